Source: an optimization exercise on an open RTL-to-GDS flow (aim: small area and a short achievable clock period). Production flows keep margins and buffers that such runs may drop. Where RTL was checked, it was by simulation tests only, not by an equivalence proof against the original. Runs are listed by start time; runs that overlapped did not see each other's results, and the first one shown may already differ from the original design. Not every run is shown, and edits may drop behaviour that the tests do not exercise. The RTL of runs 4 to 21, 23 to 25, 27 to 29, 35, 38, 39, 41, 43 to 46, 54, 55, 61 and 62 was laid out without a check of its function. Power figures rest on the tool's default switching activity, not on a simulated workload.

<file path="design/flow/config.mk">
export PLATFORM = sky130hd
export DESIGN_NAME = Nbit_ALU_Register
export DESIGN_NICKNAME = Nbit_ALU_Register
export VERILOG_FILES = /design/flow/design.v
export SDC_FILE = /design/flow/constraint.sdc
export NUM_CORES = 4
export LEC_CHECK = 0
export CAP_MARGIN = 20
export CORE_MARGIN = 2
export CORE_UTILIZATION = 40
export SLEW_MARGIN = 20
</file>
<file path="design/flow/constraint.sdc">
create_clock -name core_clock -period 15.5 [get_ports {clk}]
set_input_delay 3.1000 -clock core_clock [delete_from_list [all_inputs] [get_ports {clk}]]
set_output_delay 3.1000 -clock core_clock [all_outputs]
set_load 0.01 [all_outputs]
</file>
<file path="design/flow/design.v">
`timescale 1ns / 1ps
module FA(
    input a,b, c_in,
    output c_out, sum
    );
wire		not_a, not_b, not_c;
wire		and1_out, and2_out, and3_out, and4_out, and5_out, and6_out, and7_out;
not	   not1		(not_a, a); 
not	   not2		(not_b, b);
not	   not3		(not_c, c_in);
and		and1		(and1_out, a, not_b, not_c);
and		and2		(and2_out, not_a, b, not_c);   
and		and3		(and3_out, not_a, not_b, c_in);  
and		and4		(and4_out, a, b, c_in);
or		or1		    (sum, and1_out, and2_out, and3_out, and4_out);
and		and5		(and5_out, a, c_in);
and		and6		(and6_out, b, c_in);
and		and7		(and7_out, a, b);
or		or2		    (c_out, and5_out, and6_out, and7_out);
endmodule
`timescale 1ns / 1ps
module Nbit_ALU(r1, r2, r3, ALUop);
parameter n = 32;
input  [n-1:0] r2, r3;
input  [2:0]   ALUop;
output reg [n-1:0] r1;
wire         sub  = ALUop[0] ^ ALUop[2];
wire [n-1:0] diff = r2 + (r3 ^ {n{sub}}) + sub;
always @* begin
    case (ALUop)
        3'b000: r1 = r2;
        3'b001: r1 = ~r2;
        3'b010: r1 = diff;
        3'b011: r1 = diff;
        3'b100: r1 = r2 | r3;
        3'b101: r1 = r2 & r3;
        3'b110: r1 = {{(n-1){1'b0}}, diff[n-1]};
        default: r1 = {n{1'b0}};
    endcase
end
endmodule
`timescale 1ns / 1ps
module dff(q, d, clk);
input		d, clk;       
output reg	q;            
always @(posedge clk)
q<=d;
endmodule
`timescale 1ns / 1ps
module Nbit_Register(outo, ino, clk);
parameter n = 32;
input [n-1:0] ino;
output [n-1:0] outo;
input clk;
genvar i;
generate
for (i = 0; i < n; i = i + 1) begin: registerblk
dff Dflipflop(.q(outo[i]) , .d(ino[i]), .clk(clk) );
end
endgenerate
endmodule
`timescale 1ns / 1ps
module Nbit_ALU_Register (r2, r3, ALUop, r0, clk);
parameter n = 32;
input[n-1:0] r2, r3;
input[2:0] ALUop;
input clk;
output [n-1:0] r0;
wire[n-1:0] r1;
Nbit_ALU #(n) alu1 (.r1(r1), .r2(r2), .r3(r3), .ALUop(ALUop) );
Nbit_Register #(n) reg1 (.outo(r0), .ino(r1), .clk(clk) );
endmodule
</file>
<file path="design/flow/run.sh">
#!/bin/bash
# synth_recipe.tcl (not shown) runs the flow's synth.tcl, then flattens the netlist and writes it again
# the make line also repeats each setting of config.mk as NAME=value (left out here)
make -C /OpenROAD-flow-scripts/flow DESIGN_CONFIG=/design/flow/config.mk WORK_HOME=/design/flow/orfs CLKGATE_MAP_FILE= SYNTH_SCRIPT=/design/flow/synth_recipe.tcl finish
</file>
==> flow_summary.json, run 1 <==
{
  "num_antenna_cells": 0,
  "final_util_pct": 50.8,
  "grt_max_degree": 63,
  "p_sw_uw": 177,
  "syn_inst": 532,
  "hold_path_class": "in2reg",
  "whs_path_depth": 4,
  "slew_viol_final": 0,
  "syn_avg_cell_area_um2": 7.47,
  "cp.arrival_ns": 7.25,
  "p_int_uw": 257,
  "setup_tns_ns": 0,
  "fin_area_um2": 4920,
  "synthDistinctLibCells": 56,
  "drtIter0Drc": 200,
  "outcome": "timing/DRC/antenna clean",
  "hold_violations": 0,
  "clock-sinks": 32,
  "vias": 3934,
  "ant_nets": 0,
  "leakagePower_nw": 1.90,
  "final-seq-area_um2": 641,
  "synth_seq_cells": 32,
  "numPortBuffers": 99,
  "overflow": 0,
  "p_total_uw": 434,
  "sw_frac_of_total_pct": 40.9,
  "top_regs": "reg1.registerblk.Dflipflop.q: 32 flops",
  "synthesis.nets": 639,
  "critPathCaptureType": "flop",
  "peakVddDrop_mv": 0.0409,
  "largest_reg_flops": 32,
  "first_global_vias": 3806,
  "grt.total_usage_pct": 20.5,
  "synth_edf_count": 0,
  "antenna_found_initial": 0,
  "cts_buffers": 5,
  "synth.cell_area_um2": 3970,
  "grt_setup_unrepaired": "no",
  "finalHoldWorstSlack_ns": 3.49,
  "dp.cells": 708,
  "path_max_fanout": 41,
  "hpwl_um": 8320,
  "cp.required_ns": 15.69,
  "synth_seq_area_share_pct": 16.1,
  "post-route-drc-count": 0,
  "drive_gt1_share_pct": 4.46,
  "slew_headroom_pct": 56.2,
  "stdcell_count": 716,
  "regMostFlops": "reg1.registerblk.Dflipflop.q",
  "synth_flop_cell": "dfxtp_1",
  "wirelength_um": 11200,
  "cts_resized": 0,
  "period_minus_slack_ns": 7.06,
  "cts_tree": "done",
  "period_share_pct": 45.6,
  "synthArstFlopShare_pct": 0,
  "hold_end": "reg1.registerblk[0].Dflipflop.q$_DFF_P_",
  "critPathLaunchType": "input pin",
  "finalWorstSetupSlack_ns": 8.44,
  "rows": 36,
  "via_per_inst": 5.49,
  "clock-root-buffer": "clkbuf_8",
  "p_comb_share_pct": 60.4,
  "hold_buffers": 0,
  "die_y_um": 104,
  "globalplace.congestion": 0.912,
  "hold_start": "ALUop[0]",
  "yosys_warnings": 2,
  "first_pass_iters": 4,
  "post_cts_buffers": 0,
  "worst_pin_slew_ns": 0.656,
  "ctsHtreeMaxLevel": 2,
  "io_pins": 100,
  "core_area_um2": 9680,
  "grt_pass1_wl_um": 18400,
  "fillers": 957,
  "start_util_pct": 41.0,
  "seq_power_share_pct": 23.1,
  "die_w_um": 104,
  "fp.dieArea_um2": 10700,
  "crit_type": "in2reg",
  "layout_commonest_cell": "clkdlybuf4s50_1",
  "clkPwrFrac_pct": 16.5,
  "setup_viol": 0,
  "area_growth_pct": 23.7,
  "p_per_area_nw_per_um2": 88.4,
  "nets": 689,
  "multiInputGateArea_um2": 2950,
  "pre_cts_slack_ns": 8.15,
  "placed_area_um2": 4830,
  "clk_path_buf_depth": 2,
  "drv_cap": 0,
  "wire_per_inst_um": 15.6,
  "layout_common_cells": "clkdlybuf4s50_1, a21oi_1, xnor2_1, nor2_1, ha_1",
  "path_clk_slew_ns": 0.08,
  "fmax_ghz": 0.142
}
-- routing by layer --
layer	vias to the layer above	track usage (%)	part of all wire (%)	wire length, um
met5	-	0	0	0
met3	10	2.77	5.0	554
met4	0	6.27	1.2	137
met2	105	33.2	45	5020
met1	1811	28.3	49	5450
li1	2008	-	-	-
-- cells in the mapped netlist, types with 15 or more instances --
library cell	number	area share, %
nand2b_1	32	5.0
xor2_1	15	3.3
ha_1	38	12
o21ai_0	15	1.9
nand2_1	21	2.0
a21oi_1	64	8.1
o22ai_1	27	4.3
buf_4	33	6.2
a31oi_1	36	5.7
a21o_1	15	2.8
nor2_1	42	4.0
clkbuf_1	20	1.9
dfxtp_1	32	16
xnor2_1	45	9.9
-- critical path: stages --
cell and delay [ns]:
clkdlybuf4s50_1 0.40, buf_4 0.29, xnor2_4 0.60, buf_4 0.41, xnor2_1 0.11, ha_1 0.45
nand4_1 0.16, or4_1 0.53, a311o_1 0.31, o211ai_1 0.13, nand2_2 0.12, o21ai_4 0.21
o21bai_1 0.13, nand3_1 0.09, a21o_1 0.16
-- power by group through the flow --
stage	logic, mW	registers (mW)	clock network (mW)
3_3_place_gp	0.257	0.102	0
5_1_grt	0.289	0.102	0.0787
3_5_place_dp	0.259	0.102	0
4_1_cts	0.261	0.101	0.0748
2_1_floorplan	0.191	0.101	0
6_report	0.262	0.101	0.0716
-- cells by family (layout without fill, tap and decap cells) --
group | count (synthesis) | after routing | synth area share [%]
AO/OA/AOI/OAI | 194 | 194 | 30.4
multiplexers | 1 | 1 | 0.252
XOR/XNOR | 61 | 61 | 13.6
adder cells (fa/ha/maj) | 39 | 39 | 12.5
AND/OR/NAND/NOR | 133 | 133 | 17.1
buffers and inverters | 72 | 123 | 9.95
flip-flops | 32 | 32 | 16.1
-- cell type report --
| class | count | share of cell area [%] |
|---|---|---|
| Multi-Input combinational cell | 428 | 60.0 |
| Tap cell | 133 | 3.39 |
| Clock buffer | 8 | 1.83 |
| Sequential cell | 32 | 13.0 |
| Inverter | 10 | 0.764 |
| Timing Repair Buffer | 105 | 21.0 |
-- worst max-delay path by stage --
stage / from / end / cells after the start
final: ALUop[2] / reg1.registerblk[31].Dflipflop.q$_DFF_P_ / 15
after floorplan: ALUop[0] / reg1.registerblk[24].Dflipflop.q$_DFF_P_ / 14
after detailed placement: ALUop[2] / reg1.registerblk[31].Dflipflop.q$_DFF_P_ / 15
after global routing: ALUop[2] / reg1.registerblk[31].Dflipflop.q$_DFF_P_ / 15
after CTS: ALUop[2] / reg1.registerblk[31].Dflipflop.q$_DFF_P_ / 15
after global placement: ALUop[2] / reg1.registerblk[31].Dflipflop.q$_DFF_P_ / 15
==> run 2: changes to the inputs <==
==> design/flow/flow/run.sh (new file) <==
#!/bin/bash
# Standard ORFS layout; the only change is the cell used to buffer the ports
# (a plain buf_1 instead of the delay buffer buffer_ports picks by default).
set -euo pipefail
export BUFFER_PORTS_ARGS="-buffer_cell sky130_fd_sc_hd__buf_1"
bash standard.sh > standard.log 2>&1
==> design/flow/standard.sh (new file) <==
#!/bin/bash
# synth_recipe.tcl (not shown) runs the flow's synth.tcl, then flattens the netlist and writes it again
# the make line also repeats each setting of config.mk as NAME=value (left out here)
make -C /OpenROAD-flow-scripts/flow DESIGN_CONFIG=/design/flow/config.mk WORK_HOME=/design/flow/orfs CLKGATE_MAP_FILE= SYNTH_SCRIPT=/design/flow/synth_recipe.tcl "${@:-finish}"
removed: design/flow/run.sh
==> flow_summary.json, run 2 <==
{
  "drive_gt1_share_pct": 4.81,
  "drtIter0Drc": 250,
  "setup_viol": 0,
  "ctsHtreeMaxLevel": 2,
  "fmax_ghz": 0.150,
  "area_growth_pct": 8.50,
  "rows": 36,
  "worst_pin_slew_ns": 0.678,
  "synth.cell_area_um2": 3970,
  "post-route-drc-count": 0,
  "p_sw_uw": 176,
  "cts_buffers": 5,
  "slew_headroom_pct": 54.8,
  "critPathCaptureType": "flop",
  "final-seq-area_um2": 641,
  "period_minus_slack_ns": 6.66,
  "fp.dieArea_um2": 10700,
  "slew_viol_final": 0,
  "globalplace.congestion": 0.886,
  "seq_power_share_pct": 24.6,
  "syn_avg_cell_area_um2": 7.47,
  "fillers": 1010,
  "start_util_pct": 41.0,
  "clkPwrFrac_pct": 18.5,
  "period_share_pct": 43.0,
  "layout_common_cells": "buf_1, a21oi_1, xnor2_1, nor2_1, ha_1",
  "hold_buffers": 0,
  "sw_frac_of_total_pct": 43.1,
  "drv_cap": 0,
  "synth_seq_cells": 32,
  "nets": 689,
  "first_pass_iters": 6,
  "io_pins": 100,
  "path_max_fanout": 64,
  "num_antenna_cells": 0,
  "regMostFlops": "reg1.registerblk.Dflipflop.q",
  "layout_commonest_cell": "buf_1",
  "grt_pass1_wl_um": 17800,
  "setup_tns_ns": 0,
  "cp.required_ns": 15.70,
  "multiInputGateArea_um2": 2950,
  "p_comb_share_pct": 56.9,
  "p_comb_uw": 232,
  "yosys_warnings": 2,
  "hold_violations": 0,
  "cp.arrival_ns": 6.86,
  "grt.total_usage_pct": 19.9,
  "hold_path_class": "in2reg",
  "synth_edf_count": 0,
  "vias": 3950,
  "pre_cts_slack_ns": 8.53,
  "first_global_vias": 3702,
  "pg_clk_uw": 75.3,
  "synth_seq_area_share_pct": 16.1,
  "wirelength_um": 11000,
  "leakagePower_nw": 1.64,
  "peakVddDrop_mv": 0.0369,
  "synth_area_leaders": "dfxtp_1, ha_1, xnor2_1",
  "outcome": "timing/DRC/antenna clean",
  "via_per_inst": 5.52,
  "grt_max_degree": 65,
  "path_clk_slew_ns": 0.08,
  "clk_path_buf_depth": 2,
  "largest_reg_flops": 32,
  "cts_tree": "done",
  "synthesis.nets": 639,
  "power_leader": "combinational logic",
  "ant_nets": 0,
  "finalWorstSetupSlack_ns": 8.84,
  "synthDistinctLibCells": 56,
  "synth_flop_cell": "dfxtp_1",
  "core_area_um2": 9680,
  "clock-root-buffer": "clkbuf_8",
  "yosysMostFrequentCell": "a21oi_1",
  "yosys.area.top_type": "dfxtp_1",
  "grt_setup_unrepaired": "no",
  "p_per_area_nw_per_um2": 94.6,
  "numPortBuffers": 99,
  "syn_inst": 532,
  "hpwl_um": 8150,
  "die_y_um": 104,
  "synth_top_area_share_pct": 16.1,
  "die_w_um": 104,
  "post_cts_buffers": 0,
  "pg_seq_uw": 100,
  "wire_per_inst_um": 15.4,
  "clock-sinks": 32,
  "cts_resized": 0,
  "crit_type": "in2reg",
  "overflow": 0,
  "antenna_found_initial": 0,
  "p_int_uw": 232,
  "synthArstFlopShare_pct": 0,
  "top_regs": "reg1.registerblk.Dflipflop.q: 32 flops",
  "critPathLaunchType": "input pin",
  "synth.cells.most_frequent": "a21oi_1, xnor2_1, nor2_1, ha_1, a31oi_1"
}
run 2: routing by layer:
metal / GRT usage (%) / vias up / wire [um] / part of all wire, %
met5: 0 / - / 0 / 0
met1: 26.8 / 1808 / 5240 / 48
met2: 32.6 / 127 / 5000 / 46
li1: - / 2004 / - / -
met3: 3.46 / 11 / 602 / 5.5
met4: 5.98 / 0 / 148 / 1.3
run 2: path summary, 6_finish.rpt:
check | slack, ns | to | start | cells past startpoint
worst max-delay path | 8.84 | reg1.registerblk[31].Dflipflop.q$_DFF_P_ | ALUop[0] | 15
worst min-delay path | 3.15 | reg1.registerblk[23].Dflipflop.q$_DFF_P_ | r3[23] | 3
run 2: stage by stage:
stage	hold slack (ns)	cell area, um^2	power, mW	std cells	utilization [%]
floorplan	3.21	3970	0.292	532	-
global placement	3.47	4210	0.329	708	43.5
detailed placement	3.47	4210	0.331	708	43.5
CTS	3.15	4310	0.410	715	44.5
global route	3.15	4310	0.438	715	44.5
finish	3.15	4310	0.408	715	44.5
run 2: logic make-up (layout without fill, tap and decap cells):
kind of cell | Yosys count | count (layout) | synth area share, %
xor gates and xnor gates | 61 | 61 | 13.6
AOI/OAI and AO/OA | 194 | 194 | 30.4
DFF | 32 | 32 | 16.1
muxes | 1 | 1 | 0.252
buffers and inverters | 72 | 122 | 9.95
and+or+nand+nor | 133 | 133 | 17.1
adders and majority gates | 39 | 39 | 12.5
run 2: cell type report:
cell class | count | share of cell area (%)
multi-input combinational | 428 | 68.4
sequential | 32 | 14.9
timing repair buffer | 105 | 9.72
tap | 133 | 3.86
clock buffer | 7 | 2.24
inverter | 10 | 0.871
run 2: critical path: stages:
cell      delay, ns
clkbuf_2       0.07
buf_4          0.53
xnor2_4        0.20
buf_4          0.46
xnor2_1        0.14
ha_1           0.47
nand4_1        0.17
or4_1          0.52
a311o_1        0.31
o211ai_1       0.12
nand2_2        0.12
o21ai_4        0.22
o21bai_1       0.14
nand3_1        0.09
a21o_1         0.16
==> run 3: changes to the inputs <==
--- a/design/flow/design.v
+++ b/design/flow/design.v
@@ -23,21 +23,193 @@
 parameter n = 32;
 input  [n-1:0] r2, r3;
 input  [2:0]   ALUop;
-output reg [n-1:0] r1;
-wire         sub  = ALUop[0] ^ ALUop[2];
-wire [n-1:0] diff = r2 + (r3 ^ {n{sub}}) + sub;
+output [n-1:0] r1;
+wire arith = (ALUop == 3'b010) | (ALUop == 3'b011) | (ALUop == 3'b110);
+wire sub   = ALUop[0] ^ ALUop[2];
+wire cin   = arith & sub;
+wire slt   = (ALUop == 3'b110);
+wire [n-1:0] bb = r3 ^ {n{sub}};
+wire [n-1:0] p  = r2 ^ bb;
+wire [n-1:0] g  = r2 & bb & {n{arith}};
+reg  [n-1:0] y;
 always @* begin
     case (ALUop)
-        3'b000: r1 = r2;
-        3'b001: r1 = ~r2;
-        3'b010: r1 = diff;
-        3'b011: r1 = diff;
-        3'b100: r1 = r2 | r3;
-        3'b101: r1 = r2 & r3;
-        3'b110: r1 = {{(n-1){1'b0}}, diff[n-1]};
-        default: r1 = {n{1'b0}};
+        3'b000: y = r2;
+        3'b001: y = ~r2;
+        3'b010: y = p;
+        3'b011: y = p;
+        3'b100: y = r2 | r3;
+        3'b101: y = r2 & r3;
+        default: y = {n{1'b0}};
     endcase
 end
+wire gs0_0 = g[0] | (p[0] & cin);
+wire g1_1 = g[1] | (p[1] & gs0_0);
+wire g1_3 = g[3] | (p[3] & g[2]);
+wire p1_3 = p[3] & p[2];
+wire g1_5 = g[5] | (p[5] & g[4]);
+wire p1_5 = p[5] & p[4];
+wire g1_7 = g[7] | (p[7] & g[6]);
+wire p1_7 = p[7] & p[6];
+wire g1_9 = g[9] | (p[9] & g[8]);
+wire p1_9 = p[9] & p[8];
+wire g1_11 = g[11] | (p[11] & g[10]);
+wire p1_11 = p[11] & p[10];
+wire g1_13 = g[13] | (p[13] & g[12]);
+wire p1_13 = p[13] & p[12];
+wire g1_15 = g[15] | (p[15] & g[14]);
+wire p1_15 = p[15] & p[14];
+wire g1_17 = g[17] | (p[17] & g[16]);
+wire p1_17 = p[17] & p[16];
+wire g1_19 = g[19] | (p[19] & g[18]);
+wire p1_19 = p[19] & p[18];
+wire g1_21 = g[21] | (p[21] & g[20]);
+wire p1_21 = p[21] & p[20];
+wire g1_23 = g[23] | (p[23] & g[22]);
+wire p1_23 = p[23] & p[22];
+wire g1_25 = g[25] | (p[25] & g[24]);
+wire p1_25 = p[25] & p[24];
+wire g1_27 = g[27] | (p[27] & g[26]);
+wire p1_27 = p[27] & p[26];
+wire g1_29 = g[29] | (p[29] & g[28]);
+wire p1_29 = p[29] & p[28];
+wire g1_31 = g[31] | (p[31] & g[30]);
+wire p1_31 = p[31] & p[30];
+wire g2_3 = g1_3 | (p1_3 & g1_1);
+wire g2_5 = g1_5 | (p1_5 & g1_3);
+wire p2_5 = p1_5 & p1_3;
+wire g2_7 = g1_7 | (p1_7 & g1_5);
+wire p2_7 = p1_7 & p1_5;
+wire g2_9 = g1_9 | (p1_9 & g1_7);
+wire p2_9 = p1_9 & p1_7;
+wire g2_11 = g1_11 | (p1_11 & g1_9);
+wire p2_11 = p1_11 & p1_9;
+wire g2_13 = g1_13 | (p1_13 & g1_11);
+wire p2_13 = p1_13 & p1_11;
+wire g2_15 = g1_15 | (p1_15 & g1_13);
+wire p2_15 = p1_15 & p1_13;
+wire g2_17 = g1_17 | (p1_17 & g1_15);
+wire p2_17 = p1_17 & p1_15;
+wire g2_19 = g1_19 | (p1_19 & g1_17);
+wire p2_19 = p1_19 & p1_17;
+wire g2_21 = g1_21 | (p1_21 & g1_19);
+wire p2_21 = p1_21 & p1_19;
+wire g2_23 = g1_23 | (p1_23 & g1_21);
+wire p2_23 = p1_23 & p1_21;
+wire g2_25 = g1_25 | (p1_25 & g1_23);
+wire p2_25 = p1_25 & p1_23;
+wire g2_27 = g1_27 | (p1_27 & g1_25);
+wire p2_27 = p1_27 & p1_25;
+wire g2_29 = g1_29 | (p1_29 & g1_27);
+wire p2_29 = p1_29 & p1_27;
+wire g2_31 = g1_31 | (p1_31 & g1_29);
+wire p2_31 = p1_31 & p1_29;
+wire g3_5 = g2_5 | (p2_5 & g1_1);
+wire g3_7 = g2_7 | (p2_7 & g2_3);
+wire g3_9 = g2_9 | (p2_9 & g2_5);
+wire p3_9 = p2_9 & p2_5;
+wire g3_11 = g2_11 | (p2_11 & g2_7);
+wire p3_11 = p2_11 & p2_7;
+wire g3_13 = g2_13 | (p2_13 & g2_9);
+wire p3_13 = p2_13 & p2_9;
+wire g3_15 = g2_15 | (p2_15 & g2_11);
+wire p3_15 = p2_15 & p2_11;
+wire g3_17 = g2_17 | (p2_17 & g2_13);
+wire p3_17 = p2_17 & p2_13;
+wire g3_19 = g2_19 | (p2_19 & g2_15);
+wire p3_19 = p2_19 & p2_15;
+wire g3_21 = g2_21 | (p2_21 & g2_17);
+wire p3_21 = p2_21 & p2_17;
+wire g3_23 = g2_23 | (p2_23 & g2_19);
+wire p3_23 = p2_23 & p2_19;
+wire g3_25 = g2_25 | (p2_25 & g2_21);
+wire p3_25 = p2_25 & p2_21;
+wire g3_27 = g2_27 | (p2_27 & g2_23);
+wire p3_27 = p2_27 & p2_23;
+wire g3_29 = g2_29 | (p2_29 & g2_25);
+wire p3_29 = p2_29 & p2_25;
+wire g3_31 = g2_31 | (p2_31 & g2_27);
+wire p3_31 = p2_31 & p2_27;
+wire g4_9 = g3_9 | (p3_9 & g1_1);
+wire g4_11 = g3_11 | (p3_11 & g2_3);
+wire g4_13 = g3_13 | (p3_13 & g3_5);
+wire g4_15 = g3_15 | (p3_15 & g3_7);
+wire g4_17 = g3_17 | (p3_17 & g3_9);
+wire p4_17 = p3_17 & p3_9;
+wire g4_19 = g3_19 | (p3_19 & g3_11);
+wire p4_19 = p3_19 & p3_11;
+wire g4_21 = g3_21 | (p3_21 & g3_13);
+wire p4_21 = p3_21 & p3_13;
+wire g4_23 = g3_23 | (p3_23 & g3_15);
+wire p4_23 = p3_23 & p3_15;
+wire g4_25 = g3_25 | (p3_25 & g3_17);
+wire p4_25 = p3_25 & p3_17;
+wire g4_27 = g3_27 | (p3_27 & g3_19);
+wire p4_27 = p3_27 & p3_19;
+wire g4_29 = g3_29 | (p3_29 & g3_21);
+wire p4_29 = p3_29 & p3_21;
+wire g4_31 = g3_31 | (p3_31 & g3_23);
+wire p4_31 = p3_31 & p3_23;
+wire g5_17 = g4_17 | (p4_17 & g1_1);
+wire g5_19 = g4_19 | (p4_19 & g2_3);
+wire g5_21 = g4_21 | (p4_21 & g3_5);
+wire g5_23 = g4_23 | (p4_23 & g3_7);
+wire g5_25 = g4_25 | (p4_25 & g4_9);
+wire g5_27 = g4_27 | (p4_27 & g4_11);
+wire g5_29 = g4_29 | (p4_29 & g4_13);
+wire g5_31 = g4_31 | (p4_31 & g4_15);
+wire g6_2 = g[2] | (p[2] & g1_1);
+wire g6_4 = g[4] | (p[4] & g2_3);
+wire g6_6 = g[6] | (p[6] & g3_5);
+wire g6_8 = g[8] | (p[8] & g3_7);
+wire g6_10 = g[10] | (p[10] & g4_9);
+wire g6_12 = g[12] | (p[12] & g4_11);
+wire g6_14 = g[14] | (p[14] & g4_13);
+wire g6_16 = g[16] | (p[16] & g4_15);
+wire g6_18 = g[18] | (p[18] & g5_17);
+wire g6_20 = g[20] | (p[20] & g5_19);
+wire g6_22 = g[22] | (p[22] & g5_21);
+wire g6_24 = g[24] | (p[24] & g5_23);
+wire g6_26 = g[26] | (p[26] & g5_25);
+wire g6_28 = g[28] | (p[28] & g5_27);
+wire g6_30 = g[30] | (p[30] & g5_29);
+wire [n:0] c;
+assign c[0] = cin;
+assign c[1] = gs0_0;
+assign c[2] = g1_1;
+assign c[3] = g6_2;
+assign c[4] = g2_3;
+assign c[5] = g6_4;
+assign c[6] = g3_5;
+assign c[7] = g6_6;
+assign c[8] = g3_7;
+assign c[9] = g6_8;
+assign c[10] = g4_9;
+assign c[11] = g6_10;
+assign c[12] = g4_11;
+assign c[13] = g6_12;
+assign c[14] = g4_13;
+assign c[15] = g6_14;
+assign c[16] = g4_15;
+assign c[17] = g6_16;
+assign c[18] = g5_17;
+assign c[19] = g6_18;
+assign c[20] = g5_19;
+assign c[21] = g6_20;
+assign c[22] = g5_21;
+assign c[23] = g6_22;
+assign c[24] = g5_23;
+assign c[25] = g6_24;
+assign c[26] = g5_25;
+assign c[27] = g6_26;
+assign c[28] = g5_27;
+assign c[29] = g6_28;
+assign c[30] = g5_29;
+assign c[31] = g6_30;
+assign c[32] = g5_31;
+wire [n-1:0] y1 = ~y & {n{~slt}};
+assign r1[n-1:1] = c[n-1:1] & y1[n-1:1] | ~c[n-1:1] & y[n-1:1];
+assign r1[0] = slt ? (p[n-1] ^ c[n-1]) : (y[0] ^ c[0]);
 endmodule
 `timescale 1ns / 1ps
 module dff(q, d, clk);
--- a/design/flow/config.mk
+++ b/design/flow/config.mk
@@ -5,6 +5,7 @@
 export SDC_FILE = /design/flow/constraint.sdc
 export NUM_CORES = 4
 export LEC_CHECK = 0
+export ABC_AREA = 1
 export CAP_MARGIN = 20
 export CORE_MARGIN = 2
 export CORE_UTILIZATION = 40
==> flow_summary.json, run 3 <==
{
  "overflow": 0,
  "synthesis.nets": 698,
  "cts_buffers": 5,
  "clock-root-buffer": "clkbuf_8",
  "yosys.area.top_type": "dfxtp_1",
  "pre_cts_slack_ns": 9.46,
  "hold_violations": 0,
  "placed_area_um2": 4210,
  "p_total_uw": 340,
  "ant_nets": 0,
  "cp.required_ns": 15.70,
  "peakVddDrop_mv": 0.0386,
  "synth_area_leaders": "dfxtp_1, nand2_1, o2111ai_1",
  "post_cts_buffers": 0,
  "regMostFlops": "reg1.registerblk.Dflipflop.q",
  "drtIter0Drc": 185,
  "synth_xor_area_share_pct": 7.10,
  "synth_flop_cell": "dfxtp_1",
  "synth_edf_count": 0,
  "wirelength_um": 12400,
  "layout_commonest_cell": "nand2_1",
  "cp.arrival_ns": 5.96,
  "drive_gt1_share_pct": 7.14,
  "worst_pin_slew_ns": 1.03,
  "largest_reg_flops": 32,
  "rows": 36,
  "area_growth_pct": 8.88,
  "synth_adder_area_share_pct": 9.83,
  "post-route-drc-count": 0,
  "final_util_pct": 44.4,
  "ctsHtreeMaxLevel": 2,
  "first_global_vias": 4049,
  "fin_area_um2": 4300,
  "numPortBuffers": 99,
  "yosysMostFrequentCell": "nand2_1",
  "synth-simple-area-share_pct": 26.2,
  "period_share_pct": 37.2,
  "synthArstFlopShare_pct": 0,
  "wire_per_inst_um": 15.6,
  "leakagePower_nw": 1.81,
  "first_pass_iters": 5,
  "synth.cells.most_frequent": "nand2_1, o2111ai_1, inv_1, nor2_1, nand3_1",
  "synth_top_area_share_pct": 16.2,
  "synth.cell_area_um2": 3950,
  "layout_common_cells": "nand2_1, buf_1, o2111ai_1, inv_1, nor2_1",
  "finalWorstSetupSlack_ns": 9.73,
  "clk_path_buf_depth": 2,
  "synthDistinctLibCells": 38,
  "crit_type": "in2reg",
  "grt_max_degree": 34,
  "grt_setup_unrepaired": "no",
  "slew_viol_final": 0,
  "synth_compound_area_share_pct": 27.3,
  "synth_mux_area_share_pct": 0.285,
  "vias": 4358,
  "grt_pass1_wl_um": 19700,
  "synth_top_family_by_area": "compound AO/OA/AOI/OAI gates",
  "die_y_um": 103,
  "p_per_area_nw_per_um2": 79.1,
  "syn_inst": 599,
  "fmax_ghz": 0.173,
  "hold_buffers": 0,
  "critPathCaptureType": "flop",
  "stdcell_count": 791,
  "fp.dieArea_um2": 10700,
  "cts_resized": 0,
  "synth_seq_area_share_pct": 16.2,
  "globalplace.congestion": 0.959,
  "hold_path_class": "in2reg",
  "period_minus_slack_ns": 5.77,
  "critPathLaunchType": "input pin",
  "grt.total_usage_pct": 23.7,
  "syn_avg_cell_area_um2": 6.59,
  "die_w_um": 103,
  "top_regs": "reg1.registerblk.Dflipflop.q: 32 flops",
  "start_util_pct": 40.7,
  "synth_seq_cells": 32,
  "via_per_inst": 5.51,
  "hpwl_um": 8930,
  "dp.cells": 783,
  "yosys_warnings": 2,
  "setup_viol": 0,
  "nets": 756,
  "finalHoldWorstSlack_ns": 3.23,
  "cts_tree": "done",
  "slew_headroom_pct": 30.8,
  "drv_cap": 0,
  "path_max_fanout": 33,
  "path_clk_slew_ns": 0.08,
  "core_area_um2": 9680,
  "num_antenna_cells": 0,
  "setup_tns_ns": 0,
  "clock-sinks": 32,
  "io_pins": 100,
  "antenna_found_initial": 0,
  "fillers": 1048,
  "outcome": "timing/DRC/antenna clean"
}
[run 3: cell count changes in the layout (fill, tap and decap cells not counted), moves of 33 or more]
cell | before | now
nand2_1 | 21 | 147
o2111ai_1 | 1 | 46
xnor2_1 | 45 | 0
a21oi_1 | 64 | 22
a31oi_1 | 36 | 0
nand3_1 | 3 | 36
[run 3: area by class of cell]
class                      count  area (um^2)  area share, %
clock buffer                   8         90.1           2.10
inverter                      44          165           3.84
multi-input combinational    467         2800           65.2
sequential                    32          641           14.9
tap                          133          166           3.87
timing repair buffer         107          432           10.0
[run 3: cell families (layout without fill, tap and decap cells)]
group                    count (synthesis)  in the layout
AND/OR/NAND/NOR                        246            246
AO/OA/AOI/OAI                          157            157
buffers and inverters                  100            159
XOR/XNOR                                32             32
flip-flops                              32             32
adder cells (fa/ha/maj)                 31             31
multiplexers                             1              1
[run 3: per-layer routing]
metal	vias to the layer above	wire length, um	GRT usage (%)
met5	-	0	0
met4	0	238	7.19
met3	16	811	4.37
met2	157	5700	40.8
met1	2005	5610	30.2
li1	2180	-	-
[run 3: worst max-delay path: stages]
cell	delay, ns
buf_1	0.07
buf_4	0.30
nor2_1	0.12
nor2_4	0.11
buf_4	0.47
xor2_1	0.15
ha_1	0.32
o21ai_1	0.06
nand2_1	0.09
nand2_1	0.05
nand2_1	0.09
nand2_1	0.08
o21ai_2	0.28
nand3_2	0.10
nand2_2	0.13
nand2_1	0.06
nand2_1	0.15
nand2_1	0.09
nand3_1	0.08
nand2_1	0.06
[run 3: power breakdown]
group	switching, mW	leakage, nW	total, mW	internal (mW)
logic	0.106	1.49	0.163	0.0575
registers	0.00429	0.269	0.104	0.0996
clock network	0.0367	0.0455	0.0730	0.0363
total	0.147	1.81	0.340	0.193
[run 3: path summary, 6_finish.rpt]
kind / depth (start not counted) / start / slack, ns / end
min: 3 / r2[22] / 3.23 / reg1.registerblk[22].Dflipflop.q$_DFF_P_
max: 20 / ALUop[2] / 9.73 / reg1.registerblk[21].Dflipflop.q$_DFF_P_
## Run 4: large edit since run 3, in outline
design/flow/design.v: 244 -> 771 lines; modules unchanged: 3
  g_inv: new, 1 line
  g_nand2: new, 1 line, not shown
  g_nor2: new, 1 line, not shown
  g_nand2b: new, 1 line, not shown
  g_nor2b: new, 1 line, not shown
  g_a21oi: new, 1 line, not shown
  g_o21ai: new, 1 line, not shown
  g_a2bb2oi: new, 1 line, not shown
  g_xor2: new, 1 line, not shown
  g_xnor2: new, 1 line, not shown
  g_mux2: new, 1 line, not shown
  g_mux2i: new, 1 line, not shown
  g_buf: new, 1 line, not shown
  g_o22ai: new, 1 line, not shown
  g_a32oi: new, 1 line, not shown
  and 1 more new or edited module, 0 of them shown
  removed: FA
==> module g_inv as of run 4 <==
module g_inv    (input a, output y);               assign y = ~a;                        endmodule
--- a/design/flow/config.mk
+++ b/design/flow/config.mk
@@ -5,8 +5,9 @@
 export SDC_FILE = /design/flow/constraint.sdc
 export NUM_CORES = 4
 export LEC_CHECK = 0
-export ABC_AREA = 1
 export CAP_MARGIN = 20
 export CORE_MARGIN = 2
 export CORE_UTILIZATION = 40
 export SLEW_MARGIN = 20
+export SYNTH_HIERARCHICAL = 1
+export SYNTH_MINIMUM_KEEP_SIZE = 0
==> flow_summary.json, run 4 <==
{
  "outcome": "timing/DRC/antenna clean",
  "clk_path_buf_depth": 2,
  "hpwl_um": 5880,
  "path_clk_slew_ns": 0.06,
  "synth_seq_cells": 32,
  "cp.arrival_ns": 6.11,
  "multiInputGateArea_um2": 2090,
  "critPathCaptureType": "flop",
  "slowest_stage": "o21ai_1",
  "synth_seq_area_share_pct": 22.3,
  "critPathLaunchType": "input pin",
  "drtIter0Drc": 163,
  "syn_avg_cell_area_um2": 6.94,
  "inverters": 15,
  "core_area_um2": 6870,
  "syn_inst": 414,
  "synthDistinctLibCells": 17,
  "clock_buffers": 8,
  "num_antenna_cells": 0,
  "clock-root-buffer": "clkbuf_8",
  "finalHoldWorstSlack_ns": 3.15,
  "clock-sinks": 32,
  "p_per_area_nw_per_um2": 96.1,
  "wl_met3_um": 414,
  "grt_max_degree": 34,
  "post_cts_buffers": 0,
  "antenna_found_initial": 0,
  "critPathMaxStageDelay_ns": 0.33,
  "setup_viol": 0,
  "yosys_warnings": 7,
  "die_y_um": 88.7,
  "wl_met2_um": 3590,
  "ctsHtreeMaxLevel": 2,
  "synth_edf_count": 0,
  "grt.total_usage_pct": 20.2,
  "seq_share_pct": 18.9,
  "leakagePower_nw": 1.39,
  "wire_per_inst_um": 12.8,
  "clock_area_share_pct": 2.65,
  "synth_area_leaders": "dfxtp_1, mux2i_1, nand2_1",
  "top_regs": "reg1.registerblk.Dflipflop.q: 32 flops",
  "buffers": 102,
  "nets": 580,
  "grt_setup_unrepaired": "no",
  "hold_violations": 0,
  "fin_area_um2": 3390,
  "setup_tns_ns": 0,
  "slew_viol_final": 0,
  "fillers": 729,
  "fmax_ghz": 0.168,
  "cpLargestDelayFamily": "compound AO/OA/AOI/OAI gates",
  "crit_buf_inv": 6,
  "placed_area_um2": 3300,
  "multi_input_area_share_pct": 61.7,
  "largest_class": "multi-input gates",
  "taps": 96,
  "cpMostUsedCell": "o21ai_1",
  "ant_nets": 0,
  "io_pins": 100,
  "yosysMostFrequentCell": "nand2_1",
  "cts_tree": "done",
  "period_share_pct": 38.3,
  "worst_pin_slew_ns": 0.838,
  "hold_path_class": "in2reg",
  "final-seq-area_um2": 641,
  "area_growth_pct": 18.2,
  "die_w_um": 88.7,
  "synthesis.nets": 483,
  "layout_common_cells": "buf_1, nand2_1, nor2_1, o21ai_1, mux2i_1",
  "start_util_pct": 41.8,
  "globalplace.congestion": 0.813,
  "layout_commonest_cell": "buf_1",
  "n_sequential_cell": 32,
  "synth_top_area_share_pct": 22.3,
  "hold_buffers": 0,
  "post-route-drc-count": 0,
  "overflow": 0,
  "crit_chain": "buf_1 -> inv_2 -> ha_1 -> mux2i_2 -> buf_4 -> mux2i_1 -> nor2_1 -> o21ai_1 -> inv_1 -> o21ai_1 -> inv_1 -> o21ai_1 -> a21oi_2 -> o21ai_1 -> inv_1 -> o21ai_1 -> xor2_1 -> mux2i_1",
  "cp.required_ns": 15.67,
  "nMultiInputCombCells": 355,
  "synth.cells.most_frequent": "nand2_1, nor2_1, o21ai_1, mux2i_1",
  "grt_pass1_wl_um": 12600,
  "drv_cap": 0,
  "period_minus_slack_ns": 5.94,
  "fp.dieArea_um2": 7870,
  "rows": 30,
  "cts_buffers": 5,
  "synthArstFlopShare_pct": 0,
  "largest_reg_flops": 32,
  "yosys.area.top_type": "dfxtp_1",
  "buffer_area_share_pct": 11.6,
  "numPortBuffers": 99,
  "vias": 2996,
  "wirelength_um": 7790,
  "grtUsageMet2_pct": 34.3,
  "regMostFlops": "reg1.registerblk.Dflipflop.q",
  "grt_util_met1_pct": 26.5,
  "top_usage_layer": "met2",
  "first_pass_iters": 4,
  "drt-met1-wl_um": 3700,
  "grtUsageMet3_pct": 3.73,
  "slew_headroom_pct": 44.1
}
[run 4: power by group]
group | internal (mW) | switching [mW]
Sequential | 0.100 | 0.00441
Clock | 0.0362 | 0.0328
Combinational | 0.0572 | 0.0950
Total | 0.194 | 0.132
[run 4: modules after synthesis, one instance, submodules excluded, a selection]
module / copies in the design / flip-flops and latches / cells / cell area (um^2)
g_xor2: 6 / 0 / 1 / 8.76
g_a21oi: 25 / 0 / 1 / 8.76
g_buf: 12 / 0 / 1 / 7.51
g_mux2i: 33 / 0 / 1 / 10.0
g_xnor2: 27 / 0 / 1 / 8.76
g_nor2: 62 / 0 / 1 / 3.75
g_o22ai: 32 / 0 / 1 / 6.26
g_o21ai: 51 / 0 / 1 / 5.00
g_nand2b: 32 / 0 / 1 / 6.26
g_nand2: 78 / 0 / 1 / 3.75
g_inv: 12 / 0 / 1 / 3.75
dff: 32 / 1 / 1 / 20.0
[run 4: final timing paths]
check	startpoint	endpoint	cells after the start
worst min-delay path	ALUop[0]	reg1.registerblk[0].Dflipflop.q$_DFF_P_	3
worst max-delay path	ALUop[1]	reg1.registerblk[0].Dflipflop.q$_DFF_P_	18
[run 4: metrics by stage]
| stage | cells | worst slack [ns] | power [mW] | util [%] |
|---|---|---|---|---|
| global placement | 600 | 9.41 | 0.257 | 48.1 |
| finish | 608 | 9.56 | 0.326 | 49.4 |
| global route | 608 | 9.16 | 0.352 | 49.4 |
| CTS | 608 | 9.55 | 0.329 | 49.4 |
| floorplan | 414 | 10.02 | 0.218 | - |
| detailed placement | 600 | 9.27 | 0.258 | 48.1 |
[run 4: logic make-up (layout without fill, tap and decap cells)]
logic type	after synthesis	count (layout)	share of synthesized area [%]
fa+ha+maj	1	1	0.436
mux	34	34	11.9
xor+xnor	33	33	10.1
flops	32	32	22.3
simple gates	178	178	26.5
compound gates	109	109	23.7
buf+inv	27	125	5.10
[run 4: worst min-delay path: cells and delay by family]
family | cells | cell delay (ns)
multiplexers | 1 | 0.12
buffers and inverters | 1 | 0.09
AND/OR/NAND/NOR | 1 | 0.07
## Run 5: large edit since run 4, in outline
design/flow/design.v: 771 -> 673 lines; modules unchanged: 18
  Nbit_ALU: edited, 723 -> 625 lines, not shown
==> flow_summary.json, run 5 <==
{
  "hold_end": "reg1.registerblk[0].Dflipflop.q$_DFF_P_",
  "pg_seq_uw": 104,
  "top_regs": "reg1.registerblk.Dflipflop.q: 32 flops",
  "grt.total_usage_pct": 18.6,
  "num_antenna_cells": 0,
  "setup_viol": 0,
  "synth_area_leaders": "dfxtp_1, mux2i_1, nand2_1",
  "synth_seq_cells": 32,
  "crit_chain": "buf_1 -> inv_2 -> ha_1 -> mux2i_4 -> mux2i_1 -> nor2_1 -> o21ai_1 -> inv_1 -> o21ai_1 -> a21oi_2 -> o21ai_1 -> a21oi_2 -> inv_1 -> a21oi_2 -> o21ai_1 -> a21oi_2 -> o21ai_1 -> xor2_1 -> mux2i_1",
  "cts_resized": 0,
  "crit_type": "in2reg",
  "grt_setup_unrepaired": "no",
  "cts_buffers": 5,
  "cpLargestDelayFamily": "compound AO/OA/AOI/OAI gates",
  "synth_adder_area_share_pct": 0.477,
  "regMostFlops": "reg1.registerblk.Dflipflop.q",
  "grtUsageMet2_pct": 33.0,
  "seq_power_share_pct": 34.2,
  "hpwl_um": 4790,
  "leakagePower_nw": 1.33,
  "post_cts_buffers": 0,
  "largest_reg_flops": 32,
  "cts_tree": "done",
  "via_per_inst": 4.92,
  "final_util_pct": 49.4,
  "worst_pin_slew_ns": 0.985,
  "clk_path_buf_depth": 2,
  "cp.required_ns": 15.72,
  "yosys.area.top_type": "dfxtp_1",
  "top_usage_layer": "met2",
  "critPathLaunchType": "input pin",
  "clock-sinks": 32,
  "post-route-drc-count": 0,
  "grt_util_met1_pct": 23.1,
  "ant_nets": 0,
  "cpMostUsedCell": "o21ai_1",
  "hold_start": "ALUop[0]",
  "yosys_warnings": 7,
  "finalHoldWorstSlack_ns": 3.13,
  "ctsHtreeMaxLevel": 2,
  "pre_cts_slack_ns": 8.59,
  "wire_per_inst_um": 12.5,
  "core_area_um2": 6350,
  "overflow": 0,
  "vias": 2652,
  "slew_viol_final": 0,
  "globalplace.congestion": 0.811,
  "die_y_um": 85.0,
  "cp.depth": 19,
  "critPathCapture": "reg1.registerblk[0].Dflipflop.q$_DFF_P_",
  "layout_commonest_cell": "buf_1",
  "synth-simple-area-share_pct": 25.7,
  "drtIter0Drc": 63,
  "numPortBuffers": 99,
  "hold_buffers": 0,
  "first_global_vias": 2456,
  "stdcell_count": 539,
  "area_growth_pct": 19.4,
  "p_sw_uw": 118,
  "crit_buf_inv": 4,
  "cp.arrival_ns": 6.85,
  "p_int_uw": 187,
  "nets": 530,
  "finalWorstSetupSlack_ns": 8.87,
  "antenna_found_initial": 0,
  "setup_tns_ns": 0,
  "slowest_stage": "mux2i_4",
  "syn_inst": 365,
  "peakVddDrop_mv": 0.0455,
  "synth_seq_area_share_pct": 24.4,
  "synth_top_area_share_pct": 24.4,
  "synth_top_family_by_area": "simple AND/OR/NAND/NOR gates",
  "grtUsageMet3_pct": 3.31,
  "outcome": "timing/DRC/antenna clean",
  "p_comb_uw": 130,
  "fmax_ghz": 0.151,
  "yosysMostFrequentCell": "nand2_1",
  "hold_violations": 0,
  "layout_common_cells": "buf_1, nor2_1, nand2_1, o21ai_1, mux2i_1",
  "crit_start": "ALUop[1]",
  "drv_cap": 0,
  "sw_frac_of_total_pct": 38.7,
  "whs_path_depth": 3,
  "period_minus_slack_ns": 6.63,
  "path_max_fanout": 32,
  "synthDistinctLibCells": 17,
  "power_leader": "combinational logic",
  "start_util_pct": 41.3,
  "synth_mux_area_share_pct": 13.0,
  "critPathMaxStageDelay_ns": 0.78,
  "rows": 29,
  "period_share_pct": 42.8,
  "syn_avg_cell_area_um2": 7.19,
  "path_clk_slew_ns": 0.07,
  "wirelength_um": 6730,
  "synthArstFlopShare_pct": 0,
  "synth_edf_count": 0,
  "dp.cells": 531,
  "clkPwrFrac_pct": 23.1,
  "grt_pass1_wl_um": 11000,
  "pg_clk_uw": 70.5,
  "die_w_um": 85.0
}
-- run 5: cell types whose count changed in the layout (fill, tap and decap cells not counted), moves of 3 or more --
cell	change
xnor2_1	-5
nand2_1	-19
inv_1	-3
a21oi_2	-9
nor2_1	-4
xor2_1	+5
o21ai_1	-14
-- run 5: layout make-up --
class                      count  area, um^2
fill                         668        3210
multi-input combinational    309        1870
sequential                    32         641
timing repair buffer         101         394
tap                           77        96.3
clock buffer                   6        82.6
inverter                      12        45.0
clock inverter                 2        10.0
-- run 5: Yosys stat by module, one instance, submodules excluded, a selection --
| module | flip-flops and latches | copies in the design | cell area, um^2 | cells |
|---|---|---|---|---|
| dff | 1 | 32 | 20.0 | 1 |
| g_mux2i | 0 | 33 | 10.0 | 1 |
| g_a21oi | 0 | 16 | 8.76 | 1 |
| g_xnor2 | 0 | 22 | 8.76 | 1 |
| g_xor2 | 0 | 11 | 8.76 | 1 |
| g_buf | 0 | 12 | 7.51 | 1 |
| g_nand2b | 0 | 32 | 6.26 | 1 |
| g_o22ai | 0 | 32 | 6.26 | 1 |
| g_o21ai | 0 | 37 | 5.00 | 1 |
| g_inv | 0 | 9 | 3.75 | 1 |
| g_nand2 | 0 | 59 | 3.75 | 1 |
| g_nor2 | 0 | 58 | 3.75 | 1 |
-- run 5: metal layers --
| layer | up-vias | share of wire [%] |
|---|---|---|
| li1 | 1427 | - |
| met1 | 1161 | 46 |
| met2 | 62 | 48 |
| met3 | 2 | 4.7 |
| met4 | 0 | 0.51 |
| met5 | - | 0 |
-- run 5: kinds of logic after synthesis --
| kind of cell | after synthesis |
|---|---|
| simple gates | 155 |
| flops | 32 |
| xor+xnor | 33 |
| fa+ha+maj | 1 |
| buf+inv | 24 |
| mux | 34 |
| compound gates | 86 |
-- run 5: through the flow --
step	area (um^2)	power, mW
6_report	3140	0.305
5_1_grt	3140	0.329
4_1_cts	3140	0.309
3_5_place_dp	3040	0.236
3_3_place_gp	3030	0.234
2_1_floorplan	2630	0.202
--- run 6: outline of the changes from run 5 ---
design/flow/design.v: 673 -> 710 lines; modules unchanged: 3
  g_inv: edited, 1 -> 1 line
  g_buf: edited, 1 -> 1 line
  g_nand2: edited, 1 -> 1 line, not shown
  g_nor2: edited, 1 -> 1 line, not shown
  g_and2: new, 1 line, not shown
  g_or2: new, 1 line, not shown
  g_nand2b: edited, 1 -> 1 line, not shown
  g_a21oi: edited, 1 -> 1 line, not shown
  g_o21ai: edited, 1 -> 1 line, not shown
  g_a21o: new, 1 line, not shown
  g_o21a: new, 1 line, not shown
  g_o22ai: edited, 1 -> 1 line, not shown
  g_xor2: edited, 1 -> 1 line, not shown
  g_xnor2: edited, 1 -> 1 line, not shown
  g_mux2i: edited, 1 -> 1 line, not shown
  g_nand3: new, 1 line, not shown
  g_a31oi: new, 1 line, not shown
  Nbit_ALU: edited, 625 -> 660 lines, not shown
  removed: g_nor2b, g_a2bb2oi, g_mux2, g_a32oi
==> module g_inv as of run 6 <==
module g_inv    (input a, output y);                  assign y = ~a;                             endmodule
==> module g_buf as of run 6 <==
module g_buf    (input a, output y);                  assign y = a;                              endmodule
==> flow_summary.json, run 6 <==
{
  "synth_top_family_by_area": "simple AND/OR/NAND/NOR gates",
  "critPathLaunchType": "input pin",
  "nets": 539,
  "hold_buffers": 0,
  "layout_common_cells": "buf_1, nand2_1, nor2_1, nand2b_1, mux2i_1",
  "leakagePower_nw": 1.41,
  "start_util_pct": 41.7,
  "grt_pass1_wl_um": 11200,
  "synth_compound_area_share_pct": 20.0,
  "wire_per_inst_um": 12.7,
  "vias": 2761,
  "cts_tree": "done",
  "critPathCapture": "reg1.registerblk[0].Dflipflop.q$_DFF_P_",
  "area_growth_pct": 18.9,
  "clk_path_buf_depth": 2,
  "top_regs": "reg1.registerblk.Dflipflop.q: 32 flops",
  "yosysMostFrequentCell": "nand2_1",
  "critPathMaxStageDelay_ns": 0.36,
  "cp.arrival_ns": 6.74,
  "grtUsageMet3_pct": 3.18,
  "hold_start": "r2[31]",
  "wl_met3_um": 357,
  "cpMostUsedCell": "o21ai_1",
  "clock-root-buffer": "clkbuf_8",
  "synth_area_leaders": "dfxtp_1, mux2i_1, xnor2_1",
  "synthArstFlopShare_pct": 0,
  "io_pins": 100,
  "overflow": 0,
  "first_global_vias": 2552,
  "synth_seq_area_share_pct": 24.1,
  "synth-simple-area-share_pct": 25.5,
  "yosys_warnings": 7,
  "worst_pin_slew_ns": 1.02,
  "stdcell_count": 548,
  "via_per_inst": 5.04,
  "cts_buffers": 5,
  "synthDistinctLibCells": 16,
  "outcome": "timing/DRC/antenna clean",
  "p_per_area_nw_per_um2": 95.1,
  "peakVddDrop_mv": 0.0478,
  "hold_violations": 0,
  "period_share_pct": 42.4,
  "antenna_found_initial": 0,
  "cp.required_ns": 15.67,
  "synth.cell_area_um2": 2660,
  "path_max_fanout": 32,
  "path_clk_slew_ns": 0.07,
  "setup_tns_ns": 0,
  "ant_nets": 0,
  "synth_adder_area_share_pct": 0,
  "slew_headroom_pct": 30.5,
  "yosys.area.top_type": "dfxtp_1",
  "grt_setup_unrepaired": "no",
  "p_total_uw": 301,
  "synth_seq_cells": 32,
  "fp.dieArea_um2": 7320,
  "slowest_stage": "o21ai_1",
  "syn_inst": 374,
  "numPortBuffers": 99,
  "grt_max_degree": 34,
  "layout_commonest_cell": "buf_1",
  "die_w_um": 85.6,
  "synth_edf_count": 0,
  "dp.cells": 541,
  "period_minus_slack_ns": 6.57,
  "largest_reg_flops": 32,
  "drt-met1-wl_um": 3180,
  "hold_end": "reg1.registerblk[31].Dflipflop.q$_DFF_P_",
  "drive_gt1_share_pct": 3.18,
  "synth_top_area_share_pct": 24.1,
  "synth_flop_cell": "dfxtp_1",
  "critPathCaptureType": "flop",
  "synthesis.nets": 442,
  "cts_resized": 0,
  "syn_avg_cell_area_um2": 7.12,
  "setup_viol": 0,
  "whs_path_depth": 4,
  "globalplace.congestion": 0.827,
  "post-route-drc-count": 0,
  "synth_xor_area_share_pct": 11.2,
  "top_layer_used": "met4",
  "drtIter0Drc": 137,
  "wl_met2_um": 3400,
  "first_pass_iters": 5,
  "rows": 29,
  "clock-sinks": 32,
  "synth.cells.most_frequent": "nand2_1, nor2_1, mux2i_1, nand2b_1",
  "crit_start": "ALUop[1]",
  "crit_type": "in2reg",
  "synth_mux_area_share_pct": 13.2,
  "die_y_um": 85.6,
  "grt.total_usage_pct": 18.9,
  "ctsHtreeMaxLevel": 2,
  "crit_chain": "buf_1 -> xor2_1 -> mux2i_4 -> mux2i_1 -> nor2_1 -> o21a_1 -> o21ai_1 -> a21oi_2 -> o21ai_1 -> a21o_1 -> inv_1 -> o21ai_1 -> a21o_1 -> inv_1 -> o21ai_1 -> inv_1 -> o21ai_1 -> xor2_1 -> mux2i_1",
  "hold_path_class": "in2reg",
  "num_antenna_cells": 0,
  "core_area_um2": 6390,
  "slew_viol_final": 0,
  "grt_util_met1_pct": 23.2,
  "regMostFlops": "reg1.registerblk.Dflipflop.q",
  "grtUsageMet2_pct": 33.7,
  "top_usage_layer": "met2"
}
run 6: per-module statistics from Yosys (local to each module, per instance), excerpt:
module / flip-flops and latches / cells / times used / area (um^2)
g_o21a: 0 / 1 / 3 / 7.51
g_inv: 0 / 1 / 21 / 3.75
g_nand2b: 0 / 1 / 34 / 6.26
g_a21o: 0 / 1 / 14 / 7.51
g_o22ai: 0 / 1 / 32 / 6.26
g_and2: 0 / 1 / 4 / 6.26
g_buf: 0 / 1 / 11 / 7.51
g_or2: 0 / 1 / 1 / 6.26
g_mux2i: 0 / 1 / 35 / 10.0
g_nor2: 0 / 1 / 49 / 3.75
run 6: through the flow:
step / cell area, um^2 / worst slack [ns] / hold WS [ns] / util [%]
5_1_grt: 3160 / 8.47 / 3.26 / 49.5
3_3_place_gp: 3090 / 8.84 / 3.49 / 48.3
4_1_cts: 3160 / 8.94 / 3.22 / 49.5
3_5_place_dp: 3090 / 8.66 / 3.49 / 48.3
6_report: 3160 / 8.93 / 3.23 / 49.5
2_1_floorplan: 2660 / 9.66 / 3.28 / -
run 6: kinds of logic (layout without fill, tap and decap cells):
kind of cell | Yosys count | after routing
XOR/XNOR | 34 | 34
AO/OA/AOI/OAI | 86 | 86
flip-flops | 32 | 32
multiplexers | 35 | 35
buffers and inverters | 32 | 129
AND/OR/NAND/NOR | 155 | 155
run 6: worst max-delay path: cells and delay by family:
kind | cells | cell delay [ns]
AO/OA/AOI/OAI | 9 | 1.94
XOR/XNOR | 2 | 0.46
buffers and inverters | 4 | 0.46
multiplexers | 3 | 0.66
AND/OR/NAND/NOR | 1 | 0.08
run 6: report_power, final:
group          total [mW]  internal (mW)  switching, mW
clock network      0.0629         0.0306         0.0324
registers           0.105          0.100        0.00478
logic               0.133         0.0544         0.0785
total               0.301          0.185          0.116
run 6: final cells by class:
class	instances	area, um^2
sequential	32	641
multi-input combinational	310	1880
clock inverter	1	5.00
timing repair buffer	101	387
clock buffer	6	72.6
tap	77	96.3
fill	666	3220
inverter	21	78.8
--- run 7: outline of the changes from run 6 ---
design/flow/design.v: 710 -> 710 lines; modules unchanged: 20
  Nbit_ALU: edited, 660 -> 660 lines, not shown
==> flow_summary.json, run 7 <==
{
  "period_share_pct": 41.2,
  "top_regs": "reg1.registerblk.Dflipflop.q: 32 flops",
  "ctsHtreeMaxLevel": 2,
  "wirelength_um": 6800,
  "fillers": 727,
  "num_antenna_cells": 0,
  "fmax_ghz": 0.157,
  "nets": 539,
  "drv_cap": 0,
  "dp.cells": 544,
  "synth_flop_cell": "dfxtp_1",
  "hold_buffers": 0,
  "hold_violations": 0,
  "die_w_um": 86.4,
  "antenna_found_initial": 0,
  "yosys.area.top_type": "dfxtp_1",
  "synthDistinctLibCells": 16,
  "synth_area_leaders": "dfxtp_1, mux2i_1, nand2b_1",
  "cts_tree": "done",
  "final_util_pct": 48.1,
  "cpLargestDelayFamily": "compound AO/OA/AOI/OAI gates",
  "drtIter0Drc": 117,
  "slew_headroom_pct": 35.3,
  "path_clk_slew_ns": 0.06,
  "area_growth_pct": 18.4,
  "synth-simple-area-share_pct": 25.8,
  "core_area_um2": 6680,
  "finalWorstSetupSlack_ns": 9.11,
  "path_max_fanout": 33,
  "setup_tns_ns": 0,
  "pre_cts_slack_ns": 8.83,
  "overflow": 0,
  "top_usage_layer": "met2",
  "grt.total_usage_pct": 18.1,
  "vias": 2728,
  "synth_edf_count": 0,
  "peakVddDrop_mv": 0.0365,
  "globalplace.congestion": 0.793,
  "slew_viol_final": 0,
  "first_pass_iters": 4,
  "synthArstFlopShare_pct": 0,
  "start_util_pct": 40.6,
  "grt_max_degree": 34,
  "cts_resized": 0,
  "setup_viol": 0,
  "ant_nets": 0,
  "hold_path_class": "in2reg",
  "first_global_vias": 2486,
  "clock-sinks": 32,
  "slowest_stage": "mux2i_4",
  "fp.dieArea_um2": 7460,
  "grtUsageMet3_pct": 3.62,
  "cts_buffers": 5,
  "grt_setup_unrepaired": "no",
  "multiInputGateArea_um2": 1930,
  "die_y_um": 86.4,
  "period_minus_slack_ns": 6.39,
  "clk_path_buf_depth": 2,
  "cpMostUsedCell": "o21ai_1",
  "clock-root-buffer": "clkbuf_8",
  "grt_pass1_wl_um": 11000,
  "synth_adder_area_share_pct": 0,
  "rows": 30,
  "yosys_warnings": 7,
  "crit_chain": "buf_1 -> mux2i_4 -> mux2i_1 -> nor2_1 -> o21a_1 -> o21a_1 -> o21ai_1 -> a21oi_2 -> o21ai_1 -> a21oi_2 -> o21ai_1 -> a21oi_2 -> o21ai_1 -> xor2_1 -> mux2i_1",
  "worst_pin_slew_ns": 0.951,
  "syn_avg_cell_area_um2": 7.24,
  "via_per_inst": 4.95,
  "syn_inst": 375,
  "synth.cells.most_frequent": "nand2_1, nor2_1, mux2i_1, nand2b_1",
  "synth_mux_area_share_pct": 12.9,
  "numPortBuffers": 99,
  "grt_util_met1_pct": 22.7,
  "layout_commonest_cell": "buf_1",
  "synth_top_area_share_pct": 23.6,
  "cp.arrival_ns": 6.60,
  "hpwl_um": 4970,
  "layout_common_cells": "buf_1, nand2_1, nor2_1, nand2b_1, mux2i_1",
  "p_per_area_nw_per_um2": 92.8,
  "yosysMostFrequentCell": "nand2_1",
  "outcome": "timing/DRC/antenna clean",
  "synth_top_family_by_area": "simple AND/OR/NAND/NOR gates",
  "largest_reg_flops": 32,
  "io_pins": 100,
  "synth_compound_area_share_pct": 20.5,
  "synth.cell_area_um2": 2710,
  "post-route-drc-count": 0,
  "synthesis.nets": 443,
  "critPathMaxStageDelay_ns": 0.88,
  "critPathLaunchType": "input pin",
  "drive_gt1_share_pct": 4.46,
  "crit_type": "in2reg",
  "post_cts_buffers": 0,
  "final-seq-area_um2": 641,
  "wire_per_inst_um": 12.3,
  "critPathCaptureType": "flop",
  "leakagePower_nw": 1.43,
  "synth_seq_cells": 32,
  "crit_buf_inv": 1,
  "stdcell_count": 551,
  "cp.required_ns": 15.71,
  "synth_xor_area_share_pct": 11.0,
  "synth_seq_area_share_pct": 23.6,
  "regMostFlops": "reg1.registerblk.Dflipflop.q",
  "grtUsageMet2_pct": 31.4
}
[run 7: changes by cell type after synthesis, sizes merged]
cell | previous run | this run
o21ai | 32 | 25
buf | 11 | 12
a21oi | 5 | 11
or2 | 1 | 7
xnor2 | 30 | 21
xor2 | 4 | 13
nor2 | 49 | 52
o21a | 3 | 10
and2 | 4 | 6
a21o | 14 | 8
nand2 | 67 | 56
[run 7: through the flow]
stage | total power [mW] | cell area (um^2) | hold slack [ns]
detailed placement | 0.240 | 3140 | 3.48
finish | 0.298 | 3210 | 3.23
global route | 0.321 | 3210 | 3.27
CTS | 0.302 | 3210 | 3.23
floorplan | 0.205 | 2710 | 3.28
global placement | 0.239 | 3140 | 3.49
[run 7: final cells by class]
| type | instances | share of cell area, % |
|---|---|---|
| Clock buffer | 6 | 2.26 |
| Tap cell | 80 | 3.12 |
| Inverter | 21 | 2.45 |
| Sequential cell | 32 | 19.9 |
| Clock inverter | 1 | 0.156 |
| Multi-Input combinational cell | 310 | 60.0 |
| Timing Repair Buffer | 101 | 12.0 |
[run 7: final timing paths]
check,cells past startpoint,slack (ns),start,endpoint
max,15,9.11,ALUop[2],reg1.registerblk[0].Dflipflop.q$_DFF_P_
min,4,3.23,r2[31],reg1.registerblk[31].Dflipflop.q$_DFF_P_
[run 7: logic make-up after synthesis]
group	count (synthesis)
muxes	35
AOI/OAI and AO/OA	86
and+or+nand+nor	155
xor gates and xnor gates	34
buffers and inverters	33
DFF	32
[run 7: where the power goes]
group / switching, mW / internal (mW) / total, mW / leakage, nW
combinational: 0.0785 / 0.0543 / 0.133 / 1.11
sequential: 0.00430 / 0.100 / 0.105 / 0.270
clock: 0.0301 / 0.0305 / 0.0606 / 0.0410
[run 7: per-layer routing]
| layer | routed length (um) | up-vias |
|---|---|---|
| met4 | 90 | 0 |
| met2 | 3150 | 81 |
| met1 | 3210 | 1188 |
| met3 | 345 | 7 |
| met5 | 0 | - |
| li1 | - | 1452 |
--- run 8: outline of the changes from run 7 ---
design/flow/design.v: 710 -> 778 lines; modules unchanged: 20
  Nbit_ALU: edited, 660 -> 728 lines, not shown
==> flow_summary.json, run 8 <==
{
  "synth_flop_cell": "dfxtp_1",
  "synth_edf_count": 0,
  "vias": 3062,
  "path_max_fanout": 32,
  "fp.dieArea_um2": 7960,
  "cpMostUsedCell": "o21ai_1",
  "slew_viol_final": 0,
  "cp.required_ns": 15.68,
  "overflow": 0,
  "fmax_ghz": 0.174,
  "grt_max_degree": 34,
  "grtUsageMet2_pct": 34.8,
  "slowest_stage": "o21ai_1",
  "wire_per_inst_um": 12.9,
  "cts_tree": "done",
  "start_util_pct": 40.7,
  "first_pass_iters": 5,
  "io_pins": 100,
  "hold_path_class": "in2reg",
  "hold_violations": 0,
  "via_per_inst": 5.05,
  "synth.cell_area_um2": 2910,
  "grt_pass1_wl_um": 12700,
  "slew_headroom_pct": 52.7,
  "p_per_area_nw_per_um2": 95.7,
  "cpLargestDelayFamily": "compound AO/OA/AOI/OAI gates",
  "synth_seq_area_share_pct": 22.0,
  "ant_nets": 0,
  "globalplace.congestion": 0.832,
  "synth_top_family_by_area": "simple AND/OR/NAND/NOR gates",
  "drtIter0Drc": 128,
  "synth_mux_area_share_pct": 12.1,
  "area_growth_pct": 18.1,
  "yosysMostFrequentCell": "nor2_1",
  "clk_path_buf_depth": 2,
  "nets": 574,
  "layout_common_cells": "buf_1, nor2_1, nand2_1, o21ai_1, nand2b_1",
  "hpwl_um": 5870,
  "yosys.area.top_type": "dfxtp_1",
  "synthArstFlopShare_pct": 0,
  "period_share_pct": 37.2,
  "wl_met3_um": 371,
  "crit_type": "in2reg",
  "grt.total_usage_pct": 20.2,
  "top_usage_layer": "met2",
  "critPathLaunchType": "input pin",
  "critPathMaxStageDelay_ns": 0.38,
  "peakVddDrop_mv": 0.0478,
  "clock-root-buffer": "clkbuf_8",
  "ctsHtreeMaxLevel": 2,
  "drt-met1-wl_um": 3620,
  "synth_top_area_share_pct": 22.0,
  "synth-simple-area-share_pct": 27.1,
  "placed_area_um2": 3340,
  "top_layer_used": "met4",
  "synth_xor_area_share_pct": 10.2,
  "crit_start": "ALUop[1]",
  "critPathCapture": "reg1.registerblk[29].Dflipflop.q$_DFF_P_",
  "hold_buffers": 0,
  "num_antenna_cells": 0,
  "die_w_um": 89.2,
  "synth.cells.most_frequent": "nor2_1, nand2_1, o21ai_1, mux2i_1, nand2b_1",
  "outcome": "timing/DRC/antenna clean",
  "critPathCaptureType": "flop",
  "cp.arrival_ns": 5.94,
  "syn_inst": 409,
  "yosys_warnings": 7,
  "drv_cap": 0,
  "grt_setup_unrepaired": "no",
  "setup_viol": 0,
  "clock-sinks": 32,
  "finalHoldWorstSlack_ns": 3.22,
  "grt_util_met1_pct": 26.6,
  "post-route-drc-count": 0,
  "wirelength_um": 7840,
  "period_minus_slack_ns": 5.76,
  "crit_chain": "buf_1 -> xor2_1 -> mux2i_2 -> buf_4 -> mux2i_1 -> nor2_1 -> o21a_1 -> o21a_1 -> o21ai_1 -> inv_1 -> o21ai_1 -> a21oi_2 -> o21ai_1 -> nand2_1 -> xnor2_1",
  "antenna_found_initial": 0,
  "synth_adder_area_share_pct": 0,
  "worst_pin_slew_ns": 0.709,
  "cts_buffers": 5,
  "regMostFlops": "reg1.registerblk.Dflipflop.q",
  "path_clk_slew_ns": 0.07,
  "layout_commonest_cell": "buf_1",
  "synth_seq_cells": 32,
  "post_cts_buffers": 0,
  "fin_area_um2": 3430,
  "drive_gt1_share_pct": 6.31,
  "setup_tns_ns": 0,
  "largest_reg_flops": 32,
  "numPortBuffers": 99,
  "wl_met2_um": 3790,
  "syn_avg_cell_area_um2": 7.11,
  "leakagePower_nw": 1.40,
  "die_y_um": 89.2,
  "crit_buf_inv": 3,
  "synth_compound_area_share_pct": 24.3,
  "cts_resized": 0,
  "synth_area_leaders": "dfxtp_1, mux2i_1, nor2_1",
  "fillers": 794,
  "cp.depth": 15,
  "top_regs": "reg1.registerblk.Dflipflop.q: 32 flops",
  "first_global_vias": 2855,
  "grtUsageMet3_pct": 3.14,
  "synthDistinctLibCells": 14,
  "synthesis.nets": 477,
  "core_area_um2": 7140,
  "rows": 31
}
==> run 8: metrics by stage <==
step / utilization (%) / power, mW / setup slack [ns] / cells
floorplan: - / 0.219 / 10.30 / 409
global placement: 46.8 / 0.258 / 9.61 / 598
detailed placement: 46.8 / 0.260 / 9.49 / 598
CTS: 48.1 / 0.332 / 9.78 / 606
global route: 48.1 / 0.356 / 9.49 / 606
finish: 48.1 / 0.329 / 9.74 / 606
==> run 8: how the worst min path moves through the flow <==
stage / startpoint / slack (ns) / endpoint / cells past startpoint
3_5_place_dp: reg1.registerblk[30].Dflipflop.q$_DFF_P_ / 3.49 / r0[30] / 1
3_3_place_gp: reg1.registerblk[18].Dflipflop.q$_DFF_P_ / 3.49 / r0[18] / 1
6_report: r2[31] / 3.22 / reg1.registerblk[31].Dflipflop.q$_DFF_P_ / 4
2_1_floorplan: ALUop[0] / 3.28 / reg1.registerblk[0].Dflipflop.q$_DFF_P_ / 2
4_1_cts: r2[31] / 3.22 / reg1.registerblk[31].Dflipflop.q$_DFF_P_ / 4
5_1_grt: r2[31] / 3.24 / reg1.registerblk[31].Dflipflop.q$_DFF_P_ / 4
==> run 8: where the power goes <==
part	internal (mW)	switching, mW	total, mW
Sequential	0.101	0.00508	0.106
Combinational	0.0591	0.0940	0.153
Clock	0.0363	0.0336	0.0699
Total	0.196	0.133	0.329
==> run 8: area by class of cell <==
class | count | area [um^2] | share of cell area [%]
multi-input combinational | 356 | 2150 | 62.6
inverter | 9 | 33.8 | 0.984
sequential | 32 | 641 | 18.7
timing repair buffer | 102 | 394 | 11.5
clock buffer | 8 | 90.1 | 2.62
tap | 99 | 124 | 3.61
==> run 8: modules after synthesis (local to each module, per instance), a selection <==
module   cell area, um^2  cells inside
dff                 20.0             1
g_xnor2             8.76             1
g_a21oi             8.76             1
g_nand2             3.75             1
g_xor2              8.76             1
g_inv               3.75             1
g_or2               6.26             1
g_nor2              3.75             1
g_o22ai             6.26             1
## Run 9: large edit since run 8, in outline
design/flow/design.v: 778 -> 794 lines; modules unchanged: 20
  Nbit_ALU: edited, 728 -> 744 lines, not shown
==> flow_summary.json, run 9 <==
{
  "die_w_um": 88.7,
  "ctsHtreeMaxLevel": 2,
  "clkPwrFrac_pct": 21.1,
  "slew_viol_final": 0,
  "cpLargestDelayFamily": "compound AO/OA/AOI/OAI gates",
  "synth_edf_count": 0,
  "grt_max_degree": 34,
  "top_regs": "reg1.registerblk.Dflipflop.q: 32 flops",
  "numPortBuffers": 99,
  "clock-sinks": 32,
  "first_pass_iters": 5,
  "num_antenna_cells": 0,
  "via_per_inst": 5.02,
  "first_global_vias": 2875,
  "cp.arrival_ns": 6.03,
  "hold_path_class": "in2reg",
  "critPathCaptureType": "flop",
  "dp.cells": 604,
  "p_per_area_nw_per_um2": 96.2,
  "crit_type": "in2reg",
  "period_share_pct": 37.7,
  "grt_setup_unrepaired": "no",
  "slowest_stage": "o21ai_1",
  "critPathLaunchType": "input pin",
  "cpMostUsedCell": "o21ai_1",
  "cp.required_ns": 15.68,
  "outcome": "timing/DRC/antenna clean",
  "hold_violations": 0,
  "grt_pass1_wl_um": 12800,
  "synth_seq_cells": 32,
  "yosysMostFrequentCell": "nand2_1",
  "path_clk_slew_ns": 0.07,
  "leakagePower_nw": 1.42,
  "post-route-drc-count": 0,
  "wirelength_um": 7860,
  "synthArstFlopShare_pct": 0,
  "nets": 583,
  "rows": 30,
  "die_y_um": 88.7,
  "antenna_found_initial": 0,
  "vias": 3071,
  "drive_gt1_share_pct": 6.59,
  "critPathMaxStageDelay_ns": 0.30,
  "path_max_fanout": 32,
  "hpwl_um": 6010,
  "synthesis.nets": 484,
  "p_comb_share_pct": 46.9,
  "clock-root-buffer": "clkbuf_8",
  "hold_buffers": 0,
  "io_pins": 100,
  "p_int_uw": 195,
  "start_util_pct": 41.7,
  "synth_seq_area_share_pct": 22.3,
  "syn_inst": 416,
  "setup_tns_ns": 0,
  "drv_cap": 0,
  "yosys_warnings": 7,
  "globalplace.congestion": 0.851,
  "post_cts_buffers": 0,
  "synth_area_leaders": "dfxtp_1, mux2i_1, nand2_1",
  "period_minus_slack_ns": 5.85,
  "largest_reg_flops": 32,
  "cts_buffers": 5,
  "p_sw_uw": 133,
  "peakVddDrop_mv": 0.0357,
  "core_area_um2": 6870,
  "layout_commonest_cell": "buf_1",
  "sw_frac_of_total_pct": 40.6,
  "synth.cell_area_um2": 2870,
  "synth_top_area_share_pct": 22.3,
  "synth.cells.most_frequent": "nand2_1, nor2_1, o21ai_1, mux2i_1, nand2b_1",
  "stdcell_count": 612,
  "setup_viol": 0,
  "wire_per_inst_um": 12.8,
  "seq_power_share_pct": 31.9,
  "layout_common_cells": "buf_1, nand2_1, nor2_1, o21ai_1, nand2b_1",
  "overflow": 0,
  "worst_pin_slew_ns": 0.939,
  "cts_tree": "done",
  "placed_area_um2": 3320,
  "final_util_pct": 49.7,
  "area_growth_pct": 19.1,
  "fp.dieArea_um2": 7860,
  "ant_nets": 0,
  "fin_area_um2": 3410,
  "grt.total_usage_pct": 20.3,
  "drtIter0Drc": 104,
  "cts_resized": 0,
  "regMostFlops": "reg1.registerblk.Dflipflop.q",
  "crit_chain": "buf_1 -> xor2_1 -> mux2i_2 -> buf_4 -> mux2i_1 -> nor2_1 -> o21a_1 -> o21ai_1 -> inv_1 -> o21ai_1 -> a21o_1 -> inv_1 -> o21ai_1 -> inv_1 -> o21ai_1 -> nand2_1 -> xnor2_1",
  "slew_headroom_pct": 37.3,
  "syn_avg_cell_area_um2": 6.89,
  "yosys.area.top_type": "dfxtp_1",
  "clk_path_buf_depth": 2,
  "crit_buf_inv": 5,
  "p_total_uw": 328,
  "fmax_ghz": 0.171,
  "synth_flop_cell": "dfxtp_1",
  "synthDistinctLibCells": 14
}
[run 9: cell count changes after synthesis]
cell / change
inv_1: +8
xnor2_1: +11
o21ai_1: +11
nor2_1: -6
xor2_1: -11
buf_4: -1
nand2_1: +20
or2_1: -14
o21a_1: -16
a21o_1: +5
[run 9: power groups by stage]
stage	Clock, mW	Combinational, mW	Sequential (mW)
after global routing	0.0755	0.174	0.107
after CTS	0.0721	0.155	0.105
after global placement	0	0.151	0.107
after detailed placement	0	0.154	0.107
final	0.0695	0.154	0.105
after floorplan	0	0.102	0.117
[run 9: final timing paths]
kind	from	endpoint	slack, ns	cells after the start
worst min-delay path	ALUop[0]	reg1.registerblk[0].Dflipflop.q$_DFF_P_	3.22	3
worst max-delay path	ALUop[1]	reg1.registerblk[31].Dflipflop.q$_DFF_P_	9.65	17
[run 9: metal layers]
layer  part of all wire [%]  routed length, um  up-vias  track usage [%]
met3                    5.0                389        8             3.73
li1                       -                  -     1611                -
met2                     48               3760       77             35.0
met4                    1.2                 94        0             5.65
met1                     46               3610     1375             25.9
met5                      0                  0        -                0
[run 9: modules after synthesis, one instance, submodules excluded, excerpt]
module,copies in the design,cell area [um^2]
dff,32,20.0
g_a21o,5,7.51
g_inv,17,3.75
g_nor2,60,3.75
g_o21a,2,7.51
g_o21ai,50,5.00
g_xnor2,31,8.76
[run 9: cell type report]
class                   instances  area, um^2
clock inverters                 2        10.0
flip-flops and latches         32         641
well taps                      96         120
clock buffers                   6        82.6
fillers                       781        3460
inverters                      17        63.8
repair buffers                103         409
multi-input cells             356        2090
[run 9: cells by family after synthesis]
kind of cell              synth area share (%)
AOI/OAI and AO/OA                         23.7
muxes                                     12.2
xor gates and xnor gates                  10.4
DFF                                       22.3
and+or+nand+nor                           26.3
buffers and inverters                     5.11
[run 9: stage by stage]
step	worst slack, ns	hold slack (ns)
finish	9.65	3.22
CTS	9.62	3.22
global route	9.33	3.25
global placement	9.55	3.49
detailed placement	9.33	3.49
floorplan	10.21	3.28
--- run 10: outline of the changes from run 9 ---
design/flow/design.v: 794 -> 798 lines; modules unchanged: 20
  Nbit_ALU: edited, 744 -> 748 lines, not shown
==> flow_summary.json, run 10 <==
{
  "outcome": "timing/DRC/antenna clean",
  "drive_gt1_share_pct": 6.58,
  "post-route-drc-count": 0,
  "synth_adder_area_share_pct": 0,
  "nMultiInputCombCells": 356,
  "worst_pin_slew_ns": 0.960,
  "overflow": 0,
  "pg_clk_uw": 68.5,
  "setup_tns_ns": 0,
  "crit_type": "in2reg",
  "critPathLaunchType": "input pin",
  "synth_mux_area_share_pct": 11.7,
  "grt_pass1_wl_um": 12600,
  "path_max_fanout": 33,
  "first_global_vias": 2756,
  "pre_cts_slack_ns": 8.94,
  "syn_avg_cell_area_um2": 7.12,
  "slowest_stage": "mux2i_4",
  "area_growth_pct": 18.2,
  "synthDistinctLibCells": 16,
  "synth_seq_cells": 32,
  "p_comb_uw": 154,
  "multiInputGateArea_um2": 2210,
  "grt.total_usage_pct": 18.7,
  "synth.cells.most_frequent": "nor2_1, nand2_1, mux2i_1, nand2b_1",
  "cts_tree": "done",
  "cp.required_ns": 15.67,
  "synth-simple-area-share_pct": 26.9,
  "p_comb_share_pct": 46.9,
  "drtIter0Drc": 95,
  "leakagePower_nw": 1.52,
  "rows": 31,
  "hpwl_um": 5650,
  "period_share_pct": 40.6,
  "seq_power_share_pct": 32.2,
  "wirelength_um": 7770,
  "hold_path_class": "in2reg",
  "via_per_inst": 5.02,
  "synth_top_family_by_area": "simple AND/OR/NAND/NOR gates",
  "synthArstFlopShare_pct": 0,
  "synth_compound_area_share_pct": 24.5,
  "largest_class": "multi-input gates",
  "syn_inst": 419,
  "die_y_um": 90.4,
  "taps": 99,
  "synth_flop_cell": "dfxtp_1",
  "antenna_found_initial": 0,
  "start_util_pct": 41.1,
  "grt_setup_unrepaired": "no",
  "power_leader": "combinational logic",
  "synth_xor_area_share_pct": 9.98,
  "yosysMostFrequentCell": "nor2_1",
  "yosys.area.top_type": "dfxtp_1",
  "fillers": 805,
  "clock-root-buffer": "clkbuf_8",
  "hold_buffers": 0,
  "crit_buf_inv": 2,
  "io_pins": 100,
  "critPathCaptureType": "flop",
  "synth.cell_area_um2": 2980,
  "core_area_um2": 7250,
  "p_sw_uw": 131,
  "buffers": 102,
  "peakVddDrop_mv": 0.0341,
  "period_minus_slack_ns": 6.29,
  "hold_violations": 0,
  "num_antenna_cells": 0,
  "synth_seq_area_share_pct": 21.5,
  "seq_share_pct": 18.2,
  "slew_viol_final": 0,
  "ant_nets": 0,
  "buffer_area_share_pct": 11.2,
  "layout_common_cells": "buf_1, nor2_1, nand2_1, nand2b_1, mux2i_1",
  "synth_top_area_share_pct": 21.5,
  "top_regs": "reg1.registerblk.Dflipflop.q: 32 flops",
  "p_int_uw": 198,
  "post_cts_buffers": 0,
  "wire_per_inst_um": 12.6,
  "layout_commonest_cell": "buf_1",
  "fp.dieArea_um2": 8160,
  "crit_chain": "buf_1 -> mux2i_4 -> mux2i_1 -> nor2_1 -> o21a_1 -> o21a_1 -> o21ai_1 -> a21oi_2 -> o21ai_1 -> buf_4 -> a21oi_2 -> nor2_1 -> xor2_1",
  "synthesis.nets": 487,
  "nets": 584,
  "slew_headroom_pct": 34.6,
  "grt_max_degree": 34,
  "yosys_warnings": 7,
  "cp.arrival_ns": 6.46,
  "n_sequential_cell": 32,
  "synth_edf_count": 0,
  "cts_resized": 0,
  "clock-sinks": 32,
  "numPortBuffers": 99,
  "cts_buffers": 5,
  "globalplace.congestion": 0.827,
  "sw_frac_of_total_pct": 39.8,
  "cpLargestDelayFamily": "compound AO/OA/AOI/OAI gates",
  "setup_viol": 0,
  "clock_buffers": 8,
  "finalWorstSetupSlack_ns": 9.21,
  "clock_area_share_pct": 2.56,
  "critPathMaxStageDelay_ns": 0.89,
  "inverters": 19
}
run 10: cell types whose count changed after synthesis, sizes merged, moves of 2 or more:
cell	previous run	this run
o21ai	50	31
a21oi	20	23
xor2	3	18
xnor2	31	16
or2	0	15
o21a	2	18
nor2	60	68
and2	0	5
nand2	84	56
inv	17	19
run 10: through the flow:
step	cell area, um^2	util [%]	power [mW]	instances	hold WS, ns
3_5_place_dp	3440	47.4	0.262	608	3.49
4_1_cts	3530	48.6	0.333	616	3.23
3_3_place_gp	3440	47.4	0.260	608	3.49
5_1_grt	3530	48.6	0.355	616	3.27
6_report	3530	48.6	0.329	616	3.24
2_1_floorplan	2980	-	0.221	419	3.28
run 10: layer usage:
| layer | share of wire [%] | global-route usage [%] | vias up |
|---|---|---|---|
| met3 | 3.4 | 3.42 | 10 |
| met4 | 1.4 | 6.41 | 0 |
| li1 | - | - | 1613 |
| met1 | 48 | 24.5 | 1410 |
| met2 | 47 | 30.8 | 62 |
| met5 | 0 | 0 | - |
run 10: per-module statistics from Yosys, one instance, submodules excluded, a selection:
| module | flip-flops and latches | cell area (um^2) | times used |
|---|---|---|---|
| g_nor2 | 0 | 3.75 | 68 |
| g_and2 | 0 | 6.26 | 5 |
| g_a21o | 0 | 7.51 | 5 |
| g_mux2i | 0 | 10.0 | 35 |
| g_buf | 0 | 7.51 | 12 |
| g_xnor2 | 0 | 8.76 | 16 |
| g_inv | 0 | 3.75 | 19 |
| g_o21a | 0 | 7.51 | 18 |
| g_nand2 | 0 | 3.75 | 56 |
| g_xor2 | 0 | 8.76 | 18 |
| g_nand2b | 0 | 6.26 | 34 |
| g_or2 | 0 | 6.26 | 15 |
| g_a21oi | 0 | 8.76 | 23 |
| g_o22ai | 0 | 6.26 | 32 |
run 10: worst paths after layout:
check	endpoint	startpoint	slack, ns	cells after the start
setup / recovery	reg1.registerblk[31].Dflipflop.q$_DFF_P_	ALUop[2]	9.21	13
hold / removal	reg1.registerblk[15].Dflipflop.q$_DFF_P_	r2[15]	3.24	4
--- run 11: outline of the changes from run 10 ---
design/flow/design.v: 798 -> 722 lines; modules unchanged: 20
  Nbit_ALU: edited, 748 -> 672 lines, not shown
==> flow_summary.json, run 11 <==
{
  "regMostFlops": "reg1.registerblk.Dflipflop.q",
  "leakagePower_nw": 1.42,
  "yosysMostFrequentCell": "nor2_1",
  "die_w_um": 87.1,
  "p_comb_share_pct": 45.4,
  "io_pins": 100,
  "vias": 2789,
  "path_clk_slew_ns": 0.07,
  "critPathLaunchType": "input pin",
  "setup_tns_ns": 0,
  "antenna_found_initial": 0,
  "synth_edf_count": 0,
  "drtIter0Drc": 106,
  "cp.required_ns": 15.68,
  "hold_path_class": "in2reg",
  "die_y_um": 87.1,
  "p_int_uw": 185,
  "synth_top_area_share_pct": 23.2,
  "core_area_um2": 6760,
  "grt_pass1_wl_um": 11200,
  "top_regs": "reg1.registerblk.Dflipflop.q: 32 flops",
  "period_minus_slack_ns": 6.44,
  "nets": 545,
  "fp.dieArea_um2": 7590,
  "clock-root-buffer": "clkbuf_8",
  "layout_commonest_cell": "buf_1",
  "synth.cell_area_um2": 2760,
  "hold_violations": 0,
  "critPathMaxStageDelay_ns": 0.66,
  "placed_area_um2": 3190,
  "crit_type": "in2reg",
  "grt_setup_unrepaired": "no",
  "wire_per_inst_um": 12.7,
  "peakVddDrop_mv": 0.0355,
  "slew_headroom_pct": 33.5,
  "seq_power_share_pct": 34.9,
  "num_antenna_cells": 0,
  "overflow": 0,
  "hold_buffers": 0,
  "synth.cells.most_frequent": "nor2_1, nand2_1, mux2i_1, nand2b_1",
  "synth_seq_area_share_pct": 23.2,
  "final_util_pct": 48.2,
  "cts_resized": 0,
  "dp.cells": 550,
  "clkPwrFrac_pct": 19.7,
  "post-route-drc-count": 0,
  "pre_cts_slack_ns": 8.78,
  "yosys.area.top_type": "dfxtp_1",
  "synthDistinctLibCells": 16,
  "outcome": "timing/DRC/antenna clean",
  "first_global_vias": 2566,
  "fin_area_um2": 3250,
  "synth_flop_cell": "dfxtp_1",
  "path_max_fanout": 32,
  "critPathCaptureType": "flop",
  "sw_frac_of_total_pct": 38.8,
  "finalWorstSetupSlack_ns": 9.06,
  "p_per_area_nw_per_um2": 92.9,
  "synthArstFlopShare_pct": 0,
  "via_per_inst": 5.03,
  "ctsHtreeMaxLevel": 2,
  "synthesis.nets": 449,
  "ant_nets": 0,
  "globalplace.congestion": 0.818,
  "start_util_pct": 40.9,
  "hpwl_um": 5080,
  "fmax_ghz": 0.155,
  "first_pass_iters": 4,
  "synth_area_leaders": "dfxtp_1, mux2i_1, nor2_1",
  "crit_chain": "buf_1 -> xor2_1 -> mux2i_4 -> mux2i_1 -> nor2_1 -> o21a_1 -> o21a_1 -> o21ai_1 -> a21oi_2 -> o21ai_1 -> inv_1 -> o21a_1 -> o21ai_1 -> nand2_1 -> xnor2_1",
  "worst_pin_slew_ns": 0.977,
  "p_total_uw": 302,
  "rows": 30,
  "p_sw_uw": 117,
  "drive_gt1_share_pct": 4.63,
  "period_share_pct": 41.5,
  "grt_max_degree": 34,
  "syn_inst": 381,
  "cp.arrival_ns": 6.61,
  "finalHoldWorstSlack_ns": 3.24,
  "clk_path_buf_depth": 2,
  "numPortBuffers": 99,
  "cts_buffers": 5,
  "setup_viol": 0,
  "post_cts_buffers": 0,
  "grt.total_usage_pct": 18.4,
  "largest_reg_flops": 32,
  "syn_avg_cell_area_um2": 7.25,
  "slowest_stage": "o21ai_1",
  "clock-sinks": 32,
  "layout_common_cells": "buf_1, nor2_1, nand2_1, nand2b_1, mux2i_1",
  "yosys_warnings": 7,
  "drv_cap": 0,
  "synth_seq_cells": 32,
  "wirelength_um": 7030,
  "stdcell_count": 555,
  "cts_tree": "done",
  "slew_viol_final": 0,
  "area_growth_pct": 17.7
}
## run 11: cell count changes in the layout (fill, tap and decap cells not counted), sizes merged, moves of 2 or more
cell	change
a21oi	-10
clkbuf	-3
inv	-4
nor2	-11
o21a	-3
o21ai	-5
or2	-6
xnor2	+2
xor2	-2
## run 11: final timing paths
path | slack, ns | start | cells past startpoint | to
worst min-delay path | 3.24 | r2[29] | 4 | reg1.registerblk[29].Dflipflop.q$_DFF_P_
worst max-delay path | 9.06 | ALUop[1] | 15 | reg1.registerblk[25].Dflipflop.q$_DFF_P_
## run 11: routing by layer
metal	routed length, um	global-route usage, %	vias up
li1	-	-	1472
met1	3210	22.2	1231
met2	3360	33.2	78
met3	366	3.32	8
met4	97	5.03	0
met5	0	0	-
## run 11: cells by family after synthesis
group / Yosys count / share of synthesized area [%]
buffers and inverters: 27 / 5.30
muxes: 35 / 12.7
and+or+nand+nor: 161 / 26.3
AOI/OAI and AO/OA: 92 / 21.8
DFF: 32 / 23.2
xor gates and xnor gates: 34 / 10.8
## run 11: final cells by class
cell class / instances / area (um^2)
Sequential cell: 32 / 641
Timing Repair Buffer: 101 / 387
Multi-Input combinational cell: 322 / 2000
Clock buffer: 5 / 68.8
Fill cell: 735 / 3500
Inverter: 15 / 56.3
Tap cell: 80 / 100
## run 11: power groups by stage
stage	Combinational [mW]	Clock (mW)	Sequential, mW
floorplan	0.0917	0	0.117
global placement	0.137	0	0.107
detailed placement	0.138	0	0.107
CTS	0.139	0.0617	0.106
global route	0.154	0.0657	0.107
finish	0.137	0.0596	0.105
## run 11: critical path: cells and delay by family
family,cells,cell delay (ns)
AO/OA/AOI/OAI,7,1.90
XOR/XNOR,2,0.42
buffers and inverters,2,0.43
multiplexers,2,0.59
AND/OR/NAND/NOR,2,0.17
## Run 12: large edit since run 11, in outline
design/flow/design.v: 722 -> 738 lines; modules unchanged: 20
  Nbit_ALU: edited, 672 -> 688 lines, not shown
==> flow_summary.json, run 12 <==
{
  "outcome": "timing/DRC/antenna clean",
  "die_y_um": 86.7,
  "layout_commonest_cell": "buf_1",
  "yosysMostFrequentCell": "nand2_1",
  "via_per_inst": 4.96,
  "fp.dieArea_um2": 7510,
  "cts_tree": "done",
  "clk_path_buf_depth": 2,
  "ctsHtreeMaxLevel": 2,
  "sw_frac_of_total_pct": 38.9,
  "crit_type": "in2reg",
  "synth_seq_area_share_pct": 23.4,
  "pg_clk_uw": 69.9,
  "first_pass_iters": 5,
  "leakagePower_nw": 1.42,
  "p_sw_uw": 121,
  "cp.required_ns": 15.72,
  "core_area_um2": 6720,
  "critPathCaptureType": "flop",
  "antenna_found_initial": 0,
  "grt_setup_unrepaired": "no",
  "fmax_ghz": 0.160,
  "cp.arrival_ns": 6.47,
  "finalHoldWorstSlack_ns": 3.23,
  "peakVddDrop_mv": 0.0450,
  "yosys.area.top_type": "dfxtp_1",
  "synth_flop_cell": "dfxtp_1",
  "rows": 30,
  "first_global_vias": 2588,
  "hold_buffers": 0,
  "layout_common_cells": "buf_1, nand2_1, nor2_1, o21ai_1, nand2b_1",
  "cts_buffers": 5,
  "syn_avg_cell_area_um2": 7.03,
  "wire_per_inst_um": 12.2,
  "setup_tns_ns": 0,
  "slew_viol_final": 0,
  "slew_headroom_pct": 31.6,
  "worst_pin_slew_ns": 1.01,
  "pg_seq_uw": 105,
  "wirelength_um": 6900,
  "io_pins": 100,
  "p_comb_uw": 137,
  "regMostFlops": "reg1.registerblk.Dflipflop.q",
  "synth_seq_cells": 32,
  "path_max_fanout": 33,
  "ant_nets": 0,
  "p_total_uw": 312,
  "post-route-drc-count": 0,
  "period_share_pct": 40.3,
  "cts_resized": 0,
  "yosys_warnings": 7,
  "critPathLaunchType": "input pin",
  "synthDistinctLibCells": 16,
  "clock-sinks": 32,
  "nets": 553,
  "top_regs": "reg1.registerblk.Dflipflop.q: 32 flops",
  "grt_pass1_wl_um": 11200,
  "num_antenna_cells": 0,
  "drtIter0Drc": 109,
  "overflow": 0,
  "p_comb_share_pct": 44.0,
  "synthArstFlopShare_pct": 0,
  "drive_gt1_share_pct": 4.73,
  "area_growth_pct": 18.8,
  "hpwl_um": 4990,
  "hold_violations": 0,
  "synthesis.nets": 457,
  "largest_reg_flops": 32,
  "grt.total_usage_pct": 18.6,
  "period_minus_slack_ns": 6.25,
  "grt_max_degree": 34,
  "p_per_area_nw_per_um2": 96.2,
  "synth_top_area_share_pct": 23.4,
  "globalplace.congestion": 0.787,
  "synth_edf_count": 0,
  "post_cts_buffers": 0,
  "synth_area_leaders": "dfxtp_1, mux2i_1, nand2_1",
  "clkPwrFrac_pct": 22.4,
  "vias": 2809,
  "numPortBuffers": 99,
  "synth.cell_area_um2": 2730,
  "path_clk_slew_ns": 0.07,
  "drv_cap": 0,
  "die_w_um": 86.7,
  "start_util_pct": 40.7,
  "seq_power_share_pct": 33.6,
  "hold_path_class": "in2reg",
  "setup_viol": 0,
  "clock-root-buffer": "clkbuf_8",
  "syn_inst": 389,
  "power_leader": "combinational logic",
  "synth.cells.most_frequent": "nand2_1, nor2_1, o21ai_1, mux2i_1, nand2b_1",
  "p_int_uw": 191
}
## run 12: cells by family (layout without fill, tap and decap cells)
| kind of cell | count (synthesis) | in the layout | share of synthesized area [%] |
|---|---|---|---|
| muxes | 35 | 35 | 12.8 |
| DFF | 32 | 32 | 23.4 |
| buffers and inverters | 35 | 132 | 6.45 |
| and+or+nand+nor | 161 | 161 | 25.6 |
| AOI/OAI and AO/OA | 92 | 92 | 20.8 |
| xor gates and xnor gates | 34 | 34 | 10.9 |
## run 12: area by class of cell
type	count	area [um^2]
multi-input cells	322	1940
well taps	80	100
inverters	23	86.3
clock inverters	2	10.0
flip-flops and latches	32	641
fillers	715	3470
repair buffers	101	387
clock buffers	6	82.6
## run 12: path summary, 6_finish.rpt
path,startpoint,cells after the start,endpoint,slack (ns)
max,ALUop[2],14,reg1.registerblk[0].Dflipflop.q$_DFF_P_,9.25
min,r2[31],4,reg1.registerblk[31].Dflipflop.q$_DFF_P_,3.23
## run 12: per-stage QoR
stage / setup WS, ns / cell area (um^2) / utilization (%) / instances
after floorplan: 10.11 / 2730 / - / 389
after global placement: 9.10 / 3160 / 47.0 / 558
after detailed placement: 8.92 / 3160 / 47.0 / 558
after CTS: 9.21 / 3250 / 48.3 / 566
after global routing: 8.76 / 3250 / 48.3 / 566
final: 9.25 / 3250 / 48.3 / 566
## run 12: layer usage
metal	global-route usage (%)	vias to the layer above	wire length [um]
met4	5.40	0	80
met3	3.14	6	293
met2	31.7	61	3190
li1	-	1503	-
met5	0	-	0
met1	24.0	1239	3340
## run 12: worst max-delay path, cell delays in order
cell and delay [ns]:
buf_1 0.36, mux2i_4 0.92, mux2i_1 0.20, nor2_1 0.18
o21a_1 0.14, o21ai_1 0.11, a21oi_2 0.23, o21ai_1 0.20
a21oi_2 0.39, o21ai_1 0.16, inv_1 0.07, o21ai_1 0.09
xor2_1 0.17, mux2i_1 0.13
## Run 13: large edit since run 12, in outline
design/flow/design.v: 738 -> 976 lines; modules unchanged: 20
  Nbit_ALU: edited, 688 -> 926 lines, not shown
==> flow_summary.json, run 13 <==
{
  "hpwl_um": 8550,
  "hold_path_class": "in2reg",
  "first_global_vias": 3533,
  "sw_frac_of_total_pct": 45.3,
  "syn_inst": 508,
  "io_pins": 100,
  "slew_headroom_pct": 54.4,
  "crit_start": "ALUop[1]",
  "stdcell_count": 711,
  "pre_cts_slack_ns": 9.60,
  "largest_reg_flops": 32,
  "cts_resized": 0,
  "regMostFlops": "reg1.registerblk.Dflipflop.q",
  "p_per_area_nw_per_um2": 93.5,
  "layout_common_cells": "buf_1, nor2_1, nand2_1, o21ai_1, a21oi_2",
  "grt_pass1_wl_um": 16900,
  "synth.cells.most_frequent": "nor2_1, nand2_1, o21ai_1, a21oi_2, mux2i_1",
  "start_util_pct": 41.2,
  "finalWorstSetupSlack_ns": 9.92,
  "synthesis.nets": 576,
  "p_int_uw": 200,
  "post_cts_buffers": 0,
  "vias": 3784,
  "slowest_stage": "o21ai_1",
  "hold_buffers": 0,
  "fp.dieArea_um2": 9210,
  "grt_setup_unrepaired": "no",
  "cpMostUsedCell": "o21ai_1",
  "yosys_warnings": 7,
  "synthDistinctLibCells": 13,
  "path_max_fanout": 32,
  "synth_seq_cells": 32,
  "setup_tns_ns": 0,
  "yosys.area.top_type": "dfxtp_1",
  "fmax_ghz": 0.179,
  "finalHoldWorstSlack_ns": 3.21,
  "nets": 674,
  "hold_start": "r2[31]",
  "die_y_um": 96.0,
  "first_pass_iters": 6,
  "grt_util_met1_pct": 30.7,
  "placed_area_um2": 3830,
  "rows": 33,
  "top_regs": "reg1.registerblk.Dflipflop.q: 32 flops",
  "overflow": 0,
  "area_growth_pct": 15.6,
  "via_per_inst": 5.32,
  "worst_pin_slew_ns": 0.683,
  "drtIter0Drc": 241,
  "drv_cap": 0,
  "synth_top_area_share_pct": 18.9,
  "clk_path_buf_depth": 2,
  "clkPwrFrac_pct": 17.3,
  "numPortBuffers": 99,
  "seq_power_share_pct": 28.8,
  "leakagePower_nw": 1.54,
  "crit_type": "in2reg",
  "dp.cells": 704,
  "crit_buf_inv": 3,
  "slew_viol_final": 0,
  "outcome": "timing/DRC/antenna clean",
  "cts_tree": "done",
  "p_comb_share_pct": 53.8,
  "synth_area_leaders": "dfxtp_1, a21oi_2, nor2_1",
  "top_usage_layer": "met2",
  "cp.required_ns": 15.68,
  "crit_chain": "buf_1 -> xor2_1 -> mux2i_2 -> buf_4 -> mux2i_1 -> nor2_1 -> o21a_1 -> o21ai_1 -> inv_1 -> o21ai_1 -> a21oi_2 -> o21ai_1 -> nand2_1 -> xnor2_1",
  "whs_path_depth": 4,
  "synth_flop_cell": "dfxtp_1",
  "critPathLaunchType": "input pin",
  "post-route-drc-count": 0,
  "synth_edf_count": 0,
  "synth_seq_area_share_pct": 18.9,
  "wirelength_um": 10700,
  "yosysMostFrequentCell": "nor2_1",
  "antenna_found_initial": 0,
  "die_w_um": 96.0,
  "clock-root-buffer": "clkbuf_8",
  "cts_buffers": 5,
  "hold_end": "reg1.registerblk[31].Dflipflop.q$_DFF_P_",
  "setup_viol": 0,
  "globalplace.congestion": 0.963,
  "period_share_pct": 36.0,
  "fin_area_um2": 3910,
  "period_minus_slack_ns": 5.58,
  "core_area_um2": 8220,
  "peakVddDrop_mv": 0.0305,
  "ctsHtreeMaxLevel": 2,
  "grtUsageMet3_pct": 3.13,
  "synthArstFlopShare_pct": 0,
  "p_sw_uw": 166,
  "drive_gt1_share_pct": 10.6,
  "syn_avg_cell_area_um2": 6.66,
  "grt_max_degree": 34,
  "critPathCaptureType": "flop",
  "cp.arrival_ns": 5.76,
  "critPathMaxStageDelay_ns": 0.43,
  "path_clk_slew_ns": 0.07,
  "hold_violations": 0,
  "wire_per_inst_um": 15.1,
  "p_total_uw": 366,
  "grtUsageMet2_pct": 38.8,
  "cpLargestDelayFamily": "compound AO/OA/AOI/OAI gates",
  "layout_commonest_cell": "buf_1",
  "ant_nets": 0,
  "grt.total_usage_pct": 23.5,
  "synth.cell_area_um2": 3380,
  "final_util_pct": 47.6,
  "clock-sinks": 32,
  "num_antenna_cells": 0
}
## run 13: cells by family after synthesis
logic type / Yosys count / share of synthesized area (%)
buf+inv: 22 / 3.77
xor+xnor: 34 / 8.80
simple gates: 227 / 27.7
mux: 35 / 10.4
compound gates: 158 / 30.5
flops: 32 / 18.9
## run 13: power groups by stage
stage	Clock, mW	Sequential [mW]	Combinational, mW
after floorplan	0	0.117	0.133
after global placement	0	0.107	0.196
after detailed placement	0	0.108	0.196
after CTS	0.0645	0.106	0.197
after global routing	0.0675	0.107	0.219
final	0.0633	0.105	0.197
## run 13: per-layer routing
layer	vias to the layer above	wire, um
li1	1944	-
met1	1679	5050
met2	137	4730
met3	24	638
met4	0	321
met5	-	0
## run 13: final cells by class
cell class | count | area (um^2)
repair buffers | 103 | 402
multi-input cells | 454 | 2620
clock inverters | 1 | 5.00
flip-flops and latches | 32 | 641
clock buffers | 6 | 72.6
well taps | 105 | 131
fillers | 932 | 4300
inverters | 10 | 37.5
## run 13: modules after synthesis, one instance, submodules excluded, a selection
module   copies in the design  flops+latches  cells inside
g_nor2                     97              0             1
g_nand2                    96              0             1
g_xnor2                    21              0             1
g_xor2                     13              0             1
g_o21ai                    72              0             1
g_a21oi                    52              0             1
g_inv                      10              0             1
## run 13: worst max-delay path by stage
| stage | to | slack (ns) | depth (start not counted) |
|---|---|---|---|
| finish | reg1.registerblk[30].Dflipflop.q$_DFF_P_ | 9.92 | 14 |
| floorplan | reg1.registerblk[24].Dflipflop.q$_DFF_P_ | 10.48 | 13 |
| global placement | reg1.registerblk[30].Dflipflop.q$_DFF_P_ | 9.74 | 14 |
| global route | reg1.registerblk[30].Dflipflop.q$_DFF_P_ | 9.70 | 14 |
| CTS | reg1.registerblk[30].Dflipflop.q$_DFF_P_ | 9.90 | 14 |
| detailed placement | reg1.registerblk[30].Dflipflop.q$_DFF_P_ | 9.60 | 14 |
==> run 14: changes to the inputs <==
==> design/flow/design.v: back to that of run 8 <==
==> design/flow/flow/run.sh (replaced) <==
#!/bin/bash
# Standard ORFS layout with two changes: the ports are buffered with buf_1 (instead of the
# delay buffer buffer_ports picks by default), and timing repair aims for a setup slack of
# 10.0 ns, so that it sizes the critical paths for a shorter period than the clock's.
set -euo pipefail
export BUFFER_PORTS_ARGS="-buffer_cell sky130_fd_sc_hd__buf_1"
export SETUP_SLACK_MARGIN=10.0
bash standard.sh > standard.log 2>&1
==> flow_summary.json, run 14 <==
{
  "p_per_area_nw_per_um2": 95.5,
  "path_max_fanout": 32,
  "yosys_warnings": 7,
  "clk_path_buf_depth": 2,
  "hold_path_class": "in2reg",
  "wirelength_um": 7900,
  "leakagePower_nw": 1.42,
  "top_regs": "reg1.registerblk.Dflipflop.q: 32 flops",
  "wire_per_inst_um": 13.0,
  "period_share_pct": 34.6,
  "grt_max_degree": 34,
  "vias": 3063,
  "grt.total_usage_pct": 20.3,
  "grt_util_met1_pct": 26.6,
  "largest_reg_flops": 32,
  "top_layer_used": "met4",
  "die_y_um": 89.2,
  "syn_inst": 409,
  "yosysMostFrequentCell": "nor2_1",
  "synth_seq_cells": 32,
  "num_antenna_cells": 0,
  "grtUsageMet3_pct": 3.14,
  "post-route-drc-count": 0,
  "whs_path_depth": 3,
  "crit_start": "ALUop[1]",
  "critPathCaptureType": "flop",
  "io_pins": 100,
  "setup_viol": 0,
  "first_pass_iters": 5,
  "synth.cells.most_frequent": "nor2_1, nand2_1, o21ai_1, mux2i_1, nand2b_1",
  "p_int_uw": 198,
  "cts_tree": "done",
  "worst_pin_slew_ns": 0.695,
  "cp.depth": 15,
  "grt_pass1_wl_um": 12700,
  "clock-root-buffer": "clkbuf_8",
  "slew_headroom_pct": 53.6,
  "final_util_pct": 48.9,
  "setup_tns_ns": 0,
  "ctsHtreeMaxLevel": 2,
  "synthesis.nets": 477,
  "cp.required_ns": 15.68,
  "first_global_vias": 2865,
  "layout_commonest_cell": "buf_1",
  "outcome": "timing/DRC/antenna clean",
  "drv_cap": 0,
  "layout_common_cells": "buf_1, nor2_1, nand2_1, nand2b_1",
  "critPathCapture": "reg1.registerblk[29].Dflipflop.q$_DFF_P_",
  "cp.arrival_ns": 5.53,
  "crit_buf_inv": 3,
  "fmax_ghz": 0.187,
  "drt-met1-wl_um": 3710,
  "via_per_inst": 5.05,
  "synthArstFlopShare_pct": 0,
  "synth_flop_cell": "dfxtp_1",
  "crit_chain": "buf_2 -> xor2_1 -> mux2i_2 -> buf_12 -> mux2i_1 -> nor2_1 -> o21a_1 -> o21a_1 -> o21ai_2 -> inv_1 -> o21ai_2 -> a21oi_2 -> o21ai_1 -> nand2_1 -> xnor2_1",
  "slowest_stage": "o21ai_2",
  "start_util_pct": 40.7,
  "crit_type": "in2reg",
  "slew_viol_final": 0,
  "synth_area_leaders": "dfxtp_1, mux2i_1, nor2_1",
  "critPathMaxStageDelay_ns": 0.28,
  "sw_frac_of_total_pct": 40.5,
  "numPortBuffers": 99,
  "synthDistinctLibCells": 14,
  "cpLargestDelayFamily": "compound AO/OA/AOI/OAI gates",
  "synth_edf_count": 0,
  "nets": 574,
  "overflow": 0,
  "clock-sinks": 32,
  "grt_setup_unrepaired": "yes",
  "area_growth_pct": 20.2,
  "hold_violations": 0,
  "clkPwrFrac_pct": 21.0,
  "die_w_um": 89.2,
  "synth_top_area_share_pct": 22.0,
  "hpwl_um": 5870,
  "synth_seq_area_share_pct": 22.0,
  "hold_end": "reg1.registerblk[0].Dflipflop.q$_DFF_P_",
  "hold_buffers": 0,
  "syn_avg_cell_area_um2": 7.11,
  "top_usage_layer": "met2",
  "antenna_found_initial": 0,
  "p_sw_uw": 135,
  "critPathLaunchType": "input pin",
  "ant_nets": 0,
  "cts_buffers": 5,
  "period_minus_slack_ns": 5.36,
  "wl_met2_um": 3810,
  "fp.dieArea_um2": 7960,
  "peakVddDrop_mv": 0.0478,
  "path_clk_slew_ns": 0.07,
  "hold_start": "ALUop[0]",
  "globalplace.congestion": 0.832,
  "regMostFlops": "reg1.registerblk.Dflipflop.q",
  "yosys.area.top_type": "dfxtp_1",
  "synth.cell_area_um2": 2910,
  "drive_gt1_share_pct": 8.28,
  "wl_met3_um": 324,
  "seq_power_share_pct": 31.7,
  "rows": 31,
  "drtIter0Drc": 144,
  "p_comb_share_pct": 47.4,
  "grtUsageMet2_pct": 35.2,
  "core_area_um2": 7140
}
==> run 14: final cells by class <==
class / count / area [um^2]
Clock buffer: 8 / 90.1
Fill cell: 785 / 3640
Inverter: 9 / 33.8
Multi-Input combinational cell: 356 / 2190
Sequential cell: 32 / 641
Tap cell: 99 / 124
Timing Repair Buffer: 102 / 414
==> run 14: logic make-up (layout without fill, tap and decap cells) <==
logic type | after synthesis | in the layout | synth area share (%)
buffers and inverters | 21 | 119 | 4.26
and+or+nand+nor | 178 | 178 | 27.1
xor gates and xnor gates | 34 | 34 | 10.2
muxes | 35 | 35 | 12.1
AOI/OAI and AO/OA | 109 | 109 | 24.3
DFF | 32 | 32 | 22.0
==> run 14: power by group through the flow <==
| stage | Clock (mW) | Combinational [mW] | Sequential (mW) |
|---|---|---|---|
| finish | 0.0700 | 0.158 | 0.106 |
| detailed placement | 0 | 0.153 | 0.107 |
| global placement | 0 | 0.151 | 0.107 |
| CTS | 0.0723 | 0.155 | 0.106 |
| global route | 0.0755 | 0.178 | 0.108 |
| floorplan | 0 | 0.102 | 0.117 |
==> run 14: metrics by stage <==
stage               instances  instance area, um^2  setup WS, ns  hold slack [ns]  total power [mW]
floorplan                 409                 2910         10.30             3.28             0.219
global placement          598                 3340          9.61             3.49             0.258
detailed placement        598                 3340          9.49             3.49             0.260
CTS                       606                 3450         10.01             3.22             0.333
global route              606                 3490          9.92             3.19             0.361
finish                    606                 3490         10.14             3.18             0.334
==> run 14: repair_timing <==
action / 4_1_cts / 5_1_grt
buffers inserted: 0 / 0
endpoints found under the hold margin: 0 / 0
endpoints found under the setup margin: 6 / 15
gates resized for setup: 5 / 11
==> run 14: modules after synthesis, one instance, submodules excluded, a selection <==
module	flip-flops and latches	cells inside	copies in the design
g_o21ai	0	1	39
g_or2	0	1	14
g_xor2	0	1	14
g_o21a	0	1	18
g_inv	0	1	9
g_nand2	0	1	64
g_nor2	0	1	66
==> run 15: changes to the inputs <==
==> design/flow/flow/run.sh (replaced) <==
#!/bin/bash
# Standard ORFS layout with two changes: the ports are buffered with buf_1 (instead of the
# delay buffer buffer_ports picks by default), and timing repair aims for a setup slack of
# 10.5 ns, so that it sizes the critical paths for a shorter period than the clock's.
set -euo pipefail
export BUFFER_PORTS_ARGS="-buffer_cell sky130_fd_sc_hd__buf_1"
export SETUP_SLACK_MARGIN=10.5
bash standard.sh > standard.log 2>&1
==> flow_summary.json, run 15 <==
{
  "clock-sinks": 32,
  "cp.required_ns": 15.72,
  "hold_buffers": 0,
  "p_int_uw": 224,
  "antenna_found_initial": 0,
  "drtIter0Drc": 128,
  "via_per_inst": 5.09,
  "finalWorstSetupSlack_ns": 10.39,
  "synthesis.nets": 477,
  "n_sequential_cell": 32,
  "start_util_pct": 40.7,
  "wl_met3_um": 457,
  "worst_pin_slew_ns": 0.696,
  "sw_frac_of_total_pct": 40.6,
  "synthDistinctLibCells": 14,
  "slew_viol_final": 0,
  "yosys.area.top_type": "dfxtp_1",
  "pg_seq_uw": 105,
  "multi_input_area_share_pct": 61.7,
  "p_comb_uw": 202,
  "synth_mux_area_share_pct": 12.1,
  "synth_edf_count": 0,
  "drive_gt1_share_pct": 24.4,
  "outcome": "timing/DRC/antenna clean",
  "finalHoldWorstSlack_ns": 3.12,
  "buffer_area_share_pct": 16.5,
  "cp.arrival_ns": 5.34,
  "ant_nets": 0,
  "layout_common_cells": "buf_1, nand2_1, nor2_1, nand2b_1",
  "path_clk_slew_ns": 0.07,
  "dp.cells": 598,
  "overflow": 0,
  "path_max_fanout": 8,
  "grt_max_degree": 34,
  "power_leader": "combinational logic",
  "final-seq-area_um2": 641,
  "critPathLaunchType": "input pin",
  "setup_tns_ns": 0,
  "p_sw_uw": 153,
  "clock-root-buffer": "clkbuf_8",
  "drv_cap": 0,
  "syn_avg_cell_area_um2": 7.11,
  "layout_commonest_cell": "buf_1",
  "period_minus_slack_ns": 5.11,
  "fp.dieArea_um2": 7960,
  "largest_reg_flops": 32,
  "synth_xor_area_share_pct": 10.2,
  "buffers": 123,
  "core_area_um2": 7140,
  "synth_top_family_by_area": "simple AND/OR/NAND/NOR gates",
  "grt_setup_unrepaired": "yes",
  "largest_class": "multi-input gates",
  "stdcell_count": 627,
  "drt-met1-wl_um": 4040,
  "placed_area_um2": 3380,
  "post-route-drc-count": 0,
  "pg_clk_uw": 68.8,
  "p_per_area_nw_per_um2": 92.2,
  "synth_area_leaders": "dfxtp_1, mux2i_1, nor2_1",
  "synth.cells.most_frequent": "nor2_1, nand2_1, o21ai_1, mux2i_1, nand2b_1",
  "hold_start": "ALUop[0]",
  "final_util_pct": 57.2,
  "period_share_pct": 33.0,
  "synth_flop_cell": "dfxtp_1",
  "seq_share_pct": 15.7,
  "top_regs": "reg1.registerblk.Dflipflop.q: 32 flops",
  "clkPwrFrac_pct": 18.3,
  "synth_top_area_share_pct": 22.0,
  "synth.cell_area_um2": 2910,
  "slew_headroom_pct": 53.6,
  "synth_compound_area_share_pct": 24.3,
  "ctsHtreeMaxLevel": 2,
  "first_global_vias": 2957,
  "synth_adder_area_share_pct": 0,
  "setup_viol": 0,
  "synth-simple-area-share_pct": 27.1,
  "first_pass_iters": 5,
  "grt_pass1_wl_um": 13300,
  "hold_path_class": "in2reg",
  "num_antenna_cells": 0,
  "clk_path_buf_depth": 2,
  "cts_tree": "done",
  "vias": 3193,
  "post_cts_buffers": 10,
  "clock_buffers": 8,
  "fillers": 707,
  "pre_cts_slack_ns": 9.78,
  "crit_type": "in2reg",
  "wl_met2_um": 4280,
  "hold_violations": 0,
  "synth_seq_area_share_pct": 22.0,
  "synthArstFlopShare_pct": 0,
  "p_total_uw": 376,
  "nets": 595,
  "inverters": 9,
  "io_pins": 100,
  "synth_seq_cells": 32,
  "multiInputGateArea_um2": 2520,
  "fin_area_um2": 4080,
  "critPathCaptureType": "flop",
  "syn_inst": 409,
  "top_layer_used": "met4"
}
[run 15: changes by cell type in the layout (fill, tap and decap cells not counted), sizes merged]
cell / previous run / this run
buf: 100 / 122
clkbuf: 10 / 9
[run 15: how the worst max path moves through the flow]
| stage | start | end | slack, ns |
|---|---|---|---|
| after CTS | ALUop[1] | reg1.registerblk[0].Dflipflop.q$_DFF_P_ | 10.41 |
| after floorplan | ALUop[0] | reg1.registerblk[29].Dflipflop.q$_DFF_P_ | 10.47 |
| after global placement | ALUop[1] | reg1.registerblk[0].Dflipflop.q$_DFF_P_ | 9.84 |
| after global routing | ALUop[1] | reg1.registerblk[0].Dflipflop.q$_DFF_P_ | 10.24 |
| after detailed placement | ALUop[1] | reg1.registerblk[0].Dflipflop.q$_DFF_P_ | 9.78 |
| final | ALUop[1] | reg1.registerblk[21].Dflipflop.q$_DFF_P_ | 10.39 |
[run 15: modules after synthesis, one instance, submodules excluded, excerpt]
module,cells,cell area [um^2],flip-flops and latches
g_nand2b,1,6.26,0
g_or2,1,6.26,0
g_o21ai,1,5.00,0
g_o22ai,1,6.26,0
g_inv,1,3.75,0
g_xnor2,1,8.76,0
g_xor2,1,8.76,0
g_buf,1,7.51,0
g_mux2i,1,10.0,0
g_o21a,1,7.51,0
g_nor2,1,3.75,0
dff,1,20.0,1
g_a21oi,1,8.76,0
g_nand2,1,3.75,0
[run 15: metal layers]
layer  track usage (%)  up-vias
met2              36.6       93
li1                  -     1632
met5                 0        -
met3              3.88       13
met4              4.61        0
met1              27.4     1455
[run 15: critical path: stages]
cell and delay, ns:
buf_12 0.11, xor2_4 0.18, mux2i_4 0.24, buf_12 0.15, buf_16 0.13, mux2i_4 0.07
nor2_2 0.14, o21a_1 0.19, buf_4 0.14, o21ai_2 0.09, a21oi_2 0.18, o21ai_1 0.10
a21oi_2 0.19, o21ai_1 0.10, nand2_1 0.09, xnor2_1 0.13
==> run 16: changes to the inputs <==
==> design/flow/flow/run.sh (replaced) <==
#!/bin/bash
# Standard ORFS layout with two changes: the ports are buffered with buf_1 (instead of the
# delay buffer buffer_ports picks by default), and timing repair aims for a setup slack of
# 11.0 ns, so that it sizes the critical paths for a shorter period than the clock's.
set -euo pipefail
export BUFFER_PORTS_ARGS="-buffer_cell sky130_fd_sc_hd__buf_1"
export SETUP_SLACK_MARGIN=11.0
bash standard.sh > standard.log 2>&1
==> flow_summary.json, run 16 <==
{
  "synthArstFlopShare_pct": 0,
  "finalWorstSetupSlack_ns": 10.31,
  "critPathMaxStageDelay_ns": 0.27,
  "die_w_um": 89.2,
  "regMostFlops": "reg1.registerblk.Dflipflop.q",
  "synthesis.nets": 477,
  "peakVddDrop_mv": 0.0483,
  "cts_buffers": 5,
  "overflow": 0,
  "synth.cell_area_um2": 2910,
  "seq_power_share_pct": 24.8,
  "first_pass_iters": 4,
  "io_pins": 100,
  "inverters": 9,
  "critPathCaptureType": "flop",
  "nMultiInputCombCells": 356,
  "post-route-drc-count": 0,
  "num_antenna_cells": 0,
  "largest_reg_flops": 32,
  "setup_viol": 0,
  "fin_area_um2": 4730,
  "ant_nets": 0,
  "final-seq-area_um2": 641,
  "post_cts_buffers": 31,
  "clk_path_buf_depth": 2,
  "synth_flop_cell": "dfxtp_1",
  "p_sw_uw": 175,
  "start_util_pct": 40.7,
  "p_total_uw": 424,
  "multi_input_area_share_pct": 60.5,
  "worst_pin_slew_ns": 0.771,
  "grt_pass1_wl_um": 14700,
  "setup_tns_ns": 0,
  "p_int_uw": 249,
  "crit_buf_inv": 4,
  "grt_setup_unrepaired": "yes",
  "final_util_pct": 66.2,
  "clkPwrFrac_pct": 16.5,
  "hold_buffers": 0,
  "syn_avg_cell_area_um2": 7.11,
  "via_per_inst": 5.39,
  "multiInputGateArea_um2": 2860,
  "period_share_pct": 33.5,
  "ctsHtreeMaxLevel": 2,
  "grt_max_degree": 33,
  "pre_cts_slack_ns": 9.73,
  "placed_area_um2": 3410,
  "area_growth_pct": 62.6,
  "vias": 3544,
  "crit_chain": "buf_8 -> xor2_4 -> mux2i_4 -> buf_6 -> buf_16 -> mux2i_2 -> nand2_1 -> o21a_1 -> o21ai_2 -> buf_4 -> a21oi_4 -> o21ai_4 -> a21oi_4 -> o21ai_2 -> xor2_1 -> mux2i_1",
  "path_clk_slew_ns": 0.07,
  "rows": 31,
  "cts_tree": "done",
  "buffers": 153,
  "layout_commonest_cell": "buf_1",
  "yosys.area.top_type": "dfxtp_1",
  "top_regs": "reg1.registerblk.Dflipflop.q: 32 flops",
  "wirelength_um": 10500,
  "fmax_ghz": 0.193,
  "globalplace.congestion": 0.885,
  "grt.total_usage_pct": 23.7,
  "synth_edf_count": 0,
  "drv_cap": 0,
  "cpLargestDelayFamily": "compound AO/OA/AOI/OAI gates",
  "wire_per_inst_um": 16.0,
  "layout_common_cells": "buf_1, nand2_1, nor2_1, nand2b_1, buf_4",
  "clock-sinks": 32,
  "slew_headroom_pct": 48.6,
  "clock-root-buffer": "clkbuf_8",
  "die_y_um": 89.2,
  "critPathLaunchType": "input pin",
  "cts_resized": 77,
  "syn_inst": 409,
  "buffer_area_share_pct": 20.7,
  "largest_class": "multi-input gates",
  "synth_seq_area_share_pct": 22.0,
  "yosysMostFrequentCell": "nor2_1",
  "hold_violations": 0,
  "synth_top_area_share_pct": 22.0,
  "hpwl_um": 5850,
  "synth.cells.most_frequent": "nor2_1, nand2_1, o21ai_1, mux2i_1, nand2b_1",
  "first_global_vias": 3144,
  "synth_seq_cells": 32,
  "hold_path_class": "in2reg",
  "p_comb_share_pct": 58.7,
  "drive_gt1_share_pct": 36.7,
  "drtIter0Drc": 197,
  "p_per_area_nw_per_um2": 89.8,
  "core_area_um2": 7140,
  "n_sequential_cell": 32,
  "fillers": 587,
  "sw_frac_of_total_pct": 41.3,
  "crit_type": "in2reg",
  "nets": 625,
  "synthDistinctLibCells": 14,
  "synth_area_leaders": "dfxtp_1, mux2i_1, nor2_1",
  "slowest_stage": "mux2i_4",
  "yosys_warnings": 7,
  "path_max_fanout": 8,
  "outcome": "timing/DRC/antenna clean",
  "antenna_found_initial": 0,
  "clock_buffers": 8,
  "taps": 99,
  "leakagePower_nw": 1.78,
  "cp.required_ns": 15.68,
  "seq_share_pct": 13.6,
  "fp.dieArea_um2": 7960,
  "numPortBuffers": 99,
  "period_minus_slack_ns": 5.19,
  "slew_viol_final": 0,
  "cp.arrival_ns": 5.37,
  "clock_area_share_pct": 1.91
}
==> run 16: changes by cell type in the layout (fill, tap and decap cells not counted), moves of 7 or more <==
| cell | previous run | this run |
|---|---|---|
| mux2i_1 | 21 | 9 |
| o21ai_1 | 22 | 13 |
| buf_4 | 17 | 33 |
| nand2_1 | 62 | 55 |
| buf_6 | 2 | 16 |
| nand2_2 | 2 | 9 |
| nor2_1 | 43 | 34 |
| mux2i_4 | 5 | 18 |
==> run 16: routing by layer <==
metal	up-vias	wire (um)	track usage, %
li1	1707	-	-
met2	155	5290	40.5
met4	0	278	8.28
met1	1657	4190	30.2
met5	-	0	0
met3	25	728	3.69
==> run 16: logic make-up after synthesis <==
group           Yosys count  share of synthesized area, %
buf+inv                  21                          4.26
flops                    32                          22.0
mux                      35                          12.1
simple gates            178                          27.1
compound gates          109                          24.3
xor+xnor                 34                          10.2
==> run 16: power by group through the flow <==
stage / combinational (mW) / sequential, mW / clock (mW)
floorplan: 0.107 / 0.117 / 0
global placement: 0.156 / 0.107 / 0
detailed placement: 0.158 / 0.107 / 0
CTS: 0.201 / 0.105 / 0.0718
global route: 0.268 / 0.107 / 0.0737
finish: 0.249 / 0.105 / 0.0700
==> run 16: final timing paths <==
| path | start | end | depth (start not counted) |
|---|---|---|---|
| max | ALUop[0] | reg1.registerblk[0].Dflipflop.q$_DFF_P_ | 16 |
| min | ALUop[1] | reg1.registerblk[0].Dflipflop.q$_DFF_P_ | 4 |
==> run 16: metrics by stage <==
stage               hold slack, ns  instances
finish                        3.20        657
global placement              3.49        598
floorplan                     3.28        409
global route                  3.22        657
CTS                           3.18        640
detailed placement            3.48        598
==> run 16: Yosys stat by module, one instance, submodules excluded, a selection <==
module,copies in the design,cell area (um^2),cells inside,flops+latches
g_o21ai,39,5.00,1,0
g_buf,12,7.51,1,0
g_nand2,64,3.75,1,0
g_o21a,18,7.51,1,0
g_o22ai,32,6.26,1,0
g_inv,9,3.75,1,0
--- run 17: outline of the changes from run 16 ---
design/flow/design.v: 778 -> 719 lines; modules unchanged: 20
  g_a32oi: new, 1 line
  Nbit_ALU: edited, 728 -> 668 lines, not shown
==> module g_a32oi as of run 17 <==
module g_a32oi  (input a1, a2, a3, b1, b2, output y); assign y = ~((a1 & a2 & a3) | (b1 & b2));   endmodule
==> design/flow/flow/run.sh (replaced) <==
#!/bin/bash
# Standard ORFS layout; the only change is the cell used to buffer the ports
# (a plain buf_1 instead of the delay buffer buffer_ports picks by default).
set -euo pipefail
export BUFFER_PORTS_ARGS="-buffer_cell sky130_fd_sc_hd__buf_1"
bash standard.sh > standard.log 2>&1
==> flow_summary.json, run 17 <==
{
  "clkPwrFrac_pct": 22.5,
  "seq_power_share_pct": 34.7,
  "yosys.area.top_type": "dfxtp_1",
  "drtIter0Drc": 116,
  "core_area_um2": 6420,
  "outcome": "timing/DRC/antenna clean",
  "synthDistinctLibCells": 14,
  "multiInputGateArea_um2": 1870,
  "synth_top_area_share_pct": 23.8,
  "cts_tree": "done",
  "largest_reg_flops": 32,
  "path_max_fanout": 32,
  "stdcell_count": 553,
  "syn_avg_cell_area_um2": 7.11,
  "fmax_ghz": 0.153,
  "post_cts_buffers": 0,
  "clk_path_buf_depth": 2,
  "grt_max_degree": 34,
  "p_sw_uw": 117,
  "synth_seq_cells": 32,
  "pre_cts_slack_ns": 8.65,
  "antenna_found_initial": 0,
  "hold_buffers": 0,
  "critPathLaunchType": "input pin",
  "top_regs": "reg1.registerblk.Dflipflop.q: 32 flops",
  "cp.required_ns": 15.67,
  "grt.total_usage_pct": 18.4,
  "via_per_inst": 4.96,
  "p_comb_uw": 131,
  "peakVddDrop_mv": 0.0359,
  "syn_inst": 379,
  "die_y_um": 86.1,
  "yosysMostFrequentCell": "nor2_1",
  "cts_resized": 0,
  "nets": 543,
  "drive_gt1_share_pct": 5.46,
  "fin_area_um2": 3200,
  "hold_path_class": "in2reg",
  "regMostFlops": "reg1.registerblk.Dflipflop.q",
  "setup_viol": 0,
  "slew_viol_final": 0,
  "whs_path_depth": 4,
  "synthArstFlopShare_pct": 0,
  "clock-root-buffer": "clkbuf_8",
  "slew_headroom_pct": 35.3,
  "pg_clk_uw": 68.5,
  "placed_area_um2": 3110,
  "pg_seq_uw": 106,
  "dp.cells": 545,
  "synth_flop_cell": "dfxtp_1",
  "drv_cap": 0,
  "sw_frac_of_total_pct": 38.4,
  "synth_seq_area_share_pct": 23.8,
  "post-route-drc-count": 0,
  "hpwl_um": 4990,
  "first_global_vias": 2372,
  "critPathCaptureType": "flop",
  "ant_nets": 0,
  "first_pass_iters": 4,
  "synthesis.nets": 447,
  "path_clk_slew_ns": 0.07,
  "start_util_pct": 41.9,
  "grt_setup_unrepaired": "no",
  "numPortBuffers": 99,
  "cp.arrival_ns": 6.71,
  "layout_commonest_cell": "buf_1",
  "die_w_um": 86.1,
  "ctsHtreeMaxLevel": 2,
  "io_pins": 100,
  "cts_buffers": 5,
  "fp.dieArea_um2": 7410,
  "area_growth_pct": 19.0,
  "num_antenna_cells": 0,
  "overflow": 0,
  "leakagePower_nw": 1.40,
  "setup_tns_ns": 0,
  "grt_pass1_wl_um": 10900,
  "synth.cell_area_um2": 2690,
  "p_int_uw": 188,
  "layout_common_cells": "buf_1, nor2_1, nand2_1, nand2b_1, mux2i_1",
  "rows": 29,
  "clock-sinks": 32,
  "hold_violations": 0,
  "power_leader": "combinational logic",
  "worst_pin_slew_ns": 0.950,
  "period_share_pct": 42.2,
  "fillers": 686,
  "finalWorstSetupSlack_ns": 8.96,
  "yosys_warnings": 7,
  "globalplace.congestion": 0.837,
  "synth_edf_count": 0,
  "vias": 2742,
  "synth.cells.most_frequent": "nor2_1, nand2_1, mux2i_1, nand2b_1",
  "period_minus_slack_ns": 6.54,
  "crit_type": "in2reg",
  "synth_area_leaders": "dfxtp_1, mux2i_1, nor2_1",
  "wire_per_inst_um": 12.5,
  "p_per_area_nw_per_um2": 95.1,
  "wirelength_um": 6900,
  "p_comb_share_pct": 42.8,
  "final-seq-area_um2": 641
}
## run 17: per-layer routing
metal / wire length, um / GRT usage, %
met2: 3170 / 29.2
met4: 104 / 6.78
met1: 3280 / 24.5
met3: 347 / 3.75
met5: 0 / 0
## run 17: worst max-delay path, stage by stage
cell and delay (ns):
buf_1 0.30, xor2_1 0.16, mux2i_4 0.75, mux2i_1 0.22
nor2_1 0.18, o21a_1 0.15, o21ai_1 0.13, a21oi_2 0.24
o21ai_1 0.22, a21oi_2 0.29, o21ai_1 0.20, a21oi_2 0.21
o21ai_1 0.12, a21oi_2 0.18, nor2_1 0.07, xor2_1 0.17
## run 17: layout make-up
cell class | count | share of cell area (%)
clock buffers | 6 | 2.58
clock inverters | 2 | 0.312
inverters | 32 | 3.75
multi-input cells | 303 | 58.3
flip-flops and latches | 32 | 20.0
well taps | 77 | 3.01
repair buffers | 101 | 12.1
## run 17: cells by family (layout without fill, tap and decap cells)
family / Yosys count / in the layout / synth area share [%]
AO/OA/AOI/OAI: 86 / 86 / 20.6
XOR/XNOR: 34 / 34 / 11.1
buffers and inverters: 44 / 141 / 7.80
flip-flops: 32 / 32 / 23.8
multiplexers: 35 / 35 / 13.0
AND/OR/NAND/NOR: 148 / 148 / 23.8
## run 17: final timing paths
check / startpoint / slack, ns / end
worst min-delay path: r2[7] / 3.23 / reg1.registerblk[7].Dflipflop.q$_DFF_P_
worst max-delay path: ALUop[1] / 8.96 / reg1.registerblk[31].Dflipflop.q$_DFF_P_
## run 17: per-stage QoR
step	total power, mW	util, %	hold WS [ns]
5_1_grt	0.329	49.9	3.27
3_3_place_gp	0.237	48.5	3.49
6_report	0.305	49.9	3.23
4_1_cts	0.308	49.9	3.23
3_5_place_dp	0.238	48.5	3.49
2_1_floorplan	0.203	-	3.28
==> run 18: changes to the inputs <==
--- a/design/flow/design.v
+++ b/design/flow/design.v
@@ -543,22 +543,22 @@
 g_inv u_n_gn2 (.a(gn2), .y(n_gn2));
 wire n_tn2;
 g_inv u_n_tn2 (.a(tn2), .y(n_tn2));
-wire kn3;
-g_a32oi u_kn3 (.a1(n_tn2), .a2(G1_1), .a3(en_0), .b1(n_gn2), .b2(en_0), .y(kn3));
+wire G8_2;
+g_a21oi u_G8_2 (.a1(n_tn2), .a2(G1_1), .b1(n_gn2), .y(G8_2));
 wire G8_4;
 g_o21ai u_G8_4 (.a1(tn4), .a2(G2_3), .b1(gn4), .y(G8_4));
 wire n_gn6;
 g_inv u_n_gn6 (.a(gn6), .y(n_gn6));
 wire n_tn6;
 g_inv u_n_tn6 (.a(tn6), .y(n_tn6));
-wire kn7;
-g_a32oi u_kn7 (.a1(n_tn6), .a2(G7_5), .a3(en_0), .b1(n_gn6), .b2(en_0), .y(kn7));
+wire G8_6;
+g_a21oi u_G8_6 (.a1(n_tn6), .a2(G7_5), .b1(n_gn6), .y(G8_6));
 wire n_gn8;
 g_inv u_n_gn8 (.a(gn8), .y(n_gn8));
 wire n_tn8;
 g_inv u_n_tn8 (.a(tn8), .y(n_tn8));
-wire kn9;
-g_a32oi u_kn9 (.a1(n_tn8), .a2(G3_7), .a3(en_0), .b1(n_gn8), .b2(en_0), .y(kn9));
+wire G8_8;
+g_a21oi u_G8_8 (.a1(n_tn8), .a2(G3_7), .b1(n_gn8), .y(G8_8));
 wire G8_10;
 g_o21ai u_G8_10 (.a1(tn10), .a2(G7_9), .b1(gn10), .y(G8_10));
 wire G8_12;
@@ -567,30 +567,30 @@
 g_inv u_n_gn14 (.a(gn14), .y(n_gn14));
 wire n_tn14;
 g_inv u_n_tn14 (.a(tn14), .y(n_tn14));
-wire kn15;
-g_a32oi u_kn15 (.a1(n_tn14), .a2(G7_13), .a3(en_0), .b1(n_gn14), .b2(en_0), .y(kn15));
+wire G8_14;
+g_a21oi u_G8_14 (.a1(n_tn14), .a2(G7_13), .b1(n_gn14), .y(G8_14));
 wire G8_16;
 g_o21ai u_G8_16 (.a1(tn16), .a2(G4_15), .b1(gn16), .y(G8_16));
 wire n_gn18;
 g_inv u_n_gn18 (.a(gn18), .y(n_gn18));
 wire n_tn18;
 g_inv u_n_tn18 (.a(tn18), .y(n_tn18));
-wire kn19;
-g_a32oi u_kn19 (.a1(n_tn18), .a2(G7_17), .a3(en_1), .b1(n_gn18), .b2(en_1), .y(kn19));
+wire G8_18;
+g_a21oi u_G8_18 (.a1(n_tn18), .a2(G7_17), .b1(n_gn18), .y(G8_18));
 wire n_gn20;
 g_inv u_n_gn20 (.a(gn20), .y(n_gn20));
 wire n_tn20;
 g_inv u_n_tn20 (.a(tn20), .y(n_tn20));
-wire kn21;
-g_a32oi u_kn21 (.a1(n_tn20), .a2(G6_19), .a3(en_1), .b1(n_gn20), .b2(en_1), .y(kn21));
+wire G8_20;
+g_a21oi u_G8_20 (.a1(n_tn20), .a2(G6_19), .b1(n_gn20), .y(G8_20));
 wire G8_22;
 g_o21ai u_G8_22 (.a1(tn22), .a2(G7_21), .b1(gn22), .y(G8_22));
 wire n_gn24;
 g_inv u_n_gn24 (.a(gn24), .y(n_gn24));
 wire n_tn24;
 g_inv u_n_tn24 (.a(tn24), .y(n_tn24));
-wire kn25;
-g_a32oi u_kn25 (.a1(n_tn24), .a2(G5_23), .a3(en_1), .b1(n_gn24), .b2(en_1), .y(kn25));
+wire G8_24;
+g_a21oi u_G8_24 (.a1(n_tn24), .a2(G5_23), .b1(n_gn24), .y(G8_24));
 wire G8_26;
 g_o21ai u_G8_26 (.a1(tn26), .a2(G7_25), .b1(gn26), .y(G8_26));
 wire G8_28;
@@ -607,7 +607,9 @@
 wire kn2;
 g_nand2 u_kn2 (.a(G1_1), .b(en_0), .y(kn2));
 g_xnor2 u_r2 (.a(y2), .b(kn2), .y(r1[2]));
-g_xnor2 u_r3 (.a(y3), .b(kn3), .y(r1[3]));
+wire k3;
+g_nor2 u_k3 (.a(G8_2), .b(enn_0), .y(k3));
+g_xor2 u_r3 (.a(y3), .b(k3), .y(r1[3]));
 wire k4;
 g_nor2 u_k4 (.a(G2_3), .b(enn_0), .y(k4));
 g_xor2 u_r4 (.a(y4), .b(k4), .y(r1[4]));
@@ -617,11 +619,15 @@
 wire kn6;
 g_nand2 u_kn6 (.a(G7_5), .b(en_0), .y(kn6));
 g_xnor2 u_r6 (.a(y6), .b(kn6), .y(r1[6]));
-g_xnor2 u_r7 (.a(y7), .b(kn7), .y(r1[7]));
+wire k7;
+g_nor2 u_k7 (.a(G8_6), .b(enn_0), .y(k7));
+g_xor2 u_r7 (.a(y7), .b(k7), .y(r1[7]));
 wire kn8;
 g_nand2 u_kn8 (.a(G3_7), .b(en_0), .y(kn8));
 g_xnor2 u_r8 (.a(y8), .b(kn8), .y(r1[8]));
-g_xnor2 u_r9 (.a(y9), .b(kn9), .y(r1[9]));
+wire k9;
+g_nor2 u_k9 (.a(G8_8), .b(enn_0), .y(k9));
+g_xor2 u_r9 (.a(y9), .b(k9), .y(r1[9]));
 wire k10;
 g_nor2 u_k10 (.a(G7_9), .b(enn_0), .y(k10));
 g_xor2 u_r10 (.a(y10), .b(k10), .y(r1[10]));
@@ -637,7 +643,9 @@
 wire kn14;
 g_nand2 u_kn14 (.a(G7_13), .b(en_0), .y(kn14));
 g_xnor2 u_r14 (.a(y14), .b(kn14), .y(r1[14]));
-g_xnor2 u_r15 (.a(y15), .b(kn15), .y(r1[15]));
+wire k15;
+g_nor2 u_k15 (.a(G8_14), .b(enn_0), .y(k15));
+g_xor2 u_r15 (.a(y15), .b(k15), .y(r1[15]));
 wire k16;
 g_nor2 u_k16 (.a(G4_15), .b(enn_1), .y(k16));
 g_xor2 u_r16 (.a(y16), .b(k16), .y(r1[16]));
@@ -647,11 +655,15 @@
 wire kn18;
 g_nand2 u_kn18 (.a(G7_17), .b(en_1), .y(kn18));
 g_xnor2 u_r18 (.a(y18), .b(kn18), .y(r1[18]));
-g_xnor2 u_r19 (.a(y19), .b(kn19), .y(r1[19]));
+wire k19;
+g_nor2 u_k19 (.a(G8_18), .b(enn_1), .y(k19));
+g_xor2 u_r19 (.a(y19), .b(k19), .y(r1[19]));
 wire kn20;
 g_nand2 u_kn20 (.a(G6_19), .b(en_1), .y(kn20));
 g_xnor2 u_r20 (.a(y20), .b(kn20), .y(r1[20]));
-g_xnor2 u_r21 (.a(y21), .b(kn21), .y(r1[21]));
+wire k21;
+g_nor2 u_k21 (.a(G8_20), .b(enn_1), .y(k21));
+g_xor2 u_r21 (.a(y21), .b(k21), .y(r1[21]));
 wire k22;
 g_nor2 u_k22 (.a(G7_21), .b(enn_1), .y(k22));
 g_xor2 u_r22 (.a(y22), .b(k22), .y(r1[22]));
@@ -661,7 +673,9 @@
 wire kn24;
 g_nand2 u_kn24 (.a(G5_23), .b(en_1), .y(kn24));
 g_xnor2 u_r24 (.a(y24), .b(kn24), .y(r1[24]));
-g_xnor2 u_r25 (.a(y25), .b(kn25), .y(r1[25]));
+wire k25;
+g_nor2 u_k25 (.a(G8_24), .b(enn_1), .y(k25));
+g_xor2 u_r25 (.a(y25), .b(k25), .y(r1[25]));
 wire k26;
 g_nor2 u_k26 (.a(G7_25), .b(enn_1), .y(k26));
 g_xor2 u_r26 (.a(y26), .b(k26), .y(r1[26]));
==> flow_summary.json, run 18 <==
{
  "hpwl_um": 5080,
  "synth_edf_count": 0,
  "drt-met1-wl_um": 3280,
  "rows": 30,
  "clk_path_buf_depth": 2,
  "yosys_warnings": 7,
  "critPathLaunchType": "input pin",
  "setup_tns_ns": 0,
  "fillers": 706,
  "vias": 2785,
  "grt_max_degree": 34,
  "synth_flop_cell": "dfxtp_1",
  "overflow": 0,
  "wirelength_um": 7080,
  "fin_area_um2": 3240,
  "nets": 550,
  "synth_seq_cells": 32,
  "clock-root-buffer": "clkbuf_8",
  "grt_setup_unrepaired": "no",
  "slew_headroom_pct": 35.9,
  "start_util_pct": 40.7,
  "wl_met2_um": 3380,
  "synthDistinctLibCells": 13,
  "post_cts_buffers": 0,
  "largest_reg_flops": 32,
  "slew_viol_final": 0,
  "wire_per_inst_um": 12.6,
  "ctsHtreeMaxLevel": 2,
  "area_growth_pct": 19.0,
  "layout_commonest_cell": "buf_1",
  "cp.arrival_ns": 6.81,
  "drive_gt1_share_pct": 6.64,
  "synth.cell_area_um2": 2720,
  "finalHoldWorstSlack_ns": 3.24,
  "io_pins": 100,
  "pre_cts_slack_ns": 8.61,
  "fp.dieArea_um2": 7480,
  "p_total_uw": 311,
  "first_global_vias": 2497,
  "finalWorstSetupSlack_ns": 8.86,
  "numPortBuffers": 99,
  "worst_pin_slew_ns": 0.941,
  "dp.cells": 555,
  "yosys.area.top_type": "dfxtp_1",
  "drtIter0Drc": 124,
  "syn_inst": 386,
  "clock-sinks": 32,
  "leakagePower_nw": 1.45,
  "via_per_inst": 4.96,
  "final_util_pct": 48.5,
  "path_max_fanout": 33,
  "hold_buffers": 0,
  "path_clk_slew_ns": 0.07,
  "stdcell_count": 562,
  "placed_area_um2": 3140,
  "cts_resized": 0,
  "crit_buf_inv": 1,
  "cpLargestDelayFamily": "compound AO/OA/AOI/OAI gates",
  "ant_nets": 0,
  "regMostFlops": "reg1.registerblk.Dflipflop.q",
  "wl_met3_um": 335,
  "hold_path_class": "in2reg",
  "top_layer_used": "met4",
  "synth_seq_area_share_pct": 23.6,
  "grt.total_usage_pct": 18.4,
  "critPathMaxStageDelay_ns": 0.88,
  "synth.cells.most_frequent": "nor2_1, nand2_1, mux2i_1, nand2b_1",
  "core_area_um2": 6680,
  "die_y_um": 86.5,
  "top_regs": "reg1.registerblk.Dflipflop.q: 32 flops",
  "p_per_area_nw_per_um2": 96.1,
  "globalplace.congestion": 0.835,
  "yosysMostFrequentCell": "nor2_1",
  "synth_top_area_share_pct": 23.6,
  "layout_common_cells": "buf_1, nor2_1, nand2_1, nand2b_1, mux2i_1",
  "num_antenna_cells": 0,
  "post-route-drc-count": 0,
  "critPathCaptureType": "flop",
  "crit_chain": "buf_1 -> mux2i_4 -> mux2i_1 -> nor2_1 -> o21a_1 -> o21ai_1 -> a21oi_2 -> o21ai_1 -> a21oi_2 -> o21ai_1 -> a21oi_2 -> o21ai_1 -> a21oi_2 -> nor2_1 -> xor2_1",
  "setup_viol": 0,
  "synthesis.nets": 454,
  "first_pass_iters": 4,
  "slowest_stage": "mux2i_4",
  "cts_tree": "done",
  "syn_avg_cell_area_um2": 7.05,
  "period_minus_slack_ns": 6.64,
  "hold_violations": 0,
  "outcome": "timing/DRC/antenna clean",
  "peakVddDrop_mv": 0.0380,
  "die_w_um": 86.5,
  "period_share_pct": 42.8,
  "synth_area_leaders": "dfxtp_1, mux2i_1, nor2_1",
  "synthArstFlopShare_pct": 0,
  "drv_cap": 0,
  "grt_pass1_wl_um": 11100,
  "crit_type": "in2reg",
  "fmax_ghz": 0.151,
  "cp.required_ns": 15.67,
  "antenna_found_initial": 0,
  "cts_buffers": 5
}
-- run 18: cell families (layout without fill, tap and decap cells) --
family	Yosys count	after routing	share of synthesized area (%)
AOI/OAI and AO/OA	86	86	20.4
xor gates and xnor gates	34	34	10.9
buffers and inverters	44	140	7.73
muxes	35	35	12.9
and+or+nand+nor	155	155	24.5
DFF	32	32	23.6
-- run 18: per-layer routing --
layer / track usage, % / vias to the layer above
met5: 0 / -
met1: 23.7 / 1234
met4: 5.97 / 0
li1: - / 1476
met3: 3.71 / 8
met2: 30.9 / 67
-- run 18: final cells by class --
cell class | count | area, um^2 | share of cell area (%)
inverters | 32 | 120 | 3.71
clock buffers | 7 | 96.3 | 2.98
flip-flops and latches | 32 | 641 | 19.8
multi-input cells | 310 | 1890 | 58.5
repair buffers | 101 | 387 | 11.9
well taps | 80 | 100 | 3.09
-- run 18: Yosys stat by module, one instance, submodules excluded, excerpt --
module	area, um^2	cells inside
g_nand2b	6.26	1
g_inv	3.75	1
g_o21ai	5.00	1
g_xor2	8.76	1
g_o21a	7.51	1
g_buf	7.51	1
g_nor2	3.75	1
g_a21oi	8.76	1
g_nand2	3.75	1
dff	20.0	1
g_o22ai	6.26	1
g_mux2i	10.0	1
-- run 18: report_power, final --
| group | internal [mW] | leakage (nW) | switching, mW |
|---|---|---|---|
| clock network | 0.0396 | 0.0503 | 0.0329 |
| logic | 0.0517 | 1.13 | 0.0816 |
| registers | 0.100 | 0.270 | 0.00493 |
-- run 18: path summary, 6_finish.rpt --
path,cells past startpoint,slack (ns),endpoint,start
worst min-delay path,4,3.24,reg1.registerblk[17].Dflipflop.q$_DFF_P_,r2[17]
worst max-delay path,15,8.86,reg1.registerblk[31].Dflipflop.q$_DFF_P_,ALUop[2]
## Run 19: large edit since run 18, in outline
design/flow/design.v: 733 -> 813 lines; modules unchanged: 21
  Nbit_ALU: edited, 682 -> 762 lines, not shown
==> flow_summary.json, run 19 <==
{
  "outcome": "timing/DRC/antenna clean",
  "worst_pin_slew_ns": 0.711,
  "cpMostUsedCell": "o21ai_1",
  "critPathMaxStageDelay_ns": 0.39,
  "synth_top_area_share_pct": 21.7,
  "hold_violations": 0,
  "synth.cells.most_frequent": "nor2_1, nand2_1, o21ai_1, a21oi_2, mux2i_1",
  "top_regs": "reg1.registerblk.Dflipflop.q: 32 flops",
  "fmax_ghz": 0.172,
  "drive_gt1_share_pct": 9.52,
  "p_comb_share_pct": 46.9,
  "cts_tree": "done",
  "drv_cap": 0,
  "period_minus_slack_ns": 5.82,
  "drtIter0Drc": 156,
  "slew_viol_final": 0,
  "synth_area_leaders": "dfxtp_1, mux2i_1, a21oi_2",
  "clkPwrFrac_pct": 21.0,
  "critPathLaunchType": "input pin",
  "area_growth_pct": 18.2,
  "hold_path_class": "in2reg",
  "synth_edf_count": 0,
  "num_antenna_cells": 0,
  "sw_frac_of_total_pct": 41.3,
  "syn_inst": 426,
  "p_sw_uw": 136,
  "antenna_found_initial": 0,
  "rows": 31,
  "overflow": 0,
  "crit_buf_inv": 3,
  "largest_reg_flops": 32,
  "layout_common_cells": "buf_1, nor2_1, nand2_1, o21ai_1, a21oi_2",
  "cts_resized": 0,
  "synthesis.nets": 494,
  "path_max_fanout": 32,
  "hpwl_um": 5940,
  "yosys.area.top_type": "dfxtp_1",
  "ctsHtreeMaxLevel": 2,
  "synth.cell_area_um2": 2950,
  "synthDistinctLibCells": 13,
  "finalHoldWorstSlack_ns": 3.22,
  "yosys_warnings": 7,
  "die_w_um": 89.9,
  "globalplace.congestion": 0.917,
  "pre_cts_slack_ns": 9.39,
  "crit_chain": "buf_1 -> xor2_1 -> mux2i_2 -> buf_4 -> mux2i_1 -> nor2_1 -> o21a_1 -> o21ai_1 -> inv_1 -> o21ai_1 -> a21oi_2 -> o21ai_1 -> a21oi_2 -> xnor2_1 -> mux2i_1",
  "post_cts_buffers": 0,
  "cp.arrival_ns": 6.00,
  "setup_tns_ns": 0,
  "synth_seq_area_share_pct": 21.7,
  "synthArstFlopShare_pct": 0,
  "slew_headroom_pct": 52.6,
  "wirelength_um": 7970,
  "grt_setup_unrepaired": "no",
  "grt.total_usage_pct": 19.8,
  "post-route-drc-count": 0,
  "syn_avg_cell_area_um2": 6.93,
  "cpLargestDelayFamily": "compound AO/OA/AOI/OAI gates",
  "p_per_area_nw_per_um2": 94.6,
  "seq_power_share_pct": 32.1,
  "grt_pass1_wl_um": 13400,
  "clk_path_buf_depth": 2,
  "grt_max_degree": 34,
  "synth_flop_cell": "dfxtp_1",
  "leakagePower_nw": 1.50,
  "first_pass_iters": 6,
  "via_per_inst": 4.94,
  "layout_commonest_cell": "buf_1",
  "core_area_um2": 7210,
  "p_int_uw": 194,
  "cp.required_ns": 15.68,
  "cts_buffers": 5,
  "dp.cells": 616,
  "numPortBuffers": 99,
  "die_y_um": 89.9,
  "stdcell_count": 624,
  "io_pins": 100,
  "vias": 3080,
  "crit_type": "in2reg",
  "nets": 592,
  "start_util_pct": 40.9,
  "ant_nets": 0,
  "first_global_vias": 2952,
  "yosysMostFrequentCell": "nor2_1",
  "peakVddDrop_mv": 0.0342,
  "synth_seq_cells": 32,
  "slowest_stage": "o21ai_1",
  "path_clk_slew_ns": 0.07,
  "period_share_pct": 37.6,
  "regMostFlops": "reg1.registerblk.Dflipflop.q",
  "setup_viol": 0,
  "wire_per_inst_um": 12.8,
  "clock-root-buffer": "clkbuf_8",
  "hold_buffers": 0,
  "clock-sinks": 32,
  "finalWorstSetupSlack_ns": 9.68,
  "critPathCaptureType": "flop",
  "fp.dieArea_um2": 8080
}
-- run 19: per-layer routing --
metal  global-route usage (%)  part of all wire [%]  vias to the layer above
met3                     3.77                   6.2                       10
met2                     33.2                    45                      105
met4                     4.23                   1.1                        0
li1                         -                     -                     1621
met5                        0                     0                        -
met1                     26.5                    48                     1344
-- run 19: logic make-up after synthesis --
| logic type | after synthesis | synth area share [%] |
|---|---|---|
| multiplexers | 35 | 11.9 |
| AND/OR/NAND/NOR | 178 | 25.5 |
| AO/OA/AOI/OAI | 109 | 24.5 |
| buffers and inverters | 38 | 6.36 |
| XOR/XNOR | 34 | 10.1 |
| flip-flops | 32 | 21.7 |
-- run 19: worst paths after layout --
kind / startpoint / end / slack, ns / depth (start not counted)
worst max-delay path: ALUop[1] / reg1.registerblk[0].Dflipflop.q$_DFF_P_ / 9.68 / 15
worst min-delay path: ALUop[0] / reg1.registerblk[0].Dflipflop.q$_DFF_P_ / 3.22 / 3
-- run 19: tightest hold or removal path, stage by stage --
cell	delay, ns
buf_1	0.13
nor2_1	0.14
mux2i_1	0.08
-- run 19: area by class of cell --
type                            count  area [um^2]
Inverter                           26         97.6
Multi-Input combinational cell    356         2130
Tap cell                           99          124
Timing Repair Buffer              103          402
Clock inverter                      2         10.0
Sequential cell                    32          641
Clock buffer                        6         82.6
Fill cell                         787         3730
-- run 19: stage by stage --
stage	cell area (um^2)	utilization, %	power [mW]
2_1_floorplan	2950	-	0.221
3_3_place_gp	3390	47.1	0.260
3_5_place_dp	3400	47.1	0.262
4_1_cts	3490	48.4	0.334
5_1_grt	3490	48.4	0.357
6_report	3490	48.4	0.330
-- run 19: power groups by stage --
stage	clock [mW]	sequential, mW	combinational, mW
after global placement	0	0.108	0.153
after CTS	0.0727	0.106	0.155
after detailed placement	0	0.108	0.154
final	0.0694	0.106	0.155
after floorplan	0	0.117	0.104
after global routing	0.0766	0.108	0.173
==> run 20: changes to the inputs <==
--- a/design/flow/design.v
+++ b/design/flow/design.v
@@ -615,22 +615,22 @@
 g_inv u_n_gn2 (.a(gn2), .y(n_gn2));
 wire n_tn2;
 g_inv u_n_tn2 (.a(tn2), .y(n_tn2));
-wire G6_2;
-g_a21oi u_G6_2 (.a1(n_tn2), .a2(G1_1), .b1(n_gn2), .y(G6_2));
+wire kn3;
+g_a32oi u_kn3 (.a1(n_tn2), .a2(G1_1), .a3(en_0), .b1(n_gn2), .b2(en_0), .y(kn3));
 wire G6_4;
 g_o21ai u_G6_4 (.a1(tn4), .a2(G2_3), .b1(gn4), .y(G6_4));
 wire n_gn6;
 g_inv u_n_gn6 (.a(gn6), .y(n_gn6));
 wire n_tn6;
 g_inv u_n_tn6 (.a(tn6), .y(n_tn6));
-wire G6_6;
-g_a21oi u_G6_6 (.a1(n_tn6), .a2(G3_5), .b1(n_gn6), .y(G6_6));
+wire kn7;
+g_a32oi u_kn7 (.a1(n_tn6), .a2(G3_5), .a3(en_0), .b1(n_gn6), .b2(en_0), .y(kn7));
 wire n_gn8;
 g_inv u_n_gn8 (.a(gn8), .y(n_gn8));
 wire n_tn8;
 g_inv u_n_tn8 (.a(tn8), .y(n_tn8));
-wire G6_8;
-g_a21oi u_G6_8 (.a1(n_tn8), .a2(G3_7), .b1(n_gn8), .y(G6_8));
+wire kn9;
+g_a32oi u_kn9 (.a1(n_tn8), .a2(G3_7), .a3(en_0), .b1(n_gn8), .b2(en_0), .y(kn9));
 wire G6_10;
 g_o21ai u_G6_10 (.a1(tn10), .a2(G4_9), .b1(gn10), .y(G6_10));
 wire G6_12;
@@ -643,38 +643,38 @@
 g_inv u_n_gn18 (.a(gn18), .y(n_gn18));
 wire n_tn18;
 g_inv u_n_tn18 (.a(tn18), .y(n_tn18));
-wire G6_18;
-g_a21oi u_G6_18 (.a1(n_tn18), .a2(G5_17), .b1(n_gn18), .y(G6_18));
+wire kn19;
+g_a32oi u_kn19 (.a1(n_tn18), .a2(G5_17), .a3(en_1), .b1(n_gn18), .b2(en_1), .y(kn19));
 wire n_gn20;
 g_inv u_n_gn20 (.a(gn20), .y(n_gn20));
 wire n_tn20;
 g_inv u_n_tn20 (.a(tn20), .y(n_tn20));
-wire G6_20;
-g_a21oi u_G6_20 (.a1(n_tn20), .a2(G5_19), .b1(n_gn20), .y(G6_20));
+wire kn21;
+g_a32oi u_kn21 (.a1(n_tn20), .a2(G5_19), .a3(en_1), .b1(n_gn20), .b2(en_1), .y(kn21));
 wire n_gn22;
 g_inv u_n_gn22 (.a(gn22), .y(n_gn22));
 wire n_tn22;
 g_inv u_n_tn22 (.a(tn22), .y(n_tn22));
-wire G6_22;
-g_a21oi u_G6_22 (.a1(n_tn22), .a2(G5_21), .b1(n_gn22), .y(G6_22));
+wire kn23;
+g_a32oi u_kn23 (.a1(n_tn22), .a2(G5_21), .a3(en_1), .b1(n_gn22), .b2(en_1), .y(kn23));
 wire n_gn24;
 g_inv u_n_gn24 (.a(gn24), .y(n_gn24));
 wire n_tn24;
 g_inv u_n_tn24 (.a(tn24), .y(n_tn24));
-wire G6_24;
-g_a21oi u_G6_24 (.a1(n_tn24), .a2(G5_23), .b1(n_gn24), .y(G6_24));
+wire kn25;
+g_a32oi u_kn25 (.a1(n_tn24), .a2(G5_23), .a3(en_1), .b1(n_gn24), .b2(en_1), .y(kn25));
 wire n_gn26;
 g_inv u_n_gn26 (.a(gn26), .y(n_gn26));
 wire n_tn26;
 g_inv u_n_tn26 (.a(tn26), .y(n_tn26));
-wire G6_26;
-g_a21oi u_G6_26 (.a1(n_tn26), .a2(G5_25), .b1(n_gn26), .y(G6_26));
+wire kn27;
+g_a32oi u_kn27 (.a1(n_tn26), .a2(G5_25), .a3(en_1), .b1(n_gn26), .b2(en_1), .y(kn27));
 wire n_gn28;
 g_inv u_n_gn28 (.a(gn28), .y(n_gn28));
 wire n_tn28;
 g_inv u_n_tn28 (.a(tn28), .y(n_tn28));
-wire G6_28;
-g_a21oi u_G6_28 (.a1(n_tn28), .a2(G5_27), .b1(n_gn28), .y(G6_28));
+wire kn29;
+g_a32oi u_kn29 (.a1(n_tn28), .a2(G5_27), .a3(en_1), .b1(n_gn28), .b2(en_1), .y(kn29));
 wire n_gn30;
 g_inv u_n_gn30 (.a(gn30), .y(n_gn30));
 wire n_tn30;
@@ -687,9 +687,7 @@
 wire kn2;
 g_nand2 u_kn2 (.a(G1_1), .b(en_0), .y(kn2));
 g_xnor2 u_r2 (.a(y2), .b(kn2), .y(r1[2]));
-wire k3;
-g_nor2 u_k3 (.a(G6_2), .b(enn_0), .y(k3));
-g_xor2 u_r3 (.a(y3), .b(k3), .y(r1[3]));
+g_xnor2 u_r3 (.a(y3), .b(kn3), .y(r1[3]));
 wire k4;
 g_nor2 u_k4 (.a(G2_3), .b(enn_0), .y(k4));
 g_xor2 u_r4 (.a(y4), .b(k4), .y(r1[4]));
@@ -699,15 +697,11 @@
 wire kn6;
 g_nand2 u_kn6 (.a(G3_5), .b(en_0), .y(kn6));
 g_xnor2 u_r6 (.a(y6), .b(kn6), .y(r1[6]));
-wire k7;
-g_nor2 u_k7 (.a(G6_6), .b(enn_0), .y(k7));
-g_xor2 u_r7 (.a(y7), .b(k7), .y(r1[7]));
+g_xnor2 u_r7 (.a(y7), .b(kn7), .y(r1[7]));
 wire kn8;
 g_nand2 u_kn8 (.a(G3_7), .b(en_0), .y(kn8));
 g_xnor2 u_r8 (.a(y8), .b(kn8), .y(r1[8]));
-wire k9;
-g_nor2 u_k9 (.a(G6_8), .b(enn_0), .y(k9));
-g_xor2 u_r9 (.a(y9), .b(k9), .y(r1[9]));
+g_xnor2 u_r9 (.a(y9), .b(kn9), .y(r1[9]));
 wire k10;
 g_nor2 u_k10 (.a(G4_9), .b(enn_0), .y(k10));
 g_xor2 u_r10 (.a(y10), .b(k10), .y(r1[10]));
@@ -735,39 +729,27 @@
 wire kn18;
 g_nand2 u_kn18 (.a(G5_17), .b(en_1), .y(kn18));
 g_xnor2 u_r18 (.a(y18), .b(kn18), .y(r1[18]));
-wire k19;
-g_nor2 u_k19 (.a(G6_18), .b(enn_1), .y(k19));
-g_xor2 u_r19 (.a(y19), .b(k19), .y(r1[19]));
+g_xnor2 u_r19 (.a(y19), .b(kn19), .y(r1[19]));
 wire kn20;
 g_nand2 u_kn20 (.a(G5_19), .b(en_1), .y(kn20));
 g_xnor2 u_r20 (.a(y20), .b(kn20), .y(r1[20]));
-wire k21;
-g_nor2 u_k21 (.a(G6_20), .b(enn_1), .y(k21));
-g_xor2 u_r21 (.a(y21), .b(k21), .y(r1[21]));
+g_xnor2 u_r21 (.a(y21), .b(kn21), .y(r1[21]));
 wire kn22;
 g_nand2 u_kn22 (.a(G5_21), .b(en_1), .y(kn22));
 g_xnor2 u_r22 (.a(y22), .b(kn22), .y(r1[22]));
-wire k23;
-g_nor2 u_k23 (.a(G6_22), .b(enn_1), .y(k23));
-g_xor2 u_r23 (.a(y23), .b(k23), .y(r1[23]));
+g_xnor2 u_r23 (.a(y23), .b(kn23), .y(r1[23]));
 wire kn24;
 g_nand2 u_kn24 (.a(G5_23), .b(en_1), .y(kn24));
 g_xnor2 u_r24 (.a(y24), .b(kn24), .y(r1[24]));
-wire k25;
-g_nor2 u_k25 (.a(G6_24), .b(enn_1), .y(k25));
-g_xor2 u_r25 (.a(y25), .b(k25), .y(r1[25]));
+g_xnor2 u_r25 (.a(y25), .b(kn25), .y(r1[25]));
 wire kn26;
 g_nand2 u_kn26 (.a(G5_25), .b(en_1), .y(kn26));
 g_xnor2 u_r26 (.a(y26), .b(kn26), .y(r1[26]));
-wire k27;
-g_nor2 u_k27 (.a(G6_26), .b(enn_1), .y(k27));
-g_xor2 u_r27 (.a(y27), .b(k27), .y(r1[27]));
+g_xnor2 u_r27 (.a(y27), .b(kn27), .y(r1[27]));
 wire kn28;
 g_nand2 u_kn28 (.a(G5_27), .b(en_1), .y(kn28));
 g_xnor2 u_r28 (.a(y28), .b(kn28), .y(r1[28]));
-wire k29;
-g_nor2 u_k29 (.a(G6_28), .b(enn_1), .y(k29));
-g_xor2 u_r29 (.a(y29), .b(k29), .y(r1[29]));
+g_xnor2 u_r29 (.a(y29), .b(kn29), .y(r1[29]));
 wire kn30;
 g_nand2 u_kn30 (.a(G5_29), .b(en_1), .y(kn30));
 g_xnor2 u_r30 (.a(y30), .b(kn30), .y(r1[30]));
==> flow_summary.json, run 20 <==
{
  "outcome": "timing/DRC/antenna clean",
  "critPathMaxStageDelay_ns": 0.87,
  "crit_chain": "buf_1 -> mux2i_4 -> mux2i_1 -> nor2_1 -> o21a_1 -> o21ai_1 -> inv_1 -> o21ai_1 -> a21oi_2 -> o21ai_1 -> a21oi_2 -> nor2_1 -> xor2_1",
  "vias": 3026,
  "clock-sinks": 32,
  "fp.dieArea_um2": 7990,
  "synth.cell_area_um2": 2920,
  "regMostFlops": "reg1.registerblk.Dflipflop.q",
  "hold_violations": 0,
  "worst_pin_slew_ns": 0.944,
  "finalHoldWorstSlack_ns": 3.22,
  "ctsHtreeMaxLevel": 2,
  "critPathLaunchType": "input pin",
  "nets": 580,
  "synth_edf_count": 0,
  "p_total_uw": 326,
  "numPortBuffers": 99,
  "fillers": 758,
  "post-route-drc-count": 0,
  "synth_flop_cell": "dfxtp_1",
  "path_clk_slew_ns": 0.07,
  "crit_buf_inv": 2,
  "cts_tree": "done",
  "period_minus_slack_ns": 5.87,
  "cpMostUsedCell": "o21ai_1",
  "overflow": 0,
  "drv_cap": 0,
  "peakVddDrop_mv": 0.0336,
  "num_antenna_cells": 0,
  "yosysMostFrequentCell": "nand2_1",
  "setup_viol": 0,
  "globalplace.congestion": 0.894,
  "area_growth_pct": 17.9,
  "fmax_ghz": 0.170,
  "cts_buffers": 5,
  "grt.total_usage_pct": 19.3,
  "drive_gt1_share_pct": 7.21,
  "layout_commonest_cell": "buf_1",
  "wirelength_um": 7640,
  "yosys_warnings": 7,
  "grt_max_degree": 34,
  "layout_common_cells": "buf_1, nand2_1, nor2_1, o21ai_1",
  "clock-root-buffer": "clkbuf_8",
  "setup_tns_ns": 0,
  "start_util_pct": 40.7,
  "first_global_vias": 2695,
  "final-seq-area_um2": 641,
  "slowest_stage": "mux2i_4",
  "syn_avg_cell_area_um2": 7.00,
  "period_share_pct": 37.9,
  "yosys.area.top_type": "dfxtp_1",
  "synth_seq_cells": 32,
  "critPathCaptureType": "flop",
  "hold_buffers": 0,
  "path_max_fanout": 33,
  "finalWorstSetupSlack_ns": 9.63,
  "via_per_inst": 4.94,
  "cp.required_ns": 15.67,
  "die_y_um": 89.4,
  "post_cts_buffers": 0,
  "synth_seq_area_share_pct": 22.0,
  "grt_setup_unrepaired": "no",
  "synthArstFlopShare_pct": 0,
  "io_pins": 100,
  "cpLargestDelayFamily": "multiplexers",
  "core_area_um2": 7180,
  "synth_area_leaders": "dfxtp_1, mux2i_1, nand2_1",
  "multiInputGateArea_um2": 2110,
  "grt_pass1_wl_um": 12200,
  "antenna_found_initial": 0,
  "wire_per_inst_um": 12.5,
  "pre_cts_slack_ns": 9.28,
  "rows": 31,
  "drtIter0Drc": 153,
  "hpwl_um": 5820,
  "synthesis.nets": 485,
  "leakagePower_nw": 1.42,
  "p_per_area_nw_per_um2": 94.7,
  "cp.arrival_ns": 6.04,
  "slew_headroom_pct": 35.7,
  "largest_reg_flops": 32,
  "die_w_um": 89.4,
  "top_regs": "reg1.registerblk.Dflipflop.q: 32 flops",
  "hold_path_class": "in2reg",
  "cts_resized": 0,
  "slew_viol_final": 0,
  "clk_path_buf_depth": 2,
  "synth.cells.most_frequent": "nand2_1, nor2_1, o21ai_1, mux2i_1, nand2b_1",
  "ant_nets": 0,
  "crit_type": "in2reg",
  "syn_inst": 417,
  "synthDistinctLibCells": 14,
  "first_pass_iters": 5,
  "synth_top_area_share_pct": 22.0
}
[run 20: cells by family (layout without fill, tap and decap cells)]
kind of cell / after synthesis / in the layout / synth area share [%]
mux: 35 / 35 / 12.0
xor+xnor: 34 / 34 / 10.2
flops: 32 / 32 / 22.0
simple gates: 169 / 169 / 24.7
buf+inv: 38 / 134 / 6.43
compound gates: 109 / 109 / 24.7
[run 20: power by group]
part | switching [mW] | internal [mW]
Sequential | 0.00498 | 0.101
Combinational | 0.0946 | 0.0571
Clock | 0.0319 | 0.0362
Total | 0.131 | 0.194
[run 20: routing by layer]
metal  global-route usage (%)  vias up  wire length (um)
met5                        0        -                 0
met1                     26.1     1315              3710
met2                     32.3       87              3490
li1                         -     1618                 -
met4                     4.07        0                77
met3                     3.32        6               363
[run 20: final timing paths]
| check | startpoint | endpoint | slack (ns) | cells after the start |
|---|---|---|---|---|
| worst max-delay path | ALUop[2] | reg1.registerblk[31].Dflipflop.q$_DFF_P_ | 9.63 | 13 |
| worst min-delay path | r2[31] | reg1.registerblk[31].Dflipflop.q$_DFF_P_ | 3.22 | 4 |
[run 20: final cells by class]
cell class | instances | area share, %
inverters | 26 | 2.84
well taps | 99 | 3.60
clock buffers | 8 | 2.62
repair buffers | 100 | 11.0
flip-flops and latches | 32 | 18.6
multi-input cells | 347 | 61.3
[run 20: per-stage QoR]
step	cell area (um^2)	instances	util (%)
5_1_grt	3440	612	48.0
6_report	3440	612	48.0
3_3_place_gp	3350	604	46.6
3_5_place_dp	3350	604	46.7
4_1_cts	3440	612	48.0
2_1_floorplan	2920	417	-
--- run 21: outline of the changes from run 20 ---
design/flow/design.v: 795 -> 773 lines; modules unchanged: 21
  Nbit_ALU: edited, 744 -> 722 lines, not shown
==> flow_summary.json, run 21 <==
{
  "period_share_pct": 41.9,
  "post-route-drc-count": 0,
  "placed_area_um2": 3260,
  "period_minus_slack_ns": 6.50,
  "critPathMaxStageDelay_ns": 0.89,
  "syn_inst": 406,
  "synth_top_area_share_pct": 22.8,
  "crit_buf_inv": 1,
  "wirelength_um": 7280,
  "p_int_uw": 190,
  "fp.dieArea_um2": 7720,
  "slowest_stage": "mux2i_4",
  "synth_seq_area_share_pct": 22.8,
  "p_sw_uw": 123,
  "via_per_inst": 4.82,
  "num_antenna_cells": 0,
  "numPortBuffers": 99,
  "grt_max_degree": 34,
  "fin_area_um2": 3350,
  "hold_end": "reg1.registerblk[21].Dflipflop.q$_DFF_P_",
  "ant_nets": 0,
  "synthArstFlopShare_pct": 0,
  "hold_path_class": "in2reg",
  "nets": 570,
  "synth_seq_cells": 32,
  "die_w_um": 87.9,
  "leakagePower_nw": 1.50,
  "outcome": "timing/DRC/antenna clean",
  "cts_buffers": 5,
  "yosys_warnings": 7,
  "wire_per_inst_um": 12.1,
  "clock-sinks": 32,
  "synthDistinctLibCells": 13,
  "path_max_fanout": 32,
  "synth_area_leaders": "dfxtp_1, mux2i_1, nor2_1",
  "critPathLaunchType": "input pin",
  "top_regs": "reg1.registerblk.Dflipflop.q: 32 flops",
  "worst_pin_slew_ns": 0.965,
  "setup_tns_ns": 0,
  "layout_commonest_cell": "buf_1",
  "overflow": 0,
  "post_cts_buffers": 0,
  "hold_violations": 0,
  "whs_path_depth": 4,
  "antenna_found_initial": 0,
  "path_clk_slew_ns": 0.07,
  "rows": 30,
  "start_util_pct": 41.4,
  "p_comb_share_pct": 44.5,
  "hold_start": "r2[21]",
  "dp.cells": 591,
  "clk_path_buf_depth": 2,
  "drv_cap": 0,
  "grt_setup_unrepaired": "no",
  "synthesis.nets": 474,
  "synth_flop_cell": "dfxtp_1",
  "sw_frac_of_total_pct": 39.2,
  "area_growth_pct": 18.9,
  "fmax_ghz": 0.154,
  "yosys.area.top_type": "dfxtp_1",
  "slew_viol_final": 0,
  "critPathCaptureType": "flop",
  "p_total_uw": 313,
  "hold_buffers": 0,
  "first_pass_iters": 4,
  "finalHoldWorstSlack_ns": 3.24,
  "globalplace.congestion": 0.840,
  "clkPwrFrac_pct": 21.7,
  "seq_power_share_pct": 33.8,
  "vias": 2885,
  "drive_gt1_share_pct": 6.76,
  "die_y_um": 87.9,
  "ctsHtreeMaxLevel": 2,
  "core_area_um2": 6790,
  "p_per_area_nw_per_um2": 93.6,
  "io_pins": 100,
  "pre_cts_slack_ns": 8.67,
  "cts_resized": 0,
  "synth.cells.most_frequent": "nor2_1, nand2_1, inv_1, mux2i_1",
  "peakVddDrop_mv": 0.0331,
  "first_global_vias": 2667,
  "cp.arrival_ns": 6.67,
  "synth_edf_count": 0,
  "crit_type": "in2reg",
  "slew_headroom_pct": 34.3,
  "grt.total_usage_pct": 18.9,
  "crit_chain": "buf_1 -> mux2i_4 -> mux2i_1 -> nor2_1 -> o21a_1 -> o21ai_1 -> a21oi_2 -> o21ai_1 -> a21oi_2 -> o21ai_1 -> a21oi_2 -> nor2_1 -> xor2_1",
  "syn_avg_cell_area_um2": 6.93,
  "cts_tree": "done",
  "final_util_pct": 49.2,
  "cpLargestDelayFamily": "compound AO/OA/AOI/OAI gates",
  "finalWorstSetupSlack_ns": 9.00,
  "drtIter0Drc": 116,
  "regMostFlops": "reg1.registerblk.Dflipflop.q",
  "hpwl_um": 5360,
  "synth.cell_area_um2": 2810,
  "grt_pass1_wl_um": 11600,
  "setup_viol": 0,
  "yosysMostFrequentCell": "nor2_1",
  "clock-root-buffer": "clkbuf_8",
  "layout_common_cells": "buf_1, nor2_1, nand2_1, inv_1",
  "cp.required_ns": 15.67,
  "stdcell_count": 599,
  "largest_reg_flops": 32
}
==> run 21: cell types whose count changed in the layout (fill, tap and decap cells not counted), moves of 2 or more <==
cell,before,now
a21oi_2,26,24
xor2_1,8,17
nor2_1,66,69
a32oi_1,9,0
inv_1,26,40
xnor2_1,26,17
nand2_1,69,58
o21ai_1,40,34
==> run 21: worst max path at each step <==
stage                     startpoint                                        to  slack (ns)  cells past startpoint
after CTS                   ALUop[1]  reg1.registerblk[31].Dflipflop.q$_DFF_P_        8.96                     14
final                       ALUop[2]  reg1.registerblk[31].Dflipflop.q$_DFF_P_        9.00                     13
after global placement      ALUop[2]  reg1.registerblk[31].Dflipflop.q$_DFF_P_        8.83                     13
after global routing        ALUop[2]  reg1.registerblk[31].Dflipflop.q$_DFF_P_        8.56                     13
after detailed placement    ALUop[1]  reg1.registerblk[31].Dflipflop.q$_DFF_P_        8.67                     14
after floorplan             ALUop[0]   reg1.registerblk[0].Dflipflop.q$_DFF_P_        9.99                     14
==> run 21: cells by family after synthesis <==
family,synth area share (%)
compound gates,21.2
buf+inv,8.54
mux,12.5
flops,22.8
simple gates,24.5
xor+xnor,10.6
==> run 21: power by group through the flow <==
stage                     Clock [mW]  Sequential, mW  Combinational (mW)
final                         0.0679           0.106               0.140
after global routing          0.0734           0.107               0.157
after CTS                     0.0696           0.106               0.141
after detailed placement           0           0.108               0.140
after global placement             0           0.108               0.138
after floorplan                    0           0.117              0.0930
==> run 21: routing by layer <==
metal  part of all wire (%)  vias up  GRT usage (%)  wire [um]
met1                     44     1285           22.8       3230
met5                      0        -              0          0
met4                    1.1        0           5.45         80
li1                       -     1530              -          -
met2                     50       64           33.7       3620
met3                    4.8        6           3.96        348
==> run 21: layout make-up <==
type | instances | area (um^2)
multi-input combinational | 322 | 1960
clock buffer | 8 | 90.1
timing repair buffer | 101 | 387
fill | 734 | 3450
sequential | 32 | 641
inverter | 40 | 150
tap | 96 | 120
==> run 22: changes to the inputs <==
--- a/design/flow/design.v
+++ b/design/flow/design.v
@@ -575,22 +575,22 @@
 g_inv u_n_gn2 (.a(gn2), .y(n_gn2));
 wire n_tn2;
 g_inv u_n_tn2 (.a(tn2), .y(n_tn2));
-wire G6_2;
-g_a21oi u_G6_2 (.a1(n_tn2), .a2(G1_1), .b1(n_gn2), .y(G6_2));
+wire kn3;
+g_a32oi u_kn3 (.a1(n_tn2), .a2(G1_1), .a3(en_0), .b1(n_gn2), .b2(en_0), .y(kn3));
 wire G6_4;
 g_o21ai u_G6_4 (.a1(tn4), .a2(G2_3), .b1(gn4), .y(G6_4));
 wire n_gn6;
 g_inv u_n_gn6 (.a(gn6), .y(n_gn6));
 wire n_tn6;
 g_inv u_n_tn6 (.a(tn6), .y(n_tn6));
-wire G6_6;
-g_a21oi u_G6_6 (.a1(n_tn6), .a2(G3_5), .b1(n_gn6), .y(G6_6));
+wire kn7;
+g_a32oi u_kn7 (.a1(n_tn6), .a2(G3_5), .a3(en_0), .b1(n_gn6), .b2(en_0), .y(kn7));
 wire n_gn8;
 g_inv u_n_gn8 (.a(gn8), .y(n_gn8));
 wire n_tn8;
 g_inv u_n_tn8 (.a(tn8), .y(n_tn8));
-wire G6_8;
-g_a21oi u_G6_8 (.a1(n_tn8), .a2(G3_7), .b1(n_gn8), .y(G6_8));
+wire kn9;
+g_a32oi u_kn9 (.a1(n_tn8), .a2(G3_7), .a3(en_0), .b1(n_gn8), .b2(en_0), .y(kn9));
 wire G6_10;
 g_o21ai u_G6_10 (.a1(tn10), .a2(G4_9), .b1(gn10), .y(G6_10));
 wire G6_12;
@@ -603,38 +603,38 @@
 g_inv u_n_gn18 (.a(gn18), .y(n_gn18));
 wire n_tn18;
 g_inv u_n_tn18 (.a(tn18), .y(n_tn18));
-wire G6_18;
-g_a21oi u_G6_18 (.a1(n_tn18), .a2(G5_17), .b1(n_gn18), .y(G6_18));
+wire kn19;
+g_a32oi u_kn19 (.a1(n_tn18), .a2(G5_17), .a3(en_1), .b1(n_gn18), .b2(en_1), .y(kn19));
 wire n_gn20;
 g_inv u_n_gn20 (.a(gn20), .y(n_gn20));
 wire n_tn20;
 g_inv u_n_tn20 (.a(tn20), .y(n_tn20));
-wire G6_20;
-g_a21oi u_G6_20 (.a1(n_tn20), .a2(G5_19), .b1(n_gn20), .y(G6_20));
+wire kn21;
+g_a32oi u_kn21 (.a1(n_tn20), .a2(G5_19), .a3(en_1), .b1(n_gn20), .b2(en_1), .y(kn21));
 wire n_gn22;
 g_inv u_n_gn22 (.a(gn22), .y(n_gn22));
 wire n_tn22;
 g_inv u_n_tn22 (.a(tn22), .y(n_tn22));
-wire G6_22;
-g_a21oi u_G6_22 (.a1(n_tn22), .a2(G5_21), .b1(n_gn22), .y(G6_22));
+wire kn23;
+g_a32oi u_kn23 (.a1(n_tn22), .a2(G5_21), .a3(en_1), .b1(n_gn22), .b2(en_1), .y(kn23));
 wire n_gn24;
 g_inv u_n_gn24 (.a(gn24), .y(n_gn24));
 wire n_tn24;
 g_inv u_n_tn24 (.a(tn24), .y(n_tn24));
-wire G6_24;
-g_a21oi u_G6_24 (.a1(n_tn24), .a2(G5_23), .b1(n_gn24), .y(G6_24));
+wire kn25;
+g_a32oi u_kn25 (.a1(n_tn24), .a2(G5_23), .a3(en_1), .b1(n_gn24), .b2(en_1), .y(kn25));
 wire n_gn26;
 g_inv u_n_gn26 (.a(gn26), .y(n_gn26));
 wire n_tn26;
 g_inv u_n_tn26 (.a(tn26), .y(n_tn26));
-wire G6_26;
-g_a21oi u_G6_26 (.a1(n_tn26), .a2(G5_25), .b1(n_gn26), .y(G6_26));
+wire kn27;
+g_a32oi u_kn27 (.a1(n_tn26), .a2(G5_25), .a3(en_1), .b1(n_gn26), .b2(en_1), .y(kn27));
 wire n_gn28;
 g_inv u_n_gn28 (.a(gn28), .y(n_gn28));
 wire n_tn28;
 g_inv u_n_tn28 (.a(tn28), .y(n_tn28));
-wire G6_28;
-g_a21oi u_G6_28 (.a1(n_tn28), .a2(G5_27), .b1(n_gn28), .y(G6_28));
+wire kn29;
+g_a32oi u_kn29 (.a1(n_tn28), .a2(G5_27), .a3(en_1), .b1(n_gn28), .b2(en_1), .y(kn29));
 wire n_gn30;
 g_inv u_n_gn30 (.a(gn30), .y(n_gn30));
 wire n_tn30;
@@ -647,9 +647,7 @@
 wire kn2;
 g_nand2 u_kn2 (.a(G1_1), .b(en_0), .y(kn2));
 g_xnor2 u_r2 (.a(y2), .b(kn2), .y(r1[2]));
-wire k3;
-g_nor2 u_k3 (.a(G6_2), .b(enn_0), .y(k3));
-g_xor2 u_r3 (.a(y3), .b(k3), .y(r1[3]));
+g_xnor2 u_r3 (.a(y3), .b(kn3), .y(r1[3]));
 wire k4;
 g_nor2 u_k4 (.a(G2_3), .b(enn_0), .y(k4));
 g_xor2 u_r4 (.a(y4), .b(k4), .y(r1[4]));
@@ -659,15 +657,11 @@
 wire kn6;
 g_nand2 u_kn6 (.a(G3_5), .b(en_0), .y(kn6));
 g_xnor2 u_r6 (.a(y6), .b(kn6), .y(r1[6]));
-wire k7;
-g_nor2 u_k7 (.a(G6_6), .b(enn_0), .y(k7));
-g_xor2 u_r7 (.a(y7), .b(k7), .y(r1[7]));
+g_xnor2 u_r7 (.a(y7), .b(kn7), .y(r1[7]));
 wire kn8;
 g_nand2 u_kn8 (.a(G3_7), .b(en_0), .y(kn8));
 g_xnor2 u_r8 (.a(y8), .b(kn8), .y(r1[8]));
-wire k9;
-g_nor2 u_k9 (.a(G6_8), .b(enn_0), .y(k9));
-g_xor2 u_r9 (.a(y9), .b(k9), .y(r1[9]));
+g_xnor2 u_r9 (.a(y9), .b(kn9), .y(r1[9]));
 wire k10;
 g_nor2 u_k10 (.a(G4_9), .b(enn_0), .y(k10));
 g_xor2 u_r10 (.a(y10), .b(k10), .y(r1[10]));
@@ -695,39 +689,27 @@
 wire kn18;
 g_nand2 u_kn18 (.a(G5_17), .b(en_1), .y(kn18));
 g_xnor2 u_r18 (.a(y18), .b(kn18), .y(r1[18]));
-wire k19;
-g_nor2 u_k19 (.a(G6_18), .b(enn_1), .y(k19));
-g_xor2 u_r19 (.a(y19), .b(k19), .y(r1[19]));
+g_xnor2 u_r19 (.a(y19), .b(kn19), .y(r1[19]));
 wire kn20;
 g_nand2 u_kn20 (.a(G5_19), .b(en_1), .y(kn20));
 g_xnor2 u_r20 (.a(y20), .b(kn20), .y(r1[20]));
-wire k21;
-g_nor2 u_k21 (.a(G6_20), .b(enn_1), .y(k21));
-g_xor2 u_r21 (.a(y21), .b(k21), .y(r1[21]));
+g_xnor2 u_r21 (.a(y21), .b(kn21), .y(r1[21]));
 wire kn22;
 g_nand2 u_kn22 (.a(G5_21), .b(en_1), .y(kn22));
 g_xnor2 u_r22 (.a(y22), .b(kn22), .y(r1[22]));
-wire k23;
-g_nor2 u_k23 (.a(G6_22), .b(enn_1), .y(k23));
-g_xor2 u_r23 (.a(y23), .b(k23), .y(r1[23]));
+g_xnor2 u_r23 (.a(y23), .b(kn23), .y(r1[23]));
 wire kn24;
 g_nand2 u_kn24 (.a(G5_23), .b(en_1), .y(kn24));
 g_xnor2 u_r24 (.a(y24), .b(kn24), .y(r1[24]));
-wire k25;
-g_nor2 u_k25 (.a(G6_24), .b(enn_1), .y(k25));
-g_xor2 u_r25 (.a(y25), .b(k25), .y(r1[25]));
+g_xnor2 u_r25 (.a(y25), .b(kn25), .y(r1[25]));
 wire kn26;
 g_nand2 u_kn26 (.a(G5_25), .b(en_1), .y(kn26));
 g_xnor2 u_r26 (.a(y26), .b(kn26), .y(r1[26]));
-wire k27;
-g_nor2 u_k27 (.a(G6_26), .b(enn_1), .y(k27));
-g_xor2 u_r27 (.a(y27), .b(k27), .y(r1[27]));
+g_xnor2 u_r27 (.a(y27), .b(kn27), .y(r1[27]));
 wire kn28;
 g_nand2 u_kn28 (.a(G5_27), .b(en_1), .y(kn28));
 g_xnor2 u_r28 (.a(y28), .b(kn28), .y(r1[28]));
-wire k29;
-g_nor2 u_k29 (.a(G6_28), .b(enn_1), .y(k29));
-g_xor2 u_r29 (.a(y29), .b(k29), .y(r1[29]));
+g_xnor2 u_r29 (.a(y29), .b(kn29), .y(r1[29]));
 wire kn30;
 g_nand2 u_kn30 (.a(G5_29), .b(en_1), .y(kn30));
 g_xnor2 u_r30 (.a(y30), .b(kn30), .y(r1[30]));
==> flow_summary.json, run 22 <==
{
  "area_growth_pct": 19.2,
  "hold_buffers": 0,
  "yosys.area.top_type": "dfxtp_1",
  "top_regs": "reg1.registerblk.Dflipflop.q: 32 flops",
  "yosys_warnings": 7,
  "synthDistinctLibCells": 14,
  "stdcell_count": 574,
  "wirelength_um": 7300,
  "drv_cap": 0,
  "pg_clk_uw": 83.6,
  "p_comb_share_pct": 42.1,
  "post_cts_buffers": 0,
  "fin_area_um2": 3310,
  "vias": 2884,
  "hpwl_um": 5320,
  "synth_area_leaders": "dfxtp_1, mux2i_1, xnor2_1",
  "die_y_um": 87.4,
  "numPortBuffers": 99,
  "syn_inst": 397,
  "p_comb_uw": 138,
  "hold_violations": 0,
  "core_area_um2": 6760,
  "first_global_vias": 2635,
  "synth_flop_cell": "dfxtp_1",
  "slew_headroom_pct": 31.3,
  "critPathLaunchType": "input pin",
  "layout_common_cells": "buf_1, nor2_1, nand2_1, inv_1",
  "critPathCaptureType": "flop",
  "synth_seq_cells": 32,
  "path_clk_slew_ns": 0.08,
  "synth_top_area_share_pct": 23.0,
  "seq_power_share_pct": 32.3,
  "synth.cells.most_frequent": "nor2_1, nand2_1, inv_1, mux2i_1",
  "io_pins": 100,
  "synthArstFlopShare_pct": 0,
  "setup_viol": 0,
  "setup_tns_ns": 0,
  "dp.cells": 566,
  "worst_pin_slew_ns": 1.01,
  "synth_edf_count": 0,
  "cts_resized": 0,
  "ctsHtreeMaxLevel": 2,
  "synth.cell_area_um2": 2780,
  "yosysMostFrequentCell": "nor2_1",
  "syn_avg_cell_area_um2": 7.00,
  "synth_seq_area_share_pct": 23.0,
  "clkPwrFrac_pct": 25.5,
  "globalplace.congestion": 0.831,
  "grt_setup_unrepaired": "no",
  "cts_tree": "done",
  "ant_nets": 0,
  "grt_max_degree": 34,
  "drive_gt1_share_pct": 5.47,
  "fmax_ghz": 0.156,
  "rows": 30,
  "clk_path_buf_depth": 2,
  "peakVddDrop_mv": 0.0462,
  "p_per_area_nw_per_um2": 98.8,
  "leakagePower_nw": 1.45,
  "period_share_pct": 41.4,
  "p_int_uw": 202,
  "largest_reg_flops": 32,
  "nets": 561,
  "hold_path_class": "in2reg",
  "wire_per_inst_um": 12.7,
  "via_per_inst": 5.02,
  "grt.total_usage_pct": 19.3,
  "cp.required_ns": 15.68,
  "layout_commonest_cell": "buf_1",
  "clock-root-buffer": "clkbuf_8",
  "grt_pass1_wl_um": 11700,
  "clock-sinks": 32,
  "outcome": "timing/DRC/antenna clean",
  "cp.arrival_ns": 6.60,
  "sw_frac_of_total_pct": 38.3,
  "overflow": 0,
  "p_sw_uw": 125,
  "die_w_um": 87.4,
  "post-route-drc-count": 0,
  "power_leader": "combinational logic",
  "placed_area_um2": 3200,
  "start_util_pct": 41.1,
  "antenna_found_initial": 0,
  "fp.dieArea_um2": 7630,
  "first_pass_iters": 5,
  "cts_buffers": 5,
  "num_antenna_cells": 0,
  "slew_viol_final": 0,
  "crit_type": "in2reg",
  "drtIter0Drc": 140,
  "period_minus_slack_ns": 6.42,
  "synthesis.nets": 465,
  "path_max_fanout": 32,
  "regMostFlops": "reg1.registerblk.Dflipflop.q",
  "pg_seq_uw": 106
}
==> run 22: critical path, stage by stage <==
cell and delay [ns]:
buf_1 0.35, mux2i_4 0.92, mux2i_1 0.22, nor2_1 0.18, o21a_1 0.14, o21ai_1 0.12
a21oi_2 0.22, o21ai_1 0.25, a21oi_2 0.48, o21ai_1 0.18, a21oi_2 0.18, nor2_1 0.06
xor2_1 0.17
==> run 22: cells by family after synthesis <==
logic type / after synthesis / synth area share [%]
simple gates: 152 / 23.6
compound gates: 92 / 21.4
buf+inv: 52 / 8.64
mux: 35 / 12.6
xor+xnor: 34 / 10.7
flops: 32 / 23.0
==> run 22: worst paths after layout <==
check,end,cells past startpoint,from
worst max-delay path,reg1.registerblk[31].Dflipflop.q$_DFF_P_,13,ALUop[2]
worst min-delay path,reg1.registerblk[21].Dflipflop.q$_DFF_P_,4,r2[21]
==> run 22: cell type report <==
type / count / area (um^2)
clock inverter: 3 / 42.5
clock buffer: 5 / 68.8
timing repair buffer: 101 / 387
fill: 705 / 3440
multi-input combinational: 313 / 1920
inverter: 40 / 150
tap: 80 / 100
sequential: 32 / 641
==> run 22: per-module statistics from Yosys (local to each module, per instance), a selection <==
module,cell area [um^2],copies in the design
dff,20.0,32
g_mux2i,10.0,35
g_a21oi,8.76,15
g_xnor2,8.76,26
g_o21a,7.51,2
g_nand2b,6.26,34
==> run 22: metal layers <==
layer	vias to the layer above	track usage, %	routed length, um
li1	1525	-	-
met1	1273	24.4	3310
met2	77	33.2	3520
met3	9	3.41	363
met4	0	5.87	106
met5	-	0	0
==> run 22: through the flow <==
stage | hold slack (ns) | setup WS (ns) | util (%) | power, mW
4_1_cts | 3.23 | 9.10 | 49.0 | 0.330
6_report | 3.23 | 9.08 | 49.0 | 0.327
5_1_grt | 3.26 | 8.80 | 49.0 | 0.352
3_5_place_dp | 3.49 | 8.79 | 47.4 | 0.246
3_3_place_gp | 3.49 | 8.93 | 47.4 | 0.244
2_1_floorplan | 3.28 | 10.07 | - | 0.208
==> run 23: too many edits to list; what changed since run 22 <==
design/flow/design.v: 755 -> 841 lines; modules unchanged: 21
  Nbit_ALU: edited, 704 -> 790 lines, not shown
==> flow_summary.json, run 23 <==
{
  "outcome": "timing/DRC/antenna clean",
  "overflow": 0,
  "top_regs": "reg1.registerblk.Dflipflop.q: 32 flops",
  "peakVddDrop_mv": 0.0348,
  "crit_chain": "buf_1 -> mux2i_4 -> mux2i_1 -> nor2_1 -> o21a_1 -> o21ai_1 -> a21oi_2 -> o21ai_1 -> a21oi_2 -> o21ai_1 -> xor2_1 -> mux2i_1",
  "regMostFlops": "reg1.registerblk.Dflipflop.q",
  "synth_compound_area_share_pct": 23.6,
  "cpMostUsedCell": "o21ai_1",
  "fmax_ghz": 0.151,
  "numPortBuffers": 99,
  "hold_path_class": "in2reg",
  "final_util_pct": 48.9,
  "synth_seq_cells": 32,
  "vias": 3112,
  "area_growth_pct": 18.9,
  "grt_pass1_wl_um": 12500,
  "grt_util_met1_pct": 24.3,
  "ant_nets": 0,
  "leakagePower_nw": 1.54,
  "clock-sinks": 32,
  "via_per_inst": 4.89,
  "yosysMostFrequentCell": "nand2_1",
  "crit_start": "ALUop[2]",
  "fin_area_um2": 3550,
  "synth_top_area_share_pct": 21.5,
  "first_global_vias": 2764,
  "setup_tns_ns": 0,
  "setup_viol": 0,
  "cts_buffers": 5,
  "drive_gt1_share_pct": 6.51,
  "period_minus_slack_ns": 6.60,
  "io_pins": 100,
  "synth_top_family_by_area": "simple AND/OR/NAND/NOR gates",
  "post-route-drc-count": 0,
  "grt.total_usage_pct": 18.1,
  "slew_viol_final": 0,
  "rows": 31,
  "top_usage_layer": "met2",
  "clock-root-buffer": "clkbuf_8",
  "hpwl_um": 5670,
  "pre_cts_slack_ns": 8.59,
  "cts_tree": "done",
  "slew_headroom_pct": 32.8,
  "syn_inst": 440,
  "hold_buffers": 0,
  "cts_resized": 0,
  "nets": 606,
  "finalWorstSetupSlack_ns": 8.90,
  "num_antenna_cells": 0,
  "synthesis.nets": 508,
  "placed_area_um2": 3440,
  "synth_mux_area_share_pct": 11.7,
  "path_max_fanout": 33,
  "synth_flop_cell": "dfxtp_1",
  "largest_reg_flops": 32,
  "wirelength_um": 7690,
  "grtUsageMet2_pct": 30.5,
  "p_per_area_nw_per_um2": 93.4,
  "critPathCapture": "reg1.registerblk[0].Dflipflop.q$_DFF_P_",
  "hold_violations": 0,
  "clk_path_buf_depth": 2,
  "fp.dieArea_um2": 8170,
  "critPathMaxStageDelay_ns": 0.90,
  "layout_commonest_cell": "buf_1",
  "die_y_um": 90.4,
  "stdcell_count": 637,
  "finalHoldWorstSlack_ns": 3.21,
  "start_util_pct": 41.2,
  "path_clk_slew_ns": 0.07,
  "synth-simple-area-share_pct": 24.2,
  "cp.arrival_ns": 6.82,
  "first_pass_iters": 4,
  "grt_max_degree": 37,
  "fillers": 781,
  "ctsHtreeMaxLevel": 2,
  "grtUsageMet3_pct": 3.09,
  "critPathCaptureType": "flop",
  "post_cts_buffers": 0,
  "synth_seq_area_share_pct": 21.5,
  "yosys.area.top_type": "dfxtp_1",
  "drtIter0Drc": 128,
  "layout_common_cells": "buf_1, nand2_1, nor2_1, inv_1, o21ai_1",
  "p_total_uw": 331,
  "cp.required_ns": 15.71,
  "synth.cell_area_um2": 2990,
  "synth_area_leaders": "dfxtp_1, mux2i_1, nand2_1",
  "wire_per_inst_um": 12.1,
  "globalplace.congestion": 0.804,
  "synth_xor_area_share_pct": 9.97,
  "period_share_pct": 42.6,
  "yosys_warnings": 7,
  "core_area_um2": 7250,
  "synthDistinctLibCells": 14,
  "synth_adder_area_share_pct": 0,
  "drv_cap": 0,
  "synthArstFlopShare_pct": 0,
  "syn_avg_cell_area_um2": 6.78,
  "crit_type": "in2reg",
  "synth_edf_count": 0,
  "worst_pin_slew_ns": 0.986,
  "critPathLaunchType": "input pin",
  "die_w_um": 90.4,
  "synth.cells.most_frequent": "nand2_1, nor2_1, inv_1, o21ai_1, mux2i_1",
  "slowest_stage": "mux2i_4",
  "dp.cells": 629,
  "antenna_found_initial": 0,
  "grt_setup_unrepaired": "no"
}
-- run 23: report_power, final --
part / internal (mW) / switching (mW) / leakage (nW)
clock: 0.0396 / 0.0325 / 0.0503
sequential: 0.101 / 0.00520 / 0.270
combinational: 0.0588 / 0.0943 / 1.22
-- run 23: how the worst min path moves through the flow --
stage,end,cells after the start,slack [ns],startpoint
global route,reg1.registerblk[31].Dflipflop.q$_DFF_P_,4,3.25,r2[31]
CTS,reg1.registerblk[31].Dflipflop.q$_DFF_P_,4,3.21,r2[31]
global placement,r0[8],1,3.49,reg1.registerblk[8].Dflipflop.q$_DFF_P_
finish,reg1.registerblk[31].Dflipflop.q$_DFF_P_,4,3.21,r2[31]
detailed placement,r0[7],1,3.49,reg1.registerblk[7].Dflipflop.q$_DFF_P_
floorplan,reg1.registerblk[0].Dflipflop.q$_DFF_P_,2,3.28,ALUop[0]
-- run 23: critical path, delay by kind of cell --
kind,cells,cell delay (ns)
muxes,3,1.25
and+or+nand+nor,1,0.18
AOI/OAI and AO/OA,6,1.72
buffers and inverters,1,0.35
xor gates and xnor gates,1,0.20
-- run 23: per-layer routing --
layer	routed length, um	share of wire, %	up-vias
met3	346	4.5	6
met5	0	0	-
li1	-	-	1669
met4	74	0.96	0
met2	3570	46	82
met1	3700	48	1355
-- run 23: final cells by class --
class / instances / area (um^2) / area share [%]
inverter: 48 / 180 / 5.08
tap: 99 / 124 / 3.49
clock buffer: 7 / 96.3 / 2.71
timing repair buffer: 103 / 409 / 11.5
sequential: 32 / 641 / 18.0
multi-input combinational: 348 / 2100 / 59.1
-- run 23: per-module statistics from Yosys, one instance, submodules excluded, a selection --
module	cells	flip-flops and latches	copies in the design	cell area [um^2]
g_mux2i	1	0	35	10.0
g_o21ai	1	0	45	5.00
g_inv	1	0	48	3.75
g_xnor2	1	0	29	8.76
g_buf	1	0	12	7.51
g_nand2b	1	0	34	6.26
g_o21a	1	0	2	7.51
dff	1	1	32	20.0
==> run 24: changes to the inputs <==
==> design/flow/design.v: back to that of run 20 <==
--- a/design/flow/config.mk
+++ b/design/flow/config.mk
@@ -8,6 +8,7 @@
 export CAP_MARGIN = 20
 export CORE_MARGIN = 2
 export CORE_UTILIZATION = 40
+export GPL_TIMING_DRIVEN = 0
 export SLEW_MARGIN = 20
 export SYNTH_HIERARCHICAL = 1
 export SYNTH_MINIMUM_KEEP_SIZE = 0
==> flow_summary.json, run 24 <==
{
  "synth.cells.most_frequent": "nand2_1, nor2_1, o21ai_1, mux2i_1, nand2b_1",
  "rows": 31,
  "grt_pass1_wl_um": 12500,
  "drtIter0Drc": 139,
  "cts_resized": 0,
  "hold_violations": 0,
  "wl_met3_um": 407,
  "path_max_fanout": 16,
  "fmax_ghz": 0.171,
  "synth_flop_cell": "dfxtp_1",
  "cts_buffers": 5,
  "setup_viol": 0,
  "yosysMostFrequentCell": "nand2_1",
  "leakagePower_nw": 1.48,
  "period_share_pct": 37.8,
  "nets": 591,
  "ant_nets": 0,
  "synth_seq_cells": 32,
  "io_pins": 100,
  "hold_start": "ALUop[0]",
  "p_int_uw": 196,
  "cp.required_ns": 15.67,
  "hold_path_class": "in2reg",
  "first_pass_iters": 4,
  "fillers": 776,
  "slew_viol_final": 0,
  "core_area_um2": 7180,
  "post-route-drc-count": 0,
  "finalHoldWorstSlack_ns": 3.22,
  "outcome": "timing/DRC/antenna clean",
  "grtUsageMet2_pct": 34.9,
  "yosys_warnings": 7,
  "wire_per_inst_um": 12.4,
  "drv_cap": 0,
  "yosys.area.top_type": "dfxtp_1",
  "area_growth_pct": 20.2,
  "clkPwrFrac_pct": 20.7,
  "via_per_inst": 4.96,
  "synth_top_area_share_pct": 22.0,
  "grt_setup_unrepaired": "no",
  "globalplace.congestion": 0.835,
  "num_antenna_cells": 0,
  "synth_area_leaders": "dfxtp_1, mux2i_1, nand2_1",
  "overflow": 0,
  "drive_gt1_share_pct": 8.78,
  "post_cts_buffers": 0,
  "multiInputGateArea_um2": 2090,
  "final-seq-area_um2": 641,
  "grt_max_degree": 21,
  "crit_type": "in2reg",
  "regMostFlops": "reg1.registerblk.Dflipflop.q",
  "fp.dieArea_um2": 7990,
  "hold_end": "reg1.registerblk[0].Dflipflop.q$_DFF_P_",
  "layout_commonest_cell": "buf_1",
  "top_usage_layer": "met2",
  "top_layer_used": "met4",
  "synth_edf_count": 0,
  "ctsHtreeMaxLevel": 2,
  "die_w_um": 89.4,
  "top_regs": "reg1.registerblk.Dflipflop.q: 32 flops",
  "pg_clk_uw": 68.1,
  "power_leader": "combinational logic",
  "p_comb_share_pct": 47.1,
  "sw_frac_of_total_pct": 40.4,
  "setup_tns_ns": 0,
  "drt-met1-wl_um": 3630,
  "clk_path_buf_depth": 2,
  "path_clk_slew_ns": 0.07,
  "clock-root-buffer": "clkbuf_8",
  "largest_reg_flops": 32,
  "synthArstFlopShare_pct": 0,
  "peakVddDrop_mv": 0.0345,
  "whs_path_depth": 3,
  "wl_met2_um": 3650,
  "synthesis.nets": 485,
  "first_global_vias": 2774,
  "layout_common_cells": "buf_1, nand2_1, nor2_1, o21ai_1, mux2i_1",
  "synthDistinctLibCells": 14,
  "dp.cells": 615,
  "p_per_area_nw_per_um2": 93.7,
  "wirelength_um": 7750,
  "numPortBuffers": 99,
  "hpwl_um": 6030,
  "vias": 3091,
  "worst_pin_slew_ns": 0.464,
  "syn_avg_cell_area_um2": 7.00,
  "syn_inst": 417,
  "p_sw_uw": 133,
  "cp.arrival_ns": 6.03,
  "synth_seq_area_share_pct": 22.0,
  "seq_power_share_pct": 32.2,
  "slew_headroom_pct": 68.9,
  "grt.total_usage_pct": 19.8,
  "p_comb_uw": 155,
  "grtUsageMet3_pct": 3.14,
  "critPathLaunchType": "input pin",
  "die_y_um": 89.4,
  "start_util_pct": 40.7,
  "stdcell_count": 623,
  "clock-sinks": 32,
  "pg_seq_uw": 106,
  "grt_util_met1_pct": 25.5,
  "antenna_found_initial": 0,
  "hold_buffers": 0,
  "critPathCaptureType": "flop",
  "cts_tree": "done",
  "period_minus_slack_ns": 5.86,
  "synth.cell_area_um2": 2920
}
==> run 24: worst max-delay path: stages <==
cell,delay (ns)
buf_1,0.26
xor2_1,0.17
mux2i_1,0.10
buf_4,0.22
mux2i_1,0.18
nor2_1,0.08
o21a_1,0.18
o21ai_1,0.40
inv_1,0.11
o21ai_1,0.38
a21oi_2,0.15
o21ai_1,0.28
a21oi_2,0.10
xnor2_1,0.22
mux2i_1,0.10
==> run 24: cells by family after synthesis <==
logic type / after synthesis / share of synthesized area (%)
buffers and inverters: 38 / 6.43
xor gates and xnor gates: 34 / 10.2
muxes: 35 / 12.0
AOI/OAI and AO/OA: 109 / 24.7
and+or+nand+nor: 169 / 24.7
DFF: 32 / 22.0
==> run 24: how the worst max path moves through the flow <==
stage             start                                       to  slack, ns  cells past startpoint
6_report       ALUop[1]  reg1.registerblk[0].Dflipflop.q$_DFF_P_       9.64                     15
3_3_place_gp   ALUop[1]  reg1.registerblk[0].Dflipflop.q$_DFF_P_       9.37                     15
2_1_floorplan  ALUop[0]  reg1.registerblk[0].Dflipflop.q$_DFF_P_      10.25                     14
5_1_grt        ALUop[1]  reg1.registerblk[0].Dflipflop.q$_DFF_P_       9.32                     15
4_1_cts        ALUop[1]  reg1.registerblk[0].Dflipflop.q$_DFF_P_       9.63                     15
3_5_place_dp   ALUop[1]  reg1.registerblk[0].Dflipflop.q$_DFF_P_       9.34                     15
==> run 24: area by class of cell <==
cell class / instances / area share [%]
plain buffers: 12 / 2.57
clock buffers: 6 / 2.36
clock inverters: 2 / 0.286
inverters: 26 / 2.78
multi-input cells: 347 / 59.6
flip-flops and latches: 32 / 18.3
well taps: 99 / 3.53
repair buffers: 99 / 10.6
==> run 24: metrics by stage <==
stage	util [%]	cell area, um^2	power, mW	worst slack (ns)
CTS	48.9	3510	0.334	9.63
global route	48.9	3510	0.357	9.32
floorplan	-	2920	0.219	10.25
global placement	47.6	3410	0.260	9.37
detailed placement	47.6	3410	0.262	9.34
finish	48.9	3510	0.328	9.64
==> run 25: changes to the inputs <==
==> design/flow/design.v: back to that of run 17 <==
==> flow_summary.json, run 25 <==
{
  "post-route-drc-count": 0,
  "nets": 553,
  "setup_viol": 0,
  "fmax_ghz": 0.159,
  "crit_start": "ALUop[1]",
  "cp.required_ns": 15.67,
  "finalWorstSetupSlack_ns": 9.21,
  "hpwl_um": 5080,
  "ctsHtreeMaxLevel": 2,
  "syn_avg_cell_area_um2": 7.11,
  "via_per_inst": 4.85,
  "stdcell_count": 563,
  "top_regs": "reg1.registerblk.Dflipflop.q: 32 flops",
  "hold_end": "reg1.registerblk[19].Dflipflop.q$_DFF_P_",
  "placed_area_um2": 3160,
  "numPortBuffers": 99,
  "critPathCaptureType": "flop",
  "peakVddDrop_mv": 0.0370,
  "overflow": 0,
  "first_pass_iters": 4,
  "critPathMaxStageDelay_ns": 0.45,
  "grt_setup_unrepaired": "no",
  "clock-root-buffer": "clkbuf_8",
  "hold_path_class": "in2reg",
  "final_util_pct": 50.7,
  "whs_path_depth": 4,
  "wire_per_inst_um": 12.1,
  "synth_edf_count": 0,
  "hold_start": "r2[19]",
  "yosysMostFrequentCell": "nor2_1",
  "cp.depth": 17,
  "grt_max_degree": 18,
  "dp.cells": 555,
  "io_pins": 100,
  "core_area_um2": 6420,
  "worst_pin_slew_ns": 0.508,
  "layout_commonest_cell": "buf_1",
  "crit_type": "in2reg",
  "slew_viol_final": 0,
  "finalHoldWorstSlack_ns": 3.24,
  "antenna_found_initial": 0,
  "synthesis.nets": 447,
  "synth_seq_area_share_pct": 23.8,
  "drv_cap": 0,
  "slowest_stage": "o21ai_1",
  "cpLargestDelayFamily": "compound AO/OA/AOI/OAI gates",
  "clock-sinks": 32,
  "slew_headroom_pct": 65.9,
  "critPathCapture": "reg1.registerblk[0].Dflipflop.q$_DFF_P_",
  "rows": 29,
  "hold_violations": 0,
  "area_growth_pct": 20.8,
  "synth_seq_cells": 32,
  "globalplace.congestion": 0.794,
  "synth.cells.most_frequent": "nor2_1, nand2_1, mux2i_1, nand2b_1",
  "crit_buf_inv": 2,
  "die_y_um": 86.1,
  "synthDistinctLibCells": 14,
  "first_global_vias": 2384,
  "setup_tns_ns": 0,
  "yosys_warnings": 7,
  "clk_path_buf_depth": 2,
  "yosys.area.top_type": "dfxtp_1",
  "regMostFlops": "reg1.registerblk.Dflipflop.q",
  "ant_nets": 0,
  "synth.cell_area_um2": 2690,
  "drtIter0Drc": 123,
  "start_util_pct": 41.9,
  "synth_area_leaders": "dfxtp_1, mux2i_1, nor2_1",
  "path_clk_slew_ns": 0.07,
  "post_cts_buffers": 0,
  "critPathLaunchType": "input pin",
  "p_total_uw": 306,
  "grt_pass1_wl_um": 10800,
  "hold_buffers": 0,
  "pre_cts_slack_ns": 8.94,
  "drive_gt1_share_pct": 7.00,
  "p_per_area_nw_per_um2": 94.1,
  "leakagePower_nw": 1.45,
  "wirelength_um": 6810,
  "cp.arrival_ns": 6.45,
  "period_share_pct": 40.6,
  "cts_resized": 0,
  "synth_top_area_share_pct": 23.8,
  "outcome": "timing/DRC/antenna clean",
  "path_max_fanout": 16,
  "fp.dieArea_um2": 7410,
  "syn_inst": 379,
  "cts_buffers": 5,
  "fin_area_um2": 3250,
  "synthArstFlopShare_pct": 0,
  "crit_chain": "buf_1 -> xor2_1 -> mux2i_1 -> buf_4 -> mux2i_1 -> nor2_1 -> o21a_1 -> o21ai_1 -> a21oi_2 -> o21ai_1 -> a21oi_2 -> o21ai_1 -> a21oi_2 -> o21ai_1 -> a21oi_2 -> xnor2_1 -> mux2i_1",
  "num_antenna_cells": 0,
  "period_minus_slack_ns": 6.29,
  "grt.total_usage_pct": 18.4,
  "synth_flop_cell": "dfxtp_1",
  "die_w_um": 86.1,
  "vias": 2728,
  "layout_common_cells": "buf_1, nor2_1, nand2_1, mux2i_1, nand2b_1",
  "cts_tree": "done",
  "largest_reg_flops": 32
}
==> run 25: logic make-up (layout without fill, tap and decap cells) <==
family | after synthesis | after routing | share of synthesized area (%)
muxes | 35 | 35 | 13.0
xor gates and xnor gates | 34 | 34 | 11.1
and+or+nand+nor | 148 | 148 | 23.8
buffers and inverters | 44 | 151 | 7.80
AOI/OAI and AO/OA | 86 | 86 | 20.6
DFF | 32 | 32 | 23.8
==> run 25: worst min-delay path, stage by stage <==
cell and delay (ns):
buf_1 0.09, nand2_1 0.10, o22ai_1 0.09, xnor2_1 0.12
==> run 25: modules after synthesis, one instance, submodules excluded, a selection <==
module    cell area [um^2]  flip-flops and latches  times used  cells inside
dff                   20.0                       1          32             1
g_mux2i               10.0                       0          35             1
g_xnor2               8.76                       0          24             1
g_a32oi               8.76                       0           7             1
g_xor2                8.76                       0          10             1
g_a21oi               8.76                       0          14             1
g_buf                 7.51                       0          12             1
g_o21a                7.51                       0           2             1
g_o22ai               6.26                       0          32             1
g_nand2b              6.26                       0          34             1
g_o21ai               5.00                       0          31             1
g_nand2               3.75                       0          55             1
==> run 25: report_power, final <==
part           switching [mW]  internal, mW  total (mW)  leakage [nW]
sequential            0.00472         0.101       0.105         0.270
combinational          0.0796        0.0533       0.133          1.13
clock                  0.0324        0.0354      0.0678        0.0510
==> run 25: area by class of cell <==
class	instances	area, um^2
clock inverters	2	10.0
clock buffers	6	82.6
fillers	690	3170
multi-input cells	303	1840
plain buffers	12	90.1
repair buffers	99	372
flip-flops and latches	32	641
inverters	32	120
well taps	77	96.3
==> run 25: layer usage <==
metal / wire, um / global-route usage (%)
met5: 0 / 0
met4: 41 / 5.63
met2: 3210 / 29.5
met3: 320 / 4.04
met1: 3230 / 24.6
==> run 26: changes to the inputs <==
==> design/flow/design.v: back to that of run 22 <==
==> flow_summary.json, run 26 <==
{
  "synth_area_leaders": "dfxtp_1, mux2i_1, xnor2_1",
  "vias": 2905,
  "syn_inst": 397,
  "slew_viol_final": 0,
  "clk_path_buf_depth": 2,
  "synth_flop_cell": "dfxtp_1",
  "cp.arrival_ns": 6.11,
  "grt_setup_unrepaired": "no",
  "peakVddDrop_mv": 0.0361,
  "critPathLaunchType": "input pin",
  "overflow": 0,
  "synth_edf_count": 0,
  "yosys.area.top_type": "dfxtp_1",
  "hold_violations": 0,
  "die_y_um": 87.4,
  "first_global_vias": 2640,
  "cp.required_ns": 15.68,
  "yosys_warnings": 7,
  "syn_avg_cell_area_um2": 7.00,
  "regMostFlops": "reg1.registerblk.Dflipflop.q",
  "slowest_stage": "o21ai_1",
  "crit_type": "in2reg",
  "fp.dieArea_um2": 7630,
  "clock-root-buffer": "clkbuf_8",
  "drive_gt1_share_pct": 6.94,
  "setup_viol": 0,
  "path_clk_slew_ns": 0.07,
  "cts_buffers": 5,
  "cts_resized": 0,
  "ctsHtreeMaxLevel": 2,
  "worst_pin_slew_ns": 0.602,
  "numPortBuffers": 99,
  "largest_reg_flops": 32,
  "synthArstFlopShare_pct": 0,
  "die_w_um": 87.4,
  "synth_top_area_share_pct": 23.0,
  "grt_pass1_wl_um": 11400,
  "globalplace.congestion": 0.785,
  "leakagePower_nw": 1.51,
  "synthDistinctLibCells": 14,
  "grt.total_usage_pct": 18.7,
  "critPathMaxStageDelay_ns": 0.52,
  "area_growth_pct": 21.5,
  "clock-sinks": 32,
  "period_minus_slack_ns": 5.93,
  "slew_headroom_pct": 59.6,
  "synth_seq_area_share_pct": 23.0,
  "layout_commonest_cell": "buf_1",
  "layout_common_cells": "buf_1, nor2_1, nand2_1, inv_1, mux2i_1",
  "crit_buf_inv": 2,
  "antenna_found_initial": 0,
  "cts_tree": "done",
  "p_per_area_nw_per_um2": 99.0,
  "hold_buffers": 0,
  "yosysMostFrequentCell": "nor2_1",
  "nets": 571,
  "hpwl_um": 5270,
  "synthesis.nets": 465,
  "period_share_pct": 38.3,
  "rows": 30,
  "hold_path_class": "in2reg",
  "setup_tns_ns": 0,
  "post-route-drc-count": 0,
  "final_util_pct": 50.0,
  "num_antenna_cells": 0,
  "io_pins": 100,
  "fmax_ghz": 0.169,
  "wirelength_um": 7110,
  "path_max_fanout": 16,
  "drtIter0Drc": 103,
  "wire_per_inst_um": 12.2,
  "start_util_pct": 41.1,
  "critPathCaptureType": "flop",
  "core_area_um2": 6760,
  "cpLargestDelayFamily": "compound AO/OA/AOI/OAI gates",
  "ant_nets": 0,
  "synth.cells.most_frequent": "nor2_1, nand2_1, inv_1, mux2i_1",
  "synth_seq_cells": 32,
  "crit_chain": "buf_1 -> xor2_1 -> mux2i_1 -> buf_4 -> mux2i_1 -> nor2_1 -> o21a_1 -> o21ai_1 -> a21oi_2 -> o21ai_1 -> a21oi_2 -> o21ai_1 -> a21oi_2 -> xnor2_1 -> mux2i_1",
  "top_regs": "reg1.registerblk.Dflipflop.q: 32 flops",
  "via_per_inst": 4.97,
  "drv_cap": 0,
  "grt_max_degree": 21,
  "synth.cell_area_um2": 2780,
  "post_cts_buffers": 0,
  "outcome": "timing/DRC/antenna clean",
  "first_pass_iters": 4
}
## run 26: cell types whose count changed in the layout (fill, tap and decap cells not counted), sizes merged
| cell | change |
|---|---|
| nor2 | +1 |
| a21oi | +1 |
| o21ai | +3 |
| clkbuf | +1 |
| xnor2 | +2 |
| bufinv | +1 |
| a32oi | +2 |
| inv | +8 |
| clkinv | -2 |
| xor2 | -2 |
| nand2 | +3 |
## run 26: cells by family after synthesis
| family | synth area share, % |
|---|---|
| compound gates | 21.4 |
| xor+xnor | 10.7 |
| buf+inv | 8.64 |
| flops | 23.0 |
| mux | 12.6 |
| simple gates | 23.6 |
## run 26: worst paths after layout
path                     start                                       to  cells past startpoint
worst max-delay path  ALUop[1]  reg1.registerblk[0].Dflipflop.q$_DFF_P_                     15
worst min-delay path  ALUop[0]  reg1.registerblk[0].Dflipflop.q$_DFF_P_                      3
## run 26: cell type report
class	instances	area, um^2
Fill cell	718	3380
Multi-Input combinational cell	313	1900
Sequential cell	32	641
Timing Repair Buffer	99	372
Inverter	40	150
Tap cell	80	100
Clock buffer	7	96.3
Buffer	12	90.1
Clock inverter	1	30.0
## run 26: through the flow
stage               cells  power (mW)  cell area, um^2  hold slack, ns  setup WS [ns]
global placement      576       0.245             3250            3.49           9.25
CTS                   584       0.338             3380            3.21           9.52
finish                584       0.334             3380            3.21           9.57
detailed placement    576       0.246             3250            3.49           9.22
global route          584       0.359             3380            3.26           9.22
floorplan             397       0.208             2780            3.28          10.07
## run 26: report_power, final
group / leakage, nW / internal [mW] / switching, mW
registers: 0.270 / 0.101 / 0.00462
clock network: 0.0645 / 0.0567 / 0.0333
logic: 1.17 / 0.0551 / 0.0837
## run 26: layer usage
layer  wire length (um)  GRT usage (%)  vias up
met5                  0              0        -
met4                 98           5.73        0
met3                394           3.98       10
met2               3260           31.0       75
met1               3360           24.3     1273
li1                   -              -     1547
==> run 27: changes to the inputs <==
==> design/flow/design.v: back to that of run 20 <==
==> design/flow/flow/run.sh (replaced) <==
#!/bin/bash
# Standard ORFS layout with two changes: the ports are buffered with buf_1 (instead of the
# delay buffer buffer_ports picks by default), and timing repair aims for a setup slack of
# 9.9 ns, so that it sizes the critical paths for a shorter period than the clock's.
set -euo pipefail
export BUFFER_PORTS_ARGS="-buffer_cell sky130_fd_sc_hd__buf_1"
export SETUP_SLACK_MARGIN=9.9
bash standard.sh > standard.log 2>&1
==> flow_summary.json, run 27 <==
{
  "outcome": "timing/DRC/antenna clean",
  "area_growth_pct": 21.2,
  "cts_tree": "done",
  "period_share_pct": 34.6,
  "syn_avg_cell_area_um2": 7.00,
  "grt_setup_unrepaired": "yes",
  "start_util_pct": 40.7,
  "die_y_um": 89.4,
  "setup_tns_ns": 0,
  "antenna_found_initial": 0,
  "synth_seq_area_share_pct": 22.0,
  "setup_viol": 0,
  "grt_pass1_wl_um": 12600,
  "ant_nets": 0,
  "num_antenna_cells": 0,
  "slew_viol_final": 0,
  "globalplace.congestion": 0.835,
  "clkPwrFrac_pct": 20.8,
  "cts_resized": 3,
  "yosys_warnings": 7,
  "stdcell_count": 623,
  "synth.cell_area_um2": 2920,
  "largest_reg_flops": 32,
  "leakagePower_nw": 1.49,
  "wirelength_um": 7680,
  "cp.required_ns": 15.68,
  "slew_headroom_pct": 79.2,
  "worst_pin_slew_ns": 0.310,
  "layout_common_cells": "buf_1, nand2_1, nor2_1, o21ai_1, mux2i_1",
  "core_area_um2": 7180,
  "layout_commonest_cell": "buf_1",
  "regMostFlops": "reg1.registerblk.Dflipflop.q",
  "via_per_inst": 4.93,
  "synth_area_leaders": "dfxtp_1, mux2i_1, nand2_1",
  "final_util_pct": 49.3,
  "p_comb_uw": 157,
  "wire_per_inst_um": 12.3,
  "p_total_uw": 331,
  "synth_flop_cell": "dfxtp_1",
  "yosys.area.top_type": "dfxtp_1",
  "drv_cap": 0,
  "fin_area_um2": 3540,
  "pg_seq_uw": 106,
  "fmax_ghz": 0.186,
  "grt_max_degree": 21,
  "clock-sinks": 32,
  "hold_start": "ALUop[0]",
  "power_leader": "combinational logic",
  "synthDistinctLibCells": 14,
  "yosysMostFrequentCell": "nand2_1",
  "critPathLaunchType": "input pin",
  "grt.total_usage_pct": 19.9,
  "p_int_uw": 197,
  "dp.cells": 615,
  "crit_type": "in2reg",
  "post-route-drc-count": 0,
  "cts_buffers": 5,
  "synthArstFlopShare_pct": 0,
  "synthesis.nets": 485,
  "p_per_area_nw_per_um2": 93.6,
  "path_max_fanout": 16,
  "hold_path_class": "in2reg",
  "hold_buffers": 0,
  "post_cts_buffers": 0,
  "top_regs": "reg1.registerblk.Dflipflop.q: 32 flops",
  "ctsHtreeMaxLevel": 2,
  "cp.arrival_ns": 5.54,
  "die_w_um": 89.4,
  "rows": 31,
  "overflow": 0,
  "fp.dieArea_um2": 7990,
  "p_comb_share_pct": 47.3,
  "finalHoldWorstSlack_ns": 3.22,
  "hpwl_um": 6030,
  "clock-root-buffer": "clkbuf_8",
  "placed_area_um2": 3410,
  "synth_edf_count": 0,
  "drive_gt1_share_pct": 9.73,
  "seq_power_share_pct": 31.9,
  "synth_top_area_share_pct": 22.0,
  "drtIter0Drc": 123,
  "period_minus_slack_ns": 5.37,
  "path_clk_slew_ns": 0.08,
  "crit_start": "ALUop[0]",
  "nets": 591,
  "pre_cts_slack_ns": 9.34,
  "p_sw_uw": 135,
  "vias": 3073,
  "first_global_vias": 2787,
  "pg_clk_uw": 68.9,
  "io_pins": 100,
  "hold_violations": 0,
  "synth_seq_cells": 32,
  "clk_path_buf_depth": 2,
  "sw_frac_of_total_pct": 40.6,
  "critPathCaptureType": "flop",
  "first_pass_iters": 4,
  "finalWorstSetupSlack_ns": 10.13,
  "numPortBuffers": 99,
  "synth.cells.most_frequent": "nand2_1, nor2_1, o21ai_1, mux2i_1, nand2b_1",
  "peakVddDrop_mv": 0.0346,
  "syn_inst": 417
}
-- run 27: cell types whose count changed after synthesis, sizes merged --
| cell | previous run | this run |
|---|---|---|
| nand2 | 58 | 69 |
| nor2 | 60 | 66 |
| a21oi | 15 | 26 |
| inv | 40 | 26 |
| o21ai | 34 | 40 |
-- run 27: final timing paths --
check             cells past startpoint                                       to
setup / recovery                     15  reg1.registerblk[0].Dflipflop.q$_DFF_P_
hold / removal                        3  reg1.registerblk[0].Dflipflop.q$_DFF_P_
-- run 27: layout make-up --
| type | count | area [um^2] |
|---|---|---|
| multi-input cells | 347 | 2120 |
| inverters | 26 | 97.6 |
| well taps | 99 | 124 |
| clock inverters | 2 | 10.0 |
| clock buffers | 6 | 82.6 |
| fillers | 766 | 3640 |
| plain buffers | 12 | 90.1 |
| repair buffers | 99 | 373 |
| flip-flops and latches | 32 | 641 |
-- run 27: layer usage --
| layer | vias to the layer above | track usage [%] | wire, um |
|---|---|---|---|
| li1 | 1638 | - | - |
| met1 | 1344 | 25.5 | 3630 |
| met2 | 86 | 35.2 | 3600 |
| met3 | 5 | 3.14 | 388 |
| met4 | 0 | 4.07 | 64 |
| met5 | - | 0 | 0 |
-- run 27: kinds of logic (layout without fill, tap and decap cells) --
logic type | after synthesis | in the layout | synth area share (%)
muxes | 35 | 35 | 12.0
xor gates and xnor gates | 34 | 34 | 10.2
DFF | 32 | 32 | 22.0
and+or+nand+nor | 169 | 169 | 24.7
buffers and inverters | 38 | 145 | 6.43
AOI/OAI and AO/OA | 109 | 109 | 24.7
-- run 27: critical path: stages --
cell     delay (ns)
buf_1          0.19
xor2_1         0.16
mux2i_1        0.10
buf_4          0.21
mux2i_1        0.18
nor2_1         0.08
o21a_1         0.21
o21ai_4        0.24
inv_1          0.12
o21ai_4        0.23
a21oi_2        0.12
o21ai_2        0.20
a21oi_2        0.09
xnor2_1        0.21
mux2i_1        0.10
==> run 28: changes to the inputs <==
==> design/flow/flow/run.sh (replaced) <==
#!/bin/bash
# Standard ORFS layout with two changes: the ports are buffered with buf_1 (instead of the
# delay buffer buffer_ports picks by default), and timing repair aims for a setup slack of
# 10.2 ns, so that it sizes the critical paths for a shorter period than the clock's.
set -euo pipefail
export BUFFER_PORTS_ARGS="-buffer_cell sky130_fd_sc_hd__buf_1"
export SETUP_SLACK_MARGIN=10.2
bash standard.sh > standard.log 2>&1
==> flow_summary.json, run 28 <==
{
  "synth.cells.most_frequent": "nand2_1, nor2_1, o21ai_1, mux2i_1, nand2b_1",
  "first_global_vias": 2797,
  "grt_setup_unrepaired": "yes",
  "path_max_fanout": 8,
  "core_area_um2": 7180,
  "yosys.area.top_type": "dfxtp_1",
  "critPathMaxStageDelay_ns": 0.23,
  "slew_headroom_pct": 78.9,
  "syn_inst": 417,
  "period_minus_slack_ns": 5.15,
  "synth_flop_cell": "dfxtp_1",
  "path_clk_slew_ns": 0.08,
  "fp.dieArea_um2": 7990,
  "yosysMostFrequentCell": "nand2_1",
  "yosys_warnings": 7,
  "synthArstFlopShare_pct": 0,
  "start_util_pct": 40.7,
  "cp.arrival_ns": 5.32,
  "regMostFlops": "reg1.registerblk.Dflipflop.q",
  "critPathCaptureType": "flop",
  "setup_tns_ns": 0,
  "grt_pass1_wl_um": 12600,
  "p_total_uw": 343,
  "synth.cell_area_um2": 2920,
  "worst_pin_slew_ns": 0.315,
  "critPathCapture": "reg1.registerblk[31].Dflipflop.q$_DFF_P_",
  "crit_chain": "buf_2 -> xor2_2 -> mux2i_4 -> buf_4 -> mux2i_1 -> nor2_2 -> o21ai_1 -> a21oi_2 -> o21ai_2 -> a21oi_4 -> o21ai_2 -> a21oi_2 -> nor2_1 -> xor2_1",
  "fillers": 761,
  "seq_power_share_pct": 30.8,
  "clk_path_buf_depth": 2,
  "synth_seq_area_share_pct": 22.0,
  "crit_start": "ALUop[0]",
  "synth_seq_cells": 32,
  "area_growth_pct": 25.9,
  "period_share_pct": 33.3,
  "globalplace.congestion": 0.835,
  "hold_path_class": "in2reg",
  "wire_per_inst_um": 12.7,
  "rows": 31,
  "layout_commonest_cell": "buf_1",
  "layout_common_cells": "buf_1, nand2_1, nor2_1, nand2b_1",
  "clkPwrFrac_pct": 20.1,
  "drive_gt1_share_pct": 13.9,
  "nets": 593,
  "ctsHtreeMaxLevel": 2,
  "synth_area_leaders": "dfxtp_1, mux2i_1, nand2_1",
  "clock-root-buffer": "clkbuf_8",
  "io_pins": 100,
  "fmax_ghz": 0.194,
  "num_antenna_cells": 0,
  "outcome": "timing/DRC/antenna clean",
  "p_sw_uw": 141,
  "largest_reg_flops": 32,
  "via_per_inst": 4.96,
  "crit_type": "in2reg",
  "cts_buffers": 5,
  "first_pass_iters": 4,
  "sw_frac_of_total_pct": 41.1,
  "crit_buf_inv": 2,
  "synthDistinctLibCells": 14,
  "finalHoldWorstSlack_ns": 3.19,
  "cp.depth": 14,
  "cp.required_ns": 15.67,
  "p_per_area_nw_per_um2": 93.2,
  "overflow": 0,
  "leakagePower_nw": 1.52,
  "synth_top_area_share_pct": 22.0,
  "critPathLaunchType": "input pin",
  "wirelength_um": 7960,
  "slew_viol_final": 0,
  "p_comb_share_pct": 49.1,
  "fin_area_um2": 3670,
  "whs_path_depth": 3,
  "antenna_found_initial": 0,
  "hold_end": "reg1.registerblk[0].Dflipflop.q$_DFF_P_",
  "drtIter0Drc": 127,
  "syn_avg_cell_area_um2": 7.00,
  "drv_cap": 0,
  "die_w_um": 89.4,
  "cts_tree": "done",
  "vias": 3098,
  "placed_area_um2": 3410,
  "grt.total_usage_pct": 20.0,
  "hold_violations": 0,
  "hold_buffers": 0,
  "hold_start": "ALUop[0]",
  "post-route-drc-count": 0,
  "hpwl_um": 6030,
  "ant_nets": 0,
  "cpLargestDelayFamily": "compound AO/OA/AOI/OAI gates",
  "top_regs": "reg1.registerblk.Dflipflop.q: 32 flops",
  "numPortBuffers": 99,
  "slowest_stage": "buf_4",
  "clock-sinks": 32,
  "die_y_um": 89.4,
  "grt_max_degree": 21,
  "setup_viol": 0,
  "synthesis.nets": 485,
  "p_int_uw": 202,
  "synth_edf_count": 0,
  "peakVddDrop_mv": 0.0347
}
## run 28: power groups by stage
stage	logic, mW	registers (mW)	clock network [mW]
CTS	0.158	0.106	0.0725
finish	0.168	0.106	0.0688
global route	0.188	0.107	0.0754
global placement	0.152	0.107	0
detailed placement	0.155	0.107	0
floorplan	0.102	0.118	0
## run 28: cell families (layout without fill, tap and decap cells)
group / Yosys count / in the layout / synth area share (%)
XOR/XNOR: 34 / 34 / 10.2
AO/OA/AOI/OAI: 109 / 109 / 24.7
multiplexers: 35 / 35 / 12.0
buffers and inverters: 38 / 147 / 6.43
flip-flops: 32 / 32 / 22.0
AND/OR/NAND/NOR: 169 / 169 / 24.7
## run 28: layout make-up
type,instances,area [um^2],area share [%]
multi-input combinational,347,2230,60.6
sequential,32,641,17.4
timing repair buffer,101,393,10.7
tap,99,124,3.37
buffer,12,101,2.76
inverter,26,97.6,2.66
clock buffer,6,82.6,2.25
clock inverter,2,10.0,0.272
## run 28: what timing repair did
item / in CTS / in global routing
pin swaps: 2 / 11
buffers inserted: 0 / 1
endpoints found under the setup margin: 14 / 18
cloned: 0 / 1
resized for setup: 7 / 32
## run 28: layer usage
| metal | GRT usage, % | wire length, um |
|---|---|---|
| met2 | 35.6 | 3830 |
| met5 | 0 | 0 |
| met3 | 3.14 | 430 |
| met1 | 25.4 | 3640 |
| met4 | 4.07 | 61 |
## run 28: metrics by stage
stage / utilization (%) / worst slack (ns) / std cells
finish: 51.2 / 10.35 / 625
global route: 51.2 / 10.15 / 625
CTS: 49.3 / 10.21 / 623
detailed placement: 47.6 / 9.34 / 615
global placement: 47.6 / 9.37 / 615
floorplan: - / 10.25 / 417
## run 28: Yosys stat by module, one instance, submodules excluded, a selection
module    times used  cells inside  cell area [um^2]  flip-flops and latches
dff               32             1              20.0                       1
g_a32oi            9             1              8.76                       0
g_buf             12             1              7.51                       0
g_nand2b          34             1              6.26                       0
g_o21ai           40             1              5.00                       0
g_nor2            66             1              3.75                       0
==> run 29: changes to the inputs <==
==> design/flow/flow/run.sh (replaced) <==
#!/bin/bash
# Standard ORFS layout with two changes: the ports are buffered with buf_1 (instead of the
# delay buffer buffer_ports picks by default), and timing repair aims for a setup slack of
# 10.5 ns, so that it sizes the critical paths for a shorter period than the clock's.
set -euo pipefail
export BUFFER_PORTS_ARGS="-buffer_cell sky130_fd_sc_hd__buf_1"
export SETUP_SLACK_MARGIN=10.5
bash standard.sh > standard.log 2>&1
==> flow_summary.json, run 29 <==
{
  "buffer_area_share_pct": 17.7,
  "synth.cell_area_um2": 2920,
  "synth_seq_cells": 32,
  "wire_per_inst_um": 14.7,
  "outcome": "timing/DRC/antenna clean",
  "nets": 616,
  "critPathLaunchType": "input pin",
  "critPathMaxStageDelay_ns": 0.23,
  "path_clk_slew_ns": 0.08,
  "synth_seq_area_share_pct": 22.0,
  "fp.dieArea_um2": 7990,
  "num_antenna_cells": 0,
  "fmax_ghz": 0.194,
  "critPathCaptureType": "flop",
  "die_y_um": 89.4,
  "hold_start": "ALUop[1]",
  "layout_commonest_cell": "buf_1",
  "slew_headroom_pct": 80.1,
  "yosys_warnings": 7,
  "vias": 3372,
  "n_sequential_cell": 32,
  "hold_buffers": 0,
  "slowest_stage": "o21ai_4",
  "hold_path_class": "in2reg",
  "period_share_pct": 33.3,
  "synth_area_leaders": "dfxtp_1, mux2i_1, nand2_1",
  "slew_viol_final": 0,
  "buffers": 136,
  "synthArstFlopShare_pct": 0,
  "first_pass_iters": 4,
  "via_per_inst": 5.20,
  "grt_setup_unrepaired": "yes",
  "overflow": 0,
  "multi_input_area_share_pct": 60.4,
  "largest_reg_flops": 32,
  "seq_share_pct": 14.7,
  "multiInputGateArea_um2": 2630,
  "crit_buf_inv": 4,
  "peakVddDrop_mv": 0.0487,
  "cp.arrival_ns": 5.33,
  "globalplace.congestion": 0.927,
  "io_pins": 100,
  "post_cts_buffers": 8,
  "wirelength_um": 9540,
  "crit_start": "ALUop[1]",
  "cts_buffers": 5,
  "period_minus_slack_ns": 5.15,
  "path_max_fanout": 8,
  "clock_area_share_pct": 2.13,
  "antenna_found_initial": 0,
  "area_growth_pct": 49.3,
  "hpwl_um": 5960,
  "clk_path_buf_depth": 2,
  "synth_flop_cell": "dfxtp_1",
  "post-route-drc-count": 0,
  "drv_cap": 0,
  "numPortBuffers": 99,
  "cts_resized": 29,
  "rows": 31,
  "die_w_um": 89.4,
  "largest_class": "multi-input gates",
  "synth_edf_count": 0,
  "finalHoldWorstSlack_ns": 3.21,
  "grt_pass1_wl_um": 13100,
  "grt.total_usage_pct": 20.9,
  "grt_max_degree": 21,
  "leakagePower_nw": 1.71,
  "worst_pin_slew_ns": 0.290,
  "p_per_area_nw_per_um2": 90.1,
  "top_regs": "reg1.registerblk.Dflipflop.q: 32 flops",
  "fillers": 662,
  "crit_chain": "buf_12 -> xor2_4 -> mux2i_4 -> buf_6 -> buf_8 -> mux2i_4 -> nor2_2 -> o21a_1 -> o21ai_4 -> inv_2 -> o21ai_4 -> a21oi_4 -> o21ai_4 -> a21oi_2 -> xnor2_1 -> mux2i_1",
  "nMultiInputCombCells": 347,
  "syn_inst": 417,
  "synth_top_area_share_pct": 22.0,
  "cts_tree": "done",
  "first_global_vias": 2875,
  "start_util_pct": 40.7,
  "synth.cells.most_frequent": "nand2_1, nor2_1, o21ai_1, mux2i_1, nand2b_1",
  "core_area_um2": 7180,
  "hold_violations": 0,
  "taps": 99,
  "yosysMostFrequentCell": "nand2_1",
  "yosys.area.top_type": "dfxtp_1",
  "clock-sinks": 32,
  "cp.required_ns": 15.68,
  "synthDistinctLibCells": 14,
  "setup_viol": 0,
  "clock_buffers": 6,
  "inverters": 26,
  "layout_common_cells": "buf_1, nand2_1, nor2_2, nand2b_1",
  "synthesis.nets": 485,
  "cpLargestDelayFamily": "compound AO/OA/AOI/OAI gates",
  "final-seq-area_um2": 641,
  "syn_avg_cell_area_um2": 7.00,
  "crit_type": "in2reg",
  "regMostFlops": "reg1.registerblk.Dflipflop.q",
  "drtIter0Drc": 144,
  "clock-root-buffer": "clkbuf_8",
  "ctsHtreeMaxLevel": 2,
  "setup_tns_ns": 0,
  "drive_gt1_share_pct": 32.8,
  "cpMostUsedCell": "o21ai_4",
  "ant_nets": 0
}
## run 29: cell counts after synthesis
No cell type changed its count.
## run 29: report_power, final
part           internal [mW]  total [mW]  switching [mW]
Clock                 0.0355      0.0703          0.0348
Sequential             0.101       0.106         0.00472
Combinational         0.0900       0.216           0.126
Total                  0.227       0.392           0.166
## run 29: layer usage
metal | vias up | global-route usage (%) | wire length [um]
met1 | 1566 | 25.3 | 4040
met3 | 13 | 3.69 | 525
li1 | 1688 | - | -
met2 | 105 | 38.5 | 4820
met5 | - | 0 | 0
met4 | 0 | 4.34 | 157
## run 29: worst paths after layout
check,end,slack (ns),cells after the start
setup / recovery,reg1.registerblk[0].Dflipflop.q$_DFF_P_,10.35,16
hold / removal,reg1.registerblk[0].Dflipflop.q$_DFF_P_,3.21,4
## run 29: through the flow
step	area [um^2]	util, %	power (mW)	setup slack (ns)	instances
after floorplan	2930	-	0.221	10.48	417
after global placement	3430	47.8	0.261	9.75	615
after detailed placement	3430	47.8	0.263	9.74	615
after CTS	3700	51.6	0.349	10.38	632
after global routing	4360	60.7	0.417	10.26	648
final	4360	60.7	0.392	10.35	648
## run 29: kinds of logic (layout without fill, tap and decap cells)
| family | count (synthesis) | in the layout | share of synthesized area, % |
|---|---|---|---|
| buf+inv | 38 | 170 | 6.43 |
| mux | 35 | 35 | 12.0 |
| flops | 32 | 32 | 22.0 |
| xor+xnor | 34 | 34 | 10.2 |
| compound gates | 109 | 109 | 24.7 |
| simple gates | 169 | 169 | 24.7 |
## run 29: per-module statistics from Yosys (local to each module, per instance), a selection
module	flip-flops and latches	copies in the design	cells
dff	1	32	1
g_mux2i	0	35	1
g_a21oi	0	26	1
g_a32oi	0	9	1
g_xnor2	0	26	1
g_xor2	0	8	1
g_buf	0	12	1
g_o21a	0	2	1
g_nand2b	0	34	1
g_o22ai	0	32	1
g_o21ai	0	40	1
g_inv	0	26	1
g_nand2	0	69	1
g_nor2	0	66	1
==> run 30: changes to the inputs <==
==> design/flow/design.v: back to that of run 22 <==
==> design/flow/flow/run.sh (replaced) <==
#!/bin/bash
# Standard ORFS layout with two changes: the ports are buffered with buf_1 (instead of the
# delay buffer buffer_ports picks by default), and timing repair aims for a setup slack of
# 10.2 ns, so that it sizes the critical paths for a shorter period than the clock's.
set -euo pipefail
export BUFFER_PORTS_ARGS="-buffer_cell sky130_fd_sc_hd__buf_1"
export SETUP_SLACK_MARGIN=10.2
bash standard.sh > standard.log 2>&1
==> flow_summary.json, run 30 <==
{
  "critPathCaptureType": "flop",
  "top_regs": "reg1.registerblk.Dflipflop.q: 32 flops",
  "drv_cap": 0,
  "ant_nets": 0,
  "io_pins": 100,
  "overflow": 0,
  "setup_tns_ns": 0,
  "syn_avg_cell_area_um2": 7.00,
  "setup_viol": 0,
  "synth_compound_area_share_pct": 21.4,
  "dp.cells": 576,
  "fin_area_um2": 3760,
  "synth_mux_area_share_pct": 12.6,
  "synth_edf_count": 0,
  "synth_seq_area_share_pct": 23.0,
  "final-seq-area_um2": 641,
  "sw_frac_of_total_pct": 38.8,
  "synth-simple-area-share_pct": 23.6,
  "synth_flop_cell": "dfxtp_1",
  "grt_util_met1_pct": 26.4,
  "clock-root-buffer": "clkbuf_8",
  "p_comb_share_pct": 48.4,
  "grt_max_degree": 21,
  "outcome": "timing/DRC/antenna clean",
  "drive_gt1_share_pct": 19.9,
  "pg_seq_uw": 106,
  "p_total_uw": 347,
  "largest_reg_flops": 32,
  "crit_start": "ALUop[0]",
  "grt_setup_unrepaired": "no",
  "slew_viol_final": 0,
  "hold_end": "reg1.registerblk[0].Dflipflop.q$_DFF_P_",
  "period_minus_slack_ns": 5.23,
  "die_y_um": 87.4,
  "grt.total_usage_pct": 19.5,
  "worst_pin_slew_ns": 0.311,
  "crit_type": "in2reg",
  "finalWorstSetupSlack_ns": 10.27,
  "stdcell_count": 607,
  "synth_seq_cells": 32,
  "antenna_found_initial": 0,
  "path_max_fanout": 8,
  "yosys.area.top_type": "dfxtp_1",
  "multiInputGateArea_um2": 2090,
  "leakagePower_nw": 1.64,
  "area_growth_pct": 35.3,
  "placed_area_um2": 3260,
  "rows": 30,
  "peakVddDrop_mv": 0.0396,
  "first_pass_iters": 4,
  "num_antenna_cells": 0,
  "hold_start": "ALUop[0]",
  "period_share_pct": 33.7,
  "layout_common_cells": "buf_1, nand2_1, nor2_1, inv_1, nand2b_1",
  "synthDistinctLibCells": 14,
  "top_usage_layer": "met2",
  "p_sw_uw": 135,
  "clock-sinks": 32,
  "p_comb_uw": 168,
  "cts_buffers": 5,
  "syn_inst": 397,
  "layout_commonest_cell": "buf_1",
  "fmax_ghz": 0.191,
  "grt_pass1_wl_um": 11900,
  "synth_top_area_share_pct": 23.0,
  "slew_headroom_pct": 79.2,
  "wire_per_inst_um": 12.9,
  "yosys_warnings": 7,
  "hold_violations": 0,
  "fillers": 671,
  "synth_top_family_by_area": "simple AND/OR/NAND/NOR gates",
  "cp.arrival_ns": 5.39,
  "finalHoldWorstSlack_ns": 3.11,
  "whs_path_depth": 3,
  "seq_power_share_pct": 30.5,
  "p_int_uw": 212,
  "synth.cells.most_frequent": "nor2_1, nand2_1, inv_1, mux2i_1",
  "synth_adder_area_share_pct": 0,
  "numPortBuffers": 99,
  "wirelength_um": 7840,
  "core_area_um2": 6760,
  "globalplace.congestion": 0.827,
  "grtUsageMet3_pct": 4.08,
  "synth_area_leaders": "dfxtp_1, mux2i_1, xnor2_1",
  "drtIter0Drc": 77,
  "fp.dieArea_um2": 7630,
  "vias": 3075,
  "cp.required_ns": 15.67,
  "pg_clk_uw": 73.3,
  "hpwl_um": 5310,
  "grtUsageMet2_pct": 31.6,
  "post-route-drc-count": 0,
  "hold_path_class": "in2reg",
  "die_w_um": 87.4,
  "ctsHtreeMaxLevel": 2,
  "first_global_vias": 2680,
  "final_util_pct": 55.7,
  "synthesis.nets": 465,
  "synth.cell_area_um2": 2780,
  "cts_tree": "done",
  "yosysMostFrequentCell": "nor2_1",
  "clkPwrFrac_pct": 21.1,
  "pre_cts_slack_ns": 9.42,
  "power_leader": "combinational logic",
  "clk_path_buf_depth": 2,
  "p_per_area_nw_per_um2": 92.2,
  "nets": 595,
  "regMostFlops": "reg1.registerblk.Dflipflop.q",
  "synth_xor_area_share_pct": 10.7,
  "start_util_pct": 41.1,
  "critPathLaunchType": "input pin",
  "path_clk_slew_ns": 0.07,
  "synthArstFlopShare_pct": 0,
  "via_per_inst": 5.07
}
-- run 30: cell types whose count changed after synthesis --
cell,before,now
inv_1,26,40
o21ai_1,40,34
a21oi_2,26,15
nor2_1,66,60
nand2_1,69,58
-- run 30: layout make-up --
type	count	area share (%)
timing repair buffer	123	15.5
inverter	40	3.99
sequential	32	17.0
tap	80	2.66
buffer	12	2.69
clock buffer	7	2.56
multi-input combinational	313	55.6
-- run 30: worst max path at each step --
stage | to | slack [ns] | cells past startpoint
after global placement | reg1.registerblk[0].Dflipflop.q$_DFF_P_ | 9.46 | 15
after floorplan | reg1.registerblk[0].Dflipflop.q$_DFF_P_ | 10.22 | 14
final | reg1.registerblk[0].Dflipflop.q$_DFF_P_ | 10.27 | 16
after detailed placement | reg1.registerblk[0].Dflipflop.q$_DFF_P_ | 9.42 | 15
after global routing | reg1.registerblk[27].Dflipflop.q$_DFF_P_ | 10.16 | 16
after CTS | reg1.registerblk[25].Dflipflop.q$_DFF_P_ | 10.20 | 14
-- run 30: what timing repair did --
item                       in CTS  in global routing
setup endpoints to repair      21                 21
pin swaps                       3                 22
gates resized for setup         5                 60
setup buffers                  10                 13
hold endpoints to repair        0                  0
hold buffers                    0                  0
gates cloned                    0                  1
-- run 30: critical path: stages --
cell	delay, ns
buf_6	0.11
xor2_1	0.16
mux2i_2	0.14
buf_4	0.16
buf_6	0.13
buf_6	0.11
mux2i_2	0.06
nor2_1	0.17
o21ai_2	0.11
a21oi_2	0.21
o21ai_4	0.11
a21oi_4	0.29
o21ai_2	0.12
a21oi_2	0.18
xnor2_1	0.14
mux2i_1	0.09
-- run 30: Yosys stat by module (local to each module, per instance), excerpt --
module,cells,flops+latches,copies in the design
g_a32oi,1,0,9
g_buf,1,0,12
g_mux2i,1,0,35
g_nand2,1,0,58
g_nor2,1,0,60
g_o22ai,1,0,32
g_xor2,1,0,8
-- run 30: per-layer routing --
metal	part of all wire, %	vias up
li1	-	1598
met1	47	1385
met2	46	86
met3	5.4	6
met4	0.98	0
met5	0	-
==> run 31: changes to the inputs <==
==> design/flow/flow/run.sh (replaced) <==
#!/bin/bash
# Standard ORFS layout with two changes: the ports are buffered with buf_1 (instead of the
# delay buffer buffer_ports picks by default), and timing repair aims for a setup slack of
# 10.5 ns, so that it sizes the critical paths for a shorter period than the clock's.
set -euo pipefail
export BUFFER_PORTS_ARGS="-buffer_cell sky130_fd_sc_hd__buf_1"
export SETUP_SLACK_MARGIN=10.5
bash standard.sh > standard.log 2>&1
==> flow_summary.json, run 31 <==
{
  "period_minus_slack_ns": 5.18,
  "synthArstFlopShare_pct": 0,
  "synth.cell_area_um2": 2780,
  "rows": 30,
  "hold_violations": 0,
  "num_antenna_cells": 0,
  "cts_buffers": 5,
  "grt.total_usage_pct": 19.8,
  "worst_pin_slew_ns": 0.294,
  "hold_path_class": "in2reg",
  "synth_flop_cell": "dfxtp_1",
  "fin_area_um2": 3890,
  "cts_tree": "done",
  "leakagePower_nw": 1.68,
  "clock-root-buffer": "clkbuf_8",
  "critPathCaptureType": "flop",
  "die_y_um": 87.4,
  "drive_gt1_share_pct": 20.3,
  "grtUsageMet2_pct": 35.6,
  "synth_top_area_share_pct": 23.0,
  "nets": 598,
  "area_growth_pct": 40.0,
  "top_usage_layer": "met2",
  "setup_viol": 0,
  "synthDistinctLibCells": 14,
  "yosysMostFrequentCell": "nor2_1",
  "core_area_um2": 6760,
  "grt_max_degree": 21,
  "fp.dieArea_um2": 7630,
  "first_pass_iters": 4,
  "cp.required_ns": 15.67,
  "hpwl_um": 5210,
  "antenna_found_initial": 0,
  "yosys.area.top_type": "dfxtp_1",
  "p_per_area_nw_per_um2": 90.3,
  "critPathLaunchType": "input pin",
  "fmax_ghz": 0.193,
  "grtUsageMet3_pct": 2.75,
  "cp.arrival_ns": 5.35,
  "drt-met1-wl_um": 3480,
  "slew_headroom_pct": 80.3,
  "crit_type": "in2reg",
  "path_clk_slew_ns": 0.06,
  "cts_resized": 21,
  "regMostFlops": "reg1.registerblk.Dflipflop.q",
  "wl_met2_um": 3960,
  "top_regs": "reg1.registerblk.Dflipflop.q: 32 flops",
  "start_util_pct": 41.1,
  "grt_pass1_wl_um": 12100,
  "peakVddDrop_mv": 0.0413,
  "wirelength_um": 7870,
  "setup_tns_ns": 0,
  "clock-sinks": 32,
  "synth_seq_area_share_pct": 23.0,
  "post-route-drc-count": 0,
  "placed_area_um2": 3280,
  "first_global_vias": 2733,
  "multiInputGateArea_um2": 2140,
  "grt_util_met1_pct": 24.6,
  "io_pins": 100,
  "layout_commonest_cell": "buf_1",
  "grt_setup_unrepaired": "yes",
  "die_w_um": 87.4,
  "finalHoldWorstSlack_ns": 3.20,
  "path_max_fanout": 8,
  "globalplace.congestion": 0.796,
  "syn_avg_cell_area_um2": 7.00,
  "wire_per_inst_um": 12.9,
  "period_share_pct": 33.4,
  "ctsHtreeMaxLevel": 2,
  "post_cts_buffers": 19,
  "overflow": 0,
  "top_layer_used": "met4",
  "clk_path_buf_depth": 2,
  "synth_area_leaders": "dfxtp_1, mux2i_1, xnor2_1",
  "synth_edf_count": 0,
  "via_per_inst": 5.06,
  "ant_nets": 0,
  "yosys_warnings": 7,
  "vias": 3089,
  "hold_buffers": 0,
  "synth.cells.most_frequent": "nor2_1, nand2_1, inv_1, mux2i_1",
  "outcome": "timing/DRC/antenna clean",
  "numPortBuffers": 99,
  "fillers": 641,
  "wl_met3_um": 344,
  "synthesis.nets": 465,
  "final-seq-area_um2": 641,
  "largest_reg_flops": 32,
  "syn_inst": 397,
  "slew_viol_final": 0,
  "synth_seq_cells": 32,
  "layout_common_cells": "buf_1, nand2_1, nor2_1, inv_1, nand2b_1",
  "drv_cap": 0,
  "drtIter0Drc": 119
}
==> run 31: cell counts after synthesis <==
No cell type changed its count.
==> run 31: metrics by stage <==
| step | power [mW] | utilization [%] | setup slack (ns) | instances |
|---|---|---|---|---|
| 4_1_cts | 0.334 | 53.9 | 10.37 | 604 |
| 2_1_floorplan | 0.211 | - | 10.33 | 397 |
| 5_1_grt | 0.374 | 57.6 | 10.18 | 611 |
| 3_3_place_gp | 0.248 | 48.5 | 9.72 | 576 |
| 6_report | 0.351 | 57.6 | 10.32 | 611 |
| 3_5_place_dp | 0.249 | 48.5 | 9.70 | 576 |
==> run 31: final cells by class <==
cell class	count	share of cell area, %
Multi-Input combinational cell	313	54.9
Clock buffer	8	2.32
Buffer	12	2.70
Timing Repair Buffer	126	17.2
Tap cell	80	2.57
Inverter	40	3.86
Sequential cell	32	16.5
==> run 31: where the power goes <==
part           switching [mW]  internal [mW]  total, mW
Clock                  0.0325         0.0362     0.0687
Combinational          0.0991         0.0775      0.177
Sequential            0.00500          0.101      0.106
==> run 31: worst paths after layout <==
path | start | to | slack (ns) | depth (start not counted)
setup / recovery | ALUop[0] | reg1.registerblk[0].Dflipflop.q$_DFF_P_ | 10.32 | 15
hold / removal | ALUop[1] | reg1.registerblk[0].Dflipflop.q$_DFF_P_ | 3.20 | 4
==> run 31: worst max-delay path, stage by stage <==
cell     delay [ns]
buf_8          0.10
xor2_2         0.16
mux2i_2        0.19
buf_6          0.20
mux2i_4        0.08
nor2_1         0.12
o21a_1         0.19
o21ai_2        0.10
a21oi_4        0.20
o21ai_4        0.09
a21oi_4        0.30
o21ai_2        0.11
a21oi_2        0.18
xnor2_1        0.13
mux2i_1        0.09
==> run 31: cell families (layout without fill, tap and decap cells) <==
group           count (synthesis)  in the layout  share of synthesized area (%)
simple gates                  152            152                           23.6
compound gates                 92             92                           21.4
buf+inv                        52            186                           8.64
mux                            35             35                           12.6
xor+xnor                       34             34                           10.7
flops                          32             32                           23.0
==> run 32: changes to the inputs <==
==> design/flow/flow/run.sh (replaced) <==
#!/bin/bash
# Standard ORFS layout with two changes: the ports are buffered with buf_1 (instead of the
# delay buffer buffer_ports picks by default), and timing repair aims for a setup slack of
# 9.9 ns, so that it sizes the critical paths for a shorter period than the clock's.
set -euo pipefail
export BUFFER_PORTS_ARGS="-buffer_cell sky130_fd_sc_hd__buf_1"
export SETUP_SLACK_MARGIN=9.9
bash standard.sh > standard.log 2>&1
==> flow_summary.json, run 32 <==
{
  "p_comb_share_pct": 42.7,
  "critPathMaxStageDelay_ns": 0.27,
  "outcome": "timing/DRC/antenna clean",
  "wirelength_um": 7110,
  "power_leader": "combinational logic",
  "via_per_inst": 4.96,
  "wire_per_inst_um": 12.1,
  "num_antenna_cells": 0,
  "hold_violations": 0,
  "hold_buffers": 0,
  "ctsHtreeMaxLevel": 2,
  "first_global_vias": 2660,
  "p_total_uw": 342,
  "finalWorstSetupSlack_ns": 10.13,
  "slowest_stage": "a21oi_2",
  "hpwl_um": 5270,
  "cp.arrival_ns": 5.54,
  "seq_power_share_pct": 30.9,
  "grt_max_degree": 21,
  "first_pass_iters": 4,
  "cp.required_ns": 15.67,
  "placed_area_um2": 3250,
  "clock-root-buffer": "clkbuf_8",
  "period_share_pct": 34.6,
  "setup_viol": 0,
  "hold_end": "reg1.registerblk[0].Dflipflop.q$_DFF_P_",
  "synth_flop_cell": "dfxtp_1",
  "synthesis.nets": 465,
  "overflow": 0,
  "clkPwrFrac_pct": 26.4,
  "dp.cells": 576,
  "p_per_area_nw_per_um2": 99.2,
  "start_util_pct": 41.1,
  "antenna_found_initial": 0,
  "grt.total_usage_pct": 18.9,
  "regMostFlops": "reg1.registerblk.Dflipflop.q",
  "hold_start": "ALUop[0]",
  "cts_tree": "done",
  "synth_area_leaders": "dfxtp_1, mux2i_1, xnor2_1",
  "synthDistinctLibCells": 14,
  "slew_headroom_pct": 70.6,
  "io_pins": 100,
  "syn_inst": 397,
  "drtIter0Drc": 96,
  "synth_top_area_share_pct": 23.0,
  "yosysMostFrequentCell": "nor2_1",
  "synth_edf_count": 0,
  "worst_pin_slew_ns": 0.438,
  "layout_commonest_cell": "buf_1",
  "core_area_um2": 6760,
  "drive_gt1_share_pct": 8.46,
  "grt_setup_unrepaired": "no",
  "largest_reg_flops": 32,
  "pg_seq_uw": 106,
  "synth_seq_cells": 32,
  "fp.dieArea_um2": 7630,
  "clk_path_buf_depth": 2,
  "hold_path_class": "in2reg",
  "numPortBuffers": 99,
  "stdcell_count": 588,
  "globalplace.congestion": 0.785,
  "finalHoldWorstSlack_ns": 3.21,
  "syn_avg_cell_area_um2": 7.00,
  "p_comb_uw": 146,
  "synth.cells.most_frequent": "nor2_1, nand2_1, inv_1, mux2i_1",
  "path_max_fanout": 16,
  "fmax_ghz": 0.186,
  "p_int_uw": 218,
  "layout_common_cells": "buf_1, nor2_1, nand2_1, inv_1, mux2i_1",
  "fin_area_um2": 3450,
  "yosys_warnings": 7,
  "yosys.area.top_type": "dfxtp_1",
  "p_sw_uw": 124,
  "sw_frac_of_total_pct": 36.3,
  "period_minus_slack_ns": 5.37,
  "die_w_um": 87.4,
  "post-route-drc-count": 0,
  "crit_type": "in2reg",
  "area_growth_pct": 23.9,
  "crit_chain": "clkbuf_2 -> xor2_1 -> mux2i_1 -> buf_4 -> mux2i_1 -> nor2_1 -> o21a_1 -> o21ai_2 -> a21oi_2 -> o21ai_4 -> a21oi_4 -> buf_12 -> o21ai_1 -> a32oi_1 -> xnor2_1",
  "grt_pass1_wl_um": 11600,
  "setup_tns_ns": 0,
  "synthArstFlopShare_pct": 0,
  "path_clk_slew_ns": 0.07,
  "whs_path_depth": 3,
  "pre_cts_slack_ns": 9.22,
  "critPathLaunchType": "input pin",
  "cts_buffers": 5,
  "final_util_pct": 51.0,
  "ant_nets": 0,
  "top_regs": "reg1.registerblk.Dflipflop.q: 32 flops",
  "post_cts_buffers": 1,
  "leakagePower_nw": 1.54,
  "slew_viol_final": 0,
  "cts_resized": 3,
  "pg_clk_uw": 90.4,
  "vias": 2915,
  "die_y_um": 87.4,
  "synth.cell_area_um2": 2780,
  "synth_seq_area_share_pct": 23.0,
  "drv_cap": 0,
  "cpMostUsedCell": "mux2i_1",
  "critPathCaptureType": "flop",
  "peakVddDrop_mv": 0.0373,
  "clock-sinks": 32,
  "nets": 575,
  "rows": 30
}
==> run 32: changes by cell type in the layout (fill, tap and decap cells not counted), moves of 4 or more <==
cell	previous run	this run
nand2_2	4	0
o21ai_1	23	32
nor2_1	45	60
nand2_1	54	58
buf_6	5	0
o21ai_2	7	1
nor2_2	14	0
mux2i_1	24	35
mux2i_2	8	0
buf_4	29	15
==> run 32: worst max-delay path by stage <==
stage,startpoint,end,slack [ns],cells after the start
6_report,ALUop[1],reg1.registerblk[21].Dflipflop.q$_DFF_P_,10.13,15
3_3_place_gp,ALUop[1],reg1.registerblk[0].Dflipflop.q$_DFF_P_,9.25,15
5_1_grt,ALUop[1],reg1.registerblk[27].Dflipflop.q$_DFF_P_,9.91,15
3_5_place_dp,ALUop[1],reg1.registerblk[0].Dflipflop.q$_DFF_P_,9.22,15
2_1_floorplan,ALUop[0],reg1.registerblk[0].Dflipflop.q$_DFF_P_,10.07,14
4_1_cts,ALUop[1],reg1.registerblk[0].Dflipflop.q$_DFF_P_,9.97,15
==> run 32: critical path: cells and delay by family <==
| family | cells | cell delay, ns |
|---|---|---|
| compound gates | 7 | 1.18 |
| xor+xnor | 2 | 0.28 |
| buf+inv | 3 | 0.53 |
| mux | 2 | 0.30 |
| simple gates | 1 | 0.14 |
==> run 32: kinds of logic after synthesis <==
| group | share of synthesized area, % |
|---|---|
| buffers and inverters | 8.64 |
| muxes | 12.6 |
| xor gates and xnor gates | 10.7 |
| DFF | 23.0 |
| and+or+nand+nor | 23.6 |
| AOI/OAI and AO/OA | 21.4 |
==> run 32: final cells by class <==
cell class	count	area [um^2]
buffer	12	90.1
clock buffer	7	96.3
clock inverter	1	30.0
fill	709	3310
inverter	40	150
multi-input combinational	313	1920
sequential	32	641
tap	80	100
timing repair buffer	103	417
==> run 32: metal layers <==
metal  track usage, %  up-vias  part of all wire, %  wire length (um)
li1                 -     1550                    -                 -
met5                0        -                    0                 0
met1             24.4     1287                   48              3380
met2             31.4       72                   46              3270
met3             3.98        6                  5.2               370
met4             5.73        0                  1.2                84
==> run 33: changes to the inputs <==
--- a/design/flow/config.mk
+++ b/design/flow/config.mk
@@ -7,7 +7,7 @@
 export LEC_CHECK = 0
 export CAP_MARGIN = 20
 export CORE_MARGIN = 2
-export CORE_UTILIZATION = 40
+export CORE_UTILIZATION = 60
 export GPL_TIMING_DRIVEN = 0
 export SLEW_MARGIN = 20
 export SYNTH_HIERARCHICAL = 1
==> flow_summary.json, run 33 <==
{
  "hold_violations": 0,
  "largest_reg_flops": 32,
  "grt_setup_unrepaired": "no",
  "stdcell_count": 561,
  "fin_area_um2": 3370,
  "whs_path_depth": 3,
  "grt_max_degree": 21,
  "pg_clk_uw": 69.0,
  "synth_area_leaders": "dfxtp_1, mux2i_1, xnor2_1",
  "p_per_area_nw_per_um2": 95.2,
  "critPathCaptureType": "flop",
  "pre_cts_slack_ns": 9.29,
  "setup_viol": 0,
  "regMostFlops": "reg1.registerblk.Dflipflop.q",
  "synthDistinctLibCells": 14,
  "via_per_inst": 5.27,
  "cts_tree": "done",
  "hold_buffers": 0,
  "ant_nets": 0,
  "clkPwrFrac_pct": 21.5,
  "top_regs": "reg1.registerblk.Dflipflop.q: 32 flops",
  "start_util_pct": 63.0,
  "synth_compound_area_share_pct": 21.4,
  "top_layer_used": "met4",
  "grt_util_met1_pct": 35.9,
  "finalWorstSetupSlack_ns": 10.04,
  "die_w_um": 72.1,
  "first_pass_iters": 5,
  "vias": 2958,
  "p_comb_share_pct": 45.5,
  "cts_buffers": 5,
  "p_sw_uw": 125,
  "wl_met3_um": 380,
  "hpwl_um": 4930,
  "synth.cells.most_frequent": "nor2_1, nand2_1, inv_1, mux2i_1",
  "pg_seq_uw": 106,
  "synth_top_area_share_pct": 23.0,
  "synthArstFlopShare_pct": 0,
  "slew_viol_final": 0,
  "placed_area_um2": 3220,
  "seq_power_share_pct": 33.0,
  "p_comb_uw": 146,
  "clock-sinks": 32,
  "synth_mux_area_share_pct": 12.6,
  "drive_gt1_share_pct": 8.06,
  "num_antenna_cells": 0,
  "grt_pass1_wl_um": 11300,
  "cp.arrival_ns": 5.64,
  "synth_edf_count": 0,
  "wl_met2_um": 3280,
  "p_total_uw": 321,
  "synth_adder_area_share_pct": 0,
  "synth_seq_cells": 32,
  "syn_inst": 397,
  "top_usage_layer": "met2",
  "worst_pin_slew_ns": 0.479,
  "yosysMostFrequentCell": "nor2_1",
  "globalplace.congestion": 0.815,
  "power_leader": "combinational logic",
  "core_area_um2": 4410,
  "fmax_ghz": 0.183,
  "hold_path_class": "in2reg",
  "layout_commonest_cell": "buf_1",
  "path_clk_slew_ns": 0.07,
  "wirelength_um": 6940,
  "ctsHtreeMaxLevel": 2,
  "drt-met1-wl_um": 3220,
  "synth_top_family_by_area": "simple AND/OR/NAND/NOR gates",
  "final_util_pct": 76.3,
  "clock-root-buffer": "clkbuf_8",
  "area_growth_pct": 21.1,
  "nets": 576,
  "cp.required_ns": 15.68,
  "dp.cells": 548,
  "period_minus_slack_ns": 5.46,
  "synth_seq_area_share_pct": 23.0,
  "slew_headroom_pct": 67.8,
  "fp.dieArea_um2": 5190,
  "period_share_pct": 35.2,
  "rows": 24,
  "crit_type": "in2reg",
  "synth-simple-area-share_pct": 23.6,
  "yosys.area.top_type": "dfxtp_1",
  "layout_common_cells": "buf_1, nor2_1, nand2_1, inv_1, mux2i_1",
  "synth_xor_area_share_pct": 10.7,
  "path_max_fanout": 16,
  "synthesis.nets": 465,
  "wire_per_inst_um": 12.4,
  "synth_flop_cell": "dfxtp_1",
  "peakVddDrop_mv": 0.0645,
  "drv_cap": 0,
  "yosys_warnings": 7,
  "p_int_uw": 196,
  "grtUsageMet3_pct": 3.75,
  "grt.total_usage_pct": 26.8,
  "sw_frac_of_total_pct": 38.9,
  "die_y_um": 72.1,
  "numPortBuffers": 99,
  "synth.cell_area_um2": 2780,
  "leakagePower_nw": 1.52,
  "grtUsageMet2_pct": 45.2,
  "setup_tns_ns": 0,
  "critPathLaunchType": "input pin",
  "io_pins": 100,
  "first_global_vias": 2634,
  "drtIter0Drc": 174,
  "post-route-drc-count": 0,
  "clk_path_buf_depth": 2,
  "finalHoldWorstSlack_ns": 3.22,
  "overflow": 0,
  "syn_avg_cell_area_um2": 7.00,
  "antenna_found_initial": 0,
  "outcome": "timing/DRC/antenna clean"
}
run 33: cell counts after synthesis:
Identical to the previous run, type by type.
run 33: cells by family (layout without fill, tap and decap cells):
family / after synthesis / count (layout)
buffers and inverters: 52 / 163
AO/OA/AOI/OAI: 92 / 93
XOR/XNOR: 34 / 34
flip-flops: 32 / 32
AND/OR/NAND/NOR: 152 / 152
multiplexers: 35 / 35
run 33: worst max-delay path, stage by stage:
cell	delay (ns)
clkbuf_2	0.14
xor2_1	0.17
mux2i_1	0.18
buf_4	0.26
mux2i_1	0.12
nor2_1	0.14
o21a_1	0.14
o21ai_1	0.14
a21oi_2	0.26
o21ai_4	0.11
buf_4	0.17
a21oi_2	0.22
o21ai_1	0.12
a32oi_1	0.24
xnor2_1	0.10
run 33: path summary, 6_finish.rpt:
kind     start                                        to  slack, ns
min   ALUop[0]   reg1.registerblk[0].Dflipflop.q$_DFF_P_       3.22
max   ALUop[1]  reg1.registerblk[21].Dflipflop.q$_DFF_P_      10.04
run 33: layout make-up:
type                    instances  area [um^2]
plain buffers                  12         90.1
clock buffers                   8         90.1
fillers                       390         1050
inverters                      40          150
multi-input cells             314         1930
flip-flops and latches         32          641
well taps                      52         65.1
repair buffers                103          404
run 33: modules after synthesis (local to each module, per instance), a selection:
| module | times used | flip-flops and latches | cell area (um^2) | cells |
|---|---|---|---|---|
| dff | 32 | 1 | 20.0 | 1 |
| g_mux2i | 35 | 0 | 10.0 | 1 |
| g_a21oi | 15 | 0 | 8.76 | 1 |
| g_xnor2 | 26 | 0 | 8.76 | 1 |
| g_o21a | 2 | 0 | 7.51 | 1 |
| g_nand2b | 34 | 0 | 6.26 | 1 |
| g_nand2 | 58 | 0 | 3.75 | 1 |
run 33: repair_timing:
item / in CTS / in global routing
endpoints found under the setup margin: 16 / 11
cloned: 0 / 1
gates resized for setup: 3 / 2
pin swaps: 0 / 3
setup buffers: 0 / 4
==> run 34: changes to the inputs <==
--- a/design/flow/config.mk
+++ b/design/flow/config.mk
@@ -7,7 +7,8 @@
 export LEC_CHECK = 0
 export CAP_MARGIN = 20
 export CORE_MARGIN = 2
-export CORE_UTILIZATION = 60
+export CORE_UTILIZATION = 40
+export CTS_BUF_LIST = sky130_fd_sc_hd__clkbuf_4
 export GPL_TIMING_DRIVEN = 0
 export SLEW_MARGIN = 20
 export SYNTH_HIERARCHICAL = 1
==> flow_summary.json, run 34 <==
{
  "outcome": "timing/DRC/antenna clean",
  "crit_start": "ALUop[1]",
  "multiInputGateArea_um2": 1930,
  "synth_seq_cells": 32,
  "critPathCaptureType": "flop",
  "worst_pin_slew_ns": 0.442,
  "peakVddDrop_mv": 0.0370,
  "crit_type": "in2reg",
  "fillers": 712,
  "clock-root-buffer": "clkbuf_4",
  "cpLargestDelayFamily": "compound AO/OA/AOI/OAI gates",
  "synth_flop_cell": "dfxtp_1",
  "layout_common_cells": "buf_1, nor2_1, nand2_1, inv_1, mux2i_1",
  "crit_chain": "clkbuf_2 -> xor2_1 -> mux2i_1 -> buf_6 -> mux2i_1 -> nor2_1 -> o21a_1 -> o21ai_1 -> a21oi_2 -> o21ai_4 -> buf_12 -> a21oi_4 -> o21ai_1 -> a21oi_2 -> nor2_1 -> xor2_1",
  "layout_commonest_cell": "buf_1",
  "die_w_um": 87.4,
  "num_antenna_cells": 0,
  "via_per_inst": 4.99,
  "leakagePower_nw": 1.53,
  "synth_edf_count": 0,
  "cp.arrival_ns": 5.62,
  "hold_buffers": 0,
  "synth_seq_area_share_pct": 23.0,
  "path_clk_slew_ns": 0.11,
  "cts_resized": 3,
  "drv_cap": 0,
  "cp.depth": 16,
  "period_minus_slack_ns": 5.40,
  "grt_pass1_wl_um": 11600,
  "nets": 578,
  "area_growth_pct": 23.0,
  "synthesis.nets": 465,
  "slew_headroom_pct": 70.4,
  "path_max_fanout": 16,
  "synth_top_area_share_pct": 23.0,
  "synth.cells.most_frequent": "nor2_1, nand2_1, inv_1, mux2i_1",
  "critPathCapture": "reg1.registerblk[31].Dflipflop.q$_DFF_P_",
  "grt.total_usage_pct": 19.0,
  "hpwl_um": 5270,
  "setup_tns_ns": 0,
  "largest_reg_flops": 32,
  "cts_buffers": 5,
  "ctsHtreeMaxLevel": 2,
  "fmax_ghz": 0.185,
  "rows": 30,
  "vias": 2950,
  "setup_viol": 0,
  "syn_inst": 397,
  "slowest_stage": "a21oi_2",
  "die_y_um": 87.4,
  "synthArstFlopShare_pct": 0,
  "yosysMostFrequentCell": "nor2_1",
  "wire_per_inst_um": 12.4,
  "regMostFlops": "reg1.registerblk.Dflipflop.q",
  "crit_buf_inv": 3,
  "yosys_warnings": 7,
  "globalplace.congestion": 0.785,
  "cts_tree": "done",
  "p_total_uw": 319,
  "grt_max_degree": 21,
  "post_cts_buffers": 0,
  "hold_violations": 0,
  "synth.cell_area_um2": 2780,
  "fp.dieArea_um2": 7630,
  "cp.required_ns": 15.72,
  "core_area_um2": 6760,
  "ant_nets": 0,
  "synthDistinctLibCells": 14,
  "hold_path_class": "in2reg",
  "period_share_pct": 34.8,
  "drive_gt1_share_pct": 8.41,
  "antenna_found_initial": 0,
  "post-route-drc-count": 0,
  "first_global_vias": 2663,
  "io_pins": 100,
  "drtIter0Drc": 98,
  "grt_setup_unrepaired": "no",
  "overflow": 0,
  "slew_viol_final": 0,
  "clk_path_buf_depth": 2,
  "wirelength_um": 7350,
  "final-seq-area_um2": 641,
  "clock-sinks": 32,
  "first_pass_iters": 4,
  "yosys.area.top_type": "dfxtp_1",
  "top_regs": "reg1.registerblk.Dflipflop.q: 32 flops",
  "critPathLaunchType": "input pin",
  "synth_area_leaders": "dfxtp_1, mux2i_1, xnor2_1",
  "numPortBuffers": 99,
  "start_util_pct": 41.1,
  "critPathMaxStageDelay_ns": 0.24,
  "syn_avg_cell_area_um2": 7.00,
  "p_per_area_nw_per_um2": 93.3
}
-- run 34: cell counts after synthesis --
No cell type changed its count.
-- run 34: cells by family (layout without fill, tap and decap cells) --
group,count (synthesis),after routing,share of synthesized area [%]
buf+inv,52,165,8.64
compound gates,92,93,21.4
mux,35,35,12.6
simple gates,152,152,23.6
xor+xnor,34,34,10.7
flops,32,32,23.0
-- run 34: final cells by class --
type / count / share of cell area [%]
tap: 80 / 2.93
timing repair buffer: 105 / 12.6
clock buffer: 5 / 1.10
sequential: 32 / 18.7
multi-input combinational: 314 / 56.4
inverter: 40 / 4.39
clock inverter: 3 / 1.10
buffer: 12 / 2.75
-- run 34: routing by layer --
metal	global-route usage (%)	wire length, um
met5	0	0
met4	6.57	95
met3	3.98	307
met2	31.3	3440
met1	24.5	3510
-- run 34: worst min-delay path by stage --
stage	to	cells after the start	from
4_1_cts	reg1.registerblk[0].Dflipflop.q$_DFF_P_	3	ALUop[0]
3_3_place_gp	r0[10]	1	reg1.registerblk[10].Dflipflop.q$_DFF_P_
2_1_floorplan	reg1.registerblk[0].Dflipflop.q$_DFF_P_	2	ALUop[0]
5_1_grt	reg1.registerblk[11].Dflipflop.q$_DFF_P_	4	r2[11]
3_5_place_dp	r0[7]	1	reg1.registerblk[7].Dflipflop.q$_DFF_P_
6_report	reg1.registerblk[0].Dflipflop.q$_DFF_P_	3	ALUop[0]
-- run 34: through the flow --
step,instances,worst slack (ns),util [%],instance area (um^2),hold WS (ns)
floorplan,397,10.07,-,2780,3.28
global placement,576,9.25,48.1,3250,3.49
detailed placement,576,9.22,48.1,3250,3.49
CTS,584,9.94,49.5,3350,3.15
global route,591,9.91,50.6,3420,3.19
finish,591,10.10,50.6,3420,3.16
-- run 34: report_power, final --
group / internal (mW) / switching [mW] / leakage (nW)
combinational: 0.0614 / 0.0880 / 1.22
sequential: 0.101 / 0.00463 / 0.270
clock: 0.0329 / 0.0311 / 0.0403
total: 0.195 / 0.124 / 1.53
--- run 35: outline of the changes from run 34 ---
design/flow/design.v: 755 -> 769 lines; modules unchanged: 21
  Nbit_ALU: edited, 704 -> 718 lines, not shown
--- a/design/flow/config.mk
+++ b/design/flow/config.mk
@@ -8,7 +8,6 @@
 export CAP_MARGIN = 20
 export CORE_MARGIN = 2
 export CORE_UTILIZATION = 40
-export CTS_BUF_LIST = sky130_fd_sc_hd__clkbuf_4
 export GPL_TIMING_DRIVEN = 0
 export SLEW_MARGIN = 20
 export SYNTH_HIERARCHICAL = 1
==> flow_summary.json, run 35 <==
{
  "start_util_pct": 41.6,
  "synth_top_family_by_area": "simple AND/OR/NAND/NOR gates",
  "outcome": "timing/DRC/antenna clean",
  "path_clk_slew_ns": 0.08,
  "clkPwrFrac_pct": 21.7,
  "sw_frac_of_total_pct": 39.5,
  "clk_path_buf_depth": 2,
  "clock-sinks": 32,
  "cp.required_ns": 15.68,
  "post-route-drc-count": 0,
  "globalplace.congestion": 0.863,
  "io_pins": 100,
  "grt_pass1_wl_um": 11900,
  "finalHoldWorstSlack_ns": 3.23,
  "syn_avg_cell_area_um2": 7.03,
  "synth.cells.most_frequent": "nor2_1, nand2_1, mux2i_1, inv_1, nand2b_1",
  "synth_adder_area_share_pct": 0,
  "cp.arrival_ns": 5.52,
  "regMostFlops": "reg1.registerblk.Dflipflop.q",
  "num_antenna_cells": 0,
  "cts_tree": "done",
  "layout_common_cells": "buf_1, nor2_1, nand2_1, nand2b_1, inv_1",
  "fin_area_um2": 3600,
  "synth_seq_cells": 32,
  "p_total_uw": 328,
  "via_per_inst": 4.85,
  "placed_area_um2": 3330,
  "cts_buffers": 5,
  "hold_path_class": "in2reg",
  "antenna_found_initial": 0,
  "yosys.area.top_type": "dfxtp_1",
  "numPortBuffers": 99,
  "overflow": 0,
  "p_sw_uw": 129,
  "hold_buffers": 0,
  "synthDistinctLibCells": 14,
  "synth_xor_area_share_pct": 10.5,
  "nets": 587,
  "rows": 30,
  "synthesis.nets": 472,
  "vias": 2986,
  "slew_headroom_pct": 47.4,
  "synth_mux_area_share_pct": 14.4,
  "clock-root-buffer": "clkbuf_8",
  "pre_cts_slack_ns": 8.50,
  "synth_top_area_share_pct": 22.6,
  "drive_gt1_share_pct": 9.62,
  "worst_pin_slew_ns": 0.767,
  "p_comb_share_pct": 46.2,
  "period_share_pct": 34.5,
  "synth-simple-area-share_pct": 24.4,
  "largest_reg_flops": 32,
  "stdcell_count": 616,
  "synth_edf_count": 0,
  "wirelength_um": 7380,
  "fmax_ghz": 0.187,
  "first_pass_iters": 4,
  "drv_cap": 0,
  "final_util_pct": 52.7,
  "synthArstFlopShare_pct": 0,
  "seq_power_share_pct": 32.1,
  "die_w_um": 88.3,
  "slew_viol_final": 0,
  "pg_clk_uw": 71.1,
  "finalWorstSetupSlack_ns": 10.16,
  "period_minus_slack_ns": 5.34,
  "synth_seq_area_share_pct": 22.6,
  "p_int_uw": 198,
  "hpwl_um": 5530,
  "critPathCaptureType": "flop",
  "peakVddDrop_mv": 0.0334,
  "crit_type": "in2reg",
  "pg_seq_uw": 105,
  "synth_compound_area_share_pct": 21.8,
  "first_global_vias": 2732,
  "setup_tns_ns": 0,
  "synth_area_leaders": "dfxtp_1, mux2i_1, nand2b_1",
  "cts_resized": 18,
  "dp.cells": 599,
  "leakagePower_nw": 1.57,
  "grt_max_degree": 23,
  "top_regs": "reg1.registerblk.Dflipflop.q: 32 flops",
  "wire_per_inst_um": 12.0,
  "setup_viol": 0,
  "grt.total_usage_pct": 19.1,
  "layout_commonest_cell": "buf_1",
  "syn_inst": 404,
  "path_max_fanout": 20,
  "critPathLaunchType": "input pin",
  "p_per_area_nw_per_um2": 91.0,
  "yosys_warnings": 7,
  "fp.dieArea_um2": 7790,
  "core_area_um2": 6830,
  "hold_violations": 0,
  "ant_nets": 0,
  "yosysMostFrequentCell": "nor2_1",
  "grt_setup_unrepaired": "no",
  "drtIter0Drc": 105,
  "die_y_um": 88.3,
  "p_comb_uw": 151,
  "area_growth_pct": 26.8,
  "power_leader": "combinational logic",
  "post_cts_buffers": 0,
  "ctsHtreeMaxLevel": 2,
  "synth.cell_area_um2": 2840,
  "synth_flop_cell": "dfxtp_1"
}
==> run 35: worst paths after layout <==
check	end	start	cells after the start	slack, ns
worst max-delay path	reg1.registerblk[23].Dflipflop.q$_DFF_P_	ALUop[1]	14	10.16
worst min-delay path	reg1.registerblk[7].Dflipflop.q$_DFF_P_	r2[7]	4	3.23
==> run 35: layout make-up <==
class,count,area (um^2)
Buffer,4,30.0
Clock buffer,6,82.6
Clock inverter,2,10.0
Fill cell,744,3230
Inverter,40,150
Multi-Input combinational cell,328,2120
Sequential cell,32,641
Tap cell,96,120
Timing Repair Buffer,108,450
==> run 35: critical path, stage by stage <==
cell and delay, ns:
buf_4 0.23, xor2_4 0.28, mux2i_4 0.11, mux2i_1 0.18
nor2_1 0.08, o21a_1 0.20, o21ai_2 0.19, a21oi_2 0.12
o21ai_4 0.25, a21oi_4 0.11, buf_4 0.17, o21ai_1 0.19
a32oi_1 0.14, xnor2_1 0.15
==> run 35: metal layers <==
| layer | up-vias | track usage (%) | part of all wire (%) |
|---|---|---|---|
| li1 | 1597 | - | - |
| met1 | 1303 | 24.2 | 47 |
| met2 | 78 | 32.9 | 46 |
| met3 | 8 | 3.82 | 4.8 |
| met4 | 0 | 5.65 | 1.4 |
| met5 | - | 0 | 0 |
==> run 35: modules after synthesis (local to each module, per instance), a selection <==
| module | cells inside | copies in the design | area, um^2 |
|---|---|---|---|
| dff | 1 | 32 | 20.0 |
| g_mux2i | 1 | 41 | 10.0 |
| g_a32oi | 1 | 9 | 8.76 |
| g_a21oi | 1 | 15 | 8.76 |
| g_xor2 | 1 | 8 | 8.76 |
| g_xnor2 | 1 | 26 | 8.76 |
| g_buf | 1 | 4 | 7.51 |
| g_o21a | 1 | 5 | 7.51 |
| g_o22ai | 1 | 32 | 6.26 |
| g_nand2b | 1 | 40 | 6.26 |
| g_o21ai | 1 | 34 | 5.00 |
| g_nor2 | 1 | 60 | 3.75 |
==> run 36: changes to the inputs <==
==> design/flow/design.v: back to that of run 22 <==
--- a/design/flow/config.mk
+++ b/design/flow/config.mk
@@ -7,7 +7,8 @@
 export LEC_CHECK = 0
 export CAP_MARGIN = 20
 export CORE_MARGIN = 2
-export CORE_UTILIZATION = 40
+export CORE_UTILIZATION = 60
+export CTS_BUF_LIST = sky130_fd_sc_hd__clkbuf_4
 export GPL_TIMING_DRIVEN = 0
 export SLEW_MARGIN = 20
 export SYNTH_HIERARCHICAL = 1
==> flow_summary.json, run 36 <==
{
  "outcome": "timing/DRC/antenna clean",
  "setup_tns_ns": 0,
  "wl_met2_um": 3240,
  "rows": 24,
  "slew_headroom_pct": 68.0,
  "core_area_um2": 4410,
  "hpwl_um": 4930,
  "regMostFlops": "reg1.registerblk.Dflipflop.q",
  "critPathLaunchType": "input pin",
  "critPathCaptureType": "flop",
  "finalHoldWorstSlack_ns": 3.17,
  "cts_tree": "done",
  "clk_path_buf_depth": 2,
  "worst_pin_slew_ns": 0.476,
  "top_usage_layer": "met2",
  "globalplace.congestion": 0.815,
  "nets": 576,
  "period_share_pct": 35.0,
  "slew_viol_final": 0,
  "clock-sinks": 32,
  "path_clk_slew_ns": 0.11,
  "grt_util_met1_pct": 36.0,
  "clock-root-buffer": "clkbuf_4",
  "cts_buffers": 5,
  "vias": 2957,
  "fin_area_um2": 3330,
  "yosys.area.top_type": "dfxtp_1",
  "wire_per_inst_um": 12.2,
  "leakagePower_nw": 1.51,
  "fp.dieArea_um2": 5190,
  "wirelength_um": 6840,
  "crit_buf_inv": 2,
  "layout_commonest_cell": "buf_1",
  "setup_viol": 0,
  "grtUsageMet3_pct": 4.17,
  "overflow": 0,
  "wl_met3_um": 327,
  "hold_violations": 0,
  "synth_seq_area_share_pct": 23.0,
  "synthesis.nets": 465,
  "pre_cts_slack_ns": 9.29,
  "peakVddDrop_mv": 0.0498,
  "ant_nets": 0,
  "crit_type": "in2reg",
  "grt_pass1_wl_um": 11300,
  "placed_area_um2": 3220,
  "finalWorstSetupSlack_ns": 10.07,
  "final_util_pct": 75.5,
  "io_pins": 100,
  "post-route-drc-count": 0,
  "period_minus_slack_ns": 5.43,
  "grtUsageMet2_pct": 45.8,
  "crit_chain": "clkbuf_2 -> xor2_1 -> mux2i_1 -> buf_4 -> mux2i_1 -> nor2_1 -> o21a_1 -> o21ai_1 -> a21oi_2 -> o21ai_4 -> a21oi_4 -> o21ai_1 -> a32oi_1 -> xnor2_1",
  "synth_flop_cell": "dfxtp_1",
  "syn_inst": 397,
  "first_pass_iters": 5,
  "synth.cells.most_frequent": "nor2_1, nand2_1, inv_1, mux2i_1",
  "p_per_area_nw_per_um2": 90.6,
  "yosysMostFrequentCell": "nor2_1",
  "yosys_warnings": 7,
  "cp.required_ns": 15.75,
  "ctsHtreeMaxLevel": 2,
  "synth_seq_cells": 32,
  "slowest_stage": "a21oi_4",
  "grt_setup_unrepaired": "no",
  "synthArstFlopShare_pct": 0,
  "critPathMaxStageDelay_ns": 0.29,
  "hold_buffers": 0,
  "synth_top_area_share_pct": 23.0,
  "fillers": 396,
  "drtIter0Drc": 166,
  "antenna_found_initial": 0,
  "top_regs": "reg1.registerblk.Dflipflop.q: 32 flops",
  "syn_avg_cell_area_um2": 7.00,
  "path_max_fanout": 16,
  "num_antenna_cells": 0,
  "synth_edf_count": 0,
  "grt_max_degree": 21,
  "synthDistinctLibCells": 14,
  "top_layer_used": "met4",
  "synth.cell_area_um2": 2780,
  "area_growth_pct": 19.8,
  "drt-met1-wl_um": 3200,
  "synth_area_leaders": "dfxtp_1, mux2i_1, xnor2_1",
  "numPortBuffers": 99,
  "fmax_ghz": 0.184,
  "via_per_inst": 5.27,
  "die_w_um": 72.1,
  "largest_reg_flops": 32,
  "grt.total_usage_pct": 26.9,
  "layout_common_cells": "buf_1, nor2_1, nand2_1, inv_1, mux2i_1",
  "drive_gt1_share_pct": 8.25,
  "die_y_um": 72.1,
  "drv_cap": 0,
  "cp.arrival_ns": 5.68,
  "cpLargestDelayFamily": "compound AO/OA/AOI/OAI gates",
  "hold_path_class": "in2reg",
  "first_global_vias": 2635,
  "start_util_pct": 63.0
}
[run 36: logic make-up after synthesis]
group | after synthesis | share of synthesized area, %
buffers and inverters | 52 | 8.64
multiplexers | 35 | 12.6
AND/OR/NAND/NOR | 152 | 23.6
flip-flops | 32 | 23.0
AO/OA/AOI/OAI | 92 | 21.4
XOR/XNOR | 34 | 10.7
[run 36: final cells by class]
type	count	area, um^2	share of cell area, %
multi-input cells	313	1920	57.6
flip-flops and latches	32	641	19.2
repair buffers	104	412	12.4
inverters	40	150	4.51
plain buffers	12	90.1	2.70
well taps	52	65.1	1.95
clock buffers	7	52.6	1.58
clock inverters	1	3.75	0.113
[run 36: path summary, 6_finish.rpt]
path | from | to | slack [ns] | cells past startpoint
hold / removal | r2[21] | reg1.registerblk[21].Dflipflop.q$_DFF_P_ | 3.17 | 4
setup / recovery | ALUop[1] | reg1.registerblk[27].Dflipflop.q$_DFF_P_ | 10.07 | 14
[run 36: where the power goes]
group          switching, mW  leakage (nW)  internal [mW]
sequential           0.00485         0.270          0.101
clock                 0.0301        0.0338         0.0209
combinational         0.0862          1.21         0.0590
total                  0.121          1.51          0.181
[run 36: Yosys stat by module, one instance, submodules excluded, excerpt]
| module | copies in the design | flops+latches |
|---|---|---|
| g_a21oi | 15 | 0 |
| g_a32oi | 9 | 0 |
| g_buf | 12 | 0 |
| g_nand2 | 58 | 0 |
| g_o21a | 2 | 0 |
| g_o21ai | 34 | 0 |
| g_o22ai | 32 | 0 |
| g_xnor2 | 26 | 0 |
| g_xor2 | 8 | 0 |
[run 36: what timing repair did]
item | in CTS | in global routing
resized for setup | 3 | 2
setup buffers | 0 | 5
pin swaps | 0 | 3
endpoints found under the setup margin | 16 | 9
[run 36: stage by stage]
step / total power, mW / cells
6_report: 0.302 / 561
5_1_grt: 0.323 / 561
4_1_cts: 0.298 / 556
3_5_place_dp: 0.245 / 548
3_3_place_gp: 0.242 / 548
2_1_floorplan: 0.208 / 397
==> run 37: changes to the inputs <==
==> design/flow/flow/run.sh (replaced) <==
#!/bin/bash
# Standard ORFS layout with two changes: the ports are buffered with buf_1 (instead of the
# delay buffer buffer_ports picks by default), and timing repair aims for a setup slack of
# 9.7 ns, so that it sizes the critical paths for a shorter period than the clock's.
set -euo pipefail
export BUFFER_PORTS_ARGS="-buffer_cell sky130_fd_sc_hd__buf_1"
export SETUP_SLACK_MARGIN=9.7
bash standard.sh > standard.log 2>&1
==> flow_summary.json, run 37 <==
{
  "synth_edf_count": 0,
  "antenna_found_initial": 0,
  "synth_flop_cell": "dfxtp_1",
  "yosys_warnings": 7,
  "inverters": 40,
  "area_growth_pct": 18.4,
  "io_pins": 100,
  "clk_path_buf_depth": 2,
  "grt_util_met1_pct": 35.9,
  "nMultiInputCombCells": 313,
  "ant_nets": 0,
  "synth-simple-area-share_pct": 23.6,
  "crit_chain": "buf_1 -> xor2_1 -> mux2i_1 -> buf_4 -> mux2i_1 -> nor2_1 -> o21a_1 -> o21ai_1 -> a21oi_2 -> o21ai_4 -> a21oi_4 -> o21ai_1 -> a32oi_1 -> xnor2_1",
  "stdcell_count": 556,
  "cp.required_ns": 15.75,
  "largest_reg_flops": 32,
  "yosysMostFrequentCell": "nor2_1",
  "seq_share_pct": 19.5,
  "hold_violations": 0,
  "hold_start": "r2[21]",
  "ctsHtreeMaxLevel": 2,
  "multi_input_area_share_pct": 58.3,
  "synth_adder_area_share_pct": 0,
  "top_regs": "reg1.registerblk.Dflipflop.q: 32 flops",
  "drive_gt1_share_pct": 6.94,
  "synthDistinctLibCells": 14,
  "drtIter0Drc": 206,
  "slowest_stage": "o21ai_4",
  "final-seq-area_um2": 641,
  "finalWorstSetupSlack_ns": 9.91,
  "top_usage_layer": "met2",
  "slew_headroom_pct": 68.7,
  "wl_met2_um": 3180,
  "core_area_um2": 4410,
  "fin_area_um2": 3290,
  "regMostFlops": "reg1.registerblk.Dflipflop.q",
  "start_util_pct": 63.0,
  "hold_path_class": "in2reg",
  "first_global_vias": 2629,
  "overflow": 0,
  "outcome": "timing/DRC/antenna clean",
  "synth_seq_area_share_pct": 23.0,
  "critPathMaxStageDelay_ns": 0.32,
  "critPathLaunchType": "input pin",
  "setup_viol": 0,
  "syn_inst": 397,
  "crit_type": "in2reg",
  "pre_cts_slack_ns": 9.29,
  "die_w_um": 72.1,
  "cts_resized": 1,
  "nets": 571,
  "grt_max_degree": 21,
  "wirelength_um": 6780,
  "via_per_inst": 5.28,
  "cpLargestDelayFamily": "compound AO/OA/AOI/OAI gates",
  "taps": 52,
  "synth.cells.most_frequent": "nor2_1, nand2_1, inv_1, mux2i_1",
  "multiInputGateArea_um2": 1920,
  "synth.cell_area_um2": 2780,
  "syn_avg_cell_area_um2": 7.00,
  "synth_top_family_by_area": "simple AND/OR/NAND/NOR gates",
  "first_pass_iters": 5,
  "peakVddDrop_mv": 0.0497,
  "clock_buffers": 7,
  "fp.dieArea_um2": 5190,
  "path_max_fanout": 16,
  "synth_seq_cells": 32,
  "p_per_area_nw_per_um2": 90.6,
  "critPathCaptureType": "flop",
  "synth_top_area_share_pct": 23.0,
  "grt_setup_unrepaired": "no",
  "rows": 24,
  "hold_buffers": 0,
  "numPortBuffers": 99,
  "cts_tree": "done",
  "drv_cap": 0,
  "synth_compound_area_share_pct": 21.4,
  "clock-root-buffer": "clkbuf_4",
  "grt.total_usage_pct": 26.8,
  "clock_area_share_pct": 1.71,
  "synth_mux_area_share_pct": 12.6,
  "period_share_pct": 36.0,
  "grt_pass1_wl_um": 11300,
  "finalHoldWorstSlack_ns": 3.17,
  "p_total_uw": 298,
  "post_cts_buffers": 0,
  "die_y_um": 72.1,
  "hpwl_um": 4930,
  "synthArstFlopShare_pct": 0,
  "buffer_area_share_pct": 14.0,
  "buffers": 111,
  "cp.arrival_ns": 5.84,
  "wl_met3_um": 406,
  "hold_end": "reg1.registerblk[21].Dflipflop.q$_DFF_P_",
  "period_minus_slack_ns": 5.59,
  "path_clk_slew_ns": 0.11,
  "crit_buf_inv": 2,
  "placed_area_um2": 3220,
  "post-route-drc-count": 0,
  "largest_class": "multi-input gates",
  "n_sequential_cell": 32,
  "whs_path_depth": 4
}
-- run 37: kinds of logic (layout without fill, tap and decap cells) --
group | after synthesis | count (layout)
AOI/OAI and AO/OA | 92 | 92
xor gates and xnor gates | 34 | 34
buffers and inverters | 52 | 159
DFF | 32 | 32
muxes | 35 | 35
and+or+nand+nor | 152 | 152
-- run 37: power breakdown --
| group | leakage, nW | total (mW) | switching (mW) | internal (mW) |
|---|---|---|---|---|
| registers | 0.270 | 0.106 | 0.00479 | 0.101 |
| clock network | 0.0338 | 0.0515 | 0.0306 | 0.0209 |
| logic | 1.18 | 0.141 | 0.0851 | 0.0559 |
| total | 1.48 | 0.298 | 0.120 | 0.178 |
-- run 37: how the worst max path moves through the flow --
stage                     slack, ns  startpoint                                  endpoint  depth (start not counted)
after CTS                      9.84    ALUop[1]   reg1.registerblk[0].Dflipflop.q$_DFF_P_                         15
after global routing           9.72    ALUop[1]  reg1.registerblk[31].Dflipflop.q$_DFF_P_                         15
after floorplan               10.07    ALUop[0]   reg1.registerblk[0].Dflipflop.q$_DFF_P_                         14
after detailed placement       9.29    ALUop[1]   reg1.registerblk[0].Dflipflop.q$_DFF_P_                         15
after global placement         9.37    ALUop[1]   reg1.registerblk[0].Dflipflop.q$_DFF_P_                         15
final                          9.91    ALUop[1]  reg1.registerblk[27].Dflipflop.q$_DFF_P_                         14
-- run 37: Yosys stat by module (local to each module, per instance), excerpt --
module / cells / flip-flops and latches
g_xor2: 1 / 0
g_o22ai: 1 / 0
g_nand2: 1 / 0
g_buf: 1 / 0
g_o21ai: 1 / 0
g_inv: 1 / 0
g_mux2i: 1 / 0
g_nor2: 1 / 0
g_a32oi: 1 / 0
g_o21a: 1 / 0
g_xnor2: 1 / 0
g_nand2b: 1 / 0
-- run 37: tightest hold or removal path, stage by stage --
cell and delay (ns):
buf_1 0.08, nand2_1 0.09, o22ai_1 0.09, xnor2_1 0.12
==> run 38: changes to the inputs <==
==> design/flow/design.v: back to that of run 20 <==
==> design/flow/flow/run.sh (replaced) <==
#!/bin/bash
# Standard ORFS layout with two changes: the ports are buffered with buf_1 (instead of the
# delay buffer buffer_ports picks by default), and timing repair aims for a setup slack of
# 9.9 ns, so that it sizes the critical paths for a shorter period than the clock's.
set -euo pipefail
export BUFFER_PORTS_ARGS="-buffer_cell sky130_fd_sc_hd__buf_1"
export SETUP_SLACK_MARGIN=9.9
bash standard.sh > standard.log 2>&1
==> flow_summary.json, run 38 <==
{
  "fp.dieArea_um2": 5440,
  "top_regs": "reg1.registerblk.Dflipflop.q: 32 flops",
  "hpwl_um": 5570,
  "via_per_inst": 5.53,
  "antenna_found_initial": 0,
  "slew_headroom_pct": 78.8,
  "crit_buf_inv": 3,
  "dp.cells": 570,
  "drive_gt1_share_pct": 9.35,
  "cp.required_ns": 15.73,
  "largest_reg_flops": 32,
  "period_share_pct": 34.9,
  "first_pass_iters": 6,
  "globalplace.congestion": 0.940,
  "synth_adder_area_share_pct": 0,
  "synth-simple-area-share_pct": 24.7,
  "finalWorstSetupSlack_ns": 10.09,
  "io_pins": 100,
  "numPortBuffers": 99,
  "hold_violations": 0,
  "synth_mux_area_share_pct": 12.0,
  "setup_tns_ns": 0,
  "crit_chain": "buf_1 -> xor2_1 -> mux2i_1 -> buf_4 -> mux2i_1 -> nor2_1 -> o21a_1 -> o21ai_2 -> inv_1 -> o21ai_2 -> a21oi_2 -> o21ai_2 -> a21oi_2 -> xnor2_1 -> mux2i_1",
  "fillers": 402,
  "final_util_pct": 72.9,
  "grt_max_degree": 21,
  "layout_commonest_cell": "buf_1",
  "worst_pin_slew_ns": 0.316,
  "synthDistinctLibCells": 14,
  "clock-root-buffer": "clkbuf_4",
  "rows": 25,
  "vias": 3196,
  "fmax_ghz": 0.185,
  "wire_per_inst_um": 12.6,
  "yosys.area.top_type": "dfxtp_1",
  "peakVddDrop_mv": 0.0471,
  "critPathCaptureType": "flop",
  "layout_common_cells": "buf_1, nand2_1, nor2_1, o21ai_1, mux2i_1",
  "ant_nets": 0,
  "path_clk_slew_ns": 0.11,
  "start_util_pct": 62.2,
  "synth_flop_cell": "dfxtp_1",
  "grt_setup_unrepaired": "no",
  "synth.cell_area_um2": 2920,
  "die_y_um": 73.7,
  "critPathMaxStageDelay_ns": 0.28,
  "clock-sinks": 32,
  "cp.arrival_ns": 5.64,
  "p_per_area_nw_per_um2": 90.1,
  "nets": 591,
  "first_global_vias": 2794,
  "finalHoldWorstSlack_ns": 3.16,
  "cts_buffers": 5,
  "synthArstFlopShare_pct": 0,
  "syn_avg_cell_area_um2": 7.00,
  "hold_buffers": 0,
  "hold_path_class": "in2reg",
  "area_growth_pct": 17.2,
  "outcome": "timing/DRC/antenna clean",
  "setup_viol": 0,
  "critPathLaunchType": "input pin",
  "core_area_um2": 4690,
  "drtIter0Drc": 190,
  "p_total_uw": 308,
  "synth_compound_area_share_pct": 24.7,
  "overflow": 0,
  "synth_xor_area_share_pct": 10.2,
  "ctsHtreeMaxLevel": 2,
  "fin_area_um2": 3420,
  "drv_cap": 0,
  "pre_cts_slack_ns": 9.40,
  "period_minus_slack_ns": 5.41,
  "synth.cells.most_frequent": "nand2_1, nor2_1, o21ai_1, mux2i_1, nand2b_1",
  "synth_top_family_by_area": "compound AO/OA/AOI/OAI gates",
  "slowest_stage": "o21ai_2",
  "cts_tree": "done",
  "slew_viol_final": 0,
  "leakagePower_nw": 1.47,
  "cts_resized": 2,
  "clk_path_buf_depth": 2,
  "yosys_warnings": 7,
  "synth_seq_cells": 32,
  "placed_area_um2": 3360,
  "synth_area_leaders": "dfxtp_1, mux2i_1, nand2_1",
  "grt_pass1_wl_um": 11600,
  "synthesis.nets": 485,
  "post-route-drc-count": 0,
  "cpLargestDelayFamily": "compound AO/OA/AOI/OAI gates",
  "synth_top_area_share_pct": 22.0,
  "yosysMostFrequentCell": "nand2_1",
  "path_max_fanout": 16,
  "syn_inst": 417,
  "stdcell_count": 578,
  "crit_type": "in2reg",
  "die_w_um": 73.7,
  "grt.total_usage_pct": 26.8,
  "post_cts_buffers": 0,
  "num_antenna_cells": 0,
  "synth_seq_area_share_pct": 22.0,
  "wirelength_um": 7290,
  "synth_edf_count": 0,
  "regMostFlops": "reg1.registerblk.Dflipflop.q"
}
run 38: changes by cell type in the layout (fill, tap and decap cells not counted), sizes merged:
cell	change
clkbuf	-1
clkinv	+2
a21oi	+11
inv	-14
nor2	+6
buf	-1
nand2	+11
o21ai	+6
run 38: per-module statistics from Yosys (local to each module, per instance), a selection:
module | copies in the design | cell area, um^2 | cells
g_xor2 | 8 | 8.76 | 1
g_a21oi | 26 | 8.76 | 1
g_nand2b | 34 | 6.26 | 1
g_o21ai | 40 | 5.00 | 1
g_nor2 | 66 | 3.75 | 1
g_buf | 12 | 7.51 | 1
g_nand2 | 69 | 3.75 | 1
g_o22ai | 32 | 6.26 | 1
g_inv | 26 | 3.75 | 1
g_a32oi | 9 | 8.76 | 1
dff | 32 | 20.0 | 1
g_o21a | 2 | 7.51 | 1
g_mux2i | 35 | 10.0 | 1
run 38: area by class of cell:
| cell class | instances | area, um^2 | share of cell area (%) |
|---|---|---|---|
| Multi-Input combinational cell | 347 | 2100 | 61.4 |
| Tap cell | 54 | 67.6 | 1.98 |
| Timing Repair Buffer | 99 | 373 | 10.9 |
| Sequential cell | 32 | 641 | 18.7 |
| Inverter | 26 | 97.6 | 2.85 |
| Clock buffer | 5 | 37.5 | 1.10 |
| Buffer | 12 | 90.1 | 2.63 |
| Clock inverter | 3 | 13.8 | 0.402 |
run 38: where the power goes:
group	total (mW)	internal [mW]	switching, mW
Clock	0.0470	0.0166	0.0304
Sequential	0.105	0.101	0.00447
Combinational	0.156	0.0595	0.0962
run 38: routing by layer:
metal	global-route usage (%)	share of wire (%)
met5	0	0
met4	7.47	1.4
met3	5.49	6.0
met2	48.1	48
met1	32.0	45
run 38: path summary, 6_finish.rpt:
path                  cells after the start  startpoint                                  endpoint  slack, ns
worst min-delay path                      4      r2[31]  reg1.registerblk[31].Dflipflop.q$_DFF_P_       3.16
worst max-delay path                     15    ALUop[0]   reg1.registerblk[0].Dflipflop.q$_DFF_P_      10.09
==> run 39: changes to the inputs <==
==> design/flow/flow/run.sh (replaced) <==
#!/bin/bash
# Standard ORFS layout with two changes: the ports are buffered with buf_1 (instead of the
# delay buffer buffer_ports picks by default), and timing repair aims for a setup slack of
# 10.1 ns, so that it sizes the critical paths for a shorter period than the clock's.
set -euo pipefail
export BUFFER_PORTS_ARGS="-buffer_cell sky130_fd_sc_hd__buf_1"
export SETUP_SLACK_MARGIN=10.1
bash standard.sh > standard.log 2>&1
==> flow_summary.json, run 39 <==
{
  "outcome": "timing/DRC/antenna clean",
  "stdcell_count": 578,
  "yosys.area.top_type": "dfxtp_1",
  "clk_path_buf_depth": 2,
  "hold_buffers": 0,
  "worst_pin_slew_ns": 0.306,
  "first_pass_iters": 9,
  "die_y_um": 73.7,
  "top_regs": "reg1.registerblk.Dflipflop.q: 32 flops",
  "grt_setup_unrepaired": "no",
  "cp.depth": 14,
  "cpMostUsedCell": "mux2i_1",
  "cp.arrival_ns": 5.52,
  "clock-root-buffer": "clkbuf_4",
  "synthDistinctLibCells": 14,
  "setup_viol": 0,
  "synth_area_leaders": "dfxtp_1, mux2i_1, nand2_1",
  "p_per_area_nw_per_um2": 90.4,
  "hold_path_class": "in2reg",
  "post-route-drc-count": 0,
  "setup_tns_ns": 0,
  "leakagePower_nw": 1.47,
  "yosys_warnings": 7,
  "fp.dieArea_um2": 5440,
  "layout_common_cells": "buf_1, nand2_1, nor2_1, o21ai_1, mux2i_1",
  "layout_commonest_cell": "buf_1",
  "ant_nets": 0,
  "synth_edf_count": 0,
  "drtIter0Drc": 183,
  "cpLargestDelayFamily": "compound AO/OA/AOI/OAI gates",
  "numPortBuffers": 99,
  "drv_cap": 0,
  "critPathMaxStageDelay_ns": 0.25,
  "period_minus_slack_ns": 5.28,
  "slowest_stage": "buf_1",
  "synth.cells.most_frequent": "nand2_1, nor2_1, o21ai_1, mux2i_1, nand2b_1",
  "num_antenna_cells": 0,
  "whs_path_depth": 3,
  "crit_type": "in2reg",
  "hold_end": "reg1.registerblk[0].Dflipflop.q$_DFF_P_",
  "grt.total_usage_pct": 26.9,
  "yosysMostFrequentCell": "nand2_1",
  "first_global_vias": 2801,
  "cts_buffers": 5,
  "peakVddDrop_mv": 0.0475,
  "cts_tree": "done",
  "post_cts_buffers": 0,
  "nets": 591,
  "fmax_ghz": 0.189,
  "area_growth_pct": 17.9,
  "via_per_inst": 5.53,
  "core_area_um2": 4690,
  "hold_violations": 0,
  "synthesis.nets": 485,
  "critPathCapture": "reg1.registerblk[0].Dflipflop.q$_DFF_P_",
  "rows": 25,
  "largest_reg_flops": 32,
  "hpwl_um": 5570,
  "crit_buf_inv": 3,
  "grt_max_degree": 21,
  "period_share_pct": 34.1,
  "slew_headroom_pct": 79.4,
  "synth_seq_area_share_pct": 22.0,
  "overflow": 0,
  "crit_start": "ALUop[2]",
  "synth_top_area_share_pct": 22.0,
  "vias": 3198,
  "slew_viol_final": 0,
  "path_clk_slew_ns": 0.11,
  "critPathLaunchType": "input pin",
  "drive_gt1_share_pct": 9.73,
  "wire_per_inst_um": 12.7,
  "synthArstFlopShare_pct": 0,
  "ctsHtreeMaxLevel": 2,
  "die_w_um": 73.7,
  "synth.cell_area_um2": 2920,
  "cp.required_ns": 15.74,
  "io_pins": 100,
  "start_util_pct": 62.2,
  "critPathCaptureType": "flop",
  "antenna_found_initial": 0,
  "globalplace.congestion": 0.940,
  "synth_flop_cell": "dfxtp_1",
  "regMostFlops": "reg1.registerblk.Dflipflop.q",
  "wirelength_um": 7320,
  "hold_start": "ALUop[0]",
  "syn_avg_cell_area_um2": 7.00,
  "path_max_fanout": 16,
  "synth_seq_cells": 32,
  "dp.cells": 570,
  "clock-sinks": 32,
  "syn_inst": 417,
  "crit_chain": "buf_1 -> mux2i_1 -> buf_4 -> mux2i_1 -> nor2_1 -> o21a_1 -> o21ai_4 -> inv_1 -> o21ai_4 -> a21oi_2 -> o21ai_2 -> a21oi_2 -> xnor2_1 -> mux2i_1",
  "grt_pass1_wl_um": 11700
}
[run 39: changes by cell type in the layout (fill, tap and decap cells not counted)]
cell     delta
o21ai_2     -1
o21ai_1     -1
o21ai_4     +2
buf_1       -1
buf_2       +1
[run 39: modules after synthesis (local to each module, per instance), excerpt]
module | times used | area [um^2]
g_o21ai | 40 | 5.00
g_nand2 | 69 | 3.75
dff | 32 | 20.0
g_a21oi | 26 | 8.76
g_nand2b | 34 | 6.26
g_buf | 12 | 7.51
[run 39: cell type report]
type,count,area [um^2]
Tap cell,54,67.6
Timing Repair Buffer,99,374
Fill cell,398,1250
Buffer,12,90.1
Inverter,26,97.6
Clock inverter,3,13.8
Sequential cell,32,641
Clock buffer,5,37.5
Multi-Input combinational cell,347,2120
[run 39: power by group]
part	switching (mW)	internal [mW]
registers	0.00450	0.101
logic	0.0972	0.0602
clock network	0.0316	0.0166
[run 39: metrics by stage]
stage | worst slack [ns] | area, um^2 | util, % | hold WS (ns) | total power, mW
floorplan | 10.25 | 2920 | - | 3.28 | 0.219
global placement | 9.46 | 3360 | 71.5 | 3.49 | 0.257
detailed placement | 9.40 | 3360 | 71.5 | 3.48 | 0.260
CTS | 10.12 | 3420 | 72.9 | 3.14 | 0.309
global route | 10.13 | 3440 | 73.3 | 3.09 | 0.336
finish | 10.22 | 3440 | 73.3 | 3.10 | 0.311
[run 39: logic make-up (layout without fill, tap and decap cells)]
kind of cell	Yosys count	count (layout)	synth area share [%]
AO/OA/AOI/OAI	109	109	24.7
XOR/XNOR	34	34	10.2
buffers and inverters	38	145	6.43
flip-flops	32	32	22.0
multiplexers	35	35	12.0
AND/OR/NAND/NOR	169	169	24.7
[run 39: timing repair]
item                                    CTS  global route
endpoints found under the setup margin    9             5
hold endpoints to repair                  0             0
gates cloned                              0             0
resized for setup                         4             4
[run 39: routing by layer]
metal	vias to the layer above	global-route usage, %	wire, um
li1	1641	-	-
met1	1437	32.1	3320
met4	0	7.47	93
met2	110	48.1	3490
met5	-	0	0
met3	10	5.49	416
==> run 40: changes to the inputs <==
==> design/flow/design.v: back to that of run 22 <==
==> design/flow/flow/run.sh (replaced) <==
#!/bin/bash
# Standard ORFS layout with two changes: the ports are buffered with buf_1 (instead of the
# delay buffer buffer_ports picks by default), and timing repair aims for a setup slack of
# 9.9 ns, so that it sizes the critical paths for a shorter period than the clock's.
set -euo pipefail
export BUFFER_PORTS_ARGS="-buffer_cell sky130_fd_sc_hd__buf_1"
export SETUP_SLACK_MARGIN=9.9
bash standard.sh > standard.log 2>&1
--- a/design/flow/config.mk
+++ b/design/flow/config.mk
@@ -7,7 +7,7 @@
 export LEC_CHECK = 0
 export CAP_MARGIN = 20
 export CORE_MARGIN = 2
-export CORE_UTILIZATION = 60
+export CORE_UTILIZATION = 70
 export CTS_BUF_LIST = sky130_fd_sc_hd__clkbuf_4
 export GPL_TIMING_DRIVEN = 0
 export SLEW_MARGIN = 20
==> flow_summary.json, run 40 <==
{
  "outcome": "timing/DRC/antenna clean",
  "post-route-drc-count": 0,
  "final_util_pct": 90.8,
  "crit_type": "in2reg",
  "slew_headroom_pct": 71.3,
  "die_y_um": 67.0,
  "period_minus_slack_ns": 5.53,
  "peakVddDrop_mv": 0.0676,
  "critPathMaxStageDelay_ns": 0.26,
  "fp.dieArea_um2": 4490,
  "path_max_fanout": 8,
  "ctsHtreeMaxLevel": 2,
  "die_w_um": 67.0,
  "grt_max_degree": 21,
  "first_pass_iters": 8,
  "synth-simple-area-share_pct": 23.6,
  "nets": 577,
  "cp.required_ns": 15.77,
  "seq_power_share_pct": 32.4,
  "hold_start": "r2[7]",
  "crit_start": "ALUop[1]",
  "yosysMostFrequentCell": "nor2_1",
  "clock-root-buffer": "clkbuf_4",
  "regMostFlops": "reg1.registerblk.Dflipflop.q",
  "grt_setup_unrepaired": "no",
  "hold_violations": 0,
  "hpwl_um": 5340,
  "syn_avg_cell_area_um2": 7.00,
  "synth_flop_cell": "dfxtp_1",
  "worst_pin_slew_ns": 0.427,
  "wire_per_inst_um": 14.9,
  "p_comb_uw": 156,
  "cpMostUsedCell": "o21ai_1",
  "yosys.area.top_type": "dfxtp_1",
  "crit_buf_inv": 4,
  "synth_xor_area_share_pct": 10.7,
  "p_total_uw": 328,
  "overflow": 0,
  "slew_viol_final": 0,
  "period_share_pct": 35.7,
  "synth_top_area_share_pct": 23.0,
  "grt_pass1_wl_um": 11300,
  "p_int_uw": 195,
  "cp.arrival_ns": 5.81,
  "rows": 22,
  "pg_clk_uw": 65.8,
  "top_regs": "reg1.registerblk.Dflipflop.q: 32 flops",
  "num_antenna_cells": 0,
  "synthesis.nets": 465,
  "synth_top_family_by_area": "simple AND/OR/NAND/NOR gates",
  "power_leader": "combinational logic",
  "synth_edf_count": 0,
  "synth_seq_area_share_pct": 23.0,
  "clkPwrFrac_pct": 20.1,
  "synth.cell_area_um2": 2780,
  "grt.total_usage_pct": 32.6,
  "synth_area_leaders": "dfxtp_1, mux2i_1, xnor2_1",
  "setup_tns_ns": 0,
  "drv_cap": 0,
  "cpLargestDelayFamily": "compound AO/OA/AOI/OAI gates",
  "fillers": 185,
  "start_util_pct": 74.3,
  "synthDistinctLibCells": 14,
  "setup_viol": 0,
  "layout_commonest_cell": "buf_1",
  "clock-sinks": 32,
  "via_per_inst": 5.92,
  "cp.depth": 15,
  "sw_frac_of_total_pct": 40.4,
  "ant_nets": 0,
  "p_comb_share_pct": 47.5,
  "area_growth_pct": 22.3,
  "yosys_warnings": 7,
  "drive_gt1_share_pct": 9.22,
  "layout_common_cells": "buf_1, nor2_1, nand2_1, inv_1, mux2i_1",
  "hold_buffers": 0,
  "synth_mux_area_share_pct": 12.6,
  "cts_buffers": 5,
  "synth_adder_area_share_pct": 0,
  "critPathCapture": "reg1.registerblk[19].Dflipflop.q$_DFF_P_",
  "io_pins": 100,
  "numPortBuffers": 99,
  "pg_seq_uw": 106,
  "cts_tree": "done",
  "drtIter0Drc": 369,
  "crit_chain": "buf_2 -> xor2_1 -> mux2i_1 -> buf_6 -> buf_4 -> mux2i_1 -> nor2_1 -> o21ai_1 -> a21oi_2 -> o21ai_1 -> a21oi_4 -> buf_12 -> o21ai_1 -> a32oi_1 -> xnor2_1",
  "first_global_vias": 2707,
  "vias": 3304,
  "p_per_area_nw_per_um2": 96.5,
  "wirelength_um": 8310,
  "hold_path_class": "in2reg",
  "hold_end": "reg1.registerblk[7].Dflipflop.q$_DFF_P_",
  "whs_path_depth": 4,
  "synth_compound_area_share_pct": 21.4,
  "synth_seq_cells": 32,
  "fmax_ghz": 0.181,
  "finalWorstSetupSlack_ns": 9.97,
  "path_clk_slew_ns": 0.12,
  "p_sw_uw": 133,
  "largest_reg_flops": 32,
  "clk_path_buf_depth": 2,
  "globalplace.congestion": 0.863
}
==> run 40: timing repair <==
action / CTS / global route
endpoints found under the hold margin: 0 / 0
setup buffers: 0 / 6
resized for setup: 5 / 6
pin swaps: 2 / 2
endpoints found under the setup margin: 17 / 14
==> run 40: through the flow <==
| stage | hold slack [ns] | std cells | area (um^2) |
|---|---|---|---|
| after floorplan | 3.28 | 397 | 2780 |
| after global placement | 3.49 | 544 | 3210 |
| after detailed placement | 3.48 | 544 | 3210 |
| after CTS | 3.18 | 552 | 3310 |
| after global routing | 3.20 | 558 | 3400 |
| final | 3.19 | 558 | 3400 |
==> run 40: area by class of cell <==
class,instances,area (um^2),area share [%]
multi-input combinational,313,1940,57.2
sequential,32,641,18.8
timing repair buffer,105,432,12.7
inverter,40,150,4.42
buffer,12,93.8,2.76
tap,48,60.1,1.77
clock inverter,3,42.5,1.25
clock buffer,5,37.5,1.10
==> run 40: modules after synthesis (local to each module, per instance), excerpt <==
| module | copies in the design | flip-flops and latches | cells inside | cell area (um^2) |
|---|---|---|---|---|
| g_mux2i | 35 | 0 | 1 | 10.0 |
| g_o22ai | 32 | 0 | 1 | 6.26 |
| g_nand2 | 58 | 0 | 1 | 3.75 |
| g_inv | 40 | 0 | 1 | 3.75 |
| g_nand2b | 34 | 0 | 1 | 6.26 |
| g_buf | 12 | 0 | 1 | 7.51 |
| dff | 32 | 1 | 1 | 20.0 |
| g_nor2 | 60 | 0 | 1 | 3.75 |
| g_a21oi | 15 | 0 | 1 | 8.76 |
| g_a32oi | 9 | 0 | 1 | 8.76 |
| g_o21ai | 34 | 0 | 1 | 5.00 |
| g_xnor2 | 26 | 0 | 1 | 8.76 |
| g_xor2 | 8 | 0 | 1 | 8.76 |
==> run 40: per-layer routing <==
metal  track usage [%]  up-vias  share of wire, %
met2              56.4      208                49
met1              38.9     1493                38
met3              5.74       50               8.7
li1                  -     1553                 -
met4              14.3        0               4.4
met5                 0        -                 0
==> run 41: changes to the inputs <==
==> design/flow/design.v: back to that of run 17 <==
--- a/design/flow/config.mk
+++ b/design/flow/config.mk
@@ -7,7 +7,7 @@
 export LEC_CHECK = 0
 export CAP_MARGIN = 20
 export CORE_MARGIN = 2
-export CORE_UTILIZATION = 70
+export CORE_UTILIZATION = 60
 export CTS_BUF_LIST = sky130_fd_sc_hd__clkbuf_4
 export GPL_TIMING_DRIVEN = 0
 export SLEW_MARGIN = 20
==> flow_summary.json, run 41 <==
{
  "io_pins": 100,
  "power_leader": "combinational logic",
  "synthArstFlopShare_pct": 0,
  "hold_end": "reg1.registerblk[0].Dflipflop.q$_DFF_P_",
  "via_per_inst": 5.38,
  "synth_seq_area_share_pct": 23.8,
  "regMostFlops": "reg1.registerblk.Dflipflop.q",
  "syn_avg_cell_area_um2": 7.11,
  "start_util_pct": 61.9,
  "die_w_um": 71.0,
  "pg_clk_uw": 44.7,
  "whs_path_depth": 3,
  "overflow": 0,
  "critPathMaxStageDelay_ns": 0.25,
  "fp.dieArea_um2": 5040,
  "synth_top_family_by_area": "simple AND/OR/NAND/NOR gates",
  "slowest_stage": "mux2i_2",
  "antenna_found_initial": 0,
  "path_clk_slew_ns": 0.09,
  "pg_seq_uw": 105,
  "p_comb_share_pct": 49.2,
  "finalWorstSetupSlack_ns": 10.06,
  "synth_compound_area_share_pct": 20.6,
  "hold_violations": 0,
  "critPathCaptureType": "flop",
  "clock-root-buffer": "clkbuf_4",
  "pre_cts_slack_ns": 9.14,
  "top_regs": "reg1.registerblk.Dflipflop.q: 32 flops",
  "post-route-drc-count": 0,
  "drive_gt1_share_pct": 10.3,
  "synth_flop_cell": "dfxtp_1",
  "nets": 563,
  "yosys_warnings": 7,
  "slew_headroom_pct": 80.4,
  "synth_adder_area_share_pct": 0,
  "cp.arrival_ns": 5.66,
  "ant_nets": 0,
  "rows": 24,
  "worst_pin_slew_ns": 0.292,
  "setup_tns_ns": 0,
  "drtIter0Drc": 102,
  "crit_chain": "buf_2 -> xor2_1 -> mux2i_2 -> buf_6 -> buf_4 -> mux2i_1 -> nor2_1 -> o21ai_4 -> a21oi_4 -> o21ai_4 -> a21oi_4 -> o21ai_2 -> a21oi_2 -> o21ai_2 -> a21oi_2 -> xnor2_1 -> mux2i_1",
  "layout_commonest_cell": "buf_1",
  "synthesis.nets": 447,
  "drv_cap": 0,
  "numPortBuffers": 99,
  "seq_power_share_pct": 35.6,
  "fmax_ghz": 0.184,
  "clkPwrFrac_pct": 15.1,
  "hold_buffers": 0,
  "outcome": "timing/DRC/antenna clean",
  "period_minus_slack_ns": 5.44,
  "p_per_area_nw_per_um2": 89.0,
  "p_int_uw": 177,
  "crit_buf_inv": 3,
  "synth_edf_count": 0,
  "yosys.area.top_type": "dfxtp_1",
  "wire_per_inst_um": 12.6,
  "period_share_pct": 35.1,
  "grt.total_usage_pct": 27.4,
  "cts_buffers": 5,
  "cpLargestDelayFamily": "compound AO/OA/AOI/OAI gates",
  "first_global_vias": 2634,
  "ctsHtreeMaxLevel": 2,
  "cts_tree": "done",
  "largest_reg_flops": 32,
  "peakVddDrop_mv": 0.0526,
  "path_max_fanout": 8,
  "synth.cells.most_frequent": "nor2_1, nand2_1, mux2i_1, nand2b_1",
  "p_comb_uw": 145,
  "p_sw_uw": 119,
  "cp.required_ns": 15.72,
  "synth_seq_cells": 32,
  "placed_area_um2": 3130,
  "core_area_um2": 4350,
  "globalplace.congestion": 0.829,
  "grt_pass1_wl_um": 11300,
  "hold_start": "ALUop[0]",
  "slew_viol_final": 0,
  "grt_setup_unrepaired": "no",
  "sw_frac_of_total_pct": 40.2,
  "clock-sinks": 32,
  "area_growth_pct": 23.2,
  "yosysMostFrequentCell": "nor2_1",
  "first_pass_iters": 5,
  "critPathLaunchType": "input pin",
  "setup_viol": 0,
  "synth_area_leaders": "dfxtp_1, mux2i_1, nor2_1",
  "synth_mux_area_share_pct": 13.0,
  "wirelength_um": 6870,
  "hold_path_class": "in2reg",
  "leakagePower_nw": 1.49,
  "num_antenna_cells": 0,
  "fin_area_um2": 3320,
  "synth_xor_area_share_pct": 11.1,
  "synth_top_area_share_pct": 23.8,
  "clk_path_buf_depth": 2,
  "synth-simple-area-share_pct": 23.8,
  "hpwl_um": 4670,
  "vias": 2941,
  "synthDistinctLibCells": 14,
  "grt_max_degree": 18
}
[run 41: changes by cell type in the layout (fill, tap and decap cells not counted), moves of 2 or more]
cell / delta
inv_1: -8
o21ai_1: -4
buf_4: +3
nand2_1: -3
a32oi_1: -2
clkbuf_2: +2
clkinv_1: +2
mux2i_1: -2
mux2i_2: +2
xnor2_1: -2
xor2_1: +2
[run 41: per-stage QoR]
step / util (%) / hold slack [ns] / total power, mW / cells
3_3_place_gp: 72.0 / 3.49 / 0.236 / 530
4_1_cts: 73.8 / 3.17 / 0.288 / 539
6_report: 76.2 / 3.16 / 0.295 / 547
2_1_floorplan: - / 3.28 / 0.203 / 379
3_5_place_dp: 72.0 / 3.48 / 0.239 / 530
5_1_grt: 76.2 / 3.17 / 0.317 / 547
[run 41: worst max-delay path by stage]
stage                  start                                      end  slack [ns]  cells past startpoint
finish              ALUop[1]  reg1.registerblk[0].Dflipflop.q$_DFF_P_       10.06                     17
global route        ALUop[1]  reg1.registerblk[0].Dflipflop.q$_DFF_P_        9.90                     17
CTS                 ALUop[2]  reg1.registerblk[0].Dflipflop.q$_DFF_P_        9.90                     16
detailed placement  ALUop[1]  reg1.registerblk[0].Dflipflop.q$_DFF_P_        9.14                     17
global placement    ALUop[1]  reg1.registerblk[0].Dflipflop.q$_DFF_P_        9.17                     17
floorplan           ALUop[0]  reg1.registerblk[0].Dflipflop.q$_DFF_P_        9.91                     16
[run 41: layout make-up]
class	count	area, um^2
clock inverter	2	7.51
fill	368	1040
buffer	12	97.6
inverter	32	120
timing repair buffer	109	450
sequential	32	641
clock buffer	5	37.5
tap	52	65.1
multi-input combinational	303	1900
[run 41: repair_timing]
item                                    CTS  global route
endpoints found under the setup margin    9            10
gates cloned                              0             1
gates resized for setup                   4            12
setup buffers                             2             7
pin swaps                                 2             4
[run 41: routing by layer]
metal	wire length [um]	GRT usage, %	part of all wire (%)
met4	53	7.34	0.77
met1	3030	36.0	44
met2	3300	46.1	48
met5	0	0	0
met3	489	5.13	7.1
==> run 42: changes to the inputs <==
==> design/flow/design.v: back to that of run 22 <==
==> design/flow/flow/run.sh (replaced) <==
#!/bin/bash
# Standard ORFS layout with two changes: the ports are buffered with buf_1 (instead of the
# delay buffer buffer_ports picks by default), and timing repair aims for a setup slack of
# 10.1 ns, so that it sizes the critical paths for a shorter period than the clock's.
set -euo pipefail
export BUFFER_PORTS_ARGS="-buffer_cell sky130_fd_sc_hd__buf_1"
export SETUP_SLACK_MARGIN=10.1
bash standard.sh > standard.log 2>&1
==> flow_summary.json, run 42 <==
{
  "slew_viol_final": 0,
  "wl_met3_um": 402,
  "finalWorstSetupSlack_ns": 10.25,
  "multiInputGateArea_um2": 1950,
  "clock-root-buffer": "clkbuf_4",
  "synth_flop_cell": "dfxtp_1",
  "top_usage_layer": "met2",
  "grt.total_usage_pct": 28.7,
  "worst_pin_slew_ns": 0.294,
  "top_layer_used": "met4",
  "clkPwrFrac_pct": 16.7,
  "fin_area_um2": 3360,
  "p_int_uw": 181,
  "core_area_um2": 4410,
  "overflow": 0,
  "first_pass_iters": 6,
  "start_util_pct": 63.0,
  "syn_inst": 397,
  "hold_violations": 0,
  "slew_headroom_pct": 80.4,
  "hold_end": "reg1.registerblk[0].Dflipflop.q$_DFF_P_",
  "synth_top_area_share_pct": 23.0,
  "layout_commonest_cell": "buf_1",
  "fp.dieArea_um2": 5190,
  "largest_class": "multi-input gates",
  "rows": 24,
  "critPathMaxStageDelay_ns": 0.25,
  "nMultiInputCombCells": 314,
  "cp.arrival_ns": 5.47,
  "p_total_uw": 305,
  "cts_buffers": 5,
  "wire_per_inst_um": 12.8,
  "grtUsageMet3_pct": 5.42,
  "outcome": "timing/DRC/antenna clean",
  "wl_met2_um": 3400,
  "whs_path_depth": 3,
  "post-route-drc-count": 0,
  "nets": 576,
  "setup_viol": 0,
  "die_w_um": 72.1,
  "hold_start": "ALUop[0]",
  "grt_setup_unrepaired": "no",
  "leakagePower_nw": 1.51,
  "crit_chain": "clkbuf_2 -> xor2_1 -> mux2i_2 -> buf_6 -> mux2i_1 -> nor2_1 -> o21a_1 -> o21ai_2 -> a21oi_2 -> o21ai_4 -> a21oi_4 -> o21ai_2 -> a21oi_2 -> nor2_1 -> xor2_1",
  "synthDistinctLibCells": 14,
  "hpwl_um": 5090,
  "cp.required_ns": 15.72,
  "cts_tree": "done",
  "largest_reg_flops": 32,
  "antenna_found_initial": 0,
  "ctsHtreeMaxLevel": 2,
  "path_max_fanout": 8,
  "setup_tns_ns": 0,
  "die_y_um": 72.1,
  "synth_edf_count": 0,
  "finalHoldWorstSlack_ns": 3.11,
  "p_per_area_nw_per_um2": 90.8,
  "sw_frac_of_total_pct": 40.8,
  "fmax_ghz": 0.190,
  "final_util_pct": 76.1,
  "clock_buffers": 7,
  "grt_util_met1_pct": 35.6,
  "grtUsageMet2_pct": 48.6,
  "yosys.area.top_type": "dfxtp_1",
  "layout_common_cells": "buf_1, nor2_1, nand2_1, inv_1",
  "clock_area_share_pct": 1.68,
  "synth_seq_area_share_pct": 23.0,
  "grt_pass1_wl_um": 12000,
  "n_sequential_cell": 32,
  "critPathLaunchType": "input pin",
  "top_regs": "reg1.registerblk.Dflipflop.q: 32 flops",
  "buffers": 115,
  "synth.cell_area_um2": 2780,
  "numPortBuffers": 99,
  "synth.cells.most_frequent": "nor2_1, nand2_1, inv_1, mux2i_1",
  "placed_area_um2": 3220,
  "peakVddDrop_mv": 0.0570,
  "regMostFlops": "reg1.registerblk.Dflipflop.q",
  "inverters": 40,
  "seq_share_pct": 19.1,
  "buffer_area_share_pct": 14.9,
  "crit_start": "ALUop[1]",
  "fillers": 352,
  "crit_type": "in2reg",
  "drive_gt1_share_pct": 9.63,
  "drv_cap": 0,
  "drtIter0Drc": 172,
  "pre_cts_slack_ns": 9.45,
  "syn_avg_cell_area_um2": 7.00,
  "yosysMostFrequentCell": "nor2_1",
  "final-seq-area_um2": 641,
  "taps": 52,
  "vias": 2987,
  "globalplace.congestion": 0.832,
  "hold_path_class": "in2reg",
  "path_clk_slew_ns": 0.10,
  "period_minus_slack_ns": 5.25,
  "synth_seq_cells": 32,
  "io_pins": 100,
  "critPathCapture": "reg1.registerblk[31].Dflipflop.q$_DFF_P_",
  "num_antenna_cells": 0,
  "area_growth_pct": 20.9
}
run 42: cell count changes after synthesis:
| cell | before | now |
|---|---|---|
| a32oi_1 | 7 | 9 |
| o21ai_1 | 31 | 34 |
| nand2_1 | 55 | 58 |
| xor2_1 | 10 | 8 |
| inv_1 | 32 | 40 |
| a21oi_2 | 14 | 15 |
| nor2_1 | 59 | 60 |
| xnor2_1 | 24 | 26 |
run 42: cells by family (layout without fill, tap and decap cells):
| kind of cell | Yosys count | after routing | share of synthesized area (%) |
|---|---|---|---|
| AOI/OAI and AO/OA | 92 | 93 | 21.4 |
| xor gates and xnor gates | 34 | 34 | 10.7 |
| buffers and inverters | 52 | 163 | 8.64 |
| DFF | 32 | 32 | 23.0 |
| muxes | 35 | 35 | 12.6 |
| and+or+nand+nor | 152 | 152 | 23.6 |
run 42: critical path: cells and delay by family:
kind	cells	cell delay (ns)
AOI/OAI and AO/OA	7	1.16
buffers and inverters	2	0.32
xor gates and xnor gates	2	0.35
and+or+nand+nor	2	0.21
muxes	2	0.33
run 42: per-module statistics from Yosys, one instance, submodules excluded, a selection:
module    copies in the design  cells inside  cell area (um^2)
dff                         32             1              20.0
g_a21oi                     15             1              8.76
g_a32oi                      9             1              8.76
g_buf                       12             1              7.51
g_inv                       40             1              3.75
g_mux2i                     35             1              10.0
g_nand2                     58             1              3.75
g_nand2b                    34             1              6.26
g_nor2                      60             1              3.75
g_o21a                       2             1              7.51
g_o21ai                     34             1              5.00
g_o22ai                     32             1              6.26
g_xnor2                     26             1              8.76
run 42: power groups by stage:
stage	Clock [mW]	Sequential (mW)	Combinational [mW]
2_1_floorplan	0	0.117	0.0910
3_3_place_gp	0	0.107	0.135
3_5_place_dp	0	0.107	0.139
4_1_cts	0.0513	0.105	0.144
5_1_grt	0.0544	0.107	0.166
6_report	0.0510	0.105	0.149
run 42: timing repair:
item	4_1_cts	5_1_grt
endpoints found under the hold margin	0	0
gates cloned	1	1
setup buffers	2	1
resized for setup	2	11
setup endpoints to repair	16	22
pin swaps	3	0
--- run 43: outline of the changes from run 42 ---
design/flow/design.v: 755 -> 795 lines; modules unchanged: 21
  Nbit_ALU: edited, 704 -> 744 lines, not shown
==> flow_summary.json, run 43 <==
{
  "outcome": "timing/DRC/antenna clean",
  "overflow": 0,
  "die_y_um": 73.7,
  "critPathLaunchType": "input pin",
  "synth.cells.most_frequent": "nand2_1, nor2_1, o21ai_1, mux2i_1, nand2b_1",
  "period_minus_slack_ns": 5.14,
  "synth_top_area_share_pct": 22.0,
  "synthesis.nets": 485,
  "p_int_uw": 178,
  "ant_nets": 0,
  "seq_power_share_pct": 34.3,
  "pg_seq_uw": 106,
  "cts_resized": 2,
  "setup_viol": 0,
  "cts_buffers": 5,
  "power_leader": "combinational logic",
  "yosys_warnings": 7,
  "worst_pin_slew_ns": 0.301,
  "finalHoldWorstSlack_ns": 3.16,
  "first_pass_iters": 5,
  "leakagePower_nw": 1.48,
  "drv_cap": 0,
  "slew_viol_final": 0,
  "grt_pass1_wl_um": 11800,
  "hpwl_um": 5510,
  "path_clk_slew_ns": 0.11,
  "top_regs": "reg1.registerblk.Dflipflop.q: 32 flops",
  "p_per_area_nw_per_um2": 89.5,
  "grt_max_degree": 21,
  "synth_seq_cells": 32,
  "core_area_um2": 4690,
  "critPathCaptureType": "flop",
  "layout_common_cells": "buf_1, nand2_1, nor2_1, o21ai_1",
  "peakVddDrop_mv": 0.0432,
  "whs_path_depth": 4,
  "period_share_pct": 33.2,
  "synth_seq_area_share_pct": 22.0,
  "sw_frac_of_total_pct": 42.3,
  "slew_headroom_pct": 79.8,
  "synthArstFlopShare_pct": 0,
  "p_total_uw": 308,
  "first_global_vias": 2789,
  "numPortBuffers": 99,
  "fmax_ghz": 0.195,
  "synth_edf_count": 0,
  "wire_per_inst_um": 12.4,
  "final_util_pct": 73.4,
  "clock-root-buffer": "clkbuf_4",
  "yosysMostFrequentCell": "nand2_1",
  "dp.cells": 570,
  "post_cts_buffers": 0,
  "cp.arrival_ns": 5.38,
  "finalWorstSetupSlack_ns": 10.36,
  "crit_chain": "buf_1 -> nor2_1 -> xor2_1 -> buf_4 -> mux2i_1 -> nor2_1 -> nor2_1 -> nand2_1 -> nor2_1 -> nand2_1 -> o21ai_2 -> a21oi_2 -> xnor2_1 -> mux2i_1",
  "synth_area_leaders": "dfxtp_1, mux2i_1, nand2_1",
  "hold_path_class": "in2reg",
  "pg_clk_uw": 47.2,
  "ctsHtreeMaxLevel": 2,
  "grt_setup_unrepaired": "no",
  "slowest_stage": "mux2i_1",
  "path_max_fanout": 16,
  "wirelength_um": 7190,
  "io_pins": 100,
  "die_w_um": 73.7,
  "post-route-drc-count": 0,
  "setup_tns_ns": 0,
  "hold_buffers": 0,
  "globalplace.congestion": 0.885,
  "clock-sinks": 32,
  "synthDistinctLibCells": 14,
  "p_comb_share_pct": 50.4,
  "start_util_pct": 62.1,
  "p_comb_uw": 155,
  "yosys.area.top_type": "dfxtp_1",
  "placed_area_um2": 3350,
  "largest_reg_flops": 32,
  "fp.dieArea_um2": 5430,
  "fillers": 390,
  "vias": 3127,
  "drtIter0Drc": 179,
  "num_antenna_cells": 0,
  "synth_flop_cell": "dfxtp_1",
  "hold_violations": 0,
  "area_growth_pct": 18.2,
  "critPathCapture": "reg1.registerblk[0].Dflipflop.q$_DFF_P_",
  "syn_inst": 417,
  "grt.total_usage_pct": 27.0,
  "syn_avg_cell_area_um2": 6.99,
  "fin_area_um2": 3440,
  "hold_end": "reg1.registerblk[31].Dflipflop.q$_DFF_P_",
  "crit_type": "in2reg",
  "cpMostUsedCell": "nor2_1",
  "clkPwrFrac_pct": 15.3,
  "p_sw_uw": 130,
  "crit_start": "ALUop[0]",
  "rows": 25,
  "antenna_found_initial": 0,
  "pre_cts_slack_ns": 9.59,
  "synth.cell_area_um2": 2910,
  "drive_gt1_share_pct": 10.1,
  "layout_commonest_cell": "buf_1",
  "stdcell_count": 580,
  "via_per_inst": 5.39,
  "clk_path_buf_depth": 2,
  "regMostFlops": "reg1.registerblk.Dflipflop.q",
  "critPathMaxStageDelay_ns": 0.23,
  "nets": 593,
  "cp.required_ns": 15.73,
  "hold_start": "r2[31]",
  "cts_tree": "done"
}
run 43: changes by cell type in the layout (fill, tap and decap cells not counted), sizes merged, moves of 4 or more:
cell / previous run / this run
nor2: 60 / 67
clkbuf: 10 / 6
nand2: 58 / 69
inv: 40 / 26
o21ai: 34 / 40
a21oi: 16 / 26
run 43: per-module statistics from Yosys, one instance, submodules excluded, excerpt:
module	flip-flops and latches	cells	area (um^2)
dff	1	1	20.0
g_a21oi	0	1	8.76
g_a32oi	0	1	8.76
g_buf	0	1	7.51
g_inv	0	1	3.75
g_mux2i	0	1	10.0
g_nand2	0	1	3.75
g_nand2b	0	1	6.26
g_nor2	0	1	3.75
g_o21a	0	1	7.51
g_o21ai	0	1	5.00
g_o22ai	0	1	6.26
g_xnor2	0	1	8.76
g_xor2	0	1	8.76
run 43: cell families (layout without fill, tap and decap cells):
group                     after synthesis  after routing  synth area share (%)
and+or+nand+nor                       170            170                  24.8
AOI/OAI and AO/OA                     108            108                  24.5
buffers and inverters                  38            147                  6.44
muxes                                  35             35                  12.0
xor gates and xnor gates               34             34                  10.2
DFF                                    32             32                  22.0
run 43: final cells by class:
| class | instances | area (um^2) | area share, % |
|---|---|---|---|
| plain buffers | 12 | 93.8 | 2.73 |
| clock buffers | 5 | 37.5 | 1.09 |
| clock inverters | 3 | 13.8 | 0.400 |
| inverters | 26 | 97.6 | 2.83 |
| multi-input cells | 347 | 2100 | 61.1 |
| flip-flops and latches | 32 | 641 | 18.6 |
| well taps | 54 | 67.6 | 1.96 |
| repair buffers | 101 | 388 | 11.3 |
run 43: worst max-delay path: cells and delay by family:
| kind | cells | cell delay (ns) |
|---|---|---|
| buffers and inverters | 2 | 0.41 |
| AO/OA/AOI/OAI | 2 | 0.30 |
| XOR/XNOR | 2 | 0.38 |
| multiplexers | 2 | 0.32 |
| AND/OR/NAND/NOR | 6 | 0.87 |
run 43: layer usage:
layer	routed length [um]	global-route usage (%)
met3	423	5.21
met4	103	8.69
met1	3320	33.0
met5	0	0
met2	3340	47.1
==> run 44: too many edits to list; what changed since run 43 <==
design/flow/design.v: 795 -> 719 lines; modules unchanged: 21
  Nbit_ALU: edited, 744 -> 668 lines, not shown
==> flow_summary.json, run 44 <==
{
  "path_max_fanout": 8,
  "pre_cts_slack_ns": 9.31,
  "fmax_ghz": 0.190,
  "core_area_um2": 4320,
  "path_clk_slew_ns": 0.10,
  "drtIter0Drc": 181,
  "ant_nets": 0,
  "crit_type": "in2reg",
  "die_y_um": 71.0,
  "placed_area_um2": 3130,
  "setup_viol": 0,
  "seq_power_share_pct": 35.3,
  "slowest_stage": "xor2_2",
  "p_per_area_nw_per_um2": 88.3,
  "finalHoldWorstSlack_ns": 3.15,
  "synthDistinctLibCells": 14,
  "first_pass_iters": 4,
  "cts_tree": "done",
  "fin_area_um2": 3370,
  "layout_common_cells": "buf_1, nand2_1, nor2_1, nand2b_1",
  "whs_path_depth": 3,
  "overflow": 0,
  "first_global_vias": 2630,
  "drive_gt1_share_pct": 13.2,
  "globalplace.congestion": 0.799,
  "seq_share_pct": 19.0,
  "wire_per_inst_um": 12.8,
  "n_sequential_cell": 32,
  "setup_tns_ns": 0,
  "cpLargestDelayFamily": "compound AO/OA/AOI/OAI gates",
  "cp.arrival_ns": 5.48,
  "leakagePower_nw": 1.49,
  "critPathLaunchType": "input pin",
  "outcome": "timing/DRC/antenna clean",
  "synth.cell_area_um2": 2690,
  "largest_reg_flops": 32,
  "wirelength_um": 6940,
  "yosys.area.top_type": "dfxtp_1",
  "sw_frac_of_total_pct": 40.5,
  "slew_viol_final": 0,
  "grtUsageMet2_pct": 46.3,
  "via_per_inst": 5.31,
  "die_w_um": 71.0,
  "synth_seq_cells": 32,
  "top_regs": "reg1.registerblk.Dflipflop.q: 32 flops",
  "grt.total_usage_pct": 26.7,
  "stdcell_count": 543,
  "hold_start": "ALUop[0]",
  "final_util_pct": 78.0,
  "hold_buffers": 0,
  "p_int_uw": 177,
  "slew_headroom_pct": 83.1,
  "ctsHtreeMaxLevel": 2,
  "p_sw_uw": 121,
  "hold_violations": 0,
  "nMultiInputCombCells": 303,
  "drv_cap": 0,
  "cp.required_ns": 15.73,
  "rows": 24,
  "clock-root-buffer": "clkbuf_4",
  "layout_commonest_cell": "buf_1",
  "synthArstFlopShare_pct": 0,
  "grt_setup_unrepaired": "no",
  "buffer_area_share_pct": 16.2,
  "p_comb_share_pct": 49.9,
  "synth.cells.most_frequent": "nor2_1, nand2_1, mux2i_1, nand2b_1",
  "grtUsageMet3_pct": 4.56,
  "largest_class": "multi-input gates",
  "io_pins": 100,
  "finalWorstSetupSlack_ns": 10.25,
  "clock_area_share_pct": 1.11,
  "synth_flop_cell": "dfxtp_1",
  "period_minus_slack_ns": 5.25,
  "nets": 561,
  "syn_inst": 379,
  "critPathMaxStageDelay_ns": 0.23,
  "fp.dieArea_um2": 5040,
  "synth_seq_area_share_pct": 23.8,
  "top_usage_layer": "met2",
  "synth_area_leaders": "dfxtp_1, mux2i_1, nor2_1",
  "cts_buffers": 5,
  "yosysMostFrequentCell": "nor2_1",
  "yosys_warnings": 7,
  "vias": 2881,
  "final-seq-area_um2": 641,
  "hold_end": "reg1.registerblk[0].Dflipflop.q$_DFF_P_",
  "period_share_pct": 33.9,
  "clock_buffers": 5,
  "regMostFlops": "reg1.registerblk.Dflipflop.q",
  "syn_avg_cell_area_um2": 7.10,
  "hpwl_um": 4790,
  "fillers": 362,
  "cpMostUsedCell": "nor2_1",
  "multi_input_area_share_pct": 58.2,
  "grt_util_met1_pct": 34.1,
  "inverters": 32,
  "grt_max_degree": 17,
  "synth_top_area_share_pct": 23.8,
  "post-route-drc-count": 0,
  "hold_path_class": "in2reg",
  "worst_pin_slew_ns": 0.247,
  "dp.cells": 530
}
run 44: changes by cell type in the layout (fill, tap and decap cells not counted), moves of 3 or more:
cell     previous run  this run
nand2_1            69        54
nor2_1             67        52
a21oi_2            26        12
o21ai_1            36        23
nor2_2              0         7
inv_1              26        32
buf_4              13        17
mux2i_1            34        30
mux2i_2             1         4
run 44: cells by family after synthesis:
kind of cell              count (synthesis)  share of synthesized area, %
AOI/OAI and AO/OA                        85                          20.3
buffers and inverters                    44                          7.81
muxes                                    35                          13.0
and+or+nand+nor                         149                          24.0
xor gates and xnor gates                 34                          11.1
DFF                                      32                          23.8
run 44: what timing repair did:
| item | 4_1_cts | 5_1_grt |
|---|---|---|
| setup endpoints to repair | 9 | 10 |
| gates cloned | 0 | 1 |
| resized for setup | 9 | 31 |
| pin swaps | 3 | 16 |
| buffers inserted | 2 | 5 |
run 44: power by group through the flow:
stage	Clock [mW]	Sequential, mW	Combinational [mW]
finish	0.0442	0.105	0.149
global route	0.0458	0.106	0.164
CTS	0.0442	0.105	0.138
detailed placement	0	0.107	0.132
global placement	0	0.107	0.129
floorplan	0	0.117	0.0859
run 44: how the worst max path moves through the flow:
stage / from / endpoint / cells after the start / slack [ns]
2_1_floorplan: ALUop[2] / reg1.registerblk[0].Dflipflop.q$_DFF_P_ / 15 / 10.12
6_report: ALUop[0] / reg1.registerblk[31].Dflipflop.q$_DFF_P_ / 16 / 10.25
3_5_place_dp: ALUop[2] / reg1.registerblk[0].Dflipflop.q$_DFF_P_ / 16 / 9.31
5_1_grt: ALUop[0] / reg1.registerblk[0].Dflipflop.q$_DFF_P_ / 16 / 10.05
4_1_cts: ALUop[0] / reg1.registerblk[31].Dflipflop.q$_DFF_P_ / 16 / 10.11
3_3_place_gp: ALUop[2] / reg1.registerblk[0].Dflipflop.q$_DFF_P_ / 16 / 9.36
run 44: per-layer routing:
layer | vias to the layer above | part of all wire [%]
met5 | - | 0
met4 | 0 | 1.3
met3 | 9 | 7.1
met2 | 98 | 48
met1 | 1282 | 44
li1 | 1492 | -
--- run 45: outline of the changes from run 44 ---
design/flow/design.v: 719 -> 733 lines; modules unchanged: 21
  Nbit_ALU: edited, 668 -> 682 lines, not shown
==> flow_summary.json, run 45 <==
{
  "synth_seq_cells": 32,
  "p_comb_uw": 154,
  "crit_start": "ALUop[2]",
  "yosysMostFrequentCell": "nor2_1",
  "area_growth_pct": 28.4,
  "cts_tree": "done",
  "drtIter0Drc": 222,
  "synthArstFlopShare_pct": 0,
  "final-seq-area_um2": 641,
  "cp.arrival_ns": 5.43,
  "wire_per_inst_um": 13.7,
  "clkPwrFrac_pct": 16.6,
  "synthesis.nets": 454,
  "period_share_pct": 33.5,
  "hold_end": "reg1.registerblk[31].Dflipflop.q$_DFF_P_",
  "via_per_inst": 5.49,
  "grt_setup_unrepaired": "no",
  "antenna_found_initial": 0,
  "synth_flop_cell": "dfxtp_1",
  "grt_max_degree": 34,
  "whs_path_depth": 4,
  "ctsHtreeMaxLevel": 2,
  "fin_area_um2": 3460,
  "crit_chain": "buf_2 -> nor2_4 -> xor2_4 -> buf_4 -> mux2i_1 -> nand2_1 -> o21ai_1 -> a21oi_2 -> o21ai_2 -> a21oi_4 -> o21ai_2 -> a21oi_2 -> xnor2_1 -> mux2i_1",
  "pre_cts_slack_ns": 9.05,
  "final_util_pct": 79.5,
  "dp.cells": 537,
  "p_total_uw": 311,
  "setup_viol": 0,
  "hpwl_um": 4720,
  "layout_commonest_cell": "buf_1",
  "crit_buf_inv": 2,
  "path_max_fanout": 8,
  "yosys_warnings": 7,
  "synth_seq_area_share_pct": 23.8,
  "finalWorstSetupSlack_ns": 10.31,
  "critPathLaunchType": "input pin",
  "rows": 24,
  "crit_type": "in2reg",
  "fillers": 336,
  "nets": 577,
  "drv_cap": 0,
  "critPathMaxStageDelay_ns": 0.26,
  "leakagePower_nw": 1.53,
  "io_pins": 100,
  "cpLargestDelayFamily": "compound AO/OA/AOI/OAI gates",
  "clock-root-buffer": "clkbuf_4",
  "die_y_um": 71.0,
  "setup_tns_ns": 0,
  "period_minus_slack_ns": 5.19,
  "synth_top_area_share_pct": 23.8,
  "slew_headroom_pct": 52.7,
  "vias": 3085,
  "overflow": 0,
  "multiInputGateArea_um2": 2030,
  "die_w_um": 71.0,
  "ant_nets": 0,
  "worst_pin_slew_ns": 0.709,
  "p_per_area_nw_per_um2": 89.9,
  "synthDistinctLibCells": 14,
  "p_comb_share_pct": 49.5,
  "synth_edf_count": 0,
  "critPathCaptureType": "flop",
  "first_pass_iters": 5,
  "finalHoldWorstSlack_ns": 3.16,
  "syn_avg_cell_area_um2": 6.98,
  "drive_gt1_share_pct": 10.8,
  "synth_area_leaders": "dfxtp_1, mux2i_1, nor2_1",
  "hold_path_class": "in2reg",
  "layout_common_cells": "buf_1, nand2_1, nor2_1, inv_1, mux2i_1",
  "hold_violations": 0,
  "synth.cells.most_frequent": "nor2_1, nand2_1, inv_1, mux2i_1",
  "fp.dieArea_um2": 5040,
  "cts_buffers": 5,
  "synth.cell_area_um2": 2690,
  "yosys.area.top_type": "dfxtp_1",
  "post-route-drc-count": 0,
  "core_area_um2": 4350,
  "placed_area_um2": 3190,
  "pg_seq_uw": 106,
  "slowest_stage": "buf_2",
  "sw_frac_of_total_pct": 41.2,
  "top_regs": "reg1.registerblk.Dflipflop.q: 32 flops",
  "largest_reg_flops": 32,
  "grt.total_usage_pct": 30.1,
  "cp.required_ns": 15.74,
  "stdcell_count": 562,
  "slew_viol_final": 0,
  "p_sw_uw": 128,
  "hold_start": "r2[31]",
  "syn_inst": 386,
  "outcome": "timing/DRC/antenna clean",
  "first_global_vias": 2816,
  "peakVddDrop_mv": 0.0484,
  "clk_path_buf_depth": 2,
  "clock-sinks": 32,
  "fmax_ghz": 0.193,
  "path_clk_slew_ns": 0.10,
  "globalplace.congestion": 0.794,
  "grt_pass1_wl_um": 12200,
  "pg_clk_uw": 51.5,
  "p_int_uw": 183,
  "regMostFlops": "reg1.registerblk.Dflipflop.q",
  "num_antenna_cells": 0,
  "wirelength_um": 7710,
  "power_leader": "combinational logic",
  "seq_power_share_pct": 34.0,
  "start_util_pct": 61.9,
  "numPortBuffers": 99
}
-- run 45: cell types whose count changed after synthesis, sizes merged --
cell and change:
a21oi +1, a32oi +2, buf -11, inv +8, nand2 +3, nor2 +1, o21ai +3, xnor2 +2
xor2 -2
-- run 45: area by class of cell --
type	count	share of cell area, %
Multi-Input combinational cell	316	58.8
Sequential cell	32	18.5
Timing Repair Buffer	113	14.6
Inverter	40	4.34
Tap cell	52	1.88
Clock buffer	7	1.52
Buffer	1	0.217
Clock inverter	1	0.108
-- run 45: logic make-up (layout without fill, tap and decap cells) --
logic type      after synthesis  after routing  synth area share, %
mux                          35             36                 13.0
buf+inv                      41            162                 5.85
flops                        32             32                 23.8
xor+xnor                     34             35                 11.1
simple gates                153            153                 24.5
compound gates               91             92                 21.8
-- run 45: what timing repair did --
action / in CTS / in global routing
resized for setup: 6 / 8
endpoints found under the setup margin: 25 / 11
hold buffers: 0 / 0
pin swaps: 0 / 3
setup buffers: 11 / 3
cloned: 2 / 1
-- run 45: worst max path at each step --
stage                     cells after the start                                       end  slack [ns]
after floorplan                              12  reg1.registerblk[31].Dflipflop.q$_DFF_P_       10.14
after detailed placement                     12   reg1.registerblk[0].Dflipflop.q$_DFF_P_        9.05
after CTS                                    14  reg1.registerblk[31].Dflipflop.q$_DFF_P_       10.11
after global placement                       12  reg1.registerblk[31].Dflipflop.q$_DFF_P_        9.18
final                                        14   reg1.registerblk[0].Dflipflop.q$_DFF_P_       10.31
after global routing                         14  reg1.registerblk[31].Dflipflop.q$_DFF_P_       10.10
-- run 45: layer usage --
metal / vias up / global-route usage [%] / share of wire [%]
met5: - / 0 / 0
li1: 1567 / - / -
met2: 133 / 53.6 / 49
met3: 24 / 6.70 / 6.7
met4: 0 / 9.64 / 2.3
met1: 1361 / 35.8 / 42
==> run 46: too many edits to list; what changed since run 45 <==
design/flow/design.v: 733 -> 745 lines; modules unchanged: 21
  Nbit_ALU: edited, 682 -> 694 lines, not shown
==> flow_summary.json, run 46 <==
{
  "outcome": "timing/DRC/antenna clean",
  "clock-root-buffer": "clkbuf_4",
  "critPathMaxStageDelay_ns": 0.28,
  "crit_type": "in2reg",
  "critPathCaptureType": "flop",
  "syn_avg_cell_area_um2": 6.99,
  "dp.cells": 543,
  "final-seq-area_um2": 641,
  "p_int_uw": 181,
  "hold_buffers": 0,
  "p_per_area_nw_per_um2": 87.5,
  "finalHoldWorstSlack_ns": 3.17,
  "synth_seq_cells": 32,
  "start_util_pct": 62.5,
  "sw_frac_of_total_pct": 41.2,
  "cp.arrival_ns": 5.49,
  "syn_inst": 392,
  "synth.cells.most_frequent": "nor2_1, nand2_1, inv_1, mux2i_1, nand2b_1",
  "critPathLaunchType": "input pin",
  "synthArstFlopShare_pct": 0,
  "grt.total_usage_pct": 28.3,
  "synth.cell_area_um2": 2740,
  "regMostFlops": "reg1.registerblk.Dflipflop.q",
  "p_comb_share_pct": 50.1,
  "vias": 3103,
  "seq_power_share_pct": 34.2,
  "stdcell_count": 571,
  "power_leader": "combinational logic",
  "fp.dieArea_um2": 5120,
  "pg_seq_uw": 105,
  "pg_clk_uw": 48.3,
  "finalWorstSetupSlack_ns": 10.23,
  "slowest_stage": "a21oi_4",
  "antenna_found_initial": 0,
  "path_clk_slew_ns": 0.11,
  "num_antenna_cells": 0,
  "ant_nets": 0,
  "worst_pin_slew_ns": 0.681,
  "wirelength_um": 7350,
  "first_global_vias": 2748,
  "layout_commonest_cell": "buf_1",
  "p_total_uw": 308,
  "synth_edf_count": 0,
  "grt_setup_unrepaired": "yes",
  "p_comb_uw": 154,
  "grt_max_degree": 21,
  "drtIter0Drc": 191,
  "yosysMostFrequentCell": "nor2_1",
  "area_growth_pct": 28.4,
  "period_minus_slack_ns": 5.27,
  "placed_area_um2": 3220,
  "hpwl_um": 4960,
  "slew_viol_final": 0,
  "cpLargestDelayFamily": "compound AO/OA/AOI/OAI gates",
  "final_util_pct": 80.3,
  "cts_buffers": 5,
  "crit_chain": "clkbuf_4 -> nor2_4 -> xor2_4 -> buf_4 -> buf_4 -> mux2i_1 -> nand2_1 -> o21ai_1 -> a21oi_2 -> o21ai_4 -> a21oi_4 -> o21ai_2 -> a21oi_2 -> xnor2_1 -> mux2i_1",
  "die_y_um": 71.6,
  "synth_seq_area_share_pct": 23.4,
  "p_sw_uw": 127,
  "synth_flop_cell": "dfxtp_1",
  "rows": 24,
  "fmax_ghz": 0.190,
  "yosys.area.top_type": "dfxtp_1",
  "setup_viol": 0,
  "clk_path_buf_depth": 2,
  "yosys_warnings": 7,
  "fillers": 350,
  "multiInputGateArea_um2": 2030,
  "top_regs": "reg1.registerblk.Dflipflop.q: 32 flops",
  "hold_violations": 0,
  "numPortBuffers": 99,
  "synthesis.nets": 460,
  "cts_tree": "done",
  "cp.required_ns": 15.72,
  "first_pass_iters": 5,
  "core_area_um2": 4380,
  "overflow": 0,
  "via_per_inst": 5.43,
  "post-route-drc-count": 0,
  "drive_gt1_share_pct": 10.8,
  "setup_tns_ns": 0,
  "pre_cts_slack_ns": 9.03,
  "drv_cap": 0,
  "nets": 586,
  "globalplace.congestion": 0.841,
  "synth_area_leaders": "dfxtp_1, mux2i_1, nor2_1",
  "ctsHtreeMaxLevel": 2,
  "hold_path_class": "in2reg",
  "crit_buf_inv": 3,
  "clock-sinks": 32,
  "largest_reg_flops": 32,
  "layout_common_cells": "buf_1, nor2_1, nand2_1, inv_1, nand2b_1",
  "slew_headroom_pct": 54.6,
  "wire_per_inst_um": 12.9,
  "die_w_um": 71.6,
  "io_pins": 100,
  "clkPwrFrac_pct": 15.7,
  "synthDistinctLibCells": 14,
  "leakagePower_nw": 1.58,
  "grt_pass1_wl_um": 11900,
  "peakVddDrop_mv": 0.0598,
  "fin_area_um2": 3520,
  "period_share_pct": 34.0,
  "path_max_fanout": 11,
  "synth_top_area_share_pct": 23.4
}
run 46: cell types whose count changed in the layout (fill, tap and decap cells not counted), moves of 2 or more:
| cell | change |
|---|---|
| nand2b_1 | +3 |
| o21ai_2 | -2 |
| clkinv_2 | +2 |
| o21a_1 | +2 |
| o21ai_1 | +2 |
| buf_4 | +6 |
run 46: path summary, 6_finish.rpt:
path / from / to / slack [ns] / cells past startpoint
setup / recovery: ALUop[2] / reg1.registerblk[0].Dflipflop.q$_DFF_P_ / 10.23 / 15
hold / removal: r2[27] / reg1.registerblk[27].Dflipflop.q$_DFF_P_ / 3.17 / 4
run 46: kinds of logic (layout without fill, tap and decap cells):
kind of cell           count (synthesis)  count (layout)  synth area share (%)
AND/OR/NAND/NOR                      155             155                  24.5
flip-flops                            32              32                  23.4
AO/OA/AOI/OAI                         92              92                  21.7
XOR/XNOR                              35              35                  11.2
buffers and inverters                 42             169                  6.03
multiplexers                          36              36                  13.2
run 46: layout make-up:
| type | count | area share [%] |
|---|---|---|
| buffer | 2 | 0.427 |
| clock buffer | 5 | 1.07 |
| clock inverter | 3 | 0.391 |
| inverter | 40 | 4.27 |
| multi-input combinational | 318 | 57.7 |
| sequential | 32 | 18.2 |
| tap | 52 | 1.85 |
| timing repair buffer | 119 | 16.1 |
run 46: tightest hold or removal path: cells and delay by family:
kind	cells	cell delay [ns]
buffers and inverters	1	0.08
XOR/XNOR	1	0.12
AND/OR/NAND/NOR	1	0.10
AO/OA/AOI/OAI	1	0.09
run 46: metal layers:
layer / GRT usage [%] / vias to the layer above / routed length (um)
met4: 7.55 / 0 / 70
li1: - / 1584 / -
met2: 47.7 / 114 / 3440
met3: 4.22 / 8 / 487
met5: 0 / - / 0
met1: 37.8 / 1397 / 3350
run 46: what timing repair did:
| action | in CTS | in global routing |
|---|---|---|
| gates resized for setup | 9 | 4 |
| endpoints found under the setup margin | 23 | 13 |
| pin swaps | 0 | 7 |
| buffers inserted | 6 | 14 |
==> run 47: changes to the inputs <==
--- a/design/flow/design.v
+++ b/design/flow/design.v
@@ -25,26 +25,36 @@
 output [n-1:0] r1;
 wire o02n;
 g_nor2 u_o02n (.a(ALUop[0]), .b(ALUop[2]), .y(o02n));
+wire t0n_d;
+g_mux2i u_t0n_d (.a0(ALUop[0]), .a1(ALUop[1]), .s(ALUop[2]), .y(t0n_d));
 wire t0n_0;
-g_mux2i u_t0n_0 (.a0(ALUop[0]), .a1(ALUop[1]), .s(ALUop[2]), .y(t0n_0));
+g_buf u_t0n_0 (.a(t0n_d), .y(t0n_0));
 wire t0n_1;
-g_mux2i u_t0n_1 (.a0(ALUop[0]), .a1(ALUop[1]), .s(ALUop[2]), .y(t0n_1));
+g_buf u_t0n_1 (.a(t0n_d), .y(t0n_1));
+wire t1n_d;
+g_xor2 u_t1n_d (.a(ALUop[1]), .b(o02n), .y(t1n_d));
 wire t1n_0;
-g_xor2 u_t1n_0 (.a(ALUop[1]), .b(o02n), .y(t1n_0));
+g_buf u_t1n_0 (.a(t1n_d), .y(t1n_0));
 wire t1n_1;
-g_xor2 u_t1n_1 (.a(ALUop[1]), .b(o02n), .y(t1n_1));
+g_buf u_t1n_1 (.a(t1n_d), .y(t1n_1));
+wire esn_d;
+g_o21a u_esn_d (.a1(ALUop[1]), .a2(ALUop[0]), .b1(ALUop[2]), .y(esn_d));
 wire esn_0;
-g_o21a u_esn_0 (.a1(ALUop[1]), .a2(ALUop[0]), .b1(ALUop[2]), .y(esn_0));
+g_buf u_esn_0 (.a(esn_d), .y(esn_0));
 wire esn_1;
-g_o21a u_esn_1 (.a1(ALUop[1]), .a2(ALUop[0]), .b1(ALUop[2]), .y(esn_1));
+g_buf u_esn_1 (.a(esn_d), .y(esn_1));
+wire ecn_d;
+g_nand2b u_ecn_d (.an(ALUop[1]), .b(ALUop[2]), .y(ecn_d));
 wire ecn_0;
-g_nand2b u_ecn_0 (.an(ALUop[1]), .b(ALUop[2]), .y(ecn_0));
+g_buf u_ecn_0 (.a(ecn_d), .y(ecn_0));
 wire ecn_1;
-g_nand2b u_ecn_1 (.an(ALUop[1]), .b(ALUop[2]), .y(ecn_1));
+g_buf u_ecn_1 (.a(ecn_d), .y(ecn_1));
+wire enn_d;
+g_nand2b u_enn_d (.an(ALUop[2]), .b(ALUop[1]), .y(enn_d));
 wire enn_0;
-g_nand2b u_enn_0 (.an(ALUop[2]), .b(ALUop[1]), .y(enn_0));
+g_buf u_enn_0 (.a(enn_d), .y(enn_0));
 wire enn_1;
-g_nand2b u_enn_1 (.an(ALUop[2]), .b(ALUop[1]), .y(enn_1));
+g_buf u_enn_1 (.a(enn_d), .y(enn_1));
 wire en_d;
 g_inv u_en_d (.a(enn_0), .y(en_d));
 wire en_0;
@@ -380,7 +390,7 @@
 wire y31;
 g_o22ai u_y31 (.a1(gn31), .a2(ecn_1), .b1(pn31), .b2(esn_1), .y(y31));
 wire t0p;
-g_inv u_t0p (.a(t0n_0), .y(t0p));
+g_inv u_t0p (.a(t0n_d), .y(t0p));
 wire G0n;
 g_mux2i u_G0n (.a0(t0p), .a1(r2[0]), .s(r3[0]), .y(G0n));
 wire G1_1;
--- a/design/flow/config.mk
+++ b/design/flow/config.mk
@@ -8,7 +8,7 @@
 export CAP_MARGIN = 20
 export CORE_MARGIN = 2
 export CORE_UTILIZATION = 60
-export CTS_BUF_LIST = sky130_fd_sc_hd__clkbuf_4
+export CTS_BUF_LIST = sky130_fd_sc_hd__clkbuf_4 sky130_fd_sc_hd__clkbuf_8
 export GPL_TIMING_DRIVEN = 0
 export SLEW_MARGIN = 20
 export SYNTH_HIERARCHICAL = 1
==> flow_summary.json, run 47 <==
{
  "ctsHtreeMaxLevel": 2,
  "num_antenna_cells": 0,
  "clock-sinks": 32,
  "wire_per_inst_um": 12.2,
  "syn_avg_cell_area_um2": 6.99,
  "wirelength_um": 6900,
  "clk_path_buf_depth": 2,
  "antenna_found_initial": 0,
  "critPathLaunchType": "input pin",
  "clock-root-buffer": "clkbuf_8",
  "synth.cells.most_frequent": "nor2_1, nand2_1, inv_1, mux2i_1",
  "cp.required_ns": 15.68,
  "yosysMostFrequentCell": "nor2_1",
  "crit_buf_inv": 3,
  "start_util_pct": 62.9,
  "drv_cap": 0,
  "grtUsageMet3_pct": 4.58,
  "globalplace.congestion": 0.827,
  "post-route-drc-count": 0,
  "grt_max_degree": 21,
  "synth_edf_count": 0,
  "finalWorstSetupSlack_ns": 10.28,
  "fmax_ghz": 0.191,
  "dp.cells": 548,
  "grt.total_usage_pct": 27.2,
  "slowest_stage": "xor2_1",
  "die_y_um": 72.0,
  "drive_gt1_share_pct": 9.96,
  "stdcell_count": 564,
  "rows": 24,
  "synth_mux_area_share_pct": 12.6,
  "top_usage_layer": "met2",
  "path_max_fanout": 12,
  "p_per_area_nw_per_um2": 93.7,
  "synth-simple-area-share_pct": 23.7,
  "fp.dieArea_um2": 5190,
  "fillers": 354,
  "cpLargestDelayFamily": "compound AO/OA/AOI/OAI gates",
  "drtIter0Drc": 182,
  "slew_viol_final": 0,
  "core_area_um2": 4410,
  "syn_inst": 397,
  "critPathMaxStageDelay_ns": 0.22,
  "synthDistinctLibCells": 14,
  "top_regs": "reg1.registerblk.Dflipflop.q: 32 flops",
  "hpwl_um": 4830,
  "grt_pass1_wl_um": 11600,
  "first_global_vias": 2735,
  "synthArstFlopShare_pct": 0,
  "synth_top_family_by_area": "simple AND/OR/NAND/NOR gates",
  "layout_common_cells": "buf_1, nor2_1, nand2_1, inv_1",
  "outcome": "timing/DRC/antenna clean",
  "setup_tns_ns": 0,
  "largest_reg_flops": 32,
  "ant_nets": 0,
  "synth_area_leaders": "dfxtp_1, mux2i_1, nor2_1",
  "crit_type": "in2reg",
  "setup_viol": 0,
  "cts_buffers": 5,
  "grtUsageMet2_pct": 45.2,
  "cp.arrival_ns": 5.40,
  "hold_path_class": "in2reg",
  "synth_seq_area_share_pct": 23.1,
  "synth_xor_area_share_pct": 10.7,
  "period_minus_slack_ns": 5.22,
  "slew_headroom_pct": 69.7,
  "multiInputGateArea_um2": 1940,
  "synth_compound_area_share_pct": 21.2,
  "synth_adder_area_share_pct": 0,
  "leakagePower_nw": 1.53,
  "grt_util_met1_pct": 35.9,
  "synth.cell_area_um2": 2780,
  "critPathCaptureType": "flop",
  "worst_pin_slew_ns": 0.451,
  "area_growth_pct": 23.1,
  "numPortBuffers": 99,
  "die_w_um": 72.0,
  "hold_violations": 0,
  "yosys.area.top_type": "dfxtp_1",
  "io_pins": 100,
  "grt_setup_unrepaired": "no",
  "cpMostUsedCell": "nor2_1",
  "period_share_pct": 33.7,
  "synth_top_area_share_pct": 23.1,
  "overflow": 0,
  "pre_cts_slack_ns": 9.44,
  "peakVddDrop_mv": 0.0675,
  "synth_seq_cells": 32,
  "via_per_inst": 5.32,
  "cts_tree": "done",
  "layout_commonest_cell": "buf_1",
  "nets": 579,
  "p_total_uw": 320,
  "first_pass_iters": 5,
  "finalHoldWorstSlack_ns": 3.19,
  "regMostFlops": "reg1.registerblk.Dflipflop.q",
  "synth_flop_cell": "dfxtp_1",
  "synthesis.nets": 465,
  "crit_chain": "buf_2 -> nor2_1 -> xor2_1 -> buf_6 -> buf_4 -> mux2i_1 -> nor2_1 -> nor2_1 -> a21oi_2 -> o21ai_2 -> a21oi_4 -> o21ai_1 -> a21oi_2 -> nor2_1 -> xor2_1",
  "path_clk_slew_ns": 0.08,
  "final-seq-area_um2": 641,
  "yosys_warnings": 7,
  "vias": 3003
}
run 47: routing by layer:
layer | share of wire (%) | up-vias
li1 | - | 1564
met1 | 46 | 1314
met3 | 6.1 | 15
met5 | 0 | -
met4 | 2.0 | 0
met2 | 45 | 110
run 47: through the flow:
stage,instance area (um^2),utilization [%]
2_1_floorplan,2780,-
3_3_place_gp,3210,72.8
3_5_place_dp,3210,72.8
4_1_cts,3330,75.4
5_1_grt,3420,77.4
6_report,3420,77.4
run 47: per-module statistics from Yosys, one instance, submodules excluded, excerpt:
module | copies in the design | flops+latches | cells inside | area, um^2
g_nor2 | 61 | 0 | 1 | 3.75
g_o21a | 1 | 0 | 1 | 7.51
g_xor2 | 8 | 0 | 1 | 8.76
g_a32oi | 9 | 0 | 1 | 8.76
g_buf | 12 | 0 | 1 | 7.51
g_inv | 40 | 0 | 1 | 3.75
g_mux2i | 35 | 0 | 1 | 10.0
g_nand2b | 34 | 0 | 1 | 6.26
g_a21oi | 15 | 0 | 1 | 8.76
g_xnor2 | 26 | 0 | 1 | 8.76
g_nand2 | 58 | 0 | 1 | 3.75
run 47: path summary, 6_finish.rpt:
kind | start | cells after the start | endpoint
max | ALUop[2] | 15 | reg1.registerblk[31].Dflipflop.q$_DFF_P_
min | ALUop[0] | 3 | reg1.registerblk[0].Dflipflop.q$_DFF_P_
run 47: area by class of cell:
cell class | count | area share, %
buffer | 12 | 2.86
clock buffer | 5 | 2.01
clock inverter | 3 | 0.695
inverter | 40 | 4.39
multi-input combinational | 314 | 56.9
sequential | 32 | 18.7
tap | 52 | 1.90
timing repair buffer | 106 | 12.5
run 47: power by group:
part / internal, mW / switching [mW] / total, mW
clock: 0.0318 / 0.0359 / 0.0676
combinational: 0.0599 / 0.0873 / 0.147
sequential: 0.101 / 0.00477 / 0.106
run 47: repair_timing:
item,4_1_cts,5_1_grt
gates cloned,0,1
hold buffers,0,0
resized for setup,5,8
pin swaps,1,3
setup endpoints to repair,17,12
buffers inserted,0,7
==> run 48: changes to the inputs <==
--- a/design/flow/config.mk
+++ b/design/flow/config.mk
@@ -8,7 +8,7 @@
 export CAP_MARGIN = 20
 export CORE_MARGIN = 2
 export CORE_UTILIZATION = 60
-export CTS_BUF_LIST = sky130_fd_sc_hd__clkbuf_4 sky130_fd_sc_hd__clkbuf_8
+export CTS_BUF_LIST = sky130_fd_sc_hd__clkbuf_4
 export GPL_TIMING_DRIVEN = 0
 export SLEW_MARGIN = 20
 export SYNTH_HIERARCHICAL = 1
==> flow_summary.json, run 48 <==
{
  "fp.dieArea_um2": 5190,
  "period_minus_slack_ns": 5.20,
  "synth.cell_area_um2": 2780,
  "setup_tns_ns": 0,
  "syn_inst": 397,
  "fillers": 375,
  "post-route-drc-count": 0,
  "leakagePower_nw": 1.50,
  "synth_seq_cells": 32,
  "clk_path_buf_depth": 2,
  "synthArstFlopShare_pct": 0,
  "yosys_warnings": 7,
  "grt_pass1_wl_um": 11700,
  "io_pins": 100,
  "drive_gt1_share_pct": 8.48,
  "critPathCaptureType": "flop",
  "p_int_uw": 176,
  "grt.total_usage_pct": 27.5,
  "clock-sinks": 32,
  "hold_path_class": "in2reg",
  "synthesis.nets": 465,
  "critPathLaunchType": "input pin",
  "rows": 24,
  "p_sw_uw": 125,
  "peakVddDrop_mv": 0.0645,
  "cp.required_ns": 15.74,
  "finalWorstSetupSlack_ns": 10.30,
  "syn_avg_cell_area_um2": 6.99,
  "hpwl_um": 4830,
  "overflow": 0,
  "cts_buffers": 5,
  "layout_commonest_cell": "buf_1",
  "cp.arrival_ns": 5.44,
  "outcome": "timing/DRC/antenna clean",
  "vias": 2981,
  "ctsHtreeMaxLevel": 2,
  "regMostFlops": "reg1.registerblk.Dflipflop.q",
  "drv_cap": 0,
  "synth_edf_count": 0,
  "period_share_pct": 33.5,
  "p_total_uw": 300,
  "synth.cells.most_frequent": "nor2_1, nand2_1, inv_1, mux2i_1",
  "cts_tree": "done",
  "worst_pin_slew_ns": 0.464,
  "synthDistinctLibCells": 14,
  "hold_end": "reg1.registerblk[0].Dflipflop.q$_DFF_P_",
  "hold_start": "ALUop[0]",
  "path_clk_slew_ns": 0.12,
  "grt_setup_unrepaired": "no",
  "synth_area_leaders": "dfxtp_1, mux2i_1, nor2_1",
  "nets": 574,
  "fmax_ghz": 0.192,
  "p_per_area_nw_per_um2": 90.1,
  "start_util_pct": 62.9,
  "first_pass_iters": 5,
  "hold_violations": 0,
  "slew_viol_final": 0,
  "die_y_um": 72.0,
  "grt_max_degree": 21,
  "critPathCapture": "reg1.registerblk[31].Dflipflop.q$_DFF_P_",
  "setup_viol": 0,
  "globalplace.congestion": 0.827,
  "crit_type": "in2reg",
  "wire_per_inst_um": 12.1,
  "yosysMostFrequentCell": "nor2_1",
  "synth_flop_cell": "dfxtp_1",
  "whs_path_depth": 3,
  "sw_frac_of_total_pct": 41.5,
  "core_area_um2": 4410,
  "clock-root-buffer": "clkbuf_4",
  "seq_power_share_pct": 35.1,
  "die_w_um": 72.0,
  "synth_seq_area_share_pct": 23.1,
  "crit_chain": "clkbuf_2 -> mux2i_2 -> buf_6 -> mux2i_1 -> nor2_1 -> o21ai_1 -> a21oi_2 -> o21ai_4 -> a21oi_4 -> o21ai_1 -> a21oi_2 -> nor2_1 -> xor2_1",
  "wl_met2_um": 3150,
  "antenna_found_initial": 0,
  "crit_buf_inv": 2,
  "top_layer_used": "met4",
  "multiInputGateArea_um2": 1930,
  "clkPwrFrac_pct": 17.4,
  "synth_top_area_share_pct": 23.1,
  "layout_common_cells": "buf_1, nor2_1, nand2_1, inv_1",
  "slowest_stage": "mux2i_2",
  "largest_reg_flops": 32,
  "first_global_vias": 2723,
  "num_antenna_cells": 0,
  "cpLargestDelayFamily": "compound AO/OA/AOI/OAI gates",
  "pre_cts_slack_ns": 9.44,
  "top_regs": "reg1.registerblk.Dflipflop.q: 32 flops",
  "wl_met3_um": 418,
  "drt-met1-wl_um": 3120,
  "p_comb_share_pct": 47.5,
  "area_growth_pct": 20.0,
  "critPathMaxStageDelay_ns": 0.33,
  "path_max_fanout": 16,
  "yosys.area.top_type": "dfxtp_1",
  "final-seq-area_um2": 641,
  "numPortBuffers": 99,
  "cp.depth": 13,
  "ant_nets": 0,
  "slew_headroom_pct": 68.9,
  "via_per_inst": 5.33,
  "wirelength_um": 6780,
  "drtIter0Drc": 201,
  "crit_start": "ALUop[2]"
}
[run 48: repair_timing]
item                       CTS  global route
hold buffers                 0             0
hold endpoints to repair     0             0
gates cloned                 1             0
setup endpoints to repair   16            15
pin swaps                    1             3
buffers inserted             0             2
gates resized for setup      4             5
[run 48: layout make-up]
cell class	count	area share, %
Clock buffer	5	1.13
Inverter	40	4.51
Clock inverter	3	0.713
Multi-Input combinational cell	314	57.8
Sequential cell	32	19.2
Tap cell	52	1.95
Buffer	12	2.93
Timing Repair Buffer	101	11.7
[run 48: power by group through the flow]
stage	sequential (mW)	combinational (mW)	clock (mW)
6_report	0.105	0.143	0.0521
5_1_grt	0.107	0.160	0.0550
4_1_cts	0.105	0.141	0.0527
3_5_place_dp	0.107	0.136	0
3_3_place_gp	0.107	0.134	0
2_1_floorplan	0.117	0.0901	0
[run 48: through the flow]
stage / std cells / hold WS, ns / cell area, um^2 / utilization [%]
6_report: 559 / 3.12 / 3330 / 75.5
5_1_grt: 559 / 3.13 / 3330 / 75.5
4_1_cts: 557 / 3.15 / 3310 / 74.9
3_5_place_dp: 548 / 3.48 / 3210 / 72.8
3_3_place_gp: 548 / 3.49 / 3210 / 72.8
2_1_floorplan: 397 / 3.28 / 2780 / -
[run 48: cell families after synthesis]
kind of cell / Yosys count / synth area share (%)
AO/OA/AOI/OAI: 91 / 21.2
XOR/XNOR: 34 / 10.7
buffers and inverters: 52 / 8.65
flip-flops: 32 / 23.1
multiplexers: 35 / 12.6
AND/OR/NAND/NOR: 153 / 23.7
[run 48: per-layer routing]
metal,global-route usage (%),vias up
li1,-,1557
met1,36.7,1307
met2,46.4,108
met3,4.44,9
met4,6.92,0
met5,0,-
==> run 49: changes to the inputs <==
==> design/flow/flow/run.sh (replaced) <==
#!/bin/bash
# Standard ORFS layout with two changes: the ports are buffered with buf_1 (instead of the
# delay buffer buffer_ports picks by default), and timing repair aims for a setup slack of
# 10.3 ns, so that it sizes the critical paths for a shorter period than the clock's.
set -euo pipefail
export BUFFER_PORTS_ARGS="-buffer_cell sky130_fd_sc_hd__buf_1"
export SETUP_SLACK_MARGIN=10.3
bash standard.sh > standard.log 2>&1
==> flow_summary.json, run 49 <==
{
  "outcome": "timing/DRC/antenna clean",
  "synthArstFlopShare_pct": 0,
  "num_antenna_cells": 0,
  "yosys.area.top_type": "dfxtp_1",
  "area_growth_pct": 23.4,
  "overflow": 0,
  "grt_max_degree": 21,
  "synth_seq_area_share_pct": 23.1,
  "p_total_uw": 304,
  "period_share_pct": 32.8,
  "setup_tns_ns": 0,
  "syn_inst": 397,
  "vias": 2962,
  "largest_reg_flops": 32,
  "drt-met1-wl_um": 3150,
  "hold_violations": 0,
  "cp.required_ns": 15.78,
  "slew_headroom_pct": 78.6,
  "worst_pin_slew_ns": 0.313,
  "critPathLaunchType": "input pin",
  "numPortBuffers": 99,
  "wl_met3_um": 442,
  "finalHoldWorstSlack_ns": 3.15,
  "nets": 579,
  "pre_cts_slack_ns": 9.62,
  "synthesis.nets": 465,
  "die_y_um": 72.0,
  "p_per_area_nw_per_um2": 88.8,
  "slew_viol_final": 0,
  "cpLargestDelayFamily": "compound AO/OA/AOI/OAI gates",
  "core_area_um2": 4410,
  "drtIter0Drc": 112,
  "clock-sinks": 32,
  "synth_area_leaders": "dfxtp_1, mux2i_1, nor2_1",
  "top_regs": "reg1.registerblk.Dflipflop.q: 32 flops",
  "hold_start": "ALUop[0]",
  "hpwl_um": 4870,
  "synth.cells.most_frequent": "nor2_1, nand2_1, inv_1, mux2i_1",
  "drive_gt1_share_pct": 11.3,
  "layout_common_cells": "buf_1, nand2_1, nor2_1, inv_1, nand2b_1",
  "synth_edf_count": 0,
  "placed_area_um2": 3220,
  "antenna_found_initial": 0,
  "crit_type": "in2reg",
  "yosys_warnings": 7,
  "hold_path_class": "in2reg",
  "peakVddDrop_mv": 0.0565,
  "rows": 24,
  "wirelength_um": 7020,
  "die_w_um": 72.0,
  "crit_chain": "buf_2 -> nor2_4 -> xor2_2 -> buf_6 -> mux2i_1 -> nor2_1 -> o21ai_1 -> a21oi_2 -> o21ai_4 -> buf_4 -> a21oi_2 -> o21ai_1 -> a32oi_1 -> xnor2_1",
  "synth.cell_area_um2": 2780,
  "globalplace.congestion": 0.798,
  "cts_tree": "done",
  "drv_cap": 0,
  "grt_pass1_wl_um": 11000,
  "synthDistinctLibCells": 14,
  "path_max_fanout": 8,
  "period_minus_slack_ns": 5.08,
  "wl_met2_um": 3370,
  "fillers": 351,
  "critPathMaxStageDelay_ns": 0.23,
  "cp.arrival_ns": 5.36,
  "fmax_ghz": 0.197,
  "final_util_pct": 77.6,
  "synth_top_area_share_pct": 23.1,
  "synth_flop_cell": "dfxtp_1",
  "yosysMostFrequentCell": "nor2_1",
  "leakagePower_nw": 1.53,
  "layout_commonest_cell": "buf_1",
  "clock-root-buffer": "clkbuf_4",
  "first_global_vias": 2640,
  "top_layer_used": "met4",
  "io_pins": 100,
  "start_util_pct": 62.9,
  "first_pass_iters": 5,
  "slowest_stage": "xor2_2",
  "crit_buf_inv": 3,
  "grt_setup_unrepaired": "no",
  "syn_avg_cell_area_um2": 6.99,
  "via_per_inst": 5.25,
  "grt.total_usage_pct": 26.3,
  "path_clk_slew_ns": 0.10,
  "dp.cells": 548,
  "stdcell_count": 564,
  "post-route-drc-count": 0,
  "wire_per_inst_um": 12.4,
  "cts_buffers": 5,
  "regMostFlops": "reg1.registerblk.Dflipflop.q",
  "finalWorstSetupSlack_ns": 10.42,
  "ctsHtreeMaxLevel": 2,
  "crit_start": "ALUop[0]",
  "critPathCaptureType": "flop",
  "fin_area_um2": 3430,
  "synth_seq_cells": 32,
  "ant_nets": 0,
  "fp.dieArea_um2": 5190,
  "setup_viol": 0,
  "clk_path_buf_depth": 2
}
## run 49: cell families after synthesis
| logic type | synth area share, % |
|---|---|
| compound gates | 21.2 |
| xor+xnor | 10.7 |
| mux | 12.6 |
| simple gates | 23.7 |
| buf+inv | 8.65 |
| flops | 23.1 |
## run 49: final cells by class
class / instances / area, um^2 / share of cell area, %
Timing Repair Buffer: 106 / 434 / 12.7
Buffer: 12 / 105 / 3.07
Multi-Input combinational cell: 314 / 1980 / 57.8
Inverter: 40 / 150 / 4.38
Tap cell: 52 / 65.1 / 1.90
Sequential cell: 32 / 641 / 18.7
Clock inverter: 3 / 13.8 / 0.402
Clock buffer: 5 / 37.5 / 1.10
## run 49: metal layers
metal / global-route usage [%] / up-vias
met5: 0 / -
met3: 6.11 / 6
met1: 32.8 / 1304
met2: 45.7 / 93
li1: - / 1559
met4: 7.34 / 0
## run 49: power by group
part / switching (mW) / total, mW / internal [mW]
registers: 0.00438 / 0.105 / 0.101
clock network: 0.0309 / 0.0475 / 0.0166
logic: 0.0897 / 0.152 / 0.0620
## run 49: Yosys stat by module (local to each module, per instance), excerpt
module   cells  cell area [um^2]  flip-flops and latches  copies in the design
g_xor2       1              8.76                       0                     8
dff          1              20.0                       1                    32
g_mux2i      1              10.0                       0                    35
g_o21a       1              7.51                       0                     1
g_inv        1              3.75                       0                    40
g_xnor2      1              8.76                       0                    26
g_buf        1              7.51                       0                    12
g_o21ai      1              5.00                       0                    34
g_a32oi      1              8.76                       0                     9
g_a21oi      1              8.76                       0                    15
## run 49: worst paths after layout
check                                  endpoint  slack (ns)  depth (start not counted)
max    reg1.registerblk[27].Dflipflop.q$_DFF_P_       10.42                         14
min     reg1.registerblk[0].Dflipflop.q$_DFF_P_        3.15                          3
## run 49: timing repair
action                     4_1_cts  5_1_grt
hold buffers                     0        0
gates cloned                     1        2
buffers inserted                 2        3
setup endpoints to repair       17       19
gates resized for setup          4       29
pin swaps                        3       11
==> run 50: changes to the inputs <==
==> design/flow/flow/run.sh (replaced) <==
#!/bin/bash
# Standard ORFS layout with two changes: the ports are buffered with buf_1 (instead of the
# delay buffer buffer_ports picks by default), and timing repair aims for a setup slack of
# 9.95 ns, so that it sizes the critical paths for a shorter period than the clock's.
set -euo pipefail
export BUFFER_PORTS_ARGS="-buffer_cell sky130_fd_sc_hd__buf_1"
export SETUP_SLACK_MARGIN=9.95
bash standard.sh > standard.log 2>&1
==> flow_summary.json, run 50 <==
{
  "critPathMaxStageDelay_ns": 0.31,
  "hold_violations": 0,
  "p_per_area_nw_per_um2": 90.1,
  "peakVddDrop_mv": 0.0643,
  "rows": 24,
  "critPathCaptureType": "flop",
  "final_util_pct": 74.7,
  "cpLargestDelayFamily": "compound AO/OA/AOI/OAI gates",
  "cp.depth": 13,
  "drive_gt1_share_pct": 7.54,
  "drt-met1-wl_um": 3080,
  "clock-root-buffer": "clkbuf_4",
  "critPathLaunchType": "input pin",
  "critPathCapture": "reg1.registerblk[31].Dflipflop.q$_DFF_P_",
  "largest_reg_flops": 32,
  "cp.arrival_ns": 5.57,
  "ant_nets": 0,
  "layout_common_cells": "buf_1, nor2_1, nand2_1, inv_1",
  "via_per_inst": 5.25,
  "post-route-drc-count": 0,
  "fp.dieArea_um2": 5190,
  "cp.required_ns": 15.74,
  "yosys_warnings": 7,
  "grt.total_usage_pct": 26.9,
  "slew_headroom_pct": 69.5,
  "p_total_uw": 297,
  "synth.cells.most_frequent": "nor2_1, nand2_1, inv_1, mux2i_1",
  "drv_cap": 0,
  "wire_per_inst_um": 11.9,
  "syn_inst": 397,
  "stdcell_count": 556,
  "outcome": "timing/DRC/antenna clean",
  "p_comb_share_pct": 47.0,
  "period_minus_slack_ns": 5.33,
  "cts_buffers": 5,
  "yosys.area.top_type": "dfxtp_1",
  "hpwl_um": 4830,
  "placed_area_um2": 3210,
  "hold_path_class": "in2reg",
  "path_max_fanout": 16,
  "grt_setup_unrepaired": "no",
  "crit_buf_inv": 2,
  "area_growth_pct": 18.8,
  "synth_seq_area_share_pct": 23.1,
  "yosysMostFrequentCell": "nor2_1",
  "fmax_ghz": 0.188,
  "wl_met2_um": 3040,
  "synth_seq_cells": 32,
  "crit_type": "in2reg",
  "core_area_um2": 4410,
  "clk_path_buf_depth": 2,
  "grt_max_degree": 21,
  "hold_buffers": 0,
  "post_cts_buffers": 0,
  "regMostFlops": "reg1.registerblk.Dflipflop.q",
  "die_w_um": 72.0,
  "slew_viol_final": 0,
  "dp.cells": 548,
  "synth_edf_count": 0,
  "num_antenna_cells": 0,
  "wl_met3_um": 413,
  "finalWorstSetupSlack_ns": 10.17,
  "setup_viol": 0,
  "synthesis.nets": 465,
  "synth_flop_cell": "dfxtp_1",
  "drtIter0Drc": 193,
  "p_sw_uw": 123,
  "syn_avg_cell_area_um2": 6.99,
  "synth_area_leaders": "dfxtp_1, mux2i_1, nor2_1",
  "worst_pin_slew_ns": 0.455,
  "first_pass_iters": 5,
  "crit_start": "ALUop[2]",
  "clkPwrFrac_pct": 17.5,
  "crit_chain": "clkbuf_2 -> mux2i_2 -> buf_4 -> mux2i_1 -> nor2_1 -> o21ai_1 -> a21oi_2 -> o21ai_4 -> a21oi_4 -> o21ai_1 -> a21oi_2 -> nor2_1 -> xor2_1",
  "hold_start": "r2[7]",
  "grt_pass1_wl_um": 11400,
  "setup_tns_ns": 0,
  "layout_commonest_cell": "buf_1",
  "start_util_pct": 62.9,
  "sw_frac_of_total_pct": 41.3,
  "cts_resized": 2,
  "path_clk_slew_ns": 0.12,
  "finalHoldWorstSlack_ns": 3.16,
  "top_layer_used": "met4",
  "pre_cts_slack_ns": 9.44,
  "synth.cell_area_um2": 2780,
  "nets": 571,
  "leakagePower_nw": 1.48,
  "numPortBuffers": 99,
  "clock-sinks": 32,
  "synth_top_area_share_pct": 23.1,
  "first_global_vias": 2702,
  "seq_power_share_pct": 35.5,
  "synthArstFlopShare_pct": 0,
  "period_share_pct": 34.4,
  "ctsHtreeMaxLevel": 2,
  "vias": 2917,
  "cts_tree": "done",
  "hold_end": "reg1.registerblk[7].Dflipflop.q$_DFF_P_",
  "io_pins": 100,
  "die_y_um": 72.0,
  "slowest_stage": "mux2i_2",
  "wirelength_um": 6620,
  "antenna_found_initial": 0,
  "overflow": 0,
  "whs_path_depth": 4,
  "p_int_uw": 174,
  "synthDistinctLibCells": 14,
  "top_regs": "reg1.registerblk.Dflipflop.q: 32 flops",
  "fin_area_um2": 3300,
  "globalplace.congestion": 0.827
}
==> run 50: cell types whose count changed in the layout (fill, tap and decap cells not counted), sizes merged <==
cell / change
clkinv: -2
buf: -6
clkbuf: -1
clkinvlp: +2
a21oi: -1
==> run 50: power by group through the flow <==
stage          combinational, mW  sequential (mW)  clock (mW)
3_3_place_gp               0.134            0.107           0
4_1_cts                    0.139            0.105      0.0527
3_5_place_dp               0.136            0.107           0
2_1_floorplan             0.0901            0.117           0
6_report                   0.140            0.105      0.0520
5_1_grt                    0.157            0.107      0.0552
==> run 50: cells by family (layout without fill, tap and decap cells) <==
group	after synthesis	in the layout	share of synthesized area [%]
AO/OA/AOI/OAI	91	91	21.2
XOR/XNOR	34	34	10.7
buffers and inverters	52	159	8.65
flip-flops	32	32	23.1
multiplexers	35	35	12.6
AND/OR/NAND/NOR	153	153	23.7
==> run 50: layer usage <==
metal,GRT usage (%),vias to the layer above
li1,-,1545
met1,35.5,1266
met2,45.6,97
met3,4.44,9
met4,6.92,0
met5,0,-
==> run 50: modules after synthesis, one instance, submodules excluded, excerpt <==
module	times used	flip-flops and latches	cell area (um^2)	cells inside
g_o21ai	34	0	5.00	1
g_nand2b	34	0	6.26	1
g_a21oi	15	0	8.76	1
g_nand2	58	0	3.75	1
g_xnor2	26	0	8.76	1
dff	32	1	20.0	1
g_a32oi	9	0	8.76	1
g_o21a	1	0	7.51	1
g_nor2	61	0	3.75	1
g_o22ai	32	0	6.26	1
g_buf	12	0	7.51	1
g_mux2i	35	0	10.0	1
g_xor2	8	0	8.76	1
==> run 50: final cells by class <==
class | instances | area (um^2)
buffer | 12 | 90.1
clock buffer | 5 | 37.5
clock inverter | 3 | 23.8
fill | 380 | 1120
inverter | 40 | 150
multi-input combinational | 313 | 1920
sequential | 32 | 641
tap | 52 | 65.1
timing repair buffer | 99 | 373
==> run 51: changes to the inputs <==
==> design/flow/flow/run.sh (replaced) <==
#!/bin/bash
# Standard ORFS layout with two changes: the ports are buffered with buf_1 (instead of the
# delay buffer buffer_ports picks by default), and timing repair aims for a setup slack of
# 10.1 ns, so that it sizes the critical paths for a shorter period than the clock's.
set -euo pipefail
export BUFFER_PORTS_ARGS="-buffer_cell sky130_fd_sc_hd__buf_1"
export SETUP_SLACK_MARGIN=10.1
bash standard.sh > standard.log 2>&1
--- a/design/flow/config.mk
+++ b/design/flow/config.mk
@@ -8,7 +8,9 @@
 export CAP_MARGIN = 20
 export CORE_MARGIN = 2
 export CORE_UTILIZATION = 60
-export CTS_BUF_LIST = sky130_fd_sc_hd__clkbuf_4
+export CTS_BUF_LIST = sky130_fd_sc_hd__clkbuf_8
+export CTS_CLUSTER_DIAMETER = 200
+export CTS_CLUSTER_SIZE = 32
 export GPL_TIMING_DRIVEN = 0
 export SLEW_MARGIN = 20
 export SYNTH_HIERARCHICAL = 1
==> flow_summary.json, run 51 <==
{
  "drv_cap": 0,
  "first_global_vias": 2735,
  "synth_area_leaders": "dfxtp_1, mux2i_1, nor2_1",
  "yosys_warnings": 7,
  "finalHoldWorstSlack_ns": 3.19,
  "cp.arrival_ns": 5.40,
  "grt_setup_unrepaired": "no",
  "start_util_pct": 62.9,
  "via_per_inst": 5.32,
  "wl_met3_um": 421,
  "wirelength_um": 6900,
  "ant_nets": 0,
  "ctsHtreeMaxLevel": 2,
  "slew_viol_final": 0,
  "pre_cts_slack_ns": 9.44,
  "largest_reg_flops": 32,
  "crit_type": "in2reg",
  "area_growth_pct": 23.1,
  "synth_seq_cells": 32,
  "cts_tree": "done",
  "hold_buffers": 0,
  "vias": 3003,
  "layout_commonest_cell": "buf_1",
  "clkPwrFrac_pct": 21.1,
  "synthArstFlopShare_pct": 0,
  "fin_area_um2": 3420,
  "finalWorstSetupSlack_ns": 10.28,
  "fmax_ghz": 0.191,
  "first_pass_iters": 5,
  "grt.total_usage_pct": 27.2,
  "io_pins": 100,
  "fillers": 354,
  "dp.cells": 548,
  "clock-sinks": 32,
  "slowest_stage": "xor2_1",
  "setup_viol": 0,
  "drive_gt1_share_pct": 9.96,
  "post-route-drc-count": 0,
  "hold_violations": 0,
  "core_area_um2": 4410,
  "slew_headroom_pct": 69.7,
  "p_comb_share_pct": 45.9,
  "cpMostUsedCell": "nor2_1",
  "critPathCaptureType": "flop",
  "period_share_pct": 33.7,
  "globalplace.congestion": 0.827,
  "cts_buffers": 5,
  "peakVddDrop_mv": 0.0675,
  "path_clk_slew_ns": 0.08,
  "die_w_um": 72.0,
  "drtIter0Drc": 182,
  "top_layer_used": "met4",
  "nets": 579,
  "yosys.area.top_type": "dfxtp_1",
  "num_antenna_cells": 0,
  "clk_path_buf_depth": 2,
  "setup_tns_ns": 0,
  "final_util_pct": 77.4,
  "synth.cells.most_frequent": "nor2_1, nand2_1, inv_1, mux2i_1",
  "hold_path_class": "in2reg",
  "top_regs": "reg1.registerblk.Dflipflop.q: 32 flops",
  "numPortBuffers": 99,
  "synth.cell_area_um2": 2780,
  "sw_frac_of_total_pct": 39.9,
  "cp.required_ns": 15.68,
  "fp.dieArea_um2": 5190,
  "crit_chain": "buf_2 -> nor2_1 -> xor2_1 -> buf_6 -> buf_4 -> mux2i_1 -> nor2_1 -> nor2_1 -> a21oi_2 -> o21ai_2 -> a21oi_4 -> o21ai_1 -> a21oi_2 -> nor2_1 -> xor2_1",
  "hpwl_um": 4830,
  "path_max_fanout": 12,
  "synth_edf_count": 0,
  "wl_met2_um": 3140,
  "syn_avg_cell_area_um2": 6.99,
  "antenna_found_initial": 0,
  "p_int_uw": 192,
  "cpLargestDelayFamily": "compound AO/OA/AOI/OAI gates",
  "grt_pass1_wl_um": 11600,
  "regMostFlops": "reg1.registerblk.Dflipflop.q",
  "p_sw_uw": 128,
  "outcome": "timing/DRC/antenna clean",
  "wire_per_inst_um": 12.2,
  "critPathMaxStageDelay_ns": 0.22,
  "rows": 24,
  "stdcell_count": 564,
  "critPathLaunchType": "input pin",
  "placed_area_um2": 3210,
  "seq_power_share_pct": 32.9,
  "synthesis.nets": 465,
  "grt_max_degree": 21,
  "leakagePower_nw": 1.53,
  "syn_inst": 397,
  "clock-root-buffer": "clkbuf_8",
  "synth_seq_area_share_pct": 23.1,
  "worst_pin_slew_ns": 0.451,
  "crit_buf_inv": 3,
  "synth_flop_cell": "dfxtp_1",
  "layout_common_cells": "buf_1, nor2_1, nand2_1, inv_1",
  "overflow": 0,
  "die_y_um": 72.0,
  "period_minus_slack_ns": 5.22,
  "yosysMostFrequentCell": "nor2_1",
  "p_per_area_nw_per_um2": 93.7,
  "p_total_uw": 320,
  "drt-met1-wl_um": 3200,
  "synth_top_area_share_pct": 23.1,
  "synthDistinctLibCells": 14
}
-- run 51: what timing repair did --
action	CTS	global route
pin swaps	1	3
endpoints found under the setup margin	17	12
setup buffers	0	7
gates cloned	0	1
gates resized for setup	5	8
-- run 51: cell type report --
class / instances / area (um^2) / area share (%)
Tap cell: 52 / 65.1 / 1.90
Sequential cell: 32 / 641 / 18.7
Multi-Input combinational cell: 314 / 1940 / 56.9
Buffer: 12 / 97.6 / 2.86
Timing Repair Buffer: 106 / 428 / 12.5
Clock buffer: 5 / 68.8 / 2.01
Clock inverter: 3 / 23.8 / 0.695
Inverter: 40 / 150 / 4.39
-- run 51: per-layer routing --
metal | up-vias | GRT usage (%)
li1 | 1564 | -
met1 | 1314 | 35.9
met2 | 110 | 45.2
met3 | 15 | 4.58
met4 | 0 | 9.22
met5 | - | 0
-- run 51: logic make-up (layout without fill, tap and decap cells) --
| group | Yosys count | in the layout | share of synthesized area [%] |
|---|---|---|---|
| buf+inv | 52 | 166 | 8.65 |
| flops | 32 | 32 | 23.1 |
| compound gates | 91 | 92 | 21.2 |
| mux | 35 | 35 | 12.6 |
| simple gates | 153 | 153 | 23.7 |
| xor+xnor | 34 | 34 | 10.7 |
-- run 51: worst min-delay path: stages --
cell and delay (ns):
clkbuf_2 0.16, nor2_1 0.07, mux2i_1 0.11
-- run 51: worst paths after layout --
check	from	to	depth (start not counted)
max	ALUop[2]	reg1.registerblk[31].Dflipflop.q$_DFF_P_	15
min	ALUop[0]	reg1.registerblk[0].Dflipflop.q$_DFF_P_	3
-- run 51: power by group through the flow --
stage | Combinational, mW | Sequential (mW) | Clock [mW]
after detailed placement | 0.136 | 0.107 | 0
after CTS | 0.140 | 0.105 | 0.0684
after global placement | 0.134 | 0.107 | 0
after floorplan | 0.0901 | 0.117 | 0
final | 0.147 | 0.106 | 0.0676
after global routing | 0.165 | 0.107 | 0.0712
==> run 52: changes to the inputs <==
==> design/flow/flow/run.sh (replaced) <==
#!/bin/bash
# Standard ORFS layout with three changes: the ports are buffered with buf_1 (instead of the
# delay buffer buffer_ports picks by default); timing repair aims for a setup slack of
# 10.3 ns, so that it sizes the critical paths for a shorter period than the clock's; and
# that repair only resizes cells and swaps pins (no new buffers).
set -euo pipefail
export BUFFER_PORTS_ARGS="-buffer_cell sky130_fd_sc_hd__buf_1"
export SETUP_SLACK_MARGIN=10.3
export SETUP_MOVE_SEQUENCE=unbuffer,sizeup,swap
bash standard.sh > standard.log 2>&1
--- a/design/flow/config.mk
+++ b/design/flow/config.mk
@@ -8,9 +8,7 @@
 export CAP_MARGIN = 20
 export CORE_MARGIN = 2
 export CORE_UTILIZATION = 60
-export CTS_BUF_LIST = sky130_fd_sc_hd__clkbuf_8
-export CTS_CLUSTER_DIAMETER = 200
-export CTS_CLUSTER_SIZE = 32
+export CTS_BUF_LIST = sky130_fd_sc_hd__clkbuf_4
 export GPL_TIMING_DRIVEN = 0
 export SLEW_MARGIN = 20
 export SYNTH_HIERARCHICAL = 1
==> flow_summary.json, run 52 <==
{
  "drtIter0Drc": 121,
  "fmax_ghz": 0.196,
  "p_per_area_nw_per_um2": 88.3,
  "first_pass_iters": 6,
  "hpwl_um": 4870,
  "hold_path_class": "in2reg",
  "stdcell_count": 556,
  "wire_per_inst_um": 12.5,
  "pg_clk_uw": 48.6,
  "period_share_pct": 32.9,
  "outcome": "timing/DRC/antenna clean",
  "num_antenna_cells": 0,
  "synth_top_area_share_pct": 23.1,
  "placed_area_um2": 3220,
  "wirelength_um": 6940,
  "clock-sinks": 32,
  "dp.cells": 548,
  "slew_headroom_pct": 79.0,
  "synth_area_leaders": "dfxtp_1, mux2i_1, nor2_1",
  "grt_setup_unrepaired": "no",
  "regMostFlops": "reg1.registerblk.Dflipflop.q",
  "p_sw_uw": 126,
  "grt.total_usage_pct": 25.9,
  "sw_frac_of_total_pct": 41.5,
  "yosysMostFrequentCell": "nor2_1",
  "antenna_found_initial": 0,
  "leakagePower_nw": 1.50,
  "post-route-drc-count": 0,
  "fp.dieArea_um2": 5190,
  "globalplace.congestion": 0.798,
  "cp.required_ns": 15.73,
  "final_util_pct": 77.7,
  "setup_viol": 0,
  "power_leader": "combinational logic",
  "worst_pin_slew_ns": 0.307,
  "start_util_pct": 62.9,
  "synthDistinctLibCells": 14,
  "syn_inst": 397,
  "layout_commonest_cell": "buf_1",
  "seq_power_share_pct": 34.7,
  "yosys_warnings": 7,
  "final-seq-area_um2": 641,
  "peakVddDrop_mv": 0.0567,
  "rows": 24,
  "via_per_inst": 5.31,
  "synthesis.nets": 465,
  "area_growth_pct": 23.5,
  "layout_common_cells": "buf_1, nand2_1, nor2_1, inv_1, nand2b_1",
  "syn_avg_cell_area_um2": 6.99,
  "critPathCaptureType": "flop",
  "slew_viol_final": 0,
  "p_int_uw": 177,
  "synth_flop_cell": "dfxtp_1",
  "clock-root-buffer": "clkbuf_4",
  "p_total_uw": 303,
  "clk_path_buf_depth": 2,
  "period_minus_slack_ns": 5.10,
  "synthArstFlopShare_pct": 0,
  "die_y_um": 72.0,
  "crit_type": "in2reg",
  "synth_mux_area_share_pct": 12.6,
  "vias": 2951,
  "io_pins": 100,
  "cp.arrival_ns": 5.33,
  "core_area_um2": 4410,
  "numPortBuffers": 99,
  "clkPwrFrac_pct": 16.0,
  "synth_adder_area_share_pct": 0,
  "multiInputGateArea_um2": 2030,
  "synth_seq_area_share_pct": 23.1,
  "die_w_um": 72.0,
  "cts_buffers": 5,
  "pre_cts_slack_ns": 9.62,
  "ctsHtreeMaxLevel": 2,
  "hold_violations": 0,
  "synth.cells.most_frequent": "nor2_1, nand2_1, inv_1, mux2i_1",
  "top_regs": "reg1.registerblk.Dflipflop.q: 32 flops",
  "p_comb_share_pct": 49.3,
  "first_global_vias": 2604,
  "cts_tree": "done",
  "synth_compound_area_share_pct": 21.2,
  "finalHoldWorstSlack_ns": 3.07,
  "synth.cell_area_um2": 2780,
  "synth_seq_cells": 32,
  "overflow": 0,
  "path_clk_slew_ns": 0.11,
  "p_comb_uw": 149,
  "fillers": 346,
  "pg_seq_uw": 105,
  "critPathLaunchType": "input pin",
  "path_max_fanout": 16,
  "setup_tns_ns": 0,
  "largest_reg_flops": 32,
  "nets": 571,
  "grt_pass1_wl_um": 10900,
  "synth_top_family_by_area": "simple AND/OR/NAND/NOR gates",
  "yosys.area.top_type": "dfxtp_1",
  "drv_cap": 0,
  "synth-simple-area-share_pct": 23.7,
  "drive_gt1_share_pct": 12.1,
  "synth_xor_area_share_pct": 10.7,
  "finalWorstSetupSlack_ns": 10.40,
  "grt_max_degree": 21,
  "synth_edf_count": 0,
  "fin_area_um2": 3430,
  "ant_nets": 0
}
[run 52: cell types whose count changed in the layout (fill, tap and decap cells not counted), moves of 5 or more]
cell,before,now
buf_4,17,8
o21ai_1,32,25
o21ai_2,1,8
mux2i_1,34,28
clkbuf_4,0,5
clkbuf_8,5,0
mux2i_2,0,5
[run 52: metal layers]
layer | vias to the layer above | track usage, % | share of wire, % | wire, um
met5 | - | 0 | 0 | 0
met4 | 0 | 6.92 | 0.78 | 54
met3 | 6 | 6.11 | 6.5 | 452
met2 | 99 | 45.0 | 48 | 3330
met1 | 1302 | 32.2 | 45 | 3100
li1 | 1544 | - | - | -
[run 52: logic make-up (layout without fill, tap and decap cells)]
group,count (synthesis),after routing
buffers and inverters,52,159
and+or+nand+nor,153,153
AOI/OAI and AO/OA,91,91
xor gates and xnor gates,34,34
muxes,35,35
DFF,32,32
[run 52: final timing paths]
check / from / end / slack (ns) / cells after the start
min: ALUop[0] / reg1.registerblk[0].Dflipflop.q$_DFF_P_ / 3.07 / 3
max: ALUop[1] / reg1.registerblk[31].Dflipflop.q$_DFF_P_ / 10.40 / 13
[run 52: worst max-delay path: stages]
cell	delay (ns)
clkbuf_2	0.20
xor2_2	0.21
buf_6	0.22
mux2i_2	0.11
nor2_2	0.16
nor2_2	0.07
a21oi_4	0.23
o21ai_4	0.14
a21oi_4	0.34
o21ai_2	0.11
a21oi_2	0.18
nor2_1	0.08
xor2_1	0.16
[run 52: area by class of cell]
| type | count | share of cell area (%) |
|---|---|---|
| Buffer | 12 | 3.17 |
| Clock buffer | 5 | 1.09 |
| Clock inverter | 3 | 0.401 |
| Inverter | 40 | 4.38 |
| Multi-Input combinational cell | 313 | 59.1 |
| Sequential cell | 32 | 18.7 |
| Tap cell | 52 | 1.90 |
| Timing Repair Buffer | 99 | 11.3 |
[run 52: timing repair]
item,4_1_cts,5_1_grt
resized for setup,7,37
buffers inserted,0,0
setup endpoints to repair,17,9
pin swaps,3,19
hold buffers,0,0
==> run 53: changes to the inputs <==
==> design/flow/flow/run.sh (replaced) <==
#!/bin/bash
# Standard ORFS layout with three changes: the ports are buffered with buf_1 (instead of the
# delay buffer buffer_ports picks by default); timing repair aims for a setup slack of
# 10.6 ns, so that it sizes the critical paths for a shorter period than the clock's; and
# that repair only resizes cells and swaps pins (no new buffers).
set -euo pipefail
export BUFFER_PORTS_ARGS="-buffer_cell sky130_fd_sc_hd__buf_1"
export SETUP_SLACK_MARGIN=10.6
export SETUP_MOVE_SEQUENCE=unbuffer,sizeup,swap
bash standard.sh > standard.log 2>&1
==> flow_summary.json, run 53 <==
{
  "yosysMostFrequentCell": "nor2_1",
  "synthArstFlopShare_pct": 0,
  "synth_seq_cells": 32,
  "overflow": 0,
  "cp.required_ns": 15.73,
  "syn_inst": 397,
  "p_sw_uw": 125,
  "vias": 2968,
  "top_usage_layer": "met2",
  "drv_cap": 0,
  "p_comb_uw": 152,
  "wl_met2_um": 3290,
  "largest_reg_flops": 32,
  "cts_tree": "done",
  "synthesis.nets": 465,
  "fp.dieArea_um2": 5190,
  "first_global_vias": 2737,
  "finalWorstSetupSlack_ns": 10.42,
  "path_max_fanout": 16,
  "synth.cell_area_um2": 2780,
  "grtUsageMet2_pct": 46.3,
  "post-route-drc-count": 0,
  "wire_per_inst_um": 12.3,
  "antenna_found_initial": 0,
  "clock-sinks": 32,
  "seq_power_share_pct": 34.8,
  "dp.cells": 548,
  "io_pins": 100,
  "path_clk_slew_ns": 0.10,
  "nets": 571,
  "grt_pass1_wl_um": 11200,
  "hold_violations": 0,
  "outcome": "timing/DRC/antenna clean",
  "hpwl_um": 4830,
  "grt.total_usage_pct": 26.4,
  "yosys_warnings": 7,
  "pre_cts_slack_ns": 9.76,
  "yosys.area.top_type": "dfxtp_1",
  "start_util_pct": 62.9,
  "hold_buffers": 0,
  "p_int_uw": 179,
  "fmax_ghz": 0.197,
  "stdcell_count": 555,
  "period_share_pct": 32.8,
  "slew_viol_final": 0,
  "die_y_um": 72.0,
  "p_per_area_nw_per_um2": 86.6,
  "drtIter0Drc": 135,
  "cts_buffers": 5,
  "area_growth_pct": 26.2,
  "grt_setup_unrepaired": "yes",
  "cp.arrival_ns": 5.31,
  "die_w_um": 72.0,
  "core_area_um2": 4410,
  "finalHoldWorstSlack_ns": 3.05,
  "via_per_inst": 5.35,
  "synth_edf_count": 0,
  "hold_path_class": "in2reg",
  "placed_area_um2": 3250,
  "period_minus_slack_ns": 5.08,
  "worst_pin_slew_ns": 0.320,
  "top_regs": "reg1.registerblk.Dflipflop.q: 32 flops",
  "clkPwrFrac_pct": 15.1,
  "ant_nets": 0,
  "pg_seq_uw": 105,
  "critPathCaptureType": "flop",
  "top_layer_used": "met4",
  "critPathLaunchType": "input pin",
  "rows": 24,
  "p_comb_share_pct": 50.2,
  "post_cts_buffers": 0,
  "wl_met3_um": 405,
  "synth_area_leaders": "dfxtp_1, mux2i_1, nor2_1",
  "synthDistinctLibCells": 14,
  "syn_avg_cell_area_um2": 6.99,
  "ctsHtreeMaxLevel": 2,
  "grt_max_degree": 21,
  "final_util_pct": 79.4,
  "clock-root-buffer": "clkbuf_4",
  "synth_top_area_share_pct": 23.1,
  "slew_headroom_pct": 78.6,
  "clk_path_buf_depth": 2,
  "grtUsageMet3_pct": 5.28,
  "globalplace.congestion": 0.812,
  "p_total_uw": 303,
  "synth_flop_cell": "dfxtp_1",
  "setup_tns_ns": 0,
  "numPortBuffers": 99,
  "setup_viol": 0,
  "wirelength_um": 6830,
  "layout_common_cells": "buf_1, nand2_1, nor2_1, inv_1, nand2b_1",
  "drive_gt1_share_pct": 13.1,
  "first_pass_iters": 4,
  "pg_clk_uw": 45.6,
  "sw_frac_of_total_pct": 41.1,
  "leakagePower_nw": 1.51,
  "num_antenna_cells": 0,
  "regMostFlops": "reg1.registerblk.Dflipflop.q",
  "synth_seq_area_share_pct": 23.1,
  "grt_util_met1_pct": 32.3,
  "synth.cells.most_frequent": "nor2_1, nand2_1, inv_1, mux2i_1",
  "fin_area_um2": 3500,
  "drt-met1-wl_um": 3040,
  "crit_type": "in2reg",
  "power_leader": "combinational logic",
  "layout_commonest_cell": "buf_1",
  "peakVddDrop_mv": 0.0514
}
## run 53: cell counts after synthesis
No cell type changed its count.
## run 53: area by class of cell
type / instances / area, um^2
buffer: 12 / 118
clock buffer: 5 / 37.5
clock inverter: 2 / 7.51
fill: 313 / 911
inverter: 40 / 150
multi-input combinational: 313 / 2090
sequential: 32 / 641
tap: 52 / 65.1
timing repair buffer: 99 / 399
## run 53: logic make-up after synthesis
kind of cell	Yosys count	synth area share, %
AOI/OAI and AO/OA	91	21.2
muxes	35	12.6
and+or+nand+nor	153	23.7
xor gates and xnor gates	34	10.7
DFF	32	23.1
buffers and inverters	52	8.65
## run 53: critical path, cell delays in order
cell and delay, ns:
buf_12 0.11, nor2_4 0.14, xor2_4 0.21, buf_12 0.19
mux2i_4 0.09, nor2_2 0.14, o21ai_2 0.11, a21oi_4 0.23
o21ai_4 0.13, a21oi_4 0.33, o21ai_2 0.11, a21oi_2 0.18
xnor2_1 0.14, mux2i_1 0.09
## run 53: path summary, 6_finish.rpt
path  startpoint                                      end  slack, ns  depth (start not counted)
max     ALUop[0]  reg1.registerblk[0].Dflipflop.q$_DFF_P_      10.42                         14
min     ALUop[0]  reg1.registerblk[0].Dflipflop.q$_DFF_P_       3.05                          3
## run 53: Yosys stat by module (local to each module, per instance), excerpt
module / cell area (um^2) / times used / flip-flops and latches
g_nand2b: 6.26 / 34 / 0
g_o21a: 7.51 / 1 / 0
g_a32oi: 8.76 / 9 / 0
g_o22ai: 6.26 / 32 / 0
g_nor2: 3.75 / 61 / 0
g_xor2: 8.76 / 8 / 0
g_a21oi: 8.76 / 15 / 0
g_xnor2: 8.76 / 26 / 0
dff: 20.0 / 32 / 1
g_mux2i: 10.0 / 35 / 0
g_buf: 7.51 / 12 / 0
g_o21ai: 5.00 / 34 / 0
g_nand2: 3.75 / 58 / 0
## run 53: what timing repair did
action | CTS | global route
resized for setup | 18 | 35
pin swaps | 11 | 18
endpoints found under the setup margin | 24 | 20
==> run 54: changes to the inputs <==
--- a/design/flow/design.v
+++ b/design/flow/design.v
@@ -25,36 +25,48 @@
 output [n-1:0] r1;
 wire o02n;
 g_nor2 u_o02n (.a(ALUop[0]), .b(ALUop[2]), .y(o02n));
-wire t0n_d;
-g_mux2i u_t0n_d (.a0(ALUop[0]), .a1(ALUop[1]), .s(ALUop[2]), .y(t0n_d));
+wire t0n_d0;
+g_mux2i u_t0n_d0 (.a0(ALUop[0]), .a1(ALUop[1]), .s(ALUop[2]), .y(t0n_d0));
+wire t0n_d1;
+g_mux2i u_t0n_d1 (.a0(ALUop[0]), .a1(ALUop[1]), .s(ALUop[2]), .y(t0n_d1));
 wire t0n_0;
-g_buf u_t0n_0 (.a(t0n_d), .y(t0n_0));
+g_buf u_t0n_0 (.a(t0n_d0), .y(t0n_0));
 wire t0n_1;
-g_buf u_t0n_1 (.a(t0n_d), .y(t0n_1));
-wire t1n_d;
-g_xor2 u_t1n_d (.a(ALUop[1]), .b(o02n), .y(t1n_d));
+g_buf u_t0n_1 (.a(t0n_d1), .y(t0n_1));
+wire t0n_dx;
+g_mux2i u_t0n_dx (.a0(ALUop[0]), .a1(ALUop[1]), .s(ALUop[2]), .y(t0n_dx));
+wire t1n_d0;
+g_xor2 u_t1n_d0 (.a(ALUop[1]), .b(o02n), .y(t1n_d0));
+wire t1n_d1;
+g_xor2 u_t1n_d1 (.a(ALUop[1]), .b(o02n), .y(t1n_d1));
 wire t1n_0;
-g_buf u_t1n_0 (.a(t1n_d), .y(t1n_0));
+g_buf u_t1n_0 (.a(t1n_d0), .y(t1n_0));
 wire t1n_1;
-g_buf u_t1n_1 (.a(t1n_d), .y(t1n_1));
-wire esn_d;
-g_o21a u_esn_d (.a1(ALUop[1]), .a2(ALUop[0]), .b1(ALUop[2]), .y(esn_d));
+g_buf u_t1n_1 (.a(t1n_d1), .y(t1n_1));
+wire esn_d0;
+g_o21a u_esn_d0 (.a1(ALUop[1]), .a2(ALUop[0]), .b1(ALUop[2]), .y(esn_d0));
+wire esn_d1;
+g_o21a u_esn_d1 (.a1(ALUop[1]), .a2(ALUop[0]), .b1(ALUop[2]), .y(esn_d1));
 wire esn_0;
-g_buf u_esn_0 (.a(esn_d), .y(esn_0));
+g_buf u_esn_0 (.a(esn_d0), .y(esn_0));
 wire esn_1;
-g_buf u_esn_1 (.a(esn_d), .y(esn_1));
-wire ecn_d;
-g_nand2b u_ecn_d (.an(ALUop[1]), .b(ALUop[2]), .y(ecn_d));
+g_buf u_esn_1 (.a(esn_d1), .y(esn_1));
+wire ecn_d0;
+g_nand2b u_ecn_d0 (.an(ALUop[1]), .b(ALUop[2]), .y(ecn_d0));
+wire ecn_d1;
+g_nand2b u_ecn_d1 (.an(ALUop[1]), .b(ALUop[2]), .y(ecn_d1));
 wire ecn_0;
-g_buf u_ecn_0 (.a(ecn_d), .y(ecn_0));
+g_buf u_ecn_0 (.a(ecn_d0), .y(ecn_0));
 wire ecn_1;
-g_buf u_ecn_1 (.a(ecn_d), .y(ecn_1));
-wire enn_d;
-g_nand2b u_enn_d (.an(ALUop[2]), .b(ALUop[1]), .y(enn_d));
+g_buf u_ecn_1 (.a(ecn_d1), .y(ecn_1));
+wire enn_d0;
+g_nand2b u_enn_d0 (.an(ALUop[2]), .b(ALUop[1]), .y(enn_d0));
+wire enn_d1;
+g_nand2b u_enn_d1 (.an(ALUop[2]), .b(ALUop[1]), .y(enn_d1));
 wire enn_0;
-g_buf u_enn_0 (.a(enn_d), .y(enn_0));
+g_buf u_enn_0 (.a(enn_d0), .y(enn_0));
 wire enn_1;
-g_buf u_enn_1 (.a(enn_d), .y(enn_1));
+g_buf u_enn_1 (.a(enn_d1), .y(enn_1));
 wire en_d;
 g_inv u_en_d (.a(enn_0), .y(en_d));
 wire en_0;
@@ -390,7 +402,7 @@
 wire y31;
 g_o22ai u_y31 (.a1(gn31), .a2(ecn_1), .b1(pn31), .b2(esn_1), .y(y31));
 wire t0p;
-g_inv u_t0p (.a(t0n_d), .y(t0p));
+g_inv u_t0p (.a(t0n_dx), .y(t0p));
 wire G0n;
 g_mux2i u_G0n (.a0(t0p), .a1(r2[0]), .s(r3[0]), .y(G0n));
 wire G1_1;
==> design/flow/flow/run.sh (replaced) <==
#!/bin/bash
# Standard ORFS layout with two changes: the ports are buffered with buf_1 (instead of the
# delay buffer buffer_ports picks by default), and timing repair aims for a setup slack of
# 10.1 ns, so that it sizes the critical paths for a shorter period than the clock's.
set -euo pipefail
export BUFFER_PORTS_ARGS="-buffer_cell sky130_fd_sc_hd__buf_1"
export SETUP_SLACK_MARGIN=10.1
bash standard.sh > standard.log 2>&1
==> flow_summary.json, run 54 <==
{
  "globalplace.congestion": 0.837,
  "hold_path_class": "in2reg",
  "cp.required_ns": 15.75,
  "path_clk_slew_ns": 0.11,
  "synth_top_area_share_pct": 22.7,
  "first_global_vias": 2714,
  "first_pass_iters": 6,
  "p_int_uw": 183,
  "hold_violations": 0,
  "synthArstFlopShare_pct": 0,
  "grt_max_degree": 21,
  "slew_viol_final": 0,
  "regMostFlops": "reg1.registerblk.Dflipflop.q",
  "p_per_area_nw_per_um2": 89.5,
  "hold_buffers": 0,
  "ant_nets": 0,
  "wirelength_um": 6860,
  "hpwl_um": 4960,
  "ctsHtreeMaxLevel": 2,
  "outcome": "timing/DRC/antenna clean",
  "top_regs": "reg1.registerblk.Dflipflop.q: 32 flops",
  "p_total_uw": 305,
  "die_y_um": 72.6,
  "setup_viol": 0,
  "start_util_pct": 63.6,
  "synth.cell_area_um2": 2830,
  "cpLargestDelayFamily": "compound AO/OA/AOI/OAI gates",
  "grt_setup_unrepaired": "no",
  "num_antenna_cells": 0,
  "leakagePower_nw": 1.55,
  "layout_commonest_cell": "buf_1",
  "post_cts_buffers": 0,
  "cts_resized": 4,
  "fp.dieArea_um2": 5270,
  "io_pins": 100,
  "nets": 583,
  "syn_avg_cell_area_um2": 7.01,
  "drv_cap": 0,
  "clk_path_buf_depth": 2,
  "setup_tns_ns": 0,
  "via_per_inst": 5.30,
  "synthesis.nets": 471,
  "critPathMaxStageDelay_ns": 0.25,
  "cp.arrival_ns": 5.51,
  "syn_inst": 403,
  "final-seq-area_um2": 641,
  "drtIter0Drc": 157,
  "hold_start": "r2[31]",
  "yosys.area.top_type": "dfxtp_1",
  "vias": 3009,
  "period_share_pct": 33.9,
  "multiInputGateArea_um2": 1970,
  "rows": 24,
  "synth.cells.most_frequent": "nor2_1, nand2_1, inv_1, mux2i_1, nand2b_1",
  "synth_seq_area_share_pct": 22.7,
  "area_growth_pct": 20.5,
  "synth_area_leaders": "dfxtp_1, mux2i_1, nor2_1",
  "critPathLaunchType": "input pin",
  "synthDistinctLibCells": 14,
  "slowest_stage": "a21oi_2",
  "die_w_um": 72.6,
  "peakVddDrop_mv": 0.0438,
  "numPortBuffers": 99,
  "crit_buf_inv": 3,
  "post-route-drc-count": 0,
  "core_area_um2": 4440,
  "overflow": 0,
  "synth_edf_count": 0,
  "yosysMostFrequentCell": "nor2_1",
  "yosys_warnings": 7,
  "slew_headroom_pct": 68.9,
  "crit_type": "in2reg",
  "cts_tree": "done",
  "p_comb_share_pct": 48.6,
  "synth_seq_cells": 32,
  "grt_pass1_wl_um": 11200,
  "synth_flop_cell": "dfxtp_1",
  "cts_buffers": 5,
  "seq_power_share_pct": 34.7,
  "finalHoldWorstSlack_ns": 3.16,
  "period_minus_slack_ns": 5.26,
  "fillers": 393,
  "largest_reg_flops": 32,
  "grt.total_usage_pct": 26.2,
  "crit_start": "ALUop[2]",
  "layout_common_cells": "buf_1, nor2_1, nand2_1, inv_1, mux2i_1",
  "drive_gt1_share_pct": 9.11,
  "critPathCaptureType": "flop",
  "clock-root-buffer": "clkbuf_4",
  "clkPwrFrac_pct": 16.7,
  "worst_pin_slew_ns": 0.464,
  "p_sw_uw": 122,
  "sw_frac_of_total_pct": 39.9,
  "wire_per_inst_um": 12.1,
  "fmax_ghz": 0.190,
  "crit_chain": "buf_2 -> nor2_2 -> xor2_1 -> buf_4 -> mux2i_1 -> nor2_1 -> nor2_1 -> a21oi_2 -> o21ai_4 -> a21oi_4 -> buf_12 -> o21ai_1 -> a32oi_1 -> xnor2_1",
  "antenna_found_initial": 0,
  "cpMostUsedCell": "nor2_1",
  "clock-sinks": 32,
  "path_max_fanout": 16
}
[run 54: cells by family after synthesis]
logic type,count (synthesis),share of synthesized area [%]
flip-flops,32,22.7
buffers and inverters,52,8.50
XOR/XNOR,35,10.9
AND/OR/NAND/NOR,155,23.8
multiplexers,37,13.1
AO/OA/AOI/OAI,92,21.1
[run 54: worst paths after layout]
| path | end | slack (ns) | depth (start not counted) |
|---|---|---|---|
| worst max-delay path | reg1.registerblk[23].Dflipflop.q$_DFF_P_ | 10.24 | 14 |
| worst min-delay path | reg1.registerblk[31].Dflipflop.q$_DFF_P_ | 3.16 | 4 |
[run 54: cell type report]
class / count / area share [%]
Multi-Input combinational cell: 319 / 57.9
Sequential cell: 32 / 18.8
Timing Repair Buffer: 105 / 12.7
Inverter: 40 / 4.41
Buffer: 12 / 2.65
Tap cell: 52 / 1.91
Clock buffer: 7 / 1.54
Clock inverter: 1 / 0.110
[run 54: power groups by stage]
stage	clock (mW)	combinational (mW)	sequential, mW
after floorplan	0	0.0908	0.117
after global placement	0	0.135	0.107
after detailed placement	0	0.138	0.107
after CTS	0.0529	0.141	0.105
after global routing	0.0552	0.165	0.107
final	0.0509	0.148	0.106
[run 54: tightest hold or removal path: stages]
cell and delay, ns:
buf_1 0.09, nand2_1 0.08, o22ai_1 0.08, xor2_1 0.11
[run 54: routing by layer]
metal	GRT usage, %	up-vias	share of wire [%]	routed length, um
met3	3.87	8	5.0	343
met4	8.23	0	1.1	76
li1	-	1568	-	-
met1	31.9	1343	46	3150
met5	0	-	0	0
met2	47.3	90	48	3290
[run 54: per-stage QoR]
stage          utilization, %  cell area (um^2)  setup WS [ns]  instances
2_1_floorplan               -              2830          10.22        403
3_3_place_gp             73.4              3260           9.33        554
3_5_place_dp             73.4              3260           9.27        554
4_1_cts                  75.1              3340          10.11        562
5_1_grt                  76.6              3410          10.09        568
6_report                 76.6              3410          10.24        568
==> run 55: changes to the inputs <==
--- a/design/flow/design.v
+++ b/design/flow/design.v
@@ -465,124 +465,164 @@
 g_nor2 u_T1_29 (.a(tn29), .b(tn28), .y(T1_29));
 wire G2_3;
 g_a21oi u_G2_3 (.a1(T1_3), .a2(G1_1), .b1(G1_3), .y(G2_3));
+wire G2_5;
+g_a21oi u_G2_5 (.a1(T1_5), .a2(G1_3), .b1(G1_5), .y(G2_5));
+wire T2_5;
+g_nand2 u_T2_5 (.a(T1_5), .b(T1_3), .y(T2_5));
 wire G2_7;
 g_a21oi u_G2_7 (.a1(T1_7), .a2(G1_5), .b1(G1_7), .y(G2_7));
 wire T2_7;
 g_nand2 u_T2_7 (.a(T1_7), .b(T1_5), .y(T2_7));
+wire G2_9;
+g_a21oi u_G2_9 (.a1(T1_9), .a2(G1_7), .b1(G1_9), .y(G2_9));
+wire T2_9;
+g_nand2 u_T2_9 (.a(T1_9), .b(T1_7), .y(T2_9));
 wire G2_11;
 g_a21oi u_G2_11 (.a1(T1_11), .a2(G1_9), .b1(G1_11), .y(G2_11));
 wire T2_11;
 g_nand2 u_T2_11 (.a(T1_11), .b(T1_9), .y(T2_11));
+wire G2_13;
+g_a21oi u_G2_13 (.a1(T1_13), .a2(G1_11), .b1(G1_13), .y(G2_13));
+wire T2_13;
+g_nand2 u_T2_13 (.a(T1_13), .b(T1_11), .y(T2_13));
 wire G2_15;
 g_a21oi u_G2_15 (.a1(T1_15), .a2(G1_13), .b1(G1_15), .y(G2_15));
 wire T2_15;
 g_nand2 u_T2_15 (.a(T1_15), .b(T1_13), .y(T2_15));
+wire G2_17;
+g_a21oi u_G2_17 (.a1(T1_17), .a2(G1_15), .b1(G1_17), .y(G2_17));
+wire T2_17;
+g_nand2 u_T2_17 (.a(T1_17), .b(T1_15), .y(T2_17));
 wire G2_19;
 g_a21oi u_G2_19 (.a1(T1_19), .a2(G1_17), .b1(G1_19), .y(G2_19));
 wire T2_19;
 g_nand2 u_T2_19 (.a(T1_19), .b(T1_17), .y(T2_19));
+wire G2_21;
+g_a21oi u_G2_21 (.a1(T1_21), .a2(G1_19), .b1(G1_21), .y(G2_21));
+wire T2_21;
+g_nand2 u_T2_21 (.a(T1_21), .b(T1_19), .y(T2_21));
 wire G2_23;
 g_a21oi u_G2_23 (.a1(T1_23), .a2(G1_21), .b1(G1_23), .y(G2_23));
 wire T2_23;
 g_nand2 u_T2_23 (.a(T1_23), .b(T1_21), .y(T2_23));
+wire G2_25;
+g_a21oi u_G2_25 (.a1(T1_25), .a2(G1_23), .b1(G1_25), .y(G2_25));
+wire T2_25;
+g_nand2 u_T2_25 (.a(T1_25), .b(T1_23), .y(T2_25));
 wire G2_27;
 g_a21oi u_G2_27 (.a1(T1_27), .a2(G1_25), .b1(G1_27), .y(G2_27));
 wire T2_27;
 g_nand2 u_T2_27 (.a(T1_27), .b(T1_25), .y(T2_27));
-wire n_G1_5;
-g_inv u_n_G1_5 (.a(G1_5), .y(n_G1_5));
-wire n_T1_5;
-g_inv u_n_T1_5 (.a(T1_5), .y(n_T1_5));
+wire G2_29;
+g_a21oi u_G2_29 (.a1(T1_29), .a2(G1_27), .b1(G1_29), .y(G2_29));
+wire T2_29;
+g_nand2 u_T2_29 (.a(T1_29), .b(T1_27), .y(T2_29));
+wire n_G1_1;
+g_inv u_n_G1_1 (.a(G1_1), .y(n_G1_1));
 wire G3_5;
-g_o21ai u_G3_5 (.a1(n_T1_5), .a2(G2_3), .b1(n_G1_5), .y(G3_5));
+g_o21ai u_G3_5 (.a1(T2_5), .a2(n_G1_1), .b1(G2_5), .y(G3_5));
 wire G3_7;
 g_o21ai u_G3_7 (.a1(T2_7), .a2(G2_3), .b1(G2_7), .y(G3_7));
-wire n_G1_13;
-g_inv u_n_G1_13 (.a(G1_13), .y(n_G1_13));
-wire n_T1_13;
-g_inv u_n_T1_13 (.a(T1_13), .y(n_T1_13));
+wire G3_9;
+g_o21ai u_G3_9 (.a1(T2_9), .a2(G2_5), .b1(G2_9), .y(G3_9));
+wire T3_9;
+g_nor2 u_T3_9 (.a(T2_9), .b(T2_5), .y(T3_9));
+wire G3_11;
+g_o21ai u_G3_11 (.a1(T2_11), .a2(G2_7), .b1(G2_11), .y(G3_11));
+wire T3_11;
+g_nor2 u_T3_11 (.a(T2_11), .b(T2_7), .y(T3_11));
 wire G3_13;
-g_o21ai u_G3_13 (.a1(n_T1_13), .a2(G2_11), .b1(n_G1_13), .y(G3_13));
+g_o21ai u_G3_13 (.a1(T2_13), .a2(G2_9), .b1(G2_13), .y(G3_13));
 wire T3_13;
-g_nor2 u_T3_13 (.a(n_T1_13), .b(T2_11), .y(T3_13));
+g_nor2 u_T3_13 (.a(T2_13), .b(T2_9), .y(T3_13));
 wire G3_15;
 g_o21ai u_G3_15 (.a1(T2_15), .a2(G2_11), .b1(G2_15), .y(G3_15));
 wire T3_15;
 g_nor2 u_T3_15 (.a(T2_15), .b(T2_11), .y(T3_15));
-wire n_G1_21;
-g_inv u_n_G1_21 (.a(G1_21), .y(n_G1_21));
-wire n_T1_21;
-g_inv u_n_T1_21 (.a(T1_21), .y(n_T1_21));
+wire G3_17;
+g_o21ai u_G3_17 (.a1(T2_17), .a2(G2_13), .b1(G2_17), .y(G3_17));
+wire T3_17;
+g_nor2 u_T3_17 (.a(T2_17), .b(T2_13), .y(T3_17));
+wire G3_19;
+g_o21ai u_G3_19 (.a1(T2_19), .a2(G2_15), .b1(G2_19), .y(G3_19));
+wire T3_19;
+g_nor2 u_T3_19 (.a(T2_19), .b(T2_15), .y(T3_19));
 wire G3_21;
-g_o21ai u_G3_21 (.a1(n_T1_21), .a2(G2_19), .b1(n_G1_21), .y(G3_21));
+g_o21ai u_G3_21 (.a1(T2_21), .a2(G2_17), .b1(G2_21), .y(G3_21));
 wire T3_21;
-g_nor2 u_T3_21 (.a(n_T1_21), .b(T2_19), .y(T3_21));
+g_nor2 u_T3_21 (.a(T2_21), .b(T2_17), .y(T3_21));
 wire G3_23;
 g_o21ai u_G3_23 (.a1(T2_23), .a2(G2_19), .b1(G2_23), .y(G3_23));
 wire T3_23;
 g_nor2 u_T3_23 (.a(T2_23), .b(T2_19), .y(T3_23));
-wire n_G1_29;
-g_inv u_n_G1_29 (.a(G1_29), .y(n_G1_29));
-wire n_T1_29;
-g_inv u_n_T1_29 (.a(T1_29), .y(n_T1_29));
+wire G3_25;
+g_o21ai u_G3_25 (.a1(T2_25), .a2(G2_21), .b1(G2_25), .y(G3_25));
+wire T3_25;
+g_nor2 u_T3_25 (.a(T2_25), .b(T2_21), .y(T3_25));
+wire G3_27;
+g_o21ai u_G3_27 (.a1(T2_27), .a2(G2_23), .b1(G2_27), .y(G3_27));
+wire T3_27;
+g_nor2 u_T3_27 (.a(T2_27), .b(T2_23), .y(T3_27));
 wire G3_29;
-g_o21ai u_G3_29 (.a1(n_T1_29), .a2(G2_27), .b1(n_G1_29), .y(G3_29));
+g_o21ai u_G3_29 (.a1(T2_29), .a2(G2_25), .b1(G2_29), .y(G3_29));
 wire T3_29;
-g_nor2 u_T3_29 (.a(n_T1_29), .b(T2_27), .y(T3_29));
+g_nor2 u_T3_29 (.a(T2_29), .b(T2_25), .y(T3_29));
 wire G4_9;
-g_a21oi u_G4_9 (.a1(T1_9), .a2(G3_7), .b1(G1_9), .y(G4_9));
-wire n_G2_11;
-g_inv u_n_G2_11 (.a(G2_11), .y(n_G2_11));
-wire n_T2_11;
-g_inv u_n_T2_11 (.a(T2_11), .y(n_T2_11));
+g_a21oi u_G4_9 (.a1(T3_9), .a2(G1_1), .b1(G3_9), .y(G4_9));
+wire n_G2_3;
+g_inv u_n_G2_3 (.a(G2_3), .y(n_G2_3));
 wire G4_11;
-g_a21oi u_G4_11 (.a1(n_T2_11), .a2(G3_7), .b1(n_G2_11), .y(G4_11));
+g_a21oi u_G4_11 (.a1(T3_11), .a2(n_G2_3), .b1(G3_11), .y(G4_11));
 wire G4_13;
-g_a21oi u_G4_13 (.a1(T3_13), .a2(G3_7), .b1(G3_13), .y(G4_13));
+g_a21oi u_G4_13 (.a1(T3_13), .a2(G3_5), .b1(G3_13), .y(G4_13));
 wire G4_15;
 g_a21oi u_G4_15 (.a1(T3_15), .a2(G3_7), .b1(G3_15), .y(G4_15));
+wire G4_17;
+g_a21oi u_G4_17 (.a1(T3_17), .a2(G3_9), .b1(G3_17), .y(G4_17));
+wire T4_17;
+g_nand2 u_T4_17 (.a(T3_17), .b(T3_9), .y(T4_17));
+wire G4_19;
+g_a21oi u_G4_19 (.a1(T3_19), .a2(G3_11), .b1(G3_19), .y(G4_19));
+wire T4_19;
+g_nand2 u_T4_19 (.a(T3_19), .b(T3_11), .y(T4_19));
+wire G4_21;
+g_a21oi u_G4_21 (.a1(T3_21), .a2(G3_13), .b1(G3_21), .y(G4_21));
+wire T4_21;
+g_nand2 u_T4_21 (.a(T3_21), .b(T3_13), .y(T4_21));
+wire G4_23;
+g_a21oi u_G4_23 (.a1(T3_23), .a2(G3_15), .b1(G3_23), .y(G4_23));
+wire T4_23;
+g_nand2 u_T4_23 (.a(T3_23), .b(T3_15), .y(T4_23));
 wire G4_25;
-g_a21oi u_G4_25 (.a1(T1_25), .a2(G3_23), .b1(G1_25), .y(G4_25));
+g_a21oi u_G4_25 (.a1(T3_25), .a2(G3_17), .b1(G3_25), .y(G4_25));
 wire T4_25;
-g_nand2 u_T4_25 (.a(T1_25), .b(T3_23), .y(T4_25));
-wire n_G2_27;
-g_inv u_n_G2_27 (.a(G2_27), .y(n_G2_27));
-wire n_T2_27;
-g_inv u_n_T2_27 (.a(T2_27), .y(n_T2_27));
+g_nand2 u_T4_25 (.a(T3_25), .b(T3_17), .y(T4_25));
 wire G4_27;
-g_a21oi u_G4_27 (.a1(n_T2_27), .a2(G3_23), .b1(n_G2_27), .y(G4_27));
+g_a21oi u_G4_27 (.a1(T3_27), .a2(G3_19), .b1(G3_27), .y(G4_27));
 wire T4_27;
-g_nand2 u_T4_27 (.a(n_T2_27), .b(T3_23), .y(T4_27));
+g_nand2 u_T4_27 (.a(T3_27), .b(T3_19), .y(T4_27));
 wire G4_29;
-g_a21oi u_G4_29 (.a1(T3_29), .a2(G3_23), .b1(G3_29), .y(G4_29));
+g_a21oi u_G4_29 (.a1(T3_29), .a2(G3_21), .b1(G3_29), .y(G4_29));
 wire T4_29;
-g_nand2 u_T4_29 (.a(T3_29), .b(T3_23), .y(T4_29));
-wire n_G1_17;
-g_inv u_n_G1_17 (.a(G1_17), .y(n_G1_17));
-wire n_T1_17;
-g_inv u_n_T1_17 (.a(T1_17), .y(n_T1_17));
+g_nand2 u_T4_29 (.a(T3_29), .b(T3_21), .y(T4_29));
 wire G5_17;
-g_o21ai u_G5_17 (.a1(n_T1_17), .a2(G4_15), .b1(n_G1_17), .y(G5_17));
+g_o21ai u_G5_17 (.a1(T4_17), .a2(n_G1_1), .b1(G4_17), .y(G5_17));
 wire G5_19;
-g_o21ai u_G5_19 (.a1(T2_19), .a2(G4_15), .b1(G2_19), .y(G5_19));
-wire n_G3_21;
-g_inv u_n_G3_21 (.a(G3_21), .y(n_G3_21));
-wire n_T3_21;
-g_inv u_n_T3_21 (.a(T3_21), .y(n_T3_21));
+g_o21ai u_G5_19 (.a1(T4_19), .a2(G2_3), .b1(G4_19), .y(G5_19));
+wire n_G3_5;
+g_inv u_n_G3_5 (.a(G3_5), .y(n_G3_5));
 wire G5_21;
-g_o21ai u_G5_21 (.a1(n_T3_21), .a2(G4_15), .b1(n_G3_21), .y(G5_21));
-wire n_G3_23;
-g_inv u_n_G3_23 (.a(G3_23), .y(n_G3_23));
-wire n_T3_23;
-g_inv u_n_T3_23 (.a(T3_23), .y(n_T3_23));
+g_o21ai u_G5_21 (.a1(T4_21), .a2(n_G3_5), .b1(G4_21), .y(G5_21));
+wire n_G3_7;
+g_inv u_n_G3_7 (.a(G3_7), .y(n_G3_7));
 wire G5_23;
-g_o21ai u_G5_23 (.a1(n_T3_23), .a2(G4_15), .b1(n_G3_23), .y(G5_23));
+g_o21ai u_G5_23 (.a1(T4_23), .a2(n_G3_7), .b1(G4_23), .y(G5_23));
 wire G5_25;
-g_o21ai u_G5_25 (.a1(T4_25), .a2(G4_15), .b1(G4_25), .y(G5_25));
+g_o21ai u_G5_25 (.a1(T4_25), .a2(G4_9), .b1(G4_25), .y(G5_25));
 wire G5_27;
-g_o21ai u_G5_27 (.a1(T4_27), .a2(G4_15), .b1(G4_27), .y(G5_27));
+g_o21ai u_G5_27 (.a1(T4_27), .a2(G4_11), .b1(G4_27), .y(G5_27));
 wire G5_29;
-g_o21ai u_G5_29 (.a1(T4_29), .a2(G4_15), .b1(G4_29), .y(G5_29));
+g_o21ai u_G5_29 (.a1(T4_29), .a2(G4_13), .b1(G4_29), .y(G5_29));
 wire n_gn2;
 g_inv u_n_gn2 (.a(gn2), .y(n_gn2));
 wire n_tn2;
==> flow_summary.json, run 55 <==
{
  "layout_common_cells": "buf_1, nand2_1, nor2_1, mux2i_1",
  "path_clk_slew_ns": 0.11,
  "io_pins": 100,
  "grt_max_degree": 21,
  "finalWorstSetupSlack_ns": 10.34,
  "placed_area_um2": 3420,
  "dp.cells": 589,
  "clock-root-buffer": "clkbuf_4",
  "crit_type": "in2reg",
  "nets": 597,
  "finalHoldWorstSlack_ns": 3.14,
  "drv_cap": 0,
  "slowest_stage": "o21ai_4",
  "hpwl_um": 5800,
  "hold_buffers": 0,
  "area_growth_pct": 19.2,
  "overflow": 0,
  "synth.cell_area_um2": 2960,
  "synth_edf_count": 0,
  "pre_cts_slack_ns": 9.36,
  "first_pass_iters": 5,
  "leakagePower_nw": 1.51,
  "yosys.area.top_type": "dfxtp_1",
  "cts_buffers": 5,
  "regMostFlops": "reg1.registerblk.Dflipflop.q",
  "critPathCaptureType": "flop",
  "wire_per_inst_um": 12.9,
  "slew_headroom_pct": 75.9,
  "die_y_um": 74.3,
  "rows": 25,
  "top_regs": "reg1.registerblk.Dflipflop.q: 32 flops",
  "yosysMostFrequentCell": "nand2_1",
  "hold_violations": 0,
  "cp.required_ns": 15.74,
  "final_util_pct": 74.3,
  "synth_seq_cells": 32,
  "globalplace.congestion": 0.905,
  "cp.arrival_ns": 5.41,
  "grt.total_usage_pct": 27.1,
  "synth-simple-area-share_pct": 24.8,
  "synth_top_area_share_pct": 21.6,
  "yosys_warnings": 7,
  "synthDistinctLibCells": 14,
  "synth_mux_area_share_pct": 12.5,
  "critPathMaxStageDelay_ns": 0.25,
  "grt_setup_unrepaired": "no",
  "fmax_ghz": 0.194,
  "synth_xor_area_share_pct": 10.3,
  "synth_seq_area_share_pct": 21.6,
  "stdcell_count": 597,
  "largest_reg_flops": 32,
  "hold_path_class": "in2reg",
  "post_cts_buffers": 0,
  "first_global_vias": 2763,
  "path_max_fanout": 16,
  "ant_nets": 0,
  "synth_flop_cell": "dfxtp_1",
  "numPortBuffers": 99,
  "cpLargestDelayFamily": "compound AO/OA/AOI/OAI gates",
  "p_total_uw": 329,
  "synth.cells.most_frequent": "nand2_1, nor2_1, o21ai_1, mux2i_1, nand2b_1",
  "setup_viol": 0,
  "drtIter0Drc": 147,
  "critPathLaunchType": "input pin",
  "fin_area_um2": 3530,
  "synth_compound_area_share_pct": 24.4,
  "antenna_found_initial": 0,
  "cts_tree": "done",
  "clock-sinks": 32,
  "ctsHtreeMaxLevel": 2,
  "post-route-drc-count": 0,
  "layout_commonest_cell": "buf_1",
  "vias": 3219,
  "num_antenna_cells": 0,
  "setup_tns_ns": 0,
  "outcome": "timing/DRC/antenna clean",
  "crit_chain": "buf_2 -> nor2_2 -> xor2_1 -> buf_6 -> mux2i_1 -> nor2_1 -> o21ai_4 -> inv_1 -> o21ai_2 -> a21oi_2 -> o21ai_1 -> a21oi_2 -> xnor2_1 -> mux2i_1",
  "synth_top_family_by_area": "simple AND/OR/NAND/NOR gates",
  "crit_buf_inv": 3,
  "synth_area_leaders": "dfxtp_1, mux2i_1, nand2_1",
  "p_per_area_nw_per_um2": 93.1,
  "core_area_um2": 4750,
  "worst_pin_slew_ns": 0.352,
  "clk_path_buf_depth": 2,
  "syn_inst": 423,
  "wirelength_um": 7690,
  "die_w_um": 74.3,
  "slew_viol_final": 0,
  "syn_avg_cell_area_um2": 7.00,
  "synth_adder_area_share_pct": 0,
  "period_minus_slack_ns": 5.16,
  "fp.dieArea_um2": 5520,
  "grt_pass1_wl_um": 11700,
  "start_util_pct": 62.3,
  "drive_gt1_share_pct": 10.2,
  "period_share_pct": 33.3,
  "via_per_inst": 5.39,
  "synthesis.nets": 491,
  "synthArstFlopShare_pct": 0,
  "peakVddDrop_mv": 0.0558
}
==> run 55: cell count changes in the layout (fill, tap and decap cells not counted), moves of 2 or more <==
| cell | delta |
|---|---|
| o21ai_2 | +3 |
| nor2_1 | +6 |
| nand2_1 | +11 |
| clkbuf_4 | -2 |
| inv_1 | -14 |
| a21oi_2 | +12 |
| o21ai_1 | +3 |
| buf_4 | -6 |
==> run 55: per-module statistics from Yosys (local to each module, per instance), excerpt <==
module,times used,cell area [um^2]
g_a21oi,26,8.76
g_buf,12,7.51
g_nand2,69,3.75
g_nand2b,36,6.26
g_o21a,2,7.51
g_o21ai,40,5.00
==> run 55: area by class of cell <==
cell class / instances / area, um^2
fill: 433 / 1220
inverter: 26 / 97.6
sequential: 32 / 641
multi-input combinational: 353 / 2160
clock inverter: 3 / 37.5
buffer: 12 / 93.8
timing repair buffer: 99 / 375
tap: 67 / 83.8
clock buffer: 5 / 37.5
==> run 55: power breakdown <==
| group | total (mW) | leakage, nW | internal (mW) | switching (mW) |
|---|---|---|---|---|
| Combinational | 0.158 | 1.20 | 0.0604 | 0.0975 |
| Sequential | 0.106 | 0.270 | 0.101 | 0.00492 |
| Clock | 0.0648 | 0.0403 | 0.0329 | 0.0319 |
| Total | 0.329 | 1.51 | 0.194 | 0.134 |
==> run 55: routing by layer <==
layer / track usage [%] / part of all wire (%) / vias to the layer above
met3: 3.93 / 6.2 / 8
met5: 0 / 0 / -
met1: 34.0 / 44 / 1445
met4: 8.13 / 1.0 / 0
li1: - / - / 1654
met2: 48.1 / 49 / 112
==> run 55: path summary, 6_finish.rpt <==
path / cells past startpoint / from / slack [ns] / to
max: 14 / ALUop[2] / 10.34 / reg1.registerblk[0].Dflipflop.q$_DFF_P_
min: 3 / ALUop[0] / 3.14 / reg1.registerblk[0].Dflipflop.q$_DFF_P_
==> run 55: what timing repair did <==
action / 4_1_cts / 5_1_grt
resized for setup: 3 / 9
pin swaps: 0 / 0
setup endpoints to repair: 11 / 11
==> run 56: changes to the inputs <==
==> design/flow/design.v: back to that of run 47 <==
--- a/design/flow/config.mk
+++ b/design/flow/config.mk
@@ -8,7 +8,6 @@
 export CAP_MARGIN = 20
 export CORE_MARGIN = 2
 export CORE_UTILIZATION = 60
-export CTS_BUF_LIST = sky130_fd_sc_hd__clkbuf_4
 export GPL_TIMING_DRIVEN = 0
 export SLEW_MARGIN = 20
 export SYNTH_HIERARCHICAL = 1
==> flow_summary.json, run 56 <==
{
  "cp.depth": 15,
  "globalplace.congestion": 0.827,
  "largest_reg_flops": 32,
  "synth_top_area_share_pct": 23.1,
  "synth_seq_area_share_pct": 23.1,
  "rows": 24,
  "grt_setup_unrepaired": "no",
  "io_pins": 100,
  "top_layer_used": "met4",
  "crit_chain": "buf_2 -> nor2_1 -> xor2_1 -> buf_6 -> buf_4 -> mux2i_1 -> nor2_1 -> nor2_1 -> a21oi_2 -> o21ai_2 -> a21oi_4 -> o21ai_1 -> a21oi_2 -> nor2_1 -> xor2_1",
  "clk_path_buf_depth": 2,
  "hold_buffers": 0,
  "ant_nets": 0,
  "regMostFlops": "reg1.registerblk.Dflipflop.q",
  "grt.total_usage_pct": 27.2,
  "p_sw_uw": 128,
  "vias": 3003,
  "overflow": 0,
  "drive_gt1_share_pct": 9.96,
  "fin_area_um2": 3420,
  "dp.cells": 548,
  "area_growth_pct": 23.1,
  "slowest_stage": "xor2_1",
  "synthArstFlopShare_pct": 0,
  "ctsHtreeMaxLevel": 2,
  "synth_area_leaders": "dfxtp_1, mux2i_1, nor2_1",
  "cpMostUsedCell": "nor2_1",
  "grt_max_degree": 21,
  "syn_avg_cell_area_um2": 6.99,
  "first_global_vias": 2735,
  "p_int_uw": 192,
  "crit_buf_inv": 3,
  "hold_violations": 0,
  "post_cts_buffers": 0,
  "p_per_area_nw_per_um2": 93.7,
  "path_max_fanout": 12,
  "clkPwrFrac_pct": 21.1,
  "grtUsageMet3_pct": 4.58,
  "period_minus_slack_ns": 5.22,
  "first_pass_iters": 5,
  "drtIter0Drc": 182,
  "finalHoldWorstSlack_ns": 3.19,
  "slew_viol_final": 0,
  "wl_met2_um": 3140,
  "hpwl_um": 4830,
  "setup_tns_ns": 0,
  "critPathLaunchType": "input pin",
  "cts_tree": "done",
  "synth.cell_area_um2": 2780,
  "cts_buffers": 5,
  "synth_mux_area_share_pct": 12.6,
  "outcome": "timing/DRC/antenna clean",
  "top_usage_layer": "met2",
  "synth_adder_area_share_pct": 0,
  "synth_xor_area_share_pct": 10.7,
  "num_antenna_cells": 0,
  "die_y_um": 72.0,
  "syn_inst": 397,
  "synth_top_family_by_area": "simple AND/OR/NAND/NOR gates",
  "die_w_um": 72.0,
  "period_share_pct": 33.7,
  "grt_util_met1_pct": 35.9,
  "grtUsageMet2_pct": 45.2,
  "drt-met1-wl_um": 3200,
  "peakVddDrop_mv": 0.0675,
  "setup_viol": 0,
  "antenna_found_initial": 0,
  "fp.dieArea_um2": 5190,
  "clock-root-buffer": "clkbuf_8",
  "synth_edf_count": 0,
  "stdcell_count": 564,
  "post-route-drc-count": 0,
  "cts_resized": 5,
  "hold_path_class": "in2reg",
  "slew_headroom_pct": 69.7,
  "drv_cap": 0,
  "wire_per_inst_um": 12.2,
  "critPathCaptureType": "flop",
  "synthesis.nets": 465,
  "clock-sinks": 32,
  "p_comb_share_pct": 45.9,
  "leakagePower_nw": 1.53,
  "critPathMaxStageDelay_ns": 0.22,
  "cpLargestDelayFamily": "compound AO/OA/AOI/OAI gates",
  "crit_type": "in2reg",
  "numPortBuffers": 99,
  "yosys_warnings": 7,
  "top_regs": "reg1.registerblk.Dflipflop.q: 32 flops",
  "whs_path_depth": 3,
  "yosysMostFrequentCell": "nor2_1",
  "sw_frac_of_total_pct": 39.9,
  "synthDistinctLibCells": 14,
  "wirelength_um": 6900,
  "layout_commonest_cell": "buf_1",
  "cp.arrival_ns": 5.40,
  "wl_met3_um": 421,
  "worst_pin_slew_ns": 0.451,
  "synth.cells.most_frequent": "nor2_1, nand2_1, inv_1, mux2i_1",
  "synth-simple-area-share_pct": 23.7,
  "via_per_inst": 5.32,
  "synth_flop_cell": "dfxtp_1",
  "core_area_um2": 4410
}
==> run 56: final timing paths <==
path / startpoint / to / slack (ns)
max: ALUop[2] / reg1.registerblk[31].Dflipflop.q$_DFF_P_ / 10.28
min: ALUop[0] / reg1.registerblk[0].Dflipflop.q$_DFF_P_ / 3.19
==> run 56: power groups by stage <==
stage / Combinational, mW / Clock (mW) / Sequential, mW
after floorplan: 0.0901 / 0 / 0.117
after global placement: 0.134 / 0 / 0.107
after detailed placement: 0.136 / 0 / 0.107
after CTS: 0.140 / 0.0684 / 0.105
after global routing: 0.165 / 0.0712 / 0.107
final: 0.147 / 0.0676 / 0.106
==> run 56: through the flow <==
| stage | util (%) | setup WS [ns] | power [mW] |
|---|---|---|---|
| 6_report | 77.4 | 10.28 | 0.320 |
| 5_1_grt | 77.4 | 10.11 | 0.343 |
| 4_1_cts | 75.4 | 10.11 | 0.314 |
| 3_5_place_dp | 72.8 | 9.44 | 0.244 |
| 3_3_place_gp | 72.8 | 9.56 | 0.241 |
| 2_1_floorplan | - | 10.26 | 0.207 |
==> run 56: Yosys stat by module (local to each module, per instance), excerpt <==
module	cells	area, um^2
dff	1	20.0
g_a21oi	1	8.76
g_a32oi	1	8.76
g_buf	1	7.51
g_inv	1	3.75
g_mux2i	1	10.0
g_nand2	1	3.75
g_nand2b	1	6.26
g_nor2	1	3.75
g_o21a	1	7.51
g_o21ai	1	5.00
g_o22ai	1	6.26
g_xnor2	1	8.76
g_xor2	1	8.76
==> run 56: worst min-delay path, stage by stage <==
cell and delay, ns:
clkbuf_2 0.16, nor2_1 0.07, mux2i_1 0.11
==> run 56: final cells by class <==
cell class / instances / area, um^2
plain buffers: 12 / 97.6
clock buffers: 5 / 68.8
clock inverters: 3 / 23.8
fillers: 354 / 996
inverters: 40 / 150
multi-input cells: 314 / 1940
flip-flops and latches: 32 / 641
well taps: 52 / 65.1
repair buffers: 106 / 428
==> run 57: changes to the inputs <==
--- a/design/flow/config.mk
+++ b/design/flow/config.mk
@@ -8,6 +8,7 @@
 export CAP_MARGIN = 20
 export CORE_MARGIN = 2
 export CORE_UTILIZATION = 60
+export CTS_BUF_LIST = sky130_fd_sc_hd__clkbuf_2 sky130_fd_sc_hd__clkbuf_4
 export GPL_TIMING_DRIVEN = 0
 export SLEW_MARGIN = 20
 export SYNTH_HIERARCHICAL = 1
==> flow_summary.json, run 57 <==
{
  "buffers": 113,
  "worst_pin_slew_ns": 0.464,
  "leakagePower_nw": 1.50,
  "p_per_area_nw_per_um2": 90.1,
  "post-route-drc-count": 0,
  "yosys.area.top_type": "dfxtp_1",
  "clock-root-buffer": "clkbuf_4",
  "synth_area_leaders": "dfxtp_1, mux2i_1, nor2_1",
  "clk_path_buf_depth": 2,
  "p_int_uw": 176,
  "grt_pass1_wl_um": 11700,
  "wl_met3_um": 418,
  "yosysMostFrequentCell": "nor2_1",
  "drive_gt1_share_pct": 8.48,
  "synth_edf_count": 0,
  "fmax_ghz": 0.192,
  "wire_per_inst_um": 12.1,
  "synthesis.nets": 465,
  "drtIter0Drc": 201,
  "pg_clk_uw": 52.1,
  "first_global_vias": 2723,
  "n_sequential_cell": 32,
  "yosys_warnings": 7,
  "grt_util_met1_pct": 36.7,
  "post_cts_buffers": 0,
  "nets": 574,
  "top_regs": "reg1.registerblk.Dflipflop.q: 32 flops",
  "wl_met2_um": 3150,
  "path_clk_slew_ns": 0.12,
  "overflow": 0,
  "inverters": 40,
  "syn_inst": 397,
  "cp.arrival_ns": 5.44,
  "nMultiInputCombCells": 314,
  "core_area_um2": 4410,
  "grt_setup_unrepaired": "no",
  "p_comb_uw": 143,
  "cp.required_ns": 15.74,
  "peakVddDrop_mv": 0.0645,
  "vias": 2981,
  "cts_buffers": 5,
  "clock_area_share_pct": 1.84,
  "grtUsageMet3_pct": 4.44,
  "multiInputGateArea_um2": 1930,
  "largest_reg_flops": 32,
  "crit_start": "ALUop[2]",
  "slew_viol_final": 0,
  "synth_flop_cell": "dfxtp_1",
  "start_util_pct": 62.9,
  "ctsHtreeMaxLevel": 2,
  "die_y_um": 72.0,
  "top_usage_layer": "met2",
  "pg_seq_uw": 105,
  "hold_path_class": "in2reg",
  "die_w_um": 72.0,
  "hold_buffers": 0,
  "grtUsageMet2_pct": 46.4,
  "via_per_inst": 5.33,
  "synth_seq_cells": 32,
  "clkPwrFrac_pct": 17.4,
  "io_pins": 100,
  "clock_buffers": 5,
  "drv_cap": 0,
  "layout_common_cells": "buf_1, nor2_1, nand2_1, inv_1",
  "synth_top_area_share_pct": 23.1,
  "final-seq-area_um2": 641,
  "finalWorstSetupSlack_ns": 10.30,
  "cts_tree": "done",
  "synth.cells.most_frequent": "nor2_1, nand2_1, inv_1, mux2i_1",
  "hold_violations": 0,
  "critPathCaptureType": "flop",
  "first_pass_iters": 5,
  "synthDistinctLibCells": 14,
  "pre_cts_slack_ns": 9.44,
  "numPortBuffers": 99,
  "seq_share_pct": 19.2,
  "power_leader": "combinational logic",
  "grt.total_usage_pct": 27.5,
  "critPathLaunchType": "input pin",
  "setup_tns_ns": 0,
  "hpwl_um": 4830,
  "hold_start": "ALUop[0]",
  "period_share_pct": 33.5,
  "setup_viol": 0,
  "ant_nets": 0,
  "period_minus_slack_ns": 5.20,
  "synth_seq_area_share_pct": 23.1,
  "cts_resized": 4,
  "p_comb_share_pct": 47.5,
  "slew_headroom_pct": 68.9,
  "syn_avg_cell_area_um2": 6.99,
  "layout_commonest_cell": "buf_1",
  "seq_power_share_pct": 35.1,
  "num_antenna_cells": 0,
  "regMostFlops": "reg1.registerblk.Dflipflop.q",
  "synthArstFlopShare_pct": 0,
  "area_growth_pct": 20.0,
  "p_sw_uw": 125,
  "synth.cell_area_um2": 2780,
  "path_max_fanout": 16,
  "top_layer_used": "met4",
  "buffer_area_share_pct": 14.6,
  "fillers": 375,
  "rows": 24,
  "globalplace.congestion": 0.827,
  "antenna_found_initial": 0,
  "critPathCapture": "reg1.registerblk[31].Dflipflop.q$_DFF_P_",
  "crit_type": "in2reg",
  "outcome": "timing/DRC/antenna clean",
  "sw_frac_of_total_pct": 41.5,
  "largest_class": "multi-input gates",
  "taps": 52,
  "multi_input_area_share_pct": 57.8,
  "clock-sinks": 32,
  "drt-met1-wl_um": 3120,
  "grt_max_degree": 21,
  "wirelength_um": 6780,
  "fp.dieArea_um2": 5190
}
-- run 57: cell counts after synthesis --
No cell type changed its count.
-- run 57: worst min-delay path by stage --
stage	endpoint	slack, ns	depth (start not counted)
3_5_place_dp	r0[5]	3.48	1
6_report	reg1.registerblk[0].Dflipflop.q$_DFF_P_	3.12	3
5_1_grt	reg1.registerblk[0].Dflipflop.q$_DFF_P_	3.13	3
3_3_place_gp	r0[4]	3.49	1
2_1_floorplan	reg1.registerblk[0].Dflipflop.q$_DFF_P_	3.28	2
4_1_cts	reg1.registerblk[31].Dflipflop.q$_DFF_P_	3.15	4
-- run 57: per-stage QoR --
step                      power, mW  hold slack [ns]  utilization [%]  instance area [um^2]  std cells
after floorplan               0.207             3.28                -                  2780        397
after global placement        0.241             3.49             72.8                  3210        548
after detailed placement      0.244             3.48             72.8                  3210        548
after CTS                     0.299             3.15             74.9                  3310        557
after global routing          0.322             3.13             75.5                  3330        559
final                         0.300             3.12             75.5                  3330        559
-- run 57: worst max-delay path: stages --
cell	delay, ns
clkbuf_2	0.17
mux2i_2	0.33
buf_6	0.23
mux2i_1	0.11
nor2_1	0.13
o21ai_1	0.12
a21oi_2	0.30
o21ai_4	0.16
a21oi_4	0.23
o21ai_1	0.14
a21oi_2	0.18
nor2_1	0.07
xor2_1	0.16
-- run 57: cell families (layout without fill, tap and decap cells) --
logic type / count (synthesis) / count (layout) / share of synthesized area [%]
multiplexers: 35 / 35 / 12.6
AO/OA/AOI/OAI: 91 / 92 / 21.2
XOR/XNOR: 34 / 34 / 10.7
AND/OR/NAND/NOR: 153 / 153 / 23.7
flip-flops: 32 / 32 / 23.1
buffers and inverters: 52 / 161 / 8.65
-- run 57: Yosys stat by module (local to each module, per instance), a selection --
module	flops+latches	copies in the design	cells
g_o22ai	0	32	1
dff	1	32	1
g_xnor2	0	26	1
g_a21oi	0	15	1
g_nor2	0	61	1
g_a32oi	0	9	1
g_o21ai	0	34	1
g_nand2	0	58	1
g_buf	0	12	1
g_o21a	0	1	1
g_mux2i	0	35	1
==> run 58: changes to the inputs <==
--- a/design/flow/config.mk
+++ b/design/flow/config.mk
@@ -7,8 +7,8 @@
 export LEC_CHECK = 0
 export CAP_MARGIN = 20
 export CORE_MARGIN = 2
-export CORE_UTILIZATION = 60
-export CTS_BUF_LIST = sky130_fd_sc_hd__clkbuf_2 sky130_fd_sc_hd__clkbuf_4
+export CORE_UTILIZATION = 50
+export CTS_BUF_LIST = sky130_fd_sc_hd__clkbuf_4
 export GPL_TIMING_DRIVEN = 0
 export SLEW_MARGIN = 20
 export SYNTH_HIERARCHICAL = 1
==> flow_summary.json, run 58 <==
{
  "rows": 27,
  "leakagePower_nw": 1.49,
  "synthArstFlopShare_pct": 0,
  "synth_area_leaders": "dfxtp_1, mux2i_1, nor2_1",
  "syn_inst": 397,
  "wirelength_um": 6920,
  "synth.cell_area_um2": 2780,
  "critPathMaxStageDelay_ns": 0.29,
  "cts_resized": 2,
  "drive_gt1_share_pct": 7.72,
  "hpwl_um": 5070,
  "sw_frac_of_total_pct": 40.5,
  "grtUsageMet3_pct": 3.79,
  "p_sw_uw": 121,
  "cpLargestDelayFamily": "compound AO/OA/AOI/OAI gates",
  "synth_seq_area_share_pct": 23.1,
  "drv_cap": 0,
  "area_growth_pct": 20.1,
  "fillers": 544,
  "regMostFlops": "reg1.registerblk.Dflipflop.q",
  "cts_tree": "done",
  "seq_power_share_pct": 35.2,
  "die_y_um": 78.5,
  "largest_reg_flops": 32,
  "fmax_ghz": 0.191,
  "cpMostUsedCell": "nor2_1",
  "grt_setup_unrepaired": "no",
  "post_cts_buffers": 0,
  "p_per_area_nw_per_um2": 89.7,
  "vias": 2876,
  "cts_buffers": 5,
  "synth_flop_cell": "dfxtp_1",
  "start_util_pct": 51.0,
  "slew_viol_final": 0,
  "grt.total_usage_pct": 22.0,
  "synth.cells.most_frequent": "nor2_1, nand2_1, inv_1, mux2i_1",
  "wl_met3_um": 375,
  "synthDistinctLibCells": 14,
  "synthesis.nets": 465,
  "top_layer_used": "met4",
  "setup_viol": 0,
  "worst_pin_slew_ns": 0.457,
  "period_minus_slack_ns": 5.24,
  "first_pass_iters": 4,
  "layout_common_cells": "buf_1, nor2_1, nand2_1, inv_1",
  "slowest_stage": "a21oi_2",
  "critPathCaptureType": "flop",
  "setup_tns_ns": 0,
  "core_area_um2": 5440,
  "p_int_uw": 178,
  "cp.arrival_ns": 5.47,
  "wl_met2_um": 3110,
  "p_total_uw": 299,
  "yosys_warnings": 7,
  "fp.dieArea_um2": 6160,
  "peakVddDrop_mv": 0.0422,
  "grt_max_degree": 21,
  "hold_path_class": "in2reg",
  "yosysMostFrequentCell": "nor2_1",
  "grt_pass1_wl_um": 11000,
  "crit_chain": "clkbuf_2 -> nor2_1 -> xor2_1 -> buf_6 -> mux2i_1 -> nor2_1 -> o21ai_1 -> a21oi_2 -> o21ai_4 -> a21oi_4 -> o21ai_1 -> a21oi_2 -> nor2_1 -> xor2_1",
  "overflow": 0,
  "clock-root-buffer": "clkbuf_4",
  "outcome": "timing/DRC/antenna clean",
  "ctsHtreeMaxLevel": 2,
  "wire_per_inst_um": 12.0,
  "path_max_fanout": 16,
  "ant_nets": 0,
  "clk_path_buf_depth": 2,
  "synth_seq_cells": 32,
  "final_util_pct": 61.3,
  "synth_edf_count": 0,
  "drt-met1-wl_um": 3360,
  "critPathLaunchType": "input pin",
  "period_share_pct": 33.8,
  "path_clk_slew_ns": 0.11,
  "antenna_found_initial": 0,
  "io_pins": 100,
  "synth_top_area_share_pct": 23.1,
  "first_global_vias": 2550,
  "top_usage_layer": "met2",
  "hold_buffers": 0,
  "post-route-drc-count": 0,
  "yosys.area.top_type": "dfxtp_1",
  "slew_headroom_pct": 69.3,
  "via_per_inst": 4.98,
  "hold_violations": 0,
  "drtIter0Drc": 118,
  "numPortBuffers": 99,
  "grt_util_met1_pct": 29.5,
  "globalplace.congestion": 0.811,
  "layout_commonest_cell": "buf_1",
  "cp.required_ns": 15.73,
  "grtUsageMet2_pct": 35.9,
  "p_comb_share_pct": 47.6,
  "top_regs": "reg1.registerblk.Dflipflop.q: 32 flops",
  "clkPwrFrac_pct": 17.2,
  "clock-sinks": 32,
  "nets": 572,
  "die_w_um": 78.5,
  "crit_type": "in2reg",
  "crit_buf_inv": 2,
  "syn_avg_cell_area_um2": 6.99,
  "num_antenna_cells": 0
}
## run 58: changes by cell type in the layout (fill, tap and decap cells not counted), moves of 2 or more
cell / previous run / this run
buf_1: 96 / 98
clkbuf_2: 3 / 1
clkbuf_4: 5 / 7
clkinvlp_4: 2 / 0
## run 58: layout make-up
cell class / count / area (um^2) / share of cell area [%]
plain buffers: 12 / 93.8 / 2.81
flip-flops and latches: 32 / 641 / 19.2
repair buffers: 99 / 373 / 11.2
clock inverters: 1 / 3.75 / 0.113
inverters: 40 / 150 / 4.50
clock buffers: 7 / 52.6 / 1.58
well taps: 72 / 90.1 / 2.70
multi-input cells: 314 / 1930 / 57.9
## run 58: logic make-up (layout without fill, tap and decap cells)
| kind of cell | count (synthesis) | in the layout | synth area share [%] |
|---|---|---|---|
| AND/OR/NAND/NOR | 153 | 153 | 23.7 |
| AO/OA/AOI/OAI | 91 | 92 | 21.2 |
| buffers and inverters | 52 | 159 | 8.65 |
| multiplexers | 35 | 35 | 12.6 |
| XOR/XNOR | 34 | 34 | 10.7 |
| flip-flops | 32 | 32 | 23.1 |
## run 58: power groups by stage
stage / clock, mW / sequential (mW) / combinational [mW]
floorplan: 0 / 0.117 / 0.0901
global placement: 0 / 0.107 / 0.136
detailed placement: 0 / 0.107 / 0.138
CTS: 0.0533 / 0.105 / 0.140
global route: 0.0575 / 0.107 / 0.159
finish: 0.0513 / 0.105 / 0.142
## run 58: per-stage QoR
step	cell area [um^2]	setup slack, ns	cells	hold slack, ns
floorplan	2780	10.26	397	3.28
global placement	3240	9.54	568	3.48
detailed placement	3240	9.54	568	3.48
CTS	3310	10.13	576	3.13
global route	3330	10.09	577	3.17
finish	3330	10.26	577	3.16
## run 58: worst paths after layout
| path | startpoint | slack (ns) | cells past startpoint | to |
|---|---|---|---|---|
| max | ALUop[2] | 10.26 | 14 | reg1.registerblk[31].Dflipflop.q$_DFF_P_ |
| min | ALUop[0] | 3.16 | 3 | reg1.registerblk[0].Dflipflop.q$_DFF_P_ |
==> run 59: changes to the inputs <==
==> design/flow/config.mk (replaced) <==
export PLATFORM = sky130hd
export DESIGN_NAME = Nbit_ALU_Register
export DESIGN_NICKNAME = Nbit_ALU_Register
export VERILOG_FILES = /design/flow/design.v
export SDC_FILE = /design/flow/constraint.sdc
export NUM_CORES = 4
export LEC_CHECK = 0
export CAP_MARGIN = 0
export CORE_MARGIN = 2
export CORE_UTILIZATION = 60
export CTS_BUF_LIST = sky130_fd_sc_hd__clkbuf_4
export GPL_TIMING_DRIVEN = 0
export SLEW_MARGIN = 0
export SYNTH_HIERARCHICAL = 1
export SYNTH_MINIMUM_KEEP_SIZE = 0
==> flow_summary.json, run 59 <==
{
  "outcome": "timing/DRC/antenna clean",
  "drtIter0Drc": 201,
  "critPathCaptureType": "flop",
  "p_comb_uw": 143,
  "cp.arrival_ns": 5.44,
  "clock-sinks": 32,
  "wirelength_um": 6780,
  "crit_type": "in2reg",
  "buffers": 113,
  "synth-simple-area-share_pct": 23.7,
  "grt_pass1_wl_um": 11700,
  "nets": 574,
  "seq_share_pct": 19.2,
  "synth.cells.most_frequent": "nor2_1, nand2_1, inv_1, mux2i_1",
  "inverters": 40,
  "cts_tree": "done",
  "stdcell_count": 559,
  "synth_compound_area_share_pct": 21.2,
  "synth_adder_area_share_pct": 0,
  "dp.cells": 548,
  "syn_avg_cell_area_um2": 6.99,
  "synth_seq_area_share_pct": 23.1,
  "top_regs": "reg1.registerblk.Dflipflop.q: 32 flops",
  "synthArstFlopShare_pct": 0,
  "yosys_warnings": 7,
  "cp.required_ns": 15.74,
  "grt_setup_unrepaired": "no",
  "sw_frac_of_total_pct": 41.5,
  "fillers": 375,
  "multi_input_area_share_pct": 57.8,
  "final-seq-area_um2": 641,
  "p_per_area_nw_per_um2": 90.1,
  "power_leader": "combinational logic",
  "synth_edf_count": 0,
  "yosysMostFrequentCell": "nor2_1",
  "hpwl_um": 4830,
  "buffer_area_share_pct": 14.6,
  "start_util_pct": 62.9,
  "first_pass_iters": 5,
  "synth.cell_area_um2": 2780,
  "clkPwrFrac_pct": 17.4,
  "p_sw_uw": 125,
  "die_y_um": 72.0,
  "clock_area_share_pct": 1.84,
  "largest_class": "multi-input gates",
  "slew_headroom_pct": 68.9,
  "setup_viol": 0,
  "vias": 2981,
  "critPathLaunchType": "input pin",
  "n_sequential_cell": 32,
  "fin_area_um2": 3330,
  "worst_pin_slew_ns": 0.464,
  "via_per_inst": 5.33,
  "rows": 24,
  "cts_buffers": 5,
  "num_antenna_cells": 0,
  "taps": 52,
  "synth_top_family_by_area": "simple AND/OR/NAND/NOR gates",
  "nMultiInputCombCells": 314,
  "fp.dieArea_um2": 5190,
  "fmax_ghz": 0.192,
  "layout_common_cells": "buf_1, nor2_1, nand2_1, inv_1",
  "yosys.area.top_type": "dfxtp_1",
  "synth_flop_cell": "dfxtp_1",
  "hold_violations": 0,
  "pg_seq_uw": 105,
  "p_int_uw": 176,
  "multiInputGateArea_um2": 1930,
  "critPathMaxStageDelay_ns": 0.33,
  "core_area_um2": 4410,
  "overflow": 0,
  "area_growth_pct": 20.0,
  "wire_per_inst_um": 12.1,
  "seq_power_share_pct": 35.1,
  "regMostFlops": "reg1.registerblk.Dflipflop.q",
  "globalplace.congestion": 0.827,
  "synth_mux_area_share_pct": 12.6,
  "pg_clk_uw": 52.1,
  "largest_reg_flops": 32,
  "wl_met3_um": 418,
  "clk_path_buf_depth": 2,
  "crit_chain": "clkbuf_2 -> mux2i_2 -> buf_6 -> mux2i_1 -> nor2_1 -> o21ai_1 -> a21oi_2 -> o21ai_4 -> a21oi_4 -> o21ai_1 -> a21oi_2 -> nor2_1 -> xor2_1",
  "slew_viol_final": 0,
  "antenna_found_initial": 0,
  "path_clk_slew_ns": 0.12,
  "drive_gt1_share_pct": 8.48,
  "post-route-drc-count": 0,
  "ant_nets": 0,
  "drt-met1-wl_um": 3120,
  "layout_commonest_cell": "buf_1",
  "synth_area_leaders": "dfxtp_1, mux2i_1, nor2_1",
  "path_max_fanout": 16,
  "die_w_um": 72.0,
  "top_layer_used": "met4",
  "grt_max_degree": 21,
  "wl_met2_um": 3150,
  "clock_buffers": 5,
  "synth_top_area_share_pct": 23.1,
  "syn_inst": 397,
  "synth_xor_area_share_pct": 10.7,
  "placed_area_um2": 3210,
  "period_share_pct": 33.5
}
-- run 59: cell types whose count changed in the layout (fill, tap and decap cells not counted) --
| cell | previous run | this run |
|---|---|---|
| clkbuf_2 | 1 | 3 |
| buf_4 | 11 | 12 |
| clkinv_4 | 0 | 1 |
| o21ai_1 | 32 | 33 |
| buf_1 | 98 | 96 |
| clkinv_1 | 1 | 0 |
| clkinvlp_4 | 0 | 2 |
| clkbuf_4 | 7 | 5 |
| buf_6 | 1 | 2 |
| o21ai_2 | 1 | 0 |
-- run 59: worst max-delay path: cells and delay by family --
family / cells / cell delay (ns)
xor gates and xnor gates: 1 / 0.16
buffers and inverters: 2 / 0.40
muxes: 2 / 0.44
and+or+nand+nor: 2 / 0.20
AOI/OAI and AO/OA: 6 / 1.13
-- run 59: timing repair --
| item | in CTS | in global routing |
|---|---|---|
| setup endpoints to repair | 16 | 15 |
| cloned | 1 | 0 |
| pin swaps | 1 | 3 |
| buffers inserted | 0 | 2 |
| resized for setup | 4 | 5 |
-- run 59: cell families after synthesis --
family / after synthesis
xor+xnor: 34
mux: 35
buf+inv: 52
compound gates: 91
simple gates: 153
flops: 32
-- run 59: path summary, 6_finish.rpt --
kind,start,to,slack [ns]
hold / removal,ALUop[0],reg1.registerblk[0].Dflipflop.q$_DFF_P_,3.12
setup / recovery,ALUop[2],reg1.registerblk[31].Dflipflop.q$_DFF_P_,10.30
-- run 59: routing by layer --
metal  GRT usage, %  vias to the layer above
li1               -                     1557
met1           36.7                     1307
met2           46.4                      108
met3           4.44                        9
met4           6.92                        0
met5              0                        -
-- run 59: through the flow --
step | setup slack [ns] | power [mW] | utilization [%] | hold slack, ns
floorplan | 10.26 | 0.207 | - | 3.28
global placement | 9.56 | 0.241 | 72.8 | 3.49
detailed placement | 9.44 | 0.244 | 72.8 | 3.48
CTS | 10.12 | 0.299 | 74.9 | 3.15
global route | 10.10 | 0.322 | 75.5 | 3.13
finish | 10.30 | 0.300 | 75.5 | 3.12
==> run 60: changes to the inputs <==
==> design/flow/run.sh (new file) <==
#!/bin/bash
# synth_recipe.tcl (not shown) runs the flow's synth.tcl, then flattens the netlist and writes it again
# the make line also repeats each setting of config.mk as NAME=value (left out here)
make -C /OpenROAD-flow-scripts/flow DESIGN_CONFIG=/design/flow/config.mk WORK_HOME=/design/flow/orfs CLKGATE_MAP_FILE= SYNTH_SCRIPT=/design/flow/synth_recipe.tcl finish
--- a/design/flow/config.mk
+++ b/design/flow/config.mk
@@ -5,11 +5,11 @@
 export SDC_FILE = /design/flow/constraint.sdc
 export NUM_CORES = 4
 export LEC_CHECK = 0
-export CAP_MARGIN = 0
+export CAP_MARGIN = 20
 export CORE_MARGIN = 2
 export CORE_UTILIZATION = 60
 export CTS_BUF_LIST = sky130_fd_sc_hd__clkbuf_4
 export GPL_TIMING_DRIVEN = 0
-export SLEW_MARGIN = 0
+export SLEW_MARGIN = 20
 export SYNTH_HIERARCHICAL = 1
 export SYNTH_MINIMUM_KEEP_SIZE = 0
removed: design/flow/flow/run.sh
removed: design/flow/standard.sh
==> flow_summary.json, run 60 <==
{
  "regMostFlops": "reg1.registerblk.Dflipflop.q",
  "vias": 3143,
  "setup_tns_ns": 0,
  "worst_pin_slew_ns": 0.626,
  "setup_viol": 0,
  "fillers": 235,
  "yosys_warnings": 7,
  "period_minus_slack_ns": 6.17,
  "num_antenna_cells": 0,
  "multiInputGateArea_um2": 1900,
  "slew_headroom_pct": 58.0,
  "cts_tree": "done",
  "die_y_um": 72.0,
  "slowest_stage": "clkdlybuf4s50_1",
  "synth_flop_cell": "dfxtp_1",
  "hold_violations": 0,
  "leakagePower_nw": 1.76,
  "syn_inst": 397,
  "ctsHtreeMaxLevel": 2,
  "die_w_um": 72.0,
  "grt_setup_unrepaired": "no",
  "first_global_vias": 3061,
  "synth_edf_count": 0,
  "ant_nets": 0,
  "crit_chain": "clkdlybuf4s50_1 -> nor2_1 -> xor2_1 -> buf_4 -> mux2i_1 -> nor2_1 -> o21ai_1 -> a21oi_2 -> o21ai_1 -> a21oi_2 -> o21ai_1 -> a21oi_2 -> xnor2_1 -> mux2i_1",
  "hold_buffers": 0,
  "clk_path_buf_depth": 2,
  "hold_path_class": "in2reg",
  "hpwl_um": 6060,
  "post-route-drc-count": 0,
  "p_int_uw": 225,
  "pg_clk_uw": 65.9,
  "grt.total_usage_pct": 31.4,
  "synthesis.nets": 465,
  "area_growth_pct": 40.9,
  "wirelength_um": 7980,
  "synth.cell_area_um2": 2780,
  "io_pins": 100,
  "core_area_um2": 4410,
  "antenna_found_initial": 0,
  "post_cts_buffers": 0,
  "drive_gt1_share_pct": 6.94,
  "synthArstFlopShare_pct": 0,
  "layout_common_cells": "clkdlybuf4s50_1, nor2_1, nand2_1, inv_1, mux2i_1",
  "synth_adder_area_share_pct": 0,
  "seq_power_share_pct": 30.5,
  "via_per_inst": 5.65,
  "clock-root-buffer": "clkbuf_4",
  "critPathLaunchType": "input pin",
  "globalplace.congestion": 0.842,
  "clock-sinks": 32,
  "slew_viol_final": 0,
  "layout_commonest_cell": "clkdlybuf4s50_1",
  "whs_path_depth": 4,
  "fin_area_um2": 3910,
  "synth_seq_area_share_pct": 23.1,
  "crit_type": "in2reg",
  "cts_resized": 0,
  "cp.required_ns": 15.72,
  "synth_mux_area_share_pct": 12.6,
  "nets": 571,
  "rows": 24,
  "pg_seq_uw": 106,
  "synth_compound_area_share_pct": 21.2,
  "synth_top_family_by_area": "simple AND/OR/NAND/NOR gates",
  "synthDistinctLibCells": 14,
  "final-seq-area_um2": 641,
  "yosys.area.top_type": "dfxtp_1",
  "largest_reg_flops": 32,
  "p_comb_uw": 177,
  "first_pass_iters": 7,
  "drv_cap": 0,
  "cpLargestDelayFamily": "compound AO/OA/AOI/OAI gates",
  "dp.cells": 548,
  "critPathMaxStageDelay_ns": 0.60,
  "top_regs": "reg1.registerblk.Dflipflop.q: 32 flops",
  "numPortBuffers": 99,
  "stdcell_count": 556,
  "path_clk_slew_ns": 0.11,
  "grt_pass1_wl_um": 13100,
  "p_sw_uw": 124,
  "period_share_pct": 39.8,
  "wire_per_inst_um": 14.4,
  "placed_area_um2": 3830,
  "hold_start": "r2[11]",
  "overflow": 0,
  "peakVddDrop_mv": 0.0676,
  "cp.arrival_ns": 6.39,
  "crit_buf_inv": 2,
  "path_max_fanout": 16,
  "p_per_area_nw_per_um2": 89.2,
  "hold_end": "reg1.registerblk[11].Dflipflop.q$_DFF_P_",
  "p_comb_share_pct": 50.7,
  "synth_seq_cells": 32,
  "synth_top_area_share_pct": 23.1,
  "synth-simple-area-share_pct": 23.7,
  "fp.dieArea_um2": 5190,
  "power_leader": "combinational logic",
  "synth_xor_area_share_pct": 10.7,
  "clkPwrFrac_pct": 18.9,
  "outcome": "timing/DRC/antenna clean",
  "grt_max_degree": 21
}
run 60: cell count changes in the layout (fill, tap and decap cells not counted), moves of 2 or more:
cell | previous run | this run
clkdlybuf4s50_1 | 0 | 99
buf_1 | 96 | 0
clkbuf_2 | 3 | 0
buf_6 | 2 | 0
clkinvlp_4 | 2 | 0
run 60: routing by layer:
metal	vias up	global-route usage (%)	routed length [um]	share of wire, %
li1	1538	-	-	-
met1	1433	35.8	3200	40
met2	145	57.7	4130	52
met3	27	5.28	441	5.5
met4	0	13.2	206	2.6
met5	-	0	0	0
run 60: cell type report:
class | instances | share of cell area (%)
Clock buffer | 6 | 1.15
Inverter | 40 | 3.84
Sequential cell | 32 | 16.4
Multi-Input combinational cell | 313 | 48.4
Clock inverter | 2 | 0.895
Timing Repair Buffer | 99 | 25.3
Buffer | 12 | 2.30
Tap cell | 52 | 1.66
run 60: how the worst max path moves through the flow:
stage	from	to	slack [ns]	cells after the start
6_report	ALUop[2]	reg1.registerblk[0].Dflipflop.q$_DFF_P_	9.33	14
2_1_floorplan	ALUop[2]	reg1.registerblk[31].Dflipflop.q$_DFF_P_	10.26	13
3_5_place_dp	ALUop[2]	reg1.registerblk[0].Dflipflop.q$_DFF_P_	9.08	14
5_1_grt	ALUop[2]	reg1.registerblk[31].Dflipflop.q$_DFF_P_	9.15	13
4_1_cts	ALUop[2]	reg1.registerblk[0].Dflipflop.q$_DFF_P_	9.42	14
3_3_place_gp	ALUop[2]	reg1.registerblk[0].Dflipflop.q$_DFF_P_	9.20	13
run 60: stage by stage:
stage               setup WS (ns)  hold slack [ns]  util [%]
floorplan                   10.26             3.28         -
global placement             9.20             3.83      86.8
detailed placement           9.08             3.83      86.8
CTS                          9.42             3.52      88.6
global route                 9.15             3.54      88.6
finish                       9.33             3.53      88.6
run 60: cells by family after synthesis:
group / after synthesis
flops: 32
mux: 35
xor+xnor: 34
buf+inv: 52
simple gates: 153
compound gates: 91
## Run 61: large edit since run 60, in outline
design/flow/design.v: 755 -> 975 lines; modules unchanged: 21
  Nbit_ALU: edited, 704 -> 924 lines, not shown
removed: design/flow/run.sh
==> design/flow/flow/run.sh (new file) <==
#!/bin/bash
# Standard ORFS layout with two changes: the ports are buffered with buf_1 (instead of the
# delay buffer buffer_ports picks by default), and timing repair aims for a setup slack of
# 10.1 ns, so that it sizes the critical paths for a shorter period than the clock's.
set -euo pipefail
export BUFFER_PORTS_ARGS="-buffer_cell sky130_fd_sc_hd__buf_1"
export SETUP_SLACK_MARGIN=10.1
bash standard.sh > standard.log 2>&1
==> design/flow/standard.sh (new file) <==
#!/bin/bash
# synth_recipe.tcl (not shown) runs the flow's synth.tcl, then flattens the netlist and writes it again
# the make line also repeats each setting of config.mk as NAME=value (left out here)
make -C /OpenROAD-flow-scripts/flow DESIGN_CONFIG=/design/flow/config.mk WORK_HOME=/design/flow/orfs CLKGATE_MAP_FILE= SYNTH_SCRIPT=/design/flow/synth_recipe.tcl "${@:-finish}"
==> flow_summary.json, run 61 <==
{
  "outcome": "timing/DRC/antenna clean",
  "synth_top_area_share_pct": 19.0,
  "syn_avg_cell_area_um2": 6.66,
  "final-seq-area_um2": 641,
  "wl_met3_um": 761,
  "crit_type": "in2reg",
  "clock_area_share_pct": 1.28,
  "grt_max_degree": 18,
  "critPathLaunchType": "input pin",
  "critPathCaptureType": "flop",
  "slew_viol_final": 0,
  "top_layer_used": "met4",
  "clock_buffers": 6,
  "overflow": 0,
  "syn_inst": 506,
  "die_w_um": 78.9,
  "fin_area_um2": 3900,
  "antenna_found_initial": 0,
  "inverters": 10,
  "buffers": 110,
  "multiInputGateArea_um2": 2620,
  "stdcell_count": 684,
  "leakagePower_nw": 1.57,
  "cp.required_ns": 15.77,
  "grt_pass1_wl_um": 16800,
  "peakVddDrop_mv": 0.0544,
  "pg_seq_uw": 105,
  "synth_flop_cell": "dfxtp_1",
  "sw_frac_of_total_pct": 46.8,
  "finalHoldWorstSlack_ns": 3.16,
  "area_growth_pct": 15.7,
  "post_cts_buffers": 0,
  "clock-sinks": 32,
  "p_total_uw": 355,
  "num_antenna_cells": 0,
  "synth_xor_area_share_pct": 8.84,
  "ant_nets": 0,
  "wl_met2_um": 5100,
  "synth_seq_cells": 32,
  "path_clk_slew_ns": 0.11,
  "ctsHtreeMaxLevel": 2,
  "rows": 27,
  "dp.cells": 677,
  "synth_compound_area_share_pct": 30.4,
  "clk_path_buf_depth": 2,
  "grtUsageMet2_pct": 60.4,
  "drtIter0Drc": 326,
  "period_share_pct": 34.3,
  "top_usage_layer": "met2",
  "pg_clk_uw": 50.1,
  "period_minus_slack_ns": 5.31,
  "p_int_uw": 189,
  "synth_top_family_by_area": "compound AO/OA/AOI/OAI gates",
  "synth_mux_area_share_pct": 10.4,
  "placed_area_um2": 3830,
  "vias": 4042,
  "p_comb_share_pct": 56.3,
  "drv_cap": 0,
  "synthArstFlopShare_pct": 0,
  "finalWorstSetupSlack_ns": 10.19,
  "regMostFlops": "reg1.registerblk.Dflipflop.q",
  "buffer_area_share_pct": 11.7,
  "cts_tree": "done",
  "start_util_pct": 61.6,
  "core_area_um2": 5470,
  "seq_share_pct": 16.4,
  "layout_commonest_cell": "buf_1",
  "layout_common_cells": "buf_1, nand2_1, nor2_1, o21ai_1, a21oi_2",
  "power_leader": "combinational logic",
  "via_per_inst": 5.91,
  "pre_cts_slack_ns": 9.85,
  "grt_util_met1_pct": 39.8,
  "p_per_area_nw_per_um2": 91.2,
  "synth_area_leaders": "dfxtp_1, a21oi_2, nor2_1",
  "nMultiInputCombCells": 453,
  "synthesis.nets": 574,
  "top_regs": "reg1.registerblk.Dflipflop.q: 32 flops",
  "fp.dieArea_um2": 6230,
  "largest_class": "multi-input gates",
  "wire_per_inst_um": 15.5,
  "fillers": 493,
  "synth.cell_area_um2": 3370,
  "final_util_pct": 71.2,
  "slew_headroom_pct": 62.8,
  "hold_buffers": 0,
  "hold_start": "ALUop[0]",
  "hold_path_class": "in2reg",
  "numPortBuffers": 99,
  "setup_tns_ns": 0,
  "post-route-drc-count": 0,
  "globalplace.congestion": 1.02,
  "grt_setup_unrepaired": "no",
  "synth.cells.most_frequent": "nor2_1, nand2_1, o21ai_1, a21oi_2, mux2i_1",
  "p_sw_uw": 166,
  "synth_edf_count": 0,
  "synthDistinctLibCells": 14,
  "taps": 72,
  "first_pass_iters": 6,
  "synth_seq_area_share_pct": 19.0,
  "n_sequential_cell": 32,
  "fmax_ghz": 0.188,
  "hold_violations": 0
}
run 61: changes by cell type after synthesis, moves of 8 or more:
cell	delta
inv_1	-30
o21ai_1	+38
a21oi_2	+36
nand2_1	+38
nor2_1	+36
a32oi_1	-8
run 61: worst max-delay path: stages:
cell	delay, ns
buf_1	0.20
nor2_1	0.08
xor2_1	0.18
buf_4	0.23
mux2i_1	0.24
nand2_1	0.18
o21ai_1	0.29
a21oi_2	0.10
o21ai_1	0.32
a21oi_2	0.12
o21ai_1	0.23
nand2_1	0.11
xnor2_1	0.21
run 61: per-module statistics from Yosys, one instance, submodules excluded, excerpt:
module	cells inside	flip-flops and latches	cell area (um^2)	copies in the design
dff	1	1	20.0	32
g_a21oi	1	0	8.76	51
g_buf	1	0	7.51	11
g_nand2b	1	0	6.26	34
g_nor2	1	0	3.75	97
g_o21ai	1	0	5.00	72
g_o21a	1	0	7.51	1
g_a32oi	1	0	8.76	1
g_o22ai	1	0	6.26	32
g_inv	1	0	3.75	10
g_xor2	1	0	8.76	12
g_mux2i	1	0	10.0	35
g_nand2	1	0	3.75	96
g_xnor2	1	0	8.76	22
run 61: worst max path at each step:
| stage | startpoint | endpoint | slack (ns) | cells past startpoint |
|---|---|---|---|---|
| finish | ALUop[0] | reg1.registerblk[31].Dflipflop.q$_DFF_P_ | 10.19 | 13 |
| global route | ALUop[0] | reg1.registerblk[0].Dflipflop.q$_DFF_P_ | 10.01 | 13 |
| CTS | ALUop[2] | reg1.registerblk[0].Dflipflop.q$_DFF_P_ | 10.21 | 12 |
| detailed placement | ALUop[2] | reg1.registerblk[0].Dflipflop.q$_DFF_P_ | 9.85 | 12 |
| global placement | ALUop[2] | reg1.registerblk[0].Dflipflop.q$_DFF_P_ | 10.0 | 12 |
| floorplan | ALUop[2] | reg1.registerblk[0].Dflipflop.q$_DFF_P_ | 10.64 | 12 |
run 61: what timing repair did:
| item | in CTS | in global routing |
|---|---|---|
| endpoints found under the hold margin | 0 | 0 |
| setup endpoints to repair | 0 | 7 |
| resized for setup | 0 | 6 |
==> run 62: too many edits to list; what changed since run 61 <==
design/flow/design.v: 975 -> 841 lines; modules unchanged: 21
  Nbit_ALU: edited, 924 -> 790 lines, not shown
==> flow_summary.json, run 62 <==
{
  "crit_type": "in2reg",
  "cp.required_ns": 15.78,
  "syn_avg_cell_area_um2": 6.78,
  "critPathMaxStageDelay_ns": 0.30,
  "worst_pin_slew_ns": 0.445,
  "ant_nets": 0,
  "path_max_fanout": 16,
  "fmax_ghz": 0.194,
  "start_util_pct": 62.7,
  "regMostFlops": "reg1.registerblk.Dflipflop.q",
  "num_antenna_cells": 0,
  "grt_pass1_wl_um": 12400,
  "slew_viol_final": 0,
  "hold_path_class": "in2reg",
  "first_pass_iters": 5,
  "drv_cap": 0,
  "first_global_vias": 2979,
  "finalWorstSetupSlack_ns": 10.34,
  "rows": 25,
  "hold_buffers": 0,
  "largest_reg_flops": 32,
  "critPathLaunchType": "input pin",
  "io_pins": 100,
  "globalplace.congestion": 0.866,
  "final_util_pct": 75.2,
  "peakVddDrop_mv": 0.0537,
  "cts_tree": "done",
  "placed_area_um2": 3440,
  "cts_resized": 3,
  "sw_frac_of_total_pct": 42.4,
  "synth_flop_cell": "dfxtp_1",
  "synth.cell_area_um2": 2980,
  "post_cts_buffers": 4,
  "layout_commonest_cell": "buf_1",
  "top_regs": "reg1.registerblk.Dflipflop.q: 32 flops",
  "grt_setup_unrepaired": "no",
  "vias": 3240,
  "p_int_uw": 182,
  "clock-root-buffer": "clkbuf_4",
  "synthArstFlopShare_pct": 0,
  "clock-sinks": 32,
  "setup_tns_ns": 0,
  "yosys.area.top_type": "dfxtp_1",
  "die_y_um": 74.5,
  "grt.total_usage_pct": 28.3,
  "grt_max_degree": 22,
  "synth_area_leaders": "dfxtp_1, mux2i_1, nand2_1",
  "leakagePower_nw": 1.60,
  "p_per_area_nw_per_um2": 88.2,
  "p_comb_share_pct": 52.0,
  "path_clk_slew_ns": 0.10,
  "nets": 620,
  "synth_top_area_share_pct": 21.5,
  "syn_inst": 440,
  "numPortBuffers": 99,
  "seq_power_share_pct": 33.4,
  "hpwl_um": 5450,
  "synth_seq_area_share_pct": 21.5,
  "fp.dieArea_um2": 5550,
  "dp.cells": 606,
  "slew_headroom_pct": 70.1,
  "setup_viol": 0,
  "synthDistinctLibCells": 14,
  "clk_path_buf_depth": 2,
  "via_per_inst": 5.23,
  "crit_buf_inv": 3,
  "cpLargestDelayFamily": "compound AO/OA/AOI/OAI gates",
  "fin_area_um2": 3570,
  "ctsHtreeMaxLevel": 2,
  "hold_violations": 0,
  "cp.arrival_ns": 5.44,
  "synth_edf_count": 0,
  "overflow": 0,
  "clkPwrFrac_pct": 14.5,
  "finalHoldWorstSlack_ns": 3.12,
  "synthesis.nets": 508,
  "die_w_um": 74.5,
  "period_minus_slack_ns": 5.16,
  "outcome": "timing/DRC/antenna clean",
  "drtIter0Drc": 293,
  "synth_seq_cells": 32,
  "post-route-drc-count": 0,
  "critPathCaptureType": "flop",
  "pre_cts_slack_ns": 9.33,
  "cts_buffers": 5,
  "layout_common_cells": "buf_1, nand2_1, nor2_1, inv_1, o21ai_1",
  "yosys_warnings": 7,
  "wire_per_inst_um": 12.1,
  "p_sw_uw": 134,
  "wirelength_um": 7500,
  "period_share_pct": 33.3,
  "synth.cells.most_frequent": "nand2_1, nor2_1, inv_1, o21ai_1, mux2i_1",
  "crit_chain": "clkbuf_2 -> mux2i_1 -> buf_4 -> mux2i_1 -> nor2_1 -> o21ai_2 -> a21oi_2 -> o21ai_1 -> a21oi_4 -> buf_4 -> o21ai_1 -> nand2_1 -> xnor2_1",
  "yosysMostFrequentCell": "nand2_1",
  "antenna_found_initial": 0,
  "area_growth_pct": 19.8,
  "core_area_um2": 4750,
  "stdcell_count": 619,
  "drive_gt1_share_pct": 9.24,
  "slowest_stage": "mux2i_1",
  "p_total_uw": 315
}
run 62: per-module statistics from Yosys, one instance, submodules excluded, excerpt:
module / copies in the design / cell area [um^2] / cells
dff: 32 / 20.0 / 1
g_mux2i: 35 / 10.0 / 1
g_xnor2: 29 / 8.76 / 1
g_a21oi: 22 / 8.76 / 1
g_nand2b: 34 / 6.26 / 1
g_nor2: 63 / 3.75 / 1
g_nand2: 74 / 3.75 / 1
run 62: power groups by stage:
stage / clock, mW / combinational, mW / sequential (mW)
floorplan: 0 / 0.102 / 0.117
CTS: 0.0470 / 0.159 / 0.105
detailed placement: 0 / 0.153 / 0.107
global route: 0.0501 / 0.183 / 0.107
finish: 0.0458 / 0.164 / 0.105
global placement: 0 / 0.149 / 0.107
run 62: metal layers:
layer | routed length, um | vias to the layer above | track usage, %
met5 | 0 | - | 0
met4 | 187 | 0 | 11.9
met3 | 441 | 21 | 5.83
met2 | 3570 | 115 | 49.0
met1 | 3300 | 1410 | 34.0
li1 | - | 1694 | -
run 62: path summary, 6_finish.rpt:
path	cells after the start	endpoint	slack, ns	start
setup / recovery	13	reg1.registerblk[28].Dflipflop.q$_DFF_P_	10.34	ALUop[2]
hold / removal	3	reg1.registerblk[0].Dflipflop.q$_DFF_P_	3.12	ALUop[0]
run 62: logic make-up after synthesis:
group / count (synthesis) / synth area share [%]
AND/OR/NAND/NOR: 171 / 24.4
flip-flops: 32 / 21.5
multiplexers: 35 / 11.8
AO/OA/AOI/OAI: 108 / 23.3
XOR/XNOR: 34 / 9.99
buffers and inverters: 60 / 9.06
run 62: cell type report:
class | instances | area [um^2]
clock buffers | 5 | 37.5
multi-input cells | 348 | 2120
plain buffers | 12 | 90.1
fillers | 424 | 1180
clock inverters | 2 | 7.51
repair buffers | 105 | 418
well taps | 67 | 83.8
flip-flops and latches | 32 | 641
inverters | 48 | 180

[what the ideal ports hide]
The results above use ideal ports. As a check the final layouts listed here were re-extracted and re-timed, cells and wires unchanged.
Step 1 (the two cells are an assumption about what drives the block):
set clk [get_ports {clk}]
set_driving_cell -lib_cell sky130_fd_sc_hd__clkbuf_16 $clk
set_driving_cell -lib_cell sky130_fd_sc_hd__buf_2 [delete_from_list [all_inputs] $clk]
Step 2, shift: input delay + t, output delay - t, t = (earliest + latest rising clock arrival at the registers) / 2. This alone moves slack from input paths to output paths.
a / b / c = ideal / step 1 / step 2; a / b = the first two.
run	shift t [ns]	slack for setup (ns)	worst setup path after step 2	clock arrival spread, ns
run 1	0.318	8.439 / 8.451 / 8.133	input to register	0.008 / 0.008
run 2	0.329	8.837 / 8.847 / 8.518	input to register	0.008 / 0.008
run 3	0.336	9.733 / 9.745 / 9.409	input to register	0.014 / 0.014
run 4	0.318	9.557 / 9.567 / 9.250	input to register	0.008 / 0.009
run 5	0.314	8.871 / 8.874 / 8.561	input to register	0.007 / 0.007
run 6	0.309	8.930 / 8.935 / 8.626	input to register	0.006 / 0.006
run 7	0.306	9.115 / 9.118 / 8.811	input to register	0.005 / 0.005
run 8	0.315	9.738 / 9.739 / 9.425	input to register	0.010 / 0.009
run 9	0.319	9.650 / 9.655 / 9.336	input to register	0.012 / 0.012
run 10	0.310	9.214 / 9.222 / 8.911	input to register	0.008 / 0.007
run 11	0.309	9.063 / 9.066 / 8.756	input to register	0.009 / 0.009
run 12	0.320	9.253 / 9.259 / 8.939	input to register	0.006 / 0.006
run 13	0.323	9.923 / 9.932 / 9.609	input to register	0.008 / 0.008
run 14	0.316	10.144 / 10.147 / 9.831	input to register	0.007 / 0.008
run 15	0.316	10.387 / 10.362 / 10.046	input to register	0.008 / 0.008
run 16	0.318	10.313 / 10.298 / 9.980	input to register	0.004 / 0.004
run 17	0.310	8.964 / 8.963 / 8.653	input to register	0.008 / 0.007
run 18	0.310	8.863 / 8.862 / 8.552	input to register	0.004 / 0.004
run 19	0.314	9.678 / 9.687 / 9.373	input to register	0.005 / 0.005
run 20	0.314	9.627 / 9.632 / 9.318	input to register	0.003 / 0.004
run 21	0.310	8.999 / 9.002 / 8.692	input to register	0.003 / 0.003
run 22	0.315	9.078 / 9.083 / 8.768	input to register	0.012 / 0.012
run 23	0.311	8.896 / 8.902 / 8.591	input to register	0.011 / 0.011
run 24	0.311	9.642 / 9.647 / 9.336	input to register	0.009 / 0.008
run 25	0.310	9.214 / 9.220 / 8.909	input to register	0.008 / 0.007
run 26	0.309	9.567 / 9.569 / 9.259	input to register	0.007 / 0.007
run 27	0.314	10.133 / 10.135 / 9.822	input to register	0.010 / 0.011
run 28	0.315	10.346 / 10.354 / 10.040	input to register	0.011 / 0.011
run 29	0.320	10.346 / 10.318 / 9.999	input to register	0.009 / 0.009
run 30	0.313	10.274 / 10.270 / 9.957	input to register	0.006 / 0.006
run 31	0.318	10.319 / 10.299 / 9.981	input to register	0.007 / 0.007
run 32	0.309	10.130 / 10.134 / 9.825	input to register	0.011 / 0.011
run 33	0.315	10.038 / 10.045 / 9.730	input to register	0.008 / 0.007
run 34	0.356	10.102 / 10.106 / 9.750	input to register	0.010 / 0.011
run 35	0.318	10.160 / 10.148 / 9.830	input to register	0.006 / 0.006
run 36	0.357	10.075 / 10.078 / 9.720	input to register	0.013 / 0.013
run 37	0.360	9.914 / 9.916 / 9.556	input to register	0.011 / 0.010
run 38	0.358	10.087 / 10.081 / 9.723	input to register	0.005 / 0.005
run 39	0.365	10.220 / 10.223 / 9.858	input to register	0.005 / 0.005
run 40	0.357	9.966 / 9.973 / 9.616	input to register	0.014 / 0.015
run 41	0.358	10.059 / 10.063 / 9.705	input to register	0.018 / 0.018
run 42	0.355	10.248 / 10.253 / 9.897	input to register	0.019 / 0.019
run 43	0.364	10.359 / 10.365 / 10.000	input to register	0.009 / 0.009
run 44	0.367	10.249 / 10.249 / 9.882	input to register	0.009 / 0.009
run 45	0.369	10.308 / 10.312 / 9.943	input to register	0.008 / 0.008
run 46	0.361	10.229 / 10.234 / 9.873	input to register	0.007 / 0.007
run 47	0.316	10.277 / 10.274 / 9.958	input to register	0.008 / 0.008
run 48	0.365	10.305 / 10.294 / 9.929	input to register	0.010 / 0.010
run 49	0.365	10.419 / 10.419 / 10.054	input to register	0.011 / 0.010
run 50	0.363	10.173 / 10.160 / 9.797	input to register	0.014 / 0.014
run 51	0.316	10.277 / 10.274 / 9.958	input to register	0.008 / 0.008
run 52	0.367	10.403 / 10.395 / 10.028	input to register	0.016 / 0.016
run 53	0.358	10.418 / 10.395 / 10.037	input to register	0.004 / 0.004
run 54	0.355	10.243 / 10.249 / 9.893	input to register	0.015 / 0.015
run 55	0.368	10.336 / 10.341 / 9.973	input to register	0.003 / 0.003
run 56	0.316	10.277 / 10.274 / 9.958	input to register	0.008 / 0.008
run 57	0.365	10.305 / 10.294 / 9.929	input to register	0.010 / 0.010
run 58	0.353	10.262 / 10.270 / 9.917	input to register	0.019 / 0.019
run 59	0.365	10.305 / 10.294 / 9.929	input to register	0.010 / 0.010
run 60	0.363	9.331 / 9.328 / 8.965	input to register	0.019 / 0.019
run 61	0.370	10.190 / 10.195 / 9.824	input to register	0.017 / 0.017
run 62	0.370	10.340 / 10.342 / 9.972	input to register	0.016 / 0.016
After both steps every run listed still meets setup and hold. For run 53, which loses most, drivers alone change the setup slack by -0.023 ns; drivers and shift together by -0.381 ns.
